This is an optimization exercise on Yosys and OpenROAD, whose aim is small area, a short achievable clock period and few clock cycles per item, not a production implementation. At most, simulation tests tie the RTL to the original design; equivalence was not proved. The runs stand in the order in which they began. Some may have run side by side, so a run need not build on the results above it, and the first need not be the original design. The series may have gaps, and a smaller design here may also do less where the tests do not look. No functional check of the RTL was part of runs 2 to 11, 14 to 21, 25 to 29, 32, 43 to 47, 50 to 54, 66, 72 and 73. No driver is modelled on the clock port, so clocking that relies on it looks cheaper here than on a real chip.

`flow/config.mk`:
```
export PLATFORM = sky130hd
export DESIGN_NAME = sampledec
export DESIGN_NICKNAME = sampledec
export VERILOG_FILES = /design/flow/design.v
export SDC_FILE = /design/flow/constraint.sdc
export NUM_CORES = 4
export LEC_CHECK = 0
export CAP_MARGIN = 20
export CORE_MARGIN = 2
export CORE_UTILIZATION = 40
export SLEW_MARGIN = 20
```
`flow/constraint.sdc`:
```
create_clock -name core_clock -period 7.0 [get_ports {clk}]
set_input_delay 1.4000 -clock core_clock [delete_from_list [all_inputs] [get_ports {clk}]]
set_output_delay 1.4000 -clock core_clock [all_outputs]
set_load 0.01 [all_outputs]
```
`flow/run.sh`:
```
#!/bin/bash
# synth_recipe.tcl (not shown) runs the flow's synth.tcl, then flattens the netlist and writes it again
# the make line also repeats each setting of config.mk as NAME=value (left out here)
make -C /OpenROAD-flow-scripts/flow DESIGN_CONFIG=/design/flow/config.mk WORK_HOME=/design/flow/orfs CLKGATE_MAP_FILE= SYNTH_SCRIPT=/design/flow/synth_recipe.tcl finish
```
`flow/design.v`:
```
`timescale 1ns / 1ps
module sampledec(received,clk,start,ctrl,corrected,decodedOp,nerr,done);
	 input [14:0] received;
    input clk;
    input start;
	 input ctrl;
    output[7:0]corrected;
	 output[1:0]nerr;
	 output[14:0]decodedOp;
    reg [7:0]corrected;  
    reg [1:0]nerr;
	 reg [14:0]decodedOp;
	 output done;
	 reg done;
    reg[14:0]out;
    reg[14:0]temp;
	 reg[3:0]temp1,temp2,temp3,temp4,temp5;
	 reg[3:0]s1,s2,s3,s4;
	 reg[3:0]e1,e2;
	 reg[3:0]b,c,sum;
	 reg dout,eout;
    integer k,l,m,n,p;
	 always@(posedge clk)
	 begin
    if(start)
	 begin
	 temp=received;out=0;
	 b=0;c=0;sum=0;
	 s1=0;s2=0;s3=0;s4=0;
	 temp1=0;temp2=0;temp3=0;temp4=0;temp5=0;
	 e1=0;e2=0;
	 nerr=2'b00;
	 done=1'b0;
	 k=0;l=0;m=0;p=0;n=15;
	 end
	 else 
	 begin
	 p=p+1;
if(p<16)
begin 
	 dout=temp[0];
	 temp={temp[0],temp[14:1]};
	 b={b[0]^dout,b[0]^b[3],b[2],b[1]};
	 s1={b[3],b[2],b[1],b[0]};
	 s2={b[3]^b[1],b[1],b[2]^b[0],b[0]};
	 s4={b[3]^b[2]^b[1]^b[0],b[2]^b[0],b[1]^b[0],b[0]};
	 c={c[0]^dout,c[0]^c[3],c[2]^c[0],c[1]^c[0]};
	 s3={c[3],c[0],c[1],c[0]^c[1]^c[2]};
end
else if(p==16) 
begin
	 e1=s1;
	 temp1=mul2no(s1,s1);
	 temp2=mul2no(temp1,s1);
	 temp3=mul2no(temp2,temp2);
	 temp4=mul2no(temp3,temp3);
	 temp5=mul2no(temp4,temp1);
    sum=add(s3,temp2);
	 e2=mul2no(temp5,sum);
end
else if(p>16 && p<32) 
begin
    k=k+1;
	 eout=~((e1[0]^e2[0])|(e1[1]^e2[1])|(e1[2]^e2[2])|(e1[3]^e2[3]^1));
    e1={e1[0],e1[0]^e1[3],e1[2],e1[1]};
	 e2={e2[1],e2[0]^e2[1],e2[3]^e2[0],e2[2]};
	 if(eout)
	 begin 
	 nerr=nerr+2'b01;
	 l=k-1;
	 m=n-l;
	 if(m==15)
	 begin
	 temp[14]=~temp[14];
	 end
	 else 
	 begin
	 temp[14-m]=~temp[14-m];
	 out=temp;
	 end
	 end
	 else
	 out=temp;
end
       else if(p==32)
begin
out=temp;
case(ctrl)
1'd0:corrected=out[6:0];  
1'd1:corrected=out[14:7]; 
endcase
p=31;
decodedOp=out;
done=1'b1;
end
end
end
function[3:0]mul2no;
input [3:0]in1;
input [3:0]in2;
reg r1,r2,r3,r4;
begin
    r1=((in1[3]&in2[3])^(in1[2]&in2[0])^(in1[1]&in2[1])^(in1[0]&in2[2]));
    r2=((in1[3]&in2[2])^(in1[2]&in2[3])^(in1[2]&in2[0])^(in1[1]&in2[1])^(in1[1]&in2[0])^(in1[0]&in2[2])^(in1[0]&in2[1]));
    r3=((in1[3]&in2[1])^(in1[2]&in2[2])^(in1[1]&in2[3])^(in1[1]&in2[0])^(in1[0]&in2[1])^(in1[0]&in2[0]));
    r4=((in1[3]&in2[0])^(in1[2]&in2[1])^(in1[1]&in2[2])^(in1[0]&in2[3])^(in1[0]&in2[0]));
    mul2no={r1,r2,r3,r4};
end
endfunction
function [3:0]add;
input [3:0]in1;
input [3:0]in2;
begin
add={in1[3]^in2[3],in1[2]^in2[2],in1[1]^in2[1],in1[0]^in2[0]};	 
end
endfunction
endmodule
```
==> results.yml, run 1 <==
logic_synthesis:
  synth.most_common_cell: "nor2_1"
  fraction_of_registers_with_async_set_reset_pct: 0
  syn_nets: 1564
  synthCells: 1531
  mean_cell_area_of_the_mapped_netlist_um2: 7.61
  yosys.area.top_type_share_pct: 14.4
  synthDistinctLibCells: 92
  synth.top_cells.by_area: "dfxtp_1 (14%), xnor2_1 (12%), edfxtp_1 (9.8%), nor2_1 (6.4%), xor2_1 (5.6%)"
  synth.largest_area_cell: "dfxtp_1"
  synth_seq_area_share_pct: 24.2
  synth_commonest_cells: "nor2_1 (200), xnor2_1 (154), nand2_1 (122)"
  synthesis.area_mm2: 0.0116
  ys_seq_elements: 122
  synth_flop_cell: "dfxtp_1"
  count_of_flip_flops_with_a_built_in_enable_after_synthesis: 38
  yosysWarnings: 1
cells_and_area:
  antenna_cells_inserted: 0
  fill_cells: 2848
  final_design_area_no_fill_mm2: 0.0130
  flow.area_growth_from_synthesis_pct: 11.5
  design.final.nets: 1564
  drive_above_1_share_pct: 7.38
worst_setup_path:
  r2r.worst_path.cells: 19
  worstPathBufferInverterCount: 2
  timing.critical_path.cells: "ha_2 -> and3_1 -> xor2_2 -> a222oi_1 -> buf_4 -> and2_1 -> a31oi_1 -> or2_1 -> or4b_1 -> a221o_1 -> a2111oi_4 -> nand4_1 -> o31ai_1 -> and2_1 -> a31oi_1 -> nor4_4 -> buf_4 -> a41o_1 -> o21ai_1"
  start_kind: "flop"
  cp-end-kind: "flop"
  worstPathArrival_ns: 6.60
  critPathSlowestCell: "or4b_1"
  path_class: "reg2reg"
  worstPathMaxFanout: 28
  cp_slowest_stage_delay_ns: 0.52
  reg_to_reg_end: "temp[1]"
  critPathRequiredTime_ns: 7.17
  rrSetupSlack_ns: 0.57
  r2r-start: "k[0]"
  path_delay_family: "simple AND/OR/NAND/NOR gates"
detailed_routing:
  vias: 11100
  antenna_viol_nets_final: 0
  drt_pass1_iterations: 5
  totalWireLength_mm: 31.2
  vias_per_cell: 5.74
  drt_iter0_drc: 965
  post_drt_wl_per_cell_um: 16.2
  drc_violations_left: 0
worst_hold_path:
  timing.hold.worst_endpoint: "done"
  holdCritStartpoint: "done"
  worstHoldPathCells: 2
  kind_of_path_behind_the_tightest_hold_check: "reg2reg"
clocking:
  root_buffer: "clkbuf_16"
  hold_buffers: 0
  clkSlewWorstSetupHoldPaths_ns: 0.06
  worst_skew_pair.late_latency_ns: 0.43
  cts_made_buffers: 17
  tritoncts: "done"
  clock_path_buffers: 2
  post-cts-setup-buffer-count: 0
  cts_htree_levels: 4
  cts_num_sinks: 122
  cts-resized-gates: 0
place:
  detailedPlacementHpwl_mm: 23.1
  placedInstanceArea_mm2: 0.0124
  io_buffer_count: 43
  last_weighted_congestion_value_of_the_routability_driven_placer: 0.885
global_route:
  globalRouteOverflowTotal: 0
  first_pass_grt_wire_length_mm: 51.2
  globalRouteTotalUtil_pct: 20.2
  grt_pass1_vias: 9831
  antenna_found_initial: 0
  grt_max_degree: 53
timing:
  timing.final.crit_period_ns: 6.43
  worst_pin_slew_ns: 0.969
  grt_setup_unrepaired: "false"
  clock-skew-final_ns: 0.0131
  achievable-frequency_ghz: 0.156
  hold_viol: 0
  final_min_period_over_clock_period_pct: 91.8
  tns_ns: 0
  max_slew_margin_pct: 35.4
  max_slew_violation_total_from_the_final_report: 0
  setup-violations-final: 0
floorplanning:
  die_w_um: 175
  design.portCount: 44
  core_area_mm2: 0.0287
  die_height_um: 175
  fp-row-count: 62
  initial_core_util_pct: 40.6
  dieArea_mm2: 0.0305
run_status:
  outcome: "finished clean"
run:
  max_cap_violations: 0
## how the worst max path moves through the flow
stage | startpoint | end | slack (ns) | depth (start not counted)
3_5_place_dp | k[0] | temp[11] | 0.43 | 19
4_1_cts | k[0] | temp[1] | 0.42 | 19
2_1_floorplan | k[0] | temp[11] | 0.41 | 22
3_3_place_gp | k[0] | temp[1] | 0.59 | 19
6_report | k[0] | temp[1] | 0.57 | 19
5_1_grt | k[0] | temp[11] | 0.08 | 19
## placed cells by master (no fill, tap or decap), types with 23 or more instances in the layout
cell type        synthesis  layout
a21oi_1                 76      76
and2_1                  23      23
and3_1                  31      31
buf_4                    5      32
clkdlybuf4s50_1          0      42
dfxtp_1                 84      83
edfxtp_1                38      38
inv_1                   24      24
nand2_1                122     122
nand3_1                 86      86
nand4_1                 34      34
nor2_1                 200     199
nor3_1                  53      53
nor4_1                  27      27
o21ai_0                 44      42
xnor2_1                154     154
xor2_1                  74      74
## area by class of cell
cell class | instances | area (um2) | area share (%)
Sequential cell | 122 | 2820 | 21.7
Timing Repair Buffer | 75 | 666 | 5.13
Tap cell | 384 | 480 | 3.70
Multi-Input combinational cell | 1291 | 8350 | 64.3
Clock inverter | 13 | 125 | 0.963
Inverter | 24 | 90.1 | 0.694
Clock buffer | 19 | 454 | 3.50
## worst register-to-register path: cells and delay by family, from the launching register on
kind                       cells  cell delay, ns
AOI/OAI and AO/OA              8            2.14
xor gates and xnor gates       1            0.19
buffers and inverters          2            0.54
adders and majority gates      1            0.45
and+or+nand+nor                7            2.51
DFF                            1            0.34
## per-layer routing
layer | vias up | routed length [um] | global-route usage, % | part of all wire [%]
met5 | - | 0 | 0 | 0
met4 | 0 | 451 | 5.07 | 1.4
met3 | 34 | 1600 | 3.07 | 5.1
met2 | 328 | 13700 | 30.9 | 44
met1 | 5114 | 15400 | 29.7 | 49
li1 | 5582 | - | - | -
## stage by stage
| stage | util, % | worst slack, ns | hold slack (ns) | std cells |
|---|---|---|---|---|
| 2_1_floorplan | - | 0.412 | 0.457 | 1531 |
| 3_3_place_gp | 43.2 | 0.595 | 0.438 | 1896 |
| 3_5_place_dp | 43.2 | 0.435 | 0.451 | 1896 |
| 4_1_cts | 45.2 | 0.418 | 0.461 | 1928 |
| 5_1_grt | 45.2 | 0.0766 | 0.492 | 1928 |
| 6_report | 45.2 | 0.574 | 0.461 | 1928 |
## cell families (layout without fill, tap and decap cells)
group / count (synthesis) / count (layout) / share of synthesized area, %
compound gates: 311 / 311 / 18.1
xor+xnor: 230 / 230 / 17.5
fa+ha+maj: 15 / 15 / 1.61
buf+inv: 118 / 131 / 4.18
flops: 122 / 122 / 24.2
mux: 28 / 28 / 2.80
simple gates: 707 / 707 / 31.6
## registers in the layout, summed over array words and instances (netlist names)
register	cells
nerr	2
e2	4
b	4
corrected	8
temp	15
done	1
decodedOp	15
c	1
k	32
s3	4
p	32
e1	4
Testbench counts, summed over its fixed seeds: cycles 132,000, items 4,000.
Power of run 1 is not shown: the default activity estimate is doubtful for this run.
==> run 2: changes to the inputs <==
==> flow/design.v (replaced) <==
module sampledec(received,clk,start,ctrl,corrected,decodedOp,nerr,done);
  input [14:0] received; input clk; input start; input ctrl;
  output [7:0] corrected; output [1:0] nerr; output [14:0] decodedOp; output done;
  reg done_q, ctrl_q;
  always @(posedge clk) begin ctrl_q <= ctrl; if (start) done_q <= 1'b1; end
  assign done = done_q;
  reg [14:0] r;
  always @(posedge clk) if (start) r <= received;
  wire n1; bx2 u_n1(.a(r[1]),.b(r[2]),.y(n1));
  wire n2; bx2 u_n2(.a(r[3]),.b(r[4]),.y(n2));
  wire n3; bx2 u_n3(.a(r[6]),.b(r[8]),.y(n3));
  wire n4; bx2 u_n4(.a(r[9]),.b(r[12]),.y(n4));
  wire n5; bx2 u_n5(.a(n1),.b(n2),.y(n5));
  wire n6; bx2 u_n6(.a(n3),.b(n4),.y(n6));
  wire x0; bx2 u_x0(.a(n5),.b(n6),.y(x0));
  wire n7; bx2 u_n7(.a(r[2]),.b(r[3]),.y(n7));
  wire n8; bx2 u_n8(.a(r[4]),.b(r[5]),.y(n8));
  wire n9; bx2 u_n9(.a(r[7]),.b(r[9]),.y(n9));
  wire n10; bx2 u_n10(.a(r[10]),.b(r[13]),.y(n10));
  wire n11; bx2 u_n11(.a(n7),.b(n8),.y(n11));
  wire n12; bx2 u_n12(.a(n9),.b(n10),.y(n12));
  wire x1; bx2 u_x1(.a(n11),.b(n12),.y(x1));
  wire n13; bx2 u_n13(.a(r[3]),.b(r[4]),.y(n13));
  wire n14; bx2 u_n14(.a(r[5]),.b(r[6]),.y(n14));
  wire n15; bx2 u_n15(.a(r[8]),.b(r[10]),.y(n15));
  wire n16; bx2 u_n16(.a(r[11]),.b(r[14]),.y(n16));
  wire n17; bx2 u_n17(.a(n13),.b(n14),.y(n17));
  wire n18; bx2 u_n18(.a(n15),.b(n16),.y(n18));
  wire x2; bx2 u_x2(.a(n17),.b(n18),.y(x2));
  wire n19; bx2 u_n19(.a(r[0]),.b(r[4]),.y(n19));
  wire n20; bx2 u_n20(.a(r[5]),.b(r[6]),.y(n20));
  wire n21; bx2 u_n21(.a(r[7]),.b(r[9]),.y(n21));
  wire n22; bx2 u_n22(.a(r[11]),.b(r[12]),.y(n22));
  wire n23; bx2 u_n23(.a(n19),.b(n20),.y(n23));
  wire n24; bx2 u_n24(.a(n21),.b(n22),.y(n24));
  wire x3; bx2 u_x3(.a(n23),.b(n24),.y(x3));
  wire n25; bx2 u_n25(.a(r[0]),.b(r[5]),.y(n25));
  wire u0; bx2 u_u0(.a(n25),.b(r[10]),.y(u0));
  wire n26; bx2 u_n26(.a(r[1]),.b(r[6]),.y(n26));
  wire u1; bx2 u_u1(.a(n26),.b(r[11]),.y(u1));
  wire n27; bx2 u_n27(.a(r[2]),.b(r[7]),.y(n27));
  wire u2; bx2 u_u2(.a(n27),.b(r[12]),.y(u2));
  wire n28; bx2 u_n28(.a(r[3]),.b(r[8]),.y(n28));
  wire u3; bx2 u_u3(.a(n28),.b(r[13]),.y(u3));
  wire n29; bx2 u_n29(.a(r[4]),.b(r[9]),.y(n29));
  wire u4; bx2 u_u4(.a(n29),.b(r[14]),.y(u4));
  wire n30; bx2 u_n30(.a(u0),.b(u1),.y(n30));
  wire n31; bx2 u_n31(.a(u2),.b(u3),.y(n31));
  wire n32; bx2 u_n32(.a(n30),.b(n31),.y(n32));
  wire n33; bx2 u_n33(.a(u2),.b(u4),.y(n33));
  wire n34; bx2 u_n34(.a(u3),.b(u4),.y(n34));
  wire n35; bx2 u_n35(.a(n30),.b(u4),.y(n35));
  wire n36; bx2 u_n36(.a(u2),.b(n34),.y(n36));
  wire n37; bx2 u_n37(.a(u1),.b(n36),.y(n37));
  wire n38; bx2 u_n38(.a(u2),.b(n34),.y(n38));
  wire n39; bx2 u_n39(.a(u0),.b(n38),.y(n39));
  wire n40; bx2 u_n40(.a(n35),.b(u3),.y(n40));
  wire n41; bx2 u_n41(.a(n35),.b(u2),.y(n41));
  wire zz = ~(x0|x1|x2|x3) & ~(n37|n39|n40|n41);
  reg [4:0] cc;
  always @(*) case ({x3,x2,x1,x0})
    4'd0: cc = 5'd0;
    4'd1: cc = 5'd29;
    4'd2: cc = 5'd23;
    4'd3: cc = 5'd27;
    4'd4: cc = 5'd15;
    4'd5: cc = 5'd23;
    4'd6: cc = 5'd30;
    4'd7: cc = 5'd23;
    4'd8: cc = 5'd30;
    4'd9: cc = 5'd27;
    4'd10: cc = 5'd27;
    4'd11: cc = 5'd15;
    4'd12: cc = 5'd29;
    4'd13: cc = 5'd29;
    4'd14: cc = 5'd30;
    4'd15: cc = 5'd15;
  endcase
  wire cz0 = cc[0];
  wire yv0; bx2 u_yv0(.a(n37),.b(cz0),.y(yv0));
  wire cz1 = (cc[1] ^ zz);
  wire yv1; bx2 u_yv1(.a(n39),.b(cz1),.y(yv1));
  wire cz2 = (cc[2] ^ zz);
  wire yv2; bx2 u_yv2(.a(n40),.b(cz2),.y(yv2));
  wire cz3 = (cc[3] ^ zz);
  wire yv3; bx2 u_yv3(.a(n41),.b(cz3),.y(yv3));
  wire cz4 = (cc[4] ^ zz);
  wire yv4; bx2 u_yv4(.a(n32),.b(cz4),.y(yv4));
  wire n0v = ~(yv0|yv1|yv2|yv3);
  wire xb4; bx2 u_xb4(.a(x0),.b(x1),.y(xb4));
  wire xb5; bx2 u_xb5(.a(x1),.b(x2),.y(xb5));
  wire xb6; bx2 u_xb6(.a(x2),.b(x3),.y(xb6));
  wire xb7; bx2 u_xb7(.a(x3),.b(xb4),.y(xb7));
  wire xb8; bx2 u_xb8(.a(x0),.b(x2),.y(xb8));
  wire xb9; bx2 u_xb9(.a(x0),.b(xb7),.y(xb9));
  wire xb10; bx2 u_xb10(.a(x0),.b(xb5),.y(xb10));
  wire xb11; bx2 u_xb11(.a(x1),.b(xb6),.y(xb11));
  wire xb12; bx2 u_xb12(.a(x0),.b(xb11),.y(xb12));
  wire xb13; bx2 u_xb13(.a(x0),.b(xb6),.y(xb13));
  wire xb14; bx2 u_xb14(.a(x0),.b(x3),.y(xb14));
  wire f0; bx2 u_f0(.a(x0),.b(yv0),.y(f0));
  wire f1; bx2 u_f1(.a(x1),.b(yv1),.y(f1));
  wire f2; bx2 u_f2(.a(x2),.b(yv2),.y(f2));
  wire f3; bx2 u_f3(.a(x3),.b(yv3),.y(f3));
  wire f4; bx2 u_f4(.a(xb4),.b(yv4),.y(f4));
  wire f5; bx2 u_f5(.a(xb5),.b(yv0),.y(f5));
  wire f6; bx2 u_f6(.a(xb6),.b(yv1),.y(f6));
  wire f7; bx2 u_f7(.a(xb7),.b(yv2),.y(f7));
  wire f8; bx2 u_f8(.a(xb8),.b(yv3),.y(f8));
  wire f9; bx2 u_f9(.a(xb9),.b(yv4),.y(f9));
  wire f10; bx2 u_f10(.a(xb10),.b(yv0),.y(f10));
  wire f11; bx2 u_f11(.a(xb11),.b(yv1),.y(f11));
  wire f12; bx2 u_f12(.a(xb12),.b(yv2),.y(f12));
  wire f13; bx2 u_f13(.a(xb13),.b(yv3),.y(f13));
  wire f14; bx2 u_f14(.a(xb14),.b(yv4),.y(f14));
  wire fl0; bnor4 u_fl0(.a(f8),.b(f4),.c(f2),.d(f1),.y(fl0));
  wire fl1; bnor4 u_fl1(.a(f9),.b(f5),.c(f3),.d(f2),.y(fl1));
  wire fl2; bnor4 u_fl2(.a(f10),.b(f6),.c(f4),.d(f3),.y(fl2));
  wire fl3; bnor4 u_fl3(.a(f11),.b(f7),.c(f5),.d(f4),.y(fl3));
  wire fl4; bnor4 u_fl4(.a(f12),.b(f8),.c(f6),.d(f5),.y(fl4));
  wire fl5; bnor4 u_fl5(.a(f13),.b(f9),.c(f7),.d(f6),.y(fl5));
  wire fl6; bnor4 u_fl6(.a(f14),.b(f10),.c(f8),.d(f7),.y(fl6));
  wire fl7; bnor4 u_fl7(.a(f0),.b(f11),.c(f9),.d(f8),.y(fl7));
  wire fl8; bnor4 u_fl8(.a(f1),.b(f12),.c(f10),.d(f9),.y(fl8));
  wire fl9; bnor4 u_fl9(.a(f2),.b(f13),.c(f11),.d(f10),.y(fl9));
  wire fl10; bnor4 u_fl10(.a(f3),.b(f14),.c(f12),.d(f11),.y(fl10));
  wire fl11; bnor4 u_fl11(.a(f4),.b(f0),.c(f13),.d(f12),.y(fl11));
  wire fl12; bnor4 u_fl12(.a(f5),.b(f1),.c(f14),.d(f13),.y(fl12));
  wire fl13; bnor4 u_fl13(.a(f6),.b(f2),.c(f0),.d(f14),.y(fl13));
  wire fl14; bnor4 u_fl14(.a(f7),.b(f3),.c(f1),.d(f0),.y(fl14));
  wire [14:0] flip = {fl14, fl13, fl12, fl11, fl10, fl9, fl8, fl7, fl6, fl5, fl4, fl3, fl2, fl1, fl0};
  assign decodedOp = r ^ flip;
  assign nerr = {(|flip) & ~n0v, n0v};
  assign corrected = ctrl_q ? decodedOp[14:7] : {1'b0, decodedOp[6:0]};
endmodule
module bx2(input a, input b, output y); assign y = a ^ b; endmodule
module bnor4(input a, input b, input c, input d, output y); assign y = ~(a|b|c|d); endmodule
--- a/flow/config.mk
+++ b/flow/config.mk
@@ -9,3 +9,4 @@
 export CORE_MARGIN = 2
 export CORE_UTILIZATION = 40
 export SLEW_MARGIN = 20
+export SYNTH_HIERARCHICAL = 1
==> run 2 against run 1 <==
Net effect:
- highest routed layer unchanged
- non-clock buffer count shrank 29
- flip-flop and latch count down 106
- critical path depth shrank 4
- synthesized area fell by 84%
==> results.yml, run 2 <==
run_status:
  outcome: "finished clean"
detailed_routing:
  drc_violations_left: 0
  drt_pass1_iterations: 4
  drt_iter0_drc: 45
  met2_wirelength_mm: 2.33
  detailroute.wirelength.met3_um: 154
  route.layer.met1.wl_mm: 1.90
  post_drt_wl_per_cell_um: 16.4
floorplanning:
  initial_core_util_pct: 42.0
  die_height_um: 72.1
  core_area_mm2: 0.00441
worst_setup_path:
  critPathRequiredTime_ns: 5.60
  worstPathMaxFanout: 6
  worstPathBufferInverterCount: 1
  path_class: "reg2out"
  cp_slowest_stage_delay_ns: 0.55
  timing.critical_path.cells: "xor2_1 -> xor2_1 -> xor2_1 -> xor2_1 -> xor2_1 -> nor4_4 -> a2111oi_0 -> nor3_1 -> xor2_1 -> xor2_1 -> nor4_2 -> or4_1 -> nor4_2 -> a31oi_1 -> clkdlybuf4s50_1"
  cp-end-kind: "output pin"
global_route:
  grt_pass1_vias: 1484
  grt_max_degree: 16
  globalRouteTotalUtil_pct: 17.2
timing:
  timing.final.crit_period_ns: 6.60
  final_min_period_over_clock_period_pct: 94.3
  tns_ns: 0
  hold_viol: 0
  setup-violations-final: 0
  worst_pin_slew_ns: 0.619
  grt_setup_unrepaired: "false"
clocking:
  clock_path_buffers: 2
  post-cts-setup-buffer-count: 0
  cts_made_buffers: 3
  cts-resized-gates: 0
  root_buffer: "clkbuf_8"
  cts_htree_levels: 1
logic_synthesis:
  yosys.area.top_type_share_pct: 44.8
  synth_commonest_cells: "xor2_1 (95), nor4_2 (16), edfxtp_1 (15)"
  synth_flop_cell: "edfxtp_1"
  fraction_of_registers_with_async_set_reset_pct: 0
  synth_seq_area_share_pct: 25.4
  syn_nets: 195
  synthCells: 173
cells_and_area:
  final_common_cell: "xor2_1"
  drive_above_1_share_pct: 14.7
  antenna_cells_inserted: 0
  flow.area_growth_from_synthesis_pct: 29.3
  largest_register_ffs: 15
  fill_cells: 384
run:
  max_cap_violations: 0
place:
  detailedPlacementHpwl_mm: 3.68
==> run 2: cell families after synthesis <==
| logic type | share of synthesized area [%] |
|---|---|
| AOI/OAI and AO/OA | 2.23 |
| xor gates and xnor gates | 44.8 |
| adders and majority gates | 2.70 |
| buffers and inverters | 2.22 |
| DFF | 25.4 |
| muxes | 5.87 |
| other | 0.202 |
| and+or+nand+nor | 16.6 |
==> run 2: layer usage <==
| layer | vias to the layer above | GRT usage [%] |
|---|---|---|
| met2 | 38 | 32.0 |
| met5 | - | 0 |
| met4 | 0 | 5.45 |
| li1 | 691 | - |
| met1 | 680 | 20.8 |
| met3 | 6 | 1.53 |
==> run 2: final cells by class <==
cell class	instances	share of cell area, %
sequential	16	19.6
tap	52	2.71
inverter	4	0.626
clock buffer	4	2.29
timing repair buffer	46	18.8
multi-input combinational	148	56.0
==> run 2: path summary, 6_finish.rpt <==
check                      to  slack (ns)  cells after the start  start
worst max-delay path  nerr[1]        0.40                     15   r[6]
worst min-delay path   ctrl_q        1.60                      1   ctrl
==> run 2: per-stage QoR <==
step	hold slack (ns)	instances	instance area, um2	setup WS, ns	util, %
floorplan	1.43	173	1860	1.40	-
global placement	1.85	266	2340	0.762	53.1
detailed placement	1.86	266	2340	0.692	53.1
CTS	1.59	270	2400	0.406	54.4
global route	1.61	270	2400	0.0225	54.4
finish	1.60	270	2400	0.398	54.4
==> run 2: modules after synthesis (local to each module, per instance) <==
module	cell area, um2	copies in the design
bnor4	12.5	15
bx2	8.76	80
sampledec	967	1
Power of run 2 is not shown: default switching activity piles up to over one toggle a cycle in this logic, so the estimate is an artifact.
--- run 3: outline of the changes from run 2 ---
flow/design.v: 137 -> 137 lines; modules unchanged: 2
  sampledec: edited, 135 -> 135 lines, not shown
==> run 3 against run 2 <==
Net effect:
- design area is 13% higher
- utilization is 1.7 points lower
- maximum frequency is 41% higher
- first-iteration DRC count is 62% higher
- flip-flop and latch count is 10 higher
- die area is 15% higher
- worst setup slack better by 1.9 ns
- routed wire length is 9.7% higher
- global-route usage is 0.75 points lower
- critical path type is now in2reg
- highest routed layer unchanged
==> results.yml, run 3 <==
timing:
  timing.final.crit_period_ns: 4.67
  setup-violations-final: 0
  final_min_period_over_clock_period_pct: 66.7
  worst_pin_slew_ns: 0.963
  tns_ns: 0
  hold_viol: 0
worst_setup_path:
  critPathRequiredTime_ns: 7.06
  timing.critical_path.cells: "clkdlybuf4s50_1 -> xor2_1 -> xor2_1 -> xor2_1 -> xor2_1 -> xor2_1 -> nor4_2 -> a21oi_1 -> o41a_1 -> xor2_1 -> nor4_1"
  worstPathMaxFanout: 5
  path_class: "in2reg"
  cp-startpoint: "received[3]"
  worstPathBufferInverterCount: 1
  cp_slowest_stage_delay_ns: 0.63
global_route:
  globalRouteTotalUtil_pct: 16.5
  grt_pass1_vias: 1628
logic_synthesis:
  post_synth_xor_area_fraction_pct: 38.6
  synth_flop_cell: "edfxtp_1"
  synth_commonest_cells: "xor2_1 (95), edfxtp_1 (25), nor4_2 (16)"
  yosys.area.top_type_share_pct: 38.6
  synthCells: 182
  dominant_combinational_cell_family_by_area_after_synthesis: "XOR/XNOR gates"
  synthMuxAreaShare_pct: 4.64
  syn_nets: 203
  synthAdderAreaFrac_pct: 1.74
  synth_seq_area_share_pct: 35.8
floorplanning:
  die_height_um: 77.4
  core_area_mm2: 0.00514
  initial_core_util_pct: 41.9
clocking:
  post-cts-setup-buffer-count: 0
  root_buffer: "clkbuf_8"
  clock_path_buffers: 2
  cts-resized-gates: 0
  cts_made_buffers: 3
  cts_htree_levels: 1
cells_and_area:
  antenna_cells_inserted: 0
  largest_register_ffs: 15
  final_design_area_no_fill_mm2: 0.00271
  fill_cells: 470
  final_common_cell: "xor2_1"
  utilization_pct: 52.7
  flow.area_growth_from_synthesis_pct: 25.5
detailed_routing:
  vias: 1512
  drc_violations_left: 0
  post_drt_wl_per_cell_um: 16.5
  drt_iter0_drc: 73
place:
  detailedPlacementHpwl_mm: 4.04
  placedInstanceArea_mm2: 0.00264
run_status:
  outcome: "finished clean"
worst_hold_path:
  holdCritStartpoint: "ctrl"
## run 3: cell count changes after synthesis, sizes merged, moves of 2 or more
cell,before,now
edfxtp,15,25
nor2,5,0
nand2,0,3
nor3,1,4
and4,2,0
clkbuf,3,1
mux2i,3,1
## run 3: area by class of cell
cell class	count	area, um2	share of cell area, %
sequential	26	771	28.5
clock buffer	3	41.3	1.53
timing repair buffer	42	415	15.3
inverter	3	11.3	0.416
multi-input combinational	149	1350	49.9
tap	70	87.6	3.24
clock inverter	1	30.0	1.11
## run 3: path summary, 6_finish.rpt
| path | endpoint | slack [ns] | cells past startpoint |
|---|---|---|---|
| setup / recovery | n0q | 2.33 | 11 |
| hold / removal | ctrl_q | 1.56 | 1 |
## run 3: cell families after synthesis
group	after synthesis
adders and majority gates	3
buffers and inverters	7
DFF	26
xor gates and xnor gates	95
other	1
muxes	9
AOI/OAI and AO/OA	7
and+or+nand+nor	34
## run 3: metal layers
metal  global-route usage (%)  share of wire [%]
met5                        0                  0
met4                     4.82               0.74
met3                     1.05                3.4
met1                     20.4                 44
met2                     30.7                 52
## run 3: through the flow
step	instances	hold slack (ns)	setup WS (ns)
floorplan	182	1.43	3.11
global placement	290	1.85	2.24
detailed placement	290	1.85	2.06
CTS	294	1.56	2.32
global route	294	1.57	2.12
finish	294	1.56	2.33
## run 3: per-module statistics from Yosys, one instance, submodules excluded
module / area (um2) / flops+latches
sampledec: 1270 / 26
bnor4: 12.5 / 0
bx2: 8.76 / 0
Power of run 3 is not shown: the default activity estimate is doubtful for this run.
==> run 4: changes to the inputs <==
--- a/flow/config.mk
+++ b/flow/config.mk
@@ -8,5 +8,6 @@
 export CAP_MARGIN = 20
 export CORE_MARGIN = 2
 export CORE_UTILIZATION = 40
+export SETUP_SLACK_MARGIN = 3.5
 export SLEW_MARGIN = 20
 export SYNTH_HIERARCHICAL = 1
==> run 4 against run 3 <==
Net effect:
- still clean on timing, DRC and antenna
- via count grew 22%
- clock-buffer cell count is the same
- sequential share of layout area shrank 9.4 points
- flip-flop and latch count is the same
- critical path depth shrank 2
- non-clock buffer count grew 71
- design area grew 50%
- worst setup slack gained 0.49 ns
- first-iteration DRC count grew 11%
- largest cell class unchanged
==> results.yml, run 4 <==
timing:
  finalWorstSetupSlack_ns: 2.82
  hold_viol: 0
  whs_ns: 1.34
  setup-violations-final: 0
  worst_pin_slew_ns: 1.09
  timing.final.crit_period_ns: 4.18
  final_min_period_over_clock_period_pct: 59.7
  tns_ns: 0
logic_synthesis:
  syn_nets: 203
  synthCells: 182
  ys_seq_elements: 26
  synth_flop_cell: "edfxtp_1"
  synth_commonest_cells: "xor2_1 (95), edfxtp_1 (25), nor4_2 (16)"
  yosys.area.top_type_share_pct: 38.6
  synth_seq_area_share_pct: 35.8
clocking:
  tritoncts: "done"
  cts_htree_levels: 1
  clock_path_buffers: 2
  cts_made_buffers: 3
place:
  numPlacedInstances: 290
  placedInstanceArea_mm2: 0.00269
  detailedPlacementHpwl_mm: 4.07
  post-place-ws_ns: 2.10
global_route:
  globalRouteTotalUtil_pct: 22.3
  grt_max_degree: 26
  grt_pass1_vias: 1983
floorplanning:
  core_area_mm2: 0.00514
  initial_core_util_pct: 41.9
  die_height_um: 77.4
detailed_routing:
  vias: 1839
  drt_iter0_drc: 81
  drc_violations_left: 0
  antenna_viol_nets_final: 0
  post_drt_wl_per_cell_um: 19.7
worst_setup_path:
  worstPathBufferInverterCount: 4
  worstPathMaxFanout: 4
  path_delay_family: "XOR/XNOR gates"
  cp_slowest_stage_delay_ns: 0.50
  timing.critical_path.cells: "buf_6 -> buf_6 -> xor2_4 -> buf_4 -> xor2_2 -> nor4_2 -> nor4_1 -> a41oi_2 -> buf_2"
cells_and_area:
  final_common_cell: "buf_4"
  combined_area_of_the_multi_input_logic_cells_mm2: 0.00211
  number_of_non_filler_instances_in_the_completed_layout: 365
  final_design_area_no_fill_mm2: 0.00405
  largest_register_ffs: 15
  fill_cells: 298
  antenna_cells_inserted: 0
  layout.area.seq_um2: 771
  utilization_pct: 78.8
run_status:
  outcome: "finished clean"
==> run 4: what timing repair did <==
| action | in CTS | in global routing |
|---|---|---|
| resized for setup | 206 | 69 |
| setup endpoints to repair | 30 | 29 |
| gates cloned | 0 | 0 |
| pin swaps | 71 | 44 |
| setup buffers | 52 | 19 |
==> run 4: final timing paths <==
kind | startpoint | endpoint | cells after the start
worst max-delay path | xq[1] | nerr[1] | 9
worst min-delay path | received[6] | r[6] | 1
==> run 4: routing by layer <==
metal	global-route usage, %	part of all wire (%)	up-vias
met3	1.28	1.9	16
met5	0	0	-
met1	26.7	40	943
li1	-	-	832
met4	8.57	3.1	0
met2	41.9	55	48
==> run 4: cell families after synthesis <==
logic type / after synthesis / synth area share (%)
AND/OR/NAND/NOR: 34 / 14.6
adder cells (fa/ha/maj): 3 / 1.74
other: 1 / 0.174
XOR/XNOR: 95 / 38.6
buffers and inverters: 7 / 1.62
AO/OA/AOI/OAI: 7 / 2.84
flip-flops: 26 / 35.8
multiplexers: 9 / 4.64
==> run 4: modules after synthesis (local to each module, per instance) <==
module     area, um2  flops+latches  copies in the design
bx2             8.76              0                    80
bnor4           12.5              0                    15
sampledec       1270             26                     1
==> run 4: layout make-up <==
type,count,area share [%]
Timing Repair Buffer,113,24.7
Clock buffer,3,1.02
Inverter,3,0.278
Sequential cell,26,19.0
Clock inverter,1,0.741
Tap cell,70,2.16
Multi-Input combinational cell,149,52.1
Power of run 4 is not shown: the default activity estimate is doubtful for this run.
==> run 5: changes to the inputs <==
==> flow/design.v: back to that of run 2 <==
--- a/flow/config.mk
+++ b/flow/config.mk
@@ -8,6 +8,6 @@
 export CAP_MARGIN = 20
 export CORE_MARGIN = 2
 export CORE_UTILIZATION = 40
-export SETUP_SLACK_MARGIN = 3.5
+export SETUP_SLACK_MARGIN = 3.0
 export SLEW_MARGIN = 20
 export SYNTH_HIERARCHICAL = 1
==> run 5 against run 4 <==
Net effect:
- highest routed layer unchanged
- routed wire length is 3.8% higher
- first-iteration DRC count is 130% higher
- still clean
- critical endpoint unchanged
- non-clock buffer count is 8 higher
- clock-buffer cell count is 1 higher
- critical path depth is 9 higher
- flip-flop and latch count is 10 lower
- worst hold slack better by 0.27 ns
- sequential share of layout area is 6.6 points lower
==> results.yml, run 5 <==
cells_and_area:
  largest_register_ffs: 15
  combined_area_of_the_multi_input_logic_cells_mm2: 0.00210
  final_common_cell: "buf_4"
  layout.area.seq_um2: 470
  number_of_non_filler_instances_in_the_completed_layout: 345
  fill_cells: 200
  utilization_pct: 85.8
  antenna_cells_inserted: 0
timing:
  hold_viol: 0
  timing.final.crit_period_ns: 5.76
  worst_pin_slew_ns: 0.615
  setup-violations-final: 0
  tns_ns: 0
  final_min_period_over_clock_period_pct: 82.3
floorplanning:
  initial_core_util_pct: 42.0
  die_height_um: 72.1
  core_area_mm2: 0.00441
worst_setup_path:
  timing.critical_path.cells: "xor2_2 -> xor2_2 -> xor2_2 -> xor2_2 -> xor2_2 -> nor4_4 -> buf_6 -> buf_4 -> a311oi_2 -> a211oi_2 -> xor2_2 -> buf_6 -> xor2_4 -> nor4_4 -> or4_4 -> nor4_4 -> a31oi_1 -> buf_2"
  worstPathArrival_ns: 4.36
  cp-startpoint: "r[0]"
  endpoint: "nerr[1]"
  depth_of_the_critical_timing_path_with_buffers_and_inverters_included: 18
  worstPathBufferInverterCount: 4
  worstPathMaxFanout: 6
  path_delay_family: "XOR/XNOR gates"
  cp_slowest_stage_delay_ns: 0.55
logic_synthesis:
  ys_seq_elements: 16
  synth_seq_area_share_pct: 25.4
  synth_flop_cell: "edfxtp_1"
  synth_commonest_cells: "xor2_1 (95), nor4_2 (16), edfxtp_1 (15)"
  syn_nets: 195
  synthCells: 173
global_route:
  grt_pass1_vias: 1924
  globalRouteTotalUtil_pct: 25.1
  grt_max_degree: 16
worst_hold_path:
  worstHoldPathCells: 1
  timing.hold.worst_endpoint: "ctrl_q"
  holdCritStartpoint: "ctrl"
detailed_routing:
  post_drt_wl_per_cell_um: 21.6
  antenna_viol_nets_final: 0
  drt_iter0_drc: 185
  vias: 1806
  drc_violations_left: 0
clocking:
  cts_htree_levels: 1
  cts_made_buffers: 3
  clock_path_buffers: 2
  cts-resized-gates: 158
place:
  numPlacedInstances: 266
run_status:
  outcome: "finished clean"
[run 5: metal layers]
layer  wire length (um)  share of wire, %  vias to the layer above  global-route usage, %
met4                194               2.6                        0                   9.64
met1               2780                37                      897                   30.6
li1                   -                 -                      802                      -
met5                  0                 0                        -                      0
met3                411               5.5                       22                   3.06
met2               4060                55                       85                   45.2
[run 5: logic make-up (layout without fill, tap and decap cells)]
| kind of cell | Yosys count | after routing | share of synthesized area, % |
|---|---|---|---|
| muxes | 10 | 10 | 5.87 |
| buffers and inverters | 9 | 129 | 2.22 |
| and+or+nand+nor | 32 | 32 | 16.6 |
| adders and majority gates | 4 | 4 | 2.70 |
| xor gates and xnor gates | 95 | 95 | 44.8 |
| AOI/OAI and AO/OA | 6 | 6 | 2.23 |
| DFF | 16 | 16 | 25.4 |
| other | 1 | 1 | 0.202 |
[run 5: area by class of cell]
type / instances / area share, %
inverters: 4 / 0.397
flip-flops and latches: 16 / 12.4
well taps: 52 / 1.72
repair buffers: 121 / 28.6
multi-input cells: 148 / 55.5
clock buffers: 4 / 1.45
[run 5: metrics by stage]
stage | instance area (um2) | hold slack [ns] | setup slack [ns]
floorplan | 2030 | 1.43 | 1.71
global placement | 2510 | 1.86 | 0.863
detailed placement | 2510 | 1.87 | 0.693
CTS | 3490 | 1.61 | 1.24
global route | 3790 | 1.62 | 1.07
finish | 3790 | 1.62 | 1.24
[run 5: per-module statistics from Yosys, one instance, submodules excluded]
module	cells inside	flops+latches
bx2	1	0
bnor4	1	0
sampledec	78	16
Power of run 5 is left out: the tool's default activity adds up to more than one toggle a clock period on the data nets, which glitch-free logic cannot reach.
## Run 6: large edit since run 5, in outline
flow/design.v: 137 -> 206 lines; modules unchanged: 2
  sampledec: edited, 135 -> 178 lines, not shown
  bmux: new, 1 line, not shown
  bn1: new, 1 line
  bcube: new, 24 lines, not shown
==> module bn1 as of run 6 <==
module bn1(input [14:0] f, input n0, output y); assign y = (|f) & ~n0; endmodule
removed: flow/run.sh
==> flow/flow/run.sh (new file) <==
#!/bin/bash
# The standard layout (standard.sh), with every port buffered by a fixed cell type.
export BUFFER_PORTS_ARGS="-buffer_cell sky130_fd_sc_hd__buf_2"
bash standard.sh > standard.log 2>&1
==> flow/standard.sh (new file) <==
#!/bin/bash
# synth_recipe.tcl (not shown) runs the flow's synth.tcl, then flattens the netlist and writes it again
# the make line also repeats each setting of config.mk as NAME=value (left out here)
make -C /OpenROAD-flow-scripts/flow DESIGN_CONFIG=/design/flow/config.mk WORK_HOME=/design/flow/orfs CLKGATE_MAP_FILE= SYNTH_SCRIPT=/design/flow/synth_recipe.tcl "${@:-finish}"
--- a/flow/config.mk
+++ b/flow/config.mk
@@ -8,6 +8,5 @@
 export CAP_MARGIN = 20
 export CORE_MARGIN = 2
 export CORE_UTILIZATION = 40
-export SETUP_SLACK_MARGIN = 3.0
 export SLEW_MARGIN = 20
 export SYNTH_HIERARCHICAL = 1
==> run 6 against run 5 <==
Net effect:
- global-route usage is 11 points lower
- sequential share of layout area rose by 7.2 points
- die area rose by 28%
- flip-flop and latch count up 9
- critical path depth shrank 11
==> results.yml, run 6 <==
worst_setup_path:
  cp-startpoint: "xq[3]"
  depth_of_the_critical_timing_path_with_buffers_and_inverters_included: 7
  path_delay_family: "XOR/XNOR gates"
  worstPathArrival_ns: 2.57
  cp-end-kind: "output pin"
  cp_slowest_stage_delay_ns: 0.58
  worstPathBufferInverterCount: 1
  timing.critical_path.cells: "xor2_1 -> xor2_1 -> xor2_1 -> nor4_2 -> nor4_1 -> a41oi_1 -> buf_2"
timing:
  timing.final.crit_period_ns: 3.97
  finalWorstSetupSlack_ns: 3.03
  tns_ns: 0
  whs_ns: 0.522
  worst_pin_slew_ns: 0.764
  final_min_period_over_clock_period_pct: 56.7
  achievable-frequency_ghz: 0.252
  hold_viol: 0
worst_hold_path:
  worstHoldPathCells: 1
  holdCritStartpoint: "r[0]"
  timing.hold.worst_endpoint: "r[0]"
clocking:
  cts_htree_levels: 1
  clock_path_buffers: 2
  cts-resized-gates: 0
cells_and_area:
  final_common_cell: "xor2_1"
  combined_area_of_the_multi_input_logic_cells_mm2: 0.00169
  fill_cells: 574
  final_design_area_no_fill_mm2: 0.00255
  number_of_non_filler_instances_in_the_completed_layout: 313
  layout.area.seq_um2: 500
  utilization_pct: 43.6
  antenna_cells_inserted: 0
logic_synthesis:
  post_synth_xor_area_fraction_pct: 35.0
  ys_seq_elements: 25
  synthesized_area_fraction_occupied_by_ao_oa_aoi_and_oai_cells_pct: 1.46
  synthMuxAreaShare_pct: 20.7
  synth_flop_cell: "dfxtp_1"
  synthAdderAreaFrac_pct: 1.56
  synth.largest_area_cell: "xor2_1"
detailed_routing:
  drt_iter0_drc: 62
  vias: 1485
  post_drt_wl_per_cell_um: 15.1
  antenna_viol_nets_final: 0
  drc_violations_left: 0
floorplanning:
  core_area_mm2: 0.00585
  initial_core_util_pct: 41.1
global_route:
  globalRouteTotalUtil_pct: 14.2
  grt_pass1_vias: 1338
place:
  post-place-ws_ns: 3.29
  numPlacedInstances: 309
run_status:
  outcome: "finished clean"
[run 6: changes by cell type in the layout (fill, tap and decap cells not counted), sizes merged, moves of 5 or more]
cell           change
buf               -62
mux2              +25
dfxtp             +24
clkdlybuf4s50     -17
edfxtp            -15
nor2               -5
[run 6: layer usage]
layer,part of all wire [%],up-vias,global-route usage (%)
met5,0,-,0
met4,0.80,0,4.24
li1,-,761,-
met1,50,682,20.8
met3,3.4,4,0.659
met2,46,38,22.4
[run 6: cells by family (layout without fill, tap and decap cells)]
family                   after synthesis  in the layout
XOR/XNOR                              96             96
multiplexers                          34             34
buffers and inverters                 29             48
AND/OR/NAND/NOR                       27             27
flip-flops                            25             25
AO/OA/AOI/OAI                          4              4
adder cells (fa/ha/maj)                3              3
other                                  1              1
[run 6: cell type report]
type	instances	area share, %
flip-flops and latches	25	19.6
well taps	75	3.68
multi-input cells	165	66.3
clock inverters	1	0.196
repair buffers	42	8.25
clock buffers	3	1.62
inverters	2	0.295
[run 6: worst max path at each step]
stage                         to  slack (ns)
floorplan           corrected[4]        3.60
global placement           yq[1]        3.26
detailed placement         yq[1]        3.29
CTS                      nerr[1]        3.05
global route             nerr[1]        2.85
finish                   nerr[1]        3.03
[run 6: per-module statistics from Yosys (local to each module, per instance)]
module | cell area, um2 | cells inside | flip-flops and latches
sampledec | 698 | 52 | 25
bcube | 183 | 21 | 0
bx2 | 8.76 | 1 | 0
bmux | 15.0 | 1 | 0
bnor4 | 12.5 | 1 | 0
bn1 | 32.5 | 5 | 0
Power of run 6 is not shown: the default activity estimate is doubtful for this run.
==> run 7: changes to the inputs <==
--- a/flow/design.v
+++ b/flow/design.v
@@ -59,54 +59,30 @@
   wire y3; bx2 u_y3(.a(w3),.b(cc[3]),.y(y3));
   wire y4; bx2 u_y4(.a(w4),.b(cc[4]),.y(y4));
   reg [14:0] r; reg [3:0] xq; reg [4:0] yq;
-  wire dm0; bmux u_dm0(.s(start),.a(r[0]),.b(received[0]),.y(dm0));
-  always @(posedge clk) r[0] <= dm0;
-  wire dm1; bmux u_dm1(.s(start),.a(r[1]),.b(received[1]),.y(dm1));
-  always @(posedge clk) r[1] <= dm1;
-  wire dm2; bmux u_dm2(.s(start),.a(r[2]),.b(received[2]),.y(dm2));
-  always @(posedge clk) r[2] <= dm2;
-  wire dm3; bmux u_dm3(.s(start),.a(r[3]),.b(received[3]),.y(dm3));
-  always @(posedge clk) r[3] <= dm3;
-  wire dm4; bmux u_dm4(.s(start),.a(r[4]),.b(received[4]),.y(dm4));
-  always @(posedge clk) r[4] <= dm4;
-  wire dm5; bmux u_dm5(.s(start),.a(r[5]),.b(received[5]),.y(dm5));
-  always @(posedge clk) r[5] <= dm5;
-  wire dm6; bmux u_dm6(.s(start),.a(r[6]),.b(received[6]),.y(dm6));
-  always @(posedge clk) r[6] <= dm6;
-  wire dm7; bmux u_dm7(.s(start),.a(r[7]),.b(received[7]),.y(dm7));
-  always @(posedge clk) r[7] <= dm7;
-  wire dm8; bmux u_dm8(.s(start),.a(r[8]),.b(received[8]),.y(dm8));
-  always @(posedge clk) r[8] <= dm8;
-  wire dm9; bmux u_dm9(.s(start),.a(r[9]),.b(received[9]),.y(dm9));
-  always @(posedge clk) r[9] <= dm9;
-  wire dm10; bmux u_dm10(.s(start),.a(r[10]),.b(received[10]),.y(dm10));
-  always @(posedge clk) r[10] <= dm10;
-  wire dm11; bmux u_dm11(.s(start),.a(r[11]),.b(received[11]),.y(dm11));
-  always @(posedge clk) r[11] <= dm11;
-  wire dm12; bmux u_dm12(.s(start),.a(r[12]),.b(received[12]),.y(dm12));
-  always @(posedge clk) r[12] <= dm12;
-  wire dm13; bmux u_dm13(.s(start),.a(r[13]),.b(received[13]),.y(dm13));
-  always @(posedge clk) r[13] <= dm13;
-  wire dm14; bmux u_dm14(.s(start),.a(r[14]),.b(received[14]),.y(dm14));
-  always @(posedge clk) r[14] <= dm14;
-  wire dm15; bmux u_dm15(.s(start),.a(xq[0]),.b(x0),.y(dm15));
-  always @(posedge clk) xq[0] <= dm15;
-  wire dm16; bmux u_dm16(.s(start),.a(xq[1]),.b(x1),.y(dm16));
-  always @(posedge clk) xq[1] <= dm16;
-  wire dm17; bmux u_dm17(.s(start),.a(xq[2]),.b(x2),.y(dm17));
-  always @(posedge clk) xq[2] <= dm17;
-  wire dm18; bmux u_dm18(.s(start),.a(xq[3]),.b(x3),.y(dm18));
-  always @(posedge clk) xq[3] <= dm18;
-  wire dm19; bmux u_dm19(.s(start),.a(yq[0]),.b(y0),.y(dm19));
-  always @(posedge clk) yq[0] <= dm19;
-  wire dm20; bmux u_dm20(.s(start),.a(yq[1]),.b(y1),.y(dm20));
-  always @(posedge clk) yq[1] <= dm20;
-  wire dm21; bmux u_dm21(.s(start),.a(yq[2]),.b(y2),.y(dm21));
-  always @(posedge clk) yq[2] <= dm21;
-  wire dm22; bmux u_dm22(.s(start),.a(yq[3]),.b(y3),.y(dm22));
-  always @(posedge clk) yq[3] <= dm22;
-  wire dm23; bmux u_dm23(.s(start),.a(yq[4]),.b(y4),.y(dm23));
-  always @(posedge clk) yq[4] <= dm23;
+  always @(posedge clk) if (start) r[0] <= received[0];
+  always @(posedge clk) if (start) r[1] <= received[1];
+  always @(posedge clk) if (start) r[2] <= received[2];
+  always @(posedge clk) if (start) r[3] <= received[3];
+  always @(posedge clk) if (start) r[4] <= received[4];
+  always @(posedge clk) if (start) r[5] <= received[5];
+  always @(posedge clk) if (start) r[6] <= received[6];
+  always @(posedge clk) if (start) r[7] <= received[7];
+  always @(posedge clk) if (start) r[8] <= received[8];
+  always @(posedge clk) if (start) r[9] <= received[9];
+  always @(posedge clk) if (start) r[10] <= received[10];
+  always @(posedge clk) if (start) r[11] <= received[11];
+  always @(posedge clk) if (start) r[12] <= received[12];
+  always @(posedge clk) if (start) r[13] <= received[13];
+  always @(posedge clk) if (start) r[14] <= received[14];
+  always @(posedge clk) if (start) xq[0] <= x0;
+  always @(posedge clk) if (start) xq[1] <= x1;
+  always @(posedge clk) if (start) xq[2] <= x2;
+  always @(posedge clk) if (start) xq[3] <= x3;
+  always @(posedge clk) if (start) yq[0] <= y0;
+  always @(posedge clk) if (start) yq[1] <= y1;
+  always @(posedge clk) if (start) yq[2] <= y2;
+  always @(posedge clk) if (start) yq[3] <= y3;
+  always @(posedge clk) if (start) yq[4] <= y4;
   wire f0; bx2 u_f0(.a(xq[0]),.b(yq[0]),.y(f0));
   wire f1; bx2 u_f1(.a(xq[1]),.b(yq[1]),.y(f1));
   wire f2; bx2 u_f2(.a(xq[2]),.b(yq[2]),.y(f2));
==> run 7 against run 6 <==
Net effect:
- still clean on timing, DRC and antenna
- final cell count decreased by 7.3%
- clock-buffer cell count unchanged
- synthesized cell count is 10% lower
- routed wire length fell by 7.8%
- via count fell by 6.4%
- worst setup slack lost 0.018 ns
- global-route usage is essentially flat
- maximum frequency shrank 0.45%
- sequential share of layout area up 11 points
- flip-flop and latch count is the same
- critical path type unchanged
- highest routed layer unchanged
==> results.yml, run 7 <==
detailed_routing:
  detailroute.wirelength.met3_um: 157
  topRoutingLayerUsed: "met4"
  drt_iter0_drc: 78
  met2_wirelength_mm: 2.18
  post_drt_wl_per_cell_um: 15.1
  drc_violations_left: 0
  route.layer.met1.wl_mm: 2.01
timing:
  final_min_period_over_clock_period_pct: 56.9
  hold_viol: 0
  tns_ns: 0
  max_slew_margin_pct: 58.7
  timing.final.crit_period_ns: 3.99
  worst_pin_slew_ns: 0.618
global_route:
  global_route.usage.met3_pct: 1.70
  grt_busiest_layer: "met2"
  globalRouteMet1Util_pct: 19.2
  grt_pass1_vias: 1366
  met2_usage_pct: 23.1
  globalRouteTotalUtil_pct: 14.1
worst_setup_path:
  worstPathArrival_ns: 2.59
  worstPathBufferInverterCount: 1
  timing.critical_path.cells: "xor2_1 -> xor2_1 -> xor2_1 -> nor4_2 -> nor4_1 -> a41oi_1 -> buf_2"
  cp_slowest_stage_delay_ns: 0.55
  cp-end-kind: "output pin"
  path_delay_family: "XOR/XNOR gates"
worst_hold_path:
  timing.hold.worst_endpoint: "ctrl_q"
  holdCritStartpoint: "ctrl"
cells_and_area:
  final_common_cell: "xor2_1"
  layout.area.seq_um2: 741
  combined_area_of_the_multi_input_logic_cells_mm2: 0.00134
  number_of_non_filler_instances_in_the_completed_layout: 290
  antenna_cells_inserted: 0
  fill_cells: 532
logic_synthesis:
  synth_flop_cell: "edfxtp_1"
  ys_seq_elements: 25
  synthAdderAreaFrac_pct: 2.20
  synthesized_area_fraction_occupied_by_ao_oa_aoi_and_oai_cells_pct: 1.43
  synthMuxAreaShare_pct: 5.51
  mean_cell_area_of_the_mapped_netlist_um2: 11.5
  synth.largest_area_cell: "xor2_1"
  post_synth_xor_area_fraction_pct: 36.6
clocking:
  cts_htree_levels: 1
  clock_path_buffers: 2
  clkSlewWorstSetupHoldPaths_ns: 0.08
  cts-resized-gates: 0
floorplanning:
  initial_core_util_pct: 41.3
  core_area_mm2: 0.00551
place:
  numPlacedInstances: 286
run_status:
  outcome: "finished clean"
## run 7: cell types whose count changed after synthesis, moves of 2 or more
cell      previous run  this run
dfxtp_1             25         1
edfxtp_1             0        24
mux2_4              31         7
nand2_1              0         2
nor2_1               0         2
## run 7: final cells by class
type | instances | area share, %
tap | 72 | 3.71
clock buffer | 3 | 1.70
multi-input combinational | 145 | 55.0
timing repair buffer | 42 | 8.65
inverter | 2 | 0.309
clock inverter | 1 | 0.206
sequential | 25 | 30.5
## run 7: how the worst max path moves through the flow
stage                      from            to  slack, ns  cells after the start
after floorplan           xq[3]  corrected[4]       3.56                      7
after global placement    xq[3]       nerr[1]       3.25                      7
after detailed placement  xq[3]       nerr[1]       3.30                      7
after CTS                 xq[3]       nerr[1]       3.00                      7
after global routing      xq[3]       nerr[1]       2.85                      7
final                     xq[3]       nerr[1]       3.01                      7
## run 7: Yosys stat by module (local to each module, per instance)
module | area, um2 | copies in the design | cells inside | flops+latches
bcube | 173 | 1 | 23 | 0
bmux | 15.0 | 7 | 1 | 0
bn1 | 32.5 | 1 | 5 | 0
bnor4 | 12.5 | 16 | 1 | 0
bx2 | 8.76 | 94 | 1 | 0
sampledec | 938 | 1 | 52 | 25
## run 7: through the flow
stage	area (um2)	utilization, %	hold WS (ns)	setup slack, ns
floorplan	2270	-	1.43	3.56
global placement	2380	43.3	1.50	3.25
detailed placement	2380	43.3	1.51	3.30
CTS	2430	44.1	1.24	3.00
global route	2430	44.1	1.24	2.85
finish	2430	44.1	1.24	3.01
Power of run 7 is not shown: the default activity estimate is doubtful for this run.
==> run 8: changes to the inputs <==
==> flow/flow/run.sh (replaced) <==
#!/bin/bash
# The standard layout (standard.sh) with: every port buffered by one fixed cell type,
# power recovery (downsizing of non-critical cells) after global routing, and optional
# extra ORFS settings. Each tool's output goes to standard.log in this folder.
export BUFFER_PORTS_ARGS="-buffer_cell sky130_fd_sc_hd__buf_2"
export RECOVER_POWER=100

bash standard.sh > standard.log 2>&1
==> run 8 against run 7 <==
Net effect:
- die area stayed put
- worst setup slack got worse by 0.042 ns
- flip-flop and latch count unchanged
- synthesized cell count did not move
- critical path depth unchanged
- routed wire length rose by 0.89%
==> results.yml, run 8 <==
global_route:
  grt_max_degree: 25
  globalRouteTotalUtil_pct: 14.1
  globalRouteOverflowTotal: 0
  grt_pass1_vias: 1366
worst_setup_path:
  start_kind: "flop"
  worstPathArrival_ns: 2.63
  path_class: "reg2out"
  cp-end-kind: "output pin"
  worstPathMaxFanout: 7
  critPathRequiredTime_ns: 5.60
run:
  max_cap_violations: 0
timing:
  grt_setup_unrepaired: "false"
  hold_viol: 0
  max_slew_margin_pct: 17.8
  worst_pin_slew_ns: 1.23
  timing.final.crit_period_ns: 4.03
  achievable-frequency_ghz: 0.248
  tns_ns: 0
  final_min_period_over_clock_period_pct: 57.5
detailed_routing:
  antenna_viol_nets_final: 0
  drt_iter0_drc: 55
  totalWireLength_mm: 4.41
  drc_violations_left: 0
  vias: 1386
  vias_per_cell: 4.78
  post_drt_wl_per_cell_um: 15.2
logic_synthesis:
  synthCells: 197
  synth.largest_area_cell: "xor2_1"
  synthSimpleGateAreaFrac_pct: 12.9
  syn_nets: 219
  fraction_of_registers_with_async_set_reset_pct: 0
  synth_seq_area_share_pct: 32.6
  yosys.area.top_type_share_pct: 36.2
  synth_flop_cell: "edfxtp_1"
  synthAdderAreaFrac_pct: 2.20
  ys_seq_elements: 25
  synthesized_area_fraction_occupied_by_ao_oa_aoi_and_oai_cells_pct: 1.43
  synth.top_cells.by_area: "xor2_1 (36%), edfxtp_1 (32%), nor4_2 (9.4%), buf_4 (8.3%), mux2_4 (4.6%)"
  yosysWarnings: 8
  synthMuxAreaShare_pct: 5.51
  synthesis.area_mm2: 0.00227
  post_synth_xor_area_fraction_pct: 36.6
  mean_cell_area_of_the_mapped_netlist_um2: 11.5
  synth_commonest_cells: "xor2_1 (94), buf_4 (25), edfxtp_1 (24)"
  synthDistinctLibCells: 24
  synth.most_common_cell: "xor2_1"
cells_and_area:
  antenna_cells_inserted: 0
  fill_cells: 575
  largest_register_ffs: 15
  final_common_cell: "xor2_1"
  regMostFlops: "r"
  flow.area_growth_from_synthesis_pct: 0.936
  design.final.nets: 241
place:
  detailedPlacementHpwl_mm: 3.66
  io_buffer_count: 42
  last_weighted_congestion_value_of_the_routability_driven_placer: 0.872
floorplanning:
  fp-row-count: 27
  dieArea_mm2: 0.00630
  initial_core_util_pct: 41.3
  core_area_mm2: 0.00551
  design.portCount: 44
  die_height_um: 79.4
  die_w_um: 79.4
clocking:
  post-cts-setup-buffer-count: 0
  cts_htree_levels: 1
  clkSlewWorstSetupHoldPaths_ns: 0.08
  cts_num_sinks: 25
  clock_path_buffers: 2
  cts-resized-gates: 0
worst_hold_path:
  kind_of_path_behind_the_tightest_hold_check: "in2reg"
run_status:
  outcome: "finished clean"
-- run 8: worst max-delay path: stages (launching register included) --
cell	delay [ns]
edfxtp_1	0.55
xor2_1	0.31
xor2_1	0.22
xor2_1	0.17
nor4_1	0.53
xor2_1	0.16
mux2_1	0.31
buf_2	0.14
-- run 8: cell type report --
| class | instances | area [um2] | share of cell area, % |
|---|---|---|---|
| multi-input combinational | 145 | 1220 | 53.4 |
| clock inverter | 1 | 5.00 | 0.218 |
| sequential | 25 | 741 | 32.3 |
| timing repair buffer | 42 | 185 | 8.07 |
| clock buffer | 3 | 41.3 | 1.80 |
| tap | 72 | 90.1 | 3.93 |
| inverter | 2 | 7.51 | 0.327 |
-- run 8: per-stage QoR --
| step | util [%] | instances | hold slack, ns | worst slack [ns] | instance area [um2] |
|---|---|---|---|---|---|
| after detailed placement | 43.3 | 286 | 1.51 | 3.30 | 2380 |
| after global placement | 43.3 | 286 | 1.50 | 3.25 | 2380 |
| after floorplan | - | 197 | 1.43 | 3.56 | 2270 |
| final | 41.6 | 290 | 1.24 | 2.97 | 2290 |
| after global routing | 41.6 | 290 | 1.24 | 2.81 | 2290 |
| after CTS | 44.1 | 290 | 1.24 | 3.00 | 2430 |
-- run 8: final timing paths --
check	to	from	cells past startpoint
min	ctrl_q	ctrl	1
max	corrected[4]	xq[3]	7
-- run 8: routing by layer --
layer,vias up,wire length (um),track usage (%)
met5,-,0,0
met4,0,53,5.34
met1,654,2050,19.2
met3,6,167,1.70
li1,692,-,-
met2,34,2130,23.1
Power of run 8 is not shown: the default activity estimate is doubtful for this run.
==> run 9: changes to the inputs <==
--- a/flow/flow/run.sh
+++ b/flow/flow/run.sh
@@ -4,5 +4,5 @@
 # extra ORFS settings. Each tool's output goes to standard.log in this folder.
 export BUFFER_PORTS_ARGS="-buffer_cell sky130_fd_sc_hd__buf_2"
 export RECOVER_POWER=100
-
+export SETUP_SLACK_MARGIN=3.0
 bash standard.sh > standard.log 2>&1
==> run 9 against run 8 <==
Net effect:
- routed wire length up 0.61%
- utilization grew 0.068 points
- die area is the same
- worst hold slack is essentially flat
- flip-flop and latch count did not move
- final cell count is 0.34% higher
- largest cell class unchanged
- maximum frequency is 1.2% higher
- via count is 0.43% higher
- critical path depth shrank 1
- sequential share of layout area down 0.053 points
- first-iteration DRC count up 11%
==> results.yml, run 9 <==
run_status:
  outcome: "finished clean"
floorplanning:
  initial_core_util_pct: 41.3
  die_w_um: 79.4
  core_area_mm2: 0.00551
  die_height_um: 79.4
  fp-row-count: 27
detailed_routing:
  antenna_viol_nets_final: 0
  vias_per_cell: 4.78
  drc_violations_left: 0
  post_drt_wl_per_cell_um: 15.2
  totalWireLength_mm: 4.43
  drt_iter0_drc: 61
cells_and_area:
  final_design_area_no_fill_mm2: 0.00230
  flow.area_growth_from_synthesis_pct: 1.10
  antenna_cells_inserted: 0
  regMostFlops: "r"
  utilization_pct: 41.7
  number_of_non_filler_instances_in_the_completed_layout: 291
  drive_above_1_share_pct: 15.5
  design.final.nets: 242
  final_common_cell: "xor2_1"
worst_hold_path:
  kind_of_path_behind_the_tightest_hold_check: "in2reg"
timing:
  whs_ns: 1.24
  timing.final.crit_period_ns: 3.98
  achievable-frequency_ghz: 0.251
  worst_pin_slew_ns: 1.23
  grt_setup_unrepaired: "false"
  tns_ns: 0
  finalWorstSetupSlack_ns: 3.02
  hold_viol: 0
logic_synthesis:
  synth.largest_area_cell: "xor2_1"
  synth_flop_cell: "edfxtp_1"
  synthSimpleGateAreaFrac_pct: 12.9
  synthesis.area_mm2: 0.00227
  syn_nets: 219
  synthMuxAreaShare_pct: 5.51
  synthCells: 197
  yosysWarnings: 8
  synth_commonest_cells: "xor2_1 (94), buf_4 (25), edfxtp_1 (24)"
  synth.top_cells.by_area: "xor2_1 (36%), edfxtp_1 (32%), nor4_2 (9.4%), buf_4 (8.3%), mux2_4 (4.6%)"
  synth_seq_area_share_pct: 32.6
  synth.most_common_cell: "xor2_1"
  synthesized_area_fraction_occupied_by_ao_oa_aoi_and_oai_cells_pct: 1.43
  post_synth_xor_area_fraction_pct: 36.6
  yosys.area.top_type_share_pct: 36.2
  synthDistinctLibCells: 24
  synthAdderAreaFrac_pct: 2.20
place:
  detailedPlacementHpwl_mm: 3.66
  placedInstanceArea_mm2: 0.00238
  post-place-ws_ns: 3.30
  last_weighted_congestion_value_of_the_routability_driven_placer: 0.872
  numPlacedInstances: 286
run:
  max_cap_violations: 0
global_route:
  globalRouteTotalUtil_pct: 14.2
  globalRouteOverflowTotal: 0
  grt_max_degree: 25
  grt_pass1_vias: 1378
worst_setup_path:
  cp-end-kind: "output pin"
  worstPathMaxFanout: 4
  worstPathArrival_ns: 2.58
  path_class: "reg2out"
  critPathSlowestCell: "nor4_1"
  cp_slowest_stage_delay_ns: 0.57
  worstPathBufferInverterCount: 1
  path_delay_family: "XOR/XNOR gates"
  critPathRequiredTime_ns: 5.60
  start_kind: "flop"
clocking:
  cts_htree_levels: 1
  clkSlewWorstSetupHoldPaths_ns: 0.08
  cts_num_sinks: 25
  clock_path_buffers: 2
run 9: routing by layer:
| metal | GRT usage, % | vias up | part of all wire (%) |
|---|---|---|---|
| met4 | 5.52 | 0 | 1.6 |
| met3 | 1.81 | 10 | 3.4 |
| met2 | 23.2 | 36 | 49 |
| met1 | 19.1 | 654 | 46 |
| met5 | 0 | - | 0 |
| li1 | - | 692 | - |
run 9: modules after synthesis, one instance, submodules excluded:
module | cell area, um2 | times used | flip-flops and latches | cells inside
bx2 | 8.76 | 94 | 0 | 1
bcube | 173 | 1 | 0 | 23
bmux | 15.0 | 7 | 0 | 1
sampledec | 938 | 1 | 25 | 52
bn1 | 32.5 | 1 | 0 | 5
bnor4 | 12.5 | 16 | 0 | 1
run 9: timing repair:
action | CTS | global route
buffers inserted | 0 | 1
pin swaps | 0 | 1
setup endpoints to repair | 1 | 7
resized for setup | 1 | 1
hold buffers | 0 | 0
run 9: final timing paths:
path	start	to	cells past startpoint
max	xq[1]	corrected[6]	6
min	ctrl	ctrl_q	1
run 9: cell families after synthesis:
family / Yosys count
other cells: 1
xor+xnor: 95
mux: 9
fa+ha+maj: 4
simple gates: 31
compound gates: 5
buf+inv: 27
flops: 25
run 9: final cells by class:
class	count	area, um2
clock buffers	3	41.3
clock inverters	1	5.00
fillers	575	3210
inverters	2	7.51
multi-input cells	145	1220
flip-flops and latches	25	741
well taps	72	90.1
repair buffers	43	195
Power of run 9 is not shown: the default activity estimate is doubtful for this run.
==> run 10: changes to the inputs <==
--- a/flow/design.v
+++ b/flow/design.v
@@ -74,15 +74,24 @@
   always @(posedge clk) if (start) r[12] <= received[12];
   always @(posedge clk) if (start) r[13] <= received[13];
   always @(posedge clk) if (start) r[14] <= received[14];
-  always @(posedge clk) if (start) xq[0] <= x0;
-  always @(posedge clk) if (start) xq[1] <= x1;
-  always @(posedge clk) if (start) xq[2] <= x2;
-  always @(posedge clk) if (start) xq[3] <= x3;
-  always @(posedge clk) if (start) yq[0] <= y0;
-  always @(posedge clk) if (start) yq[1] <= y1;
-  always @(posedge clk) if (start) yq[2] <= y2;
-  always @(posedge clk) if (start) yq[3] <= y3;
-  always @(posedge clk) if (start) yq[4] <= y4;
+  wire dm15; bmux u_dm15(.s(start),.a(xq[0]),.b(x0),.y(dm15));
+  always @(posedge clk) xq[0] <= dm15;
+  wire dm16; bmux u_dm16(.s(start),.a(xq[1]),.b(x1),.y(dm16));
+  always @(posedge clk) xq[1] <= dm16;
+  wire dm17; bmux u_dm17(.s(start),.a(xq[2]),.b(x2),.y(dm17));
+  always @(posedge clk) xq[2] <= dm17;
+  wire dm18; bmux u_dm18(.s(start),.a(xq[3]),.b(x3),.y(dm18));
+  always @(posedge clk) xq[3] <= dm18;
+  wire dm19; bmux u_dm19(.s(start),.a(yq[0]),.b(y0),.y(dm19));
+  always @(posedge clk) yq[0] <= dm19;
+  wire dm20; bmux u_dm20(.s(start),.a(yq[1]),.b(y1),.y(dm20));
+  always @(posedge clk) yq[1] <= dm20;
+  wire dm21; bmux u_dm21(.s(start),.a(yq[2]),.b(y2),.y(dm21));
+  always @(posedge clk) yq[2] <= dm21;
+  wire dm22; bmux u_dm22(.s(start),.a(yq[3]),.b(y3),.y(dm22));
+  always @(posedge clk) yq[3] <= dm22;
+  wire dm23; bmux u_dm23(.s(start),.a(yq[4]),.b(y4),.y(dm23));
+  always @(posedge clk) yq[4] <= dm23;
   wire f0; bx2 u_f0(.a(xq[0]),.b(yq[0]),.y(f0));
   wire f1; bx2 u_f1(.a(xq[1]),.b(yq[1]),.y(f1));
   wire f2; bx2 u_f2(.a(xq[2]),.b(yq[2]),.y(f2));
--- a/flow/flow/run.sh
+++ b/flow/flow/run.sh
@@ -4,5 +4,5 @@
 # extra ORFS settings. Each tool's output goes to standard.log in this folder.
 export BUFFER_PORTS_ARGS="-buffer_cell sky130_fd_sc_hd__buf_2"
 export RECOVER_POWER=100
-export SETUP_SLACK_MARGIN=3.0
+
 bash standard.sh > standard.log 2>&1
==> run 10 against run 9 <==
Net effect:
- maximum frequency about the same
- final cell count grew 2.7%
- routed wire length is 4.8% higher
- synthesized cell count is 4.6% higher
- highest routed layer unchanged
- clock-buffer cell count stayed put
- worst setup slack worse by 0.00090 ns
==> results.yml, run 10 <==
run_status:
  outcome: "finished clean"
timing:
  grt_setup_unrepaired: "false"
  tns_ns: 0
  finalWorstSetupSlack_ns: 3.02
  achievable-frequency_ghz: 0.251
  whs_ns: 0.577
  hold_viol: 0
  worst_pin_slew_ns: 1.28
  setup-violations-final: 0
floorplanning:
  die_height_um: 80.1
  die_w_um: 80.1
  initial_core_util_pct: 41.8
  fp-row-count: 27
worst_setup_path:
  depth_of_the_critical_timing_path_with_buffers_and_inverters_included: 6
  critPathRequiredTime_ns: 5.60
  path_class: "reg2out"
  start_kind: "flop"
  path_delay_family: "XOR/XNOR gates"
  worstPathBufferInverterCount: 1
  reg_to_reg_end: "xq[3]"
  critPathSlowestCell: "nor4_1"
  worstPathMaxFanout: 5
  endpoint: "corrected[6]"
  cp-startpoint: "xq[1]"
  cp_slowest_stage_delay_ns: 0.60
detailed_routing:
  vias: 1439
  vias_per_cell: 4.81
  totalWireLength_mm: 4.65
  drc_violations_left: 0
  post_drt_wl_per_cell_um: 15.5
  antenna_viol_nets_final: 0
  drt_iter0_drc: 38
logic_synthesis:
  yosys.area.top_type_share_pct: 35.5
  synthesis.area_mm2: 0.00232
  synthCells: 206
  synth_flop_cell: "edfxtp_1"
  yosysWarnings: 8
  syn_nets: 228
  synth.top_cells.by_area: "xor2_1 (36%), edfxtp_1 (19%), mux2_4 (10%), nor4_2 (9.2%), dfxtp_1 (8.6%)"
  synthDistinctLibCells: 24
  synth.largest_area_cell: "xor2_1"
global_route:
  grt_max_degree: 25
  globalRouteTotalUtil_pct: 14.9
  globalRouteOverflowTotal: 0
  first_pass_grt_wire_length_mm: 7.45
  grt_pass1_vias: 1446
worst_hold_path:
  timing.hold.worst_endpoint: "yq[4]"
  worstHoldPathCells: 1
  kind_of_path_behind_the_tightest_hold_check: "reg2reg"
  holdCritStartpoint: "yq[4]"
place:
  detailedPlacementHpwl_mm: 3.83
  last_weighted_congestion_value_of_the_routability_driven_placer: 0.833
  numPlacedInstances: 295
  placedInstanceArea_mm2: 0.00243
  post-place-ws_ns: 3.31
cells_and_area:
  utilization_pct: 41.8
  number_of_non_filler_instances_in_the_completed_layout: 299
  design.final.nets: 250
  regMostFlops: "r"
  drive_above_1_share_pct: 14.5
  final_design_area_no_fill_mm2: 0.00231
  antenna_cells_inserted: 0
  final_common_cell: "xor2_1"
  flow.area_growth_from_synthesis_pct: -0.162
clocking:
  clkSlewWorstSetupHoldPaths_ns: 0.08
  cts_num_sinks: 25
  cts_htree_levels: 1
  cts-resized-gates: 0
  clock_path_buffers: 2
  hold_buffers: 0
run:
  max_cap_violations: 0
[run 10: cells by family (layout without fill, tap and decap cells)]
kind of cell / after synthesis / after routing / synth area share [%]
AOI/OAI and AO/OA: 5 / 5 / 1.40
xor gates and xnor gates: 95 / 95 / 35.9
adders and majority gates: 4 / 4 / 2.16
buffers and inverters: 27 / 48 / 8.42
DFF: 25 / 25 / 28.1
muxes: 18 / 18 / 11.2
other: 1 / 1 / 0.162
and+or+nand+nor: 31 / 31 / 12.6
[run 10: layout make-up]
class / count / area [um2]
Clock buffer: 3 / 41.3
Clock inverter: 1 / 5.00
Fill cell: 612 / 3230
Timing Repair Buffer: 42 / 183
Multi-Input combinational cell: 154 / 1340
Tap cell: 72 / 90.1
Inverter: 2 / 7.51
Sequential cell: 25 / 651
[run 10: routing by layer]
| layer | part of all wire, % | wire [um] | track usage, % |
|---|---|---|---|
| met1 | 49 | 2300 | 21.1 |
| met2 | 47 | 2160 | 24.3 |
| met3 | 3.3 | 153 | 1.91 |
| met4 | 0.69 | 32 | 3.22 |
| met5 | 0 | 0 | 0 |
[run 10: modules after synthesis, one instance, submodules excluded]
module | cell area [um2] | flip-flops and latches | copies in the design
sampledec | 848 | 25 | 1
bcube | 173 | 0 | 1
bnor4 | 12.5 | 0 | 16
bn1 | 32.5 | 0 | 1
bmux | 15.0 | 0 | 16
bx2 | 8.76 | 0 | 94
Power of run 10 is not shown: the default activity estimate is doubtful for this run.
==> run 11: changes to the inputs <==
==> flow/design.v: back to that of run 6 <==
==> run 11 against run 10 <==
Net effect:
- still clean on timing, DRC and antenna
- worst setup slack got worse by 0.13 ns
- maximum frequency fell by 3.3%
- synthesized cell count rose by 6.3%
- worst hold slack got worse by 0.073 ns
- clock skew did not move
- clock-buffer cell count did not move
- design area rose by 1.7%
- register-to-register slack barely moved
- non-clock buffer count did not move
- die area rose by 3.5%
==> results.yml, run 11 <==
logic_synthesis:
  dominant_combinational_cell_family_by_area_after_synthesis: "XOR/XNOR gates"
  synthAdderAreaFrac_pct: 1.56
  synthDistinctLibCells: 22
  post_synth_xor_area_fraction_pct: 35.0
  synthMuxAreaShare_pct: 20.7
  synth.top_cells.by_area: "xor2_1 (34%), dfxtp_1 (21%), mux2_4 (19%), nor4_2 (8.9%), buf_4 (7.8%)"
  synthSimpleGateAreaFrac_pct: 11.5
  synthCells: 219
  yosys.area.top_type_share_pct: 34.3
  synth.largest_area_cell: "xor2_1"
  yosysWarnings: 8
  synthesis.area_mm2: 0.00240
place:
  last_weighted_congestion_value_of_the_routability_driven_placer: 0.899
  detailedPlacementHpwl_mm: 3.97
  numPlacedInstances: 309
  io_buffer_count: 42
global_route:
  grt_busiest_layer: "met2"
  first_pass_grt_wire_length_mm: 7.18
  grt_max_degree: 25
  met2_usage_pct: 22.4
  grt_pass1_vias: 1338
  globalRouteMet1Util_pct: 20.8
  global_route.usage.met3_pct: 0.659
  globalRouteTotalUtil_pct: 14.2
  globalRouteOverflowTotal: 0
detailed_routing:
  totalWireLength_mm: 4.77
  post_drt_wl_per_cell_um: 15.2
  drc_violations_left: 0
  antenna_viol_nets_final: 0
  vias: 1497
  drt_iter0_drc: 53
  vias_per_cell: 4.78
timing:
  tns_ns: 0
  achievable-frequency_ghz: 0.243
  worst_pin_slew_ns: 1.39
  hold_viol: 0
  setup-violations-final: 0
  max_slew_violation_total_from_the_final_report: 0
  finalWorstSetupSlack_ns: 2.88
  grt_setup_unrepaired: "false"
clocking:
  cts-resized-gates: 0
  clock_path_buffers: 2
  cts_htree_levels: 1
  hold_buffers: 0
  cts_num_sinks: 25
  clkSlewWorstSetupHoldPaths_ns: 0.09
worst_hold_path:
  holdCritStartpoint: "r[0]"
  worstHoldPathCells: 1
  kind_of_path_behind_the_tightest_hold_check: "reg2reg"
  timing.hold.worst_endpoint: "r[0]"
cells_and_area:
  drive_above_1_share_pct: 21.0
  antenna_cells_inserted: 0
  number_of_non_filler_instances_in_the_completed_layout: 313
  design.final.nets: 260
  final_common_cell: "xor2_1"
  regMostFlops: "r"
  fill_cells: 640
floorplanning:
  die_w_um: 81.5
  design.portCount: 44
  initial_core_util_pct: 41.1
  fp-row-count: 28
worst_setup_path:
  rrSetupSlack_ns: 6.13
  endpoint: "corrected[4]"
  critPathRequiredTime_ns: 5.60
  reg_to_reg_end: "xq[3]"
  path_class: "reg2out"
  cp-startpoint: "xq[3]"
  start_kind: "flop"
  worstPathMaxFanout: 8
run_status:
  outcome: "finished clean"
run:
  max_cap_violations: 0
==> run 11: cell types whose count changed after synthesis, moves of 2 or more <==
cell,delta
edfxtp_1,-15
nor2_1,-2
mux2_4,+15
dfxtp_1,+15
nand2_1,-2
==> run 11: metrics by stage <==
step	instance area, um2	util, %	hold WS, ns
2_1_floorplan	2400	-	0.480
3_3_place_gp	2500	42.8	0.494
3_5_place_dp	2500	42.8	0.496
4_1_cts	2550	43.6	0.526
5_1_grt	2350	40.2	0.513
6_report	2350	40.2	0.505
==> run 11: critical path, stage by stage (launching register included) <==
cell and delay (ns):
dfxtp_1 0.57, xor2_1 0.27, xor2_1 0.20, xor2_1 0.16
nor4_1 0.65, xor2_1 0.16, mux2_1 0.31, buf_2 0.14
==> run 11: per-layer routing <==
layer	wire (um)	vias up
met4	65	0
met5	0	-
met3	153	8
met2	2150	39
met1	2400	684
li1	-	766
==> run 11: layout make-up <==
cell class                 instances  area [um2]  share of cell area (%)
multi-input combinational        165        1500                    63.9
sequential                        25         500                    21.3
timing repair buffer              42         201                    8.56
tap                               75        93.8                    3.99
clock buffer                       3        41.3                    1.76
inverter                           2        7.51                   0.319
clock inverter                     1        5.00                   0.213
==> run 11: Yosys stat by module (local to each module, per instance) <==
module / flip-flops and latches / area [um2]
bnor4: 0 / 12.5
bcube: 0 / 183
bn1: 0 / 32.5
bmux: 0 / 15.0
sampledec: 25 / 698
bx2: 0 / 8.76
Power of run 11 is not shown: the default activity estimate is doubtful for this run.
==> run 12: changes to the inputs <==
--- a/flow/design.v
+++ b/flow/design.v
@@ -52,61 +52,50 @@
   wire w2; bx2 u_w2(.a(t_30),.b(t_32),.y(w2));
   wire w3; bx2 u_w3(.a(t_33),.b(t_34),.y(w3));
   wire w4; bx2 u_w4(.a(t_30),.b(t_31),.y(w4));
-  wire [4:0] cc; bcube u_cube(.x({x3,x2,x1,x0}), .u({u4,u3,u2,u1,u0}), .c(cc));
-  wire y0; bx2 u_y0(.a(w0),.b(cc[0]),.y(y0));
-  wire y1; bx2 u_y1(.a(w1),.b(cc[1]),.y(y1));
-  wire y2; bx2 u_y2(.a(w2),.b(cc[2]),.y(y2));
-  wire y3; bx2 u_y3(.a(w3),.b(cc[3]),.y(y3));
-  wire y4; bx2 u_y4(.a(w4),.b(cc[4]),.y(y4));
+  wire xi4; bx2 u_xi4(.a(x0),.b(x1),.y(xi4));
+  wire xi5; bx2 u_xi5(.a(x1),.b(x2),.y(xi5));
+  wire xi6; bx2 u_xi6(.a(x2),.b(x3),.y(xi6));
+  wire xi8; bx2 u_xi8(.a(x0),.b(x2),.y(xi8));
+  wire xi9; bx2 u_xi9(.a(x1),.b(x3),.y(xi9));
+  wire xi7; bx2 u_xi7(.a(x0),.b(xi9),.y(xi7));
+  wire s1z = ~(x0|x1|x2|x3);
+  wire s3z = (u0==u1) & (u1==u2) & (u2==u3) & (u3==u4);
+  wire zz = s1z & s3z;
+  wire cc0 = x0 | xi5 | zz;
+  wire cc1 = x1 | xi6 | zz;
+  wire cc2 = x2 | xi7;
+  wire cc3 = x3 | xi8;
+  wire cc4 = xi4 | xi9;
+  wire y0; bx2 u_y0(.a(w0),.b(cc0),.y(y0));
+  wire y1; bx2 u_y1(.a(w1),.b(cc1),.y(y1));
+  wire y2; bx2 u_y2(.a(w2),.b(cc2),.y(y2));
+  wire y3; bx2 u_y3(.a(w3),.b(cc3),.y(y3));
+  wire y4; bx2 u_y4(.a(w4),.b(cc4),.y(y4));
   reg [14:0] r; reg [3:0] xq; reg [4:0] yq;
-  wire dm0; bmux u_dm0(.s(start),.a(r[0]),.b(received[0]),.y(dm0));
-  always @(posedge clk) r[0] <= dm0;
-  wire dm1; bmux u_dm1(.s(start),.a(r[1]),.b(received[1]),.y(dm1));
-  always @(posedge clk) r[1] <= dm1;
-  wire dm2; bmux u_dm2(.s(start),.a(r[2]),.b(received[2]),.y(dm2));
-  always @(posedge clk) r[2] <= dm2;
-  wire dm3; bmux u_dm3(.s(start),.a(r[3]),.b(received[3]),.y(dm3));
-  always @(posedge clk) r[3] <= dm3;
-  wire dm4; bmux u_dm4(.s(start),.a(r[4]),.b(received[4]),.y(dm4));
-  always @(posedge clk) r[4] <= dm4;
-  wire dm5; bmux u_dm5(.s(start),.a(r[5]),.b(received[5]),.y(dm5));
-  always @(posedge clk) r[5] <= dm5;
-  wire dm6; bmux u_dm6(.s(start),.a(r[6]),.b(received[6]),.y(dm6));
-  always @(posedge clk) r[6] <= dm6;
-  wire dm7; bmux u_dm7(.s(start),.a(r[7]),.b(received[7]),.y(dm7));
-  always @(posedge clk) r[7] <= dm7;
-  wire dm8; bmux u_dm8(.s(start),.a(r[8]),.b(received[8]),.y(dm8));
-  always @(posedge clk) r[8] <= dm8;
-  wire dm9; bmux u_dm9(.s(start),.a(r[9]),.b(received[9]),.y(dm9));
-  always @(posedge clk) r[9] <= dm9;
-  wire dm10; bmux u_dm10(.s(start),.a(r[10]),.b(received[10]),.y(dm10));
-  always @(posedge clk) r[10] <= dm10;
-  wire dm11; bmux u_dm11(.s(start),.a(r[11]),.b(received[11]),.y(dm11));
-  always @(posedge clk) r[11] <= dm11;
-  wire dm12; bmux u_dm12(.s(start),.a(r[12]),.b(received[12]),.y(dm12));
-  always @(posedge clk) r[12] <= dm12;
-  wire dm13; bmux u_dm13(.s(start),.a(r[13]),.b(received[13]),.y(dm13));
-  always @(posedge clk) r[13] <= dm13;
-  wire dm14; bmux u_dm14(.s(start),.a(r[14]),.b(received[14]),.y(dm14));
-  always @(posedge clk) r[14] <= dm14;
-  wire dm15; bmux u_dm15(.s(start),.a(xq[0]),.b(x0),.y(dm15));
-  always @(posedge clk) xq[0] <= dm15;
-  wire dm16; bmux u_dm16(.s(start),.a(xq[1]),.b(x1),.y(dm16));
-  always @(posedge clk) xq[1] <= dm16;
-  wire dm17; bmux u_dm17(.s(start),.a(xq[2]),.b(x2),.y(dm17));
-  always @(posedge clk) xq[2] <= dm17;
-  wire dm18; bmux u_dm18(.s(start),.a(xq[3]),.b(x3),.y(dm18));
-  always @(posedge clk) xq[3] <= dm18;
-  wire dm19; bmux u_dm19(.s(start),.a(yq[0]),.b(y0),.y(dm19));
-  always @(posedge clk) yq[0] <= dm19;
-  wire dm20; bmux u_dm20(.s(start),.a(yq[1]),.b(y1),.y(dm20));
-  always @(posedge clk) yq[1] <= dm20;
-  wire dm21; bmux u_dm21(.s(start),.a(yq[2]),.b(y2),.y(dm21));
-  always @(posedge clk) yq[2] <= dm21;
-  wire dm22; bmux u_dm22(.s(start),.a(yq[3]),.b(y3),.y(dm22));
-  always @(posedge clk) yq[3] <= dm22;
-  wire dm23; bmux u_dm23(.s(start),.a(yq[4]),.b(y4),.y(dm23));
-  always @(posedge clk) yq[4] <= dm23;
+  always @(posedge clk) if (start) r[0] <= received[0];
+  always @(posedge clk) if (start) r[1] <= received[1];
+  always @(posedge clk) if (start) r[2] <= received[2];
+  always @(posedge clk) if (start) r[3] <= received[3];
+  always @(posedge clk) if (start) r[4] <= received[4];
+  always @(posedge clk) if (start) r[5] <= received[5];
+  always @(posedge clk) if (start) r[6] <= received[6];
+  always @(posedge clk) if (start) r[7] <= received[7];
+  always @(posedge clk) if (start) r[8] <= received[8];
+  always @(posedge clk) if (start) r[9] <= received[9];
+  always @(posedge clk) if (start) r[10] <= received[10];
+  always @(posedge clk) if (start) r[11] <= received[11];
+  always @(posedge clk) if (start) r[12] <= received[12];
+  always @(posedge clk) if (start) r[13] <= received[13];
+  always @(posedge clk) if (start) r[14] <= received[14];
+  always @(posedge clk) if (start) xq[0] <= x0;
+  always @(posedge clk) if (start) xq[1] <= x1;
+  always @(posedge clk) if (start) xq[2] <= x2;
+  always @(posedge clk) if (start) xq[3] <= x3;
+  always @(posedge clk) if (start) yq[0] <= y0;
+  always @(posedge clk) if (start) yq[1] <= y1;
+  always @(posedge clk) if (start) yq[2] <= y2;
+  always @(posedge clk) if (start) yq[3] <= y3;
+  always @(posedge clk) if (start) yq[4] <= y4;
   wire f0; bx2 u_f0(.a(xq[0]),.b(yq[0]),.y(f0));
   wire f1; bx2 u_f1(.a(xq[1]),.b(yq[1]),.y(f1));
   wire f2; bx2 u_f2(.a(xq[2]),.b(yq[2]),.y(f2));
@@ -180,27 +169,3 @@
 module bnor4(input a, input b, input c, input d, output y); assign y = ~(a|b|c|d); endmodule
 module bmux(input s, input a, input b, output y); assign y = s ? b : a; endmodule
 module bn1(input [14:0] f, input n0, output y); assign y = (|f) & ~n0; endmodule
-module bcube(input [3:0] x, input [4:0] u, output reg [4:0] c);
-  wire z = (x == 4'd0) & ((u == 5'd0) | (u == 5'd31));
-  reg [4:0] t;
-  always @(*) begin case (x)
-    4'd0: t = 5'd0;
-    4'd1: t = 5'd29;
-    4'd2: t = 5'd23;
-    4'd3: t = 5'd27;
-    4'd4: t = 5'd15;
-    4'd5: t = 5'd23;
-    4'd6: t = 5'd30;
-    4'd7: t = 5'd23;
-    4'd8: t = 5'd30;
-    4'd9: t = 5'd27;
-    4'd10: t = 5'd27;
-    4'd11: t = 5'd15;
-    4'd12: t = 5'd29;
-    4'd13: t = 5'd29;
-    4'd14: t = 5'd30;
-    4'd15: t = 5'd15;
-  endcase
-  c = t | {3'b000, z, z};
-  end
-endmodule
==> flow/run.sh (new file) <==
#!/bin/bash
# synth_recipe.tcl (not shown) runs the flow's synth.tcl, then flattens the netlist and writes it again
# the make line also repeats each setting of config.mk as NAME=value (left out here)
make -C /OpenROAD-flow-scripts/flow DESIGN_CONFIG=/design/flow/config.mk WORK_HOME=/design/flow/orfs CLKGATE_MAP_FILE= SYNTH_SCRIPT=/design/flow/synth_recipe.tcl finish
removed: flow/flow/run.sh
removed: flow/standard.sh
==> run 12 against run 11 <==
Net effect:
- synthesized cell count decreased by 12%
- critical endpoint unchanged
- first-iteration DRC count decreased by 34%
- non-clock buffer count unchanged
- design area increased by 11%
- utilization increased by 7.7 points
- global-route usage increased by 1.2 points
- highest routed layer unchanged
==> results.yml, run 12 <==
run_status:
  outcome: "finished clean"
logic_synthesis:
  yosys.area.top_type_share_pct: 38.9
  synthSimpleGateAreaFrac_pct: 13.8
  synthAdderAreaFrac_pct: 0
  post_synth_xor_area_fraction_pct: 38.9
  synthMuxAreaShare_pct: 4.67
  synth.largest_area_cell: "xor2_1"
  synthCells: 193
  synthesis.area_mm2: 0.00225
global_route:
  first_pass_grt_wire_length_mm: 7.49
  met2_usage_pct: 26.9
  globalRouteMet1Util_pct: 18.7
  grt_max_degree: 25
  global_route.usage.met3_pct: 1.36
detailed_routing:
  totalWireLength_mm: 4.52
  detailroute.wirelength.met3_um: 169
  vias: 1422
  met2_wirelength_mm: 2.29
  post_drt_wl_per_cell_um: 15.8
  drc_violations_left: 0
timing:
  worst_pin_slew_ns: 1.03
  finalWorstSetupSlack_ns: 2.65
  whs_ns: 1.57
  tns_ns: 0
  max_slew_violation_total_from_the_final_report: 0
  grt_setup_unrepaired: "false"
  achievable-frequency_ghz: 0.230
  hold_viol: 0
cells_and_area:
  antenna_cells_inserted: 0
  number_of_non_filler_instances_in_the_completed_layout: 286
  fill_cells: 516
  design.final.nets: 233
  regMostFlops: "r"
run:
  max_cap_violations: 0
place:
  numPlacedInstances: 282
  detailedPlacementHpwl_mm: 3.86
  last_weighted_congestion_value_of_the_routability_driven_placer: 0.845
worst_setup_path:
  critPathSlowestCell: "edfxtp_1"
  cp_slowest_stage_delay_ns: 0.55
  cp_common_cell: "xor2_1"
  timing.critical_path.cells: "xor2_1 -> xor2_1 -> xor2_1 -> nor4_2 -> xor2_1 -> mux2_4 -> clkdlybuf4s50_1"
  start_kind: "flop"
floorplanning:
  design.portCount: 44
  fp-row-count: 27
  die_w_um: 79.0
  initial_core_util_pct: 41.1
worst_hold_path:
  kind_of_path_behind_the_tightest_hold_check: "in2reg"
clocking:
  clock_path_buffers: 2
  cts-resized-gates: 0
## run 12: changes by cell type after synthesis, moves of 3 or more
cell and delta:
dfxtp_1 -24, edfxtp_1 +24, ha_1 -3, mux2_4 -24, or2_2 +3, xor2_1 +6
## run 12: logic make-up (layout without fill, tap and decap cells)
logic type / after synthesis / after routing
xor gates and xnor gates: 100 / 100
and+or+nand+nor: 32 / 32
DFF: 25 / 25
buffers and inverters: 25 / 46
muxes: 7 / 7
AOI/OAI and AO/OA: 3 / 3
other: 1 / 1
## run 12: per-module statistics from Yosys, one instance, submodules excluded
| module | cells inside | cell area, um2 | flops+latches | copies in the design |
|---|---|---|---|---|
| bnor4 | 1 | 12.5 | 0 | 16 |
| sampledec | 65 | 1040 | 25 | 1 |
| bmux | 1 | 15.0 | 0 | 7 |
| bn1 | 5 | 32.5 | 0 | 1 |
| bx2 | 1 | 8.76 | 0 | 100 |
## run 12: final cells by class
type                       instances  area share (%)
multi-input combinational        143            50.4
clock buffer                       3            1.58
clock inverter                     1           0.286
timing repair buffer              42            16.0
sequential                        25            28.3
tap                               72            3.44
## run 12: path summary, 6_finish.rpt
kind	from	to	slack, ns	cells after the start
max	xq[3]	corrected[4]	2.65	7
min	ctrl	ctrl_q	1.57	1
## run 12: metrics by stage
step / util [%] / cell area, um2
detailed placement: 47.0 / 2570
CTS: 47.9 / 2620
global placement: 47.0 / 2570
finish: 47.9 / 2620
global route: 47.9 / 2620
floorplan: - / 2250
Testbench counts for the RTL of run 12, summed over its fixed seeds: cycles 4,000, items 4,000.
Power of run 12 is not shown: the default activity estimate is doubtful for this run.
==> run 13: changes to the inputs <==
==> flow/flow/run.sh (new file) <==
#!/bin/bash
# The standard layout (standard.sh) with: every port buffered by one fixed cell type,
# power recovery (downsizing of non-critical cells) after global routing, and optional
# extra ORFS settings. Each tool's output goes to standard.log in this folder.
export BUFFER_PORTS_ARGS="-buffer_cell sky130_fd_sc_hd__buf_2"
export RECOVER_POWER=100

bash standard.sh > standard.log 2>&1
==> flow/standard.sh (new file) <==
#!/bin/bash
# synth_recipe.tcl (not shown) runs the flow's synth.tcl, then flattens the netlist and writes it again
# the make line also repeats each setting of config.mk as NAME=value (left out here)
make -C /OpenROAD-flow-scripts/flow DESIGN_CONFIG=/design/flow/config.mk WORK_HOME=/design/flow/orfs CLKGATE_MAP_FILE= SYNTH_SCRIPT=/design/flow/synth_recipe.tcl "${@:-finish}"
removed: flow/run.sh
==> run 13 against run 12 <==
Net effect:
- routed wire length is 6.6% lower
- via count is 3.8% lower
- still clean on timing, DRC and antenna
- clock-buffer cell count stayed put
==> results.yml, run 13 <==
logic_synthesis:
  dominant_combinational_cell_family_by_area_after_synthesis: "XOR/XNOR gates"
  yosys.area.top_type_share_pct: 38.9
  post_synth_xor_area_fraction_pct: 38.9
  synthesis.area_mm2: 0.00225
  synthMuxAreaShare_pct: 4.67
  count_of_flip_flops_with_a_built_in_enable_after_synthesis: 24
  synthSimpleGateAreaFrac_pct: 13.8
  synthCells: 193
  synthAdderAreaFrac_pct: 0
worst_hold_path:
  kind_of_path_behind_the_tightest_hold_check: "in2reg"
clocking:
  cts_made_buffers: 3
  clock_path_buffers: 2
  cts-resized-gates: 0
timing:
  hold_viol: 0
  finalWorstSetupSlack_ns: 2.92
  achievable-frequency_ghz: 0.245
  grt_setup_unrepaired: "false"
  worst_pin_slew_ns: 1.22
  max_slew_violation_total_from_the_final_report: 0
cells_and_area:
  design.final.nets: 233
  antenna_cells_inserted: 0
  fill_cells: 574
  final_design_area_no_fill_mm2: 0.00227
  number_of_non_filler_instances_in_the_completed_layout: 286
  regMostFlops: "r"
detailed_routing:
  drc_violations_left: 0
  totalWireLength_mm: 4.22
  post_drt_wl_per_cell_um: 14.8
  vias: 1368
floorplanning:
  fp-row-count: 27
  design.portCount: 44
  die_w_um: 79.0
  initial_core_util_pct: 41.1
run:
  max_cap_violations: 0
worst_setup_path:
  start_kind: "flop"
  cp_common_cell: "xor2_1"
  timing.critical_path.cells: "xor2_1 -> xor2_1 -> xor2_1 -> nor4_1 -> xor2_1 -> mux2_1 -> buf_2"
  worstPathBufferInverterCount: 1
  cp-end-kind: "output pin"
  cp_slowest_stage_delay_ns: 0.58
  critPathSlowestCell: "nor4_1"
global_route:
  grt_max_degree: 25
  first_pass_grt_wire_length_mm: 6.82
  grt_pass1_vias: 1370
place:
  placedInstanceArea_mm2: 0.00236
  last_weighted_congestion_value_of_the_routability_driven_placer: 0.952
  detailedPlacementHpwl_mm: 3.51
  numPlacedInstances: 282
run_status:
  outcome: "finished clean"
[run 13: per-module statistics from Yosys, one instance, submodules excluded]
module,flops+latches,cell area [um2],cells inside
sampledec,25,1040,65
bn1,0,32.5,5
bmux,0,15.0,1
bnor4,0,12.5,1
bx2,0,8.76,1
[run 13: worst paths after layout]
kind / from / end / slack (ns) / cells past startpoint
setup / recovery: xq[3] / corrected[1] / 2.92 / 7
hold / removal: ctrl / ctrl_q / 1.24 / 1
[run 13: cell type report]
| cell class | count | area share (%) |
|---|---|---|
| Tap cell | 72 | 3.97 |
| Multi-Input combinational cell | 143 | 53.3 |
| Timing Repair Buffer | 42 | 8.10 |
| Sequential cell | 25 | 32.6 |
| Clock inverter | 1 | 0.221 |
| Clock buffer | 3 | 1.82 |
[run 13: per-stage QoR]
stage / util (%) / hold WS [ns]
finish: 41.5 / 1.24
global route: 41.5 / 1.22
CTS: 44.0 / 1.23
detailed placement: 43.2 / 1.51
global placement: 43.2 / 1.50
floorplan: - / 1.43
[run 13: cell families (layout without fill, tap and decap cells)]
group | count (synthesis) | in the layout
AO/OA/AOI/OAI | 3 | 3
XOR/XNOR | 100 | 100
buffers and inverters | 25 | 46
flip-flops | 25 | 25
multiplexers | 7 | 7
other | 1 | 1
AND/OR/NAND/NOR | 32 | 32
[run 13: routing by layer]
metal	track usage, %	part of all wire, %
met1	19.4	49
met2	23.1	46
met3	1.14	3.9
met4	5.34	0.95
met5	0	0
Power of run 13 is not shown: the default activity estimate is doubtful for this run.
## Run 14: large edit since run 13, in outline
flow/design.v: 171 -> 156 lines; modules unchanged: 4
  sampledec: edited, 167 -> 152 lines, shown in part
==> module sampledec, changes in run 14, first 19 of 216 lines <==
@@ -4,34 +4,45 @@
   reg done_q, ctrl_q;
   always @(posedge clk) begin ctrl_q <= ctrl; if (start) done_q <= 1'b1; end
   assign done = done_q;
-  wire t_1; bx2 u_t_1(.a(received[1]),.b(received[2]),.y(t_1));
-  wire t_2; bx2 u_t_2(.a(received[3]),.b(received[4]),.y(t_2));
-  wire t_3; bx2 u_t_3(.a(received[6]),.b(received[8]),.y(t_3));
-  wire t_4; bx2 u_t_4(.a(received[9]),.b(received[12]),.y(t_4));
+  wire t_1; bx2 u_t_1(.a(received[2]),.b(received[6]),.y(t_1));
+  wire t_2; bx2 u_t_2(.a(received[7]),.b(received[8]),.y(t_2));
+  wire t_3; bx2 u_t_3(.a(received[9]),.b(received[11]),.y(t_3));
+  wire t_4; bx2 u_t_4(.a(received[13]),.b(received[14]),.y(t_4));
   wire t_5; bx2 u_t_5(.a(t_1),.b(t_2),.y(t_5));
   wire t_6; bx2 u_t_6(.a(t_3),.b(t_4),.y(t_6));
-  wire x0; bx2 u_x0(.a(t_5),.b(t_6),.y(x0));
-  wire t_7; bx2 u_t_7(.a(received[2]),.b(received[3]),.y(t_7));
-  wire t_8; bx2 u_t_8(.a(received[4]),.b(received[5]),.y(t_8));
-  wire t_9; bx2 u_t_9(.a(received[7]),.b(received[9]),.y(t_9));
-  wire t_10; bx2 u_t_10(.a(received[10]),.b(received[13]),.y(t_10));
==> run 14 against run 13 <==
Net effect:
- via count rose by 1.1%
- worst setup slack improved by 0.40 ns
- critical path depth is 2 lower
- non-clock buffer count did not move
- synthesized cell count grew 2.1%
- still clean on timing, DRC and antenna
- largest cell class unchanged
- final cell count grew 1.4%
==> results.yml, run 14 <==
detailed_routing:
  vias: 1383
  post_drt_wl_per_cell_um: 14.7
  drc_violations_left: 0
  drt_pass1_iterations: 4
  antenna_viol_nets_final: 0
  totalWireLength_mm: 4.27
global_route:
  grt_pass1_vias: 1359
  first_pass_grt_wire_length_mm: 6.71
  grt_max_degree: 27
run:
  max_cap_violations: 0
cells_and_area:
  nFlopsAndLatches: 27
  combined_area_of_the_multi_input_logic_cells_mm2: 0.00123
  design.final.nets: 237
  seq-cell-share_pct: 34.0
  clock_area_share_pct: 2.07
  layout.non_clock_inverters: 1
  regMostFlops: "r"
  fill_cells: 579
  layout.area.seq_um2: 801
  largestClassByArea: "multi-input combinational cells"
  clockBufferCount: 3
  buf_share_pct: 7.70
  largest_register_ffs: 15
  antenna_cells_inserted: 0
  nonClockBufferCount: 42
  number_of_non_filler_instances_in_the_completed_layout: 290
  nMultiInputCombCells: 144
  multi_input_gate_share_of_the_layout_cell_area_pct: 52.3
timing:
  timing.final.crit_period_ns: 3.67
  max_slew_violation_total_from_the_final_report: 0
  grt_setup_unrepaired: "false"
  hold_viol: 0
  achievable-frequency_ghz: 0.272
  worst_pin_slew_ns: 1.25
  whs_ns: 1.23
floorplanning:
  die_height_um: 80.3
  dieArea_mm2: 0.00645
  die_w_um: 80.3
  fp-row-count: 27
  design.portCount: 44
  tapcell.inserted: 72
  initial_core_util_pct: 41.8
clocking:
  root_buffer: "clkbuf_8"
  tritoncts: "done"
  cts_num_sinks: 27
  clock_path_buffers: 2
  cts_made_buffers: 3
  cts-resized-gates: 0
  clkSlewWorstSetupHoldPaths_ns: 0.09
run_status:
  outcome: "finished clean"
logic_synthesis:
  ys_seq_elements: 27
  synthesis.area_mm2: 0.00233
  syn_nets: 215
  synthCells: 197
  fraction_of_registers_with_async_set_reset_pct: 0
  mean_cell_area_of_the_mapped_netlist_um2: 11.8
  synth.largest_area_cell: "xor2_1"
  synth_seq_area_share_pct: 34.4
  synth.top_cells.by_area: "xor2_1 (39%), edfxtp_1 (34%), nor4_2 (9.1%), buf_4 (8.1%), mux2_4 (4.5%)"
  synth_commonest_cells: "xor2_1 (103), edfxtp_1 (26), buf_4 (25)"
  count_of_flip_flops_with_a_built_in_enable_after_synthesis: 26
  yosys.area.top_type_share_pct: 38.7
  synthDistinctLibCells: 19
worst_setup_path:
  worstPathMaxFanout: 7
  path_class: "reg2out"
  start_kind: "flop"
  cp-end-kind: "output pin"
place:
  detailedPlacementHpwl_mm: 3.57
  numPlacedInstances: 286
  last_weighted_congestion_value_of_the_routability_driven_placer: 0.863
worst_hold_path:
  kind_of_path_behind_the_tightest_hold_check: "in2reg"
==> run 14: cell types whose count changed after synthesis, moves of 2 or more <==
cell / before / now
edfxtp_1: 24 / 26
nand4b_1: 2 / 0
nor2_1: 2 / 0
o221ai_1: 2 / 0
or2_1: 0 / 2
xor2_1: 100 / 103
==> run 14: final timing paths <==
path | from | endpoint | slack [ns] | cells after the start
max | sq[10] | corrected[5] | 3.33 | 5
min | ctrl | ctrl_q | 1.23 | 1
==> run 14: metrics by stage <==
| step | area, um2 | setup slack [ns] | util, % |
|---|---|---|---|
| finish | 2360 | 3.33 | 42.3 |
| global placement | 2440 | 3.19 | 43.8 |
| detailed placement | 2440 | 3.21 | 43.8 |
| CTS | 2490 | 3.45 | 44.7 |
| global route | 2360 | 3.18 | 42.3 |
| floorplan | 2330 | 3.71 | - |
==> run 14: worst max-delay path, stage by stage (launching register included) <==
cell,delay (ns)
edfxtp_1,0.53
xor2_1,0.25
nor4_1,0.63
xor2_1,0.18
mux2_4,0.29
clkbuf_1,0.13
==> run 14: cell families (layout without fill, tap and decap cells) <==
group,after synthesis,after routing,synth area share (%)
XOR/XNOR,103,103,38.7
AND/OR/NAND/NOR,29,29,12.5
flip-flops,27,27,34.4
buffers and inverters,26,47,8.22
multiplexers,8,8,4.94
AO/OA/AOI/OAI,3,3,1.07
other,1,1,0.161
==> run 14: per-layer routing <==
layer	global-route usage (%)	share of wire, %
met4	5.76	2.7
met5	0	0
met2	22.4	46
met1	18.5	49
met3	0.337	2.6
Power of run 14 is not shown: the default activity estimate is doubtful for this run.
==> run 15: changes to the inputs <==
==> flow/run.sh (new file) <==
#!/bin/bash
# synth_recipe.tcl (not shown) runs the flow's synth.tcl, then flattens the netlist and writes it again
# the make line also repeats each setting of config.mk as NAME=value (left out here)
make -C /OpenROAD-flow-scripts/flow DESIGN_CONFIG=/design/flow/config.mk WORK_HOME=/design/flow/orfs CLKGATE_MAP_FILE= SYNTH_SCRIPT=/design/flow/synth_recipe.tcl finish
removed: flow/flow/run.sh
removed: flow/standard.sh
==> run 15 against run 14 <==
Net effect:
- synthesized cell count stayed put
- clock-buffer cell count unchanged
- global-route usage up 1.5 points
- flip-flop and latch count unchanged
- critical path type unchanged
- die area stayed put
==> results.yml, run 15 <==
run_status:
  outcome: "finished clean"
worst_hold_path:
  holdCritStartpoint: "ctrl"
  kind_of_path_behind_the_tightest_hold_check: "in2reg"
worst_setup_path:
  worstPathMaxFanout: 7
  path_class: "reg2out"
  critPathRequiredTime_ns: 5.60
  cp-startpoint: "sq[1]"
  start_kind: "flop"
  cp-end-kind: "output pin"
floorplanning:
  initial_core_util_pct: 41.8
  design.portCount: 44
  die_w_um: 80.3
  fp-row-count: 27
  dieArea_mm2: 0.00645
  die_height_um: 80.3
place:
  detailedPlacementHpwl_mm: 3.87
  post-place-ws_ns: 2.77
  numPlacedInstances: 286
  last_weighted_congestion_value_of_the_routability_driven_placer: 0.837
  placedInstanceArea_mm2: 0.00265
detailed_routing:
  vias: 1435
  drt_pass1_iterations: 4
  post_drt_wl_per_cell_um: 15.8
  antenna_viol_nets_final: 0
  drc_violations_left: 0
  totalWireLength_mm: 4.60
logic_synthesis:
  synthCells: 197
  fraction_of_registers_with_async_set_reset_pct: 0
  syn_nets: 215
  synth_commonest_cells: "xor2_1 (103), edfxtp_1 (26), buf_4 (25)"
  synth_seq_area_share_pct: 34.4
  synth.top_cells.by_area: "xor2_1 (39%), edfxtp_1 (34%), nor4_2 (9.1%), buf_4 (8.1%), mux2_4 (4.5%)"
  synthDistinctLibCells: 19
  ys_seq_elements: 27
  synth.largest_area_cell: "xor2_1"
  synthesis.area_mm2: 0.00233
  yosys.area.top_type_share_pct: 38.7
  mean_cell_area_of_the_mapped_netlist_um2: 11.8
  count_of_flip_flops_with_a_built_in_enable_after_synthesis: 26
clocking:
  cts_made_buffers: 3
  clock_path_buffers: 2
  cts-resized-gates: 0
  cts_num_sinks: 27
  clkSlewWorstSetupHoldPaths_ns: 0.09
  root_buffer: "clkbuf_8"
  tritoncts: "done"
  cts_htree_levels: 1
timing:
  final_min_period_over_clock_period_pct: 56.6
  grt_setup_unrepaired: "false"
  finalWorstSetupSlack_ns: 3.04
  whs_ns: 1.56
  achievable-frequency_ghz: 0.253
  max_slew_margin_pct: 52.6
  hold_viol: 0
  timing.final.crit_period_ns: 3.96
  max_slew_violation_total_from_the_final_report: 0
  worst_pin_slew_ns: 0.708
global_route:
  grt_max_degree: 27
  first_pass_grt_wire_length_mm: 7.53
  globalRouteOverflowTotal: 0
  grt_pass1_vias: 1527
cells_and_area:
  antenna_cells_inserted: 0
  flow.area_growth_from_synthesis_pct: 16.6
  design.final.nets: 238
  final_common_cell: "xor2_1"
  regMostFlops: "r"
  number_of_non_filler_instances_in_the_completed_layout: 291
  utilization_pct: 48.7
  final_design_area_no_fill_mm2: 0.00272
  largest_register_ffs: 15
run:
  max_cap_violations: 0
run 15: per-layer routing:
layer  routed length [um]  global-route usage, %  part of all wire, %  vias to the layer above
met1                 2020                   17.8                   44                      689
li1                     -                      -                    -                      694
met2                 2330                   27.4                   51                       44
met4                   96                   6.61                  2.1                        0
met5                    0                      0                    0                        -
met3                  149                   1.35                  3.2                        8
run 15: worst max-delay path: stages, from the launching register on:
cell and delay (ns):
edfxtp_1 0.56, xor2_1 0.27, nor4_2 0.52, xor2_1 0.24
mux2_4 0.18, clkdlybuf4s50_1 0.52
run 15: area by class of cell:
type / instances / area (um2)
clock inverter: 1 / 7.51
inverter: 1 / 3.75
tap: 72 / 90.1
multi-input combinational: 144 / 1340
timing repair buffer: 43 / 435
sequential: 27 / 801
fill: 523 / 2860
clock buffer: 3 / 41.3
run 15: kinds of logic after synthesis:
group	Yosys count	share of synthesized area [%]
AOI/OAI and AO/OA	3	1.07
DFF	27	34.4
muxes	8	4.94
xor gates and xnor gates	103	38.7
other	1	0.161
and+or+nand+nor	29	12.5
buffers and inverters	26	8.22
run 15: worst paths after layout:
path                           end  slack [ns]  depth (start not counted)
worst max-delay path  corrected[0]        3.04                          5
worst min-delay path        ctrl_q        1.56                          1
run 15: Yosys stat by module (local to each module, per instance):
module | cells inside | flip-flops and latches
bnor4 | 1 | 0
sampledec | 66 | 27
bn1 | 5 | 0
bx2 | 1 | 0
bmux | 1 | 0
Power of run 15 is not shown: the default activity estimate is doubtful for this run.
==> run 16: changes to the inputs <==
==> flow/flow/run.sh (new file) <==
#!/bin/bash
# The standard layout (standard.sh) with: every port buffered by one fixed cell type,
# power recovery (downsizing of non-critical cells) after global routing, and optional
# extra ORFS settings. The flow's full output goes to standard.log in this folder.
export BUFFER_PORTS_ARGS="-buffer_cell sky130_fd_sc_hd__buf_2"
export RECOVER_POWER=100
export SETUP_SLACK_MARGIN=3.8
bash standard.sh > standard.log 2>&1
==> flow/standard.sh (new file) <==
#!/bin/bash
# synth_recipe.tcl (not shown) runs the flow's synth.tcl, then flattens the netlist and writes it again
# the make line also repeats each setting of config.mk as NAME=value (left out here)
make -C /OpenROAD-flow-scripts/flow DESIGN_CONFIG=/design/flow/config.mk WORK_HOME=/design/flow/orfs CLKGATE_MAP_FILE= SYNTH_SCRIPT=/design/flow/synth_recipe.tcl "${@:-finish}"
removed: flow/run.sh
==> run 16 against run 15 <==
Net effect:
- critical path depth grew 1
- maximum frequency about the same
- worst hold slack got worse by 0.35 ns
- die area is the same
- final cell count rose by 11%
- synthesized cell count unchanged
- synthesized area stayed put
- design area grew 13%
- flip-flop and latch count unchanged
- still clean on timing, DRC and antenna
- global-route usage is 1.4 points higher
- first-iteration DRC count up 3.0%
- utilization up 6.3 points
==> results.yml, run 16 <==
cells_and_area:
  final_common_cell: "xor2_1"
  regMostFlops: "r"
  clockBufferCount: 3
  buf_share_pct: 16.1
  nonClockBufferCount: 74
  fill_cells: 485
  nMultiInputCombCells: 144
  layout.non_clock_inverters: 1
  flow.area_growth_from_synthesis_pct: 31.6
  antenna_cells_inserted: 0
  largest_register_ffs: 15
  multi_input_gate_share_of_the_layout_cell_area_pct: 53.1
  layout.area.seq_um2: 801
worst_setup_path:
  worstPathBufferInverterCount: 2
  critPathSlowestCell: "nor4_1"
  path_delay_family: "simple AND/OR/NAND/NOR gates"
  start_kind: "flop"
  cp-end-kind: "output pin"
  critPathRequiredTime_ns: 5.60
  cp_slowest_stage_delay_ns: 0.65
run:
  max_cap_violations: 0
clocking:
  clock_path_buffers: 2
  cts_made_buffers: 3
  cts_num_sinks: 27
  root_buffer: "clkbuf_8"
detailed_routing:
  drt_pass1_iterations: 4
timing:
  worst_pin_slew_ns: 1.40
  max_slew_violation_total_from_the_final_report: 0
  whs_ns: 1.22
  final_min_period_over_clock_period_pct: 56.5
  max_slew_margin_pct: 6.53
  achievable-frequency_ghz: 0.253
  timing.final.crit_period_ns: 3.96
  grt_setup_unrepaired: "true"
  hold_viol: 0
logic_synthesis:
  synth_commonest_cells: "xor2_1 (103), edfxtp_1 (26), buf_4 (25)"
  count_of_flip_flops_with_a_built_in_enable_after_synthesis: 26
  synth.largest_area_cell: "xor2_1"
  dominant_combinational_cell_family_by_area_after_synthesis: "XOR/XNOR gates"
  synthAdderAreaFrac_pct: 0
  synthesis.area_mm2: 0.00233
  synthMuxAreaShare_pct: 4.94
  yosys.area.top_type_share_pct: 38.7
  mean_cell_area_of_the_mapped_netlist_um2: 11.8
floorplanning:
  die_w_um: 80.3
  dieArea_mm2: 0.00645
run_status:
  outcome: "finished clean"
worst_hold_path:
  kind_of_path_behind_the_tightest_hold_check: "in2reg"
place:
  detailedPlacementHpwl_mm: 3.58
## run 16: cell counts after synthesis
Identical to the previous run, type by type.
## run 16: layer usage
layer	vias to the layer above	wire length (um)	track usage [%]
li1	737	-	-
met1	731	2270	20.6
met2	46	2730	30.2
met3	8	180	1.12
met4	0	106	4.75
met5	-	0	0
## run 16: final timing paths
check	start	to	slack, ns	depth (start not counted)
setup / recovery	sq[8]	corrected[6]	3.04	6
hold / removal	ctrl	ctrl_q	1.22	1
## run 16: stage by stage
| step | setup slack, ns | instances |
|---|---|---|
| after floorplan | 3.83 | 197 |
| after global placement | 3.40 | 286 |
| after detailed placement | 3.39 | 286 |
| after CTS | 3.60 | 313 |
| after global routing | 2.91 | 322 |
| final | 3.04 | 322 |
## run 16: what timing repair did
action,in CTS,in global routing
gates cloned,0,0
buffers inserted,23,9
pin swaps,23,37
resized for setup,38,46
endpoints found under the setup margin,25,29
## run 16: kinds of logic (layout without fill, tap and decap cells)
kind of cell / Yosys count / in the layout
xor gates and xnor gates: 103 / 103
and+or+nand+nor: 29 / 29
DFF: 27 / 27
buffers and inverters: 26 / 79
muxes: 8 / 8
AOI/OAI and AO/OA: 3 / 3
other: 1 / 1
## run 16: per-module statistics from Yosys (local to each module, per instance)
module	times used	cell area, um2
sampledec	1	1090
bn1	1	32.5
bmux	7	15.0
bnor4	16	12.5
bx2	103	8.76
Power of run 16 is not shown: the default activity estimate is doubtful for this run.
==> run 17: changes to the inputs <==
--- a/flow/flow/run.sh
+++ b/flow/flow/run.sh
@@ -4,5 +4,5 @@
 # extra ORFS settings. The flow's full output goes to standard.log in this folder.
 export BUFFER_PORTS_ARGS="-buffer_cell sky130_fd_sc_hd__buf_2"
 export RECOVER_POWER=100
-export SETUP_SLACK_MARGIN=3.8
+export SETUP_SLACK_MARGIN=3.5
 bash standard.sh > standard.log 2>&1
==> run 17 against run 16 <==
Net effect:
- clock-buffer cell count stayed put
- global-route usage shrank 2.9 points
- first-iteration DRC count fell by 26%
- via count fell by 7.7%
- maximum frequency up 8.5%
- synthesized area is the same
- final cell count shrank 8.1%
- flip-flop and latch count unchanged
- sequential share of layout area grew 7.0 points
==> results.yml, run 17 <==
global_route:
  globalRouteTotalUtil_pct: 13.5
  globalRouteMet1Util_pct: 18.7
  global_route.usage.met3_pct: 0.337
  met2_usage_pct: 22.3
timing:
  worst_pin_slew_ns: 1.26
  achievable-frequency_ghz: 0.274
  max_slew_margin_pct: 16.2
  timing.final.crit_period_ns: 3.65
  hold_viol: 0
  grt_setup_unrepaired: "true"
  final_min_period_over_clock_period_pct: 52.1
  max_slew_violation_total_from_the_final_report: 0
worst_setup_path:
  start_kind: "flop"
  path_delay_family: "simple AND/OR/NAND/NOR gates"
  critPathSlowestCell: "nor4_1"
  cp-end-kind: "output pin"
  critPathRequiredTime_ns: 5.60
  worstPathArrival_ns: 2.25
  worstPathBufferInverterCount: 1
detailed_routing:
  met2_wirelength_mm: 2.03
  detailroute.wirelength.met3_um: 150
  antenna_viol_nets_final: 0
  topRoutingLayerUsed: "met4"
  route.layer.met1.wl_mm: 2.02
logic_synthesis:
  mean_cell_area_of_the_mapped_netlist_um2: 11.8
  synthMuxAreaShare_pct: 4.94
  dominant_combinational_cell_family_by_area_after_synthesis: "XOR/XNOR gates"
  synthesis.area_mm2: 0.00233
  yosys.area.top_type_share_pct: 38.7
  synth.largest_area_cell: "xor2_1"
  synth_commonest_cells: "xor2_1 (103), edfxtp_1 (26), buf_4 (25)"
  synthAdderAreaFrac_pct: 0
clocking:
  cts_num_sinks: 27
  root_buffer: "clkbuf_8"
  cts_made_buffers: 3
  clock_path_buffers: 2
place:
  detailedPlacementHpwl_mm: 3.57
  post-place-ws_ns: 3.21
floorplanning:
  dieArea_mm2: 0.00645
  die_w_um: 80.3
cells_and_area:
  flow.area_growth_from_synthesis_pct: 3.87
  regMostFlops: "r"
  largest_register_ffs: 15
run:
  max_cap_violations: 0
worst_hold_path:
  kind_of_path_behind_the_tightest_hold_check: "in2reg"
  timing.hold.worst_endpoint: "ctrl_q"
  holdCritStartpoint: "ctrl"
  worstHoldPathCells: 1
run_status:
  outcome: "finished clean"
## run 17: cell counts after synthesis
Identical to the previous run, type by type.
## run 17: worst max path at each step
| stage | cells after the start | start | endpoint |
|---|---|---|---|
| 2_1_floorplan | 7 | received[11] | sq[1] |
| 3_3_place_gp | 8 | received[2] | sq[1] |
| 3_5_place_dp | 8 | received[2] | sq[1] |
| 4_1_cts | 5 | sq[1] | corrected[0] |
| 5_1_grt | 8 | received[2] | sq[1] |
| 6_report | 5 | sq[8] | corrected[5] |
## run 17: repair_timing
action,in CTS,in global routing
gates resized for setup,1,7
pin swaps,1,2
setup buffers,1,5
endpoints found under the setup margin,3,9
## run 17: area by class of cell
class | instances | area [um2]
Inverter | 1 | 3.75
Sequential cell | 27 | 801
Tap cell | 72 | 90.1
Clock inverter | 1 | 7.51
Timing Repair Buffer | 48 | 228
Multi-Input combinational cell | 144 | 1250
Fill cell | 568 | 3160
Clock buffer | 3 | 41.3
## run 17: cell families (layout without fill, tap and decap cells)
family | Yosys count | in the layout
AND/OR/NAND/NOR | 29 | 29
AO/OA/AOI/OAI | 3 | 3
multiplexers | 8 | 8
other | 1 | 1
XOR/XNOR | 103 | 103
buffers and inverters | 26 | 53
flip-flops | 27 | 27
## run 17: per-stage QoR
| stage | instances | utilization (%) |
|---|---|---|
| 2_1_floorplan | 197 | - |
| 3_3_place_gp | 286 | 43.8 |
| 3_5_place_dp | 286 | 43.8 |
| 4_1_cts | 291 | 44.9 |
| 5_1_grt | 296 | 43.4 |
| 6_report | 296 | 43.4 |
Power of run 17 is not shown: the default activity estimate is doubtful for this run.
==> run 18: changes to the inputs <==
==> flow/flow/run.sh (replaced) <==
#!/bin/bash
# The standard layout (standard.sh) with: every port buffered by one fixed cell type,
# power recovery (downsizing of non-critical cells) after global routing, and optional
# extra ORFS settings. The flow's full output goes to standard.log in this folder.
export BUFFER_PORTS_ARGS="-buffer_cell sky130_fd_sc_hd__buf_1"
export RECOVER_POWER=100

bash standard.sh > standard.log 2>&1
==> run 18 against run 17 <==
Net effect:
- clock-buffer cell count stayed put
- worst setup slack better by 0.015 ns
- routed wire length is 2.6% higher
- final cell count is 1.7% lower
- global-route usage is 0.73 points higher
- flip-flop and latch count stayed put
- utilization is 1.9 points lower
- non-clock buffer count is 5 lower
- via count is 1.6% lower
- synthesized area stayed put
==> results.yml, run 18 <==
worst_hold_path:
  holdCritStartpoint: "ctrl"
  kind_of_path_behind_the_tightest_hold_check: "in2reg"
logic_synthesis:
  ys_seq_elements: 27
  mean_cell_area_of_the_mapped_netlist_um2: 11.8
  yosys.area.top_type_share_pct: 38.7
  synth.most_common_cell: "xor2_1"
  synthDistinctLibCells: 19
  synth.largest_area_cell: "xor2_1"
  count_of_flip_flops_with_a_built_in_enable_after_synthesis: 26
  synthesis.area_mm2: 0.00233
  synth.top_cells.by_area: "xor2_1 (39%), edfxtp_1 (34%), nor4_2 (9.1%), buf_4 (8.1%), mux2_4 (4.5%)"
  synth_flop_cell: "edfxtp_1"
  synth_commonest_cells: "xor2_1 (103), edfxtp_1 (26), buf_4 (25)"
floorplanning:
  design.portCount: 44
  die_height_um: 80.3
  core_area_mm2: 0.00557
  die_w_um: 80.3
  dieArea_mm2: 0.00645
clocking:
  cts_made_buffers: 3
  cts_num_sinks: 27
  root_buffer: "clkbuf_8"
  clkSlewWorstSetupHoldPaths_ns: 0.09
  post-cts-setup-buffer-count: 0
  clock_path_buffers: 2
  cts-resized-gates: 0
detailed_routing:
  antenna_viol_nets_final: 0
  post_drt_wl_per_cell_um: 15.2
  totalWireLength_mm: 4.42
  drt_iter0_drc: 7
  drc_violations_left: 0
  vias_per_cell: 4.75
timing:
  setup-violations-final: 0
  worst_pin_slew_ns: 1.38
  final_min_period_over_clock_period_pct: 51.9
  achievable-frequency_ghz: 0.275
  tns_ns: 0
  timing.final.crit_period_ns: 3.64
  max_slew_violation_total_from_the_final_report: 0
  grt_setup_unrepaired: "false"
  hold_viol: 0
  max_slew_margin_pct: 8.00
cells_and_area:
  regMostFlops: "r"
  layout.area.seq_um2: 801
  combined_area_of_the_multi_input_logic_cells_mm2: 0.00121
  antenna_cells_inserted: 0
  number_of_non_filler_instances_in_the_completed_layout: 291
  drive_above_1_share_pct: 3.65
  flow.area_growth_from_synthesis_pct: -0.698
  utilization_pct: 41.5
  design.final.nets: 238
  largest_register_ffs: 15
  fill_cells: 557
  final_design_area_no_fill_mm2: 0.00231
place:
  last_weighted_congestion_value_of_the_routability_driven_placer: 0.887
  detailedPlacementHpwl_mm: 3.60
  placedInstanceArea_mm2: 0.00240
  io_buffer_count: 42
  numPlacedInstances: 287
  post-place-ws_ns: 3.14
global_route:
  globalRouteTotalUtil_pct: 14.3
worst_setup_path:
  critPathRequiredTime_ns: 5.60
  cp-startpoint: "sq[5]"
  start_kind: "flop"
  worstPathArrival_ns: 2.24
  cp_slowest_stage_delay_ns: 0.57
  path_class: "reg2out"
  cp-end-kind: "output pin"
  critPathSlowestCell: "nor4_1"
  cp_common_cell: "xor2_1"
run:
  max_cap_violations: 0
run_status:
  outcome: "finished clean"
[run 18: cell types whose count changed in the layout (fill, tap and decap cells not counted), sizes merged]
cell	change
clkbuf	-8
clkinv	+1
clkinvlp	-1
buf	+3
[run 18: final timing paths]
| check | endpoint | slack [ns] | cells past startpoint |
|---|---|---|---|
| worst min-delay path | ctrl_q | 1.22 | 1 |
| worst max-delay path | corrected[6] | 3.36 | 5 |
[run 18: final cells by class]
class                           count  share of cell area [%]
Multi-Input combinational cell    144                    52.3
Clock inverter                      1                   0.216
Inverter                            1                   0.162
Timing Repair Buffer               43                    6.98
Tap cell                           72                    3.90
Sequential cell                    27                    34.6
Clock buffer                        3                    1.79
[run 18: kinds of logic after synthesis]
family | share of synthesized area, %
other | 0.161
AO/OA/AOI/OAI | 1.07
AND/OR/NAND/NOR | 12.5
buffers and inverters | 8.22
XOR/XNOR | 38.7
flip-flops | 34.4
multiplexers | 4.94
[run 18: routing by layer]
metal | up-vias | GRT usage, % | share of wire [%]
li1 | 698 | - | -
met1 | 648 | 19.6 | 49
met2 | 30 | 23.5 | 47
met3 | 6 | 1.12 | 2.0
met4 | 0 | 5.08 | 1.7
met5 | - | 0 | 0
[run 18: worst max-delay path: cells and delay by family, from the launching register on]
kind                   cells  cell delay (ns)
AND/OR/NAND/NOR            1             0.57
flip-flops                 1             0.51
XOR/XNOR                   2             0.46
multiplexers               1             0.32
buffers and inverters      1             0.13
Power of run 18 is not shown: the default activity estimate is doubtful for this run.
==> run 19: changes to the inputs <==
==> flow/flow/run.sh (replaced) <==
#!/bin/bash
# The standard layout (standard.sh) with: every port buffered by one fixed cell type,
# power recovery (downsizing of non-critical cells) after global routing, and optional
# extra ORFS settings. The flow's full output goes to standard.log in this folder.
export BUFFER_PORTS_ARGS="-buffer_cell sky130_fd_sc_hd__buf_2"
export RECOVER_POWER=0
export SETUP_SLACK_MARGIN=3.5
bash standard.sh > standard.log 2>&1
==> run 19 against run 18 <==
Net effect:
- via count increased by 2.5%
- flip-flop and latch count unchanged
- worst setup slack improved by 0.16 ns
- worst hold slack improved by 0.0078 ns
- synthesized area unchanged
- first-iteration DRC count grew to 3.4 times the previous value
- critical path depth unchanged
- die area unchanged
- global-route usage down 0.73 points
- maximum frequency up 4.5%
- sequential share of layout area shrank 3.8 points
- final cell count up 1.7%
- critical path type unchanged
- highest routed layer unchanged
==> results.yml, run 19 <==
floorplanning:
  die_w_um: 80.3
  design.portCount: 44
  core_area_mm2: 0.00557
  dieArea_mm2: 0.00645
timing:
  grt_setup_unrepaired: "true"
  final_min_period_over_clock_period_pct: 49.7
  setup-violations-final: 0
  worst_pin_slew_ns: 0.582
  hold_viol: 0
  tns_ns: 0
logic_synthesis:
  synth.largest_area_cell: "xor2_1"
  synthDistinctLibCells: 19
  synth_flop_cell: "edfxtp_1"
  synth_commonest_cells: "xor2_1 (103), edfxtp_1 (26), buf_4 (25)"
  synthesized_area_fraction_occupied_by_ao_oa_aoi_and_oai_cells_pct: 1.07
  ys_seq_elements: 27
  synthSimpleGateAreaFrac_pct: 12.5
  synthAdderAreaFrac_pct: 0
  synth.most_common_cell: "xor2_1"
  synth.top_cells.by_area: "xor2_1 (39%), edfxtp_1 (34%), nor4_2 (9.1%), buf_4 (8.1%), mux2_4 (4.5%)"
global_route:
  globalRouteMet1Util_pct: 18.7
  met2_usage_pct: 22.3
  globalRouteTotalUtil_pct: 13.5
  global_route.usage.met3_pct: 0.337
  grt_busiest_layer: "met2"
run_status:
  outcome: "finished clean"
worst_setup_path:
  worstPathBufferInverterCount: 1
  critPathSlowestCell: "edfxtp_1"
  path_delay_family: "flip-flops"
  worstPathArrival_ns: 2.08
  path_class: "reg2out"
  cp_slowest_stage_delay_ns: 0.51
  cp-end-kind: "output pin"
detailed_routing:
  antenna_viol_nets_final: 0
  vias_per_cell: 4.79
  drc_violations_left: 0
  drt_iter0_drc: 24
place:
  io_buffer_count: 42
  detailedPlacementHpwl_mm: 3.57
  last_weighted_congestion_value_of_the_routability_driven_placer: 0.863
cells_and_area:
  antenna_cells_inserted: 0
  fill_cells: 526
  largest_register_ffs: 15
  regMostFlops: "r"
  flow.area_growth_from_synthesis_pct: 11.5
clocking:
  clkSlewWorstSetupHoldPaths_ns: 0.09
  cts_num_sinks: 27
  cts_made_buffers: 3
worst_hold_path:
  kind_of_path_behind_the_tightest_hold_check: "in2reg"
[run 19: changes by cell type in the layout (fill, tap and decap cells not counted), sizes merged]
cell / change
clkinvlp: +1
clkbuf: -12
clkinv: -1
buf: +17
[run 19: final cells by class]
class / instances / area (um2) / share of cell area, %
flip-flops and latches: 27 / 801 / 30.8
clock inverters: 1 / 7.51 / 0.289
inverters: 1 / 3.75 / 0.145
multi-input cells: 144 / 1400 / 53.8
clock buffers: 3 / 41.3 / 1.59
well taps: 72 / 90.1 / 3.47
repair buffers: 48 / 255 / 9.83
[run 19: layer usage]
metal	vias up	part of all wire [%]	routed length (um)
met5	-	0	0
met4	0	2.5	109
met3	8	2.4	104
met2	35	48	2060
met1	678	47	2020
li1	696	-	-
[run 19: final timing paths]
| check | start | end | slack, ns | cells past startpoint |
|---|---|---|---|---|
| min | ctrl | ctrl_q | 1.23 | 1 |
| max | sq[8] | corrected[5] | 3.52 | 5 |
[run 19: per-stage QoR]
step | area (um2) | std cells | setup slack (ns) | util, %
after global placement | 2440 | 286 | 3.19 | 43.8
after floorplan | 2330 | 197 | 3.71 | -
after detailed placement | 2440 | 286 | 3.21 | 43.8
after CTS | 2500 | 291 | 3.51 | 44.9
after global routing | 2600 | 296 | 3.47 | 46.6
final | 2600 | 296 | 3.52 | 46.6
[run 19: what timing repair did]
item                                    in CTS  in global routing
endpoints found under the setup margin       3                  9
resized for setup                            1                  7
setup buffers                                1                  5
pin swaps                                    1                  2
endpoints found under the hold margin        0                  0
Power of run 19 is not shown: the default activity estimate is doubtful for this run.
==> run 20: too many edits to list; what changed since run 19 <==
flow/design.v: 156 -> 143 lines; modules unchanged: 4
  sampledec: edited, 152 -> 139 lines, shown in part
==> module sampledec as of run 20, first 14 of 139 lines <==
module sampledec(received,clk,start,ctrl,corrected,decodedOp,nerr,done);
  input [14:0] received; input clk; input start; input ctrl;
  output [7:0] corrected; output [1:0] nerr; output [14:0] decodedOp; output done;
  reg done_q, ctrl_q;
  always @(posedge clk) begin ctrl_q <= ctrl; if (start) done_q <= 1'b1; end
  assign done = done_q;
  wire t_1; bx2 u_t_1(.a(received[3]),.b(received[8]),.y(t_1));
  wire t_2; bx2 u_t_2(.a(received[4]),.b(received[14]),.y(t_2));
  wire t_3; bx2 u_t_3(.a(t_1),.b(t_2),.y(t_3));
  wire t_4; bx2 u_t_4(.a(received[5]),.b(received[10]),.y(t_4));
  wire t_5; bx2 u_t_5(.a(received[6]),.b(received[11]),.y(t_5));
  wire t_6; bx2 u_t_6(.a(t_4),.b(t_5),.y(t_6));
  wire x2; bx2 u_x2(.a(t_3),.b(t_6),.y(x2));
  wire t_7; bx2 u_t_7(.a(received[0]),.b(received[10]),.y(t_7));
==> flow/flow/run.sh (replaced) <==
#!/bin/bash
# The standard layout (standard.sh) with: every port buffered by one fixed cell type,
# power recovery (downsizing of non-critical cells) after global routing, and optional
# extra ORFS settings. The flow's full output goes to standard.log in this folder.
export BUFFER_PORTS_ARGS="-buffer_cell sky130_fd_sc_hd__buf_1"
export RECOVER_POWER=100

bash standard.sh > standard.log 2>&1
==> run 20 against run 19 <==
Net effect:
- flip-flop and latch count did not move
- maximum frequency fell by 5.1%
- critical path depth did not move
- synthesized cell count fell by 4.6%
- critical endpoint is now corrected[0]
==> results.yml, run 20 <==
run_status:
  outcome: "finished clean"
logic_synthesis:
  synth.largest_area_cell: "xor2_1"
  mean_cell_area_of_the_mapped_netlist_um2: 12.0
  syn_nets: 206
  synthesis.area_mm2: 0.00225
  yosysWarnings: 7
  ys_seq_elements: 27
  synth_commonest_cells: "xor2_1 (92), edfxtp_1 (26), buf_4 (25)"
  synth_flop_cell: "edfxtp_1"
  synthDistinctLibCells: 18
  synth.top_cells.by_area: "xor2_1 (36%), edfxtp_1 (35%), nor4_2 (9.4%), buf_4 (8.3%), mux2_4 (4.7%)"
  synth.most_common_cell: "xor2_1"
  count_of_flip_flops_with_a_built_in_enable_after_synthesis: 26
  yosys.area.top_type_share_pct: 35.8
clocking:
  tritoncts: "done"
  cts_made_buffers: 3
  cts-resized-gates: 0
  cts_htree_levels: 1
  clkSlewWorstSetupHoldPaths_ns: 0.09
  cts_num_sinks: 27
  post-cts-setup-buffer-count: 0
  root_buffer: "clkbuf_8"
worst_setup_path:
  start_kind: "flop"
  path_class: "reg2out"
  cp_common_cell: "xor2_1"
  critPathRequiredTime_ns: 5.60
  worstPathArrival_ns: 2.27
  worstPathMaxFanout: 6
  worstPathBufferInverterCount: 1
  path_delay_family: "simple AND/OR/NAND/NOR gates"
  critPathSlowestCell: "nor4_1"
  cp_slowest_stage_delay_ns: 0.59
  cp-end-kind: "output pin"
timing:
  tns_ns: 0
  achievable-frequency_ghz: 0.273
  final_min_period_over_clock_period_pct: 52.4
  hold_viol: 0
  grt_setup_unrepaired: "false"
  worst_pin_slew_ns: 1.30
  setup-violations-final: 0
cells_and_area:
  final_common_cell: "xor2_1"
  largest_register_ffs: 15
  flow.area_growth_from_synthesis_pct: -0.833
  fill_cells: 568
  antenna_cells_inserted: 0
  drive_above_1_share_pct: 5.71
  regMostFlops: "r"
  layout_common_cells: "xor2_1 (92), buf_1 (41), edfxtp_1 (26), nor4_1 (19), mux2_1 (7)"
floorplanning:
  dieArea_mm2: 0.00625
  design.portCount: 44
  initial_core_util_pct: 41.2
  die_w_um: 79.0
  fp-row-count: 27
  core_area_mm2: 0.00547
detailed_routing:
  vias_per_cell: 4.75
  drc_violations_left: 0
  drt_iter0_drc: 61
  totalWireLength_mm: 4.16
  antenna_viol_nets_final: 0
  drt_pass1_iterations: 4
  post_drt_wl_per_cell_um: 14.7
place:
  io_buffer_count: 42
  detailedPlacementHpwl_mm: 3.46
  last_weighted_congestion_value_of_the_routability_driven_placer: 0.802
run:
  max_cap_violations: 0
global_route:
  first_pass_grt_wire_length_mm: 6.59
  globalRouteOverflowTotal: 0
  globalRouteTotalUtil_pct: 13.6
  grt_pass1_vias: 1304
  antenna_found_initial: 0
worst_hold_path:
  kind_of_path_behind_the_tightest_hold_check: "in2reg"
-- run 20: cell families after synthesis --
kind of cell | Yosys count | synth area share, %
AO/OA/AOI/OAI | 5 | 2.17
XOR/XNOR | 92 | 35.8
buffers and inverters | 26 | 8.50
flip-flops | 27 | 35.6
multiplexers | 7 | 4.67
other | 1 | 0.167
AND/OR/NAND/NOR | 30 | 13.2
-- run 20: per-stage QoR --
| stage | setup slack (ns) | instance area, um2 | hold slack (ns) | instances | utilization, % |
|---|---|---|---|---|---|
| after floorplan | 3.72 | 2250 | 1.43 | 188 | - |
| after global placement | 3.19 | 2320 | 1.50 | 278 | 42.4 |
| after detailed placement | 3.15 | 2320 | 1.50 | 278 | 42.4 |
| after CTS | 3.44 | 2370 | 1.21 | 282 | 43.3 |
| after global routing | 3.21 | 2230 | 1.22 | 282 | 40.8 |
| final | 3.33 | 2230 | 1.22 | 282 | 40.8 |
-- run 20: routing by layer --
metal	up-vias	global-route usage, %	wire length [um]
li1	672	-	-
met1	635	19.6	2050
met2	29	21.8	1950
met3	4	0.682	101
met4	0	4.66	53
met5	-	0	0
-- run 20: layout make-up --
class,instances,area [um2],share of cell area [%]
clock buffers,3,41.3,1.85
clock inverters,1,7.51,0.336
inverters,1,3.75,0.168
multi-input cells,135,1130,50.5
flip-flops and latches,27,801,35.9
well taps,72,90.1,4.03
repair buffers,43,161,7.23
-- run 20: final timing paths --
path,startpoint,cells after the start,end,slack [ns]
max,sq[4],5,corrected[0],3.33
min,ctrl,1,ctrl_q,1.22
Power of run 20 is not shown: the default activity estimate is doubtful for this run.
==> run 21: changes to the inputs <==
--- a/flow/design.v
+++ b/flow/design.v
@@ -4,39 +4,39 @@
   reg done_q, ctrl_q;
   always @(posedge clk) begin ctrl_q <= ctrl; if (start) done_q <= 1'b1; end
   assign done = done_q;
-  wire t_1; bx2 u_t_1(.a(received[3]),.b(received[8]),.y(t_1));
-  wire t_2; bx2 u_t_2(.a(received[4]),.b(received[14]),.y(t_2));
+  wire t_1; bx2 u_t_1(.a(received[4]),.b(received[9]),.y(t_1));
+  wire t_2; bx2 u_t_2(.a(received[6]),.b(received[11]),.y(t_2));
   wire t_3; bx2 u_t_3(.a(t_1),.b(t_2),.y(t_3));
-  wire t_4; bx2 u_t_4(.a(received[5]),.b(received[10]),.y(t_4));
-  wire t_5; bx2 u_t_5(.a(received[6]),.b(received[11]),.y(t_5));
+  wire t_4; bx2 u_t_4(.a(received[0]),.b(received[5]),.y(t_4));
+  wire t_5; bx2 u_t_5(.a(received[7]),.b(received[12]),.y(t_5));
   wire t_6; bx2 u_t_6(.a(t_4),.b(t_5),.y(t_6));
-  wire x2; bx2 u_x2(.a(t_3),.b(t_6),.y(x2));
+  wire x3; bx2 u_x3(.a(t_3),.b(t_6),.y(x3));
   wire t_7; bx2 u_t_7(.a(received[0]),.b(received[10]),.y(t_7));
-  wire t_8; bx2 u_t_8(.a(t_7),.b(t_1),.y(t_8));
-  wire t_9; bx2 u_t_9(.a(received[7]),.b(received[12]),.y(t_9));
+  wire t_8; bx2 u_t_8(.a(received[3]),.b(received[8]),.y(t_8));
+  wire t_9; bx2 u_t_9(.a(t_7),.b(t_8),.y(t_9));
   wire t_10; bx2 u_t_10(.a(received[9]),.b(received[14]),.y(t_10));
-  wire t_11; bx2 u_t_11(.a(t_9),.b(t_10),.y(t_11));
-  wire x6; bx2 u_x6(.a(t_8),.b(t_11),.y(x6));
-  wire t_12; bx2 u_t_12(.a(t_4),.b(t_10),.y(t_12));
-  wire t_13; bx2 u_t_13(.a(received[1]),.b(received[11]),.y(t_13));
-  wire t_14; bx2 u_t_14(.a(received[2]),.b(received[12]),.y(t_14));
-  wire t_15; bx2 u_t_15(.a(t_13),.b(t_14),.y(t_15));
-  wire x8; bx2 u_x8(.a(t_12),.b(t_15),.y(x8));
-  wire t_16; bx2 u_t_16(.a(received[3]),.b(received[13]),.y(t_16));
-  wire t_17; bx2 u_t_17(.a(t_13),.b(t_16),.y(t_17));
-  wire t_18; bx2 u_t_18(.a(t_2),.b(t_9),.y(t_18));
-  wire x10; bx2 u_x10(.a(t_17),.b(t_18),.y(x10));
+  wire t_11; bx2 u_t_11(.a(t_5),.b(t_10),.y(t_11));
+  wire x6; bx2 u_x6(.a(t_9),.b(t_11),.y(x6));
+  wire t_12; bx2 u_t_12(.a(received[8]),.b(received[13]),.y(t_12));
+  wire t_13; bx2 u_t_13(.a(t_1),.b(t_12),.y(t_13));
+  wire t_14; bx2 u_t_14(.a(received[1]),.b(received[11]),.y(t_14));
+  wire t_15; bx2 u_t_15(.a(t_7),.b(t_14),.y(t_15));
+  wire x7; bx2 u_x7(.a(t_13),.b(t_15),.y(x7));
+  wire t_16; bx2 u_t_16(.a(received[2]),.b(received[7]),.y(t_16));
+  wire t_17; bx2 u_t_17(.a(t_16),.b(t_8),.y(t_17));
+  wire t_18; bx2 u_t_18(.a(t_4),.b(t_14),.y(t_18));
+  wire x14; bx2 u_x14(.a(t_17),.b(t_18),.y(x14));
   wire u0; bx2 u_u0(.a(t_7),.b(received[5]),.y(u0));
-  wire u1; bx2 u_u1(.a(t_5),.b(received[1]),.y(u1));
-  wire u2; bx2 u_u2(.a(t_14),.b(received[7]),.y(u2));
-  wire u3; bx2 u_u3(.a(t_16),.b(received[8]),.y(u3));
-  wire u4; bx2 u_u4(.a(t_2),.b(received[9]),.y(u4));
-  wire x3; bx2 u_x3(.a(x2),.b(x6),.y(x3));
-  wire x0; bx2 u_x0(.a(x2),.b(x8),.y(x0));
-  wire x4; bx2 u_x4(.a(x2),.b(x10),.y(x4));
-  wire x14; bx2 u_x14(.a(x6),.b(x8),.y(x14));
-  wire x7; bx2 u_x7(.a(x6),.b(x10),.y(x7));
-  wire x1; bx2 u_x1(.a(x8),.b(x10),.y(x1));
+  wire u1; bx2 u_u1(.a(t_2),.b(received[1]),.y(u1));
+  wire u2; bx2 u_u2(.a(t_16),.b(received[12]),.y(u2));
+  wire u3; bx2 u_u3(.a(t_12),.b(received[3]),.y(u3));
+  wire u4; bx2 u_u4(.a(t_1),.b(received[14]),.y(u4));
+  wire x2; bx2 u_x2(.a(x3),.b(x6),.y(x2));
+  wire x4; bx2 u_x4(.a(x3),.b(x7),.y(x4));
+  wire x0; bx2 u_x0(.a(x3),.b(x14),.y(x0));
+  wire x10; bx2 u_x10(.a(x6),.b(x7),.y(x10));
+  wire x8; bx2 u_x8(.a(x6),.b(x14),.y(x8));
+  wire x1; bx2 u_x1(.a(x7),.b(x14),.y(x1));
   wire t_19; bx2 u_t_19(.a(u0),.b(u1),.y(t_19));
   wire t_20; bx2 u_t_20(.a(u2),.b(u3),.y(t_20));
   wire t_21; bx2 u_t_21(.a(u3),.b(u4),.y(t_21));
@@ -47,7 +47,7 @@
   wire w2; bx2 u_w2(.a(t_19),.b(t_21),.y(w2));
   wire w3; bx2 u_w3(.a(t_22),.b(t_23),.y(w3));
   wire w4; bx2 u_w4(.a(t_19),.b(t_20),.y(w4));
-  wire s1z = ~(x2 | x6 | x8 | x10);
+  wire s1z = ~(x3 | x6 | x7 | x14);
   wire s3z = (u0==u1) & (u1==u2) & (u2==u3) & (u3==u4);
   wire zz = s1z & s3z;
   wire c0 = x0 | x10;
@@ -61,7 +61,7 @@
   wire t_27; bx2 u_t_27(.a(t_26),.b(c1),.y(t_27));
   wire sz2 = x3 | zz;
   wire x11; bx2 u_x11(.a(x6),.b(x1),.y(x11));
-  wire x13; bx2 u_x13(.a(x2),.b(x14),.y(x13));
+  wire x13; bx2 u_x13(.a(x3),.b(x8),.y(x13));
   wire sz5 = x6 | zz;
   wire t_28; bx2 u_t_28(.a(x6),.b(w0),.y(t_28));
   wire t_29; bx2 u_t_29(.a(t_28),.b(c0),.y(t_29));
==> run 21 against run 20 <==
Net effect:
- still clean on timing, DRC and antenna
- global-route usage is 0.64 points higher
- worst setup slack worse by 0.025 ns
- highest routed layer unchanged
- sequential share of layout area about the same
- via count grew 0.60%
- non-clock buffer count unchanged
==> results.yml, run 21 <==
run:
  max_cap_violations: 0
detailed_routing:
  post_drt_wl_per_cell_um: 14.9
  antenna_viol_nets_final: 0
  totalWireLength_mm: 4.21
  drc_violations_left: 0
  vias_per_cell: 4.78
  drt_pass1_iterations: 4
cells_and_area:
  regMostFlops: "r"
  final_design_area_no_fill_mm2: 0.00223
  drive_above_1_share_pct: 5.71
  flow.area_growth_from_synthesis_pct: -0.944
  layout_common_cells: "xor2_1 (92), buf_1 (41), edfxtp_1 (26), nor4_1 (19), mux2_1 (7)"
  final_common_cell: "xor2_1"
  utilization_pct: 40.8
  largest_register_ffs: 15
  antenna_cells_inserted: 0
timing:
  hold_viol: 0
  achievable-frequency_ghz: 0.271
  setup-violations-final: 0
  final_min_period_over_clock_period_pct: 52.7
  worst_pin_slew_ns: 1.38
  max_slew_violation_total_from_the_final_report: 0
  grt_setup_unrepaired: "false"
  tns_ns: 0
  whs_ns: 1.22
  finalWorstSetupSlack_ns: 3.31
floorplanning:
  fp-row-count: 27
  core_area_mm2: 0.00547
  dieArea_mm2: 0.00625
  initial_core_util_pct: 41.2
  die_w_um: 79.0
  design.portCount: 44
clocking:
  post-cts-setup-buffer-count: 0
  cts-resized-gates: 0
  clkSlewWorstSetupHoldPaths_ns: 0.09
  root_buffer: "clkbuf_8"
  cts_num_sinks: 27
  cts_made_buffers: 3
  tritoncts: "done"
logic_synthesis:
  mean_cell_area_of_the_mapped_netlist_um2: 12.0
  yosys.area.top_type_share_pct: 35.8
  syn_nets: 206
  ys_seq_elements: 27
  synth.most_common_cell: "xor2_1"
  synth_flop_cell: "edfxtp_1"
  synth_commonest_cells: "xor2_1 (92), edfxtp_1 (26), buf_4 (25)"
  synthDistinctLibCells: 18
  synthesis.area_mm2: 0.00225
  synth.largest_area_cell: "xor2_1"
  yosysWarnings: 7
  synth.top_cells.by_area: "xor2_1 (36%), edfxtp_1 (35%), nor4_2 (9.4%), buf_4 (8.3%), mux2_4 (4.7%)"
  count_of_flip_flops_with_a_built_in_enable_after_synthesis: 26
place:
  io_buffer_count: 42
  numPlacedInstances: 278
  post-place-ws_ns: 3.13
  last_weighted_congestion_value_of_the_routability_driven_placer: 0.902
  placedInstanceArea_mm2: 0.00232
  detailedPlacementHpwl_mm: 3.49
global_route:
  globalRouteOverflowTotal: 0
  antenna_found_initial: 0
  grt_pass1_vias: 1310
  first_pass_grt_wire_length_mm: 6.85
  globalRouteTotalUtil_pct: 14.2
worst_hold_path:
  kind_of_path_behind_the_tightest_hold_check: "in2reg"
worst_setup_path:
  worstPathArrival_ns: 2.29
  critPathRequiredTime_ns: 5.60
  worstPathMaxFanout: 7
  cp-end-kind: "output pin"
  path_class: "reg2out"
  start_kind: "flop"
run_status:
  outcome: "finished clean"
==> run 21: cell counts after synthesis <==
No cell type changed its count.
==> run 21: layout make-up <==
type,instances,area [um2]
Sequential cell,27,801
Multi-Input combinational cell,135,1130
Tap cell,72,90.1
Fill cell,574,3240
Clock inverter,1,5.00
Clock buffer,3,41.3
Inverter,1,3.75
Timing Repair Buffer,43,161
==> run 21: cell families (layout without fill, tap and decap cells) <==
kind of cell           after synthesis  count (layout)  synth area share (%)
buffers and inverters               26              48                  8.50
AO/OA/AOI/OAI                        5               5                  2.17
flip-flops                          27              27                  35.6
other                                1               1                 0.167
multiplexers                         7               7                  4.67
XOR/XNOR                            92              92                  35.8
AND/OR/NAND/NOR                     30              30                  13.2
==> run 21: worst paths after layout <==
check / from / end / depth (start not counted)
min: ctrl / ctrl_q / 1
max: sq[1] / corrected[0] / 5
==> run 21: Yosys stat by module, one instance, submodules excluded <==
module	times used	flops+latches	cells inside	area [um2]
sampledec	1	27	68	1110
bn1	1	0	5	32.5
bmux	7	0	1	15.0
bnor4	16	0	1	12.5
bx2	92	0	1	8.76
==> run 21: worst max-delay path, cell delays in order, from the launching register on <==
cell and delay, ns:
edfxtp_1 0.54, xor2_1 0.24, nor4_1 0.63, xor2_1 0.16, mux2_1 0.33, buf_1 0.13
==> run 21: layer usage <==
layer,vias up,global-route usage (%),wire length [um]
met3,10,1.48,104
met1,634,19.7,2080
met5,-,0,0
met2,32,23.1,1920
li1,672,-,-
met4,0,5.17,108
Power of run 21 is not shown: the default activity estimate is doubtful for this run.
--- run 22: outline of the changes from run 21 ---
flow/design.v: 143 -> 145 lines; modules unchanged: 3
  sampledec: edited, 139 -> 139 lines, shown in part
  bn1: edited, 1 -> 1 line
  bxn2: new, 1 line
  bnand4: new, 1 line
==> module sampledec, changes in run 22, first 13 of 205 lines <==
@@ -4,39 +4,39 @@
   reg done_q, ctrl_q;
   always @(posedge clk) begin ctrl_q <= ctrl; if (start) done_q <= 1'b1; end
   assign done = done_q;
-  wire t_1; bx2 u_t_1(.a(received[4]),.b(received[9]),.y(t_1));
-  wire t_2; bx2 u_t_2(.a(received[6]),.b(received[11]),.y(t_2));
+  wire t_1; bx2 u_t_1(.a(received[3]),.b(received[8]),.y(t_1));
+  wire t_2; bx2 u_t_2(.a(received[4]),.b(received[14]),.y(t_2));
   wire t_3; bx2 u_t_3(.a(t_1),.b(t_2),.y(t_3));
-  wire t_4; bx2 u_t_4(.a(received[0]),.b(received[5]),.y(t_4));
-  wire t_5; bx2 u_t_5(.a(received[7]),.b(received[12]),.y(t_5));
+  wire t_4; bx2 u_t_4(.a(received[5]),.b(received[10]),.y(t_4));
+  wire t_5; bx2 u_t_5(.a(received[6]),.b(received[11]),.y(t_5));
==> module bn1 as of run 22 <==
module bn1(input [14:0] nf, input n0, output y); assign y = ~(&nf) & ~n0; endmodule
==> module bxn2 as of run 22 <==
module bxn2(input a, input b, output y); assign y = ~(a ^ b); endmodule
==> module bnand4 as of run 22 <==
module bnand4(input a, input b, input c, input d, output y); assign y = ~(a&b&c&d); endmodule
==> run 22 against run 21 <==
Net effect:
- highest routed layer unchanged
- sequential share of layout area is 0.060 points lower
- flip-flop and latch count stayed put
- worst hold slack got worse by 0.010 ns
- clock-buffer cell count stayed put
- critical path depth is 2 higher
- non-clock buffer count unchanged
- maximum frequency increased by 5.4%
- via count rose by 1.5%
- final cell count decreased by 0.35%
- worst setup slack improved by 0.19 ns
- first-iteration DRC count shrank 22%
- critical path type is now in2reg
- synthesized area down 3.9%
==> results.yml, run 22 <==
place:
  last_weighted_congestion_value_of_the_routability_driven_placer: 0.907
  post-place-ws_ns: 3.23
  detailedPlacementHpwl_mm: 3.42
worst_setup_path:
  path_class: "in2reg"
  worstPathMaxFanout: 8
  cp-end-kind: "flop"
  critPathRequiredTime_ns: 6.99
  start_kind: "input port"
cells_and_area:
  utilization_pct: 43.2
  largest_register_ffs: 15
  combined_area_of_the_multi_input_logic_cells_mm2: 0.00113
  antenna_cells_inserted: 0
  fill_cells: 512
  final_common_cell: "xor2_1"
  final_design_area_no_fill_mm2: 0.00223
  layout_common_cells: "xor2_1 (64), buf_1 (42), xnor2_1 (28), edfxtp_1 (26), nand4_1 (18)"
global_route:
  first_pass_grt_wire_length_mm: 6.38
  globalRouteOverflowTotal: 0
  grt_pass1_vias: 1336
  grt_busiest_layer: "met2"
logic_synthesis:
  mean_cell_area_of_the_mapped_netlist_um2: 11.5
  synth_commonest_cells: "xor2_1 (64), xnor2_1 (28), edfxtp_1 (26)"
  count_of_flip_flops_with_a_built_in_enable_after_synthesis: 26
  synth.top_cells.by_area: "edfxtp_1 (36%), xor2_1 (26%), xnor2_1 (11%), buf_4 (8.7%), nand4_1 (5.2%)"
  yosys.area.top_type_share_pct: 36.1
  synth_flop_cell: "edfxtp_1"
floorplanning:
  core_area_mm2: 0.00517
  initial_core_util_pct: 41.8
  design.portCount: 44
  fp-row-count: 26
timing:
  finalWorstSetupSlack_ns: 3.50
  max_slew_violation_total_from_the_final_report: 0
  setup-violations-final: 0
  worst_pin_slew_ns: 1.37
  achievable-frequency_ghz: 0.286
clocking:
  cts_num_sinks: 27
  post-cts-setup-buffer-count: 0
  cts_made_buffers: 3
  tritoncts: "done"
  cts-resized-gates: 0
worst_hold_path:
  kind_of_path_behind_the_tightest_hold_check: "in2reg"
detailed_routing:
  antenna_viol_nets_final: 0
  totalWireLength_mm: 4.03
  topRoutingLayerUsed: "met4"
  vias_per_cell: 4.87
  post_drt_wl_per_cell_um: 14.3
  detailroute.wirelength.met3_um: 140
  drc_violations_left: 0
run_status:
  outcome: "finished clean"
-- run 22: cell types whose count changed after synthesis, sizes merged --
cell / previous run / this run
nor4: 20 / 2
xnor2: 0 / 28
o41a: 0 / 1
a41oi: 1 / 0
nand4: 0 / 18
xor2: 92 / 64
nand3: 0 / 1
nor3: 2 / 1
inv: 1 / 2
-- run 22: per-module statistics from Yosys, one instance, submodules excluded --
module,cell area (um2),flip-flops and latches,cells
sampledec,1110,27,68
bn1,38.8,0,6
bmux,15.0,0,1
bnor4,12.5,0,1
bx2,8.76,0,1
bxn2,8.76,0,1
bnand4,6.26,0,1
-- run 22: cell type report --
type | count | share of cell area, %
Timing Repair Buffer | 43 | 7.22
Clock inverter | 1 | 0.224
Inverter | 2 | 0.336
Tap cell | 70 | 3.92
Sequential cell | 27 | 35.8
Multi-Input combinational cell | 135 | 50.6
Clock buffer | 3 | 1.85
-- run 22: final timing paths --
path,start,end,slack (ns),depth (start not counted)
worst max-delay path,received[14],sq[9],3.50,7
worst min-delay path,ctrl,ctrl_q,1.21,1
-- run 22: critical path, cell delays in order --
cell,delay [ns]
buf_1,0.18
xor2_1,0.38
xor2_1,0.21
xor2_1,0.65
nor3_1,0.13
a22oi_1,0.43
o21bai_1,0.11
-- run 22: cell families (layout without fill, tap and decap cells) --
family	after synthesis	count (layout)	share of synthesized area, %
buf+inv	27	49	9.02
simple gates	30	30	9.36
flops	27	27	37.0
mux	7	7	4.86
compound gates	5	5	2.37
other cells	1	1	0.173
xor+xnor	92	92	37.2
Testbench counts for the RTL of run 22, summed over its fixed seeds: cycles 4,000, items 4,000.
Power of run 22 is not shown: the default activity estimate is doubtful for this run.
==> run 23: changes to the inputs <==
--- a/flow/config.mk
+++ b/flow/config.mk
@@ -7,6 +7,6 @@
 export LEC_CHECK = 0
 export CAP_MARGIN = 20
 export CORE_MARGIN = 2
-export CORE_UTILIZATION = 40
+export CORE_UTILIZATION = 55
 export SLEW_MARGIN = 20
 export SYNTH_HIERARCHICAL = 1
==> run 23 against run 22 <==
Net effect:
- routed wire length rose by 0.94%
- still clean on timing, DRC and antenna
- die area fell by 26%
- sequential share of layout area rose by 0.45 points
- worst setup slack got worse by 0.00098 ns
- via count rose by 0.37%
- design area fell by 1.2%
- first-iteration DRC count rose to 6.8 times the previous value
- worst hold slack improved by 0.011 ns
- synthesized area did not move
- global-route usage rose by 5.3 points
==> results.yml, run 23 <==
detailed_routing:
  vias_per_cell: 5.30
  antenna_viol_nets_final: 0
  totalWireLength_mm: 4.07
  drt_pass1_iterations: 5
  vias: 1373
  detailroute.wirelength.met3_um: 210
  post_drt_wl_per_cell_um: 15.7
  topRoutingLayerUsed: "met4"
worst_setup_path:
  worstPathBufferInverterCount: 1
  worstPathMaxFanout: 8
  cp-end-kind: "flop"
  cp_slowest_stage_delay_ns: 0.64
  cp_common_cell: "xor2_1"
  start_kind: "input port"
  path_delay_family: "XOR/XNOR gates"
  critPathSlowestCell: "xor2_1"
  depth_of_the_critical_timing_path_with_buffers_and_inverters_included: 7
  cp-startpoint: "received[14]"
  endpoint: "sq[7]"
  path_class: "in2reg"
cells_and_area:
  antenna_cells_inserted: 0
  largest_register_ffs: 15
  final_common_cell: "xor2_1"
  utilization_pct: 59.4
clocking:
  cts-resized-gates: 0
  tritoncts: "done"
  cts_made_buffers: 3
  cts_num_sinks: 27
timing:
  max_slew_violation_total_from_the_final_report: 0
  finalWorstSetupSlack_ns: 3.50
  worst_pin_slew_ns: 1.35
  setup-violations-final: 0
  achievable-frequency_ghz: 0.285
floorplanning:
  design.portCount: 44
  core_area_mm2: 0.00372
  fp-row-count: 22
worst_hold_path:
  kind_of_path_behind_the_tightest_hold_check: "in2reg"
global_route:
  grt_pass1_vias: 1319
  first_pass_grt_wire_length_mm: 6.22
  globalRouteOverflowTotal: 0
run_status:
  outcome: "finished clean"
place:
  post-place-ws_ns: 3.24
  detailedPlacementHpwl_mm: 3.35
logic_synthesis:
  synth_commonest_cells: "xor2_1 (64), xnor2_1 (28), edfxtp_1 (26)"
  count_of_flip_flops_with_a_built_in_enable_after_synthesis: 26
  synth_flop_cell: "edfxtp_1"
  synth.top_cells.by_area: "edfxtp_1 (36%), xor2_1 (26%), xnor2_1 (11%), buf_4 (8.7%), nand4_1 (5.2%)"
  mean_cell_area_of_the_mapped_netlist_um2: 11.5
  yosys.area.top_type_share_pct: 36.1
## run 23: cell counts in the layout (fill, tap and decap cells not counted)
No cell type changed its count.
## run 23: Yosys stat by module, one instance, submodules excluded
| module | cell area [um2] | flops+latches | cells | copies in the design |
|---|---|---|---|---|
| bx2 | 8.76 | 0 | 1 | 64 |
| bnand4 | 6.26 | 0 | 1 | 15 |
| bmux | 15.0 | 0 | 1 | 7 |
| bnor4 | 12.5 | 0 | 1 | 1 |
| sampledec | 1110 | 27 | 68 | 1 |
| bn1 | 38.8 | 0 | 6 | 1 |
| bxn2 | 8.76 | 0 | 1 | 28 |
## run 23: cells by family (layout without fill, tap and decap cells)
kind of cell              count (synthesis)  count (layout)  share of synthesized area, %
xor gates and xnor gates                 92              92                          37.2
and+or+nand+nor                          30              30                          9.36
DFF                                      27              27                          37.0
buffers and inverters                    27              49                          9.02
muxes                                     7               7                          4.86
AOI/OAI and AO/OA                         5               5                          2.37
other                                     1               1                         0.173
## run 23: final cells by class
cell class              count  area, um2
clock buffers               3       41.3
well taps                  48       60.1
flip-flops and latches     27        801
fillers                   337       1510
clock inverters             1       5.00
multi-input cells         135       1130
inverters                   2       7.51
repair buffers             43        161
## run 23: how the worst min path moves through the flow
stage	from	to	slack, ns	cells after the start
after global routing	ctrl	ctrl_q	1.21	1
after global placement	ctrl	ctrl_q	1.49	1
after floorplan	ctrl	ctrl_q	1.43	0
final	ctrl	ctrl_q	1.22	1
after detailed placement	ctrl	ctrl_q	1.49	1
after CTS	ctrl	ctrl_q	1.21	1
Power of run 23 is not shown: the default activity estimate is doubtful for this run.
==> run 24: changes to the inputs <==
--- a/flow/config.mk
+++ b/flow/config.mk
@@ -7,6 +7,7 @@
 export LEC_CHECK = 0
 export CAP_MARGIN = 20
 export CORE_MARGIN = 2
-export CORE_UTILIZATION = 55
+export CORE_UTILIZATION = 40
+export PLACE_DENSITY = 0.8
 export SLEW_MARGIN = 20
 export SYNTH_HIERARCHICAL = 1
==> run 24 against run 23 <==
Net effect:
- design area up 1.4%
- non-clock buffer count unchanged
- global-route usage down 4.5 points
- synthesized area unchanged
- maximum frequency down 1.6%
- sequential share of layout area down 0.49 points
- worst hold slack worse by 0.013 ns
- critical path depth down 2
- largest cell class unchanged
==> results.yml, run 24 <==
detailed_routing:
  vias: 1409
  totalWireLength_mm: 4.25
  drt_pass1_iterations: 4
  antenna_viol_nets_final: 0
  post_drt_wl_per_cell_um: 15.1
  vias_per_cell: 5.01
floorplanning:
  core_area_mm2: 0.00517
  fp-row-count: 26
  design.portCount: 44
logic_synthesis:
  yosys.area.top_type_share_pct: 36.1
  mean_cell_area_of_the_mapped_netlist_um2: 11.5
  synth_commonest_cells: "xor2_1 (64), xnor2_1 (28), edfxtp_1 (26)"
  yosysWarnings: 7
  count_of_flip_flops_with_a_built_in_enable_after_synthesis: 26
  synth.top_cells.by_area: "edfxtp_1 (36%), xor2_1 (26%), xnor2_1 (11%), buf_4 (8.7%), nand4_1 (5.2%)"
  synth_flop_cell: "edfxtp_1"
timing:
  achievable-frequency_ghz: 0.281
  finalWorstSetupSlack_ns: 3.44
  worst_pin_slew_ns: 1.44
  max_slew_violation_total_from_the_final_report: 0
  setup-violations-final: 0
global_route:
  first_pass_grt_wire_length_mm: 6.75
  globalRouteOverflowTotal: 0
  grt_pass1_vias: 1353
clocking:
  cts_num_sinks: 27
  tritoncts: "done"
  cts-resized-gates: 0
  cts_made_buffers: 3
  root_buffer: "clkbuf_8"
worst_setup_path:
  cp_common_cell: "xnor2_1"
  path_delay_family: "XOR/XNOR gates"
  start_kind: "flop"
  cp_slowest_stage_delay_ns: 0.54
  worstPathBufferInverterCount: 1
  worstPathMaxFanout: 6
  cp-end-kind: "output pin"
  path_class: "reg2out"
  critPathSlowestCell: "edfxtp_1"
cells_and_area:
  utilization_pct: 43.3
  layout_common_cells: "xor2_1 (64), buf_1 (42), xnor2_1 (28), edfxtp_1 (26), nand4_1 (18)"
  largest_register_ffs: 15
  fill_cells: 510
  antenna_cells_inserted: 0
  final_common_cell: "xor2_1"
run_status:
  outcome: "finished clean"
worst_hold_path:
  kind_of_path_behind_the_tightest_hold_check: "in2reg"
place:
  post-place-ws_ns: 3.20
  numPlacedInstances: 277
  detailedPlacementHpwl_mm: 3.43
run 24: cell count changes in the layout (fill, tap and decap cells not counted):
cell,change
clkinvlp_4,+1
clkinv_2,-1
run 24: kinds of logic after synthesis:
| logic type | count (synthesis) | synth area share, % |
|---|---|---|
| and+or+nand+nor | 30 | 9.36 |
| other | 1 | 0.173 |
| xor gates and xnor gates | 92 | 37.2 |
| muxes | 7 | 4.86 |
| buffers and inverters | 27 | 9.02 |
| AOI/OAI and AO/OA | 5 | 2.37 |
| DFF | 27 | 37.0 |
run 24: path summary, 6_finish.rpt:
| path | startpoint | end | depth (start not counted) |
|---|---|---|---|
| max | sq[4] | corrected[4] | 5 |
| min | ctrl | ctrl_q | 1 |
run 24: Yosys stat by module (local to each module, per instance):
module	cells inside	cell area, um2	flops+latches
sampledec	68	1110	27
bnor4	1	12.5	0
bmux	1	15.0	0
bn1	6	38.8	0
bx2	1	8.76	0
bxn2	1	8.76	0
bnand4	1	6.26	0
run 24: cell type report:
type,count,area (um2),area share [%]
Inverter,2,7.51,0.336
Sequential cell,27,801,35.8
Tap cell,70,87.6,3.91
Clock buffer,3,41.3,1.85
Timing Repair Buffer,43,161,7.21
Multi-Input combinational cell,135,1130,50.6
Clock inverter,1,7.51,0.336
run 24: metal layers:
metal / part of all wire, % / GRT usage (%) / up-vias
li1: - / - / 674
met1: 43 / 17.5 / 666
met2: 49 / 25.3 / 59
met3: 5.2 / 1.51 / 10
met4: 2.3 / 6.79 / 0
met5: 0 / 0 / -
Power of run 24 is not shown: the default activity estimate is doubtful for this run.
==> run 25: changes to the inputs <==
--- a/flow/design.v
+++ b/flow/design.v
@@ -4,33 +4,50 @@
   reg done_q, ctrl_q;
   always @(posedge clk) begin ctrl_q <= ctrl; if (start) done_q <= 1'b1; end
   assign done = done_q;
-  wire t_1; bx2 u_t_1(.a(received[3]),.b(received[8]),.y(t_1));
-  wire t_2; bx2 u_t_2(.a(received[4]),.b(received[14]),.y(t_2));
+  reg [14:0] r;
+  wire rn0; bmux u_rn0(.s(start),.a(r[0]),.b(received[0]),.y(rn0));
+  wire rn1; bmux u_rn1(.s(start),.a(r[1]),.b(received[1]),.y(rn1));
+  wire rn2; bmux u_rn2(.s(start),.a(r[2]),.b(received[2]),.y(rn2));
+  wire rn3; bmux u_rn3(.s(start),.a(r[3]),.b(received[3]),.y(rn3));
+  wire rn4; bmux u_rn4(.s(start),.a(r[4]),.b(received[4]),.y(rn4));
+  wire rn5; bmux u_rn5(.s(start),.a(r[5]),.b(received[5]),.y(rn5));
+  wire rn6; bmux u_rn6(.s(start),.a(r[6]),.b(received[6]),.y(rn6));
+  wire rn7; bmux u_rn7(.s(start),.a(r[7]),.b(received[7]),.y(rn7));
+  wire rn8; bmux u_rn8(.s(start),.a(r[8]),.b(received[8]),.y(rn8));
+  wire rn9; bmux u_rn9(.s(start),.a(r[9]),.b(received[9]),.y(rn9));
+  wire rn10; bmux u_rn10(.s(start),.a(r[10]),.b(received[10]),.y(rn10));
+  wire rn11; bmux u_rn11(.s(start),.a(r[11]),.b(received[11]),.y(rn11));
+  wire rn12; bmux u_rn12(.s(start),.a(r[12]),.b(received[12]),.y(rn12));
+  wire rn13; bmux u_rn13(.s(start),.a(r[13]),.b(received[13]),.y(rn13));
+  wire rn14; bmux u_rn14(.s(start),.a(r[14]),.b(received[14]),.y(rn14));
+  wire [14:0] rn = {rn14, rn13, rn12, rn11, rn10, rn9, rn8, rn7, rn6, rn5, rn4, rn3, rn2, rn1, rn0};
+  wire t_1; bx2 u_t_1(.a(rn[3]),.b(rn[8]),.y(t_1));
+  wire t_2; bx2 u_t_2(.a(rn[4]),.b(rn[14]),.y(t_2));
   wire t_3; bx2 u_t_3(.a(t_1),.b(t_2),.y(t_3));
-  wire t_4; bx2 u_t_4(.a(received[5]),.b(received[10]),.y(t_4));
-  wire t_5; bx2 u_t_5(.a(received[6]),.b(received[11]),.y(t_5));
+  wire t_4; bx2 u_t_4(.a(rn[5]),.b(rn[10]),.y(t_4));
+  wire t_5; bx2 u_t_5(.a(rn[6]),.b(rn[11]),.y(t_5));
   wire t_6; bx2 u_t_6(.a(t_4),.b(t_5),.y(t_6));
   wire x2; bx2 u_x2(.a(t_3),.b(t_6),.y(x2));
-  wire t_7; bx2 u_t_7(.a(received[0]),.b(received[10]),.y(t_7));
+  wire t_7; bx2 u_t_7(.a(rn[0]),.b(rn[10]),.y(t_7));
   wire t_8; bx2 u_t_8(.a(t_7),.b(t_1),.y(t_8));
-  wire t_9; bx2 u_t_9(.a(received[7]),.b(received[12]),.y(t_9));
-  wire t_10; bx2 u_t_10(.a(received[9]),.b(received[14]),.y(t_10));
+  wire t_9; bx2 u_t_9(.a(rn[7]),.b(rn[12]),.y(t_9));
+  wire t_10; bx2 u_t_10(.a(rn[9]),.b(rn[14]),.y(t_10));
   wire t_11; bx2 u_t_11(.a(t_9),.b(t_10),.y(t_11));
   wire x6; bx2 u_x6(.a(t_8),.b(t_11),.y(x6));
   wire t_12; bx2 u_t_12(.a(t_4),.b(t_10),.y(t_12));
-  wire t_13; bx2 u_t_13(.a(received[1]),.b(received[11]),.y(t_13));
-  wire t_14; bx2 u_t_14(.a(received[2]),.b(received[12]),.y(t_14));
+  wire t_13; bx2 u_t_13(.a(rn[1]),.b(rn[11]),.y(t_13));
+  wire t_14; bx2 u_t_14(.a(rn[2]),.b(rn[12]),.y(t_14));
   wire t_15; bx2 u_t_15(.a(t_13),.b(t_14),.y(t_15));
   wire x8; bx2 u_x8(.a(t_12),.b(t_15),.y(x8));
-  wire t_16; bx2 u_t_16(.a(received[3]),.b(received[13]),.y(t_16));
+  wire t_16; bx2 u_t_16(.a(rn[3]),.b(rn[13]),.y(t_16));
   wire t_17; bx2 u_t_17(.a(t_13),.b(t_16),.y(t_17));
   wire t_18; bx2 u_t_18(.a(t_2),.b(t_9),.y(t_18));
   wire x10; bx2 u_x10(.a(t_17),.b(t_18),.y(x10));
-  wire u0; bx2 u_u0(.a(t_7),.b(received[5]),.y(u0));
-  wire u1; bx2 u_u1(.a(t_5),.b(received[1]),.y(u1));
-  wire u2; bx2 u_u2(.a(t_14),.b(received[7]),.y(u2));
-  wire u3; bx2 u_u3(.a(t_16),.b(received[8]),.y(u3));
-  wire u4; bx2 u_u4(.a(t_2),.b(received[9]),.y(u4));
+  wire u0; bx2 u_u0(.a(t_7),.b(rn[5]),.y(u0));
+  wire u1; bx2 u_u1(.a(t_5),.b(rn[1]),.y(u1));
+  wire u2; bx2 u_u2(.a(t_14),.b(rn[7]),.y(u2));
+  wire u3; bx2 u_u3(.a(t_16),.b(rn[8]),.y(u3));
+  wire u4; bx2 u_u4(.a(t_2),.b(rn[9]),.y(u4));
   wire x3; bx2 u_x3(.a(x2),.b(x6),.y(x3));
   wire x0; bx2 u_x0(.a(x2),.b(x8),.y(x0));
   wire x4; bx2 u_x4(.a(x2),.b(x10),.y(x4));
@@ -72,8 +89,8 @@
   wire sz9 = (x10 | zz);
   wire t_34; bx2 u_t_34(.a(x8),.b(w3),.y(t_34));
   wire t_35; bxn2 u_t_35(.a(t_34),.b(c3),.y(t_35));
-  reg [14:0] r; reg [10:0] sq;
-  always @(posedge clk) if (start) begin r <= received; sq <= {t_35, sz9, t_33, t_31, t_29, sz5, x13, x11, sz2, t_27, t_25}; end
+  reg [10:0] sq;
+  always @(posedge clk) begin r <= rn; sq <= {t_35, sz9, t_33, t_31, t_29, sz5, x13, x11, sz2, t_27, t_25}; end
   wire fn0; bxn2 u_fn0(.a(sq[4]),.b(sq[6]),.y(fn0));
   wire fn2; bxn2 u_fn2(.a(sq[8]),.b(sq[9]),.y(fn2));
   wire fn3; bx2 u_fn3(.a(sq[4]),.b(sq[10]),.y(fn3));
--- a/flow/config.mk
+++ b/flow/config.mk
@@ -8,6 +8,5 @@
 export CAP_MARGIN = 20
 export CORE_MARGIN = 2
 export CORE_UTILIZATION = 40
-export PLACE_DENSITY = 0.8
 export SLEW_MARGIN = 20
 export SYNTH_HIERARCHICAL = 1
==> run 25 against run 24 <==
Net effect:
- still clean on timing, DRC and antenna
- routed wire length down 5.8%
- maximum frequency down 15%
- synthesized area down 1.6%
- first-iteration DRC count down 44%
- via count down 2.5%
- flip-flop and latch count unchanged
- global-route usage down 0.35 points
- design area down 4.2%
- die area down 1.5%
- worst setup slack worse by 0.62 ns
- utilization down 1.3 points
- final cell count up 5.0%
- critical path type is now in2reg
- critical endpoint is now sq[7]
==> results.yml, run 25 <==
run_status:
  outcome: "finished clean"
logic_synthesis:
  yosysWarnings: 7
  dominant_combinational_cell_family_by_area_after_synthesis: "XOR/XNOR gates"
  synth_flop_cell: "dfxtp_1"
  count_of_flip_flops_with_a_built_in_enable_after_synthesis: 0
  post_synth_xor_area_fraction_pct: 37.8
  synthMuxAreaShare_pct: 15.5
  synthAdderAreaFrac_pct: 0
  yosys.area.top_type_share_pct: 26.3
  synth.top_cells.by_area: "xor2_1 (26%), dfxtp_1 (25%), mux2_4 (16%), xnor2_1 (12%), buf_4 (8.8%)"
  synth_commonest_cells: "xor2_1 (64), xnor2_1 (28), dfxtp_1 (27)"
detailed_routing:
  totalWireLength_mm: 4.00
  vias_per_cell: 4.66
  topRoutingLayerUsed: "met4"
  post_drt_wl_per_cell_um: 13.6
  antenna_viol_nets_final: 0
  detailroute.wirelength.met3_um: 152
  route.layer.met1.wl_mm: 1.86
  met2_wirelength_mm: 1.86
  vias: 1374
  drt_pass1_iterations: 4
cells_and_area:
  antenna_cells_inserted: 0
  final_common_cell: "xor2_1"
  largest_register_ffs: 15
  layout_common_cells: "xor2_1 (64), buf_1 (41), xnor2_1 (28), dfxtp_1 (27), mux2_1 (21)"
floorplanning:
  die_w_um: 77.0
  design.portCount: 44
  core_area_mm2: 0.00511
  fp-row-count: 26
worst_hold_path:
  worstHoldPathCells: 1
  kind_of_path_behind_the_tightest_hold_check: "reg2reg"
timing:
  finalWorstSetupSlack_ns: 2.82
  setup-violations-final: 0
  worst_pin_slew_ns: 0.827
  achievable-frequency_ghz: 0.239
  max_slew_violation_total_from_the_final_report: 0
clocking:
  cts_num_sinks: 27
  root_buffer: "clkbuf_8"
  cts-resized-gates: 0
  tritoncts: "done"
global_route:
  grt_pass1_vias: 1404
  first_pass_grt_wire_length_mm: 6.64
  globalRouteOverflowTotal: 0
place:
  detailedPlacementHpwl_mm: 3.43
  post-place-ws_ns: 2.36
worst_setup_path:
  path_class: "in2reg"
  start_kind: "input port"
  cp-startpoint: "start"
  worstPathMaxFanout: 15
-- run 25: path summary, 6_finish.rpt --
check | end | slack (ns)
worst max-delay path | sq[7] | 2.82
worst min-delay path | r[2] | 0.55
worst max register to register | sq[7] | 4.31
worst min register to register | r[2] | 0.55
-- run 25: per-module statistics from Yosys, one instance, submodules excluded --
module	cells	cell area (um2)	flops+latches	times used
bmux	1	15.0	0	22
bn1	6	38.8	0	1
bnand4	1	6.26	0	15
bnor4	1	12.5	0	1
bx2	1	8.76	0	64
bxn2	1	8.76	0	28
sampledec	68	848	27	1
-- run 25: per-stage QoR --
stage          cells  utilization [%]
4_1_cts          295             43.7
3_5_place_dp     291             42.8
5_1_grt          295             42.0
2_1_floorplan    204                -
6_report         295             42.0
3_3_place_gp     291             42.8
-- run 25: routing by layer --
layer | up-vias | global-route usage [%]
met5 | - | 0
met3 | 12 | 1.06
met1 | 610 | 18.4
li1 | 705 | -
met4 | 0 | 7.82
met2 | 47 | 22.6
-- run 25: final cells by class --
class	count	area [um2]
multi-input combinational	150	1300
sequential	27	541
tap	70	87.6
timing repair buffer	42	158
clock buffer	3	41.3
inverter	2	7.51
fill	544	2960
clock inverter	1	5.00
-- run 25: worst max-delay path, stage by stage --
cell and delay (ns):
clkbuf_1 0.58, mux2_1 0.45, xor2_1 0.31, xor2_1 0.20
xor2_1 0.68, xor2_1 0.19, or2_2 0.35, xor2_1 0.16
Power of run 25 is not shown: the default activity estimate is doubtful for this run.
==> run 26: changes to the inputs <==
--- a/flow/design.v
+++ b/flow/design.v
@@ -4,56 +4,43 @@
   reg done_q, ctrl_q;
   always @(posedge clk) begin ctrl_q <= ctrl; if (start) done_q <= 1'b1; end
   assign done = done_q;
-  reg [14:0] r;
-  wire rn0; bmux u_rn0(.s(start),.a(r[0]),.b(received[0]),.y(rn0));
-  wire rn1; bmux u_rn1(.s(start),.a(r[1]),.b(received[1]),.y(rn1));
-  wire rn2; bmux u_rn2(.s(start),.a(r[2]),.b(received[2]),.y(rn2));
-  wire rn3; bmux u_rn3(.s(start),.a(r[3]),.b(received[3]),.y(rn3));
-  wire rn4; bmux u_rn4(.s(start),.a(r[4]),.b(received[4]),.y(rn4));
-  wire rn5; bmux u_rn5(.s(start),.a(r[5]),.b(received[5]),.y(rn5));
-  wire rn6; bmux u_rn6(.s(start),.a(r[6]),.b(received[6]),.y(rn6));
-  wire rn7; bmux u_rn7(.s(start),.a(r[7]),.b(received[7]),.y(rn7));
-  wire rn8; bmux u_rn8(.s(start),.a(r[8]),.b(received[8]),.y(rn8));
-  wire rn9; bmux u_rn9(.s(start),.a(r[9]),.b(received[9]),.y(rn9));
-  wire rn10; bmux u_rn10(.s(start),.a(r[10]),.b(received[10]),.y(rn10));
-  wire rn11; bmux u_rn11(.s(start),.a(r[11]),.b(received[11]),.y(rn11));
-  wire rn12; bmux u_rn12(.s(start),.a(r[12]),.b(received[12]),.y(rn12));
-  wire rn13; bmux u_rn13(.s(start),.a(r[13]),.b(received[13]),.y(rn13));
-  wire rn14; bmux u_rn14(.s(start),.a(r[14]),.b(received[14]),.y(rn14));
-  wire [14:0] rn = {rn14, rn13, rn12, rn11, rn10, rn9, rn8, rn7, rn6, rn5, rn4, rn3, rn2, rn1, rn0};
-  wire t_1; bx2 u_t_1(.a(rn[3]),.b(rn[8]),.y(t_1));
-  wire t_2; bx2 u_t_2(.a(rn[4]),.b(rn[14]),.y(t_2));
+  wire t_1; bx2 u_t_1(.a(received[3]),.b(received[8]),.y(t_1));
+  wire t_2; bx2 u_t_2(.a(received[4]),.b(received[14]),.y(t_2));
   wire t_3; bx2 u_t_3(.a(t_1),.b(t_2),.y(t_3));
-  wire t_4; bx2 u_t_4(.a(rn[5]),.b(rn[10]),.y(t_4));
-  wire t_5; bx2 u_t_5(.a(rn[6]),.b(rn[11]),.y(t_5));
+  wire t_4; bx2 u_t_4(.a(received[5]),.b(received[10]),.y(t_4));
+  wire t_5; bx2 u_t_5(.a(received[6]),.b(received[11]),.y(t_5));
   wire t_6; bx2 u_t_6(.a(t_4),.b(t_5),.y(t_6));
   wire x2; bx2 u_x2(.a(t_3),.b(t_6),.y(x2));
-  wire t_7; bx2 u_t_7(.a(rn[0]),.b(rn[10]),.y(t_7));
+  wire t_7; bx2 u_t_7(.a(received[0]),.b(received[10]),.y(t_7));
   wire t_8; bx2 u_t_8(.a(t_7),.b(t_1),.y(t_8));
-  wire t_9; bx2 u_t_9(.a(rn[7]),.b(rn[12]),.y(t_9));
-  wire t_10; bx2 u_t_10(.a(rn[9]),.b(rn[14]),.y(t_10));
+  wire t_9; bx2 u_t_9(.a(received[7]),.b(received[12]),.y(t_9));
+  wire t_10; bx2 u_t_10(.a(received[9]),.b(received[14]),.y(t_10));
   wire t_11; bx2 u_t_11(.a(t_9),.b(t_10),.y(t_11));
   wire x6; bx2 u_x6(.a(t_8),.b(t_11),.y(x6));
   wire t_12; bx2 u_t_12(.a(t_4),.b(t_10),.y(t_12));
-  wire t_13; bx2 u_t_13(.a(rn[1]),.b(rn[11]),.y(t_13));
-  wire t_14; bx2 u_t_14(.a(rn[2]),.b(rn[12]),.y(t_14));
+  wire t_13; bx2 u_t_13(.a(received[1]),.b(received[11]),.y(t_13));
+  wire t_14; bx2 u_t_14(.a(received[2]),.b(received[12]),.y(t_14));
   wire t_15; bx2 u_t_15(.a(t_13),.b(t_14),.y(t_15));
   wire x8; bx2 u_x8(.a(t_12),.b(t_15),.y(x8));
-  wire t_16; bx2 u_t_16(.a(rn[3]),.b(rn[13]),.y(t_16));
+  wire t_16; bx2 u_t_16(.a(received[3]),.b(received[13]),.y(t_16));
   wire t_17; bx2 u_t_17(.a(t_13),.b(t_16),.y(t_17));
   wire t_18; bx2 u_t_18(.a(t_2),.b(t_9),.y(t_18));
   wire x10; bx2 u_x10(.a(t_17),.b(t_18),.y(x10));
-  wire u0; bx2 u_u0(.a(t_7),.b(rn[5]),.y(u0));
-  wire u1; bx2 u_u1(.a(t_5),.b(rn[1]),.y(u1));
-  wire u2; bx2 u_u2(.a(t_14),.b(rn[7]),.y(u2));
-  wire u3; bx2 u_u3(.a(t_16),.b(rn[8]),.y(u3));
-  wire u4; bx2 u_u4(.a(t_2),.b(rn[9]),.y(u4));
-  wire x3; bx2 u_x3(.a(x2),.b(x6),.y(x3));
-  wire x0; bx2 u_x0(.a(x2),.b(x8),.y(x0));
-  wire x4; bx2 u_x4(.a(x2),.b(x10),.y(x4));
-  wire x14; bx2 u_x14(.a(x6),.b(x8),.y(x14));
-  wire x7; bx2 u_x7(.a(x6),.b(x10),.y(x7));
-  wire x1; bx2 u_x1(.a(x8),.b(x10),.y(x1));
+  wire xd2; bx2 u_xd2(.a(t_3),.b(t_6),.y(xd2));
+  wire xd6; bx2 u_xd6(.a(t_8),.b(t_11),.y(xd6));
+  wire xd8; bx2 u_xd8(.a(t_12),.b(t_15),.y(xd8));
+  wire xd10; bx2 u_xd10(.a(t_17),.b(t_18),.y(xd10));
+  wire u0; bx2 u_u0(.a(t_7),.b(received[5]),.y(u0));
+  wire u1; bx2 u_u1(.a(t_5),.b(received[1]),.y(u1));
+  wire u2; bx2 u_u2(.a(t_14),.b(received[7]),.y(u2));
+  wire u3; bx2 u_u3(.a(t_16),.b(received[8]),.y(u3));
+  wire u4; bx2 u_u4(.a(t_2),.b(received[9]),.y(u4));
+  wire x3; bx2 u_x3(.a(xd2),.b(xd6),.y(x3));
+  wire x0; bx2 u_x0(.a(xd2),.b(xd8),.y(x0));
+  wire x4; bx2 u_x4(.a(xd2),.b(xd10),.y(x4));
+  wire x14; bx2 u_x14(.a(xd6),.b(xd8),.y(x14));
+  wire x7; bx2 u_x7(.a(xd6),.b(xd10),.y(x7));
+  wire x1; bx2 u_x1(.a(xd8),.b(xd10),.y(x1));
   wire t_19; bx2 u_t_19(.a(u0),.b(u1),.y(t_19));
   wire t_20; bx2 u_t_20(.a(u2),.b(u3),.y(t_20));
   wire t_21; bx2 u_t_21(.a(u3),.b(u4),.y(t_21));
@@ -77,8 +64,8 @@
   wire t_26; bx2 u_t_26(.a(x1),.b(w1),.y(t_26));
   wire t_27; bxn2 u_t_27(.a(t_26),.b(c1),.y(t_27));
   wire sz2 = (x3 | zz);
-  wire x11; bx2 u_x11(.a(x6),.b(x1),.y(x11));
-  wire x13; bx2 u_x13(.a(x2),.b(x14),.y(x13));
+  wire x11; bx2 u_x11(.a(xd6),.b(x1),.y(x11));
+  wire x13; bx2 u_x13(.a(xd2),.b(x14),.y(x13));
   wire sz5 = (x6 | zz);
   wire t_28; bx2 u_t_28(.a(x6),.b(w0),.y(t_28));
   wire t_29; bx2 u_t_29(.a(t_28),.b(c0),.y(t_29));
@@ -89,8 +76,8 @@
   wire sz9 = (x10 | zz);
   wire t_34; bx2 u_t_34(.a(x8),.b(w3),.y(t_34));
   wire t_35; bxn2 u_t_35(.a(t_34),.b(c3),.y(t_35));
-  reg [10:0] sq;
-  always @(posedge clk) begin r <= rn; sq <= {t_35, sz9, t_33, t_31, t_29, sz5, x13, x11, sz2, t_27, t_25}; end
+  reg [14:0] r; reg [10:0] sq;
+  always @(posedge clk) if (start) begin r <= received; sq <= {t_35, sz9, t_33, t_31, t_29, sz5, x13, x11, sz2, t_27, t_25}; end
   wire fn0; bxn2 u_fn0(.a(sq[4]),.b(sq[6]),.y(fn0));
   wire fn2; bxn2 u_fn2(.a(sq[8]),.b(sq[9]),.y(fn2));
   wire fn3; bx2 u_fn3(.a(sq[4]),.b(sq[10]),.y(fn3));
==> run 26 against run 25 <==
Net effect:
- critical path depth shrank 3
- critical path type is now reg2out
- die area grew 3.1%
- critical endpoint is now corrected[6]
- utilization rose by 1.7 points
- worst setup slack better by 0.70 ns
- still clean
- non-clock buffer count increased by 1
- largest cell class unchanged
==> results.yml, run 26 <==
detailed_routing:
  antenna_viol_nets_final: 0
  vias_per_cell: 4.87
  totalWireLength_mm: 4.28
  post_drt_wl_per_cell_um: 15.0
  drt_pass1_iterations: 4
worst_setup_path:
  cp_slowest_stage_delay_ns: 0.53
  critPathSlowestCell: "edfxtp_1"
  worstPathMaxFanout: 6
  cp_common_cell: "xnor2_1"
  path_delay_family: "XOR/XNOR gates"
  start_kind: "flop"
  timing.critical_path.cells: "xnor2_1 -> nand4_1 -> xnor2_1 -> mux2_1 -> buf_1"
  worstPathBufferInverterCount: 1
cells_and_area:
  final_common_cell: "xor2_1"
  fill_cells: 530
  layout_common_cells: "xor2_1 (68), buf_1 (42), xnor2_1 (28), edfxtp_1 (26), nand4_1 (18)"
  antenna_cells_inserted: 0
  largest_register_ffs: 15
logic_synthesis:
  synth.top_cells.by_area: "edfxtp_1 (35%), xor2_1 (27%), xnor2_1 (11%), buf_4 (8.5%), nand4_1 (5.1%)"
  synth_flop_cell: "edfxtp_1"
  count_of_flip_flops_with_a_built_in_enable_after_synthesis: 26
  yosys.area.top_type_share_pct: 35.5
  dominant_combinational_cell_family_by_area_after_synthesis: "XOR/XNOR gates"
  synthMuxAreaShare_pct: 4.78
  yosysWarnings: 7
  synthAdderAreaFrac_pct: 0
  synth_commonest_cells: "xor2_1 (68), xnor2_1 (28), edfxtp_1 (26)"
place:
  last_weighted_congestion_value_of_the_routability_driven_placer: 0.975
  detailedPlacementHpwl_mm: 3.64
global_route:
  grt_pass1_vias: 1409
  antenna_found_initial: 0
  first_pass_grt_wire_length_mm: 6.98
  globalRouteOverflowTotal: 0
clocking:
  clock_path_buffers: 2
  tritoncts: "done"
  cts-resized-gates: 0
  cts_num_sinks: 27
  root_buffer: "clkbuf_8"
  clkSlewWorstSetupHoldPaths_ns: 0.09
timing:
  achievable-frequency_ghz: 0.287
  max_slew_margin_pct: 12.0
  setup-violations-final: 0
  worst_pin_slew_ns: 1.32
  max_slew_violation_total_from_the_final_report: 0
floorplanning:
  core_area_mm2: 0.00520
  fp-row-count: 26
  design.portCount: 44
worst_hold_path:
  kind_of_path_behind_the_tightest_hold_check: "in2reg"
run_status:
  outcome: "finished clean"
run 26: layout make-up:
cell class / count / area, um2 / share of cell area [%]
Clock inverter: 1 / 7.51 / 0.330
Multi-Input combinational cell: 139 / 1170 / 51.3
Tap cell: 70 / 87.6 / 3.85
Inverter: 2 / 7.51 / 0.330
Clock buffer: 3 / 41.3 / 1.82
Timing Repair Buffer: 43 / 161 / 7.10
Sequential cell: 27 / 801 / 35.2
run 26: per-module statistics from Yosys (local to each module, per instance), a selection:
| module | cells inside | copies in the design |
|---|---|---|
| sampledec | 68 | 1 |
| bn1 | 6 | 1 |
| bmux | 1 | 7 |
| bnor4 | 1 | 1 |
| bxn2 | 1 | 28 |
| bx2 | 1 | 68 |
run 26: routing by layer:
layer  global-route usage [%]  up-vias  routed length, um
li1                         -      684                  -
met1                     18.5      651               1890
met2                     25.9       46               2150
met3                    0.690        8                153
met4                     6.14        0                 82
met5                        0        -                  0
run 26: path summary, 6_finish.rpt:
check,start,to,depth (start not counted)
worst min-delay path,ctrl,ctrl_q,1
worst max-delay path,sq[4],corrected[6],5
run 26: through the flow:
stage / util, % / instances / hold WS [ns] / worst slack (ns) / area [um2]
final: 43.7 / 285 / 1.21 / 3.51 / 2270
after CTS: 44.4 / 285 / 1.20 / 3.54 / 2310
after detailed placement: 43.5 / 281 / 1.49 / 3.41 / 2260
after floorplan: - / 193 / 1.43 / 3.84 / 2200
after global routing: 43.7 / 285 / 1.22 / 3.35 / 2270
after global placement: 43.5 / 281 / 1.49 / 3.38 / 2260
Power of run 26 is not shown: the default activity estimate is doubtful for this run.
--- run 27: outline of the changes from run 26 ---
flow/design.v: 149 -> 141 lines; modules unchanged: 6
  sampledec: edited, 143 -> 135 lines, shown in part
==> module sampledec, changes in run 27, first 19 of 133 lines <==
@@ -4,80 +4,72 @@
   reg done_q, ctrl_q;
   always @(posedge clk) begin ctrl_q <= ctrl; if (start) done_q <= 1'b1; end
   assign done = done_q;
-  wire t_1; bx2 u_t_1(.a(received[3]),.b(received[8]),.y(t_1));
-  wire t_2; bx2 u_t_2(.a(received[4]),.b(received[14]),.y(t_2));
+  wire t_1; bx2 u_t_1(.a(received[3]),.b(received[11]),.y(t_1));
+  wire t_2; bx2 u_t_2(.a(received[5]),.b(received[10]),.y(t_2));
   wire t_3; bx2 u_t_3(.a(t_1),.b(t_2),.y(t_3));
-  wire t_4; bx2 u_t_4(.a(received[5]),.b(received[10]),.y(t_4));
-  wire t_5; bx2 u_t_5(.a(received[6]),.b(received[11]),.y(t_5));
+  wire t_4; bx2 u_t_4(.a(received[4]),.b(received[6]),.y(t_4));
+  wire t_5; bx2 u_t_5(.a(received[8]),.b(received[14]),.y(t_5));
   wire t_6; bx2 u_t_6(.a(t_4),.b(t_5),.y(t_6));
   wire x2; bx2 u_x2(.a(t_3),.b(t_6),.y(x2));
-  wire t_7; bx2 u_t_7(.a(received[0]),.b(received[10]),.y(t_7));
-  wire t_8; bx2 u_t_8(.a(t_7),.b(t_1),.y(t_8));
-  wire t_9; bx2 u_t_9(.a(received[7]),.b(received[12]),.y(t_9));
-  wire t_10; bx2 u_t_10(.a(received[9]),.b(received[14]),.y(t_10));
==> run 27 against run 26 <==
Net effect:
- critical endpoint is now sq[7]
- maximum frequency decreased by 1.7%
- clock-buffer cell count unchanged
- still clean
- via count decreased by 5.8%
- non-clock buffer count unchanged
- synthesized cell count decreased by 6.2%
- utilization decreased by 1.1 points
==> results.yml, run 27 <==
run_status:
  outcome: "finished clean"
cells_and_area:
  clockBufferCount: 3
  layout.non_clock_inverters: 3
  nMultiInputCombCells: 126
  buf_share_pct: 7.48
  nonClockBufferCount: 43
  multi_input_gate_share_of_the_layout_cell_area_pct: 48.6
  largestClassByArea: "multi-input combinational cells"
  largest_register_ffs: 15
  seq-cell-share_pct: 37.1
  layout.area.seq_um2: 801
  nFlopsAndLatches: 27
  final_common_cell: "xor2_1"
  antenna_cells_inserted: 0
timing:
  worst_pin_slew_ns: 1.38
  setup-violations-final: 0
  max_slew_margin_pct: 8.21
  achievable-frequency_ghz: 0.282
  whs_ns: 1.21
clocking:
  cts_num_sinks: 27
  clkSlewWorstSetupHoldPaths_ns: 0.10
  root_buffer: "clkbuf_8"
  clock_path_buffers: 2
  tritoncts: "done"
worst_setup_path:
  start_kind: "input port"
  critPathSlowestCell: "xor2_1"
  depth_of_the_critical_timing_path_with_buffers_and_inverters_included: 7
  path_delay_family: "XOR/XNOR gates"
  timing.critical_path.cells: "buf_1 -> xor2_1 -> xor2_1 -> xor2_1 -> xor2_1 -> or2_2 -> xor2_1"
worst_hold_path:
  worstHoldPathCells: 1
  kind_of_path_behind_the_tightest_hold_check: "in2reg"
global_route:
  grt_pass1_vias: 1290
  globalRouteOverflowTotal: 0
  first_pass_grt_wire_length_mm: 6.30
detailed_routing:
  drt_pass1_iterations: 4
  post_drt_wl_per_cell_um: 14.3
  vias_per_cell: 4.79
  antenna_viol_nets_final: 0
logic_synthesis:
  synth_flop_cell: "edfxtp_1"
  synth.top_cells.by_area: "edfxtp_1 (37%), xor2_1 (24%), xnor2_1 (12%), buf_4 (9.0%), nand4_1 (5.4%)"
  synthMuxAreaShare_pct: 5.04
  yosys.area.top_type_share_pct: 37.5
  dominant_combinational_cell_family_by_area_after_synthesis: "XOR/XNOR gates"
  synth_commonest_cells: "xor2_1 (58), xnor2_1 (28), edfxtp_1 (26)"
  synthAdderAreaFrac_pct: 0
place:
  io_buffer_count: 42
floorplanning:
  design.portCount: 44
  tapcell.inserted: 70
  core_area_mm2: 0.00507
-- run 27: changes by cell type in the layout (fill, tap and decap cells not counted), sizes merged, moves of 2 or more --
| cell | previous run | this run |
|---|---|---|
| o41ai | 0 | 2 |
| xor2 | 68 | 58 |
| buf | 42 | 36 |
| or4 | 0 | 2 |
| clkbuf | 4 | 10 |
-- run 27: path summary, 6_finish.rpt --
kind	from	endpoint	slack [ns]
worst max-delay path	received[14]	sq[7]	3.45
worst min-delay path	ctrl	ctrl_q	1.21
-- run 27: per-module statistics from Yosys, one instance, submodules excluded --
module / cells / times used / flops+latches
bx2: 1 / 58 / 0
bnor4: 1 / 1 / 0
bmux: 1 / 7 / 0
bxn2: 1 / 28 / 0
sampledec: 66 / 1 / 27
bnand4: 1 / 15 / 0
bn1: 6 / 1 / 0
-- run 27: per-stage QoR --
stage / worst slack [ns] / cell area, um2 / std cells / utilization (%)
6_report: 3.45 / 2160 / 273 / 42.5
4_1_cts: 3.44 / 2200 / 273 / 43.3
5_1_grt: 3.26 / 2160 / 273 / 42.5
3_5_place_dp: 3.15 / 2150 / 269 / 42.4
2_1_floorplan: 3.54 / 2080 / 181 / -
3_3_place_gp: 3.22 / 2150 / 269 / 42.4
-- run 27: layer usage --
| layer | GRT usage, % | share of wire (%) | wire [um] |
|---|---|---|---|
| met2 | 22.3 | 46 | 1800 |
| met1 | 19.0 | 49 | 1910 |
| met5 | 0 | 0 | 0 |
| met3 | 1.66 | 4.1 | 159 |
| met4 | 4.73 | 0.87 | 34 |
Power of run 27 is not shown: the default activity estimate is doubtful for this run.
--- run 28: outline of the changes from run 27 ---
flow/design.v: 141 -> 138 lines; modules unchanged: 6
  sampledec: edited, 135 -> 132 lines, shown in part
==> module sampledec, changes in run 28, first 20 of 134 lines <==
@@ -4,13 +4,13 @@
   reg done_q, ctrl_q;
   always @(posedge clk) begin ctrl_q <= ctrl; if (start) done_q <= 1'b1; end
   assign done = done_q;
-  wire t_1; bx2 u_t_1(.a(received[3]),.b(received[11]),.y(t_1));
-  wire t_2; bx2 u_t_2(.a(received[5]),.b(received[10]),.y(t_2));
+  wire t_1; bx2 u_t_1(.a(received[5]),.b(received[11]),.y(t_1));
+  wire t_2; bx2 u_t_2(.a(received[9]),.b(received[12]),.y(t_2));
   wire t_3; bx2 u_t_3(.a(t_1),.b(t_2),.y(t_3));
-  wire t_4; bx2 u_t_4(.a(received[4]),.b(received[6]),.y(t_4));
-  wire t_5; bx2 u_t_5(.a(received[8]),.b(received[14]),.y(t_5));
+  wire t_4; bx2 u_t_4(.a(received[0]),.b(received[6]),.y(t_4));
+  wire t_5; bx2 u_t_5(.a(received[4]),.b(received[7]),.y(t_5));
   wire t_6; bx2 u_t_6(.a(t_4),.b(t_5),.y(t_6));
-  wire x2; bx2 u_x2(.a(t_3),.b(t_6),.y(x2));
+  wire x3; bx2 u_x3(.a(t_3),.b(t_6),.y(x3));
   wire t_7; bx2 u_t_7(.a(received[0]),.b(received[8]),.y(t_7));
   wire t_8; bx2 u_t_8(.a(received[9]),.b(received[10]),.y(t_8));
   wire t_9; bx2 u_t_9(.a(t_7),.b(t_8),.y(t_9));
@@ -18,38 +18,35 @@
==> run 28 against run 27 <==
Net effect:
- global-route usage up 0.59 points
- first-iteration DRC count up 6.0%
- flip-flop and latch count unchanged
- clock-buffer cell count unchanged
- routed wire length up 2.4%
- utilization down 0.25 points
- synthesized area down 1.3%
- sequential share of layout area up 0.46 points
- design area down 1.2%
- via count down 1.1%
- critical endpoint is now sq[0]
- highest routed layer unchanged
==> results.yml, run 28 <==
run_status:
  outcome: "finished clean"
global_route:
  globalRouteOverflowTotal: 0
  first_pass_grt_wire_length_mm: 5.99
  grt_pass1_vias: 1217
cells_and_area:
  layout.area.seq_um2: 801
  final_common_cell: "xor2_1"
  antenna_cells_inserted: 0
  fill_cells: 516
  seq-cell-share_pct: 37.6
  largest_register_ffs: 15
  number_of_non_filler_instances_in_the_completed_layout: 270
  clockBufferCount: 3
  multi_input_gate_share_of_the_layout_cell_area_pct: 47.9
  utilization_pct: 42.3
  nFlopsAndLatches: 27
  buf_share_pct: 7.57
  final_design_area_no_fill_mm2: 0.00213
  nMultiInputCombCells: 123
  largestClassByArea: "multi-input combinational cells"
timing:
  tns_ns: 0
  worst_pin_slew_ns: 1.36
  whs_ns: 1.22
  setup-violations-final: 0
  finalWorstSetupSlack_ns: 3.48
  achievable-frequency_ghz: 0.284
clocking:
  root_buffer: "clkbuf_8"
  clock_path_buffers: 2
  clkSlewWorstSetupHoldPaths_ns: 0.10
logic_synthesis:
  synth_commonest_cells: "xor2_1 (55), xnor2_1 (28), edfxtp_1 (26)"
  synth_flop_cell: "edfxtp_1"
  synth_seq_area_share_pct: 38.9
  yosys.area.top_type_share_pct: 37.9
  synthCells: 178
worst_setup_path:
  timing.critical_path.cells: "buf_1 -> xor2_1 -> xor2_1 -> xor2_1 -> xor2_1 -> or2_2 -> xor2_1"
  critPathSlowestCell: "xor2_1"
  start_kind: "input port"
place:
  post-place-ws_ns: 3.22
  numPlacedInstances: 266
  placedInstanceArea_mm2: 0.00212
  io_buffer_count: 42
floorplanning:
  design.portCount: 44
  tapcell.inserted: 70
run:
  max_cap_violations: 0
worst_hold_path:
  worstHoldPathCells: 1
  kind_of_path_behind_the_tightest_hold_check: "in2reg"
  holdCritStartpoint: "ctrl"
  timing.hold.worst_endpoint: "ctrl_q"
detailed_routing:
  post_drt_wl_per_cell_um: 14.8
  vias_per_cell: 4.80
## run 28: worst max-delay path, delay by kind of cell
family	cells	cell delay, ns
xor gates and xnor gates	5	1.62
buffers and inverters	1	0.17
and+or+nand+nor	1	0.35
## run 28: how the worst max path moves through the flow
stage / from / to / slack (ns) / cells after the start
2_1_floorplan: received[14] / sq[0] / 3.63 / 6
3_3_place_gp: received[0] / sq[0] / 3.28 / 7
3_5_place_dp: received[12] / sq[0] / 3.22 / 7
4_1_cts: received[12] / sq[0] / 3.50 / 7
5_1_grt: received[12] / sq[0] / 3.31 / 7
6_report: received[12] / sq[0] / 3.48 / 7
## run 28: modules after synthesis (local to each module, per instance)
module	copies in the design	flip-flops and latches	cell area [um2]
bmux	7	0	15.0
bxn2	28	0	8.76
bnand4	15	0	6.26
sampledec	1	27	1080
bnor4	1	0	12.5
bx2	55	0	8.76
bn1	1	0	38.8
## run 28: kinds of logic after synthesis
family / count (synthesis) / share of synthesized area, %
buf+inv: 28 / 9.67
flops: 27 / 38.9
xor+xnor: 83 / 35.3
simple gates: 28 / 9.06
other cells: 1 / 0.182
mux: 7 / 5.11
compound gates: 4 / 1.76
## run 28: per-layer routing
metal  vias to the layer above  track usage (%)  share of wire, %
li1                        635                -                 -
met1                       603             20.4                47
met2                        49             21.9                47
met3                         8             1.46               4.8
met4                         0             6.43               1.9
met5                         -                0                 0
Power of run 28 is not shown: the default activity estimate is doubtful for this run.
==> run 29: changes to the inputs <==
--- a/flow/design.v
+++ b/flow/design.v
@@ -40,31 +40,35 @@
   wire t_26; bx2 u_t_26(.a(t_25),.b(t_14),.y(t_26));
   wire lm8; bx2 u_lm8(.a(t_12),.b(t_26),.y(lm8));
   wire lm10 = t_6;
-  wire x2; bx2 u_x2(.a(x3),.b(x6),.y(x2));
-  wire x4; bx2 u_x4(.a(x3),.b(x7),.y(x4));
-  wire x0; bx2 u_x0(.a(x3),.b(x14),.y(x0));
-  wire x10; bx2 u_x10(.a(x6),.b(x7),.y(x10));
-  wire x8; bx2 u_x8(.a(x6),.b(x14),.y(x8));
-  wire x1; bx2 u_x1(.a(x7),.b(x14),.y(x1));
+  wire xd3; bx2 u_xd3(.a(t_3),.b(t_6),.y(xd3));
+  wire xd6; bx2 u_xd6(.a(t_9),.b(t_12),.y(xd6));
+  wire xd7; bx2 u_xd7(.a(t_9),.b(t_15),.y(xd7));
+  wire xd14; bx2 u_xd14(.a(t_16),.b(t_18),.y(xd14));
+  wire x2; bx2 u_x2(.a(xd3),.b(xd6),.y(x2));
+  wire x4; bx2 u_x4(.a(xd3),.b(xd7),.y(x4));
+  wire x0; bx2 u_x0(.a(xd3),.b(xd14),.y(x0));
+  wire x10; bx2 u_x10(.a(xd6),.b(xd7),.y(x10));
+  wire x8; bx2 u_x8(.a(xd6),.b(xd14),.y(x8));
+  wire x1; bx2 u_x1(.a(xd7),.b(xd14),.y(x1));
   wire s1z = ~(x3 | x6 | x7 | x14);
   wire s3z = ~(lm0 | lm1 | lm7 | lm8);
   wire zz = s1z & s3z;
-  wire c0 = x0 | x10;
-  wire c1 = x1 | x6;
-  wire c2 = x2 | x7;
-  wire c3 = x3 | x8;
-  wire c4 = x4 | x14;
-  wire t_27; bx2 u_t_27(.a(lm0),.b(c0),.y(t_27));
-  wire t_28; bxn2 u_t_28(.a(lm1),.b(c1),.y(t_28));
+  wire cn0 = ~(x0 | x10);
+  wire cn1 = ~(x1 | x6);
+  wire cn2 = ~(x2 | x7);
+  wire cn3 = ~(x3 | x8);
+  wire cn4 = ~(x4 | x14);
+  wire t_27; bxn2 u_t_27(.a(lm0),.b(cn0),.y(t_27));
+  wire t_28; bx2 u_t_28(.a(lm1),.b(cn1),.y(t_28));
   wire sz2 = (x3 | zz);
-  wire x11; bx2 u_x11(.a(x6),.b(x1),.y(x11));
-  wire x13; bx2 u_x13(.a(x3),.b(x8),.y(x13));
+  wire x11; bx2 u_x11(.a(xd6),.b(x1),.y(x11));
+  wire x13; bx2 u_x13(.a(xd3),.b(x8),.y(x13));
   wire sz5 = (x6 | zz);
-  wire t_29; bx2 u_t_29(.a(lm6),.b(c0),.y(t_29));
-  wire t_30; bx2 u_t_30(.a(lm7),.b(c4),.y(t_30));
-  wire t_31; bx2 u_t_31(.a(lm8),.b(c2),.y(t_31));
+  wire t_29; bxn2 u_t_29(.a(lm6),.b(cn0),.y(t_29));
+  wire t_30; bxn2 u_t_30(.a(lm7),.b(cn4),.y(t_30));
+  wire t_31; bxn2 u_t_31(.a(lm8),.b(cn2),.y(t_31));
   wire sz9 = (x10 | zz);
-  wire t_32; bxn2 u_t_32(.a(lm10),.b(c3),.y(t_32));
+  wire t_32; bx2 u_t_32(.a(lm10),.b(cn3),.y(t_32));
   reg [14:0] r; reg [10:0] sq;
   always @(posedge clk) if (start) begin r <= received; sq <= {t_32, sz9, t_31, t_30, t_29, sz5, x13, x11, sz2, t_28, t_27}; end
   wire fn0; bxn2 u_fn0(.a(sq[4]),.b(sq[6]),.y(fn0));
==> run 29 against run 28 <==
Net effect:
- still clean
- routed wire length rose by 2.1%
- final cell count up 1.5%
- worst hold slack worse by 0.0043 ns
- non-clock buffer count did not move
- die area up 1.0%
- maximum frequency grew 1.1%
- critical path type is now reg2out
- critical endpoint is now corrected[4]
- largest cell class unchanged
- highest routed layer unchanged
==> results.yml, run 29 <==
detailed_routing:
  antenna_viol_nets_final: 0
  vias_per_cell: 4.84
  drc_violations_left: 0
  vias: 1326
  post_drt_wl_per_cell_um: 14.9
cells_and_area:
  design.final.nets: 223
  largestClassByArea: "multi-input combinational cells"
  seq-cell-share_pct: 37.2
  drive_above_1_share_pct: 1.96
  layout.area.seq_um2: 801
  final_common_cell: "xor2_1"
  multi_input_gate_share_of_the_layout_cell_area_pct: 48.5
  clockBufferCount: 3
  regMostFlops: "r"
  antenna_cells_inserted: 0
  buf_share_pct: 7.49
  fill_cells: 515
  nMultiInputCombCells: 127
  nFlopsAndLatches: 27
  combined_area_of_the_multi_input_logic_cells_mm2: 0.00104
  largest_register_ffs: 15
  clock_area_share_pct: 2.26
global_route:
  grt_pass1_vias: 1326
  first_pass_grt_wire_length_mm: 6.58
  globalRouteOverflowTotal: 0
logic_synthesis:
  synthMuxAreaShare_pct: 5.05
  synthesis.area_mm2: 0.00208
  synth_commonest_cells: "xor2_1 (57), xnor2_1 (30), edfxtp_1 (26)"
  synthAdderAreaFrac_pct: 0
  synth_flop_cell: "edfxtp_1"
  synthSimpleGateAreaFrac_pct: 8.36
  mean_cell_area_of_the_mapped_netlist_um2: 11.4
  synth.largest_area_cell: "edfxtp_1"
  dominant_combinational_cell_family_by_area_after_synthesis: "XOR/XNOR gates"
  synth_seq_area_share_pct: 38.5
  post_synth_xor_area_fraction_pct: 36.6
  synth.most_common_cell: "xor2_1"
  synthCells: 182
  synthesized_area_fraction_occupied_by_ao_oa_aoi_and_oai_cells_pct: 1.74
  count_of_flip_flops_with_a_built_in_enable_after_synthesis: 26
  syn_nets: 200
  yosys.area.top_type_share_pct: 37.5
  yosysWarnings: 7
worst_setup_path:
  cp-end-kind: "output pin"
  critPathRequiredTime_ns: 5.60
  worstPathMaxFanout: 6
  start_kind: "flop"
clocking:
  clkSlewWorstSetupHoldPaths_ns: 0.09
  cts-resized-gates: 0
  tritoncts: "done"
  root_buffer: "clkbuf_8"
  clock_path_buffers: 2
  cts_htree_levels: 1
run:
  max_cap_violations: 0
timing:
  max_slew_violation_total_from_the_final_report: 0
  worst_pin_slew_ns: 1.33
  achievable-frequency_ghz: 0.287
  setup-violations-final: 0
  whs_ns: 1.21
  max_slew_margin_pct: 11.1
  tns_ns: 0
  hold_viol: 0
floorplanning:
  initial_core_util_pct: 41.0
  design.portCount: 44
  die_w_um: 76.1
  tapcell.inserted: 70
  die_height_um: 76.1
place:
  io_buffer_count: 42
  detailedPlacementHpwl_mm: 3.38
run_status:
  outcome: "finished clean"
worst_hold_path:
  kind_of_path_behind_the_tightest_hold_check: "in2reg"
[run 29: changes by cell type in the layout (fill, tap and decap cells not counted), sizes merged]
| cell | delta |
|---|---|
| nor2 | +5 |
| xnor2 | +2 |
| xor2 | +2 |
| or2 | -5 |
[run 29: metrics by stage]
stage          utilization (%)  instances  cell area [um2]  setup slack, ns
2_1_floorplan                -        182             2080             3.82
3_3_place_gp              42.3        270             2150             3.41
3_5_place_dp              42.3        270             2150             3.33
4_1_cts                   43.2        274             2190             3.55
5_1_grt                   42.5        274             2150             3.40
6_report                  42.5        274             2150             3.51
[run 29: routing by layer]
layer / part of all wire, % / vias to the layer above / GRT usage [%]
li1: - / 649 / -
met1: 44 / 629 / 17.6
met2: 52 / 42 / 25.8
met3: 3.2 / 6 / 0.948
met4: 0.83 / 0 / 4.36
met5: 0 / - / 0
[run 29: path summary, 6_finish.rpt]
path                  startpoint      endpoint  slack [ns]  depth (start not counted)
worst max-delay path       sq[4]  corrected[4]        3.51                          5
worst min-delay path        ctrl        ctrl_q        1.21                          1
[run 29: modules after synthesis (local to each module, per instance)]
module,flip-flops and latches,area (um2),cells,copies in the design
bx2,0,8.76,1,57
bnand4,0,6.26,1,15
bxn2,0,8.76,1,30
bnor4,0,12.5,1,1
sampledec,27,1070,66,1
bn1,0,38.8,6,1
bmux,0,15.0,1,7
[run 29: critical path, stage by stage, from the launching register on]
cell and delay (ns):
edfxtp_1 0.53, xnor2_1 0.42, nand4_1 0.24, xnor2_1 0.21, mux2_1 0.30, buf_1 0.13
Power of run 29 is not shown: the default activity estimate is doubtful for this run.
==> run 30: changes to the inputs <==
--- a/flow/design.v
+++ b/flow/design.v
@@ -40,16 +40,12 @@
   wire t_26; bx2 u_t_26(.a(t_25),.b(t_14),.y(t_26));
   wire lm8; bx2 u_lm8(.a(t_12),.b(t_26),.y(lm8));
   wire lm10 = t_6;
-  wire xd3; bx2 u_xd3(.a(t_3),.b(t_6),.y(xd3));
-  wire xd6; bx2 u_xd6(.a(t_9),.b(t_12),.y(xd6));
-  wire xd7; bx2 u_xd7(.a(t_9),.b(t_15),.y(xd7));
-  wire xd14; bx2 u_xd14(.a(t_16),.b(t_18),.y(xd14));
-  wire x2; bx2 u_x2(.a(xd3),.b(xd6),.y(x2));
-  wire x4; bx2 u_x4(.a(xd3),.b(xd7),.y(x4));
-  wire x0; bx2 u_x0(.a(xd3),.b(xd14),.y(x0));
-  wire x10; bx2 u_x10(.a(xd6),.b(xd7),.y(x10));
-  wire x8; bx2 u_x8(.a(xd6),.b(xd14),.y(x8));
-  wire x1; bx2 u_x1(.a(xd7),.b(xd14),.y(x1));
+  wire x2; bx2 u_x2(.a(x3),.b(x6),.y(x2));
+  wire x4; bx2 u_x4(.a(x3),.b(x7),.y(x4));
+  wire x0; bx2 u_x0(.a(x3),.b(x14),.y(x0));
+  wire x10; bx2 u_x10(.a(x6),.b(x7),.y(x10));
+  wire x8; bx2 u_x8(.a(x6),.b(x14),.y(x8));
+  wire x1; bx2 u_x1(.a(x7),.b(x14),.y(x1));
   wire s1z = ~(x3 | x6 | x7 | x14);
   wire s3z = ~(lm0 | lm1 | lm7 | lm8);
   wire zz = s1z & s3z;
@@ -61,8 +57,8 @@
   wire t_27; bxn2 u_t_27(.a(lm0),.b(cn0),.y(t_27));
   wire t_28; bx2 u_t_28(.a(lm1),.b(cn1),.y(t_28));
   wire sz2 = (x3 | zz);
-  wire x11; bx2 u_x11(.a(xd6),.b(x1),.y(x11));
-  wire x13; bx2 u_x13(.a(xd3),.b(x8),.y(x13));
+  wire x11; bx2 u_x11(.a(x6),.b(x1),.y(x11));
+  wire x13; bx2 u_x13(.a(x3),.b(x8),.y(x13));
   wire sz5 = (x6 | zz);
   wire t_29; bxn2 u_t_29(.a(lm6),.b(cn0),.y(t_29));
   wire t_30; bxn2 u_t_30(.a(lm7),.b(cn4),.y(t_30));
==> run 30 against run 29 <==
Net effect:
- largest cell class unchanged
- sequential share of layout area increased by 0.66 points
- routed wire length down 6.6%
- utilization shrank 0.20 points
- worst hold slack improved by 0.0076 ns
- first-iteration DRC count shrank 45%
- synthesized cell count down 2.2%
==> results.yml, run 30 <==
timing:
  hold_viol: 0
  tns_ns: 0
  setup-violations-final: 0
  achievable-frequency_ghz: 0.288
  max_slew_violation_total_from_the_final_report: 0
  worst_pin_slew_ns: 1.31
  finalWorstSetupSlack_ns: 3.53
  whs_ns: 1.22
  max_slew_margin_pct: 12.9
logic_synthesis:
  synth_flop_cell: "edfxtp_1"
  synth_commonest_cells: "xor2_1 (53), xnor2_1 (30), edfxtp_1 (26)"
  synthesis.area_mm2: 0.00205
  synth.most_common_cell: "xor2_1"
  count_of_flip_flops_with_a_built_in_enable_after_synthesis: 26
  yosysWarnings: 7
  yosys.area.top_type_share_pct: 38.2
  mean_cell_area_of_the_mapped_netlist_um2: 11.5
  synthCells: 178
  syn_nets: 196
  synthDistinctLibCells: 18
  synth.largest_area_cell: "edfxtp_1"
detailed_routing:
  vias: 1274
  post_drt_wl_per_cell_um: 14.1
  drc_violations_left: 0
  topRoutingLayerUsed: "met4"
  antenna_viol_nets_final: 0
  vias_per_cell: 4.72
  detailroute.wirelength.met3_um: 121
  met2_wirelength_mm: 1.79
place:
  placedInstanceArea_mm2: 0.00211
  detailedPlacementHpwl_mm: 3.18
  post-place-ws_ns: 3.33
  io_buffer_count: 42
global_route:
  globalRouteMet1Util_pct: 18.6
  first_pass_grt_wire_length_mm: 5.53
  global_route.usage.met3_pct: 1.59
  grt_pass1_vias: 1148
  met2_usage_pct: 20.1
  globalRouteTotalUtil_pct: 12.9
  globalRouteOverflowTotal: 0
worst_setup_path:
  critPathSlowestCell: "edfxtp_1"
  start_kind: "flop"
  worstPathBufferInverterCount: 1
  timing.critical_path.cells: "xnor2_1 -> nand4_1 -> xnor2_1 -> mux2_1 -> buf_1"
  cp_slowest_stage_delay_ns: 0.54
  cp-end-kind: "output pin"
  worstPathMaxFanout: 6
  path_delay_family: "XOR/XNOR gates"
  critPathRequiredTime_ns: 5.60
  cp_common_cell: "xnor2_1"
worst_hold_path:
  worstHoldPathCells: 1
  kind_of_path_behind_the_tightest_hold_check: "in2reg"
  holdCritStartpoint: "ctrl"
  timing.hold.worst_endpoint: "ctrl_q"
clocking:
  root_buffer: "clkbuf_8"
  cts_htree_levels: 1
  cts-resized-gates: 0
  clkSlewWorstSetupHoldPaths_ns: 0.09
cells_and_area:
  final_common_cell: "xor2_1"
  final_design_area_no_fill_mm2: 0.00212
  design.final.nets: 219
  largest_register_ffs: 15
  drive_above_1_share_pct: 2.00
  fill_cells: 503
  antenna_cells_inserted: 0
floorplanning:
  die_height_um: 75.5
  initial_core_util_pct: 40.8
  design.portCount: 44
  die_w_um: 75.5
run:
  max_cap_violations: 0
run_status:
  outcome: "finished clean"
run 30: cell type report:
| class | instances | area, um2 | share of cell area (%) |
|---|---|---|---|
| clock buffers | 3 | 41.3 | 1.95 |
| clock inverters | 1 | 5.00 | 0.236 |
| well taps | 70 | 87.6 | 4.14 |
| inverters | 3 | 11.3 | 0.532 |
| multi-input cells | 123 | 1010 | 47.7 |
| repair buffers | 43 | 161 | 7.62 |
| flip-flops and latches | 27 | 801 | 37.8 |
run 30: cell families after synthesis:
family	after synthesis	synth area share [%]
AO/OA/AOI/OAI	4	1.77
XOR/XNOR	83	35.5
buffers and inverters	28	9.72
flip-flops	27	39.1
multiplexers	7	5.14
other	1	0.183
AND/OR/NAND/NOR	28	8.50
run 30: worst max path at each step:
| stage | startpoint | to | slack, ns | cells past startpoint |
|---|---|---|---|---|
| detailed placement | received[0] | sq[10] | 3.33 | 7 |
| global placement | received[0] | sq[10] | 3.43 | 7 |
| CTS | sq[4] | corrected[1] | 3.57 | 5 |
| global route | sq[10] | corrected[5] | 3.43 | 5 |
| finish | sq[4] | corrected[4] | 3.53 | 5 |
| floorplan | received[14] | sq[10] | 3.74 | 6 |
run 30: metrics by stage:
stage | std cells | utilization, %
global placement | 266 | 42.1
detailed placement | 266 | 42.1
finish | 270 | 42.3
CTS | 270 | 43.1
floorplan | 178 | -
global route | 270 | 42.3
Testbench counts for the RTL of run 30, summed over its fixed seeds: cycles 4,000, items 4,000.
Power of run 30 is not shown: the default activity estimate is doubtful for this run.
==> run 31: changes to the inputs <==
--- a/flow/config.mk
+++ b/flow/config.mk
@@ -7,6 +7,6 @@
 export LEC_CHECK = 0
 export CAP_MARGIN = 20
 export CORE_MARGIN = 2
-export CORE_UTILIZATION = 40
+export CORE_UTILIZATION = 55
 export SLEW_MARGIN = 20
 export SYNTH_HIERARCHICAL = 1
==> run 31 against run 30 <==
Net effect:
- via count is 1.9% higher
- still clean on timing, DRC and antenna
- flip-flop and latch count stayed put
- synthesized cell count stayed put
- routed wire length is 0.50% higher
==> results.yml, run 31 <==
run:
  max_cap_violations: 0
logic_synthesis:
  synth_commonest_cells: "xor2_1 (53), xnor2_1 (30), edfxtp_1 (26)"
  synthCells: 178
  yosys.area.top_type_share_pct: 38.2
  synthesis.area_mm2: 0.00205
  synthDistinctLibCells: 18
  synth_flop_cell: "edfxtp_1"
  syn_nets: 196
  fraction_of_registers_with_async_set_reset_pct: 0
  count_of_flip_flops_with_a_built_in_enable_after_synthesis: 26
  yosysWarnings: 7
  synth.most_common_cell: "xor2_1"
  mean_cell_area_of_the_mapped_netlist_um2: 11.5
clocking:
  clkSlewWorstSetupHoldPaths_ns: 0.09
  clock_path_buffers: 2
  cts-resized-gates: 0
  root_buffer: "clkbuf_8"
timing:
  whs_ns: 1.22
  max_slew_margin_pct: 12.5
  max_slew_violation_total_from_the_final_report: 0
  worst_pin_slew_ns: 1.31
  achievable-frequency_ghz: 0.289
  tns_ns: 0
  finalWorstSetupSlack_ns: 3.54
  hold_viol: 0
  setup-violations-final: 0
global_route:
  globalRouteTotalUtil_pct: 19.2
  global_route.usage.met3_pct: 1.22
  met2_usage_pct: 30.7
  first_pass_grt_wire_length_mm: 6.18
  globalRouteOverflowTotal: 0
  grt_pass1_vias: 1243
  globalRouteMet1Util_pct: 28.4
floorplanning:
  die_w_um: 65.0
  die_height_um: 65.0
  design.portCount: 44
place:
  numPlacedInstances: 244
  io_buffer_count: 42
  post-place-ws_ns: 3.26
  placedInstanceArea_mm2: 0.00208
  detailedPlacementHpwl_mm: 3.11
detailed_routing:
  met2_wirelength_mm: 1.80
  vias_per_cell: 5.23
  vias: 1298
  drt_iter0_drc: 269
  post_drt_wl_per_cell_um: 15.4
  topRoutingLayerUsed: "met4"
  detailroute.wirelength.met3_um: 159
  antenna_viol_nets_final: 0
  drc_violations_left: 0
cells_and_area:
  combined_area_of_the_multi_input_logic_cells_mm2: 0.00101
  design.final.nets: 219
  layout.area.seq_um2: 801
  number_of_non_filler_instances_in_the_completed_layout: 248
  fill_cells: 341
  final_design_area_no_fill_mm2: 0.00209
  drive_above_1_share_pct: 1.50
  utilization_pct: 57.9
  largest_register_ffs: 15
  final_common_cell: "xor2_1"
worst_setup_path:
  cp-startpoint: "sq[10]"
  critPathRequiredTime_ns: 5.60
  start_kind: "flop"
  critPathSlowestCell: "edfxtp_1"
  worstPathArrival_ns: 2.06
  cp-end-kind: "output pin"
  timing.critical_path.cells: "xor2_1 -> nand4_1 -> xnor2_1 -> mux2_1 -> buf_1"
  worstPathMaxFanout: 7
worst_hold_path:
  kind_of_path_behind_the_tightest_hold_check: "in2reg"
  worstHoldPathCells: 1
run_status:
  outcome: "finished clean"
-- run 31: changes by cell type in the layout (fill, tap and decap cells not counted), sizes merged --
cell    previous run  this run
clkinv             1         0
clkbuf             6         7
-- run 31: critical path, delay by kind of cell, from the launching register on --
| kind | cells | cell delay, ns |
|---|---|---|
| xor+xnor | 2 | 0.59 |
| simple gates | 1 | 0.27 |
| mux | 1 | 0.29 |
| flops | 1 | 0.53 |
| buf+inv | 1 | 0.13 |
-- run 31: Yosys stat by module (local to each module, per instance) --
module	cells inside	area, um2
bxn2	1	8.76
bmux	1	15.0
bx2	1	8.76
sampledec	66	1070
bn1	6	38.8
bnand4	1	6.26
bnor4	1	12.5
-- run 31: cells by family (layout without fill, tap and decap cells) --
group | count (synthesis) | in the layout | share of synthesized area (%)
xor gates and xnor gates | 83 | 83 | 35.5
and+or+nand+nor | 28 | 28 | 8.50
buffers and inverters | 28 | 50 | 9.72
DFF | 27 | 27 | 39.1
muxes | 7 | 7 | 5.14
AOI/OAI and AO/OA | 4 | 4 | 1.77
other | 1 | 1 | 0.183
-- run 31: layout make-up --
| type | count | share of cell area, % |
|---|---|---|
| Tap cell | 48 | 2.88 |
| Timing Repair Buffer | 43 | 7.73 |
| Multi-Input combinational cell | 123 | 48.4 |
| Inverter | 3 | 0.539 |
| Clock buffer | 4 | 2.16 |
| Sequential cell | 27 | 38.3 |
-- run 31: final timing paths --
kind,to
worst max-delay path,corrected[5]
worst min-delay path,ctrl_q
Power of run 31 is not shown: the default activity estimate is doubtful for this run.
--- run 32: outline of the changes from run 31 ---
flow/design.v: 138 -> 132 lines; modules unchanged: 6
  sampledec: edited, 132 -> 126 lines, shown in part
==> module sampledec, changes in run 32, first 15 of 193 lines <==
@@ -4,97 +4,90 @@
   reg done_q, ctrl_q;
   always @(posedge clk) begin ctrl_q <= ctrl; if (start) done_q <= 1'b1; end
   assign done = done_q;
-  wire t_1; bx2 u_t_1(.a(received[5]),.b(received[11]),.y(t_1));
-  wire t_2; bx2 u_t_2(.a(received[9]),.b(received[12]),.y(t_2));
+  wire t_1; bx2 u_t_1(.a(received[2]),.b(received[5]),.y(t_1));
+  wire t_2; bx2 u_t_2(.a(received[4]),.b(received[13]),.y(t_2));
   wire t_3; bx2 u_t_3(.a(t_1),.b(t_2),.y(t_3));
-  wire t_4; bx2 u_t_4(.a(received[0]),.b(received[6]),.y(t_4));
-  wire t_5; bx2 u_t_5(.a(received[4]),.b(received[7]),.y(t_5));
+  wire t_4; bx2 u_t_4(.a(received[3]),.b(received[7]),.y(t_4));
+  wire t_5; bx2 u_t_5(.a(received[9]),.b(received[10]),.y(t_5));
   wire t_6; bx2 u_t_6(.a(t_4),.b(t_5),.y(t_6));
-  wire x3; bx2 u_x3(.a(t_3),.b(t_6),.y(x3));
--- a/flow/config.mk
+++ b/flow/config.mk
@@ -7,6 +7,6 @@
 export LEC_CHECK = 0
 export CAP_MARGIN = 20
 export CORE_MARGIN = 2
-export CORE_UTILIZATION = 55
+export CORE_UTILIZATION = 40
 export SLEW_MARGIN = 20
 export SYNTH_HIERARCHICAL = 1
==> run 32 against run 31 <==
Net effect:
- critical endpoint is now corrected[2]
- critical path depth unchanged
- die area grew 31%
- design area decreased by 2.1%
- non-clock buffer count stayed put
- maximum frequency barely moved
- routed wire length down 2.4%
- global-route usage shrank 5.5 points
- utilization decreased by 15 points
- worst hold slack lost 0.0039 ns
- sequential share of layout area rose by 0.82 points
- via count fell by 6.5%
- still clean on timing, DRC and antenna
- synthesized cell count decreased by 5.1%
- critical path type unchanged
==> results.yml, run 32 <==
run_status:
  outcome: "finished clean"
timing:
  max_slew_violation_total_from_the_final_report: 0
  setup-violations-final: 0
  tns_ns: 0
  hold_viol: 0
detailed_routing:
  detailroute.wirelength.met3_um: 166
  topRoutingLayerUsed: "met4"
  drc_violations_left: 0
  vias: 1213
  met2_wirelength_mm: 1.72
  drt_iter0_drc: 76
run:
  max_cap_violations: 0
logic_synthesis:
  synthAdderAreaFrac_pct: 0
  mean_cell_area_of_the_mapped_netlist_um2: 11.7
  synthesized_area_fraction_occupied_by_ao_oa_aoi_and_oai_cells_pct: 1.71
  count_of_flip_flops_with_a_built_in_enable_after_synthesis: 26
  synthCells: 169
  yosys.area.top_type_share_pct: 39.5
  synth.most_common_cell: "xor2_1"
  post_synth_xor_area_fraction_pct: 33.6
  dominant_combinational_cell_family_by_area_after_synthesis: "XOR/XNOR gates"
  yosysWarnings: 7
  synthDistinctLibCells: 16
floorplanning:
  die_w_um: 74.3
  die_height_um: 74.3
  design.portCount: 44
cells_and_area:
  design.final.nets: 210
  combined_area_of_the_multi_input_logic_cells_um2: 950
  layout.area.seq_um2: 801
  fill_cells: 491
  largest_register_ffs: 15
clocking:
  clkSlewWorstSetupHoldPaths_ns: 0.09
  cts-resized-gates: 0
  root_buffer: "clkbuf_8"
place:
  detailedPlacementHpwl_mm: 3.12
  post-place-ws_ns: 3.51
  io_buffer_count: 42
worst_setup_path:
  critPathRequiredTime_ns: 5.60
  start_kind: "flop"
  endpoint: "corrected[2]"
  worstPathArrival_ns: 2.06
  cp-end-kind: "output pin"
  worstPathMaxFanout: 7
global_route:
  globalRouteMet1Util_pct: 19.7
  grt_pass1_vias: 1181
  globalRouteTotalUtil_pct: 13.7
  globalRouteOverflowTotal: 0
worst_hold_path:
  kind_of_path_behind_the_tightest_hold_check: "in2reg"
  worstHoldPathCells: 1
-- run 32: changes by cell type after synthesis, sizes merged --
cell    previous run  this run
xnor2             30        25
o21bai             1         3
inv                3         1
o41ai              2         0
xor2              53        51
-- run 32: layout make-up --
cell class,instances,share of cell area (%)
Inverter,1,0.184
Multi-Input combinational cell,116,46.5
Sequential cell,27,39.2
Tap cell,67,4.10
Timing Repair Buffer,43,7.89
Clock buffer,4,2.20
-- run 32: worst max-delay path: stages (launching register included) --
cell      delay (ns)
edfxtp_1        0.53
xor2_1          0.38
nand4_1         0.21
xnor2_1         0.22
mux2_1          0.33
buf_1           0.13
-- run 32: per-module statistics from Yosys, one instance, submodules excluded --
module / area, um2 / cells inside / times used / flops+latches
bnand4: 6.26 / 1 / 15 / 0
bx2: 8.76 / 1 / 51 / 0
bmux: 15.0 / 1 / 7 / 0
sampledec: 1060 / 64 / 1 / 27
bn1: 38.8 / 6 / 1 / 0
bxn2: 8.76 / 1 / 25 / 0
bnor4: 12.5 / 1 / 1 / 0
-- run 32: stage by stage --
step | std cells | cell area, um2 | util (%) | hold slack, ns
floorplan | 169 | 1980 | - | 1.43
global placement | 254 | 2040 | 42.9 | 1.49
detailed placement | 254 | 2040 | 42.9 | 1.49
CTS | 258 | 2080 | 43.8 | 1.22
global route | 258 | 2040 | 43.0 | 1.22
finish | 258 | 2040 | 43.0 | 1.22
Power of run 32 is not shown: the default activity estimate is doubtful for this run.
--- run 33: outline of the changes from run 32 ---
flow/design.v: 132 -> 132 lines; modules unchanged: 6
  sampledec: edited, 126 -> 126 lines, shown in part
==> module sampledec, changes in run 33, first 19 of 164 lines <==
@@ -4,87 +4,87 @@
   reg done_q, ctrl_q;
   always @(posedge clk) begin ctrl_q <= ctrl; if (start) done_q <= 1'b1; end
   assign done = done_q;
-  wire t_1; bx2 u_t_1(.a(received[2]),.b(received[5]),.y(t_1));
-  wire t_2; bx2 u_t_2(.a(received[4]),.b(received[13]),.y(t_2));
+  wire t_1; bx2 u_t_1(.a(received[3]),.b(received[10]),.y(t_1));
+  wire t_2; bx2 u_t_2(.a(received[7]),.b(received[9]),.y(t_2));
   wire t_3; bx2 u_t_3(.a(t_1),.b(t_2),.y(t_3));
-  wire t_4; bx2 u_t_4(.a(received[3]),.b(received[7]),.y(t_4));
-  wire t_5; bx2 u_t_5(.a(received[9]),.b(received[10]),.y(t_5));
+  wire t_4; bx2 u_t_4(.a(received[2]),.b(received[13]),.y(t_4));
+  wire t_5; bx2 u_t_5(.a(received[4]),.b(received[5]),.y(t_5));
   wire t_6; bx2 u_t_6(.a(t_4),.b(t_5),.y(t_6));
   wire x1; bx2 u_x1(.a(t_3),.b(t_6),.y(x1));
-  wire t_7; bx2 u_t_7(.a(received[5]),.b(received[8]),.y(t_7));
-  wire t_8; bx2 u_t_8(.a(received[12]),.b(received[13]),.y(t_8));
+  wire t_7; bx2 u_t_7(.a(received[2]),.b(received[14]),.y(t_7));
+  wire t_8; bx2 u_t_8(.a(received[9]),.b(received[11]),.y(t_8));
==> run 33 against run 32 <==
Net effect:
- die area unchanged
- critical path depth is the same
- non-clock buffer count unchanged
- sequential share of layout area unchanged
- maximum frequency is 1.0% higher
- synthesized cell count unchanged
- flip-flop and latch count is the same
- clock-buffer cell count unchanged
- global-route usage shrank 0.26 points
- via count is 1.5% higher
- final cell count is the same
- worst hold slack better by 0.0033 ns
- critical path type unchanged
- highest routed layer unchanged
==> results.yml, run 33 <==
run_status:
  outcome: "finished clean"
place:
  detailedPlacementHpwl_mm: 3.05
  placedInstanceArea_mm2: 0.00204
  numPlacedInstances: 254
  last_weighted_congestion_value_of_the_routability_driven_placer: 0.835
  post-place-ws_ns: 3.53
  io_buffer_count: 42
worst_setup_path:
  critPathRequiredTime_ns: 5.60
  worstPathArrival_ns: 2.02
  endpoint: "corrected[3]"
  worstPathMaxFanout: 4
  cp-end-kind: "output pin"
  path_class: "reg2out"
  cp-startpoint: "sq[9]"
  start_kind: "flop"
timing:
  tns_ns: 0
  hold_viol: 0
  setup-violations-final: 0
  max_slew_violation_total_from_the_final_report: 0
  grt_setup_unrepaired: "false"
  whs_ns: 1.22
  achievable-frequency_ghz: 0.292
cells_and_area:
  layout.area.seq_um2: 801
  utilization_pct: 43.0
  design.final.nets: 210
  nonClockBufferCount: 43
  number_of_non_filler_instances_in_the_completed_layout: 258
  nMultiInputCombCells: 116
  flow.area_growth_from_synthesis_pct: 3.35
  seq-cell-share_pct: 39.2
  combined_area_of_the_multi_input_logic_cells_um2: 950
  final_design_area_no_fill_mm2: 0.00204
  clock_area_share_pct: 2.20
  largestClassByArea: "multi-input combinational cells"
  largest_register_ffs: 15
  clockBufferCount: 4
  multi_input_gate_share_of_the_layout_cell_area_pct: 46.5
  buf_share_pct: 7.89
  fill_cells: 483
  layout.non_clock_inverters: 1
  nFlopsAndLatches: 27
logic_synthesis:
  synthesis.area_mm2: 0.00198
  synth_commonest_cells: "xor2_1 (51), edfxtp_1 (26), buf_4 (25), xnor2_1 (25), nand4_1 (18)"
  synthCells: 169
  synth.top_cells.by_area: "edfxtp_1 (39%), xor2_1 (23%), xnor2_1 (11%), buf_4 (9.5%), nand4_1 (5.7%)"
  mean_cell_area_of_the_mapped_netlist_um2: 11.7
  yosysWarnings: 7
  syn_nets: 187
  count_of_flip_flops_with_a_built_in_enable_after_synthesis: 26
  yosys.area.top_type_share_pct: 39.5
  synth.most_common_cell: "xor2_1"
  synthDistinctLibCells: 16
detailed_routing:
  vias_per_cell: 4.77
  post_drt_wl_per_cell_um: 14.5
  drt_iter0_drc: 55
  vias: 1231
  drc_violations_left: 0
clocking:
  clkSlewWorstSetupHoldPaths_ns: 0.09
  root_buffer: "clkbuf_8"
  tritoncts: "done"
  cts-resized-gates: 0
global_route:
  globalRouteTotalUtil_pct: 13.4
  globalRouteOverflowTotal: 0
  grt_pass1_vias: 1130
floorplanning:
  fp-row-count: 25
  die_w_um: 74.3
  die_height_um: 74.3
  design.portCount: 44
  tapcell.inserted: 67
run:
  max_cap_violations: 0
worst_hold_path:
  kind_of_path_behind_the_tightest_hold_check: "in2reg"
## run 33: cell counts in the layout (fill, tap and decap cells not counted)
Identical to the previous run, type by type.
## run 33: cells by family after synthesis
kind of cell / Yosys count / share of synthesized area, %
AO/OA/AOI/OAI: 4 / 1.71
XOR/XNOR: 76 / 33.6
buffers and inverters: 26 / 9.68
flip-flops: 27 / 40.5
multiplexers: 7 / 5.31
other: 1 / 0.190
AND/OR/NAND/NOR: 28 / 8.98
## run 33: worst min-delay path by stage
| stage | start | endpoint | slack, ns | cells past startpoint |
|---|---|---|---|---|
| after floorplan | ctrl | ctrl_q | 1.43 | 0 |
| after global placement | ctrl | ctrl_q | 1.49 | 1 |
| after detailed placement | ctrl | ctrl_q | 1.50 | 1 |
| after CTS | ctrl | ctrl_q | 1.22 | 1 |
| after global routing | ctrl | ctrl_q | 1.22 | 1 |
| final | ctrl | ctrl_q | 1.22 | 1 |
## run 33: critical path, cell delays in order (launching register included)
cell and delay [ns]:
edfxtp_1 0.50, xnor2_1 0.40, nand4_1 0.24, xnor2_1 0.20
mux2_1 0.30, buf_1 0.13
## run 33: per-layer routing
metal  up-vias  global-route usage [%]  share of wire, %  wire (um)
met3         2                    2.30               5.6        210
li1        609                       -                 -          -
met2        53                    21.5                47       1760
met5         -                       0                 0          0
met1       567                    19.3                47       1740
met4         0                    2.98              0.56         21
Testbench counts for the RTL of run 33, summed over its fixed seeds: cycles 4,000, items 4,000.
Power of run 33 is not shown: the default activity estimate is doubtful for this run.
==> run 34: changes to the inputs <==
--- a/flow/flow/run.sh
+++ b/flow/flow/run.sh
@@ -4,5 +4,5 @@
 # extra ORFS settings. The flow's full output goes to standard.log in this folder.
 export BUFFER_PORTS_ARGS="-buffer_cell sky130_fd_sc_hd__buf_1"
 export RECOVER_POWER=100
-
+export SETUP_SLACK_MARGIN=3.65
 bash standard.sh > standard.log 2>&1
==> run 34 against run 33 <==
Net effect:
- critical path type unchanged
- first-iteration DRC count rose by 49%
- die area did not move
- synthesized cell count unchanged
- sequential share of layout area fell by 2.6 points
- worst hold slack is essentially flat
- flip-flop and latch count stayed put
- final cell count grew 3.5%
- maximum frequency is 0.76% lower
- clock-buffer cell count is the same
- worst setup slack lost 0.026 ns
- routed wire length grew 6.6%
==> results.yml, run 34 <==
clocking:
  tritoncts: "done"
  root_buffer: "clkbuf_8"
  clkSlewWorstSetupHoldPaths_ns: 0.09
logic_synthesis:
  yosysWarnings: 7
  synthDistinctLibCells: 16
  synth_commonest_cells: "xor2_1 (51), edfxtp_1 (26), buf_4 (25), xnor2_1 (25), nand4_1 (18)"
  count_of_flip_flops_with_a_built_in_enable_after_synthesis: 26
  synthCells: 169
  synth.most_common_cell: "xor2_1"
  yosys.area.top_type_share_pct: 39.5
  synth.top_cells.by_area: "edfxtp_1 (39%), xor2_1 (23%), xnor2_1 (11%), buf_4 (9.5%), nand4_1 (5.7%)"
floorplanning:
  die_w_um: 74.3
cells_and_area:
  number_of_non_filler_instances_in_the_completed_layout: 267
  flow.area_growth_from_synthesis_pct: 10.8
  design.final.nets: 219
  layout.area.seq_um2: 801
  final_design_area_no_fill_mm2: 0.00219
  combined_area_of_the_multi_input_logic_cells_mm2: 0.00101
  fill_cells: 476
  largest_register_ffs: 15
worst_setup_path:
  worstPathMaxFanout: 4
  start_kind: "flop"
  cp-end-kind: "output pin"
  worstPathArrival_ns: 2.05
  critPathSlowestCell: "edfxtp_1"
  cp_slowest_stage_delay_ns: 0.51
  critPathRequiredTime_ns: 5.60
  worstPathBufferInverterCount: 1
  path_class: "reg2out"
  path_delay_family: "XOR/XNOR gates"
run_status:
  outcome: "finished clean"
timing:
  hold_viol: 0
  grt_setup_unrepaired: "true"
  setup-violations-final: 0
detailed_routing:
  drc_violations_left: 0
  post_drt_wl_per_cell_um: 14.9
  vias_per_cell: 4.83
  vias: 1290
run:
  max_cap_violations: 0
place:
  numPlacedInstances: 254
  last_weighted_congestion_value_of_the_routability_driven_placer: 0.835
  post-place-ws_ns: 3.53
  io_buffer_count: 42
global_route:
  globalRouteTotalUtil_pct: 13.6
  globalRouteMet1Util_pct: 19.3
  met2_usage_pct: 21.6
  globalRouteOverflowTotal: 0
  global_route.usage.met3_pct: 2.44
  grt_busiest_layer: "met2"
## run 34: cell counts after synthesis
No cell type changed its count.
## run 34: cell type report
cell class | count | area share (%)
multi-input cells | 116 | 45.9
clock buffers | 4 | 2.05
well taps | 67 | 3.82
repair buffers | 52 | 11.5
flip-flops and latches | 27 | 36.5
inverters | 1 | 0.171
## run 34: worst paths after layout
kind / cells past startpoint / to / startpoint
max: 5 / corrected[3] / sq[5]
min: 1 / ctrl_q / ctrl
## run 34: metal layers
| metal | wire (um) | share of wire, % | vias to the layer above |
|---|---|---|---|
| met2 | 1910 | 48 | 54 |
| met1 | 1800 | 45 | 602 |
| li1 | - | - | 624 |
| met5 | 0 | 0 | - |
| met4 | 69 | 1.7 | 0 |
| met3 | 211 | 5.3 | 10 |
## run 34: repair_timing
action / 4_1_cts / 5_1_grt
endpoints found under the setup margin: 2 / 15
pin swaps: 0 / 17
buffers inserted: 0 / 9
resized for setup: 4 / 24
## run 34: Yosys stat by module, one instance, submodules excluded
module     flops+latches  cells inside  area (um2)
bnor4                  0             1        12.5
bx2                    0             1        8.76
bmux                   0             1        15.0
bn1                    0             6        38.8
sampledec             27            64        1060
bxn2                   0             1        8.76
bnand4                 0             1        6.26
## run 34: cell families after synthesis
logic type,share of synthesized area [%]
xor+xnor,33.6
other cells,0.190
compound gates,1.71
mux,5.31
simple gates,8.98
buf+inv,9.68
flops,40.5
Power of run 34 is not shown: the default activity estimate is doubtful for this run.
==> run 35: changes to the inputs <==
--- a/flow/flow/run.sh
+++ b/flow/flow/run.sh
@@ -3,6 +3,6 @@
 # power recovery (downsizing of non-critical cells) after global routing, and optional
 # extra ORFS settings. The flow's full output goes to standard.log in this folder.
 export BUFFER_PORTS_ARGS="-buffer_cell sky130_fd_sc_hd__buf_1"
-export RECOVER_POWER=100
+export RECOVER_POWER=0
 export SETUP_SLACK_MARGIN=3.65
 bash standard.sh > standard.log 2>&1
==> run 35 against run 34 <==
Net effect:
- non-clock buffer count unchanged
- critical path depth unchanged
- maximum frequency increased by 2.2%
- synthesized cell count unchanged
- critical path type unchanged
- highest routed layer unchanged
==> results.yml, run 35 <==
cells_and_area:
  antenna_cells_inserted: 0
  flow.area_growth_from_synthesis_pct: 15.7
  largest_register_ffs: 15
  design.final.nets: 219
  number_of_non_filler_instances_in_the_completed_layout: 267
  regMostFlops: "r"
  utilization_pct: 48.2
  final_design_area_no_fill_mm2: 0.00229
global_route:
  globalRouteOverflowTotal: 0
  globalRouteTotalUtil_pct: 13.6
  antenna_found_initial: 0
  first_pass_grt_wire_length_mm: 5.69
  grt_pass1_vias: 1144
  grt_max_degree: 27
worst_setup_path:
  worstPathMaxFanout: 6
  start_kind: "flop"
  worstPathArrival_ns: 1.97
  cp-end-kind: "output pin"
  critPathRequiredTime_ns: 5.60
  path_class: "reg2out"
logic_synthesis:
  count_of_flip_flops_with_a_built_in_enable_after_synthesis: 26
  syn_nets: 187
  synth_commonest_cells: "xor2_1 (51), edfxtp_1 (26), buf_4 (25), xnor2_1 (25), nand4_1 (18)"
  synth.most_common_cell: "xor2_1"
  yosysWarnings: 7
  yosys.area.top_type_share_pct: 39.5
  synthDistinctLibCells: 16
  synth_seq_area_share_pct: 40.5
  synthCells: 169
  mean_cell_area_of_the_mapped_netlist_um2: 11.7
  ys_seq_elements: 27
  synth.top_cells.by_area: "edfxtp_1 (39%), xor2_1 (23%), xnor2_1 (11%), buf_4 (9.5%), nand4_1 (5.7%)"
worst_hold_path:
  worstHoldPathCells: 1
  kind_of_path_behind_the_tightest_hold_check: "in2reg"
  timing.hold.worst_endpoint: "ctrl_q"
  holdCritStartpoint: "ctrl"
floorplanning:
  design.portCount: 44
  dieArea_mm2: 0.00552
  initial_core_util_pct: 41.6
  die_height_um: 74.3
  die_w_um: 74.3
timing:
  grt_setup_unrepaired: "true"
  setup-violations-final: 0
  worst_pin_slew_ns: 0.579
  hold_viol: 0
  max_slew_violation_total_from_the_final_report: 0
  max_slew_margin_pct: 61.2
  tns_ns: 0
  achievable-frequency_ghz: 0.296
detailed_routing:
  drt_iter0_drc: 59
  drt_pass1_iterations: 4
  vias: 1280
  vias_per_cell: 4.79
  totalWireLength_mm: 3.98
  antenna_viol_nets_final: 0
  drc_violations_left: 0
  post_drt_wl_per_cell_um: 14.9
place:
  detailedPlacementHpwl_mm: 3.05
  last_weighted_congestion_value_of_the_routability_driven_placer: 0.835
  post-place-ws_ns: 3.53
  io_buffer_count: 42
  numPlacedInstances: 254
clocking:
  root_buffer: "clkbuf_8"
  clkSlewWorstSetupHoldPaths_ns: 0.09
  cts_made_buffers: 3
  tritoncts: "done"
  cts_htree_levels: 1
  hold_buffers: 0
  clock_path_buffers: 2
run_status:
  outcome: "finished clean"
run:
  max_cap_violations: 0
-- run 35: how the worst max path moves through the flow --
stage,startpoint,endpoint,slack [ns],cells after the start
2_1_floorplan,received[8],sq[7],3.98,6
3_3_place_gp,received[8],sq[7],3.57,7
3_5_place_dp,received[8],sq[7],3.53,7
4_1_cts,sq[9],corrected[5],3.65,5
5_1_grt,sq[10],nerr[1],3.57,5
6_report,sq[10],nerr[1],3.63,5
-- run 35: worst max-delay path, cell delays in order, from the launching register on --
cell	delay [ns]
edfxtp_1	0.55
xor2_2	0.25
nand4_1	0.18
nand4_1	0.13
o41a_1	0.45
clkbuf_2	0.14
-- run 35: repair_timing --
action                     4_1_cts  5_1_grt
buffers inserted                 0        9
resized for setup                4       24
pin swaps                        0       17
setup endpoints to repair        2       15
-- run 35: layer usage --
layer  routed length (um)  GRT usage (%)  vias up
met2                 1940           21.6       45
met5                    0              0        -
met1                 1770           19.3      609
met3                  212           2.44        6
met4                   51           3.77        0
li1                     -              -      620
-- run 35: area by class of cell --
cell class                 count  area (um2)
sequential                    27         801
clock buffer                   4        45.0
timing repair buffer          52         258
tap                           67        83.8
inverter                       1        3.75
multi-input combinational    116        1100
fill                         447        2460
-- run 35: logic make-up after synthesis --
logic type,after synthesis,share of synthesized area (%)
compound gates,4,1.71
xor+xnor,76,33.6
buf+inv,26,9.68
flops,27,40.5
mux,7,5.31
other cells,1,0.190
simple gates,28,8.98
Power of run 35 is not shown: the default activity estimate is doubtful for this run.
==> run 36: changes to the inputs <==
==> flow/flow/run.sh (replaced) <==
#!/bin/bash
# The standard layout (standard.sh) with: every port buffered by one fixed cell type,
# power recovery (downsizing of non-critical cells) after global routing, and optional
# extra ORFS settings. The flow's full output goes to standard.log in this folder.
export BUFFER_PORTS_ARGS="-buffer_cell sky130_fd_sc_hd__buf_1"
export RECOVER_POWER=100

bash standard.sh > standard.log 2>&1
--- a/flow/config.mk
+++ b/flow/config.mk
@@ -8,5 +8,7 @@
 export CAP_MARGIN = 20
 export CORE_MARGIN = 2
 export CORE_UTILIZATION = 40
+export CTS_CLUSTER_DIAMETER = 200
+export CTS_CLUSTER_SIZE = 30
 export SLEW_MARGIN = 20
 export SYNTH_HIERARCHICAL = 1
==> run 36 against run 35 <==
Net effect:
- via count fell by 3.8%
- highest routed layer unchanged
- worst hold slack gained 0.0010 ns
- sequential share of layout area up 4.2 points
- non-clock buffer count decreased by 9
- maximum frequency down 1.4%
- die area unchanged
==> results.yml, run 36 <==
run_status:
  outcome: "finished clean"
clocking:
  hold_buffers: 0
  clkSlewWorstSetupHoldPaths_ns: 0.09
  post-cts-setup-buffer-count: 0
  tritoncts: "done"
  cts_htree_levels: 1
  clock_path_buffers: 2
  cts-resized-gates: 0
  root_buffer: "clkbuf_8"
  cts_made_buffers: 3
logic_synthesis:
  ys_seq_elements: 27
  fraction_of_registers_with_async_set_reset_pct: 0
  synthDistinctLibCells: 16
  syn_nets: 187
  synth.top_cells.by_area: "edfxtp_1 (39%), xor2_1 (23%), xnor2_1 (11%), buf_4 (9.5%), nand4_1 (5.7%)"
  synthCells: 169
  synth_flop_cell: "edfxtp_1"
  synth_seq_area_share_pct: 40.5
  synth_commonest_cells: "xor2_1 (51), edfxtp_1 (26), buf_4 (25), xnor2_1 (25), nand4_1 (18)"
  yosys.area.top_type_share_pct: 39.5
  count_of_flip_flops_with_a_built_in_enable_after_synthesis: 26
  synthesis.area_mm2: 0.00198
  mean_cell_area_of_the_mapped_netlist_um2: 11.7
  yosysWarnings: 7
detailed_routing:
  drt_iter0_drc: 55
  vias_per_cell: 4.77
  drt_pass1_iterations: 4
  post_drt_wl_per_cell_um: 14.5
  antenna_viol_nets_final: 0
  totalWireLength_mm: 3.73
  drc_violations_left: 0
  topRoutingLayerUsed: "met4"
  met2_wirelength_mm: 1.76
  vias: 1231
  route.layer.met1.wl_mm: 1.74
  detailroute.wirelength.met3_um: 210
cells_and_area:
  flow.area_growth_from_synthesis_pct: 3.35
  design.final.nets: 210
  antenna_cells_inserted: 0
  largest_register_ffs: 15
  utilization_pct: 43.0
  regMostFlops: "r"
  number_of_non_filler_instances_in_the_completed_layout: 258
place:
  detailedPlacementHpwl_mm: 3.05
  post-place-ws_ns: 3.53
  numPlacedInstances: 254
  io_buffer_count: 42
timing:
  worst_pin_slew_ns: 1.37
  setup-violations-final: 0
  achievable-frequency_ghz: 0.292
  grt_setup_unrepaired: "false"
  hold_viol: 0
  max_slew_margin_pct: 8.85
floorplanning:
  die_w_um: 74.3
  design.portCount: 44
  die_height_um: 74.3
  initial_core_util_pct: 41.6
global_route:
  grt_max_degree: 27
  first_pass_grt_wire_length_mm: 5.62
  globalRouteOverflowTotal: 0
  antenna_found_initial: 0
  globalRouteTotalUtil_pct: 13.4
  grt_pass1_vias: 1130
worst_setup_path:
  critPathRequiredTime_ns: 5.60
  worstPathArrival_ns: 2.02
  cp-end-kind: "output pin"
  start_kind: "flop"
  worstPathMaxFanout: 4
  path_class: "reg2out"
worst_hold_path:
  kind_of_path_behind_the_tightest_hold_check: "in2reg"
run:
  max_cap_violations: 0
==> run 36: cell types whose count changed in the layout (fill, tap and decap cells not counted), sizes merged <==
cell | before | now
buf | 50 | 41
==> run 36: layout make-up <==
class | count | area, um2
multi-input combinational | 116 | 950
clock buffer | 4 | 45.0
sequential | 27 | 801
fill | 483 | 2710
tap | 67 | 83.8
inverter | 1 | 3.75
timing repair buffer | 43 | 161
==> run 36: kinds of logic after synthesis <==
group / count (synthesis) / share of synthesized area, %
other cells: 1 / 0.190
compound gates: 4 / 1.71
buf+inv: 26 / 9.68
mux: 7 / 5.31
xor+xnor: 76 / 33.6
simple gates: 28 / 8.98
flops: 27 / 40.5
==> run 36: per-layer routing <==
metal / GRT usage [%] / vias up
met5: 0 / -
met4: 2.98 / 0
met3: 2.30 / 2
met2: 21.5 / 53
met1: 19.3 / 567
li1: - / 609
==> run 36: worst paths after layout <==
kind               from            to  slack, ns  depth (start not counted)
hold / removal     ctrl        ctrl_q       1.22                          1
setup / recovery  sq[9]  corrected[3]       3.58                          5
==> run 36: per-module statistics from Yosys, one instance, submodules excluded <==
module	flip-flops and latches	cell area, um2	copies in the design	cells
sampledec	27	1060	1	64
bx2	0	8.76	51	1
bnor4	0	12.5	1	1
bn1	0	38.8	1	6
bxn2	0	8.76	25	1
bnand4	0	6.26	15	1
bmux	0	15.0	7	1
==> run 36: critical path, cell delays in order (launching register included) <==
cell      delay, ns
edfxtp_1       0.50
xnor2_1        0.40
nand4_1        0.24
xnor2_1        0.20
mux2_1         0.30
buf_1          0.13
Power of run 36 is not shown: the default activity estimate is doubtful for this run.
==> run 37: changes to the inputs <==
--- a/flow/config.mk
+++ b/flow/config.mk
@@ -8,6 +8,7 @@
 export CAP_MARGIN = 20
 export CORE_MARGIN = 2
 export CORE_UTILIZATION = 40
+export CTS_BUF_LIST = sky130_fd_sc_hd__clkbuf_16
 export CTS_CLUSTER_DIAMETER = 200
 export CTS_CLUSTER_SIZE = 30
 export SLEW_MARGIN = 20
==> run 37 against run 36 <==
Net effect:
- first-iteration DRC count grew 1.8%
- via count shrank 1.1%
- synthesized cell count is the same
- maximum frequency grew 1.0%
- highest routed layer unchanged
- global-route usage grew 0.11 points
- worst hold slack gained 0.013 ns
- critical path type unchanged
- critical path depth is the same
- final cell count is the same
==> results.yml, run 37 <==
global_route:
  globalRouteOverflowTotal: 0
  met2_usage_pct: 21.7
  grt_busiest_layer: "met2"
  globalRouteTotalUtil_pct: 13.6
  grt_max_degree: 27
  globalRouteMet1Util_pct: 19.7
  grt_pass1_vias: 1125
worst_setup_path:
  cp-end-kind: "output pin"
  worstPathMaxFanout: 4
  timing.critical_path.cells: "xnor2_1 -> nand4_1 -> xnor2_1 -> mux2_1 -> buf_1"
  critPathRequiredTime_ns: 5.60
  worstPathArrival_ns: 1.99
  cp_slowest_stage_delay_ns: 0.49
  start_kind: "flop"
  path_class: "reg2out"
  path_delay_family: "XOR/XNOR gates"
clocking:
  tritoncts: "done"
  root_buffer: "clkbuf_16"
  cts-resized-gates: 0
  cts_made_buffers: 3
  post-cts-setup-buffer-count: 0
  hold_buffers: 0
  clkSlewWorstSetupHoldPaths_ns: 0.06
  cts_htree_levels: 1
  clock_path_buffers: 2
logic_synthesis:
  mean_cell_area_of_the_mapped_netlist_um2: 11.7
  count_of_flip_flops_with_a_built_in_enable_after_synthesis: 26
  yosys.area.top_type_share_pct: 39.5
  synthesis.area_mm2: 0.00198
  synth_seq_area_share_pct: 40.5
  synth_flop_cell: "edfxtp_1"
  ys_seq_elements: 27
  syn_nets: 187
  fraction_of_registers_with_async_set_reset_pct: 0
  yosysWarnings: 7
  synth_commonest_cells: "xor2_1 (51), edfxtp_1 (26), buf_4 (25), xnor2_1 (25), nand4_1 (18)"
  synthCells: 169
  synthDistinctLibCells: 16
cells_and_area:
  antenna_cells_inserted: 0
  largest_register_ffs: 15
  combined_area_of_the_multi_input_logic_cells_um2: 950
  regMostFlops: "r"
  design.final.nets: 210
  layout.area.seq_um2: 801
  number_of_non_filler_instances_in_the_completed_layout: 258
  utilization_pct: 43.7
timing:
  grt_setup_unrepaired: "false"
  max_slew_margin_pct: 10.2
  hold_viol: 0
  achievable-frequency_ghz: 0.295
detailed_routing:
  met2_wirelength_mm: 1.75
  drc_violations_left: 0
  drt_iter0_drc: 56
  totalWireLength_mm: 3.73
  detailroute.wirelength.met3_um: 189
  antenna_viol_nets_final: 0
  post_drt_wl_per_cell_um: 14.4
  topRoutingLayerUsed: "met4"
  vias: 1217
  drt_pass1_iterations: 4
  route.layer.met1.wl_mm: 1.76
  vias_per_cell: 4.72
worst_hold_path:
  holdCritStartpoint: "ctrl"
  kind_of_path_behind_the_tightest_hold_check: "in2reg"
floorplanning:
  initial_core_util_pct: 41.6
  design.portCount: 44
place:
  detailedPlacementHpwl_mm: 3.05
  io_buffer_count: 42
  post-place-ws_ns: 3.53
run:
  max_cap_violations: 0
run_status:
  outcome: "finished clean"
## run 37: cell types whose count changed in the layout (fill, tap and decap cells not counted)
cell,before,now
inv_1,1,2
clkbuf_8,3,0
buf_1,41,40
clkbuf_16,0,3
## run 37: cell type report
class / instances / area share (%)
multi-input combinational: 116 / 45.7
sequential: 27 / 38.5
timing repair buffer: 43 / 7.77
tap: 67 / 4.03
clock buffer: 3 / 3.61
clock inverter: 1 / 0.181
inverter: 1 / 0.181
## run 37: worst paths after layout
| kind | endpoint | slack, ns | depth (start not counted) |
|---|---|---|---|
| min | ctrl_q | 1.24 | 1 |
| max | corrected[3] | 3.61 | 5 |
## run 37: kinds of logic after synthesis
logic type | count (synthesis) | share of synthesized area (%)
compound gates | 4 | 1.71
xor+xnor | 76 | 33.6
buf+inv | 26 | 9.68
flops | 27 | 40.5
mux | 7 | 5.31
other cells | 1 | 0.190
simple gates | 28 | 8.98
## run 37: Yosys stat by module (local to each module, per instance)
| module | cell area [um2] | cells | copies in the design | flops+latches |
|---|---|---|---|---|
| sampledec | 1060 | 64 | 1 | 27 |
| bx2 | 8.76 | 1 | 51 | 0 |
| bnand4 | 6.26 | 1 | 15 | 0 |
| bn1 | 38.8 | 6 | 1 | 0 |
| bxn2 | 8.76 | 1 | 25 | 0 |
| bmux | 15.0 | 1 | 7 | 0 |
| bnor4 | 12.5 | 1 | 1 | 0 |
Power of run 37 is not shown: the default activity estimate is doubtful for this run.
==> run 38: changes to the inputs <==
--- a/flow/flow/run.sh
+++ b/flow/flow/run.sh
@@ -4,5 +4,5 @@
 # extra ORFS settings. The flow's full output goes to standard.log in this folder.
 export BUFFER_PORTS_ARGS="-buffer_cell sky130_fd_sc_hd__buf_1"
 export RECOVER_POWER=100
-
+export CTS_ARGS="-sink_clustering_enable -repair_clock_nets -sink_buffer_max_cap_derate 1.0 -dont_use_dummy_load -buf_list sky130_fd_sc_hd__clkbuf_8 -root_buf sky130_fd_sc_hd__clkbuf_8"
 bash standard.sh > standard.log 2>&1
--- a/flow/config.mk
+++ b/flow/config.mk
@@ -8,8 +8,5 @@
 export CAP_MARGIN = 20
 export CORE_MARGIN = 2
 export CORE_UTILIZATION = 40
-export CTS_BUF_LIST = sky130_fd_sc_hd__clkbuf_16
-export CTS_CLUSTER_DIAMETER = 200
-export CTS_CLUSTER_SIZE = 30
 export SLEW_MARGIN = 20
 export SYNTH_HIERARCHICAL = 1
==> run 38 against run 37 <==
Net effect:
- final cell count shrank 0.39%
- utilization shrank 0.79 points
- critical endpoint unchanged
- routed wire length grew 0.19%
- sequential share of layout area grew 0.71 points
- still clean
- design area shrank 1.8%
- global-route usage shrank 0.085 points
- non-clock buffer count is the same
- clock-buffer cell count is the same
- worst setup slack lost 0.029 ns
==> results.yml, run 38 <==
run_status:
  outcome: "finished clean"
global_route:
  grt_pass1_vias: 1126
  globalRouteOverflowTotal: 0
  globalRouteTotalUtil_pct: 13.5
cells_and_area:
  antenna_cells_inserted: 0
  design.final.nets: 210
  largest_register_ffs: 15
clocking:
  cts_made_buffers: 3
  tritoncts: "done"
  hold_buffers: 0
  clock_path_buffers: 2
  root_buffer: "clkbuf_8"
  cts-resized-gates: 0
  post-cts-setup-buffer-count: 0
  clkSlewWorstSetupHoldPaths_ns: 0.09
timing:
  max_slew_margin_pct: 8.51
  grt_setup_unrepaired: "false"
logic_synthesis:
  post_synth_xor_area_fraction_pct: 33.6
  fraction_of_registers_with_async_set_reset_pct: 0
  synthesis.area_mm2: 0.00198
  synthSimpleGateAreaFrac_pct: 8.98
  yosysWarnings: 7
  synthAdderAreaFrac_pct: 0
  count_of_flip_flops_with_a_built_in_enable_after_synthesis: 26
  syn_nets: 187
  synthesized_area_fraction_occupied_by_ao_oa_aoi_and_oai_cells_pct: 1.71
  synth_seq_area_share_pct: 40.5
  yosys.area.top_type_share_pct: 39.5
  synthCells: 169
  ys_seq_elements: 27
  synthDistinctLibCells: 16
run:
  max_cap_violations: 0
detailed_routing:
  drc_violations_left: 0
  totalWireLength_mm: 3.73
  vias_per_cell: 4.74
  vias: 1218
  drt_iter0_drc: 68
worst_setup_path:
  path_class: "reg2out"
  cp_slowest_stage_delay_ns: 0.50
  start_kind: "flop"
  worstPathArrival_ns: 2.02
  path_delay_family: "XOR/XNOR gates"
  timing.critical_path.cells: "xnor2_1 -> nand4_1 -> xnor2_1 -> mux2_1 -> buf_1"
  worstPathMaxFanout: 4
place:
  io_buffer_count: 42
  detailedPlacementHpwl_mm: 3.05
floorplanning:
  design.portCount: 44
worst_hold_path:
  kind_of_path_behind_the_tightest_hold_check: "in2reg"
  holdCritStartpoint: "ctrl"
## run 38: cell counts after synthesis
Identical to the previous run, type by type.
## run 38: cell type report
cell class	instances	area (um2)	area share [%]
Multi-Input combinational cell	116	950	46.5
Sequential cell	27	801	39.2
Timing Repair Buffer	43	161	7.91
Tap cell	67	83.8	4.11
Clock buffer	3	41.3	2.02
Inverter	1	3.75	0.184
## run 38: path summary, 6_finish.rpt
path                           end  cells past startpoint
worst max-delay path  corrected[3]                      5
worst min-delay path        ctrl_q                      1
## run 38: per-module statistics from Yosys (local to each module, per instance), a selection
module     copies in the design  cell area (um2)  cells
bmux                          7             15.0      1
bnand4                       15             6.26      1
sampledec                     1             1060     64
bn1                           1             38.8      6
bnor4                         1             12.5      1
bx2                          51             8.76      1
## run 38: routing by layer
| metal | track usage (%) | wire length [um] |
|---|---|---|
| met3 | 2.30 | 195 |
| met4 | 2.98 | 21 |
| met2 | 21.4 | 1760 |
| met5 | 0 | 0 |
| met1 | 19.4 | 1760 |
## run 38: per-stage QoR
| stage | instances | setup slack [ns] | utilization (%) | cell area, um2 | hold WS [ns] |
|---|---|---|---|---|---|
| after CTS | 257 | 3.63 | 43.8 | 2080 | 1.22 |
| after global placement | 254 | 3.57 | 42.9 | 2040 | 1.49 |
| after detailed placement | 254 | 3.53 | 42.9 | 2040 | 1.50 |
| after global routing | 257 | 3.45 | 42.9 | 2040 | 1.22 |
| after floorplan | 169 | 3.98 | - | 1980 | 1.43 |
| final | 257 | 3.58 | 42.9 | 2040 | 1.22 |
Power of run 38 is not shown: the default activity estimate is doubtful for this run.
==> run 39: changes to the inputs <==
==> flow/flow/run.sh (replaced) <==
#!/bin/bash
# The standard layout (standard.sh) with: every port buffered by one fixed cell type,
# power recovery (downsizing of non-critical cells) after global routing, and optional
# extra ORFS settings. The flow's full output goes to standard.log in this folder.
export BUFFER_PORTS_ARGS="-buffer_cell sky130_fd_sc_hd__buf_1"
export RECOVER_POWER=100
export CTS_ARGS="-sink_clustering_enable -sink_clustering_size 30 -sink_clustering_max_diameter 500 -sink_clustering_levels 1 -repair_clock_nets -dont_use_dummy_load -buf_list sky130_fd_sc_hd__clkbuf_16 -root_buf sky130_fd_sc_hd__clkbuf_8"
bash standard.sh > standard.log 2>&1
==> run 39 against run 38 <==
Net effect:
- routed wire length did not move
- synthesized area did not move
- worst setup slack did not move
- critical path depth did not move
- non-clock buffer count did not move
- global-route usage did not move
- final cell count did not move
- worst hold slack did not move
- design area did not move
- utilization did not move
- maximum frequency did not move
- synthesized cell count did not move
- critical endpoint unchanged
==> results.yml, run 39 <==
run_status:
  outcome: "finished clean"
logic_synthesis:
  ys_seq_elements: 27
  synth_seq_area_share_pct: 40.5
  synthSimpleGateAreaFrac_pct: 8.98
  synthDistinctLibCells: 16
  synthAdderAreaFrac_pct: 0
  mean_cell_area_of_the_mapped_netlist_um2: 11.7
  yosys.area.top_type_share_pct: 39.5
  yosysWarnings: 7
  synthesized_area_fraction_occupied_by_ao_oa_aoi_and_oai_cells_pct: 1.71
  synthesis.area_mm2: 0.00198
  synthCells: 169
  fraction_of_registers_with_async_set_reset_pct: 0
  post_synth_xor_area_fraction_pct: 33.6
  syn_nets: 187
  synth.most_common_cell: "xor2_1"
  count_of_flip_flops_with_a_built_in_enable_after_synthesis: 26
floorplanning:
  fp-row-count: 25
  design.portCount: 44
  die_height_um: 74.3
  die_w_um: 74.3
  initial_core_util_pct: 41.6
timing:
  final_min_period_over_clock_period_pct: 48.8
  hold_viol: 0
  finalWorstSetupSlack_ns: 3.58
  max_slew_margin_pct: 8.51
  grt_setup_unrepaired: "false"
  worst_pin_slew_ns: 1.37
  max_slew_violation_total_from_the_final_report: 0
  tns_ns: 0
global_route:
  grt_pass1_vias: 1126
  globalRouteOverflowTotal: 0
  globalRouteTotalUtil_pct: 13.5
  antenna_found_initial: 0
  grt_max_degree: 27
worst_setup_path:
  worstPathMaxFanout: 4
  critPathRequiredTime_ns: 5.60
  start_kind: "flop"
  path_class: "reg2out"
  worstPathArrival_ns: 2.02
clocking:
  cts_htree_levels: 1
  cts_num_sinks: 27
  clkSlewWorstSetupHoldPaths_ns: 0.09
  cts_made_buffers: 3
  root_buffer: "clkbuf_8"
  post-cts-setup-buffer-count: 0
  cts-resized-gates: 0
  hold_buffers: 0
  tritoncts: "done"
  clock_path_buffers: 2
place:
  last_weighted_congestion_value_of_the_routability_driven_placer: 0.835
  io_buffer_count: 42
  placedInstanceArea_mm2: 0.00204
  numPlacedInstances: 254
  post-place-ws_ns: 3.53
  detailedPlacementHpwl_mm: 3.05
cells_and_area:
  antenna_cells_inserted: 0
  largest_register_ffs: 15
  number_of_non_filler_instances_in_the_completed_layout: 257
  final_design_area_no_fill_mm2: 0.00204
  fill_cells: 484
  design.final.nets: 210
detailed_routing:
  totalWireLength_mm: 3.73
  vias_per_cell: 4.74
  drt_iter0_drc: 68
  vias: 1218
  post_drt_wl_per_cell_um: 14.5
  drc_violations_left: 0
worst_hold_path:
  kind_of_path_behind_the_tightest_hold_check: "in2reg"
  holdCritStartpoint: "ctrl"
run:
  max_cap_violations: 0
-- run 39: cell counts after synthesis --
Identical to the previous run, type by type.
-- run 39: worst max-delay path, cell delays in order, from the launching register on --
cell and delay (ns):
edfxtp_1 0.50, xnor2_1 0.40, nand4_1 0.23, xnor2_1 0.20, mux2_1 0.30, buf_1 0.13
-- run 39: Yosys stat by module, one instance, submodules excluded --
module	times used	flip-flops and latches
sampledec	1	27
bn1	1	0
bmux	7	0
bnor4	1	0
bx2	51	0
bxn2	25	0
bnand4	15	0
-- run 39: metrics by stage --
| stage | hold WS [ns] | util (%) |
|---|---|---|
| 2_1_floorplan | 1.43 | - |
| 3_3_place_gp | 1.49 | 42.9 |
| 3_5_place_dp | 1.50 | 42.9 |
| 4_1_cts | 1.22 | 43.8 |
| 5_1_grt | 1.22 | 42.9 |
| 6_report | 1.22 | 42.9 |
-- run 39: cell type report --
type                    instances  area (um2)  share of cell area (%)
inverters                       1        3.75                   0.184
multi-input cells             116         950                    46.5
clock buffers                   3        41.3                    2.02
repair buffers                 43         161                    7.91
well taps                      67        83.8                    4.11
flip-flops and latches         27         801                    39.2
-- run 39: per-layer routing --
metal / global-route usage, % / part of all wire [%] / up-vias
met5: 0 / 0 / -
met3: 2.30 / 5.2 / 2
met2: 21.4 / 47 / 48
met1: 19.4 / 47 / 562
met4: 2.98 / 0.56 / 0
li1: - / - / 606
-- run 39: path summary, 6_finish.rpt --
check | to | slack, ns | depth (start not counted)
max | corrected[3] | 3.58 | 5
min | ctrl_q | 1.22 | 1
Power of run 39 is not shown: the default activity estimate is doubtful for this run.
==> run 40: changes to the inputs <==
==> flow/flow/run.sh (replaced) <==
#!/bin/bash
# The standard layout (standard.sh) with: every port buffered by one fixed cell type,
# power recovery (downsizing of non-critical cells) after global routing, and optional
# extra ORFS settings. The flow's full output goes to standard.log in this folder.
export BUFFER_PORTS_ARGS="-buffer_cell sky130_fd_sc_hd__buf_1"
export RECOVER_POWER=100
export CTS_ARGS="-repair_clock_nets -dont_use_dummy_load -buf_list sky130_fd_sc_hd__clkbuf_16 -root_buf sky130_fd_sc_hd__clkbuf_16"
bash standard.sh > standard.log 2>&1
==> run 40 against run 39 <==
Net effect:
- die area is the same
- flip-flop and latch count is the same
- utilization grew 0.71 points
- synthesized cell count is the same
- worst setup slack gained 0.016 ns
- synthesized area is the same
- non-clock buffer count is the same
- largest cell class unchanged
- routed wire length grew 0.78%
==> results.yml, run 40 <==
run_status:
  outcome: "finished clean"
cells_and_area:
  number_of_non_filler_instances_in_the_completed_layout: 257
  fill_cells: 474
  regMostFlops: "r"
  antenna_cells_inserted: 0
  final_design_area_no_fill_mm2: 0.00207
  utilization_pct: 43.6
global_route:
  grt_max_degree: 27
  global_route.usage.met3_pct: 1.90
  first_pass_grt_wire_length_mm: 5.66
  grt_busiest_layer: "met2"
  globalRouteTotalUtil_pct: 13.6
  antenna_found_initial: 0
  globalRouteOverflowTotal: 0
  grt_pass1_vias: 1129
  met2_usage_pct: 21.5
floorplanning:
  die_height_um: 74.3
  die_w_um: 74.3
  fp-row-count: 25
logic_synthesis:
  yosysWarnings: 7
  syn_nets: 187
  synthDistinctLibCells: 16
  count_of_flip_flops_with_a_built_in_enable_after_synthesis: 26
  mean_cell_area_of_the_mapped_netlist_um2: 11.7
  synthCells: 169
  yosys.area.top_type_share_pct: 39.5
  ys_seq_elements: 27
  synth_seq_area_share_pct: 40.5
clocking:
  tritoncts: "done"
  clkSlewWorstSetupHoldPaths_ns: 0.06
  hold_buffers: 0
  clock_path_buffers: 2
  post-cts-setup-buffer-count: 0
  cts_num_sinks: 27
  cts-resized-gates: 0
  root_buffer: "clkbuf_16"
  cts_made_buffers: 3
  cts_htree_levels: 1
worst_hold_path:
  holdCritStartpoint: "ctrl"
  kind_of_path_behind_the_tightest_hold_check: "in2reg"
  worstHoldPathCells: 1
  timing.hold.worst_endpoint: "ctrl_q"
worst_setup_path:
  worstPathMaxFanout: 4
  critPathRequiredTime_ns: 5.60
  path_class: "reg2out"
  worstPathArrival_ns: 2.00
  start_kind: "flop"
timing:
  finalWorstSetupSlack_ns: 3.60
  tns_ns: 0
  max_slew_violation_total_from_the_final_report: 0
  max_slew_margin_pct: 10.1
  worst_pin_slew_ns: 1.35
  whs_ns: 1.24
  final_min_period_over_clock_period_pct: 48.6
  hold_viol: 0
detailed_routing:
  post_drt_wl_per_cell_um: 14.6
  met2_wirelength_mm: 1.75
  topRoutingLayerUsed: "met4"
  route.layer.met1.wl_mm: 1.79
  totalWireLength_mm: 3.76
  drt_iter0_drc: 67
  vias_per_cell: 4.78
  drc_violations_left: 0
  detailroute.wirelength.met3_um: 197
place:
  io_buffer_count: 42
  post-place-ws_ns: 3.53
  last_weighted_congestion_value_of_the_routability_driven_placer: 0.835
  placedInstanceArea_mm2: 0.00204
  numPlacedInstances: 254
  detailedPlacementHpwl_mm: 3.05
run:
  max_cap_violations: 0
[run 40: critical path, stage by stage (launching register included)]
cell and delay (ns):
edfxtp_1 0.50, xnor2_1 0.40, nand4_1 0.23, xnor2_1 0.20, mux2_1 0.30, buf_1 0.13
[run 40: worst max path at each step]
stage	start	endpoint	slack, ns
finish	sq[9]	corrected[3]	3.60
global route	sq[8]	corrected[6]	3.47
CTS	sq[6]	corrected[1]	3.64
detailed placement	received[8]	sq[7]	3.53
global placement	received[8]	sq[7]	3.57
floorplan	received[8]	sq[7]	3.98
[run 40: per-module statistics from Yosys (local to each module, per instance)]
module | cells | area, um2
bmux | 1 | 15.0
bxn2 | 1 | 8.76
bnor4 | 1 | 12.5
bn1 | 6 | 38.8
bnand4 | 1 | 6.26
sampledec | 64 | 1060
bx2 | 1 | 8.76
[run 40: final cells by class]
cell class              instances  area [um2]  share of cell area (%)
multi-input cells             116         950                    45.8
flip-flops and latches         27         801                    38.6
repair buffers                 43         161                    7.78
well taps                      67        83.8                    4.04
clock buffers                   3        75.1                    3.62
inverters                       1        3.75                   0.181
[run 40: cells by family (layout without fill, tap and decap cells)]
kind of cell | count (synthesis) | in the layout | synth area share, %
AO/OA/AOI/OAI | 4 | 4 | 1.71
XOR/XNOR | 76 | 76 | 33.6
buffers and inverters | 26 | 47 | 9.68
flip-flops | 27 | 27 | 40.5
multiplexers | 7 | 7 | 5.31
other | 1 | 1 | 0.190
AND/OR/NAND/NOR | 28 | 28 | 8.98
Power of run 40 is not shown: the default activity estimate is doubtful for this run.
==> run 41: changes to the inputs <==
--- a/flow/design.v
+++ b/flow/design.v
@@ -88,22 +88,22 @@
   wire nfl12; bnand4 u_nfl12(.a(fn5),.b(fn1),.c(fn14),.d(fn13),.y(nfl12));
   wire nfl13; bnand4 u_nfl13(.a(sq[7]),.b(fn2),.c(fn0),.d(fn14),.y(nfl13));
   wire nfl14; bnand4 u_nfl14(.a(fn7),.b(fn3),.c(fn1),.d(fn0),.y(nfl14));
-  wire d0; bxn2 u_d0(.a(r[0]),.b(nfl0),.y(d0));
-  wire d1; bxn2 u_d1(.a(r[1]),.b(nfl1),.y(d1));
-  wire d2; bxn2 u_d2(.a(r[2]),.b(nfl2),.y(d2));
-  wire d3; bxn2 u_d3(.a(r[3]),.b(nfl3),.y(d3));
-  wire d4; bxn2 u_d4(.a(r[4]),.b(nfl4),.y(d4));
-  wire d5; bxn2 u_d5(.a(r[5]),.b(nfl5),.y(d5));
-  wire d6; bxn2 u_d6(.a(r[6]),.b(nfl6),.y(d6));
-  wire d7; bxn2 u_d7(.a(r[7]),.b(nfl7),.y(d7));
-  wire d8; bxn2 u_d8(.a(r[8]),.b(nfl8),.y(d8));
-  wire d9; bxn2 u_d9(.a(r[9]),.b(nfl9),.y(d9));
-  wire d10; bxn2 u_d10(.a(r[10]),.b(nfl10),.y(d10));
-  wire d11; bxn2 u_d11(.a(r[11]),.b(nfl11),.y(d11));
-  wire d12; bxn2 u_d12(.a(r[12]),.b(nfl12),.y(d12));
-  wire d13; bxn2 u_d13(.a(r[13]),.b(nfl13),.y(d13));
-  wire d14; bxn2 u_d14(.a(r[14]),.b(nfl14),.y(d14));
-  assign decodedOp = {d14, d13, d12, d11, d10, d9, d8, d7, d6, d5, d4, d3, d2, d1, d0};
+  wire dn0; bx2 u_dn0(.a(r[0]),.b(nfl0),.y(dn0));
+  wire dn1; bx2 u_dn1(.a(r[1]),.b(nfl1),.y(dn1));
+  wire dn2; bx2 u_dn2(.a(r[2]),.b(nfl2),.y(dn2));
+  wire dn3; bx2 u_dn3(.a(r[3]),.b(nfl3),.y(dn3));
+  wire dn4; bx2 u_dn4(.a(r[4]),.b(nfl4),.y(dn4));
+  wire dn5; bx2 u_dn5(.a(r[5]),.b(nfl5),.y(dn5));
+  wire dn6; bx2 u_dn6(.a(r[6]),.b(nfl6),.y(dn6));
+  wire dn7; bx2 u_dn7(.a(r[7]),.b(nfl7),.y(dn7));
+  wire dn8; bx2 u_dn8(.a(r[8]),.b(nfl8),.y(dn8));
+  wire dn9; bx2 u_dn9(.a(r[9]),.b(nfl9),.y(dn9));
+  wire dn10; bx2 u_dn10(.a(r[10]),.b(nfl10),.y(dn10));
+  wire dn11; bx2 u_dn11(.a(r[11]),.b(nfl11),.y(dn11));
+  wire dn12; bx2 u_dn12(.a(r[12]),.b(nfl12),.y(dn12));
+  wire dn13; bx2 u_dn13(.a(r[13]),.b(nfl13),.y(dn13));
+  wire dn14; bx2 u_dn14(.a(r[14]),.b(nfl14),.y(dn14));
+  assign decodedOp = ~{dn14, dn13, dn12, dn11, dn10, dn9, dn8, dn7, dn6, dn5, dn4, dn3, dn2, dn1, dn0};
   wire t_30; bx2 u_t_30(.a(sq[4]),.b(sq[5]),.y(t_30));
   wire ty0; bx2 u_ty0(.a(t_30),.b(sq[6]),.y(ty0));
   wire t_31; bx2 u_t_31(.a(sq[0]),.b(sq[5]),.y(t_31));
@@ -115,18 +115,19 @@
   wire n0; bnor4 u_n0(.a(ty0),.b(ty1),.c(ty2),.d(ty3),.y(n0));
   wire n1; bn1 u_n1(.nf({nfl14, nfl13, nfl12, nfl11, nfl10, nfl9, nfl8, nfl7, nfl6, nfl5, nfl4, nfl3, nfl2, nfl1, nfl0}),.n0(n0),.y(n1));
   assign nerr = {n1, n0};
-  wire co0; bmux u_co0(.s(ctrl_q),.a(d0),.b(d7),.y(co0));
-  wire co1; bmux u_co1(.s(ctrl_q),.a(d1),.b(d8),.y(co1));
-  wire co2; bmux u_co2(.s(ctrl_q),.a(d2),.b(d9),.y(co2));
-  wire co3; bmux u_co3(.s(ctrl_q),.a(d3),.b(d10),.y(co3));
-  wire co4; bmux u_co4(.s(ctrl_q),.a(d4),.b(d11),.y(co4));
-  wire co5; bmux u_co5(.s(ctrl_q),.a(d5),.b(d12),.y(co5));
-  wire co6; bmux u_co6(.s(ctrl_q),.a(d6),.b(d13),.y(co6));
+  wire co0; bmuxi u_co0(.s(ctrl_q),.a(dn0),.b(dn7),.y(co0));
+  wire co1; bmuxi u_co1(.s(ctrl_q),.a(dn1),.b(dn8),.y(co1));
+  wire co2; bmuxi u_co2(.s(ctrl_q),.a(dn2),.b(dn9),.y(co2));
+  wire co3; bmuxi u_co3(.s(ctrl_q),.a(dn3),.b(dn10),.y(co3));
+  wire co4; bmuxi u_co4(.s(ctrl_q),.a(dn4),.b(dn11),.y(co4));
+  wire co5; bmuxi u_co5(.s(ctrl_q),.a(dn5),.b(dn12),.y(co5));
+  wire co6; bmuxi u_co6(.s(ctrl_q),.a(dn6),.b(dn13),.y(co6));
   assign corrected = {decodedOp[14] & ctrl_q, co6, co5, co4, co3, co2, co1, co0};
 endmodule
 module bx2(input a, input b, output y); assign y = a ^ b; endmodule
 module bnor4(input a, input b, input c, input d, output y); assign y = ~(a|b|c|d); endmodule
 module bmux(input s, input a, input b, output y); assign y = s ? b : a; endmodule
+module bmuxi(input s, input a, input b, output y); assign y = ~(s ? b : a); endmodule
 module bn1(input [14:0] nf, input n0, output y); assign y = ~(&nf) & ~n0; endmodule
 module bxn2(input a, input b, output y); assign y = ~(a ^ b); endmodule
 module bnand4(input a, input b, input c, input d, output y); assign y = ~(a&b&c&d); endmodule
==> flow/flow/run.sh (replaced) <==
#!/bin/bash
# The standard layout (standard.sh) with: every port buffered by one fixed cell type,
# power recovery (downsizing of non-critical cells) after global routing, and optional
# extra ORFS settings. The flow's full output goes to standard.log in this folder.
export BUFFER_PORTS_ARGS="-buffer_cell sky130_fd_sc_hd__buf_1"
export RECOVER_POWER=100

bash standard.sh > standard.log 2>&1
==> run 41 against run 40 <==
Net effect:
- critical endpoint is now corrected[0]
- routed wire length down 6.8%
- non-clock buffer count unchanged
- critical path depth unchanged
==> results.yml, run 41 <==
timing:
  whs_ns: 1.22
  max_slew_violation_total_from_the_final_report: 0
  hold_viol: 0
  max_slew_margin_pct: 14.1
  final_min_period_over_clock_period_pct: 47.4
  worst_pin_slew_ns: 1.29
  tns_ns: 0
  setup-violations-final: 0
logic_synthesis:
  mean_cell_area_of_the_mapped_netlist_um2: 11.1
  count_of_flip_flops_with_a_built_in_enable_after_synthesis: 26
  yosys.area.top_type_share_pct: 41.5
  synth_seq_area_share_pct: 42.6
  synthCells: 169
  synthDistinctLibCells: 16
  yosysWarnings: 7
  synth.most_common_cell: "xor2_1"
  syn_nets: 187
  ys_seq_elements: 27
worst_setup_path:
  path_delay_family: "XOR/XNOR gates"
  worstPathBufferInverterCount: 1
  timing.critical_path.cells: "xnor2_1 -> nand4_1 -> xor2_1 -> mux2i_1 -> buf_1"
  critPathRequiredTime_ns: 5.60
  cp_slowest_stage_delay_ns: 0.49
  depth_of_the_critical_timing_path_with_buffers_and_inverters_included: 5
  start_kind: "flop"
  cp-startpoint: "sq[6]"
  worstPathArrival_ns: 1.92
  worstPathMaxFanout: 4
  critPathSlowestCell: "edfxtp_1"
  path_class: "reg2out"
cells_and_area:
  final_design_area_no_fill_mm2: 0.00207
  antenna_cells_inserted: 0
  fill_cells: 431
  regMostFlops: "r"
detailed_routing:
  topRoutingLayerUsed: "met4"
  drc_violations_left: 0
  post_drt_wl_per_cell_um: 13.6
  totalWireLength_mm: 3.51
  drt_pass1_iterations: 4
  vias_per_cell: 4.89
  met2_wirelength_mm: 1.66
  drt_iter0_drc: 135
  detailroute.wirelength.met3_um: 164
  route.layer.met1.wl_mm: 1.61
clocking:
  cts_made_buffers: 3
  clkSlewWorstSetupHoldPaths_ns: 0.09
  cts_htree_levels: 1
  tritoncts: "done"
  clock_path_buffers: 2
  cts-resized-gates: 0
  root_buffer: "clkbuf_8"
  cts_num_sinks: 27
  post-cts-setup-buffer-count: 0
global_route:
  grt_pass1_vias: 1179
  first_pass_grt_wire_length_mm: 5.66
  globalRouteTotalUtil_pct: 14.2
  global_route.usage.met3_pct: 0.833
  antenna_found_initial: 0
  globalRouteOverflowTotal: 0
  met2_usage_pct: 23.1
worst_hold_path:
  kind_of_path_behind_the_tightest_hold_check: "in2reg"
  worstHoldPathCells: 1
  holdCritStartpoint: "ctrl"
floorplanning:
  fp-row-count: 24
  design.portCount: 44
  die_height_um: 72.5
place:
  detailedPlacementHpwl_mm: 2.93
  io_buffer_count: 42
  placedInstanceArea_mm2: 0.00203
run:
  max_cap_violations: 0
run_status:
  outcome: "finished clean"
-- run 41: cell types whose count changed in the layout (fill, tap and decap cells not counted), sizes merged, moves of 7 or more --
cell,delta
mux2,-7
xnor2,-15
xor2,+15
inv,+15
mux2i,+7
-- run 41: cell families after synthesis --
group	Yosys count	share of synthesized area [%]
xor gates and xnor gates	76	35.4
and+or+nand+nor	28	9.05
DFF	27	42.6
buffers and inverters	26	7.19
muxes	7	3.73
AOI/OAI and AO/OA	4	1.80
other	1	0.200
-- run 41: path summary, 6_finish.rpt --
check	to	slack, ns
hold / removal	ctrl_q	1.22
setup / recovery	corrected[0]	3.68
-- run 41: Yosys stat by module (local to each module, per instance) --
module	area, um2	cells inside	copies in the design
bnand4	6.26	1	15
bnor4	12.5	1	1
sampledec	998	64	1
bxn2	8.76	1	10
bn1	38.8	6	1
bmuxi	10.0	1	7
bx2	8.76	1	66
-- run 41: layout make-up --
cell class	instances	area, um2	share of cell area (%)
well taps	52	65.1	3.14
repair buffers	43	161	7.79
clock buffers	3	41.3	1.99
clock inverters	1	5.00	0.242
flip-flops and latches	27	801	38.7
inverters	16	60.1	2.90
multi-input cells	116	937	45.3
-- run 41: through the flow --
stage,worst slack [ns],instances,util (%)
after floorplan,4.02,169,-
after global placement,3.48,254,45.8
after detailed placement,3.43,254,45.8
after CTS,3.70,258,46.8
after global routing,3.53,258,46.6
final,3.68,258,46.6
Testbench counts for the RTL of run 41, summed over its fixed seeds: cycles 4,000, items 4,000.
Power of run 41 is not shown: the default activity estimate is doubtful for this run.
==> run 42: changes to the inputs <==
--- a/flow/flow/run.sh
+++ b/flow/flow/run.sh
@@ -4,5 +4,5 @@
 # extra ORFS settings. The flow's full output goes to standard.log in this folder.
 export BUFFER_PORTS_ARGS="-buffer_cell sky130_fd_sc_hd__buf_1"
 export RECOVER_POWER=100
-
+export CTS_ARGS="-sink_clustering_enable -repair_clock_nets -sink_buffer_max_cap_derate 1.0 -dont_use_dummy_load -buf_list sky130_fd_sc_hd__clkbuf_8 -root_buf sky130_fd_sc_hd__clkbuf_8"
 bash standard.sh > standard.log 2>&1
==> run 42 against run 41 <==
Net effect:
- non-clock buffer count stayed put
- die area stayed put
- routed wire length is 0.37% lower
- via count is 0.24% lower
- synthesized area stayed put
- global-route usage is 0.12 points lower
- flip-flop and latch count stayed put
- design area is 0.24% lower
- clock-buffer cell count stayed put
- worst setup slack better by 0.0075 ns
- maximum frequency is 0.23% higher
- sequential share of layout area is 0.094 points higher
==> results.yml, run 42 <==
run_status:
  outcome: "finished clean"
global_route:
  globalRouteTotalUtil_pct: 14.0
  first_pass_grt_wire_length_mm: 5.63
  antenna_found_initial: 0
  met2_usage_pct: 23.1
  global_route.usage.met3_pct: 0.417
  grt_pass1_vias: 1179
clocking:
  clkSlewWorstSetupHoldPaths_ns: 0.09
  cts-resized-gates: 0
  root_buffer: "clkbuf_8"
  clock_path_buffers: 2
  post-cts-setup-buffer-count: 0
  cts_made_buffers: 3
logic_synthesis:
  ys_seq_elements: 27
  synthDistinctLibCells: 16
  post_synth_xor_area_fraction_pct: 35.4
  synthMuxAreaShare_pct: 3.73
  yosys.area.top_type_share_pct: 41.5
  mean_cell_area_of_the_mapped_netlist_um2: 11.1
  synthSimpleGateAreaFrac_pct: 9.05
  synthCells: 169
  synthesized_area_fraction_occupied_by_ao_oa_aoi_and_oai_cells_pct: 1.80
  dominant_combinational_cell_family_by_area_after_synthesis: "XOR/XNOR gates"
  synthAdderAreaFrac_pct: 0
detailed_routing:
  drc_violations_left: 0
  totalWireLength_mm: 3.49
  post_drt_wl_per_cell_um: 13.6
  drt_iter0_drc: 112
timing:
  max_slew_margin_pct: 14.1
  setup-violations-final: 0
  final_min_period_over_clock_period_pct: 47.3
  tns_ns: 0
  worst_pin_slew_ns: 1.29
  hold_viol: 0
floorplanning:
  design.portCount: 44
  fp-row-count: 24
worst_setup_path:
  start_kind: "flop"
  timing.critical_path.cells: "xor2_1 -> nand4_1 -> nand4_1 -> o41a_1 -> buf_1"
  critPathRequiredTime_ns: 5.60
  path_class: "reg2out"
  worstPathArrival_ns: 1.91
  cp_slowest_stage_delay_ns: 0.53
  worstPathMaxFanout: 7
worst_hold_path:
  kind_of_path_behind_the_tightest_hold_check: "in2reg"
cells_and_area:
  number_of_non_filler_instances_in_the_completed_layout: 257
  fill_cells: 432
place:
  io_buffer_count: 42
  numPlacedInstances: 254
  detailedPlacementHpwl_mm: 2.93
==> run 42: cell counts after synthesis <==
Identical to the previous run, type by type.
==> run 42: layout make-up <==
type / count / area [um2] / area share, %
timing repair buffer: 43 / 161 / 7.81
tap: 52 / 65.1 / 3.15
inverter: 16 / 60.1 / 2.91
multi-input combinational: 116 / 937 / 45.4
clock buffer: 3 / 41.3 / 2.00
sequential: 27 / 801 / 38.8
==> run 42: worst max-delay path: cells and delay by family, from the launching register on <==
kind	cells	cell delay, ns
XOR/XNOR	1	0.26
flip-flops	1	0.53
buffers and inverters	1	0.14
AND/OR/NAND/NOR	2	0.31
AO/OA/AOI/OAI	1	0.43
==> run 42: routing by layer <==
metal,vias up,part of all wire (%)
li1,637,-
met1,554,45
met2,63,48
met3,4,5.6
met4,0,1.4
met5,-,0
==> run 42: modules after synthesis (local to each module, per instance) <==
module | cell area, um2 | times used | cells inside
sampledec | 998 | 1 | 64
bn1 | 38.8 | 1 | 6
bx2 | 8.76 | 66 | 1
bmuxi | 10.0 | 7 | 1
bnor4 | 12.5 | 1 | 1
bxn2 | 8.76 | 10 | 1
bnand4 | 6.26 | 15 | 1
==> run 42: worst paths after layout <==
path / startpoint / to / slack (ns) / cells past startpoint
max: sq[8] / nerr[1] / 3.69 / 5
min: ctrl / ctrl_q / 1.22 / 1
==> run 42: through the flow <==
stage / area (um2) / utilization [%]
finish: 2070 / 46.5
global route: 2070 / 46.5
CTS: 2080 / 46.7
detailed placement: 2030 / 45.8
global placement: 2030 / 45.8
floorplan: 1880 / -
Power of run 42 is not shown: the default activity estimate is doubtful for this run.
--- run 43: outline of the changes from run 42 ---
flow/design.v: 133 -> 133 lines; modules unchanged: 7
  sampledec: edited, 126 -> 126 lines, shown in part
==> module sampledec, changes in run 43, first 19 of 164 lines <==
@@ -4,87 +4,87 @@
   reg done_q, ctrl_q;
   always @(posedge clk) begin ctrl_q <= ctrl; if (start) done_q <= 1'b1; end
   assign done = done_q;
-  wire t_1; bx2 u_t_1(.a(received[3]),.b(received[10]),.y(t_1));
-  wire t_2; bx2 u_t_2(.a(received[7]),.b(received[9]),.y(t_2));
+  wire t_1; bx2 u_t_1(.a(received[2]),.b(received[5]),.y(t_1));
+  wire t_2; bx2 u_t_2(.a(received[4]),.b(received[13]),.y(t_2));
   wire t_3; bx2 u_t_3(.a(t_1),.b(t_2),.y(t_3));
-  wire t_4; bx2 u_t_4(.a(received[2]),.b(received[13]),.y(t_4));
-  wire t_5; bx2 u_t_5(.a(received[4]),.b(received[5]),.y(t_5));
+  wire t_4; bx2 u_t_4(.a(received[3]),.b(received[7]),.y(t_4));
+  wire t_5; bx2 u_t_5(.a(received[9]),.b(received[10]),.y(t_5));
   wire t_6; bx2 u_t_6(.a(t_4),.b(t_5),.y(t_6));
   wire x1; bx2 u_x1(.a(t_3),.b(t_6),.y(x1));
-  wire t_7; bx2 u_t_7(.a(received[2]),.b(received[14]),.y(t_7));
-  wire t_8; bx2 u_t_8(.a(received[9]),.b(received[11]),.y(t_8));
+  wire t_7; bx2 u_t_7(.a(received[5]),.b(received[8]),.y(t_7));
+  wire t_8; bx2 u_t_8(.a(received[12]),.b(received[13]),.y(t_8));
==> run 43 against run 42 <==
Net effect:
- first-iteration DRC count down 7.1%
- clock-buffer cell count unchanged
- synthesized area up 0.40%
- non-clock buffer count unchanged
- design area up 0.18%
- utilization up 0.084 points
- global-route usage up 0.80 points
- largest cell class unchanged
- sequential share of layout area down 0.070 points
==> results.yml, run 43 <==
run_status:
  outcome: "finished clean"
place:
  placedInstanceArea_mm2: 0.00204
  last_weighted_congestion_value_of_the_routability_driven_placer: 0.834
  io_buffer_count: 42
  numPlacedInstances: 254
  detailedPlacementHpwl_mm: 3.17
worst_setup_path:
  critPathRequiredTime_ns: 5.60
  timing.critical_path.cells: "xor2_1 -> nand4_1 -> nand4_1 -> o41a_1 -> buf_1"
  path_class: "reg2out"
  worstPathArrival_ns: 1.97
  cp_slowest_stage_delay_ns: 0.53
  critPathSlowestCell: "edfxtp_1"
  start_kind: "flop"
  worstPathMaxFanout: 7
global_route:
  antenna_found_initial: 0
  first_pass_grt_wire_length_mm: 6.00
  globalRouteTotalUtil_pct: 14.8
  grt_max_degree: 27
  grt_pass1_vias: 1260
logic_synthesis:
  yosys.area.top_type_share_pct: 41.4
  yosysWarnings: 7
  synth_seq_area_share_pct: 42.4
  count_of_flip_flops_with_a_built_in_enable_after_synthesis: 26
  synthDistinctLibCells: 16
  synth.largest_area_cell: "edfxtp_1"
  synth_commonest_cells: "xor2_1 (66), edfxtp_1 (26), nand4_1 (18)"
  synthCells: 169
  ys_seq_elements: 27
  mean_cell_area_of_the_mapped_netlist_um2: 11.2
clocking:
  hold_buffers: 0
  cts_num_sinks: 27
  cts-resized-gates: 0
  cts_made_buffers: 3
  root_buffer: "clkbuf_8"
  clkSlewWorstSetupHoldPaths_ns: 0.08
  clock_path_buffers: 2
  post-cts-setup-buffer-count: 0
cells_and_area:
  final_design_area_no_fill_mm2: 0.00207
  regMostFlops: "r"
  largest_register_ffs: 15
  fill_cells: 428
  layout_common_cells: "xor2_1 (66), buf_1 (41), edfxtp_1 (26), nand4_1 (18), inv_1 (16)"
  final_common_cell: "xor2_1"
  number_of_non_filler_instances_in_the_completed_layout: 257
  utilization_pct: 46.6
detailed_routing:
  post_drt_wl_per_cell_um: 14.8
  drc_violations_left: 0
  topRoutingLayerUsed: "met4"
  vias: 1270
  met2_wirelength_mm: 1.83
  route.layer.met1.wl_mm: 1.75
  drt_iter0_drc: 104
  totalWireLength_mm: 3.81
  detailroute.wirelength.met3_um: 153
  antenna_viol_nets_final: 0
timing:
  max_slew_violation_total_from_the_final_report: 0
  tns_ns: 0
  max_slew_margin_pct: 9.94
  whs_ns: 1.23
  worst_pin_slew_ns: 1.35
  final_min_period_over_clock_period_pct: 48.1
  hold_viol: 0
  setup-violations-final: 0
  timing.final.crit_period_ns: 3.37
floorplanning:
  initial_core_util_pct: 42.5
  dieArea_mm2: 0.00528
  fp-row-count: 24
  die_height_um: 72.7
  design.portCount: 44
worst_hold_path:
  kind_of_path_behind_the_tightest_hold_check: "in2reg"
run:
  max_cap_violations: 0
[run 43: per-module statistics from Yosys (local to each module, per instance)]
| module | flip-flops and latches | copies in the design |
|---|---|---|
| bx2 | 0 | 66 |
| bnand4 | 0 | 15 |
| bnor4 | 0 | 1 |
| sampledec | 27 | 1 |
| bmuxi | 0 | 7 |
| bxn2 | 0 | 10 |
| bn1 | 0 | 1 |
[run 43: cell families after synthesis]
family,share of synthesized area [%]
xor+xnor,35.3
simple gates,9.42
flops,42.4
buf+inv,7.16
mux,3.71
compound gates,1.79
other cells,0.199
[run 43: critical path, delay by kind of cell (launching register included)]
family	cells	cell delay, ns
AND/OR/NAND/NOR	2	0.32
XOR/XNOR	1	0.26
flip-flops	1	0.53
buffers and inverters	1	0.14
AO/OA/AOI/OAI	1	0.45
[run 43: final cells by class]
type                       count  area (um2)  share of cell area [%]
clock buffer                   3        41.3                    2.00
inverter                      16        60.1                    2.90
multi-input combinational    116         941                    45.5
sequential                    27         801                    38.7
tap                           52        65.1                    3.14
timing repair buffer          43         161                    7.80
[run 43: layer usage]
metal,global-route usage (%),vias to the layer above
li1,-,636
met1,19.7,578
met2,24.7,52
met3,0.829,4
met4,7.20,0
met5,0,-
[run 43: path summary, 6_finish.rpt]
check | from | to | slack [ns] | cells past startpoint
worst min-delay path | ctrl | ctrl_q | 1.23 | 1
worst max-delay path | sq[7] | nerr[1] | 3.63 | 5
Power of run 43 is not shown: the default activity estimate is doubtful for this run.
--- run 44: outline of the changes from run 43 ---
flow/design.v: 133 -> 133 lines; modules unchanged: 7
  sampledec: edited, 126 -> 126 lines, shown in part
==> module sampledec, changes in run 44, first 19 of 164 lines <==
@@ -4,87 +4,87 @@
   reg done_q, ctrl_q;
   always @(posedge clk) begin ctrl_q <= ctrl; if (start) done_q <= 1'b1; end
   assign done = done_q;
-  wire t_1; bx2 u_t_1(.a(received[2]),.b(received[5]),.y(t_1));
-  wire t_2; bx2 u_t_2(.a(received[4]),.b(received[13]),.y(t_2));
+  wire t_1; bx2 u_t_1(.a(received[3]),.b(received[10]),.y(t_1));
+  wire t_2; bx2 u_t_2(.a(received[7]),.b(received[9]),.y(t_2));
   wire t_3; bx2 u_t_3(.a(t_1),.b(t_2),.y(t_3));
-  wire t_4; bx2 u_t_4(.a(received[3]),.b(received[7]),.y(t_4));
-  wire t_5; bx2 u_t_5(.a(received[9]),.b(received[10]),.y(t_5));
+  wire t_4; bx2 u_t_4(.a(received[2]),.b(received[13]),.y(t_4));
+  wire t_5; bx2 u_t_5(.a(received[4]),.b(received[5]),.y(t_5));
   wire t_6; bx2 u_t_6(.a(t_4),.b(t_5),.y(t_6));
   wire x1; bx2 u_x1(.a(t_3),.b(t_6),.y(x1));
-  wire t_7; bx2 u_t_7(.a(received[5]),.b(received[8]),.y(t_7));
-  wire t_8; bx2 u_t_8(.a(received[12]),.b(received[13]),.y(t_8));
+  wire t_7; bx2 u_t_7(.a(received[2]),.b(received[14]),.y(t_7));
+  wire t_8; bx2 u_t_8(.a(received[9]),.b(received[11]),.y(t_8));
==> run 44 against run 43 <==
Net effect:
- via count is 2.0% higher
- worst hold slack worse by 0.0075 ns
- first-iteration DRC count is 0.96% higher
- design area is 0.18% lower
- routed wire length is 3.8% lower
- clock-buffer cell count stayed put
- maximum frequency is 1.5% higher
==> results.yml, run 44 <==
run_status:
  outcome: "finished clean"
logic_synthesis:
  synth_commonest_cells: "xor2_1 (66), edfxtp_1 (26), nand4_1 (18)"
  synth.largest_area_cell: "edfxtp_1"
  mean_cell_area_of_the_mapped_netlist_um2: 11.1
  synth.top_cells.by_area: "edfxtp_1 (42%), xor2_1 (31%), nand4_1 (6.0%), xnor2_1 (4.7%), buf_4 (4.0%)"
  count_of_flip_flops_with_a_built_in_enable_after_synthesis: 26
  synthCells: 169
  yosys.area.top_type_share_pct: 41.5
  synth_flop_cell: "edfxtp_1"
  ys_seq_elements: 27
  synth_seq_area_share_pct: 42.6
  synthDistinctLibCells: 16
global_route:
  grt_busiest_layer: "met2"
  antenna_found_initial: 0
  grt_pass1_vias: 1224
  globalRouteTotalUtil_pct: 14.2
  globalRouteMet1Util_pct: 19.8
  first_pass_grt_wire_length_mm: 5.69
  grt_max_degree: 27
  global_route.usage.met3_pct: 0.278
detailed_routing:
  met2_wirelength_mm: 1.70
  drc_violations_left: 0
  vias: 1295
  antenna_viol_nets_final: 0
  detailroute.wirelength.met3_um: 208
  topRoutingLayerUsed: "met4"
  post_drt_wl_per_cell_um: 14.3
  drt_iter0_drc: 105
  route.layer.met1.wl_mm: 1.66
  totalWireLength_mm: 3.66
worst_setup_path:
  critPathSlowestCell: "edfxtp_1"
  critPathRequiredTime_ns: 5.60
  start_kind: "flop"
  cp-startpoint: "sq[6]"
  worstPathMaxFanout: 4
  cp_slowest_stage_delay_ns: 0.50
  worstPathArrival_ns: 1.92
  path_class: "reg2out"
  timing.critical_path.cells: "xnor2_1 -> nand4_1 -> xor2_1 -> mux2i_1 -> buf_1"
  worstPathBufferInverterCount: 1
timing:
  tns_ns: 0
  achievable-frequency_ghz: 0.301
  max_slew_violation_total_from_the_final_report: 0
  hold_viol: 0
  timing.final.crit_period_ns: 3.32
  whs_ns: 1.22
  final_min_period_over_clock_period_pct: 47.4
  max_slew_margin_pct: 11.2
  setup-violations-final: 0
clocking:
  hold_buffers: 0
  clkSlewWorstSetupHoldPaths_ns: 0.09
  cts-resized-gates: 0
  cts_made_buffers: 3
  post-cts-setup-buffer-count: 0
  root_buffer: "clkbuf_8"
place:
  io_buffer_count: 42
  placedInstanceArea_mm2: 0.00203
  detailedPlacementHpwl_mm: 3.04
  last_weighted_congestion_value_of_the_routability_driven_placer: 0.926
floorplanning:
  die_height_um: 72.5
  fp-row-count: 24
  initial_core_util_pct: 42.3
  dieArea_mm2: 0.00526
worst_hold_path:
  holdCritStartpoint: "ctrl"
  kind_of_path_behind_the_tightest_hold_check: "in2reg"
cells_and_area:
  final_common_cell: "xor2_1"
  final_design_area_no_fill_mm2: 0.00207
  design.final.nets: 225
  layout_common_cells: "xor2_1 (66), buf_1 (40), edfxtp_1 (26), nand4_1 (18), inv_1 (16)"
  regMostFlops: "r"
  largest_register_ffs: 15
-- run 44: area by class of cell --
cell class                 instances  area, um2
sequential                        27        801
multi-input combinational        116        937
fill                             459       2380
clock buffer                       3       41.3
timing repair buffer              43        161
inverter                          16       60.1
tap                               52       65.1
-- run 44: final timing paths --
check                 endpoint  slack, ns  cells past startpoint
setup / recovery  corrected[6]       3.68                      5
hold / removal          ctrl_q       1.22                      1
-- run 44: per-module statistics from Yosys (local to each module, per instance) --
module	cells inside	cell area (um2)
bmuxi	1	10.0
bn1	6	38.8
bnand4	1	6.26
bnor4	1	12.5
bx2	1	8.76
bxn2	1	8.76
sampledec	64	998
-- run 44: kinds of logic (layout without fill, tap and decap cells) --
logic type	Yosys count	after routing	synth area share (%)
flip-flops	27	27	42.6
buffers and inverters	26	62	7.19
multiplexers	7	7	3.73
AO/OA/AOI/OAI	4	4	1.80
AND/OR/NAND/NOR	28	28	9.05
XOR/XNOR	76	76	35.4
other	1	1	0.200
-- run 44: metrics by stage --
| stage | util (%) | cells |
|---|---|---|
| 6_report | 46.5 | 257 |
| 5_1_grt | 46.5 | 257 |
| 4_1_cts | 46.7 | 257 |
| 3_5_place_dp | 45.8 | 254 |
| 3_3_place_gp | 45.8 | 254 |
| 2_1_floorplan | - | 169 |
Power of run 44 is not shown: the default activity estimate is doubtful for this run.
--- run 45: outline of the changes from run 44 ---
flow/design.v: 133 -> 133 lines; modules unchanged: 7
  sampledec: edited, 126 -> 126 lines, shown in part
==> module sampledec, changes in run 45, first 19 of 163 lines <==
@@ -4,87 +4,87 @@
   reg done_q, ctrl_q;
   always @(posedge clk) begin ctrl_q <= ctrl; if (start) done_q <= 1'b1; end
   assign done = done_q;
-  wire t_1; bx2 u_t_1(.a(received[3]),.b(received[10]),.y(t_1));
-  wire t_2; bx2 u_t_2(.a(received[7]),.b(received[9]),.y(t_2));
+  wire t_1; bx2 u_t_1(.a(received[2]),.b(received[5]),.y(t_1));
+  wire t_2; bx2 u_t_2(.a(received[4]),.b(received[13]),.y(t_2));
   wire t_3; bx2 u_t_3(.a(t_1),.b(t_2),.y(t_3));
-  wire t_4; bx2 u_t_4(.a(received[2]),.b(received[13]),.y(t_4));
-  wire t_5; bx2 u_t_5(.a(received[4]),.b(received[5]),.y(t_5));
+  wire t_4; bx2 u_t_4(.a(received[3]),.b(received[7]),.y(t_4));
+  wire t_5; bx2 u_t_5(.a(received[9]),.b(received[10]),.y(t_5));
   wire t_6; bx2 u_t_6(.a(t_4),.b(t_5),.y(t_6));
   wire x1; bx2 u_x1(.a(t_3),.b(t_6),.y(x1));
-  wire t_7; bx2 u_t_7(.a(received[2]),.b(received[14]),.y(t_7));
-  wire t_8; bx2 u_t_8(.a(received[9]),.b(received[11]),.y(t_8));
+  wire t_7; bx2 u_t_7(.a(received[5]),.b(received[8]),.y(t_7));
+  wire t_8; bx2 u_t_8(.a(received[12]),.b(received[13]),.y(t_8));
==> run 45 against run 44 <==
Net effect:
- synthesized area is the same
- non-clock buffer count did not move
- design area stayed put
- worst hold slack worse by 0.00060 ns
- still clean
- critical endpoint is now nerr[1]
- highest routed layer unchanged
==> results.yml, run 45 <==
worst_setup_path:
  endpoint: "nerr[1]"
  worstPathMaxFanout: 7
  start_kind: "flop"
  worstPathArrival_ns: 1.91
  path_class: "reg2out"
  critPathRequiredTime_ns: 5.60
  cp-startpoint: "sq[7]"
worst_hold_path:
  holdCritStartpoint: "ctrl"
  timing.hold.worst_endpoint: "ctrl_q"
  worstHoldPathCells: 1
timing:
  achievable-frequency_ghz: 0.302
  tns_ns: 0
  max_slew_violation_total_from_the_final_report: 0
  max_slew_margin_pct: 9.10
  final_min_period_over_clock_period_pct: 47.3
  hold_viol: 0
  timing.final.crit_period_ns: 3.31
  whs_ns: 1.22
  setup-violations-final: 0
logic_synthesis:
  synth.top_cells.by_area: "edfxtp_1 (42%), xor2_1 (31%), nand4_1 (6.0%), xnor2_1 (4.7%), buf_4 (4.0%)"
  synth.largest_area_cell: "edfxtp_1"
  mean_cell_area_of_the_mapped_netlist_um2: 11.1
  synthDistinctLibCells: 16
  yosys.area.top_type_share_pct: 41.5
  synthCells: 169
  synth.most_common_cell: "xor2_1"
  synth_seq_area_share_pct: 42.6
  synth_flop_cell: "edfxtp_1"
  count_of_flip_flops_with_a_built_in_enable_after_synthesis: 26
detailed_routing:
  drc_violations_left: 0
  antenna_viol_nets_final: 0
  totalWireLength_mm: 3.62
  drt_iter0_drc: 122
cells_and_area:
  multi_input_gate_share_of_the_layout_cell_area_pct: 45.4
  number_of_non_filler_instances_in_the_completed_layout: 257
  combined_area_of_the_multi_input_logic_cells_um2: 937
  nMultiInputCombCells: 116
  layout_common_cells: "xor2_1 (66), buf_1 (40), edfxtp_1 (26), nand4_1 (18), inv_1 (16)"
  largest_register_ffs: 15
  layout.area.seq_um2: 801
  final_design_area_no_fill_mm2: 0.00207
  clock_area_share_pct: 2.00
  seq-cell-share_pct: 38.8
  nonClockBufferCount: 43
  nFlopsAndLatches: 27
  design.final.nets: 225
  largestClassByArea: "multi-input combinational cells"
  layout.non_clock_inverters: 16
  final_common_cell: "xor2_1"
  clockBufferCount: 3
  regMostFlops: "r"
floorplanning:
  die_height_um: 72.5
  dieArea_mm2: 0.00526
  fp-row-count: 24
  tapcell.inserted: 52
  design.portCount: 44
  initial_core_util_pct: 42.3
global_route:
  grt_pass1_vias: 1221
  globalRouteTotalUtil_pct: 14.0
  antenna_found_initial: 0
  grt_max_degree: 27
place:
  numPlacedInstances: 254
  detailedPlacementHpwl_mm: 3.00
  io_buffer_count: 42
  placedInstanceArea_mm2: 0.00203
clocking:
  hold_buffers: 0
  cts-resized-gates: 0
  cts_made_buffers: 3
  post-cts-setup-buffer-count: 0
  clkSlewWorstSetupHoldPaths_ns: 0.09
run_status:
  outcome: "finished clean"
[run 45: cell counts after synthesis]
Identical to the previous run, type by type.
[run 45: cell families after synthesis]
group                  Yosys count  synth area share (%)
XOR/XNOR                        76                  35.4
AND/OR/NAND/NOR                 28                  9.05
flip-flops                      27                  42.6
buffers and inverters           26                  7.19
multiplexers                     7                  3.73
AO/OA/AOI/OAI                    4                  1.80
other                            1                 0.200
[run 45: worst max-delay path: stages, from the launching register on]
cell	delay [ns]
edfxtp_1	0.52
xor2_1	0.25
nand4_1	0.19
nand4_1	0.11
o41a_1	0.44
buf_1	0.14
[run 45: routing by layer]
metal	track usage [%]	share of wire [%]	vias to the layer above
met5	0	0	-
met4	7.82	2.5	0
met3	0.556	3.3	6
met2	21.7	47	48
met1	19.8	47	594
li1	-	-	633
[run 45: stage by stage]
step | setup WS, ns | utilization [%]
global placement | 3.48 | 45.8
global route | 3.55 | 46.5
finish | 3.69 | 46.5
CTS | 3.67 | 46.7
detailed placement | 3.49 | 45.8
floorplan | 4.03 | -
[run 45: Yosys stat by module, one instance, submodules excluded]
| module | cells | area (um2) | times used | flops+latches |
|---|---|---|---|---|
| bmuxi | 1 | 10.0 | 7 | 0 |
| bn1 | 6 | 38.8 | 1 | 0 |
| bnand4 | 1 | 6.26 | 15 | 0 |
| bnor4 | 1 | 12.5 | 1 | 0 |
| bx2 | 1 | 8.76 | 66 | 0 |
| bxn2 | 1 | 8.76 | 10 | 0 |
| sampledec | 64 | 998 | 1 | 27 |
Power of run 45 is not shown: the default activity estimate is doubtful for this run.
--- run 46: outline of the changes from run 45 ---
flow/design.v: 133 -> 133 lines; modules unchanged: 7
  sampledec: edited, 126 -> 126 lines, shown in part
==> module sampledec, changes in run 46, first 19 of 172 lines <==
@@ -4,90 +4,90 @@
   reg done_q, ctrl_q;
   always @(posedge clk) begin ctrl_q <= ctrl; if (start) done_q <= 1'b1; end
   assign done = done_q;
-  wire t_1; bx2 u_t_1(.a(received[2]),.b(received[5]),.y(t_1));
-  wire t_2; bx2 u_t_2(.a(received[4]),.b(received[13]),.y(t_2));
+  wire t_1; bx2 u_t_1(.a(received[3]),.b(received[6]),.y(t_1));
+  wire t_2; bx2 u_t_2(.a(received[4]),.b(received[8]),.y(t_2));
   wire t_3; bx2 u_t_3(.a(t_1),.b(t_2),.y(t_3));
-  wire t_4; bx2 u_t_4(.a(received[3]),.b(received[7]),.y(t_4));
-  wire t_5; bx2 u_t_5(.a(received[9]),.b(received[10]),.y(t_5));
+  wire t_4; bx2 u_t_4(.a(received[5]),.b(received[11]),.y(t_4));
+  wire t_5; bx2 u_t_5(.a(received[10]),.b(received[14]),.y(t_5));
   wire t_6; bx2 u_t_6(.a(t_4),.b(t_5),.y(t_6));
-  wire x1; bx2 u_x1(.a(t_3),.b(t_6),.y(x1));
-  wire t_7; bx2 u_t_7(.a(received[5]),.b(received[8]),.y(t_7));
-  wire t_8; bx2 u_t_8(.a(received[12]),.b(received[13]),.y(t_8));
+  wire x2; bx2 u_x2(.a(t_3),.b(t_6),.y(x2));
+  wire t_7; bx2 u_t_7(.a(received[7]),.b(received[11]),.y(t_7));
==> run 46 against run 45 <==
Net effect:
- flip-flop and latch count stayed put
- non-clock buffer count unchanged
- synthesized area grew 0.40%
- still clean
- critical path depth unchanged
- largest cell class unchanged
- clock-buffer cell count unchanged
- first-iteration DRC count increased by 12%
- sequential share of layout area is 0.070 points lower
- final cell count did not move
- utilization rose by 0.084 points
==> results.yml, run 46 <==
clocking:
  clkSlewWorstSetupHoldPaths_ns: 0.08
  cts-resized-gates: 0
  tritoncts: "done"
  cts_num_sinks: 27
  cts_made_buffers: 3
  hold_buffers: 0
  cts_htree_levels: 1
  post-cts-setup-buffer-count: 0
detailed_routing:
  drc_violations_left: 0
  antenna_viol_nets_final: 0
  totalWireLength_mm: 3.57
  vias: 1257
logic_synthesis:
  synth_commonest_cells: "xor2_1 (65), edfxtp_1 (26), nand4_1 (18)"
  count_of_flip_flops_with_a_built_in_enable_after_synthesis: 26
  synth_flop_cell: "edfxtp_1"
  synth.largest_area_cell: "edfxtp_1"
  synth.most_common_cell: "xor2_1"
  synthCells: 169
  mean_cell_area_of_the_mapped_netlist_um2: 11.2
  synth.top_cells.by_area: "edfxtp_1 (41%), xor2_1 (30%), nand4_1 (6.0%), xnor2_1 (5.1%), buf_4 (4.0%)"
  synth_seq_area_share_pct: 42.4
  yosys.area.top_type_share_pct: 41.4
  synthDistinctLibCells: 16
cells_and_area:
  final_common_cell: "xor2_1"
  largest_register_ffs: 15
  clockBufferCount: 3
  nMultiInputCombCells: 116
  combined_area_of_the_multi_input_logic_cells_um2: 941
  multi_input_gate_share_of_the_layout_cell_area_pct: 45.5
  drive_above_1_share_pct: 1.95
  nFlopsAndLatches: 27
  design.final.nets: 225
  antenna_cells_inserted: 0
  layout_common_cells: "xor2_1 (65), buf_1 (41), edfxtp_1 (26), nand4_1 (18), inv_1 (16)"
  clock_area_share_pct: 2.00
  nonClockBufferCount: 43
  layout.non_clock_inverters: 16
floorplanning:
  design.portCount: 44
  fp-row-count: 24
  initial_core_util_pct: 42.5
  tapcell.inserted: 52
  die_height_um: 72.7
  dieArea_mm2: 0.00528
timing:
  timing.final.crit_period_ns: 3.32
  max_slew_violation_total_from_the_final_report: 0
  whs_ns: 1.23
  max_slew_margin_pct: 12.7
  tns_ns: 0
  final_min_period_over_clock_period_pct: 47.4
  finalWorstSetupSlack_ns: 3.68
  achievable-frequency_ghz: 0.301
worst_setup_path:
  path_class: "reg2out"
  critPathRequiredTime_ns: 5.60
  cp_common_cell: "nand4_1"
  path_delay_family: "flip-flops"
  cp_slowest_stage_delay_ns: 0.53
  cp-end-kind: "output pin"
  worstPathMaxFanout: 7
  start_kind: "flop"
  timing.critical_path.cells: "xor2_1 -> nand4_1 -> nand4_1 -> o41a_1 -> buf_1"
  worstPathBufferInverterCount: 1
  critPathSlowestCell: "edfxtp_1"
  worstPathArrival_ns: 1.92
place:
  post-place-ws_ns: 3.59
  io_buffer_count: 42
global_route:
  globalRouteTotalUtil_pct: 13.6
  globalRouteOverflowTotal: 0
  antenna_found_initial: 0
  grt_max_degree: 27
  grt_pass1_vias: 1154
run_status:
  outcome: "finished clean"
## run 46: final timing paths
check	from	to	depth (start not counted)
setup / recovery	sq[7]	nerr[1]	5
hold / removal	ctrl	ctrl_q	1
## run 46: through the flow
stage | instance area, um2 | std cells | utilization [%]
after floorplan | 1890 | 169 | -
after global placement | 2040 | 254 | 45.9
after detailed placement | 2040 | 254 | 45.9
after CTS | 2080 | 257 | 46.9
after global routing | 2070 | 257 | 46.6
final | 2070 | 257 | 46.6
## run 46: cell families (layout without fill, tap and decap cells)
group	Yosys count	after routing	share of synthesized area, %
muxes	7	7	3.71
xor gates and xnor gates	76	76	35.3
other	1	1	0.199
and+or+nand+nor	28	28	9.42
buffers and inverters	26	62	7.16
AOI/OAI and AO/OA	4	4	1.79
DFF	27	27	42.4
## run 46: modules after synthesis (local to each module, per instance), excerpt
module     cell area [um2]  times used  cells inside  flip-flops and latches
bx2                   8.76          65             1                       0
bmuxi                 10.0           7             1                       0
bn1                   38.8           1             6                       0
bnor4                 12.5           1             1                       0
bxn2                  8.76          11             1                       0
sampledec             1010           1            64                      27
## run 46: routing by layer
layer	vias up	global-route usage (%)	part of all wire (%)
met4	0	5.56	1.8
met2	61	21.1	46
met1	553	19.8	47
met5	-	0	0
li1	637	-	-
met3	6	1.10	5.3
Power of run 46 is not shown: the default activity estimate is doubtful for this run.
==> run 47: changes to the inputs <==
--- a/flow/design.v
+++ b/flow/design.v
@@ -51,16 +51,16 @@
   wire cn2 = ~(x2 | x12);
   wire cn3 = ~(x8 | x13);
   wire cn4 = ~(x4 | x14);
-  wire sz3 = (x5 | zz);
+  wire sz0 = (x0 | zz);
+  wire sz2 = (x2 | zz);
   wire sz4 = (x6 | zz);
-  wire sz5 = (x12 | zz);
   wire t_25; bx2 u_t_25(.a(lm6),.b(cn0),.y(t_25));
   wire t_26; bx2 u_t_26(.a(lm7),.b(cn1),.y(t_26));
   wire t_27; bx2 u_t_27(.a(lm8),.b(cn2),.y(t_27));
   wire t_28; bxn2 u_t_28(.a(lm9),.b(cn3),.y(t_28));
   wire t_29; bxn2 u_t_29(.a(lm10),.b(cn4),.y(t_29));
   reg [14:0] r; reg [10:0] sq;
-  always @(posedge clk) if (start) begin r <= received; sq <= {t_29, t_28, t_27, t_26, t_25, sz5, sz4, sz3, x2, x1, x0}; end
+  always @(posedge clk) if (start) begin r <= received; sq <= {t_29, t_28, t_27, t_26, t_25, x12, sz4, x5, sz2, x1, sz0}; end
   wire fn0; bx2 u_fn0(.a(sq[3]),.b(sq[6]),.y(fn0));
   wire fn1; bx2 u_fn1(.a(sq[4]),.b(sq[7]),.y(fn1));
   wire fn2; bx2 u_fn2(.a(sq[5]),.b(sq[8]),.y(fn2));
==> run 47 against run 46 <==
Net effect:
- flip-flop and latch count stayed put
- sequential share of layout area increased by 0.070 points
- routed wire length decreased by 0.11%
- design area fell by 0.18%
- via count fell by 1.3%
- clock-buffer cell count unchanged
- first-iteration DRC count decreased by 12%
- maximum frequency shrank 0.40%
- global-route usage rose by 0.73 points
- worst hold slack worse by 0.0095 ns
- critical path type unchanged
- critical endpoint unchanged
==> results.yml, run 47 <==
cells_and_area:
  layout.area.seq_um2: 801
  combined_area_of_the_multi_input_logic_cells_um2: 937
  seq-cell-share_pct: 38.8
  final_design_area_no_fill_mm2: 0.00207
  layout.non_clock_inverters: 16
  nFlopsAndLatches: 27
  utilization_pct: 46.5
  layout_common_cells: "xor2_1 (65), buf_1 (41), edfxtp_1 (26), nand4_1 (18), inv_1 (16)"
  final_common_cell: "xor2_1"
  clockBufferCount: 3
  largest_register_ffs: 15
  clock_area_share_pct: 2.00
  number_of_non_filler_instances_in_the_completed_layout: 257
  antenna_cells_inserted: 0
  nMultiInputCombCells: 116
  drive_above_1_share_pct: 1.46
  nonClockBufferCount: 43
  multi_input_gate_share_of_the_layout_cell_area_pct: 45.4
worst_setup_path:
  worstPathArrival_ns: 1.93
  worstPathMaxFanout: 7
  critPathRequiredTime_ns: 5.60
  start_kind: "flop"
  cp-end-kind: "output pin"
clocking:
  cts-resized-gates: 0
  cts_made_buffers: 3
  clock_path_buffers: 2
  cts_num_sinks: 27
  hold_buffers: 0
  cts_htree_levels: 1
  tritoncts: "done"
  post-cts-setup-buffer-count: 0
  clkSlewWorstSetupHoldPaths_ns: 0.09
logic_synthesis:
  synth.largest_area_cell: "edfxtp_1"
  synth.top_cells.by_area: "edfxtp_1 (42%), xor2_1 (30%), nand4_1 (6.0%), xnor2_1 (5.1%), buf_4 (4.0%)"
  synthDistinctLibCells: 16
  synthCells: 169
  synth_commonest_cells: "xor2_1 (65), edfxtp_1 (26), nand4_1 (18)"
  count_of_flip_flops_with_a_built_in_enable_after_synthesis: 26
  mean_cell_area_of_the_mapped_netlist_um2: 11.1
  synth_seq_area_share_pct: 42.6
  synth.most_common_cell: "xor2_1"
  yosys.area.top_type_share_pct: 41.5
  synth_flop_cell: "edfxtp_1"
detailed_routing:
  antenna_viol_nets_final: 0
  totalWireLength_mm: 3.56
  drc_violations_left: 0
  vias: 1241
floorplanning:
  dieArea_mm2: 0.00526
  initial_core_util_pct: 42.3
  fp-row-count: 24
  tapcell.inserted: 52
  design.portCount: 44
  die_height_um: 72.5
timing:
  max_slew_margin_pct: 10.2
  achievable-frequency_ghz: 0.300
  tns_ns: 0
  whs_ns: 1.22
  finalWorstSetupSlack_ns: 3.67
  timing.final.crit_period_ns: 3.33
  max_slew_violation_total_from_the_final_report: 0
  final_min_period_over_clock_period_pct: 47.6
  setup-violations-final: 0
global_route:
  grt_max_degree: 27
  globalRouteTotalUtil_pct: 14.4
  grt_pass1_vias: 1234
  globalRouteOverflowTotal: 0
  antenna_found_initial: 0
place:
  io_buffer_count: 42
  post-place-ws_ns: 3.55
  placedInstanceArea_mm2: 0.00203
run_status:
  outcome: "finished clean"
-- run 47: Yosys stat by module, one instance, submodules excluded --
module / area, um2 / copies in the design / flip-flops and latches
sampledec: 998 / 1 / 27
bn1: 38.8 / 1 / 0
bnor4: 12.5 / 1 / 0
bmuxi: 10.0 / 7 / 0
bx2: 8.76 / 65 / 0
bxn2: 8.76 / 11 / 0
bnand4: 6.26 / 15 / 0
-- run 47: metal layers --
metal	up-vias	wire length, um	GRT usage (%)
met5	-	0	0
met4	0	86	6.58
met3	9	130	0.556
met2	45	1610	22.6
met1	553	1730	20.6
li1	634	-	-
-- run 47: path summary, 6_finish.rpt --
check             cells past startpoint  endpoint  start  slack (ns)
setup / recovery                      5   nerr[1]  sq[7]        3.67
hold / removal                        1    ctrl_q   ctrl        1.22
-- run 47: critical path, cell delays in order (launching register included) --
cell	delay, ns
edfxtp_1	0.53
xor2_1	0.26
nand4_1	0.19
nand4_1	0.12
o41a_1	0.44
buf_1	0.14
-- run 47: cells by family (layout without fill, tap and decap cells) --
| group | after synthesis | count (layout) | share of synthesized area [%] |
|---|---|---|---|
| compound gates | 4 | 4 | 1.80 |
| xor+xnor | 76 | 76 | 35.4 |
| buf+inv | 26 | 62 | 7.19 |
| flops | 27 | 27 | 42.6 |
| mux | 7 | 7 | 3.73 |
| other cells | 1 | 1 | 0.200 |
| simple gates | 28 | 28 | 9.05 |
Power of run 47 is not shown: the default activity estimate is doubtful for this run.
==> run 48: changes to the inputs <==
==> flow/design.v: back to that of run 41 <==
--- a/flow/config.mk
+++ b/flow/config.mk
@@ -7,6 +7,6 @@
 export LEC_CHECK = 0
 export CAP_MARGIN = 20
 export CORE_MARGIN = 2
-export CORE_UTILIZATION = 40
+export CORE_UTILIZATION = 55
 export SLEW_MARGIN = 20
 export SYNTH_HIERARCHICAL = 1
==> run 48 against run 47 <==
Net effect:
- via count is 2.1% higher
- utilization up 16 points
- clock-buffer cell count did not move
- critical path depth did not move
- flip-flop and latch count unchanged
- sequential share of layout area increased by 0.14 points
- worst hold slack better by 0.00057 ns
- highest routed layer unchanged
==> results.yml, run 48 <==
detailed_routing:
  drc_violations_left: 0
  totalWireLength_mm: 3.68
  antenna_viol_nets_final: 0
logic_synthesis:
  synth.most_common_cell: "xor2_1"
  synth_flop_cell: "edfxtp_1"
  yosys.area.top_type_share_pct: 41.5
  synth_commonest_cells: "xor2_1 (66), edfxtp_1 (26), nand4_1 (18)"
  synth.top_cells.by_area: "edfxtp_1 (42%), xor2_1 (31%), nand4_1 (6.0%), xnor2_1 (4.7%), buf_4 (4.0%)"
  synthDistinctLibCells: 16
  synth_seq_area_share_pct: 42.6
clocking:
  cts_made_buffers: 3
  post-cts-setup-buffer-count: 0
  cts_num_sinks: 27
  hold_buffers: 0
  cts-resized-gates: 0
  cts_htree_levels: 1
  clkSlewWorstSetupHoldPaths_ns: 0.09
  tritoncts: "done"
  clock_path_buffers: 2
timing:
  tns_ns: 0
  max_slew_violation_total_from_the_final_report: 0
  max_slew_margin_pct: 10.9
  setup-violations-final: 0
  timing.final.crit_period_ns: 3.36
  achievable-frequency_ghz: 0.297
cells_and_area:
  final_design_area_no_fill_mm2: 0.00206
  drive_above_1_share_pct: 1.46
  layout_common_cells: "xor2_1 (66), buf_1 (41), edfxtp_1 (26), nand4_1 (18), inv_1 (16)"
  number_of_non_filler_instances_in_the_completed_layout: 251
  final_common_cell: "xor2_1"
worst_hold_path:
  worstHoldPathCells: 1
worst_setup_path:
  cp_slowest_stage_delay_ns: 0.50
  worstPathBufferInverterCount: 1
  worstPathArrival_ns: 1.96
  start_kind: "flop"
  worstPathMaxFanout: 4
  critPathRequiredTime_ns: 5.60
  critPathSlowestCell: "edfxtp_1"
  cp-end-kind: "output pin"
global_route:
  grt_pass1_vias: 1339
  grt_max_degree: 27
  antenna_found_initial: 0
  globalRouteTotalUtil_pct: 20.3
place:
  io_buffer_count: 42
  post-place-ws_ns: 3.47
floorplanning:
  fp-row-count: 21
  dieArea_mm2: 0.00390
  die_height_um: 62.5
run_status:
  outcome: "finished clean"
run 48: cell count changes after synthesis, sizes merged:
cell   previous run  this run
xnor2            11        10
xor2             65        66
run 48: modules after synthesis (local to each module, per instance):
module     flops+latches  cells inside
bmuxi                  0             1
bn1                    0             6
bnand4                 0             1
bnor4                  0             1
bx2                    0             1
bxn2                   0             1
sampledec             27            64
run 48: layout make-up:
cell class | count | area (um2) | area share [%]
inverters | 16 | 60.1 | 2.92
well taps | 46 | 57.6 | 2.80
clock buffers | 3 | 41.3 | 2.01
flip-flops and latches | 27 | 801 | 38.9
multi-input cells | 116 | 937 | 45.5
repair buffers | 43 | 161 | 7.84
run 48: worst max-delay path by stage:
stage	start	end	slack, ns	cells past startpoint
after CTS	sq[8]	corrected[2]	3.66	5
after global routing	sq[8]	corrected[2]	3.50	5
after floorplan	received[8]	sq[7]	4.02	6
final	sq[9]	corrected[2]	3.64	5
after detailed placement	received[8]	sq[10]	3.47	7
after global placement	received[8]	sq[7]	3.63	7
run 48: cells by family (layout without fill, tap and decap cells):
family	Yosys count	in the layout	share of synthesized area [%]
flops	27	27	42.6
xor+xnor	76	76	35.4
buf+inv	26	62	7.19
compound gates	4	4	1.80
other cells	1	1	0.200
mux	7	7	3.73
simple gates	28	28	9.05
run 48: per-layer routing:
layer | wire (um) | up-vias | GRT usage, %
met5 | 0 | - | 0
met3 | 172 | 4 | 1.80
li1 | - | 637 | -
met1 | 1690 | 574 | 27.4
met4 | 25 | 0 | 6.94
met2 | 1780 | 52 | 34.5
Testbench counts for the RTL of run 48, summed over its fixed seeds: cycles 4,000, items 4,000.
Power of run 48 is not shown: the default activity estimate is doubtful for this run.
==> run 49: changes to the inputs <==
--- a/flow/config.mk
+++ b/flow/config.mk
@@ -7,6 +7,6 @@
 export LEC_CHECK = 0
 export CAP_MARGIN = 20
 export CORE_MARGIN = 2
-export CORE_UTILIZATION = 55
+export CORE_UTILIZATION = 50
 export SLEW_MARGIN = 20
 export SYNTH_HIERARCHICAL = 1
==> run 49 against run 48 <==
Net effect:
- clock-buffer cell count is the same
- worst hold slack lost 0.0041 ns
- first-iteration DRC count grew to 3.1 times the previous value
- flip-flop and latch count is the same
- routed wire length shrank 2.9%
- critical path depth is the same
- critical endpoint is now nerr[1]
==> results.yml, run 49 <==
run_status:
  outcome: "finished clean"
worst_setup_path:
  cp_slowest_stage_delay_ns: 0.54
  worstPathMaxFanout: 7
  start_kind: "flop"
  critPathSlowestCell: "edfxtp_1"
  cp-end-kind: "output pin"
  cp-startpoint: "sq[8]"
  critPathRequiredTime_ns: 5.60
  worstPathBufferInverterCount: 1
  timing.critical_path.cells: "xor2_1 -> nand4_1 -> nand4_1 -> o41a_1 -> buf_1"
  worstPathArrival_ns: 1.93
timing:
  whs_ns: 1.21
  max_slew_margin_pct: 8.33
  timing.final.crit_period_ns: 3.33
  tns_ns: 0
  setup-violations-final: 0
  finalWorstSetupSlack_ns: 3.67
  max_slew_violation_total_from_the_final_report: 0
  achievable-frequency_ghz: 0.300
logic_synthesis:
  synthMuxAreaShare_pct: 3.73
  yosysWarnings: 7
  synthDistinctLibCells: 16
  yosys.area.top_type_share_pct: 41.5
  synth_seq_area_share_pct: 42.6
  synth.most_common_cell: "xor2_1"
  synth_flop_cell: "edfxtp_1"
  synthesis.area_mm2: 0.00188
  synth_commonest_cells: "xor2_1 (66), edfxtp_1 (26), nand4_1 (18)"
  dominant_combinational_cell_family_by_area_after_synthesis: "XOR/XNOR gates"
  synthCells: 169
  synth.top_cells.by_area: "edfxtp_1 (42%), xor2_1 (31%), nand4_1 (6.0%), xnor2_1 (4.7%), buf_4 (4.0%)"
  synthesized_area_fraction_occupied_by_ao_oa_aoi_and_oai_cells_pct: 1.80
  synthAdderAreaFrac_pct: 0
  synthSimpleGateAreaFrac_pct: 9.05
  post_synth_xor_area_fraction_pct: 35.4
clocking:
  post-cts-setup-buffer-count: 0
  tritoncts: "done"
  clkSlewWorstSetupHoldPaths_ns: 0.09
  cts_num_sinks: 27
  cts_htree_levels: 1
  clock_path_buffers: 2
  hold_buffers: 0
  cts-resized-gates: 0
  cts_made_buffers: 3
cells_and_area:
  number_of_non_filler_instances_in_the_completed_layout: 253
  final_design_area_no_fill_mm2: 0.00206
  combined_area_of_the_multi_input_logic_cells_um2: 937
  utilization_pct: 56.7
  final_common_cell: "xor2_1"
  fill_cells: 325
  drive_above_1_share_pct: 1.46
  layout_common_cells: "xor2_1 (66), buf_1 (40), edfxtp_1 (26), nand4_1 (18), inv_1 (16)"
  layout.area.seq_um2: 801
floorplanning:
  die_height_um: 65.3
  fp-row-count: 22
  die_w_um: 65.3
  dieArea_mm2: 0.00426
place:
  post-place-ws_ns: 3.53
  io_buffer_count: 42
  numPlacedInstances: 250
  placedInstanceArea_mm2: 0.00203
  last_weighted_congestion_value_of_the_routability_driven_placer: 0.893
detailed_routing:
  antenna_viol_nets_final: 0
  drc_violations_left: 0
  totalWireLength_mm: 3.57
  drt_iter0_drc: 170
global_route:
  globalRouteTotalUtil_pct: 17.6
  grt_pass1_vias: 1245
  grt_max_degree: 27
  antenna_found_initial: 0
worst_hold_path:
  holdCritStartpoint: "ctrl"
-- run 49: cell count changes in the layout (fill, tap and decap cells not counted) --
cell,delta
clkbuf_1,+1
buf_1,-1
-- run 49: path summary, 6_finish.rpt --
check | to | cells after the start
max | nerr[1] | 5
min | ctrl_q | 1
-- run 49: per-layer routing --
| layer | vias to the layer above | share of wire [%] | wire, um | GRT usage [%] |
|---|---|---|---|---|
| met5 | - | 0 | 0 | 0 |
| met4 | 0 | 0 | 0 | 3.65 |
| met3 | 0 | 7.4 | 263 | 2.40 |
| met2 | 56 | 47 | 1690 | 29.8 |
| met1 | 585 | 45 | 1610 | 24.1 |
| li1 | 638 | - | - | - |
-- run 49: layout make-up --
| cell class | instances | area share [%] |
|---|---|---|
| Inverter | 16 | 2.91 |
| Clock buffer | 3 | 2.00 |
| Multi-Input combinational cell | 116 | 45.5 |
| Timing Repair Buffer | 43 | 7.83 |
| Tap cell | 48 | 2.91 |
| Sequential cell | 27 | 38.9 |
-- run 49: per-module statistics from Yosys (local to each module, per instance) --
module     flops+latches  times used  area, um2  cells inside
bn1                    0           1       38.8             6
bmuxi                  0           7       10.0             1
bx2                    0          66       8.76             1
bnand4                 0          15       6.26             1
sampledec             27           1        998            64
bnor4                  0           1       12.5             1
bxn2                   0          10       8.76             1
Power of run 49 is not shown: the default activity estimate is doubtful for this run.
==> run 50: changes to the inputs <==
--- a/flow/design.v
+++ b/flow/design.v
@@ -88,22 +88,22 @@
   wire nfl12; bnand4 u_nfl12(.a(fn5),.b(fn1),.c(fn14),.d(fn13),.y(nfl12));
   wire nfl13; bnand4 u_nfl13(.a(sq[7]),.b(fn2),.c(fn0),.d(fn14),.y(nfl13));
   wire nfl14; bnand4 u_nfl14(.a(fn7),.b(fn3),.c(fn1),.d(fn0),.y(nfl14));
-  wire dn0; bx2 u_dn0(.a(r[0]),.b(nfl0),.y(dn0));
-  wire dn1; bx2 u_dn1(.a(r[1]),.b(nfl1),.y(dn1));
-  wire dn2; bx2 u_dn2(.a(r[2]),.b(nfl2),.y(dn2));
-  wire dn3; bx2 u_dn3(.a(r[3]),.b(nfl3),.y(dn3));
-  wire dn4; bx2 u_dn4(.a(r[4]),.b(nfl4),.y(dn4));
-  wire dn5; bx2 u_dn5(.a(r[5]),.b(nfl5),.y(dn5));
-  wire dn6; bx2 u_dn6(.a(r[6]),.b(nfl6),.y(dn6));
-  wire dn7; bx2 u_dn7(.a(r[7]),.b(nfl7),.y(dn7));
-  wire dn8; bx2 u_dn8(.a(r[8]),.b(nfl8),.y(dn8));
-  wire dn9; bx2 u_dn9(.a(r[9]),.b(nfl9),.y(dn9));
-  wire dn10; bx2 u_dn10(.a(r[10]),.b(nfl10),.y(dn10));
-  wire dn11; bx2 u_dn11(.a(r[11]),.b(nfl11),.y(dn11));
-  wire dn12; bx2 u_dn12(.a(r[12]),.b(nfl12),.y(dn12));
-  wire dn13; bx2 u_dn13(.a(r[13]),.b(nfl13),.y(dn13));
-  wire dn14; bx2 u_dn14(.a(r[14]),.b(nfl14),.y(dn14));
-  assign decodedOp = ~{dn14, dn13, dn12, dn11, dn10, dn9, dn8, dn7, dn6, dn5, dn4, dn3, dn2, dn1, dn0};
+  wire d0; bxn2 u_d0(.a(r[0]),.b(nfl0),.y(d0));
+  wire d1; bxn2 u_d1(.a(r[1]),.b(nfl1),.y(d1));
+  wire d2; bxn2 u_d2(.a(r[2]),.b(nfl2),.y(d2));
+  wire d3; bxn2 u_d3(.a(r[3]),.b(nfl3),.y(d3));
+  wire d4; bxn2 u_d4(.a(r[4]),.b(nfl4),.y(d4));
+  wire d5; bxn2 u_d5(.a(r[5]),.b(nfl5),.y(d5));
+  wire d6; bxn2 u_d6(.a(r[6]),.b(nfl6),.y(d6));
+  wire d7; bxn2 u_d7(.a(r[7]),.b(nfl7),.y(d7));
+  wire d8; bxn2 u_d8(.a(r[8]),.b(nfl8),.y(d8));
+  wire d9; bxn2 u_d9(.a(r[9]),.b(nfl9),.y(d9));
+  wire d10; bxn2 u_d10(.a(r[10]),.b(nfl10),.y(d10));
+  wire d11; bxn2 u_d11(.a(r[11]),.b(nfl11),.y(d11));
+  wire d12; bxn2 u_d12(.a(r[12]),.b(nfl12),.y(d12));
+  wire d13; bxn2 u_d13(.a(r[13]),.b(nfl13),.y(d13));
+  wire d14; bxn2 u_d14(.a(r[14]),.b(nfl14),.y(d14));
+  assign decodedOp = {d14, d13, d12, d11, d10, d9, d8, d7, d6, d5, d4, d3, d2, d1, d0};
   wire t_30; bx2 u_t_30(.a(sq[4]),.b(sq[5]),.y(t_30));
   wire ty0; bx2 u_ty0(.a(t_30),.b(sq[6]),.y(ty0));
   wire t_31; bx2 u_t_31(.a(sq[0]),.b(sq[5]),.y(t_31));
@@ -115,13 +115,13 @@
   wire n0; bnor4 u_n0(.a(ty0),.b(ty1),.c(ty2),.d(ty3),.y(n0));
   wire n1; bn1 u_n1(.nf({nfl14, nfl13, nfl12, nfl11, nfl10, nfl9, nfl8, nfl7, nfl6, nfl5, nfl4, nfl3, nfl2, nfl1, nfl0}),.n0(n0),.y(n1));
   assign nerr = {n1, n0};
-  wire co0; bmuxi u_co0(.s(ctrl_q),.a(dn0),.b(dn7),.y(co0));
-  wire co1; bmuxi u_co1(.s(ctrl_q),.a(dn1),.b(dn8),.y(co1));
-  wire co2; bmuxi u_co2(.s(ctrl_q),.a(dn2),.b(dn9),.y(co2));
-  wire co3; bmuxi u_co3(.s(ctrl_q),.a(dn3),.b(dn10),.y(co3));
-  wire co4; bmuxi u_co4(.s(ctrl_q),.a(dn4),.b(dn11),.y(co4));
-  wire co5; bmuxi u_co5(.s(ctrl_q),.a(dn5),.b(dn12),.y(co5));
-  wire co6; bmuxi u_co6(.s(ctrl_q),.a(dn6),.b(dn13),.y(co6));
+  wire con0; bmuxi u_con0(.s(ctrl_q),.a(d0),.b(d7),.y(con0)); wire co0 = ~con0;
+  wire con1; bmuxi u_con1(.s(ctrl_q),.a(d1),.b(d8),.y(con1)); wire co1 = ~con1;
+  wire con2; bmuxi u_con2(.s(ctrl_q),.a(d2),.b(d9),.y(con2)); wire co2 = ~con2;
+  wire con3; bmuxi u_con3(.s(ctrl_q),.a(d3),.b(d10),.y(con3)); wire co3 = ~con3;
+  wire con4; bmuxi u_con4(.s(ctrl_q),.a(d4),.b(d11),.y(con4)); wire co4 = ~con4;
+  wire con5; bmuxi u_con5(.s(ctrl_q),.a(d5),.b(d12),.y(con5)); wire co5 = ~con5;
+  wire con6; bmuxi u_con6(.s(ctrl_q),.a(d6),.b(d13),.y(con6)); wire co6 = ~con6;
   assign corrected = {decodedOp[14] & ctrl_q, co6, co5, co4, co3, co2, co1, co0};
 endmodule
 module bx2(input a, input b, output y); assign y = a ^ b; endmodule
--- a/flow/config.mk
+++ b/flow/config.mk
@@ -7,6 +7,6 @@
 export LEC_CHECK = 0
 export CAP_MARGIN = 20
 export CORE_MARGIN = 2
-export CORE_UTILIZATION = 50
+export CORE_UTILIZATION = 40
 export SLEW_MARGIN = 20
 export SYNTH_HIERARCHICAL = 1
==> run 50 against run 49 <==
Net effect:
- synthesized cell count grew 4.1%
- first-iteration DRC count shrank 60%
- via count shrank 3.7%
- global-route usage shrank 4.8 points
- routed wire length shrank 2.7%
- critical path depth grew 1
- die area grew 29%
- non-clock buffer count is the same
- flip-flop and latch count is the same
- utilization shrank 13 points
- sequential share of layout area grew 0.12 points
==> results.yml, run 50 <==
run_status:
  outcome: "finished clean"
place:
  post-place-ws_ns: 3.52
  placedInstanceArea_mm2: 0.00202
  numPlacedInstances: 261
  last_weighted_congestion_value_of_the_routability_driven_placer: 0.840
  io_buffer_count: 42
worst_setup_path:
  timing.critical_path.cells: "xor2_1 -> nand4_1 -> xnor2_1 -> mux2i_1 -> inv_1 -> buf_1"
  start_kind: "flop"
  worstPathBufferInverterCount: 2
  cp-end-kind: "output pin"
  endpoint: "corrected[0]"
  depth_of_the_critical_timing_path_with_buffers_and_inverters_included: 6
  critPathSlowestCell: "edfxtp_1"
  cp-startpoint: "sq[7]"
  critPathRequiredTime_ns: 5.60
cells_and_area:
  final_common_cell: "xor2_1"
  utilization_pct: 43.5
  drive_above_1_share_pct: 1.52
  layout.area.seq_um2: 801
  combined_area_of_the_multi_input_logic_cells_um2: 937
  layout_common_cells: "xor2_1 (51), buf_1 (41), edfxtp_1 (26), xnor2_1 (25), nand4_1 (18)"
  number_of_non_filler_instances_in_the_completed_layout: 264
clocking:
  post-cts-setup-buffer-count: 0
  tritoncts: "done"
  hold_buffers: 0
  cts_htree_levels: 1
  cts-resized-gates: 0
  cts_made_buffers: 3
  cts_num_sinks: 27
  clkSlewWorstSetupHoldPaths_ns: 0.09
timing:
  finalWorstSetupSlack_ns: 3.64
  setup-violations-final: 0
  max_slew_margin_pct: 11.9
  whs_ns: 1.22
  tns_ns: 0
  timing.final.crit_period_ns: 3.36
  achievable-frequency_ghz: 0.297
logic_synthesis:
  synth.top_cells.by_area: "edfxtp_1 (40%), xor2_1 (23%), xnor2_1 (11%), buf_4 (9.6%), nand4_1 (5.7%)"
  synth.most_common_cell: "xor2_1"
  synth_flop_cell: "edfxtp_1"
floorplanning:
  die_height_um: 74.0
  fp-row-count: 25
  die_w_um: 74.0
detailed_routing:
  drt_iter0_drc: 68
worst_hold_path:
  worstHoldPathCells: 1
  timing.hold.worst_endpoint: "ctrl_q"
global_route:
  met2_usage_pct: 20.6
  grt_busiest_layer: "met2"
  global_route.usage.met3_pct: 1.22
-- run 50: changes by cell type after synthesis, sizes merged --
cell and delta:
xor2 -15, xnor2 +15, and2 +1, nor2b -1
buf +15, inv -8
-- run 50: routing by layer --
| metal | vias up | routed length [um] |
|---|---|---|
| li1 | 624 | - |
| met1 | 553 | 1660 |
| met2 | 51 | 1610 |
| met4 | 0 | 44 |
| met3 | 4 | 158 |
| met5 | - | 0 |
-- run 50: logic make-up after synthesis --
| group | count (synthesis) | share of synthesized area (%) |
|---|---|---|
| XOR/XNOR | 76 | 33.9 |
| buffers and inverters | 33 | 11.1 |
| multiplexers | 7 | 3.57 |
| AO/OA/AOI/OAI | 4 | 1.72 |
| flip-flops | 27 | 40.8 |
| AND/OR/NAND/NOR | 28 | 8.67 |
| other | 1 | 0.191 |
-- run 50: per-module statistics from Yosys (local to each module, per instance), excerpt --
module / area [um2] / copies in the design / cells inside
bmuxi: 10.0 / 7 / 1
sampledec: 1080 / 1 / 71
bx2: 8.76 / 51 / 1
bxn2: 8.76 / 25 / 1
bn1: 38.8 / 1 / 6
bnor4: 12.5 / 1 / 1
-- run 50: area by class of cell --
| class | count | share of cell area [%] |
|---|---|---|
| Multi-Input combinational cell | 116 | 45.6 |
| Inverter | 8 | 1.46 |
| Tap cell | 67 | 4.08 |
| Sequential cell | 27 | 39.0 |
| Clock buffer | 3 | 2.01 |
| Timing Repair Buffer | 43 | 7.86 |
Power of run 50 is not shown: the default activity estimate is doubtful for this run.
==> run 51: changes to the inputs <==
--- a/flow/config.mk
+++ b/flow/config.mk
@@ -6,6 +6,8 @@
 export NUM_CORES = 4
 export LEC_CHECK = 0
 export CAP_MARGIN = 20
+export CELL_PAD_IN_SITES_DETAIL_PLACEMENT = 0
+export CELL_PAD_IN_SITES_GLOBAL_PLACEMENT = 0
 export CORE_MARGIN = 2
 export CORE_UTILIZATION = 40
 export SLEW_MARGIN = 20
==> run 51 against run 50 <==
Net effect:
- critical path type unchanged
- synthesized cell count is the same
- maximum frequency stayed put
- worst hold slack did not move
==> results.yml, run 51 <==
run_status:
  outcome: "finished clean"
floorplanning:
  dieArea_mm2: 0.00548
  fp-row-count: 25
  die_w_um: 74.0
  core_area_mm2: 0.00472
  die_height_um: 74.0
  design.portCount: 44
  initial_core_util_pct: 41.5
global_route:
  met2_usage_pct: 20.6
  globalRouteTotalUtil_pct: 12.8
  globalRouteOverflowTotal: 0
  global_route.usage.met3_pct: 1.22
  grt_busiest_layer: "met2"
  globalRouteMet1Util_pct: 17.7
timing:
  final_min_period_over_clock_period_pct: 48.0
  max_slew_violation_total_from_the_final_report: 0
  tns_ns: 0
  worst_pin_slew_ns: 1.32
  achievable-frequency_ghz: 0.297
  whs_ns: 1.22
  grt_setup_unrepaired: "false"
  finalWorstSetupSlack_ns: 3.64
  timing.final.crit_period_ns: 3.36
  max_slew_margin_pct: 11.9
  setup-violations-final: 0
  hold_viol: 0
logic_synthesis:
  synth_flop_cell: "edfxtp_1"
  count_of_flip_flops_with_a_built_in_enable_after_synthesis: 26
  mean_cell_area_of_the_mapped_netlist_um2: 11.1
  synthesis.area_mm2: 0.00196
  synth_commonest_cells: "xor2_1 (51), edfxtp_1 (26), buf_4 (25), xnor2_1 (25), nand4_1 (18)"
  synthDistinctLibCells: 16
  synth.most_common_cell: "xor2_1"
  synthCells: 176
  synth.top_cells.by_area: "edfxtp_1 (40%), xor2_1 (23%), xnor2_1 (11%), buf_4 (9.6%), nand4_1 (5.7%)"
  yosysWarnings: 7
cells_and_area:
  combined_area_of_the_multi_input_logic_cells_um2: 937
  largest_register_ffs: 15
  final_design_area_no_fill_mm2: 0.00205
  drive_above_1_share_pct: 1.52
  design.final.nets: 217
  flow.area_growth_from_synthesis_pct: 4.72
  layout.area.seq_um2: 801
  final_common_cell: "xor2_1"
  layout_common_cells: "xor2_1 (51), buf_1 (41), edfxtp_1 (26), xnor2_1 (25), nand4_1 (18)"
clocking:
  root_buffer: "clkbuf_8"
  cts-resized-gates: 0
  hold_buffers: 0
  post-cts-setup-buffer-count: 0
  clkSlewWorstSetupHoldPaths_ns: 0.09
  cts_num_sinks: 27
  tritoncts: "done"
  cts_htree_levels: 1
  cts_made_buffers: 3
place:
  placedInstanceArea_mm2: 0.00202
  last_weighted_congestion_value_of_the_routability_driven_placer: 0.840
  post-place-ws_ns: 3.52
  io_buffer_count: 42
  detailedPlacementHpwl_mm: 2.90
worst_setup_path:
  start_kind: "flop"
  critPathRequiredTime_ns: 5.60
  path_class: "reg2out"
  worstPathArrival_ns: 1.96
  cp-end-kind: "output pin"
detailed_routing:
  drt_pass1_iterations: 4
  post_drt_wl_per_cell_um: 13.2
  antenna_viol_nets_final: 0
  totalWireLength_mm: 3.47
  drt_iter0_drc: 68
  vias: 1232
worst_hold_path:
  kind_of_path_behind_the_tightest_hold_check: "in2reg"
-- run 51: cell counts in the layout (fill, tap and decap cells not counted) --
Identical to the previous run, type by type.
-- run 51: per-stage QoR --
step	instances	util, %
floorplan	176	-
global placement	261	42.8
detailed placement	261	42.8
CTS	264	43.7
global route	264	43.5
finish	264	43.5
-- run 51: cells by family (layout without fill, tap and decap cells) --
| group | count (synthesis) | after routing | synth area share (%) |
|---|---|---|---|
| compound gates | 4 | 4 | 1.72 |
| xor+xnor | 76 | 76 | 33.9 |
| buf+inv | 33 | 54 | 11.1 |
| flops | 27 | 27 | 40.8 |
| mux | 7 | 7 | 3.57 |
| other cells | 1 | 1 | 0.191 |
| simple gates | 28 | 28 | 8.67 |
-- run 51: worst max-delay path, cell delays in order (launching register included) --
cell	delay, ns
edfxtp_1	0.53
xor2_1	0.37
nand4_1	0.21
xnor2_1	0.28
mux2i_1	0.11
inv_1	0.06
buf_1	0.14
-- run 51: final timing paths --
path	startpoint	to	slack (ns)	depth (start not counted)
worst max-delay path	sq[7]	corrected[0]	3.64	6
worst min-delay path	ctrl	ctrl_q	1.22	1
-- run 51: per-layer routing --
metal / wire length (um) / vias to the layer above
met5: 0 / -
met4: 44 / 0
met3: 158 / 4
met2: 1610 / 51
met1: 1660 / 553
li1: - / 624
-- run 51: area by class of cell --
class                   count  area share [%]
multi-input cells         116            45.6
clock buffers               3            2.01
inverters                   8            1.46
repair buffers             43            7.86
well taps                  67            4.08
flip-flops and latches     27            39.0
Power of run 51 is not shown: the default activity estimate is doubtful for this run.
==> run 52: changes to the inputs <==
--- a/flow/config.mk
+++ b/flow/config.mk
@@ -6,9 +6,9 @@
 export NUM_CORES = 4
 export LEC_CHECK = 0
 export CAP_MARGIN = 20
-export CELL_PAD_IN_SITES_DETAIL_PLACEMENT = 0
-export CELL_PAD_IN_SITES_GLOBAL_PLACEMENT = 0
 export CORE_MARGIN = 2
 export CORE_UTILIZATION = 40
+export GPL_ROUTABILITY_DRIVEN = 0
+export GPL_TIMING_DRIVEN = 1
 export SLEW_MARGIN = 20
 export SYNTH_HIERARCHICAL = 1
==> run 52 against run 51 <==
Net effect:
- still clean on timing, DRC and antenna
- non-clock buffer count unchanged
- global-route usage unchanged
- sequential share of layout area did not move
- synthesized area stayed put
- final cell count stayed put
- maximum frequency stayed put
- synthesized cell count unchanged
- die area did not move
- largest cell class unchanged
==> results.yml, run 52 <==
worst_setup_path:
  cp_slowest_stage_delay_ns: 0.53
  critPathRequiredTime_ns: 5.60
  timing.critical_path.cells: "xor2_1 -> nand4_1 -> xnor2_1 -> mux2i_1 -> inv_1 -> buf_1"
  path_class: "reg2out"
timing:
  achievable-frequency_ghz: 0.297
  max_slew_violation_total_from_the_final_report: 0
  worst_pin_slew_ns: 1.32
  final_min_period_over_clock_period_pct: 48.0
  timing.final.crit_period_ns: 3.36
  whs_ns: 1.22
  max_slew_margin_pct: 11.9
  finalWorstSetupSlack_ns: 3.64
  tns_ns: 0
cells_and_area:
  layout.area.seq_um2: 801
  seq-cell-share_pct: 39.0
  nMultiInputCombCells: 116
  number_of_non_filler_instances_in_the_completed_layout: 264
  largestClassByArea: "multi-input combinational cells"
  nonClockBufferCount: 43
  buf_share_pct: 7.86
  multi_input_gate_share_of_the_layout_cell_area_pct: 45.6
  clock_area_share_pct: 2.01
  combined_area_of_the_multi_input_logic_cells_um2: 937
  drive_above_1_share_pct: 1.52
logic_synthesis:
  yosysWarnings: 7
  post_synth_xor_area_fraction_pct: 33.9
  synth_flop_cell: "edfxtp_1"
  synthCells: 176
  count_of_flip_flops_with_a_built_in_enable_after_synthesis: 26
  synthAdderAreaFrac_pct: 0
  synthDistinctLibCells: 16
  dominant_combinational_cell_family_by_area_after_synthesis: "XOR/XNOR gates"
clocking:
  cts-resized-gates: 0
  post-cts-setup-buffer-count: 0
  tritoncts: "done"
  clkSlewWorstSetupHoldPaths_ns: 0.09
worst_hold_path:
  kind_of_path_behind_the_tightest_hold_check: "in2reg"
  worstHoldPathCells: 1
  timing.hold.worst_endpoint: "ctrl_q"
floorplanning:
  dieArea_mm2: 0.00548
  tapcell.inserted: 67
detailed_routing:
  post_drt_wl_per_cell_um: 13.2
  totalWireLength_mm: 3.47
  drt_iter0_drc: 68
global_route:
  globalRouteTotalUtil_pct: 12.8
  globalRouteOverflowTotal: 0
place:
  detailedPlacementHpwl_mm: 2.90
  io_buffer_count: 42
run_status:
  outcome: "finished clean"
## run 52: worst max path at each step
stage | from | to | slack, ns | cells past startpoint
2_1_floorplan | received[8] | sq[7] | 4.02 | 6
3_3_place_gp | received[8] | sq[7] | 3.49 | 7
3_5_place_dp | received[8] | sq[7] | 3.52 | 7
4_1_cts | sq[7] | corrected[0] | 3.65 | 6
5_1_grt | sq[7] | corrected[1] | 3.47 | 6
6_report | sq[7] | corrected[0] | 3.64 | 6
## run 52: per-layer routing
layer	vias to the layer above	share of wire [%]	track usage, %
met5	-	0	0
met3	4	4.6	1.22
li1	624	-	-
met1	553	48	17.7
met4	0	1.3	5.05
met2	51	46	20.6
## run 52: critical path, delay by kind of cell (launching register included)
| family | cells | cell delay (ns) |
|---|---|---|
| flip-flops | 1 | 0.53 |
| multiplexers | 1 | 0.11 |
| buffers and inverters | 2 | 0.20 |
| AND/OR/NAND/NOR | 1 | 0.21 |
| XOR/XNOR | 2 | 0.65 |
## run 52: cells by family (layout without fill, tap and decap cells)
| group | count (synthesis) | in the layout |
|---|---|---|
| simple gates | 28 | 28 |
| compound gates | 4 | 4 |
| other cells | 1 | 1 |
| xor+xnor | 76 | 76 |
| mux | 7 | 7 |
| buf+inv | 33 | 54 |
| flops | 27 | 27 |
## run 52: Yosys stat by module, one instance, submodules excluded, a selection
module	cells inside	cell area, um2	copies in the design
bmuxi	1	10.0	7
bx2	1	8.76	51
bxn2	1	8.76	25
bnand4	1	6.26	15
bnor4	1	12.5	1
bn1	6	38.8	1
Power of run 52 is not shown: the default activity estimate is doubtful for this run.
==> run 53: changes to the inputs <==
==> flow/flow/run.sh (replaced) <==
#!/bin/bash
# The standard layout (standard.sh) with: every port buffered by one fixed cell type,
# power recovery (downsizing of non-critical cells) after global routing, and optional
# extra ORFS settings. The flow's full output goes to standard.log in this folder.
export BUFFER_PORTS_ARGS="-buffer_cell sky130_fd_sc_hd__clkbuf_1"
export RECOVER_POWER=100
export CTS_ARGS="-sink_clustering_enable -repair_clock_nets -sink_buffer_max_cap_derate 1.0 -dont_use_dummy_load -buf_list sky130_fd_sc_hd__clkbuf_8 -root_buf sky130_fd_sc_hd__clkbuf_8"
bash standard.sh > standard.log 2>&1
--- a/flow/config.mk
+++ b/flow/config.mk
@@ -8,7 +8,5 @@
 export CAP_MARGIN = 20
 export CORE_MARGIN = 2
 export CORE_UTILIZATION = 40
-export GPL_ROUTABILITY_DRIVEN = 0
-export GPL_TIMING_DRIVEN = 1
 export SLEW_MARGIN = 20
 export SYNTH_HIERARCHICAL = 1
==> run 53 against run 52 <==
Net effect:
- still clean on timing, DRC and antenna
- clock-buffer cell count unchanged
- sequential share of layout area unchanged
- synthesized cell count unchanged
- final cell count unchanged
- routed wire length increased by 0.46%
- design area unchanged
- critical path type unchanged
- critical endpoint is now corrected[3]
==> results.yml, run 53 <==
place:
  io_buffer_count: 42
  detailedPlacementHpwl_mm: 2.93
cells_and_area:
  combined_area_of_the_multi_input_logic_cells_um2: 937
  layout.area.seq_um2: 801
  nonClockBufferCount: 43
  layout_common_cells: "xor2_1 (51), clkbuf_1 (43), edfxtp_1 (26), xnor2_1 (25), nand4_1 (18)"
  largest_register_ffs: 15
  largestClassByArea: "multi-input combinational cells"
  multi_input_gate_share_of_the_layout_cell_area_pct: 45.6
  nMultiInputCombCells: 116
  layout.non_clock_inverters: 8
  number_of_non_filler_instances_in_the_completed_layout: 264
  drive_above_1_share_pct: 1.52
  buf_share_pct: 7.86
  clock_area_share_pct: 2.01
  fill_cells: 472
  seq-cell-share_pct: 39.0
worst_hold_path:
  kind_of_path_behind_the_tightest_hold_check: "in2reg"
  worstHoldPathCells: 1
worst_setup_path:
  path_delay_family: "XOR/XNOR gates"
  critPathRequiredTime_ns: 5.60
  worstPathBufferInverterCount: 2
  depth_of_the_critical_timing_path_with_buffers_and_inverters_included: 6
  cp_slowest_stage_delay_ns: 0.49
  timing.critical_path.cells: "xnor2_1 -> nand4_1 -> xnor2_1 -> mux2i_1 -> inv_1 -> clkbuf_1"
  endpoint: "corrected[3]"
  path_class: "reg2out"
  cp_common_cell: "xnor2_1"
  cp-startpoint: "sq[9]"
timing:
  achievable-frequency_ghz: 0.298
  final_min_period_over_clock_period_pct: 48.0
  tns_ns: 0
  timing.final.crit_period_ns: 3.36
  worst_pin_slew_ns: 1.34
  whs_ns: 1.22
  max_slew_margin_pct: 10.5
  max_slew_violation_total_from_the_final_report: 0
clocking:
  clkSlewWorstSetupHoldPaths_ns: 0.09
  tritoncts: "done"
  cts-resized-gates: 0
  hold_buffers: 0
  post-cts-setup-buffer-count: 0
  cts_made_buffers: 3
  cts_num_sinks: 27
  clock_path_buffers: 2
global_route:
  globalRouteTotalUtil_pct: 12.9
  globalRouteMet1Util_pct: 18.4
  globalRouteOverflowTotal: 0
  met2_usage_pct: 20.3
  antenna_found_initial: 0
  global_route.usage.met3_pct: 1.08
  grt_busiest_layer: "met2"
  grt_pass1_vias: 1134
floorplanning:
  tapcell.inserted: 67
  fp-row-count: 25
  core_area_mm2: 0.00472
  dieArea_mm2: 0.00548
run_status:
  outcome: "finished clean"
logic_synthesis:
  synthDistinctLibCells: 16
  synth_flop_cell: "edfxtp_1"
  synthesis.area_mm2: 0.00196
  synthCells: 176
  count_of_flip_flops_with_a_built_in_enable_after_synthesis: 26
  ys_seq_elements: 27
  mean_cell_area_of_the_mapped_netlist_um2: 11.1
  yosysWarnings: 7
detailed_routing:
  totalWireLength_mm: 3.49
  post_drt_wl_per_cell_um: 13.2
  drt_iter0_drc: 97
  vias_per_cell: 4.63
  drt_pass1_iterations: 4
run 53: cell counts after synthesis:
Identical to the previous run, type by type.
run 53: metrics by stage:
stage	area [um2]	util [%]	worst slack, ns
after floorplan	1960	-	4.02
after global placement	2020	42.8	3.49
after detailed placement	2020	42.8	3.48
after CTS	2060	43.7	3.63
after global routing	2050	43.5	3.45
final	2050	43.5	3.64
run 53: per-layer routing:
layer	up-vias	wire length, um
met5	-	0
met4	0	51
met3	4	207
met2	57	1570
met1	535	1660
li1	627	-
run 53: kinds of logic after synthesis:
family          share of synthesized area [%]
compound gates                           1.72
xor+xnor                                 33.9
buf+inv                                  11.1
flops                                    40.8
mux                                      3.57
other cells                             0.191
simple gates                             8.67
run 53: worst min path at each step:
| stage | start | end | slack (ns) |
|---|---|---|---|
| after global routing | ctrl | ctrl_q | 1.21 |
| after CTS | ctrl | ctrl_q | 1.21 |
| after detailed placement | ctrl | ctrl_q | 1.49 |
| after global placement | ctrl | ctrl_q | 1.49 |
| after floorplan | ctrl | ctrl_q | 1.43 |
| final | ctrl | ctrl_q | 1.22 |
run 53: Yosys stat by module (local to each module, per instance):
module | flops+latches | area, um2
bxn2 | 0 | 8.76
sampledec | 27 | 1080
bnand4 | 0 | 6.26
bmuxi | 0 | 10.0
bx2 | 0 | 8.76
bn1 | 0 | 38.8
bnor4 | 0 | 12.5
Power of run 53 is not shown: the default activity estimate is doubtful for this run.
==> run 54: changes to the inputs <==
==> flow/flow/run.sh (replaced) <==
#!/bin/bash
# The standard layout (standard.sh) with: every port buffered by one fixed cell type,
# power recovery (downsizing of non-critical cells) after global routing, and optional
# extra ORFS settings. The flow's full output goes to standard.log in this folder.
export BUFFER_PORTS_ARGS="-buffer_cell sky130_fd_sc_hd__buf_1"
export RECOVER_POWER=0
export CTS_ARGS="-sink_clustering_enable -repair_clock_nets -sink_buffer_max_cap_derate 1.0 -dont_use_dummy_load -buf_list sky130_fd_sc_hd__clkbuf_8 -root_buf sky130_fd_sc_hd__clkbuf_8"
bash standard.sh > standard.log 2>&1
==> run 54 against run 53 <==
Net effect:
- via count increased by 0.74%
- first-iteration DRC count shrank 28%
- flip-flop and latch count unchanged
- synthesized cell count is the same
- non-clock buffer count is the same
- clock-buffer cell count unchanged
- die area stayed put
- maximum frequency about the same
- worst setup slack got worse by 0.0032 ns
- worst hold slack got worse by 0.0036 ns
==> results.yml, run 54 <==
clocking:
  post-cts-setup-buffer-count: 0
  cts_num_sinks: 27
  clock_path_buffers: 2
  clkSlewWorstSetupHoldPaths_ns: 0.09
  hold_buffers: 0
  cts-resized-gates: 0
  cts_made_buffers: 3
worst_setup_path:
  timing.critical_path.cells: "xnor2_1 -> nand4_1 -> xnor2_1 -> mux2i_1 -> inv_1 -> buf_1"
  critPathRequiredTime_ns: 5.60
  path_class: "reg2out"
  worstPathBufferInverterCount: 2
  cp_common_cell: "xnor2_1"
  path_delay_family: "XOR/XNOR gates"
  cp_slowest_stage_delay_ns: 0.49
  cp-startpoint: "sq[6]"
floorplanning:
  core_area_mm2: 0.00472
  dieArea_mm2: 0.00548
logic_synthesis:
  synthesis.area_mm2: 0.00196
  count_of_flip_flops_with_a_built_in_enable_after_synthesis: 26
  yosysWarnings: 7
  ys_seq_elements: 27
  synth_flop_cell: "edfxtp_1"
  synth_seq_area_share_pct: 40.8
  synthDistinctLibCells: 16
  mean_cell_area_of_the_mapped_netlist_um2: 11.1
global_route:
  globalRouteMet1Util_pct: 17.7
  globalRouteOverflowTotal: 0
  antenna_found_initial: 0
  met2_usage_pct: 20.6
  grt_pass1_vias: 1093
  global_route.usage.met3_pct: 1.22
  grt_busiest_layer: "met2"
timing:
  final_min_period_over_clock_period_pct: 48.1
  max_slew_violation_total_from_the_final_report: 0
  tns_ns: 0
  timing.final.crit_period_ns: 3.36
  max_slew_margin_pct: 63.3
  worst_pin_slew_ns: 0.548
  achievable-frequency_ghz: 0.297
cells_and_area:
  utilization_pct: 43.7
  drive_above_1_share_pct: 2.54
  largest_register_ffs: 15
  layout_common_cells: "xor2_1 (51), buf_1 (42), edfxtp_1 (26), xnor2_1 (25), nand4_1 (18)"
run_status:
  outcome: "finished clean"
detailed_routing:
  vias_per_cell: 4.67
  post_drt_wl_per_cell_um: 13.1
place:
  io_buffer_count: 42
  detailedPlacementHpwl_mm: 2.90
worst_hold_path:
  holdCritStartpoint: "ctrl"
run 54: cell types whose count changed in the layout (fill, tap and decap cells not counted):
cell / delta
nor4_2: +1
clkbuf_1: -43
and2_0: -1
and2_1: +1
buf_1: +42
buf_4: +1
nor4_1: -1
run 54: routing by layer:
metal  share of wire (%)  routed length, um
met5                   0                  0
met4                 2.1                 74
met3                 4.5                156
met2                  46               1580
met1                  48               1650
run 54: kinds of logic (layout without fill, tap and decap cells):
family / Yosys count / in the layout / synth area share (%)
AOI/OAI and AO/OA: 4 / 4 / 1.72
xor gates and xnor gates: 76 / 76 / 33.9
buffers and inverters: 33 / 54 / 11.1
DFF: 27 / 27 / 40.8
muxes: 7 / 7 / 3.57
other: 1 / 1 / 0.191
and+or+nand+nor: 28 / 28 / 8.67
run 54: area by class of cell:
class                      instances  area, um2
fill                             460       2660
timing repair buffer              43        165
multi-input combinational        116        943
inverter                           8       30.0
clock buffer                       3       41.3
sequential                        27        801
tap                               67       83.8
run 54: per-stage QoR:
| stage | worst slack, ns | hold slack (ns) |
|---|---|---|
| 6_report | 3.64 | 1.22 |
| 4_1_cts | 3.65 | 1.21 |
| 3_5_place_dp | 3.52 | 1.50 |
| 5_1_grt | 3.47 | 1.20 |
| 3_3_place_gp | 3.49 | 1.49 |
| 2_1_floorplan | 4.02 | 1.43 |
run 54: worst paths after layout:
check | cells after the start | endpoint | slack, ns
max | 6 | corrected[0] | 3.64
min | 1 | ctrl_q | 1.22
Power of run 54 is not shown: the default activity estimate is doubtful for this run.
==> run 55: changes to the inputs <==
--- a/flow/design.v
+++ b/flow/design.v
@@ -4,29 +4,46 @@
   reg done_q, ctrl_q;
   always @(posedge clk) begin ctrl_q <= ctrl; if (start) done_q <= 1'b1; end
   assign done = done_q;
-  wire t_1; bx2 u_t_1(.a(received[3]),.b(received[10]),.y(t_1));
-  wire t_2; bx2 u_t_2(.a(received[7]),.b(received[9]),.y(t_2));
+  reg [14:0] r;
+  wire rn0; bmux u_rn0(.s(start),.a(r[0]),.b(received[0]),.y(rn0));
+  wire rn1; bmux u_rn1(.s(start),.a(r[1]),.b(received[1]),.y(rn1));
+  wire rn2; bmux u_rn2(.s(start),.a(r[2]),.b(received[2]),.y(rn2));
+  wire rn3; bmux u_rn3(.s(start),.a(r[3]),.b(received[3]),.y(rn3));
+  wire rn4; bmux u_rn4(.s(start),.a(r[4]),.b(received[4]),.y(rn4));
+  wire rn5; bmux u_rn5(.s(start),.a(r[5]),.b(received[5]),.y(rn5));
+  wire rn6; bmux u_rn6(.s(start),.a(r[6]),.b(received[6]),.y(rn6));
+  wire rn7; bmux u_rn7(.s(start),.a(r[7]),.b(received[7]),.y(rn7));
+  wire rn8; bmux u_rn8(.s(start),.a(r[8]),.b(received[8]),.y(rn8));
+  wire rn9; bmux u_rn9(.s(start),.a(r[9]),.b(received[9]),.y(rn9));
+  wire rn10; bmux u_rn10(.s(start),.a(r[10]),.b(received[10]),.y(rn10));
+  wire rn11; bmux u_rn11(.s(start),.a(r[11]),.b(received[11]),.y(rn11));
+  wire rn12; bmux u_rn12(.s(start),.a(r[12]),.b(received[12]),.y(rn12));
+  wire rn13; bmux u_rn13(.s(start),.a(r[13]),.b(received[13]),.y(rn13));
+  wire rn14; bmux u_rn14(.s(start),.a(r[14]),.b(received[14]),.y(rn14));
+  wire [14:0] rn = {rn14, rn13, rn12, rn11, rn10, rn9, rn8, rn7, rn6, rn5, rn4, rn3, rn2, rn1, rn0};
+  wire t_1; bx2 u_t_1(.a(rn[3]),.b(rn[10]),.y(t_1));
+  wire t_2; bx2 u_t_2(.a(rn[7]),.b(rn[9]),.y(t_2));
   wire t_3; bx2 u_t_3(.a(t_1),.b(t_2),.y(t_3));
-  wire t_4; bx2 u_t_4(.a(received[2]),.b(received[13]),.y(t_4));
-  wire t_5; bx2 u_t_5(.a(received[4]),.b(received[5]),.y(t_5));
+  wire t_4; bx2 u_t_4(.a(rn[2]),.b(rn[13]),.y(t_4));
+  wire t_5; bx2 u_t_5(.a(rn[4]),.b(rn[5]),.y(t_5));
   wire t_6; bx2 u_t_6(.a(t_4),.b(t_5),.y(t_6));
   wire x1; bx2 u_x1(.a(t_3),.b(t_6),.y(x1));
-  wire t_7; bx2 u_t_7(.a(received[2]),.b(received[14]),.y(t_7));
-  wire t_8; bx2 u_t_8(.a(received[9]),.b(received[11]),.y(t_8));
+  wire t_7; bx2 u_t_7(.a(rn[2]),.b(rn[14]),.y(t_7));
+  wire t_8; bx2 u_t_8(.a(rn[9]),.b(rn[11]),.y(t_8));
   wire t_9; bx2 u_t_9(.a(t_7),.b(t_8),.y(t_9));
-  wire t_10; bx2 u_t_10(.a(received[6]),.b(received[13]),.y(t_10));
-  wire t_11; bx2 u_t_11(.a(received[7]),.b(received[8]),.y(t_11));
+  wire t_10; bx2 u_t_10(.a(rn[6]),.b(rn[13]),.y(t_10));
+  wire t_11; bx2 u_t_11(.a(rn[7]),.b(rn[8]),.y(t_11));
   wire t_12; bx2 u_t_12(.a(t_10),.b(t_11),.y(t_12));
   wire x5; bx2 u_x5(.a(t_9),.b(t_12),.y(x5));
-  wire t_13; bx2 u_t_13(.a(received[0]),.b(received[13]),.y(t_13));
-  wire t_14; bx2 u_t_14(.a(received[1]),.b(received[9]),.y(t_14));
+  wire t_13; bx2 u_t_13(.a(rn[0]),.b(rn[13]),.y(t_13));
+  wire t_14; bx2 u_t_14(.a(rn[1]),.b(rn[9]),.y(t_14));
   wire t_15; bx2 u_t_15(.a(t_13),.b(t_14),.y(t_15));
-  wire t_16; bx2 u_t_16(.a(received[4]),.b(received[8]),.y(t_16));
-  wire t_17; bx2 u_t_17(.a(received[10]),.b(received[11]),.y(t_17));
+  wire t_16; bx2 u_t_16(.a(rn[4]),.b(rn[8]),.y(t_16));
+  wire t_17; bx2 u_t_17(.a(rn[10]),.b(rn[11]),.y(t_17));
   wire t_18; bx2 u_t_18(.a(t_16),.b(t_17),.y(t_18));
   wire x7; bx2 u_x7(.a(t_15),.b(t_18),.y(x7));
-  wire t_19; bx2 u_t_19(.a(received[1]),.b(received[5]),.y(t_19));
-  wire t_20; bx2 u_t_20(.a(received[10]),.b(received[12]),.y(t_20));
+  wire t_19; bx2 u_t_19(.a(rn[1]),.b(rn[5]),.y(t_19));
+  wire t_20; bx2 u_t_20(.a(rn[10]),.b(rn[12]),.y(t_20));
   wire t_21; bx2 u_t_21(.a(t_19),.b(t_20),.y(t_21));
   wire x8; bx2 u_x8(.a(t_21),.b(t_9),.y(x8));
   wire t_22; bx2 u_t_22(.a(t_1),.b(t_5),.y(t_22));
@@ -59,8 +76,8 @@
   wire t_27; bx2 u_t_27(.a(lm8),.b(cn2),.y(t_27));
   wire t_28; bxn2 u_t_28(.a(lm9),.b(cn3),.y(t_28));
   wire t_29; bx2 u_t_29(.a(lm10),.b(cn4),.y(t_29));
-  reg [14:0] r; reg [10:0] sq;
-  always @(posedge clk) if (start) begin r <= received; sq <= {t_29, t_28, t_27, t_26, t_25, x11, x7, x14, sz2, sz1, sz0}; end
+  reg [10:0] sq;
+  always @(posedge clk) begin r <= rn; sq <= {t_29, t_28, t_27, t_26, t_25, x11, x7, x14, sz2, sz1, sz0}; end
   wire fn0; bxn2 u_fn0(.a(sq[2]),.b(sq[6]),.y(fn0));
   wire fn1; bx2 u_fn1(.a(sq[5]),.b(sq[7]),.y(fn1));
   wire fn2; bx2 u_fn2(.a(sq[4]),.b(sq[8]),.y(fn2));
==> run 55 against run 54 <==
Net effect:
- global-route usage is 1.5 points higher
- routed wire length is 8.2% higher
- worst hold slack worse by 0.67 ns
- critical path depth is 2 higher
- via count is 5.0% higher
- final cell count is 0.38% higher
- die area is 1.7% lower
- synthesized area is 1.8% lower
- sequential share of layout area is 12 points lower
- synthesized cell count is 8.5% higher
- utilization is 0.96 points lower
- critical endpoint is now sq[8]
==> results.yml, run 55 <==
run_status:
  outcome: "finished clean"
logic_synthesis:
  synthMuxAreaShare_pct: 15.3
  synthAdderAreaFrac_pct: 0
  yosysWarnings: 7
  count_of_flip_flops_with_a_built_in_enable_after_synthesis: 0
  post_synth_xor_area_fraction_pct: 34.5
  synthesis.area_mm2: 0.00193
  synthDistinctLibCells: 16
  dominant_combinational_cell_family_by_area_after_synthesis: "XOR/XNOR gates"
  synth_flop_cell: "dfxtp_1"
  ys_seq_elements: 27
  synthSimpleGateAreaFrac_pct: 8.83
cells_and_area:
  fill_cells: 490
  layout.non_clock_inverters: 8
  layout_common_cells: "xor2_1 (51), buf_1 (42), dfxtp_1 (27), xnor2_1 (25), nand4_1 (18)"
  combined_area_of_the_multi_input_logic_cells_mm2: 0.00117
  nonClockBufferCount: 42
  largestClassByArea: "multi-input combinational cells"
  nMultiInputCombCells: 131
  clock_area_share_pct: 2.06
  seq-cell-share_pct: 26.9
  nFlopsAndLatches: 27
  layout.area.seq_um2: 541
  multi_input_gate_share_of_the_layout_cell_area_pct: 58.3
detailed_routing:
  topRoutingLayerUsed: "met4"
  detailroute.wirelength.met3_um: 188
  met2_wirelength_mm: 1.68
  vias_per_cell: 4.88
  post_drt_wl_per_cell_um: 14.1
  route.layer.met1.wl_mm: 1.83
timing:
  tns_ns: 0
  max_slew_violation_total_from_the_final_report: 0
  achievable-frequency_ghz: 0.250
  worst_pin_slew_ns: 1.08
  final_min_period_over_clock_period_pct: 57.1
worst_setup_path:
  critPathRequiredTime_ns: 7.15
floorplanning:
  dieArea_mm2: 0.00539
  core_area_mm2: 0.00469
  tapcell.inserted: 54
place:
  io_buffer_count: 42
  detailedPlacementHpwl_mm: 3.11
clocking:
  cts-resized-gates: 0
  hold_buffers: 0
  cts_made_buffers: 3
  post-cts-setup-buffer-count: 0
global_route:
  grt_pass1_vias: 1270
  met2_usage_pct: 22.1
  antenna_found_initial: 0
  grt_busiest_layer: "met2"
==> run 55: cell types whose count changed in the layout (fill, tap and decap cells not counted) <==
cell and delta:
mux2_4 +15, buf_4 -1, edfxtp_1 -26, dfxtp_1 +26
==> run 55: per-module statistics from Yosys, one instance, submodules excluded, excerpt <==
module     copies in the design  area [um2]  flops+latches
sampledec                     1         821             27
bnand4                       15        6.26              0
bx2                          51        8.76              0
bn1                           1        38.8              0
bxn2                         25        8.76              0
bmux                         15        15.0              0
bnor4                         1        12.5              0
==> run 55: through the flow <==
| step | hold WS, ns | instances | setup WS [ns] | util [%] | area [um2] |
|---|---|---|---|---|---|
| 3_5_place_dp | 0.533 | 262 | 2.70 | 41.9 | 1960 |
| 6_report | 0.550 | 265 | 3.00 | 42.7 | 2010 |
| 3_3_place_gp | 0.539 | 262 | 2.67 | 41.9 | 1960 |
| 5_1_grt | 0.571 | 265 | 2.78 | 42.7 | 2010 |
| 4_1_cts | 0.556 | 265 | 2.99 | 42.7 | 2010 |
| 2_1_floorplan | 0.500 | 191 | 3.84 | - | 1930 |
==> run 55: critical path: stages <==
cell    delay, ns
buf_1        0.78
mux2_4       0.38
xor2_1       0.25
xor2_1       0.33
xor2_1       0.52
xor2_1       0.22
nor2_1       0.08
xor2_1       0.18
==> run 55: final timing paths <==
kind                             from  slack [ns]  endpoint  cells after the start
worst min-delay path            r[14]        0.55     r[14]                      1
worst max register to register   r[5]        4.63     sq[8]                      7
worst max-delay path            start        3.00     sq[8]                      8
worst min register to register  r[14]        0.55     r[14]                      1
Testbench counts for the RTL of run 55, summed over its fixed seeds: cycles 4,000, items 4,000.
Power of run 55 is not shown: the default activity estimate is doubtful for this run.
==> run 56: changes to the inputs <==
--- a/flow/flow/run.sh
+++ b/flow/flow/run.sh
@@ -3,6 +3,6 @@
 # power recovery (downsizing of non-critical cells) after global routing, and optional
 # extra ORFS settings. The flow's full output goes to standard.log in this folder.
 export BUFFER_PORTS_ARGS="-buffer_cell sky130_fd_sc_hd__buf_1"
-export RECOVER_POWER=0
+export RECOVER_POWER=100
 export CTS_ARGS="-sink_clustering_enable -repair_clock_nets -sink_buffer_max_cap_derate 1.0 -dont_use_dummy_load -buf_list sky130_fd_sc_hd__clkbuf_8 -root_buf sky130_fd_sc_hd__clkbuf_8"
 bash standard.sh > standard.log 2>&1
==> run 56 against run 55 <==
Net effect:
- synthesized area is the same
- flip-flop and latch count is the same
- clock-buffer cell count is the same
- sequential share of layout area grew 0.81 points
- critical endpoint unchanged
==> results.yml, run 56 <==
detailed_routing:
  vias_per_cell: 4.91
  detailroute.wirelength.met3_um: 210
  post_drt_wl_per_cell_um: 14.1
  vias: 1300
  route.layer.met1.wl_mm: 1.82
  met2_wirelength_mm: 1.66
  totalWireLength_mm: 3.72
  topRoutingLayerUsed: "met4"
timing:
  grt_setup_unrepaired: "false"
  achievable-frequency_ghz: 0.259
  clock-skew-final_ns: 0.00259
  finalWorstSetupSlack_ns: 3.14
  hold_viol: 0
  worst_pin_slew_ns: 0.788
  setup-violations-final: 0
  max_slew_violation_total_from_the_final_report: 0
  tns_ns: 0
  max_slew_margin_pct: 47.5
  whs_ns: 0.560
  final_min_period_over_clock_period_pct: 55.2
place:
  io_buffer_count: 42
  post-place-ws_ns: 2.70
  last_weighted_congestion_value_of_the_routability_driven_placer: 0.956
  numPlacedInstances: 262
  placedInstanceArea_mm2: 0.00196
  detailedPlacementHpwl_mm: 3.11
global_route:
  grt_max_degree: 16
  grt_pass1_vias: 1270
  globalRouteOverflowTotal: 0
  antenna_found_initial: 0
logic_synthesis:
  synth.most_common_cell: "xor2_1"
  synth.largest_area_cell: "dfxtp_1"
  synth_flop_cell: "dfxtp_1"
  mean_cell_area_of_the_mapped_netlist_um2: 10.1
  count_of_flip_flops_with_a_built_in_enable_after_synthesis: 0
  synthDistinctLibCells: 16
  yosys.area.top_type_share_pct: 28.1
  synthesis.area_mm2: 0.00193
  yosysWarnings: 7
  ys_seq_elements: 27
worst_setup_path:
  depth_of_the_critical_timing_path_with_buffers_and_inverters_included: 8
  timing.critical_path.cells: "clkbuf_1 -> mux2_1 -> xor2_1 -> xor2_1 -> xor2_1 -> xor2_1 -> nor2_1 -> xor2_1"
  worstPathArrival_ns: 4.01
  cp-startpoint: "start"
  path_delay_family: "XOR/XNOR gates"
  critPathRequiredTime_ns: 7.15
  cp_slowest_stage_delay_ns: 0.58
  worstPathBufferInverterCount: 1
  r2r.worst_path.cells: 7
  critPathSlowestCell: "clkbuf_1"
  worstPathMaxFanout: 15
  r2r-start: "r[5]"
  cp_common_cell: "xor2_1"
floorplanning:
  fp-row-count: 25
  core_area_mm2: 0.00469
  dieArea_mm2: 0.00539
clocking:
  hold_buffers: 0
  post-cts-setup-buffer-count: 0
  root_buffer: "clkbuf_8"
  cts-resized-gates: 0
  worst_skew_pair.late_latency_ns: 0.27
  clock_path_buffers: 2
  cts_made_buffers: 3
cells_and_area:
  utilization_pct: 41.5
  number_of_non_filler_instances_in_the_completed_layout: 265
  layout_common_cells: "xor2_1 (51), buf_1 (41), dfxtp_1 (27), xnor2_1 (25), nand4_1 (18)"
  final_design_area_no_fill_mm2: 0.00195
worst_hold_path:
  worstHoldPathCells: 1
  holdCritStartpoint: "r[14]"
  kind_of_path_behind_the_tightest_hold_check: "reg2reg"
run_status:
  outcome: "finished clean"
-- run 56: cell families (layout without fill, tap and decap cells) --
| family | after synthesis | in the layout | synth area share [%] |
|---|---|---|---|
| muxes | 22 | 22 | 15.3 |
| DFF | 27 | 27 | 28.1 |
| xor gates and xnor gates | 76 | 76 | 34.5 |
| and+or+nand+nor | 28 | 28 | 8.83 |
| AOI/OAI and AO/OA | 4 | 4 | 1.75 |
| buffers and inverters | 33 | 53 | 11.3 |
| other | 1 | 1 | 0.195 |
-- run 56: worst paths after layout --
kind | end | slack [ns]
worst max-delay path | sq[8] | 3.14
worst min-delay path | r[14] | 0.56
worst max register to register | sq[8] | 4.59
worst min register to register | r[14] | 0.56
-- run 56: Yosys stat by module (local to each module, per instance) --
module	flip-flops and latches	cells	area, um2	copies in the design
bn1	0	6	38.8	1
bmux	0	1	15.0	15
bmuxi	0	1	10.0	7
bx2	0	1	8.76	51
sampledec	27	71	821	1
bxn2	0	1	8.76	25
bnand4	0	1	6.26	15
bnor4	0	1	12.5	1
-- run 56: final cells by class --
type	instances	area, um2
Multi-Input combinational cell	131	1110
Inverter	8	30.0
Tap cell	54	67.6
Sequential cell	27	541
Fill cell	500	2750
Timing Repair Buffer	42	158
Clock buffer	3	41.3
-- run 56: routing by layer --
layer  up-vias  track usage [%]
met4         0             5.45
met2        49             22.1
met5         -                0
li1        661                -
met3         4             1.78
met1       586             20.1
Power of run 56 is not shown: the default activity estimate is doubtful for this run.
==> run 57: changes to the inputs <==
==> flow/flow/run.sh (replaced) <==
#!/bin/bash
# The standard layout (standard.sh) with: every port buffered by one fixed cell type,
# the start port's buffer upsized after placement resizing (flow/upsize_start.tcl),
# and a clock tree built from clkbuf_8. The flow's full output goes to standard.log here.
export BUFFER_PORTS_ARGS="-buffer_cell sky130_fd_sc_hd__buf_1"
export RECOVER_POWER=0
export START_BUF_CELL=${START_BUF_CELL:-sky130_fd_sc_hd__buf_8}
export POST_RESIZE_TCL="$(pwd)/flow/upsize_start.tcl"
export CTS_ARGS="-sink_clustering_enable -repair_clock_nets -sink_buffer_max_cap_derate 1.0 -dont_use_dummy_load -buf_list sky130_fd_sc_hd__clkbuf_8 -root_buf sky130_fd_sc_hd__clkbuf_8"
bash standard.sh > standard.log 2>&1
==> flow/flow/upsize_start.tcl (new file) <==
# Upsize the input buffer on the start port: start selects the hold multiplexer
# of every stored bit, so its buffer drives a fanout of about 15.
set cell [lindex $::env(START_BUF_CELL) 0]
foreach pin [get_pins -of_objects [get_nets -of_objects [get_ports start]]] {
  if { [get_property $pin direction] == "input" } {
    set inst [get_cells -of_objects $pin]
    puts "upsize_start: [get_full_name $inst] -> $cell"
    replace_cell $inst $cell
  }
}
==> run 57 against run 56 <==
Net effect:
- synthesized area did not move
- synthesized cell count did not move
- the run now fails in placement repair
==> results.yml, run 57 <==
run_status:
  outcome: "stopped before the end"
  outcome.stop_stage: "placement repair"
  first-error: "[ERROR STA-0100] unsupported object type Port."
floorplanning:
  design.portCount: 44
  die_height_um: 73.4
  fp-row-count: 25
  initial_core_util_pct: 41.1
  die_w_um: 73.4
logic_synthesis:
  mean_cell_area_of_the_mapped_netlist_um2: 10.1
  synth_commonest_cells: "xor2_1 (51), dfxtp_1 (27), buf_4 (25), xnor2_1 (25), nand4_1 (18)"
  synth.most_common_cell: "xor2_1"
  syn_nets: 209
  synth_flop_cell: "dfxtp_1"
  ys_seq_elements: 27
  synthDistinctLibCells: 16
  count_of_flip_flops_with_a_built_in_enable_after_synthesis: 0
  yosys.area.top_type_share_pct: 28.1
  synthCells: 191
  synthSimpleGateAreaFrac_pct: 8.83
  synth_seq_area_share_pct: 28.1
  synthMuxAreaShare_pct: 15.3
  synthesis.area_mm2: 0.00193
  synthesized_area_fraction_occupied_by_ao_oa_aoi_and_oai_cells_pct: 1.75
  yosysWarnings: 7
  synthAdderAreaFrac_pct: 0
  post_synth_xor_area_fraction_pct: 34.5
  synth.top_cells.by_area: "dfxtp_1 (28%), xor2_1 (23%), mux2_4 (12%), xnor2_1 (11%), buf_4 (9.7%)"
  dominant_combinational_cell_family_by_area_after_synthesis: "XOR/XNOR gates"
  fraction_of_registers_with_async_set_reset_pct: 0
  synth.largest_area_cell: "dfxtp_1"
place:
  io_buffer_count: 42
  last_weighted_congestion_value_of_the_routability_driven_placer: 0.956
[run 57: logic make-up after synthesis]
family | after synthesis
other cells | 1
flops | 27
compound gates | 4
simple gates | 28
buf+inv | 33
xor+xnor | 76
mux | 22
[run 57: worst min-delay path by stage]
stage	start	endpoint	depth (start not counted)
after floorplan	r[0]	r[0]	1
after global placement	r[14]	r[14]	1
[run 57: stage by stage]
stage	hold slack, ns	instances
after floorplan	0.500	191
after global placement	0.539	262
[run 57: Yosys stat by module (local to each module, per instance)]
module | copies in the design | area (um2) | flip-flops and latches | cells inside
sampledec | 1 | 821 | 27 | 71
bn1 | 1 | 38.8 | 0 | 6
bmux | 15 | 15.0 | 0 | 1
bnor4 | 1 | 12.5 | 0 | 1
bmuxi | 7 | 10.0 | 0 | 1
bx2 | 51 | 8.76 | 0 | 1
bxn2 | 25 | 8.76 | 0 | 1
bnand4 | 15 | 6.26 | 0 | 1
==> run 58: changes to the inputs <==
--- a/flow/flow/run.sh
+++ b/flow/flow/run.sh
@@ -4,7 +4,7 @@
 # and a clock tree built from clkbuf_8. The flow's full output goes to standard.log here.
 export BUFFER_PORTS_ARGS="-buffer_cell sky130_fd_sc_hd__buf_1"
 export RECOVER_POWER=0
-export START_BUF_CELL=${START_BUF_CELL:-sky130_fd_sc_hd__buf_8}
+export START_BUF_CELL=${START_BUF_CELL:-sky130_fd_sc_hd__buf_4}
 export POST_RESIZE_TCL="$(pwd)/flow/upsize_start.tcl"
 export CTS_ARGS="-sink_clustering_enable -repair_clock_nets -sink_buffer_max_cap_derate 1.0 -dont_use_dummy_load -buf_list sky130_fd_sc_hd__clkbuf_8 -root_buf sky130_fd_sc_hd__clkbuf_8"
 bash standard.sh > standard.log 2>&1
==> run 58 against run 57 <==
Net effect:
- the flow again stops in placement repair
- synthesized cell count is the same
- synthesized area is the same
==> results.yml, run 58 <==
run_status:
  outcome: "stopped before the end"
  outcome.stop_stage: "placement repair"
  first-error: "[ERROR STA-0100] unsupported object type Port."
logic_synthesis:
  count_of_flip_flops_with_a_built_in_enable_after_synthesis: 0
  syn_nets: 209
  synthesis.area_mm2: 0.00193
  synth.top_cells.by_area: "dfxtp_1 (28%), xor2_1 (23%), mux2_4 (12%), xnor2_1 (11%), buf_4 (9.7%)"
  synth.most_common_cell: "xor2_1"
  mean_cell_area_of_the_mapped_netlist_um2: 10.1
  synthCells: 191
  synth_commonest_cells: "xor2_1 (51), dfxtp_1 (27), buf_4 (25), xnor2_1 (25), nand4_1 (18)"
  synth.largest_area_cell: "dfxtp_1"
  yosys.area.top_type_share_pct: 28.1
  synthDistinctLibCells: 16
  synth_flop_cell: "dfxtp_1"
  ys_seq_elements: 27
  synth_seq_area_share_pct: 28.1
  yosysWarnings: 7
  fraction_of_registers_with_async_set_reset_pct: 0
floorplanning:
  fp-row-count: 25
  initial_core_util_pct: 41.1
  die_w_um: 73.4
  die_height_um: 73.4
  design.portCount: 44
place:
  last_weighted_congestion_value_of_the_routability_driven_placer: 0.956
  io_buffer_count: 42
[run 58: cell counts after synthesis]
Identical to the previous run, type by type.
[run 58: how the worst max path moves through the flow]
stage | start | to | slack (ns) | depth (start not counted)
global placement | start | sq[8] | 2.67 | 8
floorplan | start | sq[8] | 3.84 | 7
[run 58: cells by family after synthesis]
| group | share of synthesized area, % |
|---|---|
| XOR/XNOR | 34.5 |
| buffers and inverters | 11.3 |
| AND/OR/NAND/NOR | 8.83 |
| flip-flops | 28.1 |
| multiplexers | 15.3 |
| AO/OA/AOI/OAI | 1.75 |
| other | 0.195 |
[run 58: through the flow]
step           cell area, um2  setup WS [ns]  instances  hold WS, ns
3_3_place_gp             1960           2.67        262        0.539
2_1_floorplan            1930           3.84        191        0.500
[run 58: per-module statistics from Yosys, one instance, submodules excluded]
module     copies in the design  cells  flops+latches  area, um2
sampledec                     1     71             27        821
bn1                           1      6              0       38.8
bmux                         15      1              0       15.0
bnor4                         1      1              0       12.5
bmuxi                         7      1              0       10.0
bx2                          51      1              0       8.76
bxn2                         25      1              0       8.76
bnand4                       15      1              0       6.26
==> run 59: changes to the inputs <==
--- a/flow/flow/run.sh
+++ b/flow/flow/run.sh
@@ -4,7 +4,7 @@
 # and a clock tree built from clkbuf_8. The flow's full output goes to standard.log here.
 export BUFFER_PORTS_ARGS="-buffer_cell sky130_fd_sc_hd__buf_1"
 export RECOVER_POWER=0
-export START_BUF_CELL=${START_BUF_CELL:-sky130_fd_sc_hd__buf_4}
+export START_BUF_CELL=${START_BUF_CELL:-sky130_fd_sc_hd__buf_8}
 export POST_RESIZE_TCL="$(pwd)/flow/upsize_start.tcl"
 export CTS_ARGS="-sink_clustering_enable -repair_clock_nets -sink_buffer_max_cap_derate 1.0 -dont_use_dummy_load -buf_list sky130_fd_sc_hd__clkbuf_8 -root_buf sky130_fd_sc_hd__clkbuf_8"
 bash standard.sh > standard.log 2>&1
==> flow/flow/upsize_start.tcl (replaced) <==
# Upsize the input buffer on the start port: start selects the hold multiplexer
# of every stored bit, so its buffer drives a fanout of about 15.
set cell [lindex $::env(START_BUF_CELL) 0]
foreach pin [get_pins -of_objects [get_nets start]] {
  if { [get_property $pin direction] == "input" } {
    set inst [get_cells -of_objects $pin]
    puts "upsize_start: [get_full_name $inst] -> $cell"
    replace_cell $inst $cell
  }
}
==> run 59 against run 58 <==
Net effect:
- the run now finishes clean
- synthesized cell count stayed put
- synthesized area stayed put
==> results.yml, run 59 <==
clocking:
  worst_skew_pair.late_latency_ns: 0.26
  root_buffer: "clkbuf_8"
  clock_path_buffers: 2
  hold_buffers: 0
  cts-resized-gates: 0
  cts_htree_levels: 1
logic_synthesis:
  ys_seq_elements: 27
  yosys.area.top_type_share_pct: 28.1
  synth_seq_area_share_pct: 28.1
  syn_nets: 209
  synth.most_common_cell: "xor2_1"
  synth_flop_cell: "dfxtp_1"
  synthMuxAreaShare_pct: 15.3
  mean_cell_area_of_the_mapped_netlist_um2: 10.1
  fraction_of_registers_with_async_set_reset_pct: 0
  synth_commonest_cells: "xor2_1 (51), dfxtp_1 (27), buf_4 (25), xnor2_1 (25), nand4_1 (18)"
  synth.top_cells.by_area: "dfxtp_1 (28%), xor2_1 (23%), mux2_4 (12%), xnor2_1 (11%), buf_4 (9.7%)"
  count_of_flip_flops_with_a_built_in_enable_after_synthesis: 0
  synthesized_area_fraction_occupied_by_ao_oa_aoi_and_oai_cells_pct: 1.75
  post_synth_xor_area_fraction_pct: 34.5
  dominant_combinational_cell_family_by_area_after_synthesis: "XOR/XNOR gates"
  synthAdderAreaFrac_pct: 0
  synthDistinctLibCells: 16
  synthesis.area_mm2: 0.00193
  synthCells: 191
  synth.largest_area_cell: "dfxtp_1"
  synthSimpleGateAreaFrac_pct: 8.83
  yosysWarnings: 7
detailed_routing:
  vias_per_cell: 4.89
  vias: 1295
  drt_pass1_iterations: 4
  totalWireLength_mm: 3.69
  post_drt_wl_per_cell_um: 13.9
cells_and_area:
  largest_register_ffs: 15
  final_common_cell: "xor2_1"
  regMostFlops: "r"
  drive_above_1_share_pct: 9.48
  antenna_cells_inserted: 0
  utilization_pct: 43.0
floorplanning:
  initial_core_util_pct: 41.1
  dieArea_mm2: 0.00539
  die_height_um: 73.4
  die_w_um: 73.4
  fp-row-count: 25
  design.portCount: 44
timing:
  tns_ns: 0
  max_slew_margin_pct: 62.9
  worst_pin_slew_ns: 0.554
  whs_ns: 0.556
  clock-skew-final_ns: 0.00448
  hold_viol: 0
  max_slew_violation_total_from_the_final_report: 0
  achievable-frequency_ghz: 0.299
  finalWorstSetupSlack_ns: 3.65
  grt_setup_unrepaired: "false"
  setup-violations-final: 0
worst_setup_path:
  worstPathArrival_ns: 3.48
  path_class: "in2reg"
  start_kind: "input port"
  critPathRequiredTime_ns: 7.14
  cp_slowest_stage_delay_ns: 0.50
  cp_common_cell: "xor2_1"
global_route:
  globalRouteTotalUtil_pct: 14.2
  first_pass_grt_wire_length_mm: 5.84
  grt_max_degree: 16
run:
  max_cap_violations: 0
place:
  io_buffer_count: 42
  post-place-ws_ns: 3.35
  last_weighted_congestion_value_of_the_routability_driven_placer: 0.956
worst_hold_path:
  kind_of_path_behind_the_tightest_hold_check: "reg2reg"
run_status:
  outcome: "finished clean"
==> run 59: cell counts after synthesis <==
No cell type changed its count.
==> run 59: layout make-up <==
cell class,instances,area (um2),area share (%)
multi-input cells,131,1170,57.9
flip-flops and latches,27,541,26.8
repair buffers,42,169,8.37
well taps,54,67.6,3.35
clock buffers,3,41.3,2.05
inverters,8,30.0,1.49
==> run 59: per-layer routing <==
layer  GRT usage, %  vias up  part of all wire, %
met5              0        -                    0
met4           4.44        0                  1.2
met3           2.19        6                  4.6
met2           21.8       48                   44
met1           20.5      581                   50
li1               -      660                    -
==> run 59: worst paths after layout <==
check | start | cells after the start | endpoint | slack [ns]
worst max-delay path | start | 8 | sq[8] | 3.65
worst min-delay path | r[14] | 1 | r[14] | 0.56
worst max register to register | r[5] | 7 | sq[8] | 4.63
worst min register to register | r[14] | 1 | r[14] | 0.56
==> run 59: critical path, delay by kind of cell <==
kind,cells,cell delay [ns]
buffers and inverters,1,0.17
xor gates and xnor gates,5,1.50
and+or+nand+nor,1,0.08
muxes,1,0.34
==> run 59: cells by family after synthesis <==
kind of cell | Yosys count
other | 1
AND/OR/NAND/NOR | 28
flip-flops | 27
multiplexers | 22
buffers and inverters | 33
AO/OA/AOI/OAI | 4
XOR/XNOR | 76
==> run 59: through the flow <==
step	instance area, um2	instances
after floorplan	1930	191
after global placement	1960	262
after detailed placement	1980	262
after CTS	2020	265
after global routing	2020	265
final	2020	265
Power of run 59 is not shown: the default activity estimate is doubtful for this run.
==> run 60: changes to the inputs <==
--- a/flow/flow/run.sh
+++ b/flow/flow/run.sh
@@ -4,7 +4,7 @@
 # and a clock tree built from clkbuf_8. The flow's full output goes to standard.log here.
 export BUFFER_PORTS_ARGS="-buffer_cell sky130_fd_sc_hd__buf_1"
 export RECOVER_POWER=0
-export START_BUF_CELL=${START_BUF_CELL:-sky130_fd_sc_hd__buf_8}
+export START_BUF_CELL=${START_BUF_CELL:-sky130_fd_sc_hd__buf_4}
 export POST_RESIZE_TCL="$(pwd)/flow/upsize_start.tcl"
 export CTS_ARGS="-sink_clustering_enable -repair_clock_nets -sink_buffer_max_cap_derate 1.0 -dont_use_dummy_load -buf_list sky130_fd_sc_hd__clkbuf_8 -root_buf sky130_fd_sc_hd__clkbuf_8"
 bash standard.sh > standard.log 2>&1
==> run 60 against run 59 <==
Net effect:
- routed wire length rose by 1.1%
- via count increased by 0.15%
- register-to-register slack hardly changed
- critical path type unchanged
- global-route usage fell by 0.053 points
- critical endpoint unchanged
- clock-buffer cell count unchanged
- die area stayed put
- flip-flop and latch count stayed put
==> results.yml, run 60 <==
run_status:
  outcome: "finished clean"
detailed_routing:
  route.layer.met1.wl_mm: 1.85
  vias_per_cell: 4.89
  drt_pass1_iterations: 4
  post_drt_wl_per_cell_um: 14.1
  met2_wirelength_mm: 1.62
  vias: 1297
  totalWireLength_mm: 3.73
logic_synthesis:
  synth.most_common_cell: "xor2_1"
  synth.top_cells.by_area: "dfxtp_1 (28%), xor2_1 (23%), mux2_4 (12%), xnor2_1 (11%), buf_4 (9.7%)"
  count_of_flip_flops_with_a_built_in_enable_after_synthesis: 0
  yosys.area.top_type_share_pct: 28.1
  fraction_of_registers_with_async_set_reset_pct: 0
  synth_seq_area_share_pct: 28.1
  mean_cell_area_of_the_mapped_netlist_um2: 10.1
  synthesis.area_mm2: 0.00193
  synth.largest_area_cell: "dfxtp_1"
  yosysWarnings: 7
  synth_flop_cell: "dfxtp_1"
  synthCells: 191
worst_setup_path:
  worstPathBufferInverterCount: 1
  cp_common_cell: "xor2_1"
  critPathRequiredTime_ns: 7.14
  start_kind: "input port"
  r2r-start: "r[5]"
  path_class: "in2reg"
timing:
  achievable-frequency_ghz: 0.290
  clock-skew-final_ns: 0.00172
  max_slew_margin_pct: 64.0
  tns_ns: 0
  max_slew_violation_total_from_the_final_report: 0
  hold_viol: 0
global_route:
  grt_busiest_layer: "met2"
  grt_max_degree: 16
  globalRouteTotalUtil_pct: 14.2
floorplanning:
  die_w_um: 73.4
  initial_core_util_pct: 41.1
  dieArea_mm2: 0.00539
  fp-row-count: 25
worst_hold_path:
  timing.hold.worst_endpoint: "r[14]"
  worstHoldPathCells: 1
  kind_of_path_behind_the_tightest_hold_check: "reg2reg"
cells_and_area:
  antenna_cells_inserted: 0
  largest_register_ffs: 15
  final_common_cell: "xor2_1"
clocking:
  cts_htree_levels: 1
  clock_path_buffers: 2
place:
  last_weighted_congestion_value_of_the_routability_driven_placer: 0.956
run:
  max_cap_violations: 0
## run 60: stage by stage
step	hold slack (ns)	utilization (%)	cells	worst slack [ns]	cell area [um2]
after floorplan	0.500	-	191	3.84	1930
after global placement	0.539	41.9	262	2.67	1960
after detailed placement	0.532	41.9	262	3.25	1970
after CTS	0.556	42.8	265	3.53	2010
after global routing	0.571	42.8	265	3.38	2010
final	0.557	42.8	265	3.55	2010
## run 60: worst max-delay path by stage
stage / startpoint / endpoint / slack, ns / depth (start not counted)
2_1_floorplan: start / sq[8] / 3.84 / 7
3_3_place_gp: start / sq[8] / 2.67 / 8
3_5_place_dp: start / sq[8] / 3.25 / 8
4_1_cts: start / sq[8] / 3.53 / 8
5_1_grt: start / sq[8] / 3.38 / 8
6_report: start / sq[8] / 3.55 / 8
## run 60: kinds of logic after synthesis
group / synth area share [%]
xor+xnor: 34.5
compound gates: 1.75
mux: 15.3
other cells: 0.195
flops: 28.1
simple gates: 8.83
buf+inv: 11.3
## run 60: modules after synthesis, one instance, submodules excluded
module     flops+latches  cells inside  times used
bmuxi                  0             1           7
sampledec             27            71           1
bn1                    0             6           1
bmux                   0             1          15
bnand4                 0             1          15
bx2                    0             1          51
bxn2                   0             1          25
bnor4                  0             1           1
## run 60: layout make-up
class / instances / area [um2]
Multi-Input combinational cell: 131 / 1170
Tap cell: 54 / 67.6
Fill cell: 473 / 2680
Sequential cell: 27 / 541
Timing Repair Buffer: 42 / 161
Inverter: 8 / 30.0
Clock buffer: 3 / 41.3
Power of run 60 is not shown: the default activity estimate is doubtful for this run.
==> run 61: changes to the inputs <==
==> flow/flow/run.sh (replaced) <==
#!/bin/bash
# The standard layout (standard.sh) with: every port buffered by one fixed cell type,
# the start port's buffer upsized after placement resizing (flow/upsize_start.tcl),
# power recovery (downsizing of non-critical cells) after global routing,
# and a clock tree built from clkbuf_8. The flow's full output goes to standard.log here.
export BUFFER_PORTS_ARGS="-buffer_cell sky130_fd_sc_hd__buf_1"
export RECOVER_POWER=100
export START_BUF_CELL=${START_BUF_CELL:-sky130_fd_sc_hd__buf_4}
export POST_RESIZE_TCL="$(pwd)/flow/upsize_start.tcl"
export CTS_ARGS="-sink_clustering_enable -repair_clock_nets -sink_buffer_max_cap_derate 1.0 -dont_use_dummy_load -buf_list sky130_fd_sc_hd__clkbuf_8 -root_buf sky130_fd_sc_hd__clkbuf_8"
bash standard.sh > standard.log 2>&1
--- a/flow/flow/upsize_start.tcl
+++ b/flow/flow/upsize_start.tcl
@@ -6,5 +6,6 @@
     set inst [get_cells -of_objects $pin]
     puts "upsize_start: [get_full_name $inst] -> $cell"
     replace_cell $inst $cell
+    set_dont_touch $inst
   }
 }
==> run 61 against run 60 <==
Net effect:
- sequential share of layout area is 0.86 points higher
- design area is 3.1% lower
- routed wire length is 0.27% lower
- critical endpoint unchanged
==> results.yml, run 61 <==
cells_and_area:
  final_common_cell: "xor2_1"
  layout.area.seq_um2: 541
  antenna_cells_inserted: 0
  combined_area_of_the_multi_input_logic_cells_mm2: 0.00111
  number_of_non_filler_instances_in_the_completed_layout: 265
  fill_cells: 485
logic_synthesis:
  synth_seq_area_share_pct: 28.1
  synthesis.area_mm2: 0.00193
  synthCells: 191
  count_of_flip_flops_with_a_built_in_enable_after_synthesis: 0
  synth_flop_cell: "dfxtp_1"
  synth.most_common_cell: "xor2_1"
  synthSimpleGateAreaFrac_pct: 8.83
  yosys.area.top_type_share_pct: 28.1
  synth.largest_area_cell: "dfxtp_1"
  synthesized_area_fraction_occupied_by_ao_oa_aoi_and_oai_cells_pct: 1.75
  yosysWarnings: 7
  synthAdderAreaFrac_pct: 0
  synth.top_cells.by_area: "dfxtp_1 (28%), xor2_1 (23%), mux2_4 (12%), xnor2_1 (11%), buf_4 (9.7%)"
  synthMuxAreaShare_pct: 15.3
worst_setup_path:
  endpoint: "sq[8]"
  cp-startpoint: "start"
  worstPathBufferInverterCount: 1
  start_kind: "input port"
  critPathRequiredTime_ns: 7.14
  cp_common_cell: "xor2_1"
  path_class: "in2reg"
timing:
  achievable-frequency_ghz: 0.290
  tns_ns: 0
  clock-skew-final_ns: 0.00397
  whs_ns: 0.556
  finalWorstSetupSlack_ns: 3.55
  hold_viol: 0
clocking:
  cts_htree_levels: 1
floorplanning:
  initial_core_util_pct: 41.1
  die_w_um: 73.4
detailed_routing:
  vias_per_cell: 4.93
  totalWireLength_mm: 3.72
  drt_pass1_iterations: 4
  vias: 1306
  post_drt_wl_per_cell_um: 14.0
place:
  post-place-ws_ns: 3.25
  numPlacedInstances: 262
  last_weighted_congestion_value_of_the_routability_driven_placer: 0.956
worst_hold_path:
  worstHoldPathCells: 1
  timing.hold.worst_endpoint: "r[14]"
run:
  max_cap_violations: 0
run_status:
  outcome: "finished clean"
global_route:
  grt_max_degree: 16
-- run 61: cell counts after synthesis --
Identical to the previous run, type by type.
-- run 61: metrics by stage --
| stage | instance area [um2] | utilization [%] |
|---|---|---|
| finish | 1950 | 41.5 |
| global route | 1950 | 41.5 |
| CTS | 2010 | 42.8 |
| detailed placement | 1970 | 41.9 |
| global placement | 1960 | 41.9 |
| floorplan | 1930 | - |
-- run 61: modules after synthesis (local to each module, per instance) --
module	cells inside	flops+latches	times used
bnand4	1	0	15
bmux	1	0	15
bn1	6	0	1
bx2	1	0	51
bnor4	1	0	1
sampledec	71	27	1
bxn2	1	0	25
bmuxi	1	0	7
-- run 61: cell families (layout without fill, tap and decap cells) --
family,after synthesis,in the layout
xor gates and xnor gates,76,76
buffers and inverters,33,53
and+or+nand+nor,28,28
DFF,27,27
muxes,22,22
AOI/OAI and AO/OA,4,4
other,1,1
-- run 61: worst reg2reg max path, delay by kind of cell, from the launching register on --
kind | cells | cell delay (ns)
mux | 1 | 0.35
xor+xnor | 5 | 1.52
simple gates | 1 | 0.08
flops | 1 | 0.36
-- run 61: metal layers --
layer / global-route usage [%] / wire length (um) / share of wire (%)
met1: 20.6 / 1830 / 49
met2: 21.9 / 1610 / 43
met3: 1.78 / 199 / 5.4
met4: 4.24 / 79 / 2.1
met5: 0 / 0 / 0
-- run 61: layout make-up --
cell class	instances	area share, %
flip-flops and latches	27	27.8
repair buffers	42	8.29
clock buffers	3	2.12
multi-input cells	131	56.8
inverters	8	1.54
well taps	54	3.47
Power of run 61 is not shown: the default activity estimate is doubtful for this run.
==> run 62: changes to the inputs <==
--- a/flow/flow/run.sh
+++ b/flow/flow/run.sh
@@ -5,7 +5,7 @@
 # and a clock tree built from clkbuf_8. The flow's full output goes to standard.log here.
 export BUFFER_PORTS_ARGS="-buffer_cell sky130_fd_sc_hd__buf_1"
 export RECOVER_POWER=100
-export START_BUF_CELL=${START_BUF_CELL:-sky130_fd_sc_hd__buf_4}
+export START_BUF_CELL=${START_BUF_CELL:-sky130_fd_sc_hd__buf_8}
 export POST_RESIZE_TCL="$(pwd)/flow/upsize_start.tcl"
 export CTS_ARGS="-sink_clustering_enable -repair_clock_nets -sink_buffer_max_cap_derate 1.0 -dont_use_dummy_load -buf_list sky130_fd_sc_hd__clkbuf_8 -root_buf sky130_fd_sc_hd__clkbuf_8"
 bash standard.sh > standard.log 2>&1
--- a/flow/flow/upsize_start.tcl
+++ b/flow/flow/upsize_start.tcl
@@ -9,3 +9,5 @@
     set_dont_touch $inst
   }
 }
+# connect the new cell's supply pins like every other cell's
+global_connect
==> run 62 against run 61 <==
Net effect:
- non-clock buffer count unchanged
- synthesized area unchanged
- global-route usage increased by 0.053 points
- sequential share of layout area decreased by 0.11 points
- via count decreased by 1.1%
- critical path depth unchanged
- synthesized cell count unchanged
- clock-buffer cell count unchanged
- die area unchanged
- critical endpoint unchanged
- largest cell class unchanged
- highest routed layer unchanged
==> results.yml, run 62 <==
worst_setup_path:
  worstPathBufferInverterCount: 1
  worstPathArrival_ns: 3.52
  endpoint: "sq[8]"
  cp-startpoint: "start"
  depth_of_the_critical_timing_path_with_buffers_and_inverters_included: 8
  cp_slowest_stage_delay_ns: 0.50
  critPathRequiredTime_ns: 7.14
  worstPathMaxFanout: 15
  cp_common_cell: "xor2_1"
  start_kind: "input port"
  path_class: "in2reg"
  r2r-start: "r[5]"
detailed_routing:
  drt_pass1_iterations: 4
  antenna_viol_nets_final: 0
  vias_per_cell: 4.88
  drc_violations_left: 0
  topRoutingLayerUsed: "met4"
  post_drt_wl_per_cell_um: 13.9
  detailroute.wirelength.met3_um: 164
  totalWireLength_mm: 3.69
  route.layer.met1.wl_mm: 1.86
  vias: 1292
  met2_wirelength_mm: 1.62
logic_synthesis:
  fraction_of_registers_with_async_set_reset_pct: 0
  synth.largest_area_cell: "dfxtp_1"
  synthDistinctLibCells: 16
  yosys.area.top_type_share_pct: 28.1
  synth.most_common_cell: "xor2_1"
  yosysWarnings: 7
  synth_flop_cell: "dfxtp_1"
  synthCells: 191
  synth_seq_area_share_pct: 28.1
  count_of_flip_flops_with_a_built_in_enable_after_synthesis: 0
  synth.top_cells.by_area: "dfxtp_1 (28%), xor2_1 (23%), mux2_4 (12%), xnor2_1 (11%), buf_4 (9.7%)"
  synthesis.area_mm2: 0.00193
global_route:
  globalRouteOverflowTotal: 0
  met2_usage_pct: 21.8
  grt_max_degree: 16
  global_route.usage.met3_pct: 2.19
  grt_busiest_layer: "met2"
  globalRouteMet1Util_pct: 20.5
  antenna_found_initial: 0
cells_and_area:
  combined_area_of_the_multi_input_logic_cells_mm2: 0.00111
  number_of_non_filler_instances_in_the_completed_layout: 265
  layout.area.seq_um2: 541
  antenna_cells_inserted: 0
  drive_above_1_share_pct: 1.90
  final_common_cell: "xor2_1"
  fill_cells: 490
place:
  numPlacedInstances: 262
  io_buffer_count: 42
  last_weighted_congestion_value_of_the_routability_driven_placer: 0.956
timing:
  tns_ns: 0
  grt_setup_unrepaired: "false"
  achievable-frequency_ghz: 0.296
  max_slew_violation_total_from_the_final_report: 0
  setup-violations-final: 0
  clock-skew-final_ns: 0.00420
  hold_viol: 0
floorplanning:
  initial_core_util_pct: 41.1
  die_w_um: 73.4
  core_area_mm2: 0.00469
clocking:
  clkSlewWorstSetupHoldPaths_ns: 0.09
  cts_htree_levels: 1
  root_buffer: "clkbuf_8"
  cts_made_buffers: 3
  worst_skew_pair.late_latency_ns: 0.26
worst_hold_path:
  worstHoldPathCells: 1
  timing.hold.worst_endpoint: "r[14]"
run:
  max_cap_violations: 0
run_status:
  outcome: "finished clean"
==> run 62: per-module statistics from Yosys (local to each module, per instance) <==
module,cells,times used,area [um2],flops+latches
sampledec,71,1,821,27
bx2,1,51,8.76,0
bmuxi,1,7,10.0,0
bmux,1,15,15.0,0
bnand4,1,15,6.26,0
bxn2,1,25,8.76,0
bnor4,1,1,12.5,0
bn1,6,1,38.8,0
==> run 62: final cells by class <==
| cell class | count | area share (%) |
|---|---|---|
| Tap cell | 54 | 3.46 |
| Sequential cell | 27 | 27.7 |
| Timing Repair Buffer | 42 | 8.64 |
| Clock buffer | 3 | 2.11 |
| Inverter | 8 | 1.54 |
| Multi-Input combinational cell | 131 | 56.6 |
==> run 62: kinds of logic after synthesis <==
family	share of synthesized area [%]
multiplexers	15.3
XOR/XNOR	34.5
AO/OA/AOI/OAI	1.75
AND/OR/NAND/NOR	8.83
other	0.195
flip-flops	28.1
buffers and inverters	11.3
==> run 62: per-stage QoR <==
step / hold WS, ns / cell area (um2) / util, % / worst slack, ns
3_3_place_gp: 0.539 / 1960 / 41.9 / 2.67
2_1_floorplan: 0.500 / 1930 / - / 3.84
3_5_place_dp: 0.532 / 1980 / 42.1 / 3.35
5_1_grt: 0.585 / 1950 / 41.7 / 3.44
6_report: 0.567 / 1950 / 41.7 / 3.62
4_1_cts: 0.556 / 2020 / 43.0 / 3.65
Power of run 62 is not shown: the default activity estimate is doubtful for this run.
==> run 63: changes to the inputs <==
--- a/flow/flow/upsize_start.tcl
+++ b/flow/flow/upsize_start.tcl
@@ -9,5 +9,9 @@
     set_dont_touch $inst
   }
 }
-# connect the new cell's supply pins like every other cell's
+# connect the new cell's supply pins as the platform's pdn.tcl connects every cell's
+add_global_connection -net {VDD} -inst_pattern {.*} -pin_pattern {VPWR}
+add_global_connection -net {VDD} -inst_pattern {.*} -pin_pattern {VPB}
+add_global_connection -net {VSS} -inst_pattern {.*} -pin_pattern {VGND}
+add_global_connection -net {VSS} -inst_pattern {.*} -pin_pattern {VNB}
 global_connect
==> run 63 against run 62 <==
Net effect:
- maximum frequency unchanged
- sequential share of layout area unchanged
- routed wire length is the same
- non-clock buffer count stayed put
- clock skew did not move
- critical path type unchanged
==> results.yml, run 63 <==
logic_synthesis:
  synthesized_area_fraction_occupied_by_ao_oa_aoi_and_oai_cells_pct: 1.75
  synthSimpleGateAreaFrac_pct: 8.83
  post_synth_xor_area_fraction_pct: 34.5
  synth_seq_area_share_pct: 28.1
  dominant_combinational_cell_family_by_area_after_synthesis: "XOR/XNOR gates"
  synthesis.area_mm2: 0.00193
  synth_flop_cell: "dfxtp_1"
  synthMuxAreaShare_pct: 15.3
  count_of_flip_flops_with_a_built_in_enable_after_synthesis: 0
  yosysWarnings: 7
  synthDistinctLibCells: 16
  synth.most_common_cell: "xor2_1"
  synthAdderAreaFrac_pct: 0
  synthCells: 191
  fraction_of_registers_with_async_set_reset_pct: 0
  synth.largest_area_cell: "dfxtp_1"
  synth.top_cells.by_area: "dfxtp_1 (28%), xor2_1 (23%), mux2_4 (12%), xnor2_1 (11%), buf_4 (9.7%)"
worst_setup_path:
  critPathRequiredTime_ns: 7.14
  worstPathMaxFanout: 15
  worstPathArrival_ns: 3.52
  r2r.worst_path.cells: 7
  r2r-start: "r[5]"
  start_kind: "input port"
  path_class: "in2reg"
place:
  numPlacedInstances: 262
  io_buffer_count: 42
  post-place-ws_ns: 3.35
  last_weighted_congestion_value_of_the_routability_driven_placer: 0.956
  placedInstanceArea_mm2: 0.00198
detailed_routing:
  antenna_viol_nets_final: 0
  post_drt_wl_per_cell_um: 13.9
  drc_violations_left: 0
  drt_pass1_iterations: 4
  vias: 1292
  vias_per_cell: 4.88
timing:
  final_min_period_over_clock_period_pct: 48.3
  grt_setup_unrepaired: "false"
  tns_ns: 0
  setup-violations-final: 0
  max_slew_violation_total_from_the_final_report: 0
  finalWorstSetupSlack_ns: 3.62
  achievable-frequency_ghz: 0.296
  hold_viol: 0
  clock-skew-final_ns: 0.00420
cells_and_area:
  antenna_cells_inserted: 0
  number_of_non_filler_instances_in_the_completed_layout: 265
  design.final.nets: 231
  utilization_pct: 41.7
  final_common_cell: "xor2_1"
  final_design_area_no_fill_mm2: 0.00195
  drive_above_1_share_pct: 1.90
global_route:
  globalRouteMet1Util_pct: 20.5
  grt_max_degree: 16
  global_route.usage.met3_pct: 2.19
  antenna_found_initial: 0
  met2_usage_pct: 21.8
  globalRouteOverflowTotal: 0
  grt_busiest_layer: "met2"
floorplanning:
  fp-row-count: 25
  initial_core_util_pct: 41.1
  die_w_um: 73.4
  core_area_mm2: 0.00469
clocking:
  clkSlewWorstSetupHoldPaths_ns: 0.09
  root_buffer: "clkbuf_8"
  cts_made_buffers: 3
  worst_skew_pair.late_latency_ns: 0.26
  cts_htree_levels: 1
worst_hold_path:
  timing.hold.worst_endpoint: "r[14]"
  worstHoldPathCells: 1
run_status:
  outcome: "finished clean"
run:
  max_cap_violations: 0
## run 63: cell counts in the layout (fill, tap and decap cells not counted)
No cell type changed its count.
## run 63: modules after synthesis, one instance, submodules excluded
module | cells | area, um2 | flip-flops and latches
bnand4 | 1 | 6.26 | 0
bnor4 | 1 | 12.5 | 0
bxn2 | 1 | 8.76 | 0
bn1 | 6 | 38.8 | 0
sampledec | 71 | 821 | 27
bmuxi | 1 | 10.0 | 0
bx2 | 1 | 8.76 | 0
bmux | 1 | 15.0 | 0
## run 63: worst max path at each step
stage | from | end | slack (ns) | cells past startpoint
after floorplan | start | sq[8] | 3.84 | 7
after global placement | start | sq[8] | 2.67 | 8
after detailed placement | start | sq[8] | 3.35 | 8
after CTS | start | sq[8] | 3.65 | 8
after global routing | start | sq[8] | 3.44 | 8
final | start | sq[8] | 3.62 | 8
## run 63: routing by layer
metal | vias to the layer above | share of wire, %
met4 | 0 | 1.2
met5 | - | 0
li1 | 659 | -
met2 | 46 | 44
met3 | 8 | 4.4
met1 | 579 | 50
## run 63: critical path, stage by stage
cell and delay, ns:
buf_8 0.13, mux2_1 0.42, xor2_1 0.24, xor2_1 0.32, xor2_1 0.50, xor2_1 0.22
nor2_1 0.08, xor2_1 0.19
## run 63: area by class of cell
class / instances / area [um2]
clock buffer: 3 / 41.3
fill: 490 / 2740
inverter: 8 / 30.0
multi-input combinational: 131 / 1110
sequential: 27 / 541
tap: 54 / 67.6
timing repair buffer: 42 / 169
Power of run 63 is not shown: the default activity estimate is doubtful for this run.
==> run 64: changes to the inputs <==
==> flow/flow/upsize_start.tcl (replaced) <==
# Upsize the input buffer on the start port: start selects the hold multiplexer
# of every stored bit, so its buffer drives a fanout of about 15.
set cell [lindex $::env(START_BUF_CELL) 0]
set up {}
foreach pin [get_pins -of_objects [get_nets start]] {
  if { [get_property $pin direction] == "input" } {
    set inst [get_cells -of_objects $pin]
    puts "upsize_start: [get_full_name $inst] -> $cell"
    replace_cell $inst $cell
    lappend up $inst
  }
}
# connect the new cell's supply pins as the platform's pdn.tcl connects every cell's
add_global_connection -net {VDD} -inst_pattern {.*} -pin_pattern {VPWR}
add_global_connection -net {VDD} -inst_pattern {.*} -pin_pattern {VPB}
add_global_connection -net {VSS} -inst_pattern {.*} -pin_pattern {VGND}
add_global_connection -net {VSS} -inst_pattern {.*} -pin_pattern {VNB}
global_connect
# keep power recovery from shrinking it again
foreach inst $up { set_dont_touch $inst }
==> run 64 against run 63 <==
Net effect:
- register-to-register slack hardly changed
- critical endpoint unchanged
- design area stayed put
- die area stayed put
==> results.yml, run 64 <==
run_status:
  outcome: "finished clean"
worst_hold_path:
  worstHoldPathCells: 1
  timing.hold.worst_endpoint: "r[14]"
logic_synthesis:
  synth.most_common_cell: "xor2_1"
  count_of_flip_flops_with_a_built_in_enable_after_synthesis: 0
  yosys.area.top_type_share_pct: 28.1
  synth.largest_area_cell: "dfxtp_1"
  synthCells: 191
  yosysWarnings: 7
  synth.top_cells.by_area: "dfxtp_1 (28%), xor2_1 (23%), mux2_4 (12%), xnor2_1 (11%), buf_4 (9.7%)"
  synthesis.area_mm2: 0.00193
  synthDistinctLibCells: 16
  mean_cell_area_of_the_mapped_netlist_um2: 10.1
  synth_seq_area_share_pct: 28.1
  synth_flop_cell: "dfxtp_1"
  fraction_of_registers_with_async_set_reset_pct: 0
floorplanning:
  core_area_mm2: 0.00469
  initial_core_util_pct: 41.1
  fp-row-count: 25
  die_w_um: 73.4
worst_setup_path:
  reg_to_reg_end: "sq[8]"
  cp_common_cell: "xor2_1"
  cp_slowest_stage_delay_ns: 0.50
  r2r-start: "r[5]"
  worstPathArrival_ns: 3.52
  path_class: "in2reg"
  worstPathMaxFanout: 15
  critPathSlowestCell: "xor2_1"
  timing.critical_path.cells: "buf_8 -> mux2_1 -> xor2_1 -> xor2_1 -> xor2_1 -> xor2_1 -> nor2_1 -> xor2_1"
  path_delay_family: "XOR/XNOR gates"
  worstPathBufferInverterCount: 1
  start_kind: "input port"
timing:
  finalWorstSetupSlack_ns: 3.62
  hold_viol: 0
  final_min_period_over_clock_period_pct: 48.3
  max_slew_margin_pct: 62.9
  clock-skew-final_ns: 0.00420
  tns_ns: 0
  max_slew_violation_total_from_the_final_report: 0
  grt_setup_unrepaired: "false"
  setup-violations-final: 0
cells_and_area:
  antenna_cells_inserted: 0
  utilization_pct: 41.7
  final_common_cell: "xor2_1"
  fill_cells: 490
  drive_above_1_share_pct: 1.90
  design.final.nets: 231
global_route:
  antenna_found_initial: 0
  grt_max_degree: 16
  globalRouteOverflowTotal: 0
clocking:
  root_buffer: "clkbuf_8"
  cts_made_buffers: 3
  clkSlewWorstSetupHoldPaths_ns: 0.09
  worst_skew_pair.late_latency_ns: 0.26
  cts_htree_levels: 1
detailed_routing:
  vias: 1292
  met2_wirelength_mm: 1.62
  detailroute.wirelength.met3_um: 164
  post_drt_wl_per_cell_um: 13.9
  antenna_viol_nets_final: 0
  drc_violations_left: 0
  route.layer.met1.wl_mm: 1.86
  topRoutingLayerUsed: "met4"
  drt_pass1_iterations: 4
  vias_per_cell: 4.88
run:
  max_cap_violations: 0
place:
  io_buffer_count: 42
  numPlacedInstances: 262
  post-place-ws_ns: 3.35
  placedInstanceArea_mm2: 0.00198
  last_weighted_congestion_value_of_the_routability_driven_placer: 0.956
==> run 64: cell counts in the layout (fill, tap and decap cells not counted) <==
Identical to the previous run, type by type.
==> run 64: worst reg2reg max path, cell delays in order, from the launching register on <==
cell	delay, ns
dfxtp_1	0.35
mux2_1	0.34
xor2_1	0.27
xor2_1	0.33
xor2_1	0.50
xor2_1	0.22
nor2_1	0.08
xor2_1	0.19
==> run 64: layout make-up <==
| class | instances | area [um2] | share of cell area [%] |
|---|---|---|---|
| inverter | 8 | 30.0 | 1.54 |
| sequential | 27 | 541 | 27.7 |
| timing repair buffer | 42 | 169 | 8.64 |
| multi-input combinational | 131 | 1110 | 56.6 |
| tap | 54 | 67.6 | 3.46 |
| clock buffer | 3 | 41.3 | 2.11 |
==> run 64: worst max-delay path by stage <==
stage / from / end / slack (ns) / cells past startpoint
final: start / sq[8] / 3.62 / 8
after detailed placement: start / sq[8] / 3.35 / 8
after global routing: start / sq[8] / 3.44 / 8
after CTS: start / sq[8] / 3.65 / 8
after floorplan: start / sq[8] / 3.84 / 7
after global placement: start / sq[8] / 2.67 / 8
==> run 64: layer usage <==
metal  global-route usage, %  vias up
li1                        -      659
met1                    20.5      579
met2                    21.8       46
met3                    2.19        8
met4                    4.44        0
met5                       0        -
==> run 64: logic make-up after synthesis <==
group / share of synthesized area [%]
flip-flops: 28.1
buffers and inverters: 11.3
XOR/XNOR: 34.5
multiplexers: 15.3
AND/OR/NAND/NOR: 8.83
AO/OA/AOI/OAI: 1.75
other: 0.195
Power of run 64 is not shown: the default activity estimate is doubtful for this run.
==> run 65: changes to the inputs <==
--- a/flow/flow/run.sh
+++ b/flow/flow/run.sh
@@ -5,6 +5,10 @@
 # and a clock tree built from clkbuf_8. The flow's full output goes to standard.log here.
 export BUFFER_PORTS_ARGS="-buffer_cell sky130_fd_sc_hd__buf_1"
 export RECOVER_POWER=100
+export SETUP_SLACK_MARGIN=3.7
+export SETUP_MOVE_SEQUENCE=sizeup
+export SKIP_GATE_CLONING=1
+export SKIP_LAST_GASP=1
 export START_BUF_CELL=${START_BUF_CELL:-sky130_fd_sc_hd__buf_8}
 export POST_RESIZE_TCL="$(pwd)/flow/upsize_start.tcl"
 export CTS_ARGS="-sink_clustering_enable -repair_clock_nets -sink_buffer_max_cap_derate 1.0 -dont_use_dummy_load -buf_list sky130_fd_sc_hd__clkbuf_8 -root_buf sky130_fd_sc_hd__clkbuf_8"
==> run 65 against run 64 <==
Net effect:
- still clean
- routed wire length up 7.3%
- die area unchanged
- final cell count unchanged
- sequential share of layout area down 1.1 points
- register-to-register slack about the same
- first-iteration DRC count up 27%
- synthesized area unchanged
- non-clock buffer count unchanged
- design area up 4.8%
- synthesized cell count unchanged
- global-route usage about the same
- clock-buffer cell count unchanged
- critical endpoint is now sq[7]
- largest cell class unchanged
==> results.yml, run 65 <==
detailed_routing:
  drt_iter0_drc: 80
  drt_pass1_iterations: 4
  antenna_viol_nets_final: 0
  vias: 1309
  vias_per_cell: 4.94
  drc_violations_left: 0
  post_drt_wl_per_cell_um: 14.9
global_route:
  globalRouteOverflowTotal: 0
  grt_max_degree: 16
  antenna_found_initial: 0
  first_pass_grt_wire_length_mm: 5.84
  globalRouteMet1Util_pct: 20.5
  met2_usage_pct: 21.8
  global_route.usage.met3_pct: 2.19
cells_and_area:
  layout.area.seq_um2: 544
  design.final.nets: 231
  final_common_cell: "xor2_1"
  utilization_pct: 43.7
  combined_area_of_the_multi_input_logic_cells_mm2: 0.00120
  drive_above_1_share_pct: 9.00
  layout_common_cells: "xor2_1 (42), buf_1 (41), dfxtp_1 (24), xnor2_1 (22), nand4_1 (18)"
  antenna_cells_inserted: 0
worst_setup_path:
  worstPathBufferInverterCount: 1
  worstPathMaxFanout: 15
  path_delay_family: "XOR/XNOR gates"
  worstPathArrival_ns: 3.53
  critPathSlowestCell: "xor2_1"
  cp_slowest_stage_delay_ns: 0.46
  cp_common_cell: "xor2_1"
  start_kind: "input port"
  path_class: "in2reg"
run_status:
  outcome: "finished clean"
logic_synthesis:
  yosys.area.top_type_share_pct: 28.1
  synth.most_common_cell: "xor2_1"
  yosysWarnings: 7
  mean_cell_area_of_the_mapped_netlist_um2: 10.1
  synthDistinctLibCells: 16
  synthCells: 191
  synth.top_cells.by_area: "dfxtp_1 (28%), xor2_1 (23%), mux2_4 (12%), xnor2_1 (11%), buf_4 (9.7%)"
  fraction_of_registers_with_async_set_reset_pct: 0
  synth.largest_area_cell: "dfxtp_1"
  synth_seq_area_share_pct: 28.1
  ys_seq_elements: 27
  count_of_flip_flops_with_a_built_in_enable_after_synthesis: 0
  synth_flop_cell: "dfxtp_1"
  synthesis.area_mm2: 0.00193
floorplanning:
  core_area_mm2: 0.00469
  fp-row-count: 25
  die_w_um: 73.4
  initial_core_util_pct: 41.1
timing:
  timing.final.crit_period_ns: 3.38
  max_slew_violation_total_from_the_final_report: 0
  final_min_period_over_clock_period_pct: 48.2
  setup-violations-final: 0
  clock-skew-final_ns: 0.00368
  hold_viol: 0
  grt_setup_unrepaired: "true"
  tns_ns: 0
  max_slew_margin_pct: 62.4
clocking:
  cts_htree_levels: 1
  clock_path_buffers: 2
  cts_num_sinks: 27
  root_buffer: "clkbuf_8"
  cts_made_buffers: 3
  tritoncts: "done"
  worst_skew_pair.late_latency_ns: 0.26
run:
  max_cap_violations: 0
place:
  numPlacedInstances: 262
  last_weighted_congestion_value_of_the_routability_driven_placer: 0.956
  io_buffer_count: 42
  placedInstanceArea_mm2: 0.00198
==> run 65: cells by family (layout without fill, tap and decap cells) <==
group | Yosys count | after routing | synth area share [%]
buffers and inverters | 33 | 53 | 11.3
DFF | 27 | 27 | 28.1
xor gates and xnor gates | 76 | 76 | 34.5
and+or+nand+nor | 28 | 28 | 8.83
muxes | 22 | 22 | 15.3
other | 1 | 1 | 0.195
AOI/OAI and AO/OA | 4 | 4 | 1.75
==> run 65: worst paths after layout <==
path	startpoint	to	depth (start not counted)	slack [ns]
worst min-delay path	r[14]	r[14]	1	0.57
worst min register to register	r[14]	r[14]	1	0.57
worst max register to register	r[8]	sq[7]	7	4.59
worst max-delay path	start	sq[7]	8	3.62
==> run 65: final cells by class <==
type,count,area share (%)
multi-input combinational,131,58.4
sequential,27,26.6
timing repair buffer,42,8.25
tap,54,3.30
clock buffer,3,2.02
inverter,8,1.47
==> run 65: metrics by stage <==
stage          setup WS [ns]  hold slack, ns
3_3_place_gp            2.67           0.539
3_5_place_dp            3.35           0.532
2_1_floorplan           3.84           0.500
4_1_cts                 3.70           0.556
6_report                3.62           0.570
5_1_grt                 3.49           0.599
==> run 65: per-layer routing <==
| metal | wire, um | part of all wire [%] |
|---|---|---|
| met5 | 0 | 0 |
| met4 | 52 | 1.3 |
| met3 | 235 | 5.9 |
| met2 | 1840 | 47 |
| met1 | 1830 | 46 |
Power of run 65 is not shown: the default activity estimate is doubtful for this run.
==> run 66: changes to the inputs <==
--- a/flow/design.v
+++ b/flow/design.v
@@ -5,45 +5,46 @@
   always @(posedge clk) begin ctrl_q <= ctrl; if (start) done_q <= 1'b1; end
   assign done = done_q;
   reg [14:0] r;
-  wire rn0; bmux u_rn0(.s(start),.a(r[0]),.b(received[0]),.y(rn0));
-  wire rn1; bmux u_rn1(.s(start),.a(r[1]),.b(received[1]),.y(rn1));
-  wire rn2; bmux u_rn2(.s(start),.a(r[2]),.b(received[2]),.y(rn2));
-  wire rn3; bmux u_rn3(.s(start),.a(r[3]),.b(received[3]),.y(rn3));
-  wire rn4; bmux u_rn4(.s(start),.a(r[4]),.b(received[4]),.y(rn4));
-  wire rn5; bmux u_rn5(.s(start),.a(r[5]),.b(received[5]),.y(rn5));
-  wire rn6; bmux u_rn6(.s(start),.a(r[6]),.b(received[6]),.y(rn6));
-  wire rn7; bmux u_rn7(.s(start),.a(r[7]),.b(received[7]),.y(rn7));
-  wire rn8; bmux u_rn8(.s(start),.a(r[8]),.b(received[8]),.y(rn8));
-  wire rn9; bmux u_rn9(.s(start),.a(r[9]),.b(received[9]),.y(rn9));
-  wire rn10; bmux u_rn10(.s(start),.a(r[10]),.b(received[10]),.y(rn10));
-  wire rn11; bmux u_rn11(.s(start),.a(r[11]),.b(received[11]),.y(rn11));
-  wire rn12; bmux u_rn12(.s(start),.a(r[12]),.b(received[12]),.y(rn12));
-  wire rn13; bmux u_rn13(.s(start),.a(r[13]),.b(received[13]),.y(rn13));
-  wire rn14; bmux u_rn14(.s(start),.a(r[14]),.b(received[14]),.y(rn14));
-  wire [14:0] rn = {rn14, rn13, rn12, rn11, rn10, rn9, rn8, rn7, rn6, rn5, rn4, rn3, rn2, rn1, rn0};
-  wire t_1; bx2 u_t_1(.a(rn[3]),.b(rn[10]),.y(t_1));
-  wire t_2; bx2 u_t_2(.a(rn[7]),.b(rn[9]),.y(t_2));
+  wire rnn0; bmuxi u_rnn0(.s(start),.a(r[0]),.b(received[0]),.y(rnn0));
+  wire rnn1; bmuxi u_rnn1(.s(start),.a(r[1]),.b(received[1]),.y(rnn1));
+  wire rnn2; bmuxi u_rnn2(.s(start),.a(r[2]),.b(received[2]),.y(rnn2));
+  wire rnn3; bmuxi u_rnn3(.s(start),.a(r[3]),.b(received[3]),.y(rnn3));
+  wire rnn4; bmuxi u_rnn4(.s(start),.a(r[4]),.b(received[4]),.y(rnn4));
+  wire rnn5; bmuxi u_rnn5(.s(start),.a(r[5]),.b(received[5]),.y(rnn5));
+  wire rnn6; bmuxi u_rnn6(.s(start),.a(r[6]),.b(received[6]),.y(rnn6));
+  wire rnn7; bmuxi u_rnn7(.s(start),.a(r[7]),.b(received[7]),.y(rnn7));
+  wire rnn8; bmuxi u_rnn8(.s(start),.a(r[8]),.b(received[8]),.y(rnn8));
+  wire rnn9; bmuxi u_rnn9(.s(start),.a(r[9]),.b(received[9]),.y(rnn9));
+  wire rnn10; bmuxi u_rnn10(.s(start),.a(r[10]),.b(received[10]),.y(rnn10));
+  wire rnn11; bmuxi u_rnn11(.s(start),.a(r[11]),.b(received[11]),.y(rnn11));
+  wire rnn12; bmuxi u_rnn12(.s(start),.a(r[12]),.b(received[12]),.y(rnn12));
+  wire rnn13; bmuxi u_rnn13(.s(start),.a(r[13]),.b(received[13]),.y(rnn13));
+  wire rnn14; bmuxi u_rnn14(.s(start),.a(r[14]),.b(received[14]),.y(rnn14));
+  wire [14:0] rn = ~{rnn14, rnn13, rnn12, rnn11, rnn10, rnn9, rnn8, rnn7, rnn6, rnn5, rnn4, rnn3, rnn2, rnn1, rnn0};
+  wire [14:0] rnn = {rnn14, rnn13, rnn12, rnn11, rnn10, rnn9, rnn8, rnn7, rnn6, rnn5, rnn4, rnn3, rnn2, rnn1, rnn0};
+  wire t_1; bx2 u_t_1(.a(rnn[3]),.b(rnn[10]),.y(t_1));
+  wire t_2; bx2 u_t_2(.a(rnn[7]),.b(rnn[9]),.y(t_2));
   wire t_3; bx2 u_t_3(.a(t_1),.b(t_2),.y(t_3));
-  wire t_4; bx2 u_t_4(.a(rn[2]),.b(rn[13]),.y(t_4));
-  wire t_5; bx2 u_t_5(.a(rn[4]),.b(rn[5]),.y(t_5));
+  wire t_4; bx2 u_t_4(.a(rnn[2]),.b(rnn[13]),.y(t_4));
+  wire t_5; bx2 u_t_5(.a(rnn[4]),.b(rnn[5]),.y(t_5));
   wire t_6; bx2 u_t_6(.a(t_4),.b(t_5),.y(t_6));
   wire x1; bx2 u_x1(.a(t_3),.b(t_6),.y(x1));
-  wire t_7; bx2 u_t_7(.a(rn[2]),.b(rn[14]),.y(t_7));
-  wire t_8; bx2 u_t_8(.a(rn[9]),.b(rn[11]),.y(t_8));
+  wire t_7; bx2 u_t_7(.a(rnn[2]),.b(rnn[14]),.y(t_7));
+  wire t_8; bx2 u_t_8(.a(rnn[9]),.b(rnn[11]),.y(t_8));
   wire t_9; bx2 u_t_9(.a(t_7),.b(t_8),.y(t_9));
-  wire t_10; bx2 u_t_10(.a(rn[6]),.b(rn[13]),.y(t_10));
-  wire t_11; bx2 u_t_11(.a(rn[7]),.b(rn[8]),.y(t_11));
+  wire t_10; bx2 u_t_10(.a(rnn[6]),.b(rnn[13]),.y(t_10));
+  wire t_11; bx2 u_t_11(.a(rnn[7]),.b(rnn[8]),.y(t_11));
   wire t_12; bx2 u_t_12(.a(t_10),.b(t_11),.y(t_12));
   wire x5; bx2 u_x5(.a(t_9),.b(t_12),.y(x5));
-  wire t_13; bx2 u_t_13(.a(rn[0]),.b(rn[13]),.y(t_13));
-  wire t_14; bx2 u_t_14(.a(rn[1]),.b(rn[9]),.y(t_14));
+  wire t_13; bx2 u_t_13(.a(rnn[0]),.b(rnn[13]),.y(t_13));
+  wire t_14; bx2 u_t_14(.a(rnn[1]),.b(rnn[9]),.y(t_14));
   wire t_15; bx2 u_t_15(.a(t_13),.b(t_14),.y(t_15));
-  wire t_16; bx2 u_t_16(.a(rn[4]),.b(rn[8]),.y(t_16));
-  wire t_17; bx2 u_t_17(.a(rn[10]),.b(rn[11]),.y(t_17));
+  wire t_16; bx2 u_t_16(.a(rnn[4]),.b(rnn[8]),.y(t_16));
+  wire t_17; bx2 u_t_17(.a(rnn[10]),.b(rnn[11]),.y(t_17));
   wire t_18; bx2 u_t_18(.a(t_16),.b(t_17),.y(t_18));
   wire x7; bx2 u_x7(.a(t_15),.b(t_18),.y(x7));
-  wire t_19; bx2 u_t_19(.a(rn[1]),.b(rn[5]),.y(t_19));
-  wire t_20; bx2 u_t_20(.a(rn[10]),.b(rn[12]),.y(t_20));
+  wire t_19; bx2 u_t_19(.a(rnn[1]),.b(rnn[5]),.y(t_19));
+  wire t_20; bx2 u_t_20(.a(rnn[10]),.b(rnn[12]),.y(t_20));
   wire t_21; bx2 u_t_21(.a(t_19),.b(t_20),.y(t_21));
   wire x8; bx2 u_x8(.a(t_21),.b(t_9),.y(x8));
   wire t_22; bx2 u_t_22(.a(t_1),.b(t_5),.y(t_22));
--- a/flow/flow/run.sh
+++ b/flow/flow/run.sh
@@ -5,10 +5,6 @@
 # and a clock tree built from clkbuf_8. The flow's full output goes to standard.log here.
 export BUFFER_PORTS_ARGS="-buffer_cell sky130_fd_sc_hd__buf_1"
 export RECOVER_POWER=100
-export SETUP_SLACK_MARGIN=3.7
-export SETUP_MOVE_SEQUENCE=sizeup
-export SKIP_GATE_CLONING=1
-export SKIP_LAST_GASP=1
 export START_BUF_CELL=${START_BUF_CELL:-sky130_fd_sc_hd__buf_8}
 export POST_RESIZE_TCL="$(pwd)/flow/upsize_start.tcl"
 export CTS_ARGS="-sink_clustering_enable -repair_clock_nets -sink_buffer_max_cap_derate 1.0 -dont_use_dummy_load -buf_list sky130_fd_sc_hd__clkbuf_8 -root_buf sky130_fd_sc_hd__clkbuf_8"
==> run 66 against run 65 <==
Net effect:
- still clean on timing, DRC and antenna
- routed wire length down 4.9%
- sequential share of layout area up 0.56 points
- non-clock buffer count unchanged
- via count up 4.7%
- critical endpoint unchanged
==> results.yml, run 66 <==
worst_setup_path:
  worstPathArrival_ns: 3.55
  cp-startpoint: "start"
  worstPathMaxFanout: 15
  cp_common_cell: "xor2_1"
  r2r-start: "r[8]"
  start_kind: "input port"
  worstPathBufferInverterCount: 1
  r2r.worst_path.cells: 7
  critPathSlowestCell: "mux2i_1"
  path_delay_family: "XOR/XNOR gates"
  cp_slowest_stage_delay_ns: 0.48
  path_class: "in2reg"
logic_synthesis:
  post_synth_xor_area_fraction_pct: 34.9
  synthSimpleGateAreaFrac_pct: 8.92
  synth.top_cells.by_area: "dfxtp_1 (28%), xor2_1 (23%), mux2i_1 (12%), xnor2_1 (11%), buf_4 (9.8%)"
  fraction_of_registers_with_async_set_reset_pct: 0
  synthMuxAreaShare_pct: 11.5
  synth.most_common_cell: "xor2_1"
  yosysWarnings: 7
  synthCells: 206
  synthesis.area_mm2: 0.00191
  ys_seq_elements: 27
  dominant_combinational_cell_family_by_area_after_synthesis: "XOR/XNOR gates"
  synth.largest_area_cell: "dfxtp_1"
  yosys.area.top_type_share_pct: 28.3
  count_of_flip_flops_with_a_built_in_enable_after_synthesis: 0
  mean_cell_area_of_the_mapped_netlist_um2: 9.26
  synthDistinctLibCells: 15
  synthesized_area_fraction_occupied_by_ao_oa_aoi_and_oai_cells_pct: 1.77
  synth_flop_cell: "dfxtp_1"
cells_and_area:
  layout_common_cells: "xor2_1 (51), buf_1 (41), dfxtp_1 (27), xnor2_1 (25), inv_1 (23)"
  antenna_cells_inserted: 0
  utilization_pct: 42.7
  design.final.nets: 246
  final_common_cell: "xor2_1"
timing:
  timing.final.crit_period_ns: 3.40
  tns_ns: 0
  max_slew_violation_total_from_the_final_report: 0
  grt_setup_unrepaired: "false"
  setup-violations-final: 0
  max_slew_margin_pct: 63.4
  finalWorstSetupSlack_ns: 3.60
  clock-skew-final_ns: 0.0125
  hold_viol: 0
  final_min_period_over_clock_period_pct: 48.5
clocking:
  cts_num_sinks: 27
  tritoncts: "done"
  cts_made_buffers: 3
  root_buffer: "clkbuf_8"
  worst_skew_pair.late_latency_ns: 0.27
  clock_path_buffers: 2
floorplanning:
  initial_core_util_pct: 40.9
  fp-row-count: 25
  die_w_um: 73.1
place:
  placedInstanceArea_mm2: 0.00196
  last_weighted_congestion_value_of_the_routability_driven_placer: 0.847
  io_buffer_count: 42
  post-place-ws_ns: 3.28
run:
  max_cap_violations: 0
detailed_routing:
  vias_per_cell: 4.90
  drc_violations_left: 0
  drt_iter0_drc: 79
  antenna_viol_nets_final: 0
  drt_pass1_iterations: 4
  post_drt_wl_per_cell_um: 13.4
run_status:
  outcome: "finished clean"
worst_hold_path:
  worstHoldPathCells: 2
global_route:
  antenna_found_initial: 0
  globalRouteOverflowTotal: 0
  grt_max_degree: 16
  first_pass_grt_wire_length_mm: 5.99
==> run 66: cell count changes after synthesis, sizes merged <==
| cell | before | now |
|---|---|---|
| inv | 8 | 23 |
| mux2 | 15 | 0 |
| mux2i | 7 | 22 |
==> run 66: per-layer routing <==
layer  vias to the layer above  global-route usage (%)  part of all wire (%)
li1                        690                       -                     -
met1                       633                    19.9                    47
met2                        42                    24.1                    48
met3                         6                    1.24                   4.1
met4                         0                    3.70                   1.4
met5                         -                       0                     0
==> run 66: final timing paths <==
| path | slack [ns] | end |
|---|---|---|
| worst min register to register | 0.56 | r[3] |
| worst max register to register | 4.63 | sq[7] |
| worst max-delay path | 3.60 | sq[7] |
| worst min-delay path | 0.56 | r[3] |
==> run 66: worst min-delay path: stages (launching register included) <==
cell and delay [ns]:
dfxtp_1 0.36, mux2i_1 0.12, inv_1 0.06
==> run 66: area by class of cell <==
| cell class | count | area [um2] | share of cell area [%] |
|---|---|---|---|
| timing repair buffer | 42 | 169 | 8.48 |
| clock buffer | 3 | 41.3 | 2.07 |
| tap | 54 | 67.6 | 3.39 |
| multi-input combinational | 131 | 1090 | 54.6 |
| inverter | 23 | 86.3 | 4.33 |
| sequential | 27 | 541 | 27.1 |
==> run 66: per-stage QoR <==
stage,hold WS [ns],std cells
after global placement,0.549,277
after CTS,0.563,280
after floorplan,0.487,206
after global routing,0.599,280
final,0.562,280
after detailed placement,0.537,277
Power of run 66 is not shown: the default activity estimate is doubtful for this run.
==> run 67: changes to the inputs <==
==> flow/design.v: back to that of run 55 <==
==> flow/flow/run.sh (replaced) <==
#!/bin/bash
# The standard layout (standard.sh) with: every port buffered by one fixed cell type,
# a few cells sized by hand after placement resizing (flow/upsize.tcl, list in flow/upsize.txt),
# power recovery (downsizing of non-critical cells) after global routing,
# and a clock tree built from clkbuf_8. The flow's full output goes to standard.log here.
export BUFFER_PORTS_ARGS="-buffer_cell sky130_fd_sc_hd__buf_1"
export RECOVER_POWER=100
export UPSIZE_LIST="$(pwd)/flow/upsize.txt"
export POST_RESIZE_TCL="$(pwd)/flow/upsize.tcl"
export CTS_ARGS="-sink_clustering_enable -repair_clock_nets -sink_buffer_max_cap_derate 1.0 -dont_use_dummy_load -buf_list sky130_fd_sc_hd__clkbuf_8 -root_buf sky130_fd_sc_hd__clkbuf_8"
bash standard.sh > standard.log 2>&1
==> flow/flow/upsize.tcl (new file) <==
# Gate sizing by hand after placement resizing: each entry of flow/upsize.txt names a
# net and the cell its driver becomes (start's port buffer; high-fanout XORs and flops).
set up {}
set f [open $::env(UPSIZE_LIST) r]
foreach line [split [read $f] "\n"] {
  set line [string trim $line]
  if { $line == "" || [string index $line 0] == "#" } { continue }
  lassign $line netname cell
  set net [get_nets $netname]
  foreach pin [get_pins -of_objects $net] {
    if { [get_property $pin direction] == "output" } {
      set inst [get_cells -of_objects $pin]
      puts "upsize: [get_full_name $inst] ($netname) -> $cell"
      replace_cell $inst $cell
      lappend up $inst
    }
  }
  if { $netname == "start" } {
    foreach pin [get_pins -of_objects $net] {
      if { [get_property $pin direction] == "input" } {
        set inst [get_cells -of_objects $pin]
        puts "upsize: [get_full_name $inst] ($netname port buffer) -> $cell"
        replace_cell $inst $cell
        lappend up $inst
      }
    }
  }
}
close $f
# connect the new cells' supply pins as the platform's pdn.tcl connects every cell's
add_global_connection -net {VDD} -inst_pattern {.*} -pin_pattern {VPWR}
add_global_connection -net {VDD} -inst_pattern {.*} -pin_pattern {VPB}
add_global_connection -net {VSS} -inst_pattern {.*} -pin_pattern {VGND}
add_global_connection -net {VSS} -inst_pattern {.*} -pin_pattern {VNB}
global_connect
# keep power recovery from shrinking them again
foreach inst $up { set_dont_touch $inst }
==> flow/flow/upsize.txt (new file) <==
start sky130_fd_sc_hd__buf_8
x1 sky130_fd_sc_hd__xor2_2
x5 sky130_fd_sc_hd__xor2_2
x7 sky130_fd_sc_hd__xor2_2
x8 sky130_fd_sc_hd__xor2_2
sq[0] sky130_fd_sc_hd__dfxtp_2
sq[1] sky130_fd_sc_hd__dfxtp_2
sq[2] sky130_fd_sc_hd__dfxtp_2
sq[3] sky130_fd_sc_hd__dfxtp_2
sq[4] sky130_fd_sc_hd__dfxtp_2
sq[5] sky130_fd_sc_hd__dfxtp_2
sq[6] sky130_fd_sc_hd__dfxtp_2
sq[7] sky130_fd_sc_hd__dfxtp_2
sq[8] sky130_fd_sc_hd__dfxtp_2
sq[9] sky130_fd_sc_hd__dfxtp_2
sq[10] sky130_fd_sc_hd__dfxtp_2
removed: flow/flow/upsize_start.tcl
==> run 67 against run 66 <==
Net effect:
- the flow now stops in clock tree synthesis
- synthesized area rose by 0.98%
- synthesized cell count fell by 7.3%
==> results.yml, run 67 <==
run_status:
  outcome: "stopped before the end"
  outcome.stop_stage: "clock tree synthesis"
  first-error: "[ERROR ODB-0370] Attempt to disconnect term CLK of dont_touch instance sq\\[9\\]$_DFF_P_"
logic_synthesis:
  synth_commonest_cells: "xor2_1 (51), dfxtp_1 (27), buf_4 (25), xnor2_1 (25), nand4_1 (18)"
  synthDistinctLibCells: 16
  synthCells: 191
  synth.most_common_cell: "xor2_1"
  mean_cell_area_of_the_mapped_netlist_um2: 10.1
  synth_flop_cell: "dfxtp_1"
  ys_seq_elements: 27
  syn_nets: 209
  yosysWarnings: 7
  yosys.area.top_type_share_pct: 28.1
  synth_seq_area_share_pct: 28.1
  synth.largest_area_cell: "dfxtp_1"
  synth.top_cells.by_area: "dfxtp_1 (28%), xor2_1 (23%), mux2_4 (12%), xnor2_1 (11%), buf_4 (9.7%)"
  count_of_flip_flops_with_a_built_in_enable_after_synthesis: 0
  fraction_of_registers_with_async_set_reset_pct: 0
  synthesis.area_mm2: 0.00193
place:
  detailedPlacementHpwl_mm: 3.15
  io_buffer_count: 42
  last_weighted_congestion_value_of_the_routability_driven_placer: 0.956
clocking:
  cts_num_sinks: 27
floorplanning:
  fp-row-count: 25
  initial_core_util_pct: 41.1
  die_w_um: 73.4
  design.portCount: 44
  die_height_um: 73.4
-- run 67: cell types whose count changed after synthesis, sizes merged --
cell,change
mux2,+15
inv,-15
mux2i,-15
-- run 67: how the worst min path moves through the flow --
stage / slack (ns) / endpoint / start / cells after the start
after floorplan: 0.50 / r[0] / r[0] / 1
after global placement: 0.54 / r[14] / r[14] / 1
after detailed placement: 0.53 / r[14] / r[14] / 1
-- run 67: per-module statistics from Yosys (local to each module, per instance), a selection --
module	copies in the design	flops+latches
bnand4	15	0
bmuxi	7	0
bx2	51	0
bmux	15	0
bn1	1	0
bnor4	1	0
bxn2	25	0
-- run 67: cells by family after synthesis --
logic type,after synthesis,synth area share [%]
AOI/OAI and AO/OA,4,1.75
xor gates and xnor gates,76,34.5
muxes,22,15.3
buffers and inverters,33,11.3
and+or+nand+nor,28,8.83
DFF,27,28.1
other,1,0.195
-- run 67: per-stage QoR --
step / instances / hold slack, ns / cell area, um2 / utilization (%) / worst slack (ns)
floorplan: 191 / 0.500 / 1930 / - / 3.84
global placement: 262 / 0.539 / 1960 / 41.9 / 2.67
detailed placement: 262 / 0.532 / 1990 / 42.4 / 3.37
Testbench counts for the RTL of run 67, summed over its fixed seeds: cycles 4,000, items 4,000.
==> run 68: changes to the inputs <==
==> flow/flow/upsize.txt (replaced) <==
start sky130_fd_sc_hd__buf_8
x1 sky130_fd_sc_hd__xor2_2
x5 sky130_fd_sc_hd__xor2_2
x7 sky130_fd_sc_hd__xor2_2
x8 sky130_fd_sc_hd__xor2_2
==> run 68 against run 67 <==
Net effect:
- the run now finishes clean
- synthesized area did not move
- synthesized cell count unchanged
==> results.yml, run 68 <==
logic_synthesis:
  fraction_of_registers_with_async_set_reset_pct: 0
  synth.top_cells.by_area: "dfxtp_1 (28%), xor2_1 (23%), mux2_4 (12%), xnor2_1 (11%), buf_4 (9.7%)"
  syn_nets: 209
  ys_seq_elements: 27
  synthDistinctLibCells: 16
  yosysWarnings: 7
  synth_commonest_cells: "xor2_1 (51), dfxtp_1 (27), buf_4 (25), xnor2_1 (25), nand4_1 (18)"
  count_of_flip_flops_with_a_built_in_enable_after_synthesis: 0
  yosys.area.top_type_share_pct: 28.1
  synth.most_common_cell: "xor2_1"
  synth_flop_cell: "dfxtp_1"
  mean_cell_area_of_the_mapped_netlist_um2: 10.1
  synth.largest_area_cell: "dfxtp_1"
  synth_seq_area_share_pct: 28.1
  synthCells: 191
  synthesis.area_mm2: 0.00193
worst_setup_path:
  path_class: "in2reg"
  cp-end-kind: "flop"
  start_kind: "input port"
  reg_to_reg_end: "sq[8]"
  endpoint: "sq[8]"
  rrSetupSlack_ns: 4.59
  r2r-start: "r[5]"
  critPathRequiredTime_ns: 7.14
  cp-startpoint: "start"
clocking:
  clock_path_buffers: 2
  cts-resized-gates: 0
  cts_num_sinks: 27
  hold_buffers: 0
  cts_made_buffers: 3
  post-cts-setup-buffer-count: 0
timing:
  clock-skew-final_ns: 0.00420
  tns_ns: 0
  max_slew_margin_pct: 62.9
  hold_viol: 0
  max_slew_violation_total_from_the_final_report: 0
  grt_setup_unrepaired: "false"
  worst_pin_slew_ns: 0.554
  setup-violations-final: 0
  final_min_period_over_clock_period_pct: 48.3
  timing.final.crit_period_ns: 3.38
global_route:
  grt_pass1_vias: 1231
  grt_max_degree: 16
  antenna_found_initial: 0
  globalRouteTotalUtil_pct: 14.2
  globalRouteOverflowTotal: 0
cells_and_area:
  regMostFlops: "r"
  flow.area_growth_from_synthesis_pct: 1.43
  layout_common_cells: "xor2_1 (51), buf_1 (41), dfxtp_1 (27), xnor2_1 (25), nand4_1 (18)"
  combined_area_of_the_multi_input_logic_cells_mm2: 0.00111
  design.final.nets: 231
  final_common_cell: "xor2_1"
  antenna_cells_inserted: 0
place:
  detailedPlacementHpwl_mm: 3.13
  last_weighted_congestion_value_of_the_routability_driven_placer: 0.956
  io_buffer_count: 42
detailed_routing:
  drt_pass1_iterations: 4
  post_drt_wl_per_cell_um: 13.9
  vias_per_cell: 4.88
  antenna_viol_nets_final: 0
floorplanning:
  dieArea_mm2: 0.00539
  initial_core_util_pct: 41.1
  die_height_um: 73.4
  design.portCount: 44
  die_w_um: 73.4
  fp-row-count: 25
  core_area_mm2: 0.00469
run_status:
  outcome: "finished clean"
worst_hold_path:
  holdCritStartpoint: "r[14]"
  timing.hold.worst_endpoint: "r[14]"
run:
  max_cap_violations: 0
## run 68: cell counts after synthesis
No cell type changed its count.
## run 68: final cells by class
class	instances	share of cell area, %
inverters	8	1.54
flip-flops and latches	27	27.7
clock buffers	3	2.11
multi-input cells	131	56.6
well taps	54	3.46
repair buffers	42	8.64
## run 68: critical path: stages
cell and delay (ns):
buf_8 0.13, mux2_1 0.42, xor2_1 0.24, xor2_1 0.32, xor2_1 0.50, xor2_1 0.22
nor2_1 0.08, xor2_1 0.19
## run 68: through the flow
stage               util (%)  hold slack (ns)  std cells  setup slack (ns)  area (um2)
CTS                     43.0            0.556        265              3.65        2020
global route            41.7            0.585        265              3.44        1950
global placement        41.9            0.539        262              2.67        1960
detailed placement      42.1            0.532        262              3.35        1980
floorplan                  -            0.500        191              3.84        1930
finish                  41.7            0.567        265              3.62        1950
## run 68: cell families after synthesis
family          Yosys count  share of synthesized area [%]
mux                      22                           15.3
flops                    27                           28.1
xor+xnor                 76                           34.5
buf+inv                  33                           11.3
compound gates            4                           1.75
other cells               1                          0.195
simple gates             28                           8.83
## run 68: metal layers
layer	vias up	wire length (um)	track usage, %
met5	-	0	0
li1	659	-	-
met1	579	1860	20.5
met4	0	44	4.44
met3	8	164	2.19
met2	46	1620	21.8
Power of run 68 is not shown: the default activity estimate is doubtful for this run.
==> run 69: changes to the inputs <==
--- a/flow/flow/run.sh
+++ b/flow/flow/run.sh
@@ -5,7 +5,9 @@
 # and a clock tree built from clkbuf_8. The flow's full output goes to standard.log here.
 export BUFFER_PORTS_ARGS="-buffer_cell sky130_fd_sc_hd__buf_1"
 export RECOVER_POWER=100
-export UPSIZE_LIST="$(pwd)/flow/upsize.txt"
+export UPSIZE_LIST="$(pwd)/upsize.txt"
+cp flow/upsize.txt upsize.txt
 export POST_RESIZE_TCL="$(pwd)/flow/upsize.tcl"
+export POST_CTS_TCL="$(pwd)/flow/upsize_cts.tcl"
 export CTS_ARGS="-sink_clustering_enable -repair_clock_nets -sink_buffer_max_cap_derate 1.0 -dont_use_dummy_load -buf_list sky130_fd_sc_hd__clkbuf_8 -root_buf sky130_fd_sc_hd__clkbuf_8"
 bash standard.sh > standard.log 2>&1
--- a/flow/flow/upsize.tcl
+++ b/flow/flow/upsize.tcl
@@ -33,5 +33,12 @@
 add_global_connection -net {VSS} -inst_pattern {.*} -pin_pattern {VGND}
 add_global_connection -net {VSS} -inst_pattern {.*} -pin_pattern {VNB}
 global_connect
-# keep power recovery from shrinking them again
-foreach inst $up { set_dont_touch $inst }
+# keep power recovery from shrinking them again; flip-flops only after clock tree
+# synthesis has wired their clock pins (flow/upsize_cts.tcl)
+set ff [open $::env(UPSIZE_LIST).flops w]
+foreach inst $up {
+  if { [string match *dfxtp* [get_property [get_lib_cells -of_objects $inst] name]] } {
+    puts $ff [get_full_name $inst]
+  } else { set_dont_touch $inst }
+}
+close $ff
==> flow/flow/upsize.txt (replaced) <==
start sky130_fd_sc_hd__buf_8
u_x1.y sky130_fd_sc_hd__xor2_2
u_x5.y sky130_fd_sc_hd__xor2_2
u_x7.y sky130_fd_sc_hd__xor2_2
u_x8.y sky130_fd_sc_hd__xor2_2
==> flow/flow/upsize_cts.tcl (new file) <==
# After clock tree synthesis: keep the flip-flops sized in flow/upsize.tcl from being shrunk.
set ff [open $::env(UPSIZE_LIST).flops r]
foreach name [split [read $ff] "\n"] {
  if { $name != "" } { set_dont_touch [get_cells $name] }
}
close $ff
==> run 69 against run 68 <==
Net effect:
- still clean on timing, DRC and antenna
- design area grew 0.38%
- register-to-register slack about the same
- non-clock buffer count stayed put
- synthesized area unchanged
- critical path depth decreased by 1
- critical path type unchanged
==> results.yml, run 69 <==
global_route:
  met2_usage_pct: 22.0
  grt_busiest_layer: "met2"
  globalRouteMet1Util_pct: 19.7
  globalRouteOverflowTotal: 0
  antenna_found_initial: 0
  global_route.usage.met3_pct: 1.92
  grt_pass1_vias: 1227
  globalRouteTotalUtil_pct: 14.1
detailed_routing:
  topRoutingLayerUsed: "met4"
  post_drt_wl_per_cell_um: 13.9
  antenna_viol_nets_final: 0
  drt_pass1_iterations: 4
floorplanning:
  die_height_um: 73.4
  initial_core_util_pct: 41.1
  dieArea_mm2: 0.00539
  fp-row-count: 25
run_status:
  outcome: "finished clean"
worst_setup_path:
  cp_common_cell: "xor2_1"
  endpoint: "sq[0]"
  critPathRequiredTime_ns: 7.20
  path_class: "in2reg"
  cp-startpoint: "start"
  critPathSlowestCell: "or4_1"
  timing.critical_path.cells: "buf_8 -> mux2_1 -> xor2_1 -> xor2_1 -> xor2_2 -> or4_1 -> o21bai_1"
  cp_slowest_stage_delay_ns: 0.59
timing:
  max_slew_violation_total_from_the_final_report: 0
  finalWorstSetupSlack_ns: 3.63
  hold_viol: 0
  setup-violations-final: 0
  max_slew_margin_pct: 65.5
  final_min_period_over_clock_period_pct: 48.2
logic_synthesis:
  mean_cell_area_of_the_mapped_netlist_um2: 10.1
  ys_seq_elements: 27
  synthDistinctLibCells: 16
  dominant_combinational_cell_family_by_area_after_synthesis: "XOR/XNOR gates"
  fraction_of_registers_with_async_set_reset_pct: 0
  synth_flop_cell: "dfxtp_1"
  synth.largest_area_cell: "dfxtp_1"
  synthesis.area_mm2: 0.00193
  synthAdderAreaFrac_pct: 0
  synth.most_common_cell: "xor2_1"
  synthMuxAreaShare_pct: 15.3
cells_and_area:
  design.final.nets: 231
  antenna_cells_inserted: 0
  regMostFlops: "r"
  layout_common_cells: "xor2_1 (50), buf_1 (41), dfxtp_1 (27), xnor2_1 (25), nand4_1 (18)"
place:
  last_weighted_congestion_value_of_the_routability_driven_placer: 0.956
  post-place-ws_ns: 3.39
clocking:
  cts_num_sinks: 27
==> run 69: cell counts after synthesis <==
Identical to the previous run, type by type.
==> run 69: through the flow <==
step	instance area [um2]	std cells	hold WS, ns	utilization, %
after floorplan	1930	191	0.500	-
after global placement	1960	262	0.539	41.9
after detailed placement	1980	262	0.532	42.3
after global routing	1960	265	0.584	41.8
final	1960	265	0.561	41.8
==> run 69: Yosys stat by module, one instance, submodules excluded <==
module	cells inside	area, um2
bmux	1	15.0
bmuxi	1	10.0
bn1	6	38.8
bnand4	1	6.26
bnor4	1	12.5
bx2	1	8.76
bxn2	1	8.76
sampledec	71	821
==> run 69: worst min path at each step <==
stage | startpoint | to | slack, ns | cells after the start
detailed placement | r[14] | r[14] | 0.53 | 1
finish | r[14] | r[14] | 0.56 | 1
floorplan | r[0] | r[0] | 0.50 | 1
global route | r[14] | r[14] | 0.58 | 1
global placement | r[14] | r[14] | 0.54 | 1
==> run 69: final cells by class <==
cell class | instances | area, um2
Tap cell | 54 | 67.6
Inverter | 8 | 30.0
Clock buffer | 3 | 41.3
Fill cell | 493 | 2730
Timing Repair Buffer | 42 | 169
Sequential cell | 27 | 541
Multi-Input combinational cell | 131 | 1110
==> run 69: critical path: cells and delay by family <==
| kind | cells | cell delay (ns) |
|---|---|---|
| AOI/OAI and AO/OA | 1 | 0.16 |
| muxes | 1 | 0.42 |
| and+or+nand+nor | 1 | 0.59 |
| xor gates and xnor gates | 3 | 0.86 |
| buffers and inverters | 1 | 0.14 |
Power of run 69 is not shown: the default activity estimate is doubtful for this run.
==> run 70: changes to the inputs <==
==> flow/flow/upsize.txt (replaced) <==
start sky130_fd_sc_hd__buf_8
u_x1.y sky130_fd_sc_hd__xor2_2
u_x5.y sky130_fd_sc_hd__xor2_2
u_x7.y sky130_fd_sc_hd__xor2_2
u_x8.y sky130_fd_sc_hd__xor2_2
sq[0] sky130_fd_sc_hd__dfxtp_2
sq[1] sky130_fd_sc_hd__dfxtp_2
sq[2] sky130_fd_sc_hd__dfxtp_2
sq[3] sky130_fd_sc_hd__dfxtp_2
sq[4] sky130_fd_sc_hd__dfxtp_2
sq[5] sky130_fd_sc_hd__dfxtp_2
sq[6] sky130_fd_sc_hd__dfxtp_2
sq[7] sky130_fd_sc_hd__dfxtp_2
sq[8] sky130_fd_sc_hd__dfxtp_2
sq[9] sky130_fd_sc_hd__dfxtp_2
sq[10] sky130_fd_sc_hd__dfxtp_2
==> run 70 against run 69 <==
Net effect:
- die area did not move
- utilization rose by 0.29 points
- critical path type unchanged
- critical path depth did not move
==> results.yml, run 70 <==
run_status:
  outcome: "finished clean"
worst_setup_path:
  cp_common_cell: "xor2_1"
  rrSetupSlack_ns: 4.57
  endpoint: "sq[2]"
  critPathSlowestCell: "or4_1"
  critPathRequiredTime_ns: 7.18
  depth_of_the_critical_timing_path_with_buffers_and_inverters_included: 7
  worstPathArrival_ns: 3.57
  cp_slowest_stage_delay_ns: 0.59
  path_class: "in2reg"
  start_kind: "input port"
  cp-end-kind: "flop"
  reg_to_reg_end: "sq[2]"
  path_delay_family: "XOR/XNOR gates"
  worstPathMaxFanout: 15
  timing.critical_path.cells: "buf_8 -> mux2_1 -> xor2_1 -> xor2_1 -> xor2_2 -> or4_1 -> o21bai_1"
  cp-startpoint: "start"
  worstPathBufferInverterCount: 1
global_route:
  grt_max_degree: 16
  first_pass_grt_wire_length_mm: 5.87
  antenna_found_initial: 0
  globalRouteOverflowTotal: 0
  grt_pass1_vias: 1252
  globalRouteTotalUtil_pct: 14.3
cells_and_area:
  combined_area_of_the_multi_input_logic_cells_mm2: 0.00111
  layout_common_cells: "xor2_1 (50), buf_1 (41), xnor2_1 (25), nand4_1 (18), dfxtp_1 (16)"
  design.final.nets: 231
  antenna_cells_inserted: 0
  flow.area_growth_from_synthesis_pct: 2.53
  regMostFlops: "r"
  drive_above_1_share_pct: 7.58
  layout.area.seq_um2: 554
  final_common_cell: "xor2_1"
  fill_cells: 493
  largest_register_ffs: 15
timing:
  worst_pin_slew_ns: 0.508
  max_slew_margin_pct: 66.0
  final_min_period_over_clock_period_pct: 48.4
  timing.final.crit_period_ns: 3.39
  setup-violations-final: 0
  max_slew_violation_total_from_the_final_report: 0
  hold_viol: 0
logic_synthesis:
  synth_commonest_cells: "xor2_1 (51), dfxtp_1 (27), buf_4 (25), xnor2_1 (25), nand4_1 (18)"
  yosysWarnings: 7
  ys_seq_elements: 27
  synth.largest_area_cell: "dfxtp_1"
  mean_cell_area_of_the_mapped_netlist_um2: 10.1
  synth_flop_cell: "dfxtp_1"
  syn_nets: 209
  fraction_of_registers_with_async_set_reset_pct: 0
  synthesis.area_mm2: 0.00193
  synthDistinctLibCells: 16
  synth.most_common_cell: "xor2_1"
floorplanning:
  initial_core_util_pct: 41.1
  fp-row-count: 25
  die_height_um: 73.4
  dieArea_mm2: 0.00539
  core_area_mm2: 0.00469
clocking:
  cts_num_sinks: 27
  tritoncts: "done"
detailed_routing:
  post_drt_wl_per_cell_um: 14.1
  drc_violations_left: 0
  drt_pass1_iterations: 4
  vias_per_cell: 4.99
  antenna_viol_nets_final: 0
worst_hold_path:
  kind_of_path_behind_the_tightest_hold_check: "reg2reg"
  holdCritStartpoint: "r[14]"
  worstHoldPathCells: 1
  timing.hold.worst_endpoint: "r[14]"
place:
  io_buffer_count: 42
  last_weighted_congestion_value_of_the_routability_driven_placer: 0.956
run 70: cell counts after synthesis:
Identical to the previous run, type by type.
run 70: metrics by stage:
stage	hold WS [ns]	setup slack (ns)	instances	util, %	area [um2]
after floorplan	0.500	3.84	191	-	1930
after global placement	0.539	2.67	262	41.9	1960
after detailed placement	0.533	3.36	262	42.6	2000
after global routing	0.587	3.46	265	42.1	1980
final	0.563	3.61	265	42.1	1980
run 70: layout make-up:
type                    instances  share of cell area [%]
well taps                      54                    3.42
multi-input cells             131                    56.4
inverters                       8                    1.52
flip-flops and latches         27                    28.1
repair buffers                 42                    8.55
clock buffers                   3                    2.09
run 70: logic make-up (layout without fill, tap and decap cells):
logic type / after synthesis / count (layout) / share of synthesized area, %
XOR/XNOR: 76 / 76 / 34.5
buffers and inverters: 33 / 53 / 11.3
AND/OR/NAND/NOR: 28 / 28 / 8.83
flip-flops: 27 / 27 / 28.1
multiplexers: 22 / 22 / 15.3
AO/OA/AOI/OAI: 4 / 4 / 1.75
other: 1 / 1 / 0.195
run 70: routing by layer:
layer  share of wire [%]  vias to the layer above  GRT usage [%]
li1                    -                      658              -
met1                  47                      598           20.6
met2                  44                       60           21.8
met3                 7.4                        6           1.78
met4                 1.3                        0           5.45
met5                   0                        -              0
run 70: modules after synthesis (local to each module, per instance):
module,area [um2],cells inside
bnand4,6.26,1
bmuxi,10.0,1
bn1,38.8,6
bmux,15.0,1
bxn2,8.76,1
sampledec,821,71
bx2,8.76,1
bnor4,12.5,1
Power of run 70 is not shown: the default activity estimate is doubtful for this run.
==> run 71: changes to the inputs <==
==> flow/flow/run.sh (replaced) <==
#!/bin/bash
# The standard layout (standard.sh) with: every port buffered by one fixed cell type,
# a few cells sized by hand after placement resizing (flow/upsize.tcl),
# power recovery (downsizing of non-critical cells) after global routing,
# and a clock tree built from clkbuf_8. The flow's full output goes to standard.log here.
export BUFFER_PORTS_ARGS="-buffer_cell sky130_fd_sc_hd__buf_1"
export RECOVER_POWER=100
export START_BUF_CELL=sky130_fd_sc_hd__buf_8
export XOR_MIN_FANOUT=${XOR_MIN_FANOUT:-5}
export POST_RESIZE_TCL="$(pwd)/flow/upsize.tcl"
export CTS_ARGS="-sink_clustering_enable -repair_clock_nets -sink_buffer_max_cap_derate 1.0 -dont_use_dummy_load -buf_list sky130_fd_sc_hd__clkbuf_8 -root_buf sky130_fd_sc_hd__clkbuf_8"
bash standard.sh > standard.log 2>&1
==> flow/flow/upsize.tcl (replaced) <==
# Gate sizing by hand after placement resizing:
#  - the start port's buffer (start selects the hold multiplexer of every stored bit)
#    becomes $::env(START_BUF_CELL);
#  - every xor2_1 / xnor2_1 that drives $::env(XOR_MIN_FANOUT) or more pins becomes the _2 cell.
set up {}
foreach pin [get_pins -of_objects [get_nets start]] {
  if { [get_property $pin direction] == "input" } {
    set inst [get_cells -of_objects $pin]
    puts "upsize: [get_full_name $inst] (start port buffer) -> $::env(START_BUF_CELL)"
    replace_cell $inst $::env(START_BUF_CELL)
    lappend up $inst
  }
}
foreach inst [get_cells *] {
  set m [get_property [get_lib_cells -of_objects $inst] name]
  if { $m != "sky130_fd_sc_hd__xor2_1" && $m != "sky130_fd_sc_hd__xnor2_1" } { continue }
  foreach pin [get_pins -of_objects $inst] {
    if { [get_property $pin direction] != "output" } { continue }
    set n [llength [get_pins -of_objects [get_nets -of_objects $pin]]]
    if { $n - 1 >= $::env(XOR_MIN_FANOUT) } {
      set to [string map {_1 _2} $m]
      puts "upsize: [get_full_name $inst] fanout [expr {$n - 1}] -> $to"
      replace_cell $inst $to
      lappend up $inst
    }
  }
}
# connect the new cells' supply pins as the platform's pdn.tcl connects every cell's
add_global_connection -net {VDD} -inst_pattern {.*} -pin_pattern {VPWR}
add_global_connection -net {VDD} -inst_pattern {.*} -pin_pattern {VPB}
add_global_connection -net {VSS} -inst_pattern {.*} -pin_pattern {VGND}
add_global_connection -net {VSS} -inst_pattern {.*} -pin_pattern {VNB}
global_connect
# keep power recovery from shrinking them again
foreach inst $up { set_dont_touch $inst }
removed: flow/flow/upsize.txt
removed: flow/flow/upsize_cts.tcl
==> run 71 against run 70 <==
Net effect:
- the run now fails in placement repair
- synthesized area is the same
- synthesized cell count unchanged
==> results.yml, run 71 <==
logic_synthesis:
  synthDistinctLibCells: 16
  yosys.area.top_type_share_pct: 28.1
  synth.largest_area_cell: "dfxtp_1"
  count_of_flip_flops_with_a_built_in_enable_after_synthesis: 0
  yosysWarnings: 7
  mean_cell_area_of_the_mapped_netlist_um2: 10.1
  synth.most_common_cell: "xor2_1"
  synth_seq_area_share_pct: 28.1
  syn_nets: 209
  fraction_of_registers_with_async_set_reset_pct: 0
  synth.top_cells.by_area: "dfxtp_1 (28%), xor2_1 (23%), mux2_4 (12%), xnor2_1 (11%), buf_4 (9.7%)"
  synthesis.area_mm2: 0.00193
  synth_flop_cell: "dfxtp_1"
  synth_commonest_cells: "xor2_1 (51), dfxtp_1 (27), buf_4 (25), xnor2_1 (25), nand4_1 (18)"
  ys_seq_elements: 27
  synthCells: 191
floorplanning:
  initial_core_util_pct: 41.1
  design.portCount: 44
  die_height_um: 73.4
  die_w_um: 73.4
  fp-row-count: 25
place:
  last_weighted_congestion_value_of_the_routability_driven_placer: 0.956
  io_buffer_count: 42
run_status:
  outcome: "stopped before the end"
  first-error: "[ERROR STA-2201] get_property -object_type must be specified with object name argument."
  outcome.stop_stage: "placement repair"
## run 71: cell counts after synthesis
No cell type changed its count.
## run 71: per-stage QoR
stage                   instance area, um2  setup slack, ns
after floorplan                       1930             3.84
after global placement                1960             2.67
## run 71: per-module statistics from Yosys, one instance, submodules excluded
module | cells inside | times used | area, um2 | flip-flops and latches
bmux | 1 | 15 | 15.0 | 0
bnand4 | 1 | 15 | 6.26 | 0
sampledec | 71 | 1 | 821 | 27
bn1 | 6 | 1 | 38.8 | 0
bx2 | 1 | 51 | 8.76 | 0
bmuxi | 1 | 7 | 10.0 | 0
bxn2 | 1 | 25 | 8.76 | 0
bnor4 | 1 | 1 | 12.5 | 0
## run 71: worst min path at each step
stage	from	endpoint	slack (ns)	cells after the start
floorplan	r[0]	r[0]	0.50	1
global placement	r[14]	r[14]	0.54	1
## run 71: cells by family after synthesis
kind of cell,Yosys count,synth area share (%)
other,1,0.195
buffers and inverters,33,11.3
AND/OR/NAND/NOR,28,8.83
AO/OA/AOI/OAI,4,1.75
flip-flops,27,28.1
multiplexers,22,15.3
XOR/XNOR,76,34.5
==> run 72: changes to the inputs <==
--- a/flow/design.v
+++ b/flow/design.v
@@ -60,17 +60,16 @@
   wire x13; bx2 u_x13(.a(x5),.b(x7),.y(x13));
   wire x4; bx2 u_x4(.a(x5),.b(x8),.y(x4));
   wire x11; bx2 u_x11(.a(x7),.b(x8),.y(x11));
-  wire s1z = ~(x1 | x5 | x7 | x8);
-  wire s3z = ~(lm6 | lm7 | lm8 | lm9);
-  wire zz = s1z & s3z;
+  wire s1z; bnor4 u_s1z(.a(x1),.b(x5),.c(x7),.d(x8),.y(s1z));
+  wire s3z; bnor4 u_s3z(.a(lm6),.b(lm7),.c(lm8),.d(lm9),.y(s3z));
   wire cn0 = ~(x5 | x10);
   wire cn1 = ~(x1 | x11);
   wire cn2 = ~(x2 | x7);
   wire cn3 = ~(x8 | x13);
   wire cn4 = ~(x4 | x14);
-  wire sz0 = (x1 | zz);
-  wire sz1 = (x4 | zz);
-  wire sz2 = (x2 | zz);
+  wire sz0; ba21o u_sz0(.a1(s1z),.a2(s3z),.b1(x1),.x(sz0));
+  wire sz1; ba21o u_sz1(.a1(s1z),.a2(s3z),.b1(x4),.x(sz1));
+  wire sz2; ba21o u_sz2(.a1(s1z),.a2(s3z),.b1(x2),.x(sz2));
   wire t_25; bxn2 u_t_25(.a(lm6),.b(cn0),.y(t_25));
   wire t_26; bx2 u_t_26(.a(lm7),.b(cn1),.y(t_26));
   wire t_27; bx2 u_t_27(.a(lm8),.b(cn2),.y(t_27));
@@ -143,6 +142,7 @@
 endmodule
 module bx2(input a, input b, output y); assign y = a ^ b; endmodule
 module bnor4(input a, input b, input c, input d, output y); assign y = ~(a|b|c|d); endmodule
+module ba21o(input a1, input a2, input b1, output x); assign x = (a1 & a2) | b1; endmodule
 module bmux(input s, input a, input b, output y); assign y = s ? b : a; endmodule
 module bmuxi(input s, input a, input b, output y); assign y = ~(s ? b : a); endmodule
 module bn1(input [14:0] nf, input n0, output y); assign y = ~(&nf) & ~n0; endmodule
==> run 72 against run 71 <==
Net effect:
- the run again fails in placement repair
- synthesized area rose by 0.52%
- synthesized cell count did not move
==> results.yml, run 72 <==
floorplanning:
  design.portCount: 44
  initial_core_util_pct: 41.3
  die_height_um: 73.6
  fp-row-count: 25
  die_w_um: 73.6
logic_synthesis:
  synthCells: 191
  synthesis.area_mm2: 0.00194
  count_of_flip_flops_with_a_built_in_enable_after_synthesis: 0
  mean_cell_area_of_the_mapped_netlist_um2: 10.1
  yosys.area.top_type_share_pct: 27.9
  synth_flop_cell: "dfxtp_1"
  syn_nets: 209
  fraction_of_registers_with_async_set_reset_pct: 0
  synthDistinctLibCells: 15
  yosysWarnings: 7
  synth_seq_area_share_pct: 27.9
  synth.largest_area_cell: "dfxtp_1"
  ys_seq_elements: 27
  synth.most_common_cell: "xor2_1"
  synth_commonest_cells: "xor2_1 (51), dfxtp_1 (27), buf_4 (25), xnor2_1 (25), nand4_1 (18)"
  synth.top_cells.by_area: "dfxtp_1 (28%), xor2_1 (23%), mux2_4 (12%), xnor2_1 (11%), buf_4 (9.7%)"
run_status:
  first-error: "[ERROR STA-2201] get_property -object_type must be specified with object name argument."
  outcome.stop_stage: "placement repair"
  outcome: "stopped before the end"
place:
  last_weighted_congestion_value_of_the_routability_driven_placer: 0.891
  io_buffer_count: 42
==> run 72: cell count changes after synthesis <==
cell / before / now
a21o_1: 0 / 3
o21bai_1: 3 / 0
nor4_2: 1 / 3
or4_1: 2 / 0
==> run 72: logic make-up after synthesis <==
logic type	synth area share [%]
xor+xnor	34.4
simple gates	9.30
flops	27.9
mux	15.2
other cells	0.194
compound gates	1.74
buf+inv	11.2
==> run 72: worst max-delay path by stage <==
stage          startpoint     to  slack [ns]  depth (start not counted)
2_1_floorplan       start  sq[8]        3.72                          7
3_3_place_gp        start  sq[8]        2.66                          8
==> run 72: through the flow <==
stage                   area [um2]  setup WS, ns
after global placement        1970          2.66
after floorplan               1940          3.72
==> run 72: modules after synthesis (local to each module, per instance), excerpt <==
module	flops+latches	times used	area [um2]	cells
ba21o	0	3	7.51	1
bmux	0	15	15.0	1
bmuxi	0	7	10.0	1
bn1	0	1	38.8	6
bnand4	0	15	6.26	1
bnor4	0	3	12.5	1
==> run 73: changes to the inputs <==
--- a/flow/flow/upsize.tcl
+++ b/flow/flow/upsize.tcl
@@ -12,7 +12,7 @@
   }
 }
 foreach inst [get_cells *] {
-  set m [get_property [get_lib_cells -of_objects $inst] name]
+  set m [get_property $inst ref_name]
   if { $m != "sky130_fd_sc_hd__xor2_1" && $m != "sky130_fd_sc_hd__xnor2_1" } { continue }
   foreach pin [get_pins -of_objects $inst] {
     if { [get_property $pin direction] != "output" } { continue }
==> run 73 against run 72 <==
Net effect:
- the run now finishes clean
- synthesized area did not move
- synthesized cell count did not move
==> results.yml, run 73 <==
run_status:
  outcome: "finished clean"
cells_and_area:
  largest_register_ffs: 15
  antenna_cells_inserted: 0
  regMostFlops: "r"
  utilization_pct: 42.4
  fill_cells: 481
  number_of_non_filler_instances_in_the_completed_layout: 265
  layout_common_cells: "xor2_1 (47), buf_1 (41), dfxtp_1 (27), xnor2_1 (25), nand4_1 (18)"
place:
  post-place-ws_ns: 3.43
  io_buffer_count: 42
  placedInstanceArea_mm2: 0.00202
  last_weighted_congestion_value_of_the_routability_driven_placer: 0.891
logic_synthesis:
  synthesis.area_mm2: 0.00194
  syn_nets: 209
  yosysWarnings: 7
  mean_cell_area_of_the_mapped_netlist_um2: 10.1
  synthDistinctLibCells: 15
  synthCells: 191
  yosys.area.top_type_share_pct: 27.9
  synth_commonest_cells: "xor2_1 (51), dfxtp_1 (27), buf_4 (25), xnor2_1 (25), nand4_1 (18)"
  synth.most_common_cell: "xor2_1"
  ys_seq_elements: 27
  synth_flop_cell: "dfxtp_1"
  synth.largest_area_cell: "dfxtp_1"
  count_of_flip_flops_with_a_built_in_enable_after_synthesis: 0
  fraction_of_registers_with_async_set_reset_pct: 0
  synth_seq_area_share_pct: 27.9
  synth.top_cells.by_area: "dfxtp_1 (28%), xor2_1 (23%), mux2_4 (12%), xnor2_1 (11%), buf_4 (9.7%)"
floorplanning:
  die_w_um: 73.6
  fp-row-count: 25
  design.portCount: 44
  initial_core_util_pct: 41.3
  dieArea_mm2: 0.00541
  die_height_um: 73.6
worst_setup_path:
  timing.critical_path.cells: "xor2_1 -> nand4_1 -> xnor2_1 -> mux2i_1 -> inv_1 -> buf_1"
  worstPathArrival_ns: 1.91
  reg_to_reg_end: "sq[2]"
  r2r-start: "r[5]"
  cp_slowest_stage_delay_ns: 0.51
  critPathSlowestCell: "dfxtp_1"
  start_kind: "flop"
  path_delay_family: "XOR/XNOR gates"
  cp-end-kind: "output pin"
clocking:
  post-cts-setup-buffer-count: 0
  root_buffer: "clkbuf_8"
  cts_made_buffers: 3
  cts_num_sinks: 27
  cts_htree_levels: 1
  cts-resized-gates: 0
  clkSlewWorstSetupHoldPaths_ns: 0.09
  hold_buffers: 0
  worst_skew_pair.late_latency_ns: 0.26
detailed_routing:
  drt_iter0_drc: 101
  totalWireLength_mm: 3.66
  drt_pass1_iterations: 4
  drc_violations_left: 0
  vias_per_cell: 4.82
global_route:
  antenna_found_initial: 0
  grt_max_degree: 16
  grt_pass1_vias: 1232
timing:
  max_slew_violation_total_from_the_final_report: 0
  hold_viol: 0
  final_min_period_over_clock_period_pct: 47.3
  timing.final.crit_period_ns: 3.31
  clock-skew-final_ns: 0.00626
  tns_ns: 0
  whs_ns: 0.576
  finalWorstSetupSlack_ns: 3.69
run:
  max_cap_violations: 0
worst_hold_path:
  holdCritStartpoint: "r[6]"
  timing.hold.worst_endpoint: "r[6]"
run 73: worst max-delay path by stage:
stage	startpoint	to	slack (ns)
4_1_cts	start	sq[7]	3.71
2_1_floorplan	start	sq[8]	3.72
3_5_place_dp	start	sq[8]	3.43
5_1_grt	start	sq[0]	3.51
6_report	sq[8]	corrected[6]	3.69
3_3_place_gp	start	sq[8]	2.66
run 73: cell families (layout without fill, tap and decap cells):
logic type | Yosys count | in the layout | share of synthesized area [%]
compound gates | 4 | 4 | 1.74
xor+xnor | 76 | 76 | 34.4
buf+inv | 33 | 53 | 11.2
flops | 27 | 27 | 27.9
mux | 22 | 22 | 15.2
other cells | 1 | 1 | 0.194
simple gates | 28 | 28 | 9.30
run 73: layout make-up:
class	count	area (um2)	share of cell area, %
clock buffers	3	41.3	2.08
repair buffers	42	169	8.50
well taps	54	67.6	3.40
flip-flops and latches	27	541	27.2
multi-input cells	131	1140	57.3
inverters	8	30.0	1.51
run 73: worst reg2reg max path: stages (launching register included):
cell and delay [ns]:
dfxtp_1 0.36, mux2_1 0.35, xor2_1 0.26, xor2_1 0.42
xor2_2 0.22, nor4_1 0.50, a21o_1 0.19
run 73: metal layers:
metal | wire length [um] | vias up | track usage, % | share of wire, %
met2 | 1630 | 49 | 22.7 | 44
met1 | 1760 | 563 | 19.4 | 48
met3 | 226 | 8 | 2.61 | 6.2
met5 | 0 | - | 0 | 0
met4 | 42 | 0 | 4.24 | 1.1
li1 | - | 657 | - | -
Power of run 73 is not shown: the default activity estimate is doubtful for this run.
==> run 74: changes to the inputs <==
--- a/flow/design.v
+++ b/flow/design.v
@@ -60,16 +60,17 @@
   wire x13; bx2 u_x13(.a(x5),.b(x7),.y(x13));
   wire x4; bx2 u_x4(.a(x5),.b(x8),.y(x4));
   wire x11; bx2 u_x11(.a(x7),.b(x8),.y(x11));
-  wire s1z; bnor4 u_s1z(.a(x1),.b(x5),.c(x7),.d(x8),.y(s1z));
-  wire s3z; bnor4 u_s3z(.a(lm6),.b(lm7),.c(lm8),.d(lm9),.y(s3z));
+  wire s1z = ~(x1 | x5 | x7 | x8);
+  wire s3z = ~(lm6 | lm7 | lm8 | lm9);
+  wire zz = s1z & s3z;
   wire cn0 = ~(x5 | x10);
   wire cn1 = ~(x1 | x11);
   wire cn2 = ~(x2 | x7);
   wire cn3 = ~(x8 | x13);
   wire cn4 = ~(x4 | x14);
-  wire sz0; ba21o u_sz0(.a1(s1z),.a2(s3z),.b1(x1),.x(sz0));
-  wire sz1; ba21o u_sz1(.a1(s1z),.a2(s3z),.b1(x4),.x(sz1));
-  wire sz2; ba21o u_sz2(.a1(s1z),.a2(s3z),.b1(x2),.x(sz2));
+  wire sz0 = (x1 | zz);
+  wire sz1 = (x4 | zz);
+  wire sz2 = (x2 | zz);
   wire t_25; bxn2 u_t_25(.a(lm6),.b(cn0),.y(t_25));
   wire t_26; bx2 u_t_26(.a(lm7),.b(cn1),.y(t_26));
   wire t_27; bx2 u_t_27(.a(lm8),.b(cn2),.y(t_27));
@@ -142,7 +143,6 @@
 endmodule
 module bx2(input a, input b, output y); assign y = a ^ b; endmodule
 module bnor4(input a, input b, input c, input d, output y); assign y = ~(a|b|c|d); endmodule
-module ba21o(input a1, input a2, input b1, output x); assign x = (a1 & a2) | b1; endmodule
 module bmux(input s, input a, input b, output y); assign y = s ? b : a; endmodule
 module bmuxi(input s, input a, input b, output y); assign y = ~(s ? b : a); endmodule
 module bn1(input [14:0] nf, input n0, output y); assign y = ~(&nf) & ~n0; endmodule
==> run 74 against run 73 <==
Net effect:
- flip-flop and latch count is the same
- utilization decreased by 0.080 points
- synthesized area is 0.52% lower
- final cell count stayed put
- highest routed layer unchanged
- global-route usage decreased by 0.26 points
- clock-buffer cell count stayed put
- die area shrank 0.49%
- non-clock buffer count unchanged
- worst setup slack worse by 0.016 ns
- first-iteration DRC count decreased by 35%
- design area down 0.19%
==> results.yml, run 74 <==
floorplanning:
  die_height_um: 73.4
  initial_core_util_pct: 41.1
  design.portCount: 44
  dieArea_mm2: 0.00539
logic_synthesis:
  ys_seq_elements: 27
  synthSimpleGateAreaFrac_pct: 8.83
  synth.most_common_cell: "xor2_1"
  synth.top_cells.by_area: "dfxtp_1 (28%), xor2_1 (23%), mux2_4 (12%), xnor2_1 (11%), buf_4 (9.7%)"
  synthMuxAreaShare_pct: 15.3
  mean_cell_area_of_the_mapped_netlist_um2: 10.1
  synth_flop_cell: "dfxtp_1"
  dominant_combinational_cell_family_by_area_after_synthesis: "XOR/XNOR gates"
  yosys.area.top_type_share_pct: 28.1
  syn_nets: 209
  synthesis.area_mm2: 0.00193
  synth_commonest_cells: "xor2_1 (51), dfxtp_1 (27), buf_4 (25), xnor2_1 (25), nand4_1 (18)"
  synthesized_area_fraction_occupied_by_ao_oa_aoi_and_oai_cells_pct: 1.75
  post_synth_xor_area_fraction_pct: 34.5
run_status:
  outcome: "finished clean"
timing:
  hold_viol: 0
  max_slew_violation_total_from_the_final_report: 0
  clock-skew-final_ns: 0.00433
global_route:
  antenna_found_initial: 0
  grt_max_degree: 16
  grt_pass1_vias: 1211
clocking:
  cts-resized-gates: 0
  cts_htree_levels: 1
  cts_num_sinks: 27
  hold_buffers: 0
  post-cts-setup-buffer-count: 0
  worst_skew_pair.late_latency_ns: 0.27
  clkSlewWorstSetupHoldPaths_ns: 0.09
  cts_made_buffers: 3
cells_and_area:
  largest_register_ffs: 15
  layout_common_cells: "xor2_1 (47), buf_1 (41), dfxtp_1 (27), xnor2_1 (25), nand4_1 (18)"
  regMostFlops: "r"
  fill_cells: 489
  combined_area_of_the_multi_input_logic_cells_mm2: 0.00114
  layout.area.seq_um2: 541
worst_hold_path:
  timing.hold.worst_endpoint: "r[14]"
worst_setup_path:
  start_kind: "input port"
  endpoint: "sq[1]"
  r2r-start: "r[5]"
  cp_slowest_stage_delay_ns: 0.59
  reg_to_reg_end: "sq[1]"
  path_delay_family: "XOR/XNOR gates"
detailed_routing:
  drt_pass1_iterations: 4
  drc_violations_left: 0
  drt_iter0_drc: 66
==> run 74: cell count changes in the layout (fill, tap and decap cells not counted) <==
cell	delta
a21o_1	-3
nor4_1	-1
nor4_2	-1
or4_1	+2
o21bai_1	+3
==> run 74: per-stage QoR <==
stage          area, um2  util (%)  instances  worst slack, ns  hold WS (ns)
2_1_floorplan       1930         -        191             3.84         0.500
3_3_place_gp        1960      41.9        262             2.67         0.539
3_5_place_dp        2010      42.7        262             3.39         0.537
4_1_cts             2050      43.6        265             3.69         0.561
5_1_grt             1980      42.3        265             3.50         0.594
6_report            1980      42.3        265             3.68         0.568
==> run 74: per-module statistics from Yosys (local to each module, per instance) <==
module	area [um2]	cells	times used
sampledec	821	71	1
bn1	38.8	6	1
bmux	15.0	1	15
bnor4	12.5	1	1
bmuxi	10.0	1	7
bx2	8.76	1	51
bxn2	8.76	1	25
bnand4	6.26	1	15
==> run 74: layer usage <==
| layer | global-route usage (%) | share of wire, % | vias to the layer above |
|---|---|---|---|
| met2 | 21.1 | 43 | 52 |
| li1 | - | - | 654 |
| met1 | 19.8 | 49 | 576 |
| met3 | 1.78 | 4.8 | 9 |
| met5 | 0 | 0 | - |
| met4 | 6.06 | 2.2 | 0 |
==> run 74: cell type report <==
class	instances	share of cell area (%)
clock buffer	3	2.08
inverter	8	1.51
multi-input combinational	131	57.3
sequential	27	27.2
tap	54	3.40
timing repair buffer	42	8.51
Testbench counts for the RTL of run 74, summed over its fixed seeds: cycles 4,000, items 4,000.
Power of run 74 is not shown: the default activity estimate is doubtful for this run.
==> run 75: changes to the inputs <==
--- a/flow/flow/run.sh
+++ b/flow/flow/run.sh
@@ -6,7 +6,7 @@
 export BUFFER_PORTS_ARGS="-buffer_cell sky130_fd_sc_hd__buf_1"
 export RECOVER_POWER=100
 export START_BUF_CELL=sky130_fd_sc_hd__buf_8
-export XOR_MIN_FANOUT=${XOR_MIN_FANOUT:-5}
+export XOR_MIN_FANOUT=${XOR_MIN_FANOUT:-6}
 export POST_RESIZE_TCL="$(pwd)/flow/upsize.tcl"
 export CTS_ARGS="-sink_clustering_enable -repair_clock_nets -sink_buffer_max_cap_derate 1.0 -dont_use_dummy_load -buf_list sky130_fd_sc_hd__clkbuf_8 -root_buf sky130_fd_sc_hd__clkbuf_8"
 bash standard.sh > standard.log 2>&1
==> run 75 against run 74 <==
Net effect:
- final cell count unchanged
- maximum frequency decreased by 1.5%
- highest routed layer unchanged
- register-to-register slack worse by 0.04 ns
- worst setup slack worse by 0.051 ns
- still clean on timing, DRC and antenna
- design area shrank 0.76%
- critical path type unchanged
- critical path depth unchanged
- die area is the same
==> results.yml, run 75 <==
worst_setup_path:
  start_kind: "input port"
  r2r-start: "r[5]"
  cp_slowest_stage_delay_ns: 0.59
  path_delay_family: "XOR/XNOR gates"
logic_synthesis:
  syn_nets: 209
  post_synth_xor_area_fraction_pct: 34.5
  mean_cell_area_of_the_mapped_netlist_um2: 10.1
  synthMuxAreaShare_pct: 15.3
  synthesized_area_fraction_occupied_by_ao_oa_aoi_and_oai_cells_pct: 1.75
  dominant_combinational_cell_family_by_area_after_synthesis: "XOR/XNOR gates"
  synthesis.area_mm2: 0.00193
  synth_commonest_cells: "xor2_1 (51), dfxtp_1 (27), buf_4 (25), xnor2_1 (25), nand4_1 (18)"
  synth.top_cells.by_area: "dfxtp_1 (28%), xor2_1 (23%), mux2_4 (12%), xnor2_1 (11%), buf_4 (9.7%)"
  synth_flop_cell: "dfxtp_1"
  synthSimpleGateAreaFrac_pct: 8.83
  yosys.area.top_type_share_pct: 28.1
  ys_seq_elements: 27
clocking:
  worst_skew_pair.late_latency_ns: 0.27
  cts_made_buffers: 3
  clkSlewWorstSetupHoldPaths_ns: 0.09
  cts-resized-gates: 0
  cts_num_sinks: 27
  cts_htree_levels: 1
  hold_buffers: 0
timing:
  whs_ns: 0.562
  finalWorstSetupSlack_ns: 3.63
  hold_viol: 0
detailed_routing:
  drt_iter0_drc: 77
  drc_violations_left: 0
place:
  numPlacedInstances: 262
  placedInstanceArea_mm2: 0.00199
cells_and_area:
  number_of_non_filler_instances_in_the_completed_layout: 265
  fill_cells: 486
  layout_common_cells: "xor2_1 (49), buf_1 (41), dfxtp_1 (27), xnor2_1 (25), nand4_1 (18)"
  final_design_area_no_fill_mm2: 0.00197
  regMostFlops: "r"
  utilization_pct: 42.0
global_route:
  met2_usage_pct: 22.0
  grt_max_degree: 16
  grt_pass1_vias: 1239
  grt_busiest_layer: "met2"
  global_route.usage.met3_pct: 1.78
  antenna_found_initial: 0
floorplanning:
  dieArea_mm2: 0.00539
  design.portCount: 44
  die_height_um: 73.4
  initial_core_util_pct: 41.1
worst_hold_path:
  timing.hold.worst_endpoint: "r[14]"
run_status:
  outcome: "finished clean"
## run 75: cell count changes in the layout (fill, tap and decap cells not counted)
cell	before	now
xor2_1	47	49
xor2_2	4	2
## run 75: how the worst max path moves through the flow
stage	from	to	cells after the start
floorplan	start	sq[8]	7
global placement	start	sq[8]	8
detailed placement	start	sq[2]	7
CTS	start	sq[2]	7
global route	sq[7]	corrected[3]	6
finish	start	sq[2]	7
## run 75: routing by layer
layer	vias up	share of wire (%)
met5	-	0
met4	0	1.7
met3	8	4.8
met2	40	44
met1	610	49
li1	657	-
## run 75: modules after synthesis (local to each module, per instance)
| module | times used | flops+latches | cells inside | area, um2 |
|---|---|---|---|---|
| bn1 | 1 | 0 | 6 | 38.8 |
| bmuxi | 7 | 0 | 1 | 10.0 |
| sampledec | 1 | 27 | 71 | 821 |
| bnor4 | 1 | 0 | 1 | 12.5 |
| bxn2 | 25 | 0 | 1 | 8.76 |
| bx2 | 51 | 0 | 1 | 8.76 |
| bnand4 | 15 | 0 | 1 | 6.26 |
| bmux | 15 | 0 | 1 | 15.0 |
## run 75: final cells by class
cell class | instances | area (um2) | area share (%)
multi-input combinational | 131 | 1120 | 56.9
sequential | 27 | 541 | 27.4
tap | 54 | 67.6 | 3.43
inverter | 8 | 30.0 | 1.52
clock buffer | 3 | 41.3 | 2.10
timing repair buffer | 42 | 169 | 8.58
Power of run 75 is not shown: the default activity estimate is doubtful for this run.
==> run 76: changes to the inputs <==
--- a/flow/flow/run.sh
+++ b/flow/flow/run.sh
@@ -6,7 +6,7 @@
 export BUFFER_PORTS_ARGS="-buffer_cell sky130_fd_sc_hd__buf_1"
 export RECOVER_POWER=100
 export START_BUF_CELL=sky130_fd_sc_hd__buf_8
-export XOR_MIN_FANOUT=${XOR_MIN_FANOUT:-6}
+export XOR_MIN_FANOUT=${XOR_MIN_FANOUT:-4}
 export POST_RESIZE_TCL="$(pwd)/flow/upsize.tcl"
 export CTS_ARGS="-sink_clustering_enable -repair_clock_nets -sink_buffer_max_cap_derate 1.0 -dont_use_dummy_load -buf_list sky130_fd_sc_hd__clkbuf_8 -root_buf sky130_fd_sc_hd__clkbuf_8"
 bash standard.sh > standard.log 2>&1
==> run 76 against run 75 <==
Net effect:
- die area did not move
- non-clock buffer count did not move
- clock skew fell by 0.0023 ns
- final cell count did not move
- design area rose by 5.3%
- global-route usage rose by 0.20 points
- flip-flop and latch count did not move
- worst hold slack improved by 0.0079 ns
- via count fell by 1.3%
- routed wire length rose by 1.3%
==> results.yml, run 76 <==
run_status:
  outcome: "finished clean"
logic_synthesis:
  synth_flop_cell: "dfxtp_1"
  syn_nets: 209
  synth_commonest_cells: "xor2_1 (51), dfxtp_1 (27), buf_4 (25), xnor2_1 (25), nand4_1 (18)"
  mean_cell_area_of_the_mapped_netlist_um2: 10.1
  ys_seq_elements: 27
  yosys.area.top_type_share_pct: 28.1
  synth.most_common_cell: "xor2_1"
floorplanning:
  dieArea_mm2: 0.00539
  die_height_um: 73.4
  initial_core_util_pct: 41.1
  design.portCount: 44
  core_area_mm2: 0.00469
global_route:
  antenna_found_initial: 0
  grt_busiest_layer: "met2"
  grt_pass1_vias: 1217
  global_route.usage.met3_pct: 1.65
  met2_usage_pct: 23.4
  grt_max_degree: 16
cells_and_area:
  fill_cells: 475
  layout_common_cells: "xor2_1 (41), buf_1 (41), dfxtp_1 (27), xnor2_1 (19), nand4_1 (18)"
  layout.area.seq_um2: 541
  utilization_pct: 44.2
  combined_area_of_the_multi_input_logic_cells_mm2: 0.00123
  regMostFlops: "r"
  final_design_area_no_fill_mm2: 0.00207
  number_of_non_filler_instances_in_the_completed_layout: 265
worst_setup_path:
  endpoint: "sq[2]"
  cp-startpoint: "start"
  r2r-start: "r[5]"
  start_kind: "input port"
detailed_routing:
  route.layer.met1.wl_mm: 1.85
  detailroute.wirelength.met3_um: 150
  drt_iter0_drc: 57
  met2_wirelength_mm: 1.77
  topRoutingLayerUsed: "met4"
  drc_violations_left: 0
timing:
  whs_ns: 0.570
  hold_viol: 0
  finalWorstSetupSlack_ns: 3.63
clocking:
  clkSlewWorstSetupHoldPaths_ns: 0.08
  cts_htree_levels: 1
  cts_num_sinks: 27
  cts-resized-gates: 0
  hold_buffers: 0
  cts_made_buffers: 3
  clock_path_buffers: 2
place:
  placedInstanceArea_mm2: 0.00210
  numPlacedInstances: 262
==> run 76: cell counts after synthesis <==
Identical to the previous run, type by type.
==> run 76: per-module statistics from Yosys (local to each module, per instance) <==
module     area (um2)  cells
bmux             15.0      1
bx2              8.76      1
bmuxi            10.0      1
bnand4           6.26      1
bnor4            12.5      1
bn1              38.8      6
sampledec         821     71
bxn2             8.76      1
==> run 76: layout make-up <==
class / instances / area share (%)
timing repair buffer: 42 / 8.14
sequential: 27 / 26.1
multi-input combinational: 131 / 59.1
tap: 54 / 3.26
inverter: 8 / 1.45
clock buffer: 3 / 1.99
==> run 76: cell families after synthesis <==
| kind of cell | count (synthesis) | share of synthesized area, % |
|---|---|---|
| xor gates and xnor gates | 76 | 34.5 |
| buffers and inverters | 33 | 11.3 |
| and+or+nand+nor | 28 | 8.83 |
| DFF | 27 | 28.1 |
| muxes | 22 | 15.3 |
| AOI/OAI and AO/OA | 4 | 1.75 |
| other | 1 | 0.195 |
==> run 76: how the worst min path moves through the flow <==
stage | to | slack, ns | depth (start not counted)
2_1_floorplan | r[0] | 0.50 | 1
3_3_place_gp | r[14] | 0.54 | 1
3_5_place_dp | r[14] | 0.53 | 1
4_1_cts | r[14] | 0.56 | 1
5_1_grt | r[14] | 0.58 | 1
6_report | r[14] | 0.57 | 1
==> run 76: worst max-delay path: stages <==
cell and delay, ns:
buf_8 0.14, mux2_1 0.39, xor2_1 0.27, xor2_1 0.38, xor2_2 0.21, or4_1 0.60, o21bai_1 0.17
Power of run 76 is not shown: the default activity estimate is doubtful for this run.

-- re-timing with driven ports --
How much do the figures lean on ideal ports? The routed layouts below were timed once more, with nothing changed but the port constraints.
Step 1, drivers: a clkbuf_16 drives clk and a buf_2 each remaining input, both assumed.
Step 2 times the ports against the registers' clock, not the clock port: input delays grow and output delays shrink by t, the midpoint of the rising clock arrivals with the driver on.
Three values: no drivers, after step 1, after step 2; two values: the first two.
| run | t (ns) | setup WS [ns] | worst setup path at the end | clock arrival spread, ns | pins driven straight from the clock port |
|---|---|---|---|---|---|
| run 1 | 0.480 | 0.574 / 0.574 / 0.574 | register to register | 0.013 / 0.013 | 1 |
| run 2 | 0.262 | 0.398 / 0.378 / 0.639 | register to output | 0.003 / 0.003 | 1 |
| run 3 | 0.286 | 2.328 / 2.329 / 2.042 | input to register | 0.012 / 0.013 | 1 |
| run 4 | 0.290 | 2.818 / 2.793 / 2.773 | input to register | 0.010 / 0.010 | 1 |
| run 5 | 0.264 | 1.237 / 1.214 / 1.478 | register to output | 0.005 / 0.004 | 1 |
| run 6 | 0.284 | 3.032 / 3.010 / 3.270 | input to register | 0.008 / 0.008 | 1 |
| run 7 | 0.279 | 3.014 / 2.992 / 3.270 | register to output | 0.005 / 0.005 | 1 |
| run 8 | 0.279 | 2.972 / 2.948 / 3.202 | input to register | 0.006 / 0.005 | 1 |
| run 9 | 0.279 | 3.019 / 2.996 / 3.203 | input to register | 0.006 / 0.005 | 1 |
| run 10 | 0.282 | 3.018 / 2.993 / 3.088 | input to register | 0.007 / 0.007 | 1 |
| run 11 | 0.284 | 2.884 / 2.863 / 3.111 | input to register | 0.010 / 0.011 | 1 |
| run 12 | 0.284 | 2.655 / 2.631 / 2.843 | input to register | 0.012 / 0.012 | 1 |
| run 13 | 0.282 | 2.923 / 2.899 / 3.181 | register to output | 0.002 / 0.002 | 1 |
| run 14 | 0.285 | 3.327 / 3.304 / 3.081 | input to register | 0.007 / 0.006 | 1 |
| run 15 | 0.287 | 3.041 / 3.016 / 2.766 | input to register | 0.011 / 0.011 | 1 |
| run 16 | 0.295 | 3.042 / 3.016 / 3.106 | input to register | 0.012 / 0.012 | 1 |
| run 17 | 0.285 | 3.350 / 3.327 / 3.079 | input to register | 0.007 / 0.006 | 1 |
| run 18 | 0.285 | 3.365 / 3.341 / 3.137 | input to register | 0.003 / 0.003 | 1 |
| run 19 | 0.285 | 3.520 / 3.497 / 3.409 | input to register | 0.007 / 0.006 | 1 |
| run 20 | 0.288 | 3.334 / 3.309 / 3.148 | input to register | 0.004 / 0.004 | 1 |
| run 21 | 0.290 | 3.309 / 3.283 / 3.115 | input to register | 0.010 / 0.010 | 1 |
| run 22 | 0.292 | 3.498 / 3.487 / 3.194 | input to register | 0.017 / 0.017 | 1 |
| run 23 | 0.285 | 3.497 / 3.490 / 3.215 | input to register | 0.007 / 0.008 | 1 |
| run 24 | 0.306 | 3.439 / 3.414 / 3.175 | input to register | 0.023 / 0.023 | 1 |
| run 25 | 0.289 | 2.818 / 2.810 / 2.520 | input to register | 0.010 / 0.011 | 1 |
| run 26 | 0.289 | 3.515 / 3.490 / 3.405 | input to register | 0.010 / 0.011 | 1 |
| run 27 | 0.293 | 3.454 / 3.459 / 3.166 | input to register | 0.010 / 0.010 | 1 |
| run 28 | 0.294 | 3.476 / 3.475 / 3.181 | input to register | 0.010 / 0.010 | 1 |
| run 29 | 0.287 | 3.515 / 3.491 / 3.248 | input to register | 0.011 / 0.011 | 1 |
| run 30 | 0.278 | 3.530 / 3.508 / 3.312 | input to register | 0.012 / 0.012 | 1 |
| run 31 | 0.280 | 3.543 / 3.522 / 3.276 | input to register | 0.004 / 0.005 | 1 |
| run 32 | 0.282 | 3.542 / 3.519 / 3.551 | input to register | 0.009 / 0.009 | 1 |
| run 33 | 0.282 | 3.578 / 3.554 / 3.555 | input to register | 0.004 / 0.005 | 1 |
| run 34 | 0.282 | 3.551 / 3.528 / 3.556 | input to register | 0.005 / 0.005 | 1 |
| run 35 | 0.282 | 3.626 / 3.603 / 3.538 | input to register | 0.005 / 0.005 | 1 |
| run 36 | 0.282 | 3.578 / 3.554 / 3.555 | input to register | 0.004 / 0.005 | 1 |
| run 37 | 0.279 | 3.612 / 3.584 / 3.540 | input to register | 0.003 / 0.003 | 1 |
| run 38 | 0.282 | 3.583 / 3.560 / 3.554 | input to register | 0.007 / 0.007 | 1 |
| run 39 | 0.282 | 3.583 / 3.560 / 3.554 | input to register | 0.007 / 0.007 | 1 |
| run 40 | 0.280 | 3.600 / 3.571 / 3.526 | input to register | 0.006 / 0.006 | 1 |
| run 41 | 0.286 | 3.684 / 3.660 / 3.460 | input to register | 0.009 / 0.009 | 1 |
| run 42 | 0.281 | 3.691 / 3.668 / 3.454 | input to register | 0.016 / 0.016 | 1 |
| run 43 | 0.282 | 3.630 / 3.605 / 3.590 | input to register | 0.003 / 0.003 | 1 |
| run 44 | 0.284 | 3.681 / 3.657 / 3.436 | input to register | 0.020 / 0.020 | 1 |
| run 45 | 0.284 | 3.686 / 3.662 / 3.513 | input to register | 0.014 / 0.014 | 1 |
| run 46 | 0.278 | 3.680 / 3.655 / 3.601 | input to register | 0.007 / 0.007 | 1 |
| run 47 | 0.287 | 3.666 / 3.642 / 3.560 | input to register | 0.008 / 0.008 | 1 |
| run 48 | 0.285 | 3.636 / 3.611 / 3.441 | input to register | 0.011 / 0.011 | 1 |
| run 49 | 0.280 | 3.669 / 3.647 / 3.510 | input to register | 0.019 / 0.018 | 1 |
| run 50 | 0.284 | 3.638 / 3.615 / 3.558 | input to register | 0.013 / 0.012 | 1 |
| run 51 | 0.284 | 3.638 / 3.615 / 3.558 | input to register | 0.013 / 0.012 | 1 |
| run 52 | 0.284 | 3.638 / 3.615 / 3.558 | input to register | 0.013 / 0.012 | 1 |
| run 53 | 0.283 | 3.639 / 3.617 / 3.495 | input to register | 0.010 / 0.010 | 1 |
| run 54 | 0.284 | 3.636 / 3.613 / 3.558 | input to register | 0.012 / 0.012 | 1 |
| run 55 | 0.289 | 3.002 / 2.998 / 2.709 | input to register | 0.002 / 0.003 | 1 |
| run 56 | 0.289 | 3.136 / 3.133 / 2.844 | input to register | 0.003 / 0.002 | 1 |
| run 59 | 0.286 | 3.653 / 3.630 / 3.343 | input to register | 0.005 / 0.005 | 1 |
| run 60 | 0.287 | 3.551 / 3.551 / 3.263 | input to register | 0.001 / 0.001 | 1 |
| run 61 | 0.288 | 3.547 / 3.546 / 3.258 | input to register | 0.004 / 0.004 | 1 |
| run 62 | 0.287 | 3.618 / 3.595 / 3.307 | input to register | 0.004 / 0.005 | 1 |
| run 63 | 0.287 | 3.618 / 3.595 / 3.307 | input to register | 0.004 / 0.005 | 1 |
| run 64 | 0.287 | 3.618 / 3.595 / 3.307 | input to register | 0.004 / 0.005 | 1 |
| run 65 | 0.286 | 3.625 / 3.602 / 3.316 | input to register | 0.004 / 0.004 | 1 |
| run 66 | 0.284 | 3.602 / 3.573 / 3.289 | input to register | 0.013 / 0.013 | 1 |
| run 68 | 0.287 | 3.618 / 3.595 / 3.307 | input to register | 0.004 / 0.005 | 1 |
| run 69 | 0.282 | 3.626 / 3.601 / 3.318 | input to register | 0.005 / 0.005 | 1 |
| run 70 | 0.284 | 3.612 / 3.586 / 3.302 | input to register | 0.007 / 0.007 | 1 |
| run 73 | 0.282 | 3.692 / 3.666 / 3.384 | input to register | 0.006 / 0.006 | 1 |
| run 74 | 0.294 | 3.676 / 3.651 / 3.356 | input to register | 0.004 / 0.005 | 1 |
| run 75 | 0.291 | 3.625 / 3.599 / 3.308 | input to register | 0.006 / 0.006 | 1 |
| run 76 | 0.282 | 3.629 / 3.604 / 3.322 | input to register | 0.003 / 0.004 | 1 |
After both steps setup and hold are still met in every run listed. For run 74, which loses most, drivers alone change the setup slack by -0.025 ns; drivers and shift together by -0.320 ns.
